Context: an optimization exercise on an open-source flow, tuned for small area and a short achievable clock period. The choices shown serve that exercise and are no tape-out recipe.
RTL that was checked went through simulation tests only; none was proved equivalent to the original.
Runs are listed by start time; runs that overlapped did not see each other's results, and the first one shown may already differ from the original design.
Some runs may be left out. An edit can pass the tests and still lose a function that they never use.
The RTL of runs 5, 6, 9 to 11, 17, 20, 26 and 27 was laid out without a check of its function.
Power is estimated from default activity; no workload was simulated.

==> design.v <==
`timescale 1ns / 10ps
`timescale 1ns / 10ps
module PC1(
       clk,
		 rst,       
		 nextPC,		 
		 currPC);
		 input clk,rst;		 
		 input [16 - 1:0]nextPC;		  
		 output reg [16 - 1:0]currPC;
always @( posedge clk)
begin
if (rst) begin
	 currPC <= 0;
	end else begin
	 currPC <= nextPC;
	end
end
endmodule	
`timescale 1ns / 10ps
module control(
  input [3:0] inst,
  output reg wen,
  output reg memread,
  output reg memwrite,
  output reg Branch,
  output reg alusrc,
  output reg memtoreg,
  output reg [3:0] aluop,
  output reg jr,
  output reg jump,
  output reg jal,
  output reg regdst
  );
  always@(*)
  begin
  wen = 1'b0;
  aluop = inst;
  alusrc = 1'b0;
  memtoreg = 1'b1;
  memread = 1'b0;
  memwrite = 1'b0;
  Branch = 1'b0;
  jal = 1'b0;
  jump = 1'b0;
  jr = 1'b0;
  regdst = 1'b0;
	begin
    case(inst)
    4'b0000: begin
        wen=1'b1;
        aluop=inst;
		  alusrc=1'b0;
        memtoreg=1'b1;   
		  memread= 1'b0;
		  memwrite = 1'b0;
		  Branch=1'b0;
		  jal = 1'b0;
		  jump = 1'b0;
		  jr = 1'b0;
      end
	  4'b0001: begin
        wen=1'b1;
		  aluop=inst;
		  alusrc=1'b0;
		  memtoreg=1'b1;
		  memread= 1'b0;
		  memwrite = 1'b0;
		  Branch=1'b0;
		  jal = 1'b0;
		  jump = 1'b0;
		  jr = 1'b0;
	  end
     4'b0010: begin
			 wen=1'b1;
			 aluop=inst;
			 alusrc=1'b0;
			 memtoreg=1'b1;
			 memread= 1'b0;
			 memwrite = 1'b0;
			 Branch=1'b0;
			 jal = 1'b0;
		    jump = 1'b0;
		    jr = 1'b0;
        end
        4'b0011: begin
          wen=1'b1;
          aluop=inst;
			 alusrc=1'b0;
			 memtoreg=1'b1;
			 memread= 1'b0;
			 memwrite = 1'b0;
			 Branch=1'b0;
			 jal = 1'b0;
		    jump = 1'b0;
		    jr = 1'b0;
        end
        4'b0100: begin
          wen=1'b1;
          aluop=inst;
          alusrc=1'b1;
          memtoreg=1'b1;
          memread= 1'b0;
			 memwrite = 1'b0;
          Branch=1'b0;     
			 jal = 1'b0;
		    jump = 1'b0;
		    jr = 1'b0;			 
        end
        4'b0101: begin
          wen=1'b1;
          aluop=inst;
          alusrc=1'b1;
          memtoreg=1'b1;
          memread= 1'b0;
			 memwrite = 1'b0;
			 Branch=1'b0;
			 jal = 1'b0;
		    jump = 1'b0;
		    jr = 1'b0;
        end
        4'b0110: begin
          wen=1'b1;
          aluop=inst;
          alusrc=1'b0;
          memtoreg=1'b1;
          memread= 1'b0;
			 memwrite = 1'b0;
			 Branch=1'b0;
			 jal = 1'b0;
		    jump = 1'b0;
		    jr = 1'b0;
        end
        4'b0111: begin
          wen=1'b1;
          aluop=inst;
          alusrc=1'b0;
          memtoreg=1'b1;
          memread= 1'b0;
			 memwrite = 1'b0;
          Branch=1'b0;
			 jal = 1'b0;
		    jump = 1'b0;
	    	 jr = 1'b0;
        end
          4'b1000: begin
                  wen=1'b1;
                     aluop = inst;
                     alusrc=1'b1;
                     memtoreg=1'b0;
                     memread= 1'b1;
						   memwrite = 1'b0;
							Branch=1'b0;
							jal = 1'b0;
		               jump = 1'b0;
		               jr = 1'b0;
          end
          4'b1001: begin
                wen=1'b0;
                  aluop = inst;
                  alusrc=1'b1;
                  memtoreg=1'b1;
                  memread= 1'b0;
						memwrite = 1'b1;
						Branch=1'b0;
						jal = 1'b0;
		  jump = 1'b0;
		  jr = 1'b0;
		  regdst = 1'b1;
          end
          4'b1010: begin
                wen = 1'b0;
                  aluop = inst;
                  alusrc=1'b0;
                  memtoreg=1'b1;
                  Branch=1'b1;
                  memread= 1'b0;
						memwrite = 1'b0;
						jal = 1'b0;
		            jump = 1'b0;
		            jr = 1'b0;
						regdst = 1'b1;
          end
		    4'b1011: begin
			 wen = 1'b0;
          aluop = inst;
          alusrc=1'b0;
          memtoreg=1'b1;
          Branch=1'b0;
          memread= 1'b0;
			 memwrite = 1'b0;
			 jal = 1'b0;
		    jump = 1'b1;
		    jr = 1'b0;
          end
			 4'b1100: begin 
			 wen = 1'b0;
			 aluop = inst;
			 alusrc=1'b0;
			 memtoreg=1'b1;
			 Branch=1'b0;
			 memread= 1'b0;
			 memwrite = 1'b0;
			 jal = 1'b0;
		    jump = 1'b0;
		    jr = 1'b1;
          end
			 4'b1101: begin
			 wen = 1'b1;
			 aluop = inst;
			 alusrc=1'b0;
			 memtoreg=1'b1;
			 Branch=1'b0;
			 memread= 1'b0;
			 memwrite = 1'b0;
			 jal = 1'b1;
		    jump = 1'b1;
		    jr = 1'b0;
          end
    endcase
	 end
  end
endmodule
`timescale 1ns / 10ps
module alu(
   a,    
   b,    
   op,    
   imm,    
   out,
   zero    
   );
   input [16-1:0] a, b;
   input [3:0] op;
   input [16-1:0] imm;
   output [16-1:0] out;
   output reg zero;
	reg [16-1:0] out;
always @(a or b or op or imm)
begin
   zero = (a==b);
   case(op)
       4'b0000: out = a+b;
       4'b0001: out = a - b;
       4'b0010: out = a & b;
       4'b0011:  out = a^b;
       4'b0100: out = a << imm;
       4'b0101: out = a >> imm;
       4'b0110: out = a<=b;
       4'b0111: out = a*b;
		 4'b1000: out = a+b;
		 4'b1001: out = a+b;
       default: out = 0;
   endcase
end
endmodule
`timescale 1ns / 10ps
module regfile (
	clk,
	rst,
	wen,
	raddr1, 
	raddr2, 
	waddr, 
	wdata, 
	rdata1,
	rdata2
	);
	input clk;
	input rst;
	input wen;
	input [4-1:0] raddr1; 
	input [4-1:0] raddr2; 
	input [4-1:0] waddr; 
	input [16-1:0] wdata; 
	output [16-1:0] rdata1;
	output [16-1:0] rdata2;
	reg [16-1:0] regdata [0:16-1];
integer i;
	always@(posedge clk)
		begin
			if(rst)
				begin
					for (i=0; i<16; i=i+1)
						regdata[i] <=0;
					regdata[1] <=5; 
				end
			else
				regdata[waddr] <= (wen == 1) ? wdata : regdata[waddr];
		end
	assign rdata1 =  regdata[raddr1];
	assign rdata2 =  regdata[raddr2];
endmodule 
`timescale 1ns / 1ps
module sign_extend(in, out);
input[3:0] in;
output[15:0] out;
assign out = {{12{in[3]}}, in[3:0]};
endmodule
`timescale 1ns / 10ps
module ID_EXE_stage (
	input  clk,
   input  rst,	
	input [3:0]aluop_in,
	input Branch_in,
	input [16-1:0]PCOUT_in,
	input [16-1:0] s_ext_in,
	input [16-1:0] rdata1_in,
	input [16-1:0]b_in,
	input [16-1:0] rdata2_in,
	input [4-1:0]waddr_in,
	input wen_in,
	input memread_in,
	input memwrite_in,
	input memtoreg_in,
   input jal_in,
	output reg [3:0] aluop_out,
	output reg Branch_out,
	output reg [16-1:0]PCOUT_out,
	output reg [16-1:0] s_ext_out,
	output reg [16-1:0] rdata1_out,
	output reg [16-1:0]b_out,
	output reg [16-1:0] rdata2_out,
	output reg [4-1:0]waddr_out,
	output reg wen_out,
	output reg memread_out,
	output reg memwrite_out,
	output reg memtoreg_out,
	output reg jal_out
);
always @ (posedge clk) begin
	if(rst) begin
		Branch_out <= 0;
		wen_out <= 0;
		memread_out <= 0;
		memwrite_out <= 0;
		jal_out <= 0;
	end
		 else
		 begin
		 aluop_out <= aluop_in;
		 Branch_out  <= Branch_in;
		 PCOUT_out <= PCOUT_in;
		 s_ext_out  <= s_ext_in;
		 rdata1_out    <= rdata1_in;
		 b_out <= b_in;
		 rdata2_out <= rdata2_in;
		 waddr_out <= waddr_in;
		 wen_out <= wen_in;
		 memread_out <= memread_in;
		 memwrite_out <= memwrite_in;
	    memtoreg_out <= memtoreg_in;
		 jal_out<=jal_in;
	end
end
endmodule
`timescale 1ns / 10ps
module EXE_MEM_stage (
	input  clk,  
	input  rst,
	input [16-1:0]aluout_in,
	input [16-1:0] rdata2_in,
	input [4-1:0]waddr_in,
	input wen_in,
	input memread_in,
	input memwrite_in,
	input memtoreg_in,
   input jal_in,
	input [16-1:0]PCOUT_in,
	output reg [16-1:0]aluout_out,
	output reg [16-1:0] rdata2_out,
	output reg [4-1:0]waddr_out,
	output reg wen_out,
	output reg memread_out,
	output reg memwrite_out,
	output reg memtoreg_out,
	output reg jal_out,
	output reg [16-1:0]PCOUT_out
);
always @ (posedge clk) begin
	if(rst) begin
		 wen_out <= 0;
		 memread_out <= 0;
		 memwrite_out <= 0;
		 jal_out <= 0;
	end
	else
		 begin
		 aluout_out  <= aluout_in;
		 rdata2_out <= rdata2_in;
		 waddr_out  <= waddr_in;
		 wen_out    <= wen_in;
		 memread_out <= memread_in;
		 memwrite_out <= memwrite_in;
	    memtoreg_out <= memtoreg_in;
       jal_out<=jal_in;		 
		 PCOUT_out<=PCOUT_in;
	end
end
endmodule
`timescale 1ns / 1ps
`timescale 1ns / 10ps
module MEM_WBstage(
    input [16-1:0]data_out_in,
    input [16-1:0]aluout_in,
    input [4-1:0]waddr_in,
    input wen_in,
    input memtoreg_in,
	 input clk,
	 input rst,
	 input jal_in,
	 input [16-1:0]PCOUT_in,
    output reg [16-1:0]data_out_out,
    output reg [16-1:0]aluout_out,
    output reg [4-1:0]waddr_out,
    output reg wen_out,
    output reg memtoreg_out,
	 output reg jal_out,
	 output reg [16-1:0]PCOUT_out
    );
always @ (posedge clk) 
	if(rst) begin
		 wen_out <= 0;
		 jal_out <= 0;
	end
	else
		 begin
		 data_out_out <=  data_out_in;
		 aluout_out   <=  aluout_in;
		 waddr_out    <=  waddr_in;
		 wen_out      <=  wen_in;
		 memtoreg_out <=  memtoreg_in;
		 jal_out <= jal_in;
		 PCOUT_out <= PCOUT_in;
	    end
endmodule
`timescale 1ns / 1ps
`timescale 1ns / 10ps
module pipelined_regfile_2stage(clk, rst, imem_addr, imem_data, dmem_addr, dmem_wdata, dmem_we, dmem_re, dmem_rdata, wb_en, wb_addr, wb_data);
input clk;
input rst;
output [16-1:0] imem_addr;
input  [16-1:0] imem_data;
output [16-1:0] dmem_addr;
output [16-1:0] dmem_wdata;
output dmem_we;
output dmem_re;
input  [16-1:0] dmem_rdata;
output wb_en;
output [4-1:0] wb_addr;
output [16-1:0] wb_data;
wire [16-1:0] s_ext ;
wire [16-1:0]PCOUT;
wire [16-1:0] rdata1;
wire [16-1:0] rdata2;
wire [16-1:0] aluout;
wire [16-1:0]INST;
wire [3:0] aluop;
wire Branch;
wire regdst;
wire alusrc;
wire memtoreg;
wire jump;
wire jr;
wire jal;
wire PCsrc;
wire [3:0] raddr2; 
wire zero;                               
wire [15:0] data_out ; 
wire [16-1:0]PCIN;
wire memwrite;
wire memread;
wire [16-1:0]MemToRegRes;
wire [4-1:0]waddr;
wire [16-1:0]wdata;
wire [3:0] aluop_ID_EXE;
wire Branch_ID_EXE;
wire [16-1:0]PCOUT_ID_EXE;
wire [16-1:0]s_ext_ID_EXE;
wire [16-1:0]rdata1_ID_EXE;
wire [16-1:0]b_ID_EXE;
wire [16-1:0]rdata2_ID_EXE;
wire [4-1:0]waddr_ID_EXE;
wire wen_ID_EXE;
wire memread_ID_EXE;
wire memwrite_ID_EXE;
wire memtoreg_ID_EXE;
wire jal_ID_EXE;
wire [16-1:0] aluout_EXE_MEM;
wire [16-1:0]PCOUT_EXE_MEM;
wire [16-1:0]rdata2_EXE_MEM;
wire [4-1:0]waddr_EXE_MEM;
wire wen_EXE_MEM;
wire memread_EXE_MEM;
wire memwrite_EXE_MEM;
wire memtoreg_EXE_MEM;
wire jal_EXE_MEM;
wire [16-1:0]data_out_MEM_WB;
wire [16-1:0]aluout_MEM_WB;
wire [16-1:0]PCOUT_MEM_WB;
wire [4-1:0]waddr_MEM_WB;
wire wen_MEM_WB;
wire memtoreg_MEM_WB;
wire [16-1:0]PCIN1;
wire wen;
wire jal_MEM_WB;
PC1 pc(.clk(clk),.rst(rst),.nextPC(PCIN),.currPC(PCOUT));
assign PCIN1 = PCsrc ? PCOUT_ID_EXE + s_ext_ID_EXE : PCOUT + 16'b1;  
assign imem_addr = PCOUT;
assign INST = imem_data;
control C0 (.inst(INST[15:12]),.wen(wen), .aluop(aluop),.regdst(regdst),.alusrc(alusrc),.memtoreg(memtoreg),.memread(memread),.memwrite(memwrite),.Branch(Branch),.jump(jump),.jal(jal),.jr(jr));
assign raddr2 = (regdst) ? INST[11:8] : INST[3:0] ;   
regfile  RF0 ( .clk(clk), .rst(rst), .wen(wen_MEM_WB), .raddr1(INST[7:4]), .raddr2(raddr2), .waddr(waddr), .wdata(wdata), .rdata1(rdata1), .rdata2(rdata2));
sign_extend S (.in(INST[3:0]), .out(s_ext));
wire [16-1:0]b;
assign b = (alusrc) ? s_ext : rdata2; 
ID_EXE_stage PIPE1 (.clk(clk),.rst(rst),.aluop_in(aluop),.Branch_in(Branch),.PCOUT_in(PCOUT),.s_ext_in(s_ext),.jal_in(jal),.rdata1_in(rdata1),.b_in(b),.rdata2_in(rdata2),.waddr_in(INST[11:8]),.wen_in(wen),.memwrite_in(memwrite),.memread_in(memread),.memtoreg_in(memtoreg),.aluop_out(aluop_ID_EXE),.Branch_out(Branch_ID_EXE),.PCOUT_out(PCOUT_ID_EXE),.s_ext_out(s_ext_ID_EXE),.rdata1_out(rdata1_ID_EXE),.b_out(b_ID_EXE),.rdata2_out(rdata2_ID_EXE),.waddr_out(waddr_ID_EXE),.wen_out(wen_ID_EXE),.memwrite_out(memwrite_ID_EXE),.memread_out(memread_ID_EXE),.memtoreg_out(memtoreg_ID_EXE),.jal_out(jal_ID_EXE));
alu ALU0 ( .a(rdata1_ID_EXE), .b(b_ID_EXE), .op(aluop_ID_EXE), .imm(s_ext_ID_EXE), .out(aluout),.zero(zero));
EXE_MEM_stage PIPE2 (.clk(clk),.rst(rst),.aluout_in(aluout),.rdata2_in(rdata2_ID_EXE),.PCOUT_in(PCOUT_ID_EXE),.jal_in(jal_ID_EXE),.waddr_in(waddr_ID_EXE),.wen_in(wen_ID_EXE),.memread_in(memread_ID_EXE),.memwrite_in(memwrite_ID_EXE),.memtoreg_in(memtoreg_ID_EXE),.aluout_out(aluout_EXE_MEM),.rdata2_out(rdata2_EXE_MEM),.PCOUT_out(PCOUT_EXE_MEM),.waddr_out(waddr_EXE_MEM),.wen_out(wen_EXE_MEM),.memread_out(memread_EXE_MEM),.memwrite_out(memwrite_EXE_MEM),.memtoreg_out(memtoreg_EXE_MEM),.jal_out(jal_EXE_MEM));
assign dmem_addr = aluout_EXE_MEM;
assign dmem_wdata = rdata2_EXE_MEM;
assign dmem_we = memwrite_EXE_MEM;
assign dmem_re = memread_EXE_MEM;
assign data_out = dmem_rdata;
assign MemToRegRes = (memtoreg_MEM_WB) ? aluout_MEM_WB : data_out_MEM_WB;
assign PCsrc = Branch_ID_EXE & zero;
MEM_WBstage PIPE3 (.clk(clk),.rst(rst),.data_out_in(data_out),.aluout_in(aluout_EXE_MEM),.PCOUT_in(PCOUT_EXE_MEM),.jal_in(jal_EXE_MEM),.waddr_in(waddr_EXE_MEM),.wen_in(wen_EXE_MEM),.memtoreg_in(memtoreg_EXE_MEM),.data_out_out(data_out_MEM_WB),.aluout_out(aluout_MEM_WB),.waddr_out(waddr_MEM_WB),.wen_out(wen_MEM_WB),.memtoreg_out(memtoreg_MEM_WB), .jal_out(jal_MEM_WB),.PCOUT_out(PCOUT_MEM_WB));
wire [16-1:0]jumpres;
assign jumpres = jump ? {PCOUT[15:12],INST[11:0]} : PCIN1;
assign PCIN = jr ? rdata1 : jumpres;
assign wdata = jal_MEM_WB ? PCOUT_MEM_WB : MemToRegRes;
assign waddr = jal_MEM_WB ? 4'b1111 : waddr_MEM_WB; 
assign wb_en = wen_MEM_WB;
assign wb_addr = waddr;
assign wb_data = wdata;
endmodule
==> run.sh <==
#!/bin/bash
# synth_recipe.tcl (not shown) runs the flow's synth.tcl, then flattens the netlist and writes it again
# the make line also repeats each setting of config.mk as NAME=value (left out here)
make -C /OpenROAD-flow-scripts/flow DESIGN_CONFIG=/design/flow/config.mk WORK_HOME=/design/flow/orfs CLKGATE_MAP_FILE= SYNTH_SCRIPT=/design/flow/synth_recipe.tcl finish
==> config.mk <==
export PLATFORM = sky130hd
export DESIGN_NAME = pipelined_regfile_2stage
export DESIGN_NICKNAME = pipelined_regfile_2stage
export VERILOG_FILES = /design/flow/design.v
export SDC_FILE = /design/flow/constraint.sdc
export NUM_CORES = 4
export LEC_CHECK = 0
export CAP_MARGIN = 20
export CORE_MARGIN = 2
export CORE_UTILIZATION = 40
export SLEW_MARGIN = 20
==> constraint.sdc <==
create_clock -name core_clock -period 7.0 [get_ports {clk}]
set_input_delay 1.4000 -clock core_clock [delete_from_list [all_inputs] [get_ports {clk}]]
set_output_delay 1.4000 -clock core_clock [all_outputs]
set_load 0.01 [all_outputs]
==> flow_summary_export.csv, run 1 <==
group,metric,value,unit
min_path,timing.hold.worst_path_depth,0,
drt,vias,19800,
logic_synthesis,syn-mean-instance-area,11.9,sq um
floorplan,core_region_area,69800,sq um
drt,totalWireLength,89700,um
global_routing,grt_pass1_vias,20000,
worst_setup_path,crit_fanout,15,
timing,slew-limit-headroom,22.7,%
clock_tree,ctsResizeCount,0,
global_routing,maximum_number_of_pins_on_one_net_before_global_route_repair,80,
clock_tree,cts_hold_buffers,0,
logic_synthesis,edff_count_synth,439,
timing,finalHoldWorstSlack,0.417,ns
pwr,power_density,309,nW/um^2
worst_setup_path,critPathLaunchType,"flip-flop",
global_routing,grt_overall_usage,25.0,%
worst_setup_path,worst_setup_path_end_kind,"flip-flop",
worst_setup_path,critPathRequiredTime,7.35,ns
floorplan,floorplan.io_pins,105,
drt,detail-route-antenna-nets,0,
logic_synthesis,syn_inst,2353,
pwr,maximum_vdd_ir_drop,290,uV
worst_setup_path,reg2reg_depth,18,
clock_tree,cts_root_buf,"sky130_fd_sc_hd__clkbuf_16",
worst_setup_path,critical_path_buf_inv_count,4,
worst_setup_path,timing.setup.critical_path_class,"flip-flop to flip-flop",
min_path,worst_hold_path_class,"flip-flop to flip-flop",
clock_tree,htree_levels,2,
global_routing,number_of_antenna_violations_at_the_first_check_in_global_routing,5,
clock_tree,clock_tree_from_tritoncts,"yes",
floorplan,dieWidth,269,um
floorplan,fp.dieArea,72400,sq um
min_path,hold_path_end,"PIPE3.waddr_out[1]$_DFFE_PN_",
floorplan,initial_core_utilization,40.3,%
clock_tree,cts.reportedPaths.clkPinSlew,0.06,ns
worst_setup_path,cp_slowest_cell,"sky130_fd_sc_hd__edfxtp_1",
timing,setup_repair_after_global_routing_missed_its_margin,"false",
clock_tree,postCtsSetupRepairBufs,0,
logic_synthesis,synth_top_area_share,46.9,%
timing,hold_violations,0,
clock_tree,cts-root-to-sink-buffers,3,
pwr,cellLeakagePower,0.0123,uW
logic_synthesis,synth.ff_latch_count,466,
timing,setup_viol_count_final,0,
logic_synthesis,ys_warn_count,7,
logic_synthesis,synth-xor-area-share,2.03,%
floorplan,die_height,269,um
placement,gpl.final_weighted_congestion,0.966,
layout,layout.nets,2617,
logic_synthesis,synth_area,28100,sq um
floorplan,rows,97,
drt,detail_route.first_pass.iterations,5,
layout,layout-drive-gt1-share,12.6,%
worst_setup_path,timing.rr.end,"PIPE2.aluout_out[15]$_DFFE_PN_",
worst_setup_path,path_delay_family,"adder cells",
timing,pin_slew_with_the_least_headroom_to_its_limit,1.16,ns
logic_synthesis,synth_adder_area_share,10.2,%
worst_setup_path,cp.arrival,6.62,ns
logic_synthesis,synth.yosys.seq_area_share,48.8,%
worst_setup_path,crit_path_max_incr_delay,0.78,ns
clock_tree,clk-insertion-delay-late,0.64,ns
min_path,hold_path.startpoint,"PIPE2.waddr_out[1]$_DFFE_PN_",
logic_synthesis,synth_simple_gate_area_share,12.2,%
logic_synthesis,synth.mux.area_fraction,14.4,%
timing,report.final.slew_viol_count,0,
logic_synthesis,netlist_top_cells_area,"sky130_fd_sc_hd__edfxtp_1, sky130_fd_sc_hd__mux4_2, sky130_fd_sc_hd__fa_1",
run,max-cap-violations,0,
timing,finalClockSkew,0.0520,ns
global_routing,grt_pass1_wl,133000,um
status,run_status,"no timing/DRC/antenna violations",
worst_setup_path,ff2ff_setup_slack,0.73,ns
drt,drt_iter0_markers,2274,
timing,finalCriticalPeriod,6.27,ns
clock_tree,tritoncts.num_buffers,52,
logic_synthesis,synth_compound_gate_area_share,7.67,%
logic_synthesis,synth_cell_type_count,76,
logic_synthesis,synth_ff_type,"sky130_fd_sc_hd__edfxtp_1",
timing,timing.fmax,160,MHz
global_routing,gr-total-overflow,0,
logic_synthesis,postSynth.asyncResetShare,0,%
placement,place.detailed.hpwl,63100,um
placement,port_buffers,104,
layout,area_growth_syn_to_layout,13.6,%
layout,fillCellCount,6341,
drt,vias_per_cell,5.86,
worst_setup_path,worstPathCellList,"ha_1, fa_1, inv_1, fa_1, fa_1, fa_1, inv_1, fa_1, inv_1, fa_1, inv_1, ha_1, and2_1, o21a_1, a211oi_1, a21oi_1, xnor2_1, a221o_1",
timing,fin_crit_sh,89.6,%
drt,drc,0,
logic_synthesis,netlist.top_cell.by_area,"sky130_fd_sc_hd__edfxtp_1",
worst_setup_path,rr_startpoint,"PIPE1.rdata1_out[5]$_DFFE_PN_",
clock_tree,clock_tree_sinks,466,
timing,fin_tns_setup,0,ns
logic_synthesis,main_combinational_cell_family_by_area_after_synthesis,"multiplexers",
drt,avgRoutedWirePerCell,26.5,um
worst_setup_path,most_frequent_cell_on_the_critical_path,"sky130_fd_sc_hd__fa_1",
-- flip-flops by register name (all words and copies together), names as in the netlist, 4 cells and up --
name and cells:
PIPE3.waddr_out 4, PIPE2.rdata2_out 16, PIPE1.aluop_out 4, RF0.regdata 256, PIPE1.s_ext_out 4, PIPE3.data_out_out 16, PIPE2.waddr_out 4, PIPE2.aluout_out 16
pc.currPC 16, PIPE1.waddr_out 4, PIPE1.rdata1_out 16, PIPE3.PCOUT_out 16, PIPE1.rdata2_out 16, PIPE1.PCOUT_out 16, PIPE3.aluout_out 16, PIPE2.PCOUT_out 16
PIPE1.b_out 16
-- worst register-to-register path: stages (launching register included) --
cell,delay [ns]
sky130_fd_sc_hd__edfxtp_1,0.78
sky130_fd_sc_hd__ha_1,0.50
sky130_fd_sc_hd__fa_1,0.48
sky130_fd_sc_hd__inv_1,0.08
sky130_fd_sc_hd__fa_1,0.43
sky130_fd_sc_hd__fa_1,0.43
sky130_fd_sc_hd__fa_1,0.50
sky130_fd_sc_hd__inv_1,0.06
sky130_fd_sc_hd__fa_1,0.52
sky130_fd_sc_hd__inv_1,0.05
sky130_fd_sc_hd__fa_1,0.47
sky130_fd_sc_hd__inv_1,0.04
sky130_fd_sc_hd__ha_1,0.33
sky130_fd_sc_hd__and2_1,0.18
sky130_fd_sc_hd__o21a_1,0.16
sky130_fd_sc_hd__a211oi_1,0.38
sky130_fd_sc_hd__a21oi_1,0.14
sky130_fd_sc_hd__xnor2_1,0.15
sky130_fd_sc_hd__a221o_1,0.34
-- power breakdown --
part / switching, uW / internal (uW) / total (uW) / leakage, uW
Sequential: 202 / 3260 / 3470 / 0.00469
Combinational: 2070 / 1530 / 3600 / 0.00674
Clock: 1200 / 1610 / 2810 / 0.000855
Total: 3470 / 6400 / 9870 / 0.0123
-- synth_stat cells, drive strengths merged, types with 43 or more instances --
master  number
edfxtp     439
inv        172
xnor2       46
fa          83
mux2i       67
nor2       362
clkbuf     121
and2        64
o21ai       43
mux4       145
ha          97
nand2      192
a21oi       90
-- cells by family after synthesis --
kind of cell | Yosys count
compound gates | 315
xor+xnor | 65
fa+ha+maj | 180
buf+inv | 329
flops | 466
mux | 220
simple gates | 778
-- layer usage --
layer	up-vias	track usage, %	part of all wire, %	wire length [um]
met3	191	4.67	8.1	7260
met2	906	40.8	48	42800
met1	10100	33.6	41	36400
met5	-	0	0.030	27
met4	4	8.59	3.5	3160
li1	8612	-	-	-
-- area by class of cell --
class	instances	area, sq um	area share, %
timing repair buffer	153	1430	4.47
tap	940	1180	3.69
antenna	1	2.50	0.00784
sequential	466	13700	43.0
inverter	172	653	2.05
clock inverter	26	314	0.984
multi-input combinational	1558	13200	41.3
clock buffer	71	1440	4.52
-- placed cells by master (no fill, tap or decap), types with 28 or more instances in the layout --
master,n
sky130_fd_sc_hd__edfxtp_1,439
sky130_fd_sc_hd__nor2_1,362
sky130_fd_sc_hd__nand2_1,192
sky130_fd_sc_hd__inv_1,170
sky130_fd_sc_hd__mux4_2,145
sky130_fd_sc_hd__clkdlybuf4s50_1,102
sky130_fd_sc_hd__ha_1,97
sky130_fd_sc_hd__fa_1,83
sky130_fd_sc_hd__a21oi_1,82
sky130_fd_sc_hd__and2_1,63
sky130_fd_sc_hd__mux2i_1,63
sky130_fd_sc_hd__clkbuf_16,53
sky130_fd_sc_hd__buf_4,48
sky130_fd_sc_hd__xnor2_1,46
sky130_fd_sc_hd__nor3_1,35
sky130_fd_sc_hd__a211oi_1,32
sky130_fd_sc_hd__o21ai_0,29
sky130_fd_sc_hd__nand2b_1,28
-- through the flow --
stage	worst slack (ns)	utilization [%]	instances	area (sq um)	power [uW]
floorplan	1.15	-	2353	28100	5950
global placement	0.860	43.2	3289	30100	7070
detailed placement	0.752	43.2	3289	30200	7100
CTS	0.751	45.7	3386	31900	9910
global route	0.525	45.7	3386	31900	10400
finish	0.731	45.7	3387	31900	9870
-- worst max path at each step --
stage,slack [ns],to,startpoint,cells after the start
2_1_floorplan,1.15,RF0.regdata[0][0]$_SDFFCE_PN0P_,rst,4
3_3_place_gp,0.86,PIPE2.aluout_out[15]$_DFFE_PN_,PIPE1.rdata1_out[5]$_DFFE_PN_,18
3_5_place_dp,0.75,PIPE2.aluout_out[15]$_DFFE_PN_,PIPE1.rdata1_out[5]$_DFFE_PN_,18
4_1_cts,0.75,PIPE2.aluout_out[15]$_DFFE_PN_,PIPE1.rdata1_out[5]$_DFFE_PN_,18
5_1_grt,0.52,PIPE2.aluout_out[15]$_DFFE_PN_,PIPE1.rdata1_out[5]$_DFFE_PN_,18
6_report,0.73,PIPE2.aluout_out[15]$_DFFE_PN_,PIPE1.rdata1_out[5]$_DFFE_PN_,18
==> run 2, diff against run 1 <==
==> design.v (replaced) <==
`timescale 1ns / 10ps
`timescale 1ns / 10ps
module alu (
  input  [15:0] a,       
  input  [15:0] b,       
  input  [3:0]  op,
  input  [3:0]  imm,
  output reg [15:0] out,
  output [15:0] carry,   
  output        zero     
);
  wire [15:0] sext = {{12{imm[3]}}, imm};
  wire sub = (op == 4'b0001) | (op == 4'b0110);
  wire [15:0] bb = (op == 4'b1000 || op == 4'b1001) ? sext : b;
  wire [16:0] sum = {1'b0, a} + {1'b0, sub ? ~bb : bb} + {16'd0, sub};
  assign zero = (a == b);
  wire le = ~sum[16] | zero;        
  wire [15:0] ms;
  mul_csa M (.a(a), .b(b), .s(ms), .c(carry));
  wire [15:0] shl = imm[3] ? 16'd0 : a << imm[2:0];
  wire [15:0] shr = imm[3] ? 16'd0 : a >> imm[2:0];
  always @(*) begin
    case (op)
      4'b0000, 4'b0001, 4'b1000, 4'b1001: out = sum[15:0];
      4'b0010: out = a & b;
      4'b0011: out = a ^ b;
      4'b0100: out = shl;
      4'b0101: out = shr;
      4'b0110: out = {15'd0, le};
      4'b0111: out = ms;
      default: out = 16'd0;
    endcase
  end
endmodule
module mul_csa (
  input  [15:0] a,
  input  [15:0] b,
  output [15:0] s,
  output [15:0] c
);
  wire [15:0] pp0 = a[15:0] & {16{b[0]}};
  wire [14:0] pp1 = a[14:0] & {15{b[1]}};
  wire [13:0] pp2 = a[13:0] & {14{b[2]}};
  wire [12:0] pp3 = a[12:0] & {13{b[3]}};
  wire [11:0] pp4 = a[11:0] & {12{b[4]}};
  wire [10:0] pp5 = a[10:0] & {11{b[5]}};
  wire [9:0] pp6 = a[9:0] & {10{b[6]}};
  wire [8:0] pp7 = a[8:0] & {9{b[7]}};
  wire [7:0] pp8 = a[7:0] & {8{b[8]}};
  wire [6:0] pp9 = a[6:0] & {7{b[9]}};
  wire [5:0] pp10 = a[5:0] & {6{b[10]}};
  wire [4:0] pp11 = a[4:0] & {5{b[11]}};
  wire [3:0] pp12 = a[3:0] & {4{b[12]}};
  wire [2:0] pp13 = a[2:0] & {3{b[13]}};
  wire [1:0] pp14 = a[1:0] & {2{b[14]}};
  wire [0:0] pp15 = a[0:0] & {1{b[15]}};
  wire s0 = pp0[13] ^ pp1[12];
  wire c0 = pp0[13] & pp1[12];
  wire s1 = pp0[14] ^ pp1[13] ^ pp2[12];
  wire c1 = (pp0[14] & pp1[13]) | (pp0[14] & pp2[12]) | (pp1[13] & pp2[12]);
  wire s2 = pp3[11] ^ pp4[10];
  wire c2 = pp3[11] & pp4[10];
  wire s3 = pp0[15] ^ pp1[14] ^ pp2[13];
  wire c3 = (pp0[15] & pp1[14]) | (pp0[15] & pp2[13]) | (pp1[14] & pp2[13]);
  wire s4 = pp3[12] ^ pp4[11] ^ pp5[10];
  wire c4 = (pp3[12] & pp4[11]) | (pp3[12] & pp5[10]) | (pp4[11] & pp5[10]);
  wire s5 = pp6[9] ^ pp7[8];
  wire c5 = pp6[9] & pp7[8];
  wire s6 = pp0[9] ^ pp1[8];
  wire c6 = pp0[9] & pp1[8];
  wire s7 = pp0[10] ^ pp1[9] ^ pp2[8];
  wire c7 = (pp0[10] & pp1[9]) | (pp0[10] & pp2[8]) | (pp1[9] & pp2[8]);
  wire s8 = pp3[7] ^ pp4[6];
  wire c8 = pp3[7] & pp4[6];
  wire s9 = pp0[11] ^ pp1[10] ^ pp2[9];
  wire c9 = (pp0[11] & pp1[10]) | (pp0[11] & pp2[9]) | (pp1[10] & pp2[9]);
  wire s10 = pp3[8] ^ pp4[7] ^ pp5[6];
  wire c10 = (pp3[8] & pp4[7]) | (pp3[8] & pp5[6]) | (pp4[7] & pp5[6]);
  wire s11 = pp6[5] ^ pp7[4];
  wire c11 = pp6[5] & pp7[4];
  wire s12 = pp0[12] ^ pp1[11] ^ pp2[10];
  wire c12 = (pp0[12] & pp1[11]) | (pp0[12] & pp2[10]) | (pp1[11] & pp2[10]);
  wire s13 = pp3[9] ^ pp4[8] ^ pp5[7];
  wire c13 = (pp3[9] & pp4[8]) | (pp3[9] & pp5[7]) | (pp4[8] & pp5[7]);
  wire s14 = pp6[6] ^ pp7[5] ^ pp8[4];
  wire c14 = (pp6[6] & pp7[5]) | (pp6[6] & pp8[4]) | (pp7[5] & pp8[4]);
  wire s15 = pp9[3] ^ pp10[2];
  wire c15 = pp9[3] & pp10[2];
  wire s16 = pp2[11] ^ pp3[10] ^ pp4[9];
  wire c16 = (pp2[11] & pp3[10]) | (pp2[11] & pp4[9]) | (pp3[10] & pp4[9]);
  wire s17 = pp5[8] ^ pp6[7] ^ pp7[6];
  wire c17 = (pp5[8] & pp6[7]) | (pp5[8] & pp7[6]) | (pp6[7] & pp7[6]);
  wire s18 = pp8[5] ^ pp9[4] ^ pp10[3];
  wire c18 = (pp8[5] & pp9[4]) | (pp8[5] & pp10[3]) | (pp9[4] & pp10[3]);
  wire s19 = pp11[2] ^ pp12[1] ^ pp13[0];
  wire c19 = (pp11[2] & pp12[1]) | (pp11[2] & pp13[0]) | (pp12[1] & pp13[0]);
  wire s20 = pp5[9] ^ pp6[8] ^ pp7[7];
  wire c20 = (pp5[9] & pp6[8]) | (pp5[9] & pp7[7]) | (pp6[8] & pp7[7]);
  wire s21 = pp8[6] ^ pp9[5] ^ pp10[4];
  wire c21 = (pp8[6] & pp9[5]) | (pp8[6] & pp10[4]) | (pp9[5] & pp10[4]);
  wire s22 = pp11[3] ^ pp12[2] ^ pp13[1];
  wire c22 = (pp11[3] & pp12[2]) | (pp11[3] & pp13[1]) | (pp12[2] & pp13[1]);
  wire s23 = pp14[0] ^ c0 ^ s1;
  wire c23 = (pp14[0] & c0) | (pp14[0] & s1) | (c0 & s1);
  wire s24 = pp8[7] ^ pp9[6] ^ pp10[5];
  wire c24 = (pp8[7] & pp9[6]) | (pp8[7] & pp10[5]) | (pp9[6] & pp10[5]);
  wire s25 = pp11[4] ^ pp12[3] ^ pp13[2];
  wire c25 = (pp11[4] & pp12[3]) | (pp11[4] & pp13[2]) | (pp12[3] & pp13[2]);
  wire s26 = pp14[1] ^ pp15[0] ^ c1;
  wire c26 = (pp14[1] & pp15[0]) | (pp14[1] & c1) | (pp15[0] & c1);
  wire s27 = c2 ^ s3 ^ s4;
  wire c27 = (c2 & s3) | (c2 & s4) | (s3 & s4);
  wire s28 = pp0[6] ^ pp1[5];
  wire c28 = pp0[6] & pp1[5];
  wire s29 = pp0[7] ^ pp1[6] ^ pp2[5];
  wire c29 = (pp0[7] & pp1[6]) | (pp0[7] & pp2[5]) | (pp1[6] & pp2[5]);
  wire s30 = pp3[4] ^ pp4[3];
  wire c30 = pp3[4] & pp4[3];
  wire s31 = pp0[8] ^ pp1[7] ^ pp2[6];
  wire c31 = (pp0[8] & pp1[7]) | (pp0[8] & pp2[6]) | (pp1[7] & pp2[6]);
  wire s32 = pp3[5] ^ pp4[4] ^ pp5[3];
  wire c32 = (pp3[5] & pp4[4]) | (pp3[5] & pp5[3]) | (pp4[4] & pp5[3]);
  wire s33 = pp6[2] ^ pp7[1];
  wire c33 = pp6[2] & pp7[1];
  wire s34 = pp2[7] ^ pp3[6] ^ pp4[5];
  wire c34 = (pp2[7] & pp3[6]) | (pp2[7] & pp4[5]) | (pp3[6] & pp4[5]);
  wire s35 = pp5[4] ^ pp6[3] ^ pp7[2];
  wire c35 = (pp5[4] & pp6[3]) | (pp5[4] & pp7[2]) | (pp6[3] & pp7[2]);
  wire s36 = pp8[1] ^ pp9[0] ^ s6;
  wire c36 = (pp8[1] & pp9[0]) | (pp8[1] & s6) | (pp9[0] & s6);
  wire s37 = pp5[5] ^ pp6[4] ^ pp7[3];
  wire c37 = (pp5[5] & pp6[4]) | (pp5[5] & pp7[3]) | (pp6[4] & pp7[3]);
  wire s38 = pp8[2] ^ pp9[1] ^ pp10[0];
  wire c38 = (pp8[2] & pp9[1]) | (pp8[2] & pp10[0]) | (pp9[1] & pp10[0]);
  wire s39 = c6 ^ s7 ^ s8;
  wire c39 = (c6 & s7) | (c6 & s8) | (s7 & s8);
  wire s40 = pp8[3] ^ pp9[2] ^ pp10[1];
  wire c40 = (pp8[3] & pp9[2]) | (pp8[3] & pp10[1]) | (pp9[2] & pp10[1]);
  wire s41 = pp11[0] ^ c7 ^ c8;
  wire c41 = (pp11[0] & c7) | (pp11[0] & c8) | (c7 & c8);
  wire s42 = s9 ^ s10 ^ s11;
  wire c42 = (s9 & s10) | (s9 & s11) | (s10 & s11);
  wire s43 = pp11[1] ^ pp12[0] ^ c9;
  wire c43 = (pp11[1] & pp12[0]) | (pp11[1] & c9) | (pp12[0] & c9);
  wire s44 = c10 ^ c11 ^ s12;
  wire c44 = (c10 & c11) | (c10 & s12) | (c11 & s12);
  wire s45 = s13 ^ s14 ^ s15;
  wire c45 = (s13 & s14) | (s13 & s15) | (s14 & s15);
  wire s46 = s0 ^ c12 ^ c13;
  wire c46 = (s0 & c12) | (s0 & c13) | (c12 & c13);
  wire s47 = c14 ^ c15 ^ s16;
  wire c47 = (c14 & c15) | (c14 & s16) | (c15 & s16);
  wire s48 = s17 ^ s18 ^ s19;
  wire c48 = (s17 & s18) | (s17 & s19) | (s18 & s19);
  wire s49 = s2 ^ c16 ^ c17;
  wire c49 = (s2 & c16) | (s2 & c17) | (c16 & c17);
  wire s50 = c18 ^ c19 ^ s20;
  wire c50 = (c18 & c19) | (c18 & s20) | (c19 & s20);
  wire s51 = s21 ^ s22 ^ s23;
  wire c51 = (s21 & s22) | (s21 & s23) | (s22 & s23);
  wire s52 = s5 ^ c20 ^ c21;
  wire c52 = (s5 & c20) | (s5 & c21) | (c20 & c21);
  wire s53 = c22 ^ c23 ^ s24;
  wire c53 = (c22 & c23) | (c22 & s24) | (c23 & s24);
  wire s54 = s25 ^ s26 ^ s27;
  wire c54 = (s25 & s26) | (s25 & s27) | (s26 & s27);
  wire s55 = pp0[4] ^ pp1[3];
  wire c55 = pp0[4] & pp1[3];
  wire s56 = pp0[5] ^ pp1[4] ^ pp2[3];
  wire c56 = (pp0[5] & pp1[4]) | (pp0[5] & pp2[3]) | (pp1[4] & pp2[3]);
  wire s57 = pp3[2] ^ pp4[1];
  wire c57 = pp3[2] & pp4[1];
  wire s58 = pp2[4] ^ pp3[3] ^ pp4[2];
  wire c58 = (pp2[4] & pp3[3]) | (pp2[4] & pp4[2]) | (pp3[3] & pp4[2]);
  wire s59 = pp5[1] ^ pp6[0] ^ s28;
  wire c59 = (pp5[1] & pp6[0]) | (pp5[1] & s28) | (pp6[0] & s28);
  wire s60 = pp5[2] ^ pp6[1] ^ pp7[0];
  wire c60 = (pp5[2] & pp6[1]) | (pp5[2] & pp7[0]) | (pp6[1] & pp7[0]);
  wire s61 = c28 ^ s29 ^ s30;
  wire c61 = (c28 & s29) | (c28 & s30) | (s29 & s30);
  wire s62 = pp8[0] ^ c29 ^ c30;
  wire c62 = (pp8[0] & c29) | (pp8[0] & c30) | (c29 & c30);
  wire s63 = s31 ^ s32 ^ s33;
  wire c63 = (s31 & s32) | (s31 & s33) | (s32 & s33);
  wire s64 = c31 ^ c32 ^ c33;
  wire c64 = (c31 & c32) | (c31 & c33) | (c32 & c33);
  wire s65 = s34 ^ s35 ^ s36;
  wire c65 = (s34 & s35) | (s34 & s36) | (s35 & s36);
  wire s66 = c34 ^ c35 ^ c36;
  wire c66 = (c34 & c35) | (c34 & c36) | (c35 & c36);
  wire s67 = s37 ^ s38 ^ s39;
  wire c67 = (s37 & s38) | (s37 & s39) | (s38 & s39);
  wire s68 = c37 ^ c38 ^ c39;
  wire c68 = (c37 & c38) | (c37 & c39) | (c38 & c39);
  wire s69 = s40 ^ s41 ^ s42;
  wire c69 = (s40 & s41) | (s40 & s42) | (s41 & s42);
  wire s70 = c40 ^ c41 ^ c42;
  wire c70 = (c40 & c41) | (c40 & c42) | (c41 & c42);
  wire s71 = s43 ^ s44 ^ s45;
  wire c71 = (s43 & s44) | (s43 & s45) | (s44 & s45);
  wire s72 = c43 ^ c44 ^ c45;
  wire c72 = (c43 & c44) | (c43 & c45) | (c44 & c45);
  wire s73 = s46 ^ s47 ^ s48;
  wire c73 = (s46 & s47) | (s46 & s48) | (s47 & s48);
  wire s74 = c46 ^ c47 ^ c48;
  wire c74 = (c46 & c47) | (c46 & c48) | (c47 & c48);
  wire s75 = s49 ^ s50 ^ s51;
  wire c75 = (s49 & s50) | (s49 & s51) | (s50 & s51);
  wire s76 = c49 ^ c50 ^ c51;
  wire c76 = (c49 & c50) | (c49 & c51) | (c50 & c51);
  wire s77 = s52 ^ s53 ^ s54;
  wire c77 = (s52 & s53) | (s52 & s54) | (s53 & s54);
  wire s78 = pp0[3] ^ pp1[2];
  wire c78 = pp0[3] & pp1[2];
  wire s79 = pp2[2] ^ pp3[1] ^ pp4[0];
  wire c79 = (pp2[2] & pp3[1]) | (pp2[2] & pp4[0]) | (pp3[1] & pp4[0]);
  wire s80 = pp5[0] ^ c55 ^ s56;
  wire c80 = (pp5[0] & c55) | (pp5[0] & s56) | (c55 & s56);
  wire s81 = c56 ^ c57 ^ s58;
  wire c81 = (c56 & c57) | (c56 & s58) | (c57 & s58);
  wire s82 = c58 ^ c59 ^ s60;
  wire c82 = (c58 & c59) | (c58 & s60) | (c59 & s60);
  wire s83 = c60 ^ c61 ^ s62;
  wire c83 = (c60 & c61) | (c60 & s62) | (c61 & s62);
  wire s84 = c62 ^ c63 ^ s64;
  wire c84 = (c62 & c63) | (c62 & s64) | (c63 & s64);
  wire s85 = c64 ^ c65 ^ s66;
  wire c85 = (c64 & c65) | (c64 & s66) | (c65 & s66);
  wire s86 = c66 ^ c67 ^ s68;
  wire c86 = (c66 & c67) | (c66 & s68) | (c67 & s68);
  wire s87 = c68 ^ c69 ^ s70;
  wire c87 = (c68 & c69) | (c68 & s70) | (c69 & s70);
  wire s88 = c70 ^ c71 ^ s72;
  wire c88 = (c70 & c71) | (c70 & s72) | (c71 & s72);
  wire s89 = c72 ^ c73 ^ s74;
  wire c89 = (c72 & c73) | (c72 & s74) | (c73 & s74);
  wire s90 = c74 ^ c75 ^ s76;
  wire c90 = (c74 & c75) | (c74 & s76) | (c75 & s76);
  wire s91 = pp0[2] ^ pp1[1];
  wire c91 = pp0[2] & pp1[1];
  wire s92 = pp2[1] ^ pp3[0] ^ s78;
  wire c92 = (pp2[1] & pp3[0]) | (pp2[1] & s78) | (pp3[0] & s78);
  wire s93 = s55 ^ c78 ^ s79;
  wire c93 = (s55 & c78) | (s55 & s79) | (c78 & s79);
  wire s94 = s57 ^ c79 ^ s80;
  wire c94 = (s57 & c79) | (s57 & s80) | (c79 & s80);
  wire s95 = s59 ^ c80 ^ s81;
  wire c95 = (s59 & c80) | (s59 & s81) | (c80 & s81);
  wire s96 = s61 ^ c81 ^ s82;
  wire c96 = (s61 & c81) | (s61 & s82) | (c81 & s82);
  wire s97 = s63 ^ c82 ^ s83;
  wire c97 = (s63 & c82) | (s63 & s83) | (c82 & s83);
  wire s98 = s65 ^ c83 ^ s84;
  wire c98 = (s65 & c83) | (s65 & s84) | (c83 & s84);
  wire s99 = s67 ^ c84 ^ s85;
  wire c99 = (s67 & c84) | (s67 & s85) | (c84 & s85);
  wire s100 = s69 ^ c85 ^ s86;
  wire c100 = (s69 & c85) | (s69 & s86) | (c85 & s86);
  wire s101 = s71 ^ c86 ^ s87;
  wire c101 = (s71 & c86) | (s71 & s87) | (c86 & s87);
  wire s102 = s73 ^ c87 ^ s88;
  wire c102 = (s73 & c87) | (s73 & s88) | (c87 & s88);
  wire s103 = s75 ^ c88 ^ s89;
  wire c103 = (s75 & c88) | (s75 & s89) | (c88 & s89);
  wire s104 = s77 ^ c89 ^ s90;
  wire c104 = (s77 & c89) | (s77 & s90) | (c89 & s90);
  assign s = {c103, c102, c101, c100, c99, c98, c97, c96, c95, c94, c93, c92, c91, pp2[0], pp0[1], pp0[0]};
  assign c = {s104, s103, s102, s101, s100, s99, s98, s97, s96, s95, s94, s93, s92, s91, pp1[0], 1'b0};
endmodule
`timescale 1ns / 10ps
module regfile (
  input              clk,
  input              rst,
  input              wen,
  input  [3:0]       raddr1,
  input  [3:0]       raddr2,
  input  [3:0]       waddr,
  input  [15:0]      wdata,
  output [15:0]      rdata1,
  output [15:0]      rdata2
);
  reg [15:0] regdata [0:15];
  wire [15:0] wd = rst ? 16'd0 : wdata;
  genvar i;
  generate
    for (i = 0; i < 16; i = i + 1) begin : r
      wire we = rst | (wen & (waddr == i));
      always @(posedge clk)
        if (we) regdata[i] <= (i == 1) ? (wd | {13'd0, rst, 1'b0, rst}) : wd;
    end
  endgenerate
  assign rdata1 = regdata[raddr1];
  assign rdata2 = regdata[raddr2];
endmodule
`timescale 1ns / 1ps
`timescale 1ns / 10ps
module pipelined_regfile_2stage(clk, rst, imem_addr, imem_data, dmem_addr, dmem_wdata, dmem_we, dmem_re, dmem_rdata, wb_en, wb_addr, wb_data);
input clk;
input rst;
output [15:0] imem_addr;
input  [15:0] imem_data;
output [15:0] dmem_addr;
output [15:0] dmem_wdata;
output dmem_we;
output dmem_re;
input  [15:0] dmem_rdata;
output wb_en;
output [3:0] wb_addr;
output [15:0] wb_data;
reg  [15:0] pc;
wire [15:0] inst = imem_data;
wire [3:0]  op = inst[15:12];
wire        regdst = (op == 4'b1001) | (op == 4'b1010);
wire        jump = (op == 4'b1011) | (op == 4'b1101);
wire        jr = (op == 4'b1100);
wire [15:0] rdata1, rdata2;
wire [3:0]  raddr2 = regdst ? inst[11:8] : inst[3:0];
reg         wb_wen;
reg  [3:0]  wb_rd;
reg  [15:0] wb_val;
regfile RF0 (.clk(clk), .rst(rst), .wen(wb_wen), .raddr1(inst[7:4]), .raddr2(raddr2),
             .waddr(wb_rd), .wdata(wb_val), .rdata1(rdata1), .rdata2(rdata2));
reg         ex_v;
reg  [3:0]  ex_op, ex_imm, ex_rd;
reg  [15:0] ex_a, ex_b, ex_pc;
always @(posedge clk) begin
  ex_v   <= ~rst;
  ex_op  <= op;
  ex_imm <= inst[3:0];
  ex_rd  <= inst[11:8];
  ex_a   <= rdata1;
  ex_b   <= rdata2;
  ex_pc  <= pc;
end
wire [15:0] aluout, alucarry;
wire        zero;
alu ALU0 (.a(ex_a), .b(ex_b), .op(ex_op), .imm(ex_imm), .out(aluout), .carry(alucarry), .zero(zero));
wire ex_jal = (ex_op == 4'b1101);
wire ex_mul = (ex_op == 4'b0111);
wire taken  = ex_v & (ex_op == 4'b1010) & zero;
wire [15:0] btarget = ex_pc + {{12{ex_imm[3]}}, ex_imm};
wire [15:0] pc_next = jr ? rdata1 :
                      jump ? {pc[15:12], inst[11:0]} :
                      taken ? btarget : pc + 16'd1;
always @(posedge clk)
  pc <= rst ? 16'd0 : pc_next;
assign imem_addr = pc;
reg         mem_wen, mem_re, mem_we, mem_mul;
reg  [3:0]  mem_rd;
reg  [15:0] mem_res, mem_aux;
always @(posedge clk) begin
  mem_wen <= ~rst & ex_v & ((ex_op <= 4'b1000) | ex_jal);
  mem_re  <= ~rst & ex_v & (ex_op == 4'b1000);
  mem_we  <= ~rst & ex_v & (ex_op == 4'b1001);
  mem_mul <= ex_mul;
  mem_rd  <= ex_jal ? 4'd15 : ex_rd;
  mem_res <= ex_jal ? ex_pc : aluout;
  mem_aux <= ex_mul ? alucarry : ex_b;
end
assign dmem_addr  = mem_res;
assign dmem_wdata = mem_aux;
assign dmem_we    = mem_we;
assign dmem_re    = mem_re;
wire [15:0] mem_val = mem_re ? dmem_rdata : mem_mul ? mem_res + mem_aux : mem_res;
always @(posedge clk) begin
  wb_wen <= ~rst & mem_wen;
  wb_rd  <= mem_rd;
  wb_val <= mem_val;
end
assign wb_en   = wb_wen;
assign wb_addr = wb_rd;
assign wb_data = wb_val;
endmodule
==> run 2 against run 1 <==
Effect of this change: the layout now fails its checks (antenna violations); setup slack improved by 1.5 ns; global-route usage is 4.5 points higher; first-iteration DRC count increased by 23%; clock skew is 0.036 ns lower; fmax is 33% higher; critical path depth fell by 7; critical endpoint is now mem_res[15]$_DFF_P_; highest routed layer is now met4; sequential power shrank 3%; critical path type unchanged; sequential share of layout area shrank 3.5 points.
==> flow_summary_export.csv, run 2 <==
group,metric,value,unit
timing,fin_tns_setup,0,ns
layout,area_growth_syn_to_layout,16.1,%
clock_tree,cts-root-to-sink-buffers,3,
placement,port_buffers,104,
timing,fin_crit_sh,67.4,%
clock_tree,clock_tree_sinks,394,
logic_synthesis,syn_inst,2082,
clock_tree,postCtsSetupRepairBufs,0,
timing,setup_repair_after_global_routing_missed_its_margin,"false",
run,max-cap-violations,0,
floorplan,initial_core_utilization,40.4,%
pwr,cellLeakagePower,0.00990,uW
clock_tree,clk-insertion-delay-late,0.60,ns
layout,layout-drive-gt1-share,10.7,%
global_routing,grt_pass1_wl,129000,um
worst_setup_path,timing.critical_path.from,"ex_b[1]$_DFF_P_",
timing,finalCriticalPeriod,4.72,ns
logic_synthesis,synth_cell_type_count,86,
clock_tree,cts_root_buf,"sky130_fd_sc_hd__clkbuf_16",
timing,timing.fmax,212,MHz
logic_synthesis,synth.ff_latch_count,394,
layout,layout.nets,2362,
timing,setup_viol_count_final,0,
floorplan,fp.dieArea,58900,sq um
logic_synthesis,netlist_top_cells_area,"sky130_fd_sc_hd__edfxtp_1, sky130_fd_sc_hd__dfxtp_1, sky130_fd_sc_hd__fa_1",
timing,finalHoldWorstSlack,0.323,ns
global_routing,maximum_number_of_pins_on_one_net_before_global_route_repair,47,
drt,drc,0,
floorplan,dieWidth,243,um
logic_synthesis,synth.yosys.seq_area_share,45.8,%
logic_synthesis,netlist.top_cell.by_area,"sky130_fd_sc_hd__edfxtp_1",
timing,report.final.slew_viol_count,0,
logic_synthesis,synth_area,22800,sq um
clock_tree,ctsResizeCount,0,
layout,final_cell_mix,"sky130_fd_sc_hd__edfxtp_1, sky130_fd_sc_hd__nand2_1, sky130_fd_sc_hd__a22oi_1, sky130_fd_sc_hd__dfxtp_1, sky130_fd_sc_hd__clkdlybuf4s50_1",
worst_setup_path,reg2reg_depth,11,
logic_synthesis,postSynth.asyncResetShare,0,%
timing,slew-limit-headroom,19.5,%
placement,place.detailed.hpwl,59500,um
drt,totalWireLength,88600,um
logic_synthesis,synth_most_common_cell,"sky130_fd_sc_hd__edfxtp_1",
timing,finalClockSkew,0.0163,ns
timing,hold_violations,0,
global_routing,gr-total-overflow,0,
layout,largest_register_ffs,256,
worst_setup_path,critPathRequiredTime,7.39,ns
drt,detail-route-antenna-nets,1,
clock_tree,clock_tree_from_tritoncts,"yes",
global_routing,number_of_antenna_violations_at_the_first_check_in_global_routing,1,
logic_synthesis,ys_warn_count,4,
worst_setup_path,worst_setup_path_end_kind,"flip-flop",
floorplan,die_height,243,um
drt,drt_iter0_markers,2808,
clock_tree,cts.reportedPaths.clkPinSlew,0.06,ns
floorplan,core_region_area,56400,sq um
layout,max_flop_register,"RF0.regdata",
pwr,maximum_vdd_ir_drop,206,uV
clock_tree,tritoncts.num_buffers,44,
drt,avgRoutedWirePerCell,29.9,um
logic_synthesis,edff_count_synth,256,
pwr,power_density,319,nW/um^2
drt,detail_route.first_pass.iterations,10,
worst_setup_path,cp.arrival,5.11,ns
worst_setup_path,timing.setup.critical_path_class,"flip-flop to flip-flop",
logic_synthesis,netlist_top_cells_count,"sky130_fd_sc_hd__edfxtp_1, sky130_fd_sc_hd__nand2_1, sky130_fd_sc_hd__a22oi_1",
min_path,worst_hold_path_class,"flip-flop to flip-flop",
floorplan,floorplan.io_pins,105,
global_routing,grt_pass1_vias,18800,
logic_synthesis,syn-mean-instance-area,11.0,sq um
drt,vias_per_cell,6.41,
worst_setup_path,ff2ff_setup_slack,2.28,ns
status,violations,"antenna violations",
layout,layout_commonest_cell,"sky130_fd_sc_hd__edfxtp_1",
drt,vias,19000,
worst_setup_path,rr_startpoint,"ex_b[1]$_DFF_P_",
logic_synthesis,synth_ff_type,"sky130_fd_sc_hd__edfxtp_1",
worst_setup_path,crit_fanout,16,
global_routing,grt_overall_usage,29.6,%
clock_tree,cts_hold_buffers,0,
clock_tree,htree_levels,2,
placement,gpl.final_weighted_congestion,0.956,
worst_setup_path,critPathLaunchType,"flip-flop",
floorplan,rows,87,
worst_setup_path,endpoint,"mem_res[15]$_DFF_P_",
status,run_status,"finished with violations",
timing,pin_slew_with_the_least_headroom_to_its_limit,1.21,ns
logic_synthesis,synth_top_area_share,33.7,%
worst_setup_path,timing.rr.end,"mem_res[15]$_DFF_P_",
run 2: cell count changes after synthesis, sizes merged, moves of 29 or more:
cell | previous run | this run
a22o | 2 | 33
a22oi | 9 | 169
dfxtp | 27 | 138
edfxtp | 439 | 256
inv | 172 | 86
mux2i | 67 | 38
mux4 | 145 | 5
nor2 | 362 | 97
o21ai | 43 | 82
run 2: metrics by stage:
stage          power (uW)  worst slack, ns  instance area (sq um)  std cells  utilization (%)
2_1_floorplan        4940             2.90                  22800       2082                -
3_3_place_gp         6080             2.02                  24900       2870             44.1
3_5_place_dp         6120             2.16                  25000       2881             44.3
4_1_cts              8410             2.36                  26400       2963             46.9
5_1_grt              8800             2.24                  26500       2963             46.9
6_report             8440             2.28                  26500       2968             46.9
run 2: where the power goes:
group / internal (uW) / total [uW] / switching, uW
Clock: 1340 / 2300 / 965
Combinational: 1170 / 2750 / 1580
Sequential: 2930 / 3380 / 455
Total: 5440 / 8440 / 3000
run 2: worst min-delay path by stage:
stage	cells after the start	endpoint	slack (ns)	from
after global routing	0	wb_rd[1]$_DFF_P_	0.33	mem_rd[1]$_SDFF_PP1_
after global placement	0	wb_rd[2]$_DFF_P_	0.31	mem_rd[2]$_SDFF_PP1_
after floorplan	0	wb_rd[0]$_DFF_P_	0.31	mem_rd[0]$_SDFF_PP1_
after detailed placement	0	wb_rd[1]$_DFF_P_	0.31	mem_rd[1]$_SDFF_PP1_
after CTS	0	wb_rd[1]$_DFF_P_	0.33	mem_rd[1]$_SDFF_PP1_
final	0	wb_rd[2]$_DFF_P_	0.32	mem_rd[2]$_SDFF_PP1_
run 2: area by class of cell:
cell class / instances / area [sq um]
flip-flops and latches: 394 / 10500
multi-input cells: 1464 / 11600
repair buffers: 180 / 1670
well taps: 756 / 946
clock buffers: 61 / 1260
diodes: 5 / 12.5
clock inverters: 21 / 180
fillers: 5174 / 29900
inverters: 87 / 327
run 2: kinds of logic after synthesis:
family	after synthesis	share of synthesized area, %
AND/OR/NAND/NOR	594	14.3
flip-flops	394	45.8
multiplexers	54	2.92
AO/OA/AOI/OAI	567	18.1
adder cells (fa/ha/maj)	157	11.3
buffers and inverters	224	4.07
XOR/XNOR	92	3.53
run 2: critical path, stage by stage (launching register included):
cell	delay (ns)
sky130_fd_sc_hd__dfxtp_1	0.97
sky130_fd_sc_hd__and2_1	0.26
sky130_fd_sc_hd__fa_1	0.43
sky130_fd_sc_hd__inv_1	0.09
sky130_fd_sc_hd__fa_1	0.42
sky130_fd_sc_hd__fa_1	0.54
sky130_fd_sc_hd__fa_1	0.56
sky130_fd_sc_hd__inv_1	0.06
sky130_fd_sc_hd__fa_1	0.41
sky130_fd_sc_hd__a221oi_1	0.32
sky130_fd_sc_hd__o221a_2	0.23
sky130_fd_sc_hd__o21ai_0	0.21
run 2: layer usage:
| layer | vias to the layer above | share of wire (%) | global-route usage (%) |
|---|---|---|---|
| met1 | 9237 | 37 | 37.0 |
| li1 | 8011 | - | - |
| met2 | 1352 | 46 | 47.4 |
| met3 | 416 | 10 | 6.41 |
| met5 | - | 0 | 0 |
| met4 | 0 | 7.0 | 16.7 |
==> run 3, diff against run 2 <==
--- a/config.mk
+++ b/config.mk
@@ -9,3 +9,4 @@
 export CORE_MARGIN = 2
 export CORE_UTILIZATION = 40
+export SETUP_SLACK_MARGIN = 2.5
 export SLEW_MARGIN = 20
==> run 3 against run 2 <==
Effect of this change: the run now finishes clean; via count down 0.46%; die area unchanged; routed wire length about the same; critical path type unchanged; highest routed layer unchanged.
==> flow_summary_export.csv, run 3 <==
group,metric,value,unit
status,run_status,"no timing/DRC/antenna violations",
placement,place.detailed.hpwl,59500,um
logic_synthesis,syn_inst,2082,
logic_synthesis,synth_ff_type,"sky130_fd_sc_hd__edfxtp_1",
drt,detail-route-antenna-nets,0,
clock_tree,clk-insertion-delay-late,0.60,ns
clock_tree,htree_levels,2,
floorplan,initial_core_utilization,40.4,%
global_routing,grt_pass1_wl,129000,um
logic_synthesis,postSynth.asyncResetShare,0,%
pwr,internal_dissipation,5440,uW
logic_synthesis,netlist_top_cells_area,"sky130_fd_sc_hd__edfxtp_1, sky130_fd_sc_hd__dfxtp_1, sky130_fd_sc_hd__fa_1",
worst_setup_path,crit_fanout,9,
timing,timing.fmax,225,MHz
layout,fillCellCount,5177,
layout,layout.nets,2362,
worst_setup_path,timing.rr.end,"mem_res[15]$_DFF_P_",
pwr,p_seq_share,40.1,%
layout,area_of_the_multi_input_gates,11600,sq um
placement,port_buffers,104,
worst_setup_path,critPathRequiredTime,7.39,ns
timing,finalClockSkew,0.0143,ns
timing,report.final.slew_viol_count,0,
floorplan,floorplan.io_pins,105,
timing,fin_tns_setup,0,ns
worst_setup_path,critPathLaunchType,"flip-flop",
worst_setup_path,worst_setup_path_end_kind,"flip-flop",
worst_setup_path,reg2reg_depth,10,
floorplan,rows,87,
global_routing,maximum_number_of_pins_on_one_net_before_global_route_repair,47,
logic_synthesis,synth_area,22800,sq um
clock_tree,clock_tree_sinks,394,
timing,fin_crit_sh,63.6,%
placement,gpl.final_weighted_congestion,0.956,
floorplan,die_height,243,um
clock_tree,cts_root_buf,"sky130_fd_sc_hd__clkbuf_16",
drt,totalWireLength,88500,um
placement,detailed_place.area,25000,sq um
logic_synthesis,syn-mean-instance-area,11.0,sq um
clock_tree,cts.reportedPaths.clkPinSlew,0.06,ns
worst_setup_path,rr_startpoint,"ex_b[10]$_DFF_P_",
clock_tree,cts-root-to-sink-buffers,3,
pwr,power_density,319,nW/um^2
drt,vias_per_cell,6.39,
timing,setup_viol_count_final,0,
logic_synthesis,synth_cell_type_count,86,
worst_setup_path,timing.setup.critical_path_class,"flip-flop to flip-flop",
timing,slew-limit-headroom,17.8,%
logic_synthesis,synth.yosys.seq_area_share,45.8,%
drt,drt_iter0_markers,2795,
pwr,cellLeakagePower,0.00990,uW
layout,regArea,10500,sq um
layout,final_core_util,46.9,%
pwr,combinationalPowerShare,32.6,%
logic_synthesis,netlist_top_cells_count,"sky130_fd_sc_hd__edfxtp_1, sky130_fd_sc_hd__nand2_1, sky130_fd_sc_hd__a22oi_1",
run,max-cap-violations,0,
global_routing,grt_overall_usage,29.6,%
clock_tree,tritoncts.num_buffers,44,
logic_synthesis,synth_most_common_cell,"sky130_fd_sc_hd__edfxtp_1",
global_routing,gr-total-overflow,0,
floorplan,dieWidth,243,um
global_routing,grt_pass1_vias,18800,
timing,hold_violations,0,
logic_synthesis,netlist.top_cell.by_area,"sky130_fd_sc_hd__edfxtp_1",
timing,finalCriticalPeriod,4.45,ns
logic_synthesis,edff_count_synth,256,
layout,area_growth_syn_to_layout,16.1,%
drt,avgRoutedWirePerCell,29.9,um
layout,layout-drive-gt1-share,11.1,%
floorplan,core_region_area,56400,sq um
drt,detail_route.first_pass.iterations,8,
clock_tree,clock_tree_from_tritoncts,"yes",
layout,stdcell_area,26500,sq um
drt,drc,0,
drt,vias,18900,
pwr,proportion_of_power_drawn_by_the_clock_network,27.3,%
timing,pin_slew_with_the_least_headroom_to_its_limit,1.23,ns
logic_synthesis,synth_top_area_share,33.7,%
floorplan,fp.dieArea,58900,sq um
layout,antenna_cells,0,
worst_setup_path,cp.arrival,4.84,ns
min_path,timing.hold.worst_path_depth,0,
layout,largest_register_ffs,256,
logic_synthesis,synth.ff_latch_count,394,
layout,final_cell_mix,"sky130_fd_sc_hd__edfxtp_1, sky130_fd_sc_hd__nand2_1, sky130_fd_sc_hd__a22oi_1, sky130_fd_sc_hd__dfxtp_1, sky130_fd_sc_hd__clkdlybuf4s50_1",
min_path,hold_path.startpoint,"mem_rd[2]$_SDFF_PP1_",
timing,setup_repair_after_global_routing_missed_its_margin,"false",
pwr,maximum_vdd_ir_drop,205,uV
clock_tree,postCtsSetupRepairBufs,0,
min_path,hold_path_end,"wb_rd[2]$_DFF_P_",
worst_setup_path,ff2ff_setup_slack,2.55,ns
logic_synthesis,ys_warn_count,4,
pwr,switching_power_as_a_share_of_total_power,35.5,%
layout,layout_commonest_cell,"sky130_fd_sc_hd__edfxtp_1",
pwr,p_sw,3000,uW
layout,max_flop_register,"RF0.regdata",
global_routing,number_of_antenna_violations_at_the_first_check_in_global_routing,1,
min_path,worst_hold_path_class,"flip-flop to flip-flop",
-- run 3: final cells by class --
cell class / instances / area share [%]
tap: 756 / 3.57
multi-input combinational: 1464 / 43.9
clock buffer: 61 / 4.75
sequential: 394 / 39.5
clock inverter: 21 / 0.681
inverter: 87 / 1.23
timing repair buffer: 180 / 6.31
-- run 3: per-layer routing --
metal	up-vias	track usage (%)	wire, um
met2	1323	47.4	40700
met1	9197	37.0	32800
met5	-	0	0
met3	413	6.41	8890
met4	0	16.7	6210
li1	7996	-	-
-- run 3: power by group through the flow --
stage	Clock, uW	Sequential (uW)	Combinational (uW)
floorplan	0	3210	1740
global placement	0	3420	2660
detailed placement	0	3410	2710
CTS	2310	3370	2720
global route	2410	3410	2980
finish	2300	3390	2750
-- run 3: cells by family after synthesis --
family | count (synthesis) | synth area share (%)
AOI/OAI and AO/OA | 567 | 18.1
DFF | 394 | 45.8
xor gates and xnor gates | 92 | 3.53
muxes | 54 | 2.92
adders and majority gates | 157 | 11.3
buffers and inverters | 224 | 4.07
and+or+nand+nor | 594 | 14.3
-- run 3: worst max path at each step --
stage                startpoint             endpoint  slack, ns  cells past startpoint
6_report       ex_b[10]$_DFF_P_  mem_res[15]$_DFF_P_       2.55                     10
5_1_grt        ex_b[10]$_DFF_P_  mem_res[15]$_DFF_P_       2.51                     10
4_1_cts        ex_a[11]$_DFF_P_  mem_res[15]$_DFF_P_       2.53                     12
3_5_place_dp      imem_data[12]      ex_b[0]$_DFF_P_       2.16                     13
3_3_place_gp      imem_data[12]      ex_b[7]$_DFF_P_       2.02                     10
2_1_floorplan   ex_a[0]$_DFF_P_  mem_res[15]$_DFF_P_       2.90                     12
-- run 3: per-stage QoR --
step                      instances  hold WS (ns)  setup slack (ns)  power, uW
after global routing           2963         0.328              2.51       8800
after global placement         2870         0.310              2.02       6080
after detailed placement       2881         0.314              2.16       6120
after CTS                      2963         0.326              2.53       8410
final                          2963         0.324              2.55       8440
after floorplan                2082         0.310              2.90       4940
-- run 3: critical path, stage by stage, from the launching register on --
cell and delay (ns):
sky130_fd_sc_hd__dfxtp_1 0.72, sky130_fd_sc_hd__nand2_1 0.17, sky130_fd_sc_hd__fa_1 0.53, sky130_fd_sc_hd__fa_1 0.46, sky130_fd_sc_hd__fa_1 0.52, sky130_fd_sc_hd__fa_1 0.55, sky130_fd_sc_hd__inv_1 0.06, sky130_fd_sc_hd__fa_1 0.47
sky130_fd_sc_hd__a221oi_1 0.32, sky130_fd_sc_hd__o221a_2 0.23, sky130_fd_sc_hd__o21ai_0 0.21
-- run 3: timing repair --
item,in CTS,in global routing
endpoints found under the setup margin,1,2
gates resized for setup,3,6
hold buffers,0,0
==> run 4, diff against run 3 <==
--- a/config.mk
+++ b/config.mk
@@ -9,4 +9,5 @@
 export CORE_MARGIN = 2
 export CORE_UTILIZATION = 40
+export CTS_BUF_LIST = sky130_fd_sc_hd__clkbuf_4 sky130_fd_sc_hd__clkbuf_8
 export SETUP_SLACK_MARGIN = 2.5
 export SLEW_MARGIN = 20
==> run 4 against run 3 <==
Effect of this change: largest power group unchanged; first-iteration DRC count down 5.0%; critical endpoint unchanged; fmax fell by 0.43%; critical path type unchanged; cell count rose by 1.8%; count of clock-buffer cells in the layout increased by 35; sequential share of layout area down 0.074 points; final area up 0.21%; combinational power about the same; setup slack got worse by 0.019 ns; clock power fell by 3%.
==> flow_summary_export.csv, run 4 <==
group,metric,value,unit
drt,drt_iter0_markers,2655,
layout,area_growth_syn_to_layout,16.3,%
logic_synthesis,netlist_top_cells_area,"sky130_fd_sc_hd__edfxtp_1, sky130_fd_sc_hd__dfxtp_1, sky130_fd_sc_hd__fa_1",
floorplan,rows,87,
min_path,worst_hold_path_class,"flip-flop to flip-flop",
layout,layout_commonest_cell,"sky130_fd_sc_hd__edfxtp_1",
logic_synthesis,netlist.top_cell.by_area,"sky130_fd_sc_hd__edfxtp_1",
placement,gpl.final_weighted_congestion,0.956,
timing,setup_repair_after_global_routing_missed_its_margin,"false",
floorplan,initial_core_utilization,40.4,%
pwr,maximum_vdd_ir_drop,176,uV
logic_synthesis,ys_warn_count,4,
timing,hold_violations,0,
clock_tree,clock_tree_sinks,394,
worst_setup_path,critPathRequiredTime,7.48,ns
clock_tree,clk-insertion-delay-late,0.70,ns
timing,fin_crit_sh,63.8,%
placement,place.detailed.hpwl,59500,um
floorplan,die_height,243,um
drt,avgRoutedWirePerCell,29.5,um
global_routing,grt_pass1_wl,129000,um
min_path,hold_path.startpoint,"mem_rd[2]$_SDFF_PP1_",
drt,drc,0,
layout,largest_register_ffs,256,
logic_synthesis,syn_inst,2082,
global_routing,number_of_antenna_violations_at_the_first_check_in_global_routing,2,
logic_synthesis,synth_top_area_share,33.7,%
timing,finalCriticalPeriod,4.47,ns
worst_setup_path,worst_setup_path_end_kind,"flip-flop",
layout,final_cell_mix,"sky130_fd_sc_hd__edfxtp_1, sky130_fd_sc_hd__nand2_1, sky130_fd_sc_hd__a22oi_1, sky130_fd_sc_hd__dfxtp_1, sky130_fd_sc_hd__clkdlybuf4s50_1",
timing,pin_slew_with_the_least_headroom_to_its_limit,1.14,ns
logic_synthesis,synth.yosys.seq_area_share,45.8,%
logic_synthesis,postSynth.asyncResetShare,0,%
logic_synthesis,synth_most_common_cell,"sky130_fd_sc_hd__edfxtp_1",
floorplan,fp.dieArea,58900,sq um
layout,fillCellCount,5211,
floorplan,core_region_area,56400,sq um
floorplan,floorplan.io_pins,105,
worst_setup_path,timing.critical_path.from,"ex_b[10]$_DFF_P_",
global_routing,grt_overall_usage,29.7,%
logic_synthesis,syn-mean-instance-area,11.0,sq um
timing,slew-limit-headroom,23.7,%
drt,vias_per_cell,6.35,
clock_tree,postCtsSetupRepairBufs,0,
worst_setup_path,timing.setup.critical_path_class,"flip-flop to flip-flop",
clock_tree,htree_levels,3,
layout,final-instance-count-excl-fill,3016,
timing,finalClockSkew,0.0419,ns
pwr,cellLeakagePower,0.00998,uW
placement,placedCellCount,2881,
timing,fin_tns_setup,0,ns
clock_tree,cts_root_buf,"sky130_fd_sc_hd__clkbuf_8",
layout,layout.nets,2389,
floorplan,dieWidth,243,um
clock_tree,clock_tree_from_tritoncts,"yes",
layout,max_flop_register,"RF0.regdata",
timing,timing.fmax,224,MHz
drt,vias,19200,
worst_setup_path,critPathLaunchType,"flip-flop",
drt,detail-route-antenna-nets,0,
run,max-cap-violations,0,
logic_synthesis,synth_area,22800,sq um
clock_tree,cts-root-to-sink-buffers,3,
drt,detail_route.first_pass.iterations,8,
global_routing,grt_pass1_vias,19000,
logic_synthesis,synth_cell_type_count,86,
placement,port_buffers,104,
timing,report.final.slew_viol_count,0,
logic_synthesis,synth.ff_latch_count,394,
global_routing,gr-total-overflow,0,
worst_setup_path,rr_startpoint,"ex_b[10]$_DFF_P_",
worst_setup_path,crit_fanout,9,
timing,setup_viol_count_final,0,
clock_tree,cts.reportedPaths.clkPinSlew,0.06,ns
clock_tree,tritoncts.num_buffers,71,
drt,totalWireLength,89000,um
clock_tree,cts_hold_buffers,0,
logic_synthesis,synth_ff_type,"sky130_fd_sc_hd__edfxtp_1",
logic_synthesis,edff_count_synth,256,
global_routing,maximum_number_of_pins_on_one_net_before_global_route_repair,47,
logic_synthesis,netlist_top_cells_count,"sky130_fd_sc_hd__edfxtp_1, sky130_fd_sc_hd__nand2_1, sky130_fd_sc_hd__a22oi_1",
worst_setup_path,cp.arrival,4.95,ns
pwr,power_density,316,nW/um^2
status,run_status,"no timing/DRC/antenna violations",
layout,layout-drive-gt1-share,13.1,%
## run 4: logic make-up (layout without fill, tap and decap cells)
family                   count (synthesis)  count (layout)  synth area share [%]
adder cells (fa/ha/maj)                157             157                  11.3
multiplexers                            54              54                  2.92
XOR/XNOR                                92              92                  3.53
flip-flops                             394             394                  45.8
buffers and inverters                  224             399                  4.07
AO/OA/AOI/OAI                          567             567                  18.1
other                                    0               3                     0
AND/OR/NAND/NOR                        594             594                  14.3
## run 4: power by group
part           internal (uW)  switching [uW]
combinational           1170            1580
sequential              2930             454
clock                   1230            1010
total                   5330            3050
## run 4: critical path: stages, from the launching register on
cell,delay [ns]
sky130_fd_sc_hd__dfxtp_1,0.75
sky130_fd_sc_hd__nand2_1,0.17
sky130_fd_sc_hd__fa_1,0.59
sky130_fd_sc_hd__fa_1,0.48
sky130_fd_sc_hd__fa_1,0.47
sky130_fd_sc_hd__fa_1,0.52
sky130_fd_sc_hd__inv_1,0.06
sky130_fd_sc_hd__fa_1,0.47
sky130_fd_sc_hd__a221oi_1,0.32
sky130_fd_sc_hd__o221a_2,0.24
sky130_fd_sc_hd__o21ai_0,0.19
## run 4: timing repair
item                                   in CTS  in global routing
pin swaps                                   0                  0
gates resized for setup                     4                  7
setup endpoints to repair                   1                  3
endpoints found under the hold margin       0                  0
## run 4: worst paths after layout
kind                              end  slack, ns  cells after the start
setup / recovery  mem_res[15]$_DFF_P_       2.53                     10
hold / removal       wb_rd[2]$_DFF_P_       0.32                      0
setup reg to reg  mem_res[15]$_DFF_P_       2.53                     10
hold reg to reg      wb_rd[2]$_DFF_P_       0.32                      0
## run 4: stage by stage
stage | instance area [sq um] | setup WS [ns] | total power (uW) | util [%] | hold WS, ns
3_5_place_dp | 25000 | 2.16 | 6120 | 44.3 | 0.314
6_report | 26500 | 2.53 | 8380 | 47.0 | 0.321
3_3_place_gp | 24900 | 2.02 | 6080 | 44.1 | 0.310
5_1_grt | 26500 | 2.51 | 8770 | 47.0 | 0.330
4_1_cts | 26500 | 2.51 | 8370 | 47.0 | 0.322
2_1_floorplan | 22800 | 2.90 | 4940 | - | 0.310
## run 4: layer usage
layer / wire length, um / track usage [%] / part of all wire (%)
met4: 6110 / 17.5 / 6.9
met2: 40900 / 47.4 / 46
met1: 33000 / 36.0 / 37
met5: 13 / 0 / 0.015
met3: 8930 / 7.88 / 10
## run 4: area by class of cell
type	count	area (sq um)	share of cell area, %
tap	756	946	3.57
antenna	3	7.51	0.0283
clock buffer	96	1220	4.60
inverter	87	327	1.23
sequential	394	10500	39.5
timing repair buffer	180	1670	6.29
multi-input combinational	1464	11600	43.8
clock inverter	36	263	0.991
==> run 5, diff against run 4 <==
--- a/design.v
+++ b/design.v
@@ -4,38 +4,44 @@
   input  [15:0] a,       
   input  [15:0] b,       
+  input  [15:0] pc,      
   input  [3:0]  op,
   input  [3:0]  imm,
-  output reg [15:0] out,
-  output [15:0] carry,   
+  output [15:0] out,
+  output [15:0] aux,
+  output [15:0] x2,      
+  output [15:0] x3,
+  output        cin,
   output        zero     
 );
   wire [15:0] sext = {{12{imm[3]}}, imm};
-  wire sub = (op == 4'b0001) | (op == 4'b0110);
-  wire [15:0] bb = (op == 4'b1000 || op == 4'b1001) ? sext : b;
-  wire [16:0] sum = {1'b0, a} + {1'b0, sub ? ~bb : bb} + {16'd0, sub};
+  wire [15:0] addr = a + sext;
   assign zero = (a == b);
-  wire le = ~sum[16] | zero;        
-  wire [15:0] ms;
-  mul_csa M (.a(a), .b(b), .s(ms), .c(carry));
-  wire [15:0] shl = imm[3] ? 16'd0 : a << imm[2:0];
-  wire [15:0] shr = imm[3] ? 16'd0 : a >> imm[2:0];
-  always @(*) begin
-    case (op)
-      4'b0000, 4'b0001, 4'b1000, 4'b1001: out = sum[15:0];
-      4'b0010: out = a & b;
-      4'b0011: out = a ^ b;
-      4'b0100: out = shl;
-      4'b0101: out = shr;
-      4'b0110: out = {15'd0, le};
-      4'b0111: out = ms;
-      default: out = 16'd0;
-    endcase
-  end
+  wire [15:0] ms, mc, m2, m3;
+  mul_csa M (.a(a), .b(b), .v0(ms), .v1(mc), .v2(m2), .v3(m3));
+  wire sel_a   = (op == 4'b0000) | (op == 4'b0001) | (op == 4'b0110);
+  wire sel_and = (op == 4'b0010);
+  wire sel_xor = (op == 4'b0011);
+  wire sel_mul = (op == 4'b0111) | (op == 4'b0100) | (op == 4'b0101);
+  wire sel_adr = (op == 4'b1000) | (op == 4'b1001);
+  wire sel_pc  = (op == 4'b1101);
+  wire sub     = (op == 4'b0001) | (op == 4'b0110);
+  assign out = ({16{sel_a}}   & a)
+             | ({16{sel_and}} & (a & b))
+             | ({16{sel_xor}} & (a ^ b))
+             | ({16{sel_mul}} & ms)
+             | ({16{sel_adr}} & addr)
+             | ({16{sel_pc}}  & pc);
+  assign aux = sel_mul ? mc : ({16{sel_a | sel_adr}} & (b ^ {16{sub}}));
+  assign x2 = {16{sel_mul}} & m2;
+  assign x3 = {16{sel_mul}} & m3;
+  assign cin = sub;
 endmodule
 module mul_csa (
   input  [15:0] a,
   input  [15:0] b,
-  output [15:0] s,
-  output [15:0] c
+  output [15:0] v0,
+  output [15:0] v1,
+  output [15:0] v2,
+  output [15:0] v3
 );
   wire [15:0] pp0 = a[15:0] & {16{b[0]}};
@@ -211,60 +217,75 @@
   wire s77 = s52 ^ s53 ^ s54;
   wire c77 = (s52 & s53) | (s52 & s54) | (s53 & s54);
-  wire s78 = pp0[3] ^ pp1[2];
-  wire c78 = pp0[3] & pp1[2];
-  wire s79 = pp2[2] ^ pp3[1] ^ pp4[0];
-  wire c79 = (pp2[2] & pp3[1]) | (pp2[2] & pp4[0]) | (pp3[1] & pp4[0]);
-  wire s80 = pp5[0] ^ c55 ^ s56;
-  wire c80 = (pp5[0] & c55) | (pp5[0] & s56) | (c55 & s56);
-  wire s81 = c56 ^ c57 ^ s58;
-  wire c81 = (c56 & c57) | (c56 & s58) | (c57 & s58);
-  wire s82 = c58 ^ c59 ^ s60;
-  wire c82 = (c58 & c59) | (c58 & s60) | (c59 & s60);
-  wire s83 = c60 ^ c61 ^ s62;
-  wire c83 = (c60 & c61) | (c60 & s62) | (c61 & s62);
-  wire s84 = c62 ^ c63 ^ s64;
-  wire c84 = (c62 & c63) | (c62 & s64) | (c63 & s64);
-  wire s85 = c64 ^ c65 ^ s66;
-  wire c85 = (c64 & c65) | (c64 & s66) | (c65 & s66);
-  wire s86 = c66 ^ c67 ^ s68;
-  wire c86 = (c66 & c67) | (c66 & s68) | (c67 & s68);
-  wire s87 = c68 ^ c69 ^ s70;
-  wire c87 = (c68 & c69) | (c68 & s70) | (c69 & s70);
-  wire s88 = c70 ^ c71 ^ s72;
-  wire c88 = (c70 & c71) | (c70 & s72) | (c71 & s72);
-  wire s89 = c72 ^ c73 ^ s74;
-  wire c89 = (c72 & c73) | (c72 & s74) | (c73 & s74);
-  wire s90 = c74 ^ c75 ^ s76;
-  wire c90 = (c74 & c75) | (c74 & s76) | (c75 & s76);
-  wire s91 = pp0[2] ^ pp1[1];
-  wire c91 = pp0[2] & pp1[1];
-  wire s92 = pp2[1] ^ pp3[0] ^ s78;
-  wire c92 = (pp2[1] & pp3[0]) | (pp2[1] & s78) | (pp3[0] & s78);
-  wire s93 = s55 ^ c78 ^ s79;
-  wire c93 = (s55 & c78) | (s55 & s79) | (c78 & s79);
-  wire s94 = s57 ^ c79 ^ s80;
-  wire c94 = (s57 & c79) | (s57 & s80) | (c79 & s80);
-  wire s95 = s59 ^ c80 ^ s81;
-  wire c95 = (s59 & c80) | (s59 & s81) | (c80 & s81);
-  wire s96 = s61 ^ c81 ^ s82;
-  wire c96 = (s61 & c81) | (s61 & s82) | (c81 & s82);
-  wire s97 = s63 ^ c82 ^ s83;
-  wire c97 = (s63 & c82) | (s63 & s83) | (c82 & s83);
-  wire s98 = s65 ^ c83 ^ s84;
-  wire c98 = (s65 & c83) | (s65 & s84) | (c83 & s84);
-  wire s99 = s67 ^ c84 ^ s85;
-  wire c99 = (s67 & c84) | (s67 & s85) | (c84 & s85);
-  wire s100 = s69 ^ c85 ^ s86;
-  wire c100 = (s69 & c85) | (s69 & s86) | (c85 & s86);
-  wire s101 = s71 ^ c86 ^ s87;
-  wire c101 = (s71 & c86) | (s71 & s87) | (c86 & s87);
-  wire s102 = s73 ^ c87 ^ s88;
-  wire c102 = (s73 & c87) | (s73 & s88) | (c87 & s88);
-  wire s103 = s75 ^ c88 ^ s89;
-  wire c103 = (s75 & c88) | (s75 & s89) | (c88 & s89);
-  wire s104 = s77 ^ c89 ^ s90;
-  wire c104 = (s77 & c89) | (s77 & s90) | (c89 & s90);
-  assign s = {c103, c102, c101, c100, c99, c98, c97, c96, c95, c94, c93, c92, c91, pp2[0], pp0[1], pp0[0]};
-  assign c = {s104, s103, s102, s101, s100, s99, s98, s97, s96, s95, s94, s93, s92, s91, pp1[0], 1'b0};
+  assign v0 = {c74, c72, c70, c68, c66, c64, c62, c60, c58, c56, pp5[0], pp2[2], pp0[3], pp0[2], pp0[1], pp0[0]};
+  assign v1 = {c75, c73, c71, c69, c67, c65, c63, c61, c59, c57, c55, pp3[1], pp1[2], pp1[1], pp1[0], 1'b0};
+  assign v2 = {s76, s74, s72, s70, s68, s66, s64, s62, s60, s58, s56, pp4[0], pp2[1], pp2[0], 1'b0, 1'b0};
+  assign v3 = {s77, s75, s73, s71, s69, s67, s65, s63, s61, s59, s57, s55, pp3[0], 1'b0, 1'b0, 1'b0};
+endmodule
+module mem_add (
+  input  [15:0] v0,
+  input  [15:0] v1,
+  input  [15:0] v2,
+  input  [15:0] v3,
+  input         cin,
+  output [15:0] sum,
+  output        hi
+);
+  wire ms0 = v0[3] ^ v1[3];
+  wire mc0 = v0[3] & v1[3];
+  wire ms1 = v0[4] ^ v1[4] ^ v2[4];
+  wire mc1 = (v0[4] & v1[4]) | (v0[4] & v2[4]) | (v1[4] & v2[4]);
+  wire ms2 = v0[5] ^ v1[5] ^ v2[5];
+  wire mc2 = (v0[5] & v1[5]) | (v0[5] & v2[5]) | (v1[5] & v2[5]);
+  wire ms3 = v0[6] ^ v1[6] ^ v2[6];
+  wire mc3 = (v0[6] & v1[6]) | (v0[6] & v2[6]) | (v1[6] & v2[6]);
+  wire ms4 = v0[7] ^ v1[7] ^ v2[7];
+  wire mc4 = (v0[7] & v1[7]) | (v0[7] & v2[7]) | (v1[7] & v2[7]);
+  wire ms5 = v0[8] ^ v1[8] ^ v2[8];
+  wire mc5 = (v0[8] & v1[8]) | (v0[8] & v2[8]) | (v1[8] & v2[8]);
+  wire ms6 = v0[9] ^ v1[9] ^ v2[9];
+  wire mc6 = (v0[9] & v1[9]) | (v0[9] & v2[9]) | (v1[9] & v2[9]);
+  wire ms7 = v0[10] ^ v1[10] ^ v2[10];
+  wire mc7 = (v0[10] & v1[10]) | (v0[10] & v2[10]) | (v1[10] & v2[10]);
+  wire ms8 = v0[11] ^ v1[11] ^ v2[11];
+  wire mc8 = (v0[11] & v1[11]) | (v0[11] & v2[11]) | (v1[11] & v2[11]);
+  wire ms9 = v0[12] ^ v1[12] ^ v2[12];
+  wire mc9 = (v0[12] & v1[12]) | (v0[12] & v2[12]) | (v1[12] & v2[12]);
+  wire ms10 = v0[13] ^ v1[13] ^ v2[13];
+  wire mc10 = (v0[13] & v1[13]) | (v0[13] & v2[13]) | (v1[13] & v2[13]);
+  wire ms11 = v0[14] ^ v1[14] ^ v2[14];
+  wire mc11 = (v0[14] & v1[14]) | (v0[14] & v2[14]) | (v1[14] & v2[14]);
+  wire ms12 = v0[15] ^ v1[15] ^ v2[15];
+  wire mc12 = (v0[15] & v1[15]) | (v0[15] & v2[15]) | (v1[15] & v2[15]);
+  wire ms13 = v0[2] ^ v1[2];
+  wire mc13 = v0[2] & v1[2];
+  wire ms14 = v2[3] ^ v3[3] ^ ms0;
+  wire mc14 = (v2[3] & v3[3]) | (v2[3] & ms0) | (v3[3] & ms0);
+  wire ms15 = v3[4] ^ mc0 ^ ms1;
+  wire mc15 = (v3[4] & mc0) | (v3[4] & ms1) | (mc0 & ms1);
+  wire ms16 = v3[5] ^ mc1 ^ ms2;
+  wire mc16 = (v3[5] & mc1) | (v3[5] & ms2) | (mc1 & ms2);
+  wire ms17 = v3[6] ^ mc2 ^ ms3;
+  wire mc17 = (v3[6] & mc2) | (v3[6] & ms3) | (mc2 & ms3);
+  wire ms18 = v3[7] ^ mc3 ^ ms4;
+  wire mc18 = (v3[7] & mc3) | (v3[7] & ms4) | (mc3 & ms4);
+  wire ms19 = v3[8] ^ mc4 ^ ms5;
+  wire mc19 = (v3[8] & mc4) | (v3[8] & ms5) | (mc4 & ms5);
+  wire ms20 = v3[9] ^ mc5 ^ ms6;
+  wire mc20 = (v3[9] & mc5) | (v3[9] & ms6) | (mc5 & ms6);
+  wire ms21 = v3[10] ^ mc6 ^ ms7;
+  wire mc21 = (v3[10] & mc6) | (v3[10] & ms7) | (mc6 & ms7);
+  wire ms22 = v3[11] ^ mc7 ^ ms8;
+  wire mc22 = (v3[11] & mc7) | (v3[11] & ms8) | (mc7 & ms8);
+  wire ms23 = v3[12] ^ mc8 ^ ms9;
+  wire mc23 = (v3[12] & mc8) | (v3[12] & ms9) | (mc8 & ms9);
+  wire ms24 = v3[13] ^ mc9 ^ ms10;
+  wire mc24 = (v3[13] & mc9) | (v3[13] & ms10) | (mc9 & ms10);
+  wire ms25 = v3[14] ^ mc10 ^ ms11;
+  wire mc25 = (v3[14] & mc10) | (v3[14] & ms11) | (mc10 & ms11);
+  wire ms26 = v3[15] ^ mc11 ^ ms12;
+  wire mc26 = (v3[15] & mc11) | (v3[15] & ms12) | (mc11 & ms12);
+  wire [16:0] t = {1'b0, {mc25, mc24, mc23, mc22, mc21, mc20, mc19, mc18, mc17, mc16, mc15, mc14, mc13, v2[2], v0[1], v1[0]}} + {1'b0, {ms26, ms25, ms24, ms23, ms22, ms21, ms20, ms19, ms18, ms17, ms16, ms15, ms14, ms13, v1[1], v0[0]}} + {16'd0, cin};
+  assign sum = t[15:0];
+  assign hi = t[16] ^ mc12 ^ mc26;
 endmodule
 `timescale 1ns / 10ps
@@ -314,4 +335,6 @@
 wire        jump = (op == 4'b1011) | (op == 4'b1101);
 wire        jr = (op == 4'b1100);
+wire        shl = (op == 4'b0100);
+wire        shr = (op == 4'b0101);
 wire [15:0] rdata1, rdata2;
 wire [3:0]  raddr2 = regdst ? inst[11:8] : inst[3:0];
@@ -321,4 +344,9 @@
 regfile RF0 (.clk(clk), .rst(rst), .wen(wb_wen), .raddr1(inst[7:4]), .raddr2(raddr2),
              .waddr(wb_rd), .wdata(wb_val), .rdata1(rdata1), .rdata2(rdata2));
+function [15:0] rev16(input [15:0] x);
+  integer k;
+  for (k = 0; k < 16; k = k + 1) rev16[k] = x[15-k];
+endfunction
+wire [15:0] pow2 = inst[3] ? 16'd0 : (16'd1 << inst[2:0]);
 reg         ex_v;
 reg  [3:0]  ex_op, ex_imm, ex_rd;
@@ -328,15 +356,14 @@
   ex_op  <= op;
   ex_imm <= inst[3:0];
-  ex_rd  <= inst[11:8];
-  ex_a   <= rdata1;
-  ex_b   <= rdata2;
+  ex_rd  <= (op == 4'b1101) ? 4'd15 : inst[11:8];
+  ex_a   <= shr ? rev16(rdata1) : rdata1;
+  ex_b   <= (shl | shr) ? pow2 : rdata2;
   ex_pc  <= pc;
 end
-wire [15:0] aluout, alucarry;
-wire        zero;
-alu ALU0 (.a(ex_a), .b(ex_b), .op(ex_op), .imm(ex_imm), .out(aluout), .carry(alucarry), .zero(zero));
-wire ex_jal = (ex_op == 4'b1101);
-wire ex_mul = (ex_op == 4'b0111);
-wire taken  = ex_v & (ex_op == 4'b1010) & zero;
+wire [15:0] ex_out, ex_aux, ex_x2, ex_x3;
+wire        ex_cin, zero;
+alu ALU0 (.a(ex_a), .b(ex_b), .pc(ex_pc), .op(ex_op), .imm(ex_imm),
+          .out(ex_out), .aux(ex_aux), .x2(ex_x2), .x3(ex_x3), .cin(ex_cin), .zero(zero));
+wire taken = ex_v & (ex_op == 4'b1010) & zero;
 wire [15:0] btarget = ex_pc + {{12{ex_imm[3]}}, ex_imm};
 wire [15:0] pc_next = jr ? rdata1 :
@@ -346,15 +373,21 @@
   pc <= rst ? 16'd0 : pc_next;
 assign imem_addr = pc;
-reg         mem_wen, mem_re, mem_we, mem_mul;
+reg         mem_wen, mem_re, mem_we;
+reg         mem_cin, mem_com, mem_eq, mem_rev;
 reg  [3:0]  mem_rd;
-reg  [15:0] mem_res, mem_aux;
+reg  [15:0] mem_res, mem_aux, mem_x2, mem_x3;
 always @(posedge clk) begin
-  mem_wen <= ~rst & ex_v & ((ex_op <= 4'b1000) | ex_jal);
+  mem_wen <= ~rst & ex_v & ((ex_op <= 4'b1000) | (ex_op == 4'b1101));
   mem_re  <= ~rst & ex_v & (ex_op == 4'b1000);
   mem_we  <= ~rst & ex_v & (ex_op == 4'b1001);
-  mem_mul <= ex_mul;
-  mem_rd  <= ex_jal ? 4'd15 : ex_rd;
-  mem_res <= ex_jal ? ex_pc : aluout;
-  mem_aux <= ex_mul ? alucarry : ex_b;
+  mem_cin <= ex_cin;
+  mem_com <= (ex_op == 4'b0110);
+  mem_eq  <= zero;
+  mem_rev <= (ex_op == 4'b0101);
+  mem_rd  <= ex_rd;
+  mem_res <= ex_out;
+  mem_aux <= ex_aux;
+  mem_x2  <= ex_x2;
+  mem_x3  <= ex_x3;
 end
 assign dmem_addr  = mem_res;
@@ -362,5 +395,12 @@
 assign dmem_we    = mem_we;
 assign dmem_re    = mem_re;
-wire [15:0] mem_val = mem_re ? dmem_rdata : mem_mul ? mem_res + mem_aux : mem_res;
+wire [15:0] sum;
+wire        sum_hi;
+mem_add ADD0 (.v0(mem_res), .v1(mem_aux), .v2(mem_x2), .v3(mem_x3), .cin(mem_cin),
+              .sum(sum), .hi(sum_hi));
+wire        le = ~sum_hi | mem_eq;
+wire [15:0] mem_val = mem_re  ? dmem_rdata :
+                      mem_com ? {15'd0, le} :
+                      mem_rev ? rev16(sum[15:0]) : sum[15:0];
 always @(posedge clk) begin
   wb_wen <= ~rst & mem_wen;
--- a/config.mk
+++ b/config.mk
@@ -9,5 +9,4 @@
 export CORE_MARGIN = 2
 export CORE_UTILIZATION = 40
-export CTS_BUF_LIST = sky130_fd_sc_hd__clkbuf_4 sky130_fd_sc_hd__clkbuf_8
-export SETUP_SLACK_MARGIN = 2.5
+export SETUP_SLACK_MARGIN = 3.6
 export SLEW_MARGIN = 20
==> run 5 against run 4 <==
Effect of this change: sequential power rose by 7.7%; register-to-register slack improved by 1.1 ns; synthesized cell count rose by 8.8%; clock skew fell by 0.021 ns; clock power rose by 16%; total power rose by 6.2%; worst hold slack improved by 0.0037 ns; still clean; largest cell class unchanged; combinational power fell by 3%; cell count rose by 6.2%; final area rose by 7.2%; sequential cell count rose by 30; highest routed layer unchanged.
==> flow_summary_export.csv, run 5 <==
group,metric,value,unit
status,run_status,"no timing/DRC/antenna violations",
floorplan,fp.dieArea,61700,sq um
drt,drt_iter0_markers,2386,
pwr,p_seq_share,41.0,%
timing,hold_violations,0,
worst_setup_path,crit_path_max_incr_delay,0.86,ns
timing,report.final.slew_viol_count,0,
placement,gpl.final_weighted_congestion,0.961,
logic_synthesis,synth_top_area_share,32.2,%
clock_tree,cts.reportedPaths.clkPinSlew,0.06,ns
logic_synthesis,synth.yosys.seq_area_share,46.3,%
layout,layout_commonest_cell,"sky130_fd_sc_hd__edfxtp_1",
global_routing,use_met2,48.5,%
floorplan,die_height,248,um
clock_tree,cts_root_buf,"sky130_fd_sc_hd__clkbuf_16",
floorplan,floorplan.io_pins,105,
min_path,hold_path.startpoint,"ex_rd[2]$_SDFF_PP1_",
timing,timing.fmax,285,MHz
placement,port_buffers,104,
layout,largest_register_ffs,256,
pwr,combinationalPowerShare,29.9,%
worst_setup_path,timing.setup.critical_path_class,"primary input to flip-flop",
floorplan,dieWidth,248,um
pwr,power_density,313,nW/um^2
timing,setup_viol_count_final,0,
global_routing,maximum_number_of_pins_on_one_net_before_global_route_repair,41,
logic_synthesis,edff_count_synth,256,
logic_synthesis,netlist.top_cell.by_area,"sky130_fd_sc_hd__edfxtp_1",
timing,finalClockSkew,0.0214,ns
pwr,proportion_of_power_drawn_by_the_clock_network,29.1,%
timing,finalCriticalPeriod,3.51,ns
clock_tree,clock_tree_sinks,424,
logic_synthesis,synth_most_common_cell,"sky130_fd_sc_hd__edfxtp_1",
logic_synthesis,netlist_top_cells_area,"sky130_fd_sc_hd__edfxtp_1, sky130_fd_sc_hd__dfxtp_1, sky130_fd_sc_hd__fa_1",
logic_synthesis,synth_area,23900,sq um
logic_synthesis,synth_ff_type,"sky130_fd_sc_hd__edfxtp_1",
timing,slew-limit-headroom,22.5,%
drt,detail_route.first_pass.iterations,9,
timing,fin_tns_setup,0,ns
worst_setup_path,critPathRequiredTime,7.42,ns
logic_synthesis,netlist_top_cells_count,"sky130_fd_sc_hd__edfxtp_1, sky130_fd_sc_hd__nand2_1, sky130_fd_sc_hd__dfxtp_1",
drt,detail-route-antenna-nets,0,
worst_setup_path,critPathLaunchType,"primary input",
drt,avgRoutedWirePerCell,29.5,um
worst_setup_path,most_frequent_cell_on_the_critical_path,"sky130_fd_sc_hd__buf_4",
clock_tree,clk-insertion-delay-late,0.61,ns
clock_tree,cts_hold_buffers,0,
pwr,p_sw,3120,uW
global_routing,grt_overall_usage,30.3,%
clock_tree,cts-root-to-sink-buffers,3,
pwr,cellLeakagePower,0.0106,uW
layout,layout-drive-gt1-share,14.2,%
drt,totalWireLength,94500,um
logic_synthesis,syn_inst,2265,
layout,layout.nets,2584,
logic_synthesis,postSynth.asyncResetShare,0,%
layout,final_cell_mix,"sky130_fd_sc_hd__edfxtp_1, sky130_fd_sc_hd__nand2_1, sky130_fd_sc_hd__dfxtp_1, sky130_fd_sc_hd__a22oi_1, sky130_fd_sc_hd__inv_1",
worst_setup_path,rr_startpoint,"mem_res[6]$_DFF_P_",
logic_synthesis,synth.ff_latch_count,424,
timing,worst_slack,3.49,ns
floorplan,core_region_area,59000,sq um
logic_synthesis,synth_cell_type_count,82,
layout,final-instance-count-excl-fill,3204,
global_routing,use_met3,6.36,%
global_routing,number_of_antenna_violations_at_the_first_check_in_global_routing,2,
worst_setup_path,worst_setup_path_end_kind,"flip-flop",
pwr,internal_dissipation,5780,uW
worst_setup_path,worstPathCellList,"buf_4, nor2b_2, buf_4, nand2_1, o21ai_0, a32oi_1, nor2_1, o32ai_1, a211oi_1",
logic_synthesis,ys_warn_count,3,
layout,fillCellCount,5363,
drt,drc,0,
timing,finalHoldWorstSlack,0.325,ns
clock_tree,htree_levels,2,
layout,area_growth_syn_to_layout,19.1,%
worst_setup_path,cp_slowest_cell,"sky130_fd_sc_hd__o32ai_1",
worst_setup_path,crit_fanout,31,
timing,pin_slew_with_the_least_headroom_to_its_limit,1.16,ns
placement,placedCellCount,3076,
timing,fin_crit_sh,50.2,%
pwr,maximum_vdd_ir_drop,356,uV
global_routing,gr-total-overflow,0,
clock_tree,clock_tree_from_tritoncts,"yes",
drt,vias,20200,
worst_setup_path,cp.arrival,3.94,ns
placement,place.detailed.hpwl,64200,um
global_routing,top_usage_layer,"met2",
timing,setup_repair_after_global_routing_missed_its_margin,"true",
pwr,power_total,8900,uW
pwr,switching_power_as_a_share_of_total_power,35.0,%
run,max-cap-violations,0,
global_routing,grt_pass1_wl,135000,um
logic_synthesis,syn-mean-instance-area,10.5,sq um
drt,vias_per_cell,6.31,
floorplan,rows,89,
global_routing,grt_pass1_vias,19800,
global_routing,gr-usage-met1,37.9,%
clock_tree,tritoncts.num_buffers,47,
floorplan,initial_core_utilization,40.4,%
layout,max_flop_register,"RF0.regdata",
worst_setup_path,timing.critical_path.from,"imem_data[7]",
placement,pre_cts_slack,2.12,ns
min_path,worst_hold_path_class,"flip-flop to flip-flop",
run 5: cells by family (layout without fill, tap and decap cells):
kind of cell             Yosys count  after routing  share of synthesized area [%]
adder cells (fa/ha/maj)          159            159                           11.0
XOR/XNOR                          83             83                           3.08
flip-flops                       424            424                           46.3
buffers and inverters            277            441                           4.67
AND/OR/NAND/NOR                  670            670                           14.5
multiplexers                      56             56                           2.45
other                              0              2                              0
AO/OA/AOI/OAI                    596            596                           18.0
run 5: final timing paths:
check | end | slack (ns) | depth (start not counted)
worst min register to register | mem_rd[2]$_DFF_P_ | 0.33 | 0
worst max-delay path | pc[7]$_SDFF_PP0_ | 3.49 | 9
worst max register to register | wb_val[15]$_DFF_P_ | 3.67 | 13
worst min-delay path | mem_rd[2]$_DFF_P_ | 0.33 | 0
run 5: repair_timing:
item,CTS,global route
cloned,0,0
setup endpoints to repair,62,42
buffers inserted,23,16
pin swaps,20,25
resized for setup,82,56
hold endpoints to repair,0,0
run 5: area by class of cell:
| cell class | count | area, sq um | area share, % |
|---|---|---|---|
| Multi-Input combinational cell | 1564 | 12200 | 43.1 |
| Timing Repair Buffer | 210 | 1970 | 6.94 |
| Sequential cell | 424 | 11100 | 39.0 |
| Tap cell | 773 | 967 | 3.40 |
| Clock inverter | 29 | 373 | 1.31 |
| Inverter | 144 | 548 | 1.93 |
| Clock buffer | 58 | 1240 | 4.35 |
| Antenna cell | 2 | 5.00 | 0.0176 |
run 5: through the flow:
stage          area, sq um  util (%)
2_1_floorplan        23900         -
3_3_place_gp         25900      43.8
3_5_place_dp         26000      44.0
4_1_cts              28100      47.6
5_1_grt              28400      48.2
6_report             28400      48.2
run 5: routing by layer:
| layer | share of wire (%) | wire length, um |
|---|---|---|
| met5 | 0.013 | 12 |
| met4 | 6.5 | 6180 |
| met3 | 9.3 | 8800 |
| met2 | 46 | 43600 |
| met1 | 38 | 35900 |
run 5: critical path, delay by kind of cell:
kind                   cells  cell delay [ns]
AO/OA/AOI/OAI              4             1.44
buffers and inverters      2             0.65
AND/OR/NAND/NOR            3             0.39
run 5: power by group through the flow:
stage          clock network (uW)  logic, uW  registers (uW)
6_report                     2590       2660            3650
4_1_cts                      2620       2540            3630
2_1_floorplan                   0       1510            3440
3_5_place_dp                    0       2410            3670
5_1_grt                      2720       2900            3670
3_3_place_gp                    0       2370            3680
==> run 6, diff against run 5 <==
--- a/config.mk
+++ b/config.mk
@@ -9,4 +9,6 @@
 export CORE_MARGIN = 2
 export CORE_UTILIZATION = 40
+export CTS_CLUSTER_DIAMETER = 60
+export CTS_CLUSTER_SIZE = 20
 export SETUP_SLACK_MARGIN = 3.6
 export SLEW_MARGIN = 20
==> run 6 against run 5 <==
Effect of this change: still clean on timing, DRC and antenna; cell count shrank 0.47%; total power shrank 3.2%; worst hold slack gained 0.0036 ns; setup slack gained 0.14 ns; combinational power grew 2%; count of clock-buffer cells in the layout shrank 16; largest cell class unchanged; largest power group unchanged; highest routed layer is now met4.
==> flow_summary_export.csv, run 6 <==
group,metric,value,unit
timing,fin_tns_setup,0,ns
worst_setup_path,critPathLaunchType,"primary input",
logic_synthesis,synth_most_common_cell,"sky130_fd_sc_hd__edfxtp_1",
layout,final-instance-count-excl-fill,3189,
drt,vias_per_cell,6.30,
timing,pin_slew_with_the_least_headroom_to_its_limit,1.17,ns
worst_setup_path,timing.critical_path.from,"imem_data[1]",
logic_synthesis,syn-mean-instance-area,10.5,sq um
floorplan,die_height,248,um
logic_synthesis,netlist_top_cells_area,"sky130_fd_sc_hd__edfxtp_1, sky130_fd_sc_hd__dfxtp_1, sky130_fd_sc_hd__fa_1",
placement,place.detailed.hpwl,64200,um
logic_synthesis,synth_top_area_share,32.2,%
placement,detailed_place.area,26000,sq um
pwr,cellLeakagePower,0.0105,uW
floorplan,fp.dieArea,61700,sq um
status,run_status,"no timing/DRC/antenna violations",
logic_synthesis,postSynth.asyncResetShare,0,%
timing,setup_viol_count_final,0,
floorplan,rows,89,
worst_setup_path,timing.setup.critical_path_class,"primary input to flip-flop",
worst_setup_path,worst_setup_path_end_kind,"flip-flop",
logic_synthesis,netlist_top_cells_count,"sky130_fd_sc_hd__edfxtp_1, sky130_fd_sc_hd__nand2_1, sky130_fd_sc_hd__dfxtp_1",
timing,hold_violations,0,
min_path,hold_path.startpoint,"ex_rd[3]$_SDFF_PP1_",
placement,port_buffers,104,
layout,layout-drive-gt1-share,14.3,%
worst_setup_path,rr_startpoint,"mem_res[4]$_DFF_P_",
global_routing,maximum_number_of_pins_on_one_net_before_global_route_repair,41,
global_routing,gr-total-overflow,0,
logic_synthesis,synth_cell_type_count,82,
min_path,worst_hold_path_class,"flip-flop to flip-flop",
layout,largest_register_ffs,256,
timing,worst_slack,3.63,ns
global_routing,grt_pass1_vias,19700,
floorplan,initial_core_utilization,40.4,%
global_routing,grt_overall_usage,30.3,%
layout,stdcell_area,28200,sq um
logic_synthesis,synth.yosys.seq_area_share,46.3,%
clock_tree,clk-insertion-delay-late,0.59,ns
drt,vias,20100,
drt,drt_iter0_markers,2254,
clock_tree,cts_hold_buffers,0,
clock_tree,cts-root-to-sink-buffers,3,
timing,finalClockSkew,0.0252,ns
clock_tree,clock_tree_from_tritoncts,"yes",
layout,max_flop_register,"RF0.regdata",
timing,fin_crit_sh,48.2,%
timing,timing.fmax,297,MHz
placement,placedCellCount,3076,
logic_synthesis,synth.ff_latch_count,424,
drt,detail_route.first_pass.iterations,7,
drt,drc,0,
floorplan,dieWidth,248,um
placement,gpl.final_weighted_congestion,0.961,
logic_synthesis,synth_area,23900,sq um
placement,pre_cts_slack,2.12,ns
clock_tree,clock_tree_sinks,424,
pwr,power_density,305,nW/um^2
drt,totalWireLength,94500,um
worst_setup_path,crit_fanout,12,
global_routing,number_of_antenna_violations_at_the_first_check_in_global_routing,2,
drt,avgRoutedWirePerCell,29.6,um
drt,detail-route-antenna-nets,0,
layout,layout.nets,2580,
timing,setup_repair_after_global_routing_missed_its_margin,"true",
logic_synthesis,syn_inst,2265,
clock_tree,cts.reportedPaths.clkPinSlew,0.08,ns
floorplan,floorplan.io_pins,105,
run,max-cap-violations,0,
clock_tree,cts_root_buf,"sky130_fd_sc_hd__clkbuf_16",
timing,finalCriticalPeriod,3.37,ns
timing,slew-limit-headroom,21.8,%
layout,layout_commonest_cell,"sky130_fd_sc_hd__edfxtp_1",
worst_setup_path,critPathRequiredTime,7.52,ns
clock_tree,htree_levels,2,
logic_synthesis,edff_count_synth,256,
layout,fillCellCount,5388,
pwr,maximum_vdd_ir_drop,352,uV
worst_setup_path,cp.arrival,3.89,ns
timing,report.final.slew_viol_count,0,
global_routing,grt_pass1_wl,135000,um
layout,area_growth_syn_to_layout,18.2,%
clock_tree,tritoncts.num_buffers,38,
logic_synthesis,synth_ff_type,"sky130_fd_sc_hd__edfxtp_1",
logic_synthesis,netlist.top_cell.by_area,"sky130_fd_sc_hd__edfxtp_1",
logic_synthesis,ys_warn_count,3,
floorplan,core_region_area,59000,sq um
layout,final_cell_mix,"sky130_fd_sc_hd__edfxtp_1, sky130_fd_sc_hd__nand2_1, sky130_fd_sc_hd__dfxtp_1, sky130_fd_sc_hd__a22oi_1, sky130_fd_sc_hd__inv_1",
-- run 6: cell types whose count changed in the layout (fill, tap and decap cells not counted), moves of 4 or more --
cell                        before  now
sky130_fd_sc_hd__bufinv_16       6    1
sky130_fd_sc_hd__clkbuf_1        9    1
sky130_fd_sc_hd__inv_12          0    6
sky130_fd_sc_hd__inv_8           0    6
sky130_fd_sc_hd__clkbuf_16      47   40
sky130_fd_sc_hd__clkinv_1        5    1
sky130_fd_sc_hd__buf_4          87   91
-- run 6: worst paths after layout --
| kind | depth (start not counted) | to | slack (ns) |
|---|---|---|---|
| worst max-delay path | 8 | ex_b[6]$_DFF_P_ | 3.63 |
| worst min-delay path | 0 | mem_rd[3]$_DFF_P_ | 0.33 |
| worst max register to register | 11 | wb_val[0]$_DFF_P_ | 3.63 |
| worst min register to register | 0 | mem_rd[3]$_DFF_P_ | 0.33 |
-- run 6: cells by family (layout without fill, tap and decap cells) --
family,Yosys count,in the layout,synth area share [%]
xor+xnor,83,83,3.08
simple gates,670,670,14.5
mux,56,56,2.45
buf+inv,277,426,4.67
flops,424,424,46.3
compound gates,596,596,18.0
other cells,0,2,0
fa+ha+maj,159,159,11.0
-- run 6: cell type report --
| cell class | count | area (sq um) | share of cell area [%] |
|---|---|---|---|
| Tap cell | 773 | 967 | 3.43 |
| Antenna cell | 2 | 5.00 | 0.0177 |
| Sequential cell | 424 | 11100 | 39.3 |
| Clock buffer | 42 | 1010 | 3.59 |
| Clock inverter | 25 | 307 | 1.09 |
| Multi-Input combinational cell | 1564 | 12300 | 43.5 |
| Inverter | 144 | 546 | 1.93 |
| Timing Repair Buffer | 215 | 2000 | 7.08 |
-- run 6: timing repair --
item,CTS,global route
pin swaps,18,22
endpoints found under the setup margin,62,45
gates resized for setup,85,57
hold endpoints to repair,0,0
setup buffers,31,12
-- run 6: power by group --
group	internal (uW)	switching, uW	total (uW)
logic	1130	1580	2710
clock network	1160	1110	2260
registers	3180	465	3640
-- run 6: per-layer routing --
layer / share of wire [%] / GRT usage, %
met3: 8.9 / 6.28
met2: 47 / 49.2
met1: 38 / 37.9
met5: 0 / 0
met4: 6.1 / 16.4
-- run 6: critical path: stages --
cell                            delay [ns]
sky130_fd_sc_hd__dlygate4sd2_1        0.62
sky130_fd_sc_hd__nand2_1              0.46
sky130_fd_sc_hd__o31ai_4              0.65
sky130_fd_sc_hd__buf_8                0.26
sky130_fd_sc_hd__a22oi_1              0.11
sky130_fd_sc_hd__nand4_1              0.11
sky130_fd_sc_hd__o32ai_1              0.11
sky130_fd_sc_hd__o21ai_1              0.14
-- run 6: per-stage QoR --
stage / hold slack [ns] / utilization, % / power (uW)
detailed placement: 0.312 / 44.0 / 6080
finish: 0.329 / 47.8 / 8610
global route: 0.338 / 47.8 / 8990
floorplan: 0.310 / - / 4960
global placement: 0.312 / 43.8 / 6060
CTS: 0.321 / 47.2 / 8440
==> run 7, diff against run 6 <==
--- a/design.v
+++ b/design.v
@@ -294,6 +294,6 @@
   input              rst,
   input              wen,
-  input  [3:0]       raddr1,
-  input  [3:0]       raddr2,
+  input  [15:0]      rsel1,     
+  input  [15:0]      rsel2,
   input  [3:0]       waddr,
   input  [15:0]      wdata,
@@ -311,6 +311,16 @@
     end
   endgenerate
-  assign rdata1 = regdata[raddr1];
-  assign rdata2 = regdata[raddr2];
+  reg [15:0] rd1, rd2;
+  integer k;
+  always @(*) begin
+    rd1 = 16'd0;
+    rd2 = 16'd0;
+    for (k = 0; k < 16; k = k + 1) begin
+      rd1 = rd1 | ({16{rsel1[k]}} & regdata[k]);
+      rd2 = rd2 | ({16{rsel2[k]}} & regdata[k]);
+    end
+  end
+  assign rdata1 = rd1;
+  assign rdata2 = rd2;
 endmodule
 `timescale 1ns / 1ps
@@ -338,9 +348,12 @@
 wire        shr = (op == 4'b0101);
 wire [15:0] rdata1, rdata2;
-wire [3:0]  raddr2 = regdst ? inst[11:8] : inst[3:0];
+wire [15:0] sel_rs = 16'd1 << inst[7:4];
+wire [15:0] sel_rd = 16'd1 << inst[11:8];
+wire [15:0] sel_rt = 16'd1 << inst[3:0];
+wire [15:0] sel2 = regdst ? sel_rd : sel_rt;
 reg         wb_wen;
 reg  [3:0]  wb_rd;
 reg  [15:0] wb_val;
-regfile RF0 (.clk(clk), .rst(rst), .wen(wb_wen), .raddr1(inst[7:4]), .raddr2(raddr2),
+regfile RF0 (.clk(clk), .rst(rst), .wen(wb_wen), .rsel1(sel_rs), .rsel2(sel2),
              .waddr(wb_rd), .wdata(wb_val), .rdata1(rdata1), .rdata2(rdata2));
 function [15:0] rev16(input [15:0] x);
==> flow/run.sh (new file) <==
#!/bin/bash
# The standard layout, with plain buffers (not delay cells) on the ports.
set -euo pipefail
export BUFFER_PORTS_ARGS="-buffer_cell sky130_fd_sc_hd__buf_2"
bash standard.sh > standard.log 2>&1
==> standard.sh (new file) <==
#!/bin/bash
# synth_recipe.tcl (not shown) runs the flow's synth.tcl, then flattens the netlist and writes it again
# the make line also repeats each setting of config.mk as NAME=value (left out here)
make -C /OpenROAD-flow-scripts/flow DESIGN_CONFIG=/design/flow/config.mk WORK_HOME=/design/flow/orfs CLKGATE_MAP_FILE= SYNTH_SCRIPT=/design/flow/synth_recipe.tcl "${@:-finish}"
--- a/config.mk
+++ b/config.mk
@@ -11,4 +11,4 @@
 export CTS_CLUSTER_DIAMETER = 60
 export CTS_CLUSTER_SIZE = 20
-export SETUP_SLACK_MARGIN = 3.6
+export SETUP_SLACK_MARGIN = 3.9
 export SLEW_MARGIN = 20
removed: run.sh
==> run 7 against run 6 <==
Effect of this change: setup slack got worse by 0.24 ns; count of clock-buffer cells in the layout fell by 1; combinational power fell by 7%; clock power barely moved; cell count fell by 6.5%; routed wire length fell by 6.8%; utilization rose by 1.3 points; area after synthesis fell by 4.8%; critical path depth rose by 7; fmax fell by 6.6%; sequential cell count did not move; critical endpoint is now wb_val[0]$_DFF_P_.
==> flow_summary_export.csv, run 7 <==
group,metric,value,unit
global_routing,grt_pass1_wl,123000,um
clock_tree,cts.reportedPaths.clkPinSlew,0.08,ns
floorplan,core_region_area,56300,sq um
min_path,worst_hold_path_class,"flip-flop to flip-flop",
layout,layout.nets,2388,
layout,final-instance-count-excl-fill,2982,
clock_tree,cts-root-to-sink-buffers,3,
layout,final_cell_mix,"sky130_fd_sc_hd__edfxtp_1, sky130_fd_sc_hd__dfxtp_1, sky130_fd_sc_hd__buf_4, sky130_fd_sc_hd__a22oi_1, sky130_fd_sc_hd__nand2_1",
clock_tree,htree_levels,2,
timing,slew-limit-headroom,24.1,%
layout,area_growth_syn_to_layout,21.6,%
layout,final_core_util,49.1,%
timing,timing.fmax,277,MHz
placement,gpl.final_weighted_congestion,0.952,
layout,layout_commonest_cell,"sky130_fd_sc_hd__edfxtp_1",
floorplan,fp.dieArea,58700,sq um
worst_setup_path,ff2ff_setup_slack,3.39,ns
timing,setup_viol_count_final,0,
timing,pin_slew_with_the_least_headroom_to_its_limit,1.13,ns
logic_synthesis,synth_ff_type,"sky130_fd_sc_hd__edfxtp_1",
timing,finalHoldWorstSlack,0.327,ns
timing,report.final.slew_viol_count,0,
layout,max_flop_register,"RF0.regdata",
clock_tree,clock_tree_sinks,424,
placement,place.detailed.hpwl,56800,um
timing,finalCriticalPeriod,3.61,ns
global_routing,maximum_number_of_pins_on_one_net_before_global_route_repair,39,
global_routing,gr-total-overflow,0,
min_path,hold_path_end,"wb_rd[3]$_DFF_P_",
worst_setup_path,critical_path_cell_count,15,
clock_tree,clk-insertion-delay-late,0.60,ns
timing,finalClockSkew,0.0283,ns
clock_tree,cts_hold_buffers,0,
logic_synthesis,syn-mean-instance-area,11.5,sq um
drt,drt_iter0_markers,2656,
worst_setup_path,cp.arrival,4.09,ns
worst_setup_path,timing.setup.critical_path_class,"flip-flop to flip-flop",
pwr,maximum_vdd_ir_drop,221,uV
drt,vias_per_cell,6.28,
floorplan,rows,87,
floorplan,dieWidth,242,um
worst_setup_path,reg2reg_depth,15,
drt,vias,18700,
global_routing,grt_pass1_vias,18000,
worst_setup_path,worstPathCellList,"fa_1, inv_1, fa_1, inv_2, ha_4, o21a_1, o31a_1, o31ai_4, o211ai_1, buf_4, a311oi_2, buf_4, a21oi_2, xnor2_2, a221oi_2",
placement,placedCellCount,2773,
timing,hold_violations,0,
floorplan,floorplan.io_pins,105,
floorplan,die_height,242,um
worst_setup_path,critical_path_buf_inv_count,4,
timing,fin_tns_setup,0,ns
logic_synthesis,edff_count_synth,256,
run,max-cap-violations,0,
logic_synthesis,synth.ff_latch_count,424,
worst_setup_path,critPathLaunchType,"flip-flop",
global_routing,grt_overall_usage,28.6,%
worst_setup_path,path_delay_family,"compound AO/OA/AOI/OAI gates",
timing,fin_crit_sh,51.6,%
drt,detail_route.first_pass.iterations,10,
pwr,power_total,8530,uW
timing,setup_repair_after_global_routing_missed_its_margin,"true",
worst_setup_path,critPathRequiredTime,7.48,ns
logic_synthesis,ys_warn_count,3,
logic_synthesis,synth_top_area_share,33.8,%
worst_setup_path,rr_startpoint,"mem_res[4]$_DFF_P_",
global_routing,use_met3,6.11,%
logic_synthesis,synth.yosys.seq_area_share,48.6,%
global_routing,top_usage_layer,"met2",
worst_setup_path,crit_path_max_incr_delay,0.54,ns
global_routing,use_met2,46.4,%
clock_tree,clock_tree_from_tritoncts,"yes",
pwr,cellLeakagePower,0.0107,uW
drt,detail-route-antenna-nets,0,
drt,drc,0,
min_path,timing.hold.worst_path_depth,0,
status,run_status,"no timing/DRC/antenna violations",
logic_synthesis,postSynth.asyncResetShare,0,%
drt,avgRoutedWirePerCell,29.5,um
clock_tree,cts_root_buf,"sky130_fd_sc_hd__clkbuf_16",
global_routing,number_of_antenna_violations_at_the_first_check_in_global_routing,2,
logic_synthesis,syn_inst,1976,
worst_setup_path,timing.rr.end,"wb_val[0]$_DFF_P_",
pwr,power_density,309,nW/um^2
worst_setup_path,cp_slowest_cell,"sky130_fd_sc_hd__fa_1",
floorplan,initial_core_utilization,40.4,%
clock_tree,tritoncts.num_buffers,39,
global_routing,gr-usage-met1,35.0,%
layout,largest_register_ffs,256,
worst_setup_path,crit_fanout,4,
logic_synthesis,netlist_top_cells_count,"sky130_fd_sc_hd__edfxtp_1, sky130_fd_sc_hd__dfxtp_1, sky130_fd_sc_hd__a22oi_1",
logic_synthesis,netlist_top_cells_area,"sky130_fd_sc_hd__edfxtp_1, sky130_fd_sc_hd__dfxtp_1, sky130_fd_sc_hd__fa_1",
logic_synthesis,synth_most_common_cell,"sky130_fd_sc_hd__edfxtp_1",
layout,layout-drive-gt1-share,24.0,%
placement,port_buffers,104,
drt,totalWireLength,88100,um
min_path,hold_path.startpoint,"mem_rd[3]$_DFF_P_",
worst_setup_path,worst_setup_path_end_kind,"flip-flop",
logic_synthesis,netlist.top_cell.by_area,"sky130_fd_sc_hd__edfxtp_1",
logic_synthesis,synth_cell_type_count,77,
logic_synthesis,synth_area,22700,sq um
==> run 7: cell count changes after synthesis, moves of 17 or more <==
cell,change
sky130_fd_sc_hd__nor2_1,-17
sky130_fd_sc_hd__clkbuf_1,-18
sky130_fd_sc_hd__a22o_1,+44
sky130_fd_sc_hd__o21ai_0,-35
sky130_fd_sc_hd__mux2_2,-17
sky130_fd_sc_hd__nand2_1,-60
sky130_fd_sc_hd__a221oi_1,+37
sky130_fd_sc_hd__a21oi_1,-40
sky130_fd_sc_hd__nand2b_1,-18
sky130_fd_sc_hd__inv_1,-58
sky130_fd_sc_hd__a32oi_1,-19
==> run 7: worst max path at each step <==
| stage | slack (ns) | from | end |
|---|---|---|---|
| after CTS | 3.46 | mem_res[4]$_DFF_P_ | wb_val[0]$_DFF_P_ |
| after detailed placement | 2.62 | imem_data[12] | ex_b[2]$_DFF_P_ |
| after global placement | 2.72 | imem_data[12] | ex_b[9]$_SDFF_PN0_ |
| after floorplan | 3.42 | imem_data[12] | ex_b[11]$_SDFF_PN0_ |
| final | 3.39 | mem_res[4]$_DFF_P_ | wb_val[0]$_DFF_P_ |
| after global routing | 3.29 | mem_res[4]$_DFF_P_ | wb_val[0]$_DFF_P_ |
==> run 7: cell families (layout without fill, tap and decap cells) <==
group / Yosys count / count (layout) / synth area share, %
muxes: 40 / 41 / 1.97
DFF: 424 / 424 / 48.6
other: 0 / 1 / 0
and+or+nand+nor: 552 / 552 / 13.8
buffers and inverters: 196 / 444 / 3.86
adders and majority gates: 159 / 159 / 11.5
xor gates and xnor gates: 90 / 90 / 3.50
AOI/OAI and AO/OA: 515 / 515 / 16.8
==> run 7: layout make-up <==
type | count | area, sq um
Multi-Input combinational cell | 1357 | 11500
Fill cell | 4914 | 28700
Antenna cell | 1 | 2.50
Sequential cell | 424 | 11100
Tap cell | 756 | 946
Clock inverter | 30 | 363
Clock buffer | 41 | 983
Inverter | 86 | 323
Timing Repair Buffer | 287 | 2410
==> run 7: where the power goes <==
group | total, uW | internal, uW | switching, uW
combinational | 2530 | 1050 | 1480
sequential | 3710 | 3180 | 532
clock | 2290 | 1150 | 1140
total | 8530 | 5380 | 3150
==> run 7: worst reg2reg max path, delay by kind of cell (launching register included) <==
| family | cells | cell delay [ns] |
|---|---|---|
| buffers and inverters | 4 | 0.44 |
| adders and majority gates | 3 | 1.26 |
| DFF | 1 | 0.35 |
| xor gates and xnor gates | 1 | 0.19 |
| AOI/OAI and AO/OA | 7 | 1.28 |
==> run 7: metal layers <==
layer,vias to the layer above,part of all wire (%)
li1,7898,-
met1,9180,37
met2,1266,46
met3,391,9.4
met4,0,6.8
met5,-,0
==> run 7: repair_timing <==
item,CTS,global route
pin swaps,45,47
gates cloned,1,4
resized for setup,110,96
setup buffers,89,42
setup endpoints to repair,73,59
==> run 7: metrics by stage <==
stage,instance area [sq um],worst slack (ns)
final,27600,3.39
after floorplan,22900,3.42
after CTS,26800,3.46
after global placement,24200,2.72
after detailed placement,24200,2.62
after global routing,27600,3.29
==> run 8, diff against run 7 <==
==> run.sh (new file) <==
#!/bin/bash
# synth_recipe.tcl (not shown) runs the flow's synth.tcl, then flattens the netlist and writes it again
# the make line also repeats each setting of config.mk as NAME=value (left out here)
make -C /OpenROAD-flow-scripts/flow DESIGN_CONFIG=/design/flow/config.mk WORK_HOME=/design/flow/orfs CLKGATE_MAP_FILE= SYNTH_SCRIPT=/design/flow/synth_recipe.tcl finish
--- a/config.mk
+++ b/config.mk
@@ -11,4 +11,4 @@
 export CTS_CLUSTER_DIAMETER = 60
 export CTS_CLUSTER_SIZE = 20
-export SETUP_SLACK_MARGIN = 3.9
+export SETUP_SLACK_MARGIN = 3.6
 export SLEW_MARGIN = 20
removed: flow/run.sh
removed: standard.sh
==> run 8 against run 7 <==
Effect of this change: still clean; critical path depth unchanged; area after synthesis unchanged; global-route usage decreased by 0.25 points; die area unchanged; via count decreased by 2.6%; count of clock-buffer cells in the layout increased by 7.
==> flow_summary_export.csv, run 8 <==
group,metric,value,unit
pwr,p_sw,3000,uW
global_routing,number_of_antenna_violations_at_the_first_check_in_global_routing,1,
layout,area_growth_syn_to_layout,18.8,%
timing,pin_slew_with_the_least_headroom_to_its_limit,1.12,ns
clock_tree,cts_root_buf,"sky130_fd_sc_hd__clkbuf_16",
timing,finalClockSkew,0.0195,ns
drt,avgRoutedWirePerCell,29.2,um
clock_tree,clock_tree_sinks,424,
logic_synthesis,syn_inst,1976,
timing,slew-limit-headroom,25.1,%
layout,max_flop_register,"RF0.regdata",
drt,drc,0,
floorplan,fp.dieArea,58700,sq um
drt,detail_route.first_pass.iterations,6,
logic_synthesis,syn-mean-instance-area,11.5,sq um
clock_tree,clk-insertion-delay-late,0.58,ns
pwr,cellLeakagePower,0.0101,uW
floorplan,rows,87,
logic_synthesis,ys_warn_count,3,
pwr,switching_power_as_a_share_of_total_power,35.9,%
clock_tree,tritoncts.num_buffers,38,
worst_setup_path,cp_slowest_cell,"sky130_fd_sc_hd__fa_1",
logic_synthesis,synth_top_area_share,33.8,%
worst_setup_path,rr_startpoint,"mem_x2[4]$_DFF_P_",
clock_tree,cts.reportedPaths.clkPinSlew,0.08,ns
drt,drt_iter0_markers,2475,
floorplan,floorplan.io_pins,105,
global_routing,maximum_number_of_pins_on_one_net_before_global_route_repair,40,
timing,setup_repair_after_global_routing_missed_its_margin,"true",
timing,fin_crit_sh,49.9,%
worst_setup_path,worst_setup_path_end_kind,"flip-flop",
pwr,proportion_of_power_drawn_by_the_clock_network,26.2,%
drt,vias_per_cell,6.26,
status,run_status,"no timing/DRC/antenna violations",
worst_setup_path,crit_fanout,3,
placement,place.detailed.hpwl,57100,um
worst_setup_path,timing.setup.critical_path_class,"flip-flop to flip-flop",
clock_tree,cts-root-to-sink-buffers,3,
pwr,p_seq_share,44.7,%
min_path,worst_hold_path_class,"flip-flop to flip-flop",
logic_synthesis,synth.yosys.seq_area_share,48.6,%
timing,report.final.slew_viol_count,0,
global_routing,grt_pass1_wl,123000,um
timing,finalHoldWorstSlack,0.327,ns
timing,hold_violations,0,
logic_synthesis,synth_ff_type,"sky130_fd_sc_hd__edfxtp_1",
global_routing,grt_overall_usage,28.4,%
logic_synthesis,edff_count_synth,256,
logic_synthesis,synth_most_common_cell,"sky130_fd_sc_hd__edfxtp_1",
layout,largest_register_ffs,256,
clock_tree,clock_tree_from_tritoncts,"yes",
timing,finalCriticalPeriod,3.49,ns
floorplan,die_height,242,um
logic_synthesis,synth_cell_type_count,77,
placement,port_buffers,104,
pwr,combinationalPowerShare,29.2,%
worst_setup_path,critPathLaunchType,"flip-flop",
floorplan,dieWidth,242,um
logic_synthesis,postSynth.asyncResetShare,0,%
logic_synthesis,netlist_top_cells_count,"sky130_fd_sc_hd__edfxtp_1, sky130_fd_sc_hd__dfxtp_1, sky130_fd_sc_hd__a22oi_1",
floorplan,initial_core_utilization,40.4,%
drt,totalWireLength,85000,um
layout,layout.nets,2321,
timing,setup_viol_count_final,0,
logic_synthesis,netlist.top_cell.by_area,"sky130_fd_sc_hd__edfxtp_1",
worst_setup_path,timing.critical_path.from,"mem_x2[4]$_DFF_P_",
min_path,hold_path.startpoint,"ex_rd[2]$_SDFF_PP1_",
worst_setup_path,critPathRequiredTime,7.47,ns
worst_setup_path,worstPathCellList,"fa_1, inv_2, fa_1, inv_2, ha_4, o21a_1, o31a_1, o31ai_4, o211ai_1, buf_4, buf_4, a31oi_4, xnor2_2, mux2i_1, o31ai_2",
timing,timing.fmax,286,MHz
worst_setup_path,reg2reg_depth,15,
logic_synthesis,synth_area,22700,sq um
timing,fin_tns_setup,0,ns
clock_tree,htree_levels,2,
logic_synthesis,netlist_top_cells_area,"sky130_fd_sc_hd__edfxtp_1, sky130_fd_sc_hd__dfxtp_1, sky130_fd_sc_hd__fa_1",
logic_synthesis,synth.ff_latch_count,424,
placement,gpl.final_weighted_congestion,0.978,
clock_tree,cts_hold_buffers,0,
layout,final_cell_mix,"sky130_fd_sc_hd__edfxtp_1, sky130_fd_sc_hd__dfxtp_1, sky130_fd_sc_hd__a22oi_1, sky130_fd_sc_hd__nand2_1, sky130_fd_sc_hd__and2_1",
floorplan,core_region_area,56300,sq um
pwr,maximum_vdd_ir_drop,186,uV
worst_setup_path,crit_path_max_incr_delay,0.56,ns
drt,detail-route-antenna-nets,0,
pwr,power_density,309,nW/um^2
drt,vias,18300,
global_routing,grt_pass1_vias,18200,
global_routing,gr-total-overflow,0,
min_path,timing.hold.worst_path_depth,0,
layout,layout_commonest_cell,"sky130_fd_sc_hd__edfxtp_1",
pwr,internal_dissipation,5350,uW
run,max-cap-violations,0,
layout,layout-drive-gt1-share,14.9,%
worst_setup_path,cp.arrival,3.97,ns
run 8: cell types whose count changed in the layout (fill, tap and decap cells not counted), sizes merged, moves of 2 or more:
cell           previous run  this run
buf                     285       121
clkdlybuf4s50             0        93
inv                     106        94
clkbuf                   43        54
clkinv                    6        13
clkinvlp                  3         1
run 8: final cells by class:
| cell class | instances | area, sq um |
|---|---|---|
| antenna | 1 | 2.50 |
| clock buffer | 48 | 1050 |
| clock inverter | 22 | 240 |
| fill | 5017 | 29300 |
| inverter | 86 | 323 |
| multi-input combinational | 1356 | 11300 |
| sequential | 424 | 11100 |
| tap | 756 | 946 |
| timing repair buffer | 222 | 2050 |
run 8: power groups by stage:
stage / Clock [uW] / Combinational [uW] / Sequential [uW]
2_1_floorplan: 0 / 1440 / 3450
3_5_place_dp: 0 / 2230 / 3760
6_report: 2180 / 2430 / 3730
4_1_cts: 2210 / 2340 / 3720
3_3_place_gp: 0 / 2190 / 3770
5_1_grt: 2310 / 2640 / 3770
run 8: through the flow:
stage | setup WS [ns] | instance area [sq um] | util (%) | instances | total power (uW)
global placement | 2.21 | 24700 | 43.9 | 2780 | 5970
finish | 3.51 | 27000 | 48.0 | 2915 | 8350
CTS | 3.52 | 26600 | 47.3 | 2892 | 8270
floorplan | 3.42 | 22800 | - | 1976 | 4900
global route | 3.35 | 27000 | 48.0 | 2914 | 8720
detailed placement | 2.19 | 24700 | 43.9 | 2781 | 5990
run 8: repair_timing:
item,in CTS,in global routing
gates cloned,1,1
buffers inserted,40,21
gates resized for setup,98,51
pin swaps,19,24
hold endpoints to repair,0,0
endpoints found under the setup margin,69,37
run 8: cells by family (layout without fill, tap and decap cells):
family / after synthesis / count (layout) / synth area share (%)
and+or+nand+nor: 552 / 552 / 13.8
AOI/OAI and AO/OA: 515 / 515 / 16.8
DFF: 424 / 424 / 48.6
buffers and inverters: 196 / 378 / 3.86
adders and majority gates: 159 / 159 / 11.5
xor gates and xnor gates: 90 / 90 / 3.50
muxes: 40 / 40 / 1.97
other: 0 / 1 / 0
run 8: final timing paths:
| kind | end | slack (ns) |
|---|---|---|
| worst max register to register | wb_val[3]$_DFF_P_ | 3.51 |
| worst min-delay path | mem_rd[2]$_DFF_P_ | 0.33 |
| worst max-delay path | wb_val[3]$_DFF_P_ | 3.51 |
| worst min register to register | mem_rd[2]$_DFF_P_ | 0.33 |
run 8: critical path, delay by kind of cell (launching register included):
family / cells / cell delay (ns)
buf+inv: 4 / 0.35
flops: 1 / 0.33
fa+ha+maj: 3 / 1.33
compound gates: 6 / 0.94
xor+xnor: 1 / 0.29
mux: 1 / 0.15
run 8: routing by layer:
metal	GRT usage, %	wire length [um]	vias up
li1	-	-	7769
met1	35.4	31900	8860
met2	45.6	39200	1265
met3	5.51	8100	357
met4	17.2	5870	0
met5	0	0	-
==> run 9, diff against run 8 <==
--- a/design.v
+++ b/design.v
@@ -17,16 +17,25 @@
   wire [15:0] addr = a + sext;
   assign zero = (a == b);
+  wire        le = (a <= b);
+  wire [15:0] shl = imm[3] ? 16'd0 : a << imm[2:0];
+  wire [15:0] shr = imm[3] ? 16'd0 : a >> imm[2:0];
   wire [15:0] ms, mc, m2, m3;
   mul_csa M (.a(a), .b(b), .v0(ms), .v1(mc), .v2(m2), .v3(m3));
-  wire sel_a   = (op == 4'b0000) | (op == 4'b0001) | (op == 4'b0110);
+  wire sel_a   = (op == 4'b0000) | (op == 4'b0001);
   wire sel_and = (op == 4'b0010);
   wire sel_xor = (op == 4'b0011);
-  wire sel_mul = (op == 4'b0111) | (op == 4'b0100) | (op == 4'b0101);
+  wire sel_shl = (op == 4'b0100);
+  wire sel_shr = (op == 4'b0101);
+  wire sel_com = (op == 4'b0110);
+  wire sel_mul = (op == 4'b0111);
   wire sel_adr = (op == 4'b1000) | (op == 4'b1001);
   wire sel_pc  = (op == 4'b1101);
-  wire sub     = (op == 4'b0001) | (op == 4'b0110);
+  wire sub     = (op == 4'b0001);
   assign out = ({16{sel_a}}   & a)
              | ({16{sel_and}} & (a & b))
              | ({16{sel_xor}} & (a ^ b))
+             | ({16{sel_shl}} & shl)
+             | ({16{sel_shr}} & shr)
+             | {15'd0, sel_com & le}
              | ({16{sel_mul}} & ms)
              | ({16{sel_adr}} & addr)
@@ -228,6 +237,5 @@
   input  [15:0] v3,
   input         cin,
-  output [15:0] sum,
-  output        hi
+  output [15:0] sum
 );
   wire ms0 = v0[3] ^ v1[3];
@@ -285,7 +293,5 @@
   wire ms26 = v3[15] ^ mc11 ^ ms12;
   wire mc26 = (v3[15] & mc11) | (v3[15] & ms12) | (mc11 & ms12);
-  wire [16:0] t = {1'b0, {mc25, mc24, mc23, mc22, mc21, mc20, mc19, mc18, mc17, mc16, mc15, mc14, mc13, v2[2], v0[1], v1[0]}} + {1'b0, {ms26, ms25, ms24, ms23, ms22, ms21, ms20, ms19, ms18, ms17, ms16, ms15, ms14, ms13, v1[1], v0[0]}} + {16'd0, cin};
-  assign sum = t[15:0];
-  assign hi = t[16] ^ mc12 ^ mc26;
+  assign sum = {mc25, mc24, mc23, mc22, mc21, mc20, mc19, mc18, mc17, mc16, mc15, mc14, mc13, v2[2], v0[1], v1[0]} + {ms26, ms25, ms24, ms23, ms22, ms21, ms20, ms19, ms18, ms17, ms16, ms15, ms14, ms13, v1[1], v0[0]} + {15'd0, cin};
 endmodule
 `timescale 1ns / 10ps
@@ -302,11 +308,13 @@
 );
   reg [15:0] regdata [0:15];
-  wire [15:0] wd = rst ? 16'd0 : wdata;
+  reg rst_q;
+  always @(posedge clk) rst_q <= rst;
+  wire [15:0] wd = rst_q ? 16'd0 : wdata;
   genvar i;
   generate
     for (i = 0; i < 16; i = i + 1) begin : r
-      wire we = rst | (wen & (waddr == i));
+      wire we = rst_q | (wen & (waddr == i));
       always @(posedge clk)
-        if (we) regdata[i] <= (i == 1) ? (wd | {13'd0, rst, 1'b0, rst}) : wd;
+        if (we) regdata[i] <= (i == 1) ? (wd | {13'd0, rst_q, 1'b0, rst_q}) : wd;
     end
   endgenerate
@@ -345,6 +353,4 @@
 wire        jump = (op == 4'b1011) | (op == 4'b1101);
 wire        jr = (op == 4'b1100);
-wire        shl = (op == 4'b0100);
-wire        shr = (op == 4'b0101);
 wire [15:0] rdata1, rdata2;
 wire [15:0] sel_rs = 16'd1 << inst[7:4];
@@ -357,9 +363,4 @@
 regfile RF0 (.clk(clk), .rst(rst), .wen(wb_wen), .rsel1(sel_rs), .rsel2(sel2),
              .waddr(wb_rd), .wdata(wb_val), .rdata1(rdata1), .rdata2(rdata2));
-function [15:0] rev16(input [15:0] x);
-  integer k;
-  for (k = 0; k < 16; k = k + 1) rev16[k] = x[15-k];
-endfunction
-wire [15:0] pow2 = inst[3] ? 16'd0 : (16'd1 << inst[2:0]);
 reg         ex_v;
 reg  [3:0]  ex_op, ex_imm, ex_rd;
@@ -370,6 +371,6 @@
   ex_imm <= inst[3:0];
   ex_rd  <= (op == 4'b1101) ? 4'd15 : inst[11:8];
-  ex_a   <= shr ? rev16(rdata1) : rdata1;
-  ex_b   <= (shl | shr) ? pow2 : rdata2;
+  ex_a   <= rdata1;
+  ex_b   <= rdata2;
   ex_pc  <= pc;
 end
@@ -387,5 +388,5 @@
 assign imem_addr = pc;
 reg         mem_wen, mem_re, mem_we;
-reg         mem_cin, mem_com, mem_eq, mem_rev;
+reg         mem_cin;
 reg  [3:0]  mem_rd;
 reg  [15:0] mem_res, mem_aux, mem_x2, mem_x3;
@@ -395,7 +396,4 @@
   mem_we  <= ~rst & ex_v & (ex_op == 4'b1001);
   mem_cin <= ex_cin;
-  mem_com <= (ex_op == 4'b0110);
-  mem_eq  <= zero;
-  mem_rev <= (ex_op == 4'b0101);
   mem_rd  <= ex_rd;
   mem_res <= ex_out;
@@ -409,11 +407,7 @@
 assign dmem_re    = mem_re;
 wire [15:0] sum;
-wire        sum_hi;
 mem_add ADD0 (.v0(mem_res), .v1(mem_aux), .v2(mem_x2), .v3(mem_x3), .cin(mem_cin),
-              .sum(sum), .hi(sum_hi));
-wire        le = ~sum_hi | mem_eq;
-wire [15:0] mem_val = mem_re  ? dmem_rdata :
-                      mem_com ? {15'd0, le} :
-                      mem_rev ? rev16(sum[15:0]) : sum[15:0];
+              .sum(sum));
+wire [15:0] mem_val = mem_re ? dmem_rdata : sum;
 always @(posedge clk) begin
   wb_wen <= ~rst & mem_wen;
--- a/config.mk
+++ b/config.mk
@@ -11,4 +11,5 @@
 export CTS_CLUSTER_DIAMETER = 60
 export CTS_CLUSTER_SIZE = 20
-export SETUP_SLACK_MARGIN = 3.6
+export SETUP_SLACK_MARGIN = 3.8
 export SLEW_MARGIN = 20
+export SYNTH_HIERARCHICAL = 1
==> run 9 against run 8 <==
Effect of this change: total power decreased by 2.1%; die area increased by 5.8%; critical path depth decreased by 2; cell count increased by 2.0%; synthesized cell count increased by 6.3%; area after synthesis increased by 5.9%; count of clock-buffer cells in the layout decreased by 4; sequential power decreased by 7.2%; register-to-register slack improved by 0.22 ns; final area increased by 4.3%; combinational power about the same; critical path type unchanged; largest power group unchanged.
==> flow_summary_export.csv, run 9 <==
group,metric,value,unit
drt,totalWireLength,80500,um
logic_synthesis,synth_area,24100,sq um
clock_tree,cts.reportedPaths.clkPinSlew,0.08,ns
drt,drt_iter0_markers,1996,
drt,wl_met2,37000,um
placement,placedCellCount,2867,
timing,report.final.slew_viol_count,0,
pwr,cellLeakagePower,0.0107,uW
floorplan,rows,89,
global_routing,grt_overall_usage,25.4,%
worst_setup_path,rr_startpoint,"mem_x2[4]$_DFF_P_",
timing,finalClockSkew,0.0209,ns
layout,stdcell_area,28200,sq um
pwr,maximum_vdd_ir_drop,178,uV
clock_tree,clock_tree_from_tritoncts,"yes",
layout,final-instance-count-excl-fill,2972,
timing,setup_repair_after_global_routing_missed_its_margin,"true",
worst_setup_path,ff2ff_setup_slack,3.72,ns
drt,top_signal_layer_used,"met4",
worst_setup_path,reg2reg_depth,13,
layout,area_growth_syn_to_layout,17.0,%
clock_tree,htree_levels,2,
worst_setup_path,crit_fanout,3,
min_path,hold_path_end,"wb_rd[3]$_DFF_P_",
worst_setup_path,critPathLaunchType,"flip-flop",
clock_tree,cts_hold_buffers,0,
min_path,worst_hold_path_class,"flip-flop to flip-flop",
worst_setup_path,timing.setup.critical_path_class,"flip-flop to flip-flop",
timing,fin_crit_sh,46.8,%
logic_synthesis,ys_warn_count,9,
global_routing,maximum_number_of_pins_on_one_net_before_global_route_repair,59,
layout,max_flop_register,"RF0.regdata",
drt,detail_route.first_pass.iterations,8,
clock_tree,tritoncts.num_buffers,37,
floorplan,dieWidth,249,um
drt,avgRoutedWirePerCell,27.1,um
layout,layout-drive-gt1-share,17.5,%
status,run_status,"no timing/DRC/antenna violations",
floorplan,fp.dieArea,62100,sq um
worst_setup_path,critPathRequiredTime,7.46,ns
timing,setup_viol_count_final,0,
placement,gpl.final_weighted_congestion,0.989,
drt,vias,18200,
drt,met1Wirelength,33700,um
clock_tree,clock_tree_sinks,422,
global_routing,grt_pass1_vias,18000,
timing,finalCriticalPeriod,3.28,ns
worst_setup_path,cp.arrival,3.74,ns
global_routing,grt_pass1_wl,119000,um
drt,detailroute.wirelength.met3,6460,um
floorplan,core_region_area,59200,sq um
timing,timing.fmax,305,MHz
layout,final_cell_mix,"sky130_fd_sc_hd__edfxtp_1, sky130_fd_sc_hd__a22o_1, sky130_fd_sc_hd__inv_1, sky130_fd_sc_hd__dfxtp_1, sky130_fd_sc_hd__nand2_1",
pwr,power_density,290,nW/um^2
min_path,hold_path.startpoint,"mem_rd[3]$_DFF_P_",
layout,largest_register_ffs,256,
global_routing,number_of_antenna_violations_at_the_first_check_in_global_routing,4,
floorplan,die_height,249,um
timing,hold_violations,0,
floorplan,floorplan.io_pins,105,
layout,layout.nets,2376,
layout,layout_commonest_cell,"sky130_fd_sc_hd__edfxtp_1",
logic_synthesis,syn-mean-instance-area,11.5,sq um
worst_setup_path,timing.rr.end,"wb_val[14]$_DFF_P_",
placement,place.detailed.hpwl,57400,um
placement,detailed_place.area,25500,sq um
logic_synthesis,syn_inst,2100,
layout,final_core_util,47.5,%
floorplan,initial_core_utilization,40.6,%
placement,port_buffers,104,
worst_setup_path,timing.critical_path.from,"mem_x2[4]$_DFF_P_",
run,max-cap-violations,0,
worst_setup_path,worst_setup_path_end_kind,"flip-flop",
timing,pin_slew_with_the_least_headroom_to_its_limit,1.12,ns
clock_tree,cts-root-to-sink-buffers,3,
drt,vias_per_cell,6.12,
min_path,timing.hold.worst_path_depth,0,
clock_tree,cts_root_buf,"sky130_fd_sc_hd__clkbuf_16",
global_routing,gr-total-overflow,0,
drt,detail-route-antenna-nets,0,
timing,finalHoldWorstSlack,0.329,ns
layout,fillCellCount,5316,
drt,drc,0,
clock_tree,clk-insertion-delay-late,0.58,ns
timing,fin_tns_setup,0,ns
timing,slew-limit-headroom,25.5,%
run 9: cell types whose count changed in the layout (fill, tap and decap cells not counted), moves of 27 or more:
cell / delta
sky130_fd_sc_hd__a221oi_1: +47
sky130_fd_sc_hd__a221oi_2: +27
sky130_fd_sc_hd__a22o_1: +95
sky130_fd_sc_hd__a22oi_1: -111
sky130_fd_sc_hd__inv_1: +66
sky130_fd_sc_hd__nand3_1: -43
sky130_fd_sc_hd__nor2_1: -28
run 9: how the worst max path moves through the flow:
| stage | to | slack [ns] |
|---|---|---|
| 6_report | wb_val[14]$_DFF_P_ | 3.72 |
| 5_1_grt | wb_val[14]$_DFF_P_ | 3.61 |
| 4_1_cts | wb_val[14]$_DFF_P_ | 3.66 |
| 3_5_place_dp | ex_b[0]$_DFF_P_ | 2.38 |
| 3_3_place_gp | ex_b[2]$_DFF_P_ | 2.32 |
| 2_1_floorplan | ex_b[10]$_DFF_P_ | 3.80 |
run 9: metrics by stage:
step / setup WS, ns / total power, uW
floorplan: 3.80 / 4870
global placement: 2.32 / 5660
detailed placement: 2.38 / 5680
CTS: 3.66 / 8100
global route: 3.61 / 8560
finish: 3.72 / 8170
run 9: repair_timing:
item                                    CTS  global route
gates cloned                              1             0
pin swaps                                23            32
endpoints found under the setup margin   68            48
resized for setup                       143            84
setup buffers                            16            19
run 9: cell type report:
class	count	area [sq um]	area share [%]
multi-input combinational	1354	12300	43.6
sequential	422	11100	39.3
timing repair buffer	201	1920	6.82
clock buffer	44	1000	3.57
tap	773	967	3.44
inverter	153	574	2.04
clock inverter	24	344	1.22
antenna	1	2.50	0.00889
run 9: critical path, cell delays in order, from the launching register on:
cell and delay [ns]:
sky130_fd_sc_hd__dfxtp_1 0.31, sky130_fd_sc_hd__inv_1 0.05, sky130_fd_sc_hd__fa_1 0.50, sky130_fd_sc_hd__fa_1 0.52, sky130_fd_sc_hd__inv_2 0.05, sky130_fd_sc_hd__ha_4 0.22, sky130_fd_sc_hd__a21o_4 0.23, sky130_fd_sc_hd__a221oi_4 0.26
sky130_fd_sc_hd__buf_6 0.16, sky130_fd_sc_hd__o21ai_2 0.09, sky130_fd_sc_hd__a31o_1 0.21, sky130_fd_sc_hd__a21oi_2 0.18, sky130_fd_sc_hd__xnor2_2 0.10, sky130_fd_sc_hd__mux2_2 0.27
run 9: report_power, final:
part / total (uW) / switching [uW] / leakage (uW) / internal [uW]
sequential: 3460 / 348 / 0.00401 / 3110
clock: 2290 / 1080 / 0.000657 / 1210
combinational: 2430 / 1410 / 0.00602 / 1020
run 9: routing by layer:
metal	vias up	global-route usage, %
li1	7981	-
met1	9046	34.4
met2	969	40.6
met3	199	4.04
met4	0	10.3
met5	-	0
==> run 10, diff against run 9 <==
--- a/design.v
+++ b/design.v
@@ -29,5 +29,7 @@
   wire sel_com = (op == 4'b0110);
   wire sel_mul = (op == 4'b0111);
-  wire sel_adr = (op == 4'b1000) | (op == 4'b1001);
+  wire sel_lw  = (op == 4'b1000);
+  wire sel_sw  = (op == 4'b1001);
+  wire sel_adr = sel_lw | sel_sw;
   wire sel_pc  = (op == 4'b1101);
   wire sub     = (op == 4'b0001);
@@ -41,8 +43,8 @@
              | ({16{sel_adr}} & addr)
              | ({16{sel_pc}}  & pc);
-  assign aux = sel_mul ? mc : ({16{sel_a | sel_adr}} & (b ^ {16{sub}}));
+  assign aux = sel_mul ? mc : sel_lw ? ~addr : ({16{sel_a | sel_sw}} & (b ^ {16{sub}}));
   assign x2 = {16{sel_mul}} & m2;
   assign x3 = {16{sel_mul}} & m3;
-  assign cin = sub;
+  assign cin = sub | sel_lw;
 endmodule
 module mul_csa (
@@ -241,58 +243,114 @@
   wire ms0 = v0[3] ^ v1[3];
   wire mc0 = v0[3] & v1[3];
-  wire ms1 = v0[4] ^ v1[4] ^ v2[4];
-  wire mc1 = (v0[4] & v1[4]) | (v0[4] & v2[4]) | (v1[4] & v2[4]);
-  wire ms2 = v0[5] ^ v1[5] ^ v2[5];
-  wire mc2 = (v0[5] & v1[5]) | (v0[5] & v2[5]) | (v1[5] & v2[5]);
-  wire ms3 = v0[6] ^ v1[6] ^ v2[6];
-  wire mc3 = (v0[6] & v1[6]) | (v0[6] & v2[6]) | (v1[6] & v2[6]);
-  wire ms4 = v0[7] ^ v1[7] ^ v2[7];
-  wire mc4 = (v0[7] & v1[7]) | (v0[7] & v2[7]) | (v1[7] & v2[7]);
-  wire ms5 = v0[8] ^ v1[8] ^ v2[8];
-  wire mc5 = (v0[8] & v1[8]) | (v0[8] & v2[8]) | (v1[8] & v2[8]);
-  wire ms6 = v0[9] ^ v1[9] ^ v2[9];
-  wire mc6 = (v0[9] & v1[9]) | (v0[9] & v2[9]) | (v1[9] & v2[9]);
-  wire ms7 = v0[10] ^ v1[10] ^ v2[10];
-  wire mc7 = (v0[10] & v1[10]) | (v0[10] & v2[10]) | (v1[10] & v2[10]);
-  wire ms8 = v0[11] ^ v1[11] ^ v2[11];
-  wire mc8 = (v0[11] & v1[11]) | (v0[11] & v2[11]) | (v1[11] & v2[11]);
-  wire ms9 = v0[12] ^ v1[12] ^ v2[12];
-  wire mc9 = (v0[12] & v1[12]) | (v0[12] & v2[12]) | (v1[12] & v2[12]);
-  wire ms10 = v0[13] ^ v1[13] ^ v2[13];
-  wire mc10 = (v0[13] & v1[13]) | (v0[13] & v2[13]) | (v1[13] & v2[13]);
-  wire ms11 = v0[14] ^ v1[14] ^ v2[14];
-  wire mc11 = (v0[14] & v1[14]) | (v0[14] & v2[14]) | (v1[14] & v2[14]);
-  wire ms12 = v0[15] ^ v1[15] ^ v2[15];
-  wire mc12 = (v0[15] & v1[15]) | (v0[15] & v2[15]) | (v1[15] & v2[15]);
+  wire ms1, mc1, mt1;
+  xor2 mX1a (.a(v0[4]), .b(v1[4]), .y(mt1));
+  xor2 mX1b (.a(mt1), .b(v2[4]), .y(ms1));
+  maj3 mM1 (.a(v0[4]), .b(v1[4]), .c(v2[4]), .y(mc1));
+  wire ms2, mc2, mt2;
+  xor2 mX2a (.a(v0[5]), .b(v1[5]), .y(mt2));
+  xor2 mX2b (.a(mt2), .b(v2[5]), .y(ms2));
+  maj3 mM2 (.a(v0[5]), .b(v1[5]), .c(v2[5]), .y(mc2));
+  wire ms3, mc3, mt3;
+  xor2 mX3a (.a(v0[6]), .b(v1[6]), .y(mt3));
+  xor2 mX3b (.a(mt3), .b(v2[6]), .y(ms3));
+  maj3 mM3 (.a(v0[6]), .b(v1[6]), .c(v2[6]), .y(mc3));
+  wire ms4, mc4, mt4;
+  xor2 mX4a (.a(v0[7]), .b(v1[7]), .y(mt4));
+  xor2 mX4b (.a(mt4), .b(v2[7]), .y(ms4));
+  maj3 mM4 (.a(v0[7]), .b(v1[7]), .c(v2[7]), .y(mc4));
+  wire ms5, mc5, mt5;
+  xor2 mX5a (.a(v0[8]), .b(v1[8]), .y(mt5));
+  xor2 mX5b (.a(mt5), .b(v2[8]), .y(ms5));
+  maj3 mM5 (.a(v0[8]), .b(v1[8]), .c(v2[8]), .y(mc5));
+  wire ms6, mc6, mt6;
+  xor2 mX6a (.a(v0[9]), .b(v1[9]), .y(mt6));
+  xor2 mX6b (.a(mt6), .b(v2[9]), .y(ms6));
+  maj3 mM6 (.a(v0[9]), .b(v1[9]), .c(v2[9]), .y(mc6));
+  wire ms7, mc7, mt7;
+  xor2 mX7a (.a(v0[10]), .b(v1[10]), .y(mt7));
+  xor2 mX7b (.a(mt7), .b(v2[10]), .y(ms7));
+  maj3 mM7 (.a(v0[10]), .b(v1[10]), .c(v2[10]), .y(mc7));
+  wire ms8, mc8, mt8;
+  xor2 mX8a (.a(v0[11]), .b(v1[11]), .y(mt8));
+  xor2 mX8b (.a(mt8), .b(v2[11]), .y(ms8));
+  maj3 mM8 (.a(v0[11]), .b(v1[11]), .c(v2[11]), .y(mc8));
+  wire ms9, mc9, mt9;
+  xor2 mX9a (.a(v0[12]), .b(v1[12]), .y(mt9));
+  xor2 mX9b (.a(mt9), .b(v2[12]), .y(ms9));
+  maj3 mM9 (.a(v0[12]), .b(v1[12]), .c(v2[12]), .y(mc9));
+  wire ms10, mc10, mt10;
+  xor2 mX10a (.a(v0[13]), .b(v1[13]), .y(mt10));
+  xor2 mX10b (.a(mt10), .b(v2[13]), .y(ms10));
+  maj3 mM10 (.a(v0[13]), .b(v1[13]), .c(v2[13]), .y(mc10));
+  wire ms11, mc11, mt11;
+  xor2 mX11a (.a(v0[14]), .b(v1[14]), .y(mt11));
+  xor2 mX11b (.a(mt11), .b(v2[14]), .y(ms11));
+  maj3 mM11 (.a(v0[14]), .b(v1[14]), .c(v2[14]), .y(mc11));
+  wire ms12, mc12, mt12;
+  xor2 mX12a (.a(v0[15]), .b(v1[15]), .y(mt12));
+  xor2 mX12b (.a(mt12), .b(v2[15]), .y(ms12));
+  maj3 mM12 (.a(v0[15]), .b(v1[15]), .c(v2[15]), .y(mc12));
   wire ms13 = v0[2] ^ v1[2];
   wire mc13 = v0[2] & v1[2];
-  wire ms14 = v2[3] ^ v3[3] ^ ms0;
-  wire mc14 = (v2[3] & v3[3]) | (v2[3] & ms0) | (v3[3] & ms0);
-  wire ms15 = v3[4] ^ mc0 ^ ms1;
-  wire mc15 = (v3[4] & mc0) | (v3[4] & ms1) | (mc0 & ms1);
-  wire ms16 = v3[5] ^ mc1 ^ ms2;
-  wire mc16 = (v3[5] & mc1) | (v3[5] & ms2) | (mc1 & ms2);
-  wire ms17 = v3[6] ^ mc2 ^ ms3;
-  wire mc17 = (v3[6] & mc2) | (v3[6] & ms3) | (mc2 & ms3);
-  wire ms18 = v3[7] ^ mc3 ^ ms4;
-  wire mc18 = (v3[7] & mc3) | (v3[7] & ms4) | (mc3 & ms4);
-  wire ms19 = v3[8] ^ mc4 ^ ms5;
-  wire mc19 = (v3[8] & mc4) | (v3[8] & ms5) | (mc4 & ms5);
-  wire ms20 = v3[9] ^ mc5 ^ ms6;
-  wire mc20 = (v3[9] & mc5) | (v3[9] & ms6) | (mc5 & ms6);
-  wire ms21 = v3[10] ^ mc6 ^ ms7;
-  wire mc21 = (v3[10] & mc6) | (v3[10] & ms7) | (mc6 & ms7);
-  wire ms22 = v3[11] ^ mc7 ^ ms8;
-  wire mc22 = (v3[11] & mc7) | (v3[11] & ms8) | (mc7 & ms8);
-  wire ms23 = v3[12] ^ mc8 ^ ms9;
-  wire mc23 = (v3[12] & mc8) | (v3[12] & ms9) | (mc8 & ms9);
-  wire ms24 = v3[13] ^ mc9 ^ ms10;
-  wire mc24 = (v3[13] & mc9) | (v3[13] & ms10) | (mc9 & ms10);
-  wire ms25 = v3[14] ^ mc10 ^ ms11;
-  wire mc25 = (v3[14] & mc10) | (v3[14] & ms11) | (mc10 & ms11);
-  wire ms26 = v3[15] ^ mc11 ^ ms12;
-  wire mc26 = (v3[15] & mc11) | (v3[15] & ms12) | (mc11 & ms12);
+  wire ms14, mc14, mt14;
+  xor2 mX14a (.a(v2[3]), .b(v3[3]), .y(mt14));
+  xor2 mX14b (.a(mt14), .b(ms0), .y(ms14));
+  maj3 mM14 (.a(v2[3]), .b(v3[3]), .c(ms0), .y(mc14));
+  wire ms15, mc15, mt15;
+  xor2 mX15a (.a(v3[4]), .b(mc0), .y(mt15));
+  xor2 mX15b (.a(mt15), .b(ms1), .y(ms15));
+  maj3 mM15 (.a(v3[4]), .b(mc0), .c(ms1), .y(mc15));
+  wire ms16, mc16, mt16;
+  xor2 mX16a (.a(v3[5]), .b(mc1), .y(mt16));
+  xor2 mX16b (.a(mt16), .b(ms2), .y(ms16));
+  maj3 mM16 (.a(v3[5]), .b(mc1), .c(ms2), .y(mc16));
+  wire ms17, mc17, mt17;
+  xor2 mX17a (.a(v3[6]), .b(mc2), .y(mt17));
+  xor2 mX17b (.a(mt17), .b(ms3), .y(ms17));
+  maj3 mM17 (.a(v3[6]), .b(mc2), .c(ms3), .y(mc17));
+  wire ms18, mc18, mt18;
+  xor2 mX18a (.a(v3[7]), .b(mc3), .y(mt18));
+  xor2 mX18b (.a(mt18), .b(ms4), .y(ms18));
+  maj3 mM18 (.a(v3[7]), .b(mc3), .c(ms4), .y(mc18));
+  wire ms19, mc19, mt19;
+  xor2 mX19a (.a(v3[8]), .b(mc4), .y(mt19));
+  xor2 mX19b (.a(mt19), .b(ms5), .y(ms19));
+  maj3 mM19 (.a(v3[8]), .b(mc4), .c(ms5), .y(mc19));
+  wire ms20, mc20, mt20;
+  xor2 mX20a (.a(v3[9]), .b(mc5), .y(mt20));
+  xor2 mX20b (.a(mt20), .b(ms6), .y(ms20));
+  maj3 mM20 (.a(v3[9]), .b(mc5), .c(ms6), .y(mc20));
+  wire ms21, mc21, mt21;
+  xor2 mX21a (.a(v3[10]), .b(mc6), .y(mt21));
+  xor2 mX21b (.a(mt21), .b(ms7), .y(ms21));
+  maj3 mM21 (.a(v3[10]), .b(mc6), .c(ms7), .y(mc21));
+  wire ms22, mc22, mt22;
+  xor2 mX22a (.a(v3[11]), .b(mc7), .y(mt22));
+  xor2 mX22b (.a(mt22), .b(ms8), .y(ms22));
+  maj3 mM22 (.a(v3[11]), .b(mc7), .c(ms8), .y(mc22));
+  wire ms23, mc23, mt23;
+  xor2 mX23a (.a(v3[12]), .b(mc8), .y(mt23));
+  xor2 mX23b (.a(mt23), .b(ms9), .y(ms23));
+  maj3 mM23 (.a(v3[12]), .b(mc8), .c(ms9), .y(mc23));
+  wire ms24, mc24, mt24;
+  xor2 mX24a (.a(v3[13]), .b(mc9), .y(mt24));
+  xor2 mX24b (.a(mt24), .b(ms10), .y(ms24));
+  maj3 mM24 (.a(v3[13]), .b(mc9), .c(ms10), .y(mc24));
+  wire ms25, mc25, mt25;
+  xor2 mX25a (.a(v3[14]), .b(mc10), .y(mt25));
+  xor2 mX25b (.a(mt25), .b(ms11), .y(ms25));
+  maj3 mM25 (.a(v3[14]), .b(mc10), .c(ms11), .y(mc25));
+  wire ms26, mc26, mt26;
+  xor2 mX26a (.a(v3[15]), .b(mc11), .y(mt26));
+  xor2 mX26b (.a(mt26), .b(ms12), .y(ms26));
+  maj3 mM26 (.a(v3[15]), .b(mc11), .c(ms12), .y(mc26));
   assign sum = {mc25, mc24, mc23, mc22, mc21, mc20, mc19, mc18, mc17, mc16, mc15, mc14, mc13, v2[2], v0[1], v1[0]} + {ms26, ms25, ms24, ms23, ms22, ms21, ms20, ms19, ms18, ms17, ms16, ms15, ms14, ms13, v1[1], v0[0]} + {15'd0, cin};
 endmodule
+module xor2 (input a, input b, output y);
+  assign y = a ^ b;
+endmodule
+module maj3 (input a, input b, input c, output y);
+  assign y = (a & b) | (a & c) | (b & c);
+endmodule
 `timescale 1ns / 10ps
 module regfile (
@@ -409,5 +467,5 @@
 mem_add ADD0 (.v0(mem_res), .v1(mem_aux), .v2(mem_x2), .v3(mem_x3), .cin(mem_cin),
               .sum(sum));
-wire [15:0] mem_val = mem_re ? dmem_rdata : sum;
+wire [15:0] mem_val = sum | ({16{mem_re}} & dmem_rdata);
 always @(posedge clk) begin
   wb_wen <= ~rst & mem_wen;
--- a/config.mk
+++ b/config.mk
@@ -11,5 +11,5 @@
 export CTS_CLUSTER_DIAMETER = 60
 export CTS_CLUSTER_SIZE = 20
-export SETUP_SLACK_MARGIN = 3.8
+export SETUP_SLACK_MARGIN = 3.9
 export SLEW_MARGIN = 20
 export SYNTH_HIERARCHICAL = 1
==> run 10 against run 9 <==
Effect of this change: critical path depth fell by 4; fmax shrank 1.7%; first-iteration DRC count rose by 18%; count of clock-buffer cells in the layout shrank 2; setup slack got worse by 0.056 ns; sequential cell count unchanged; via count is 7.9% higher; global-route usage up 2.4 points; clock skew up 0.014 ns; utilization up 0.70 points; highest routed layer unchanged.
==> flow_summary_export.csv, run 10 <==
group,metric,value,unit
drt,avgRoutedWirePerCell,28.6,um
drt,top_signal_layer_used,"met4",
layout,layout_commonest_cell,"sky130_fd_sc_hd__edfxtp_1",
worst_setup_path,worst_setup_path_end_kind,"flip-flop",
worst_setup_path,crit_fanout,3,
clock_tree,cts-root-to-sink-buffers,3,
logic_synthesis,syn_inst,2203,
floorplan,core_region_area,60500,sq um
floorplan,die_height,251,um
layout,antenna_cells,0,
placement,port_buffers,104,
clock_tree,clock_tree_from_tritoncts,"yes",
clock_tree,cts_hold_buffers,0,
clock_tree,tritoncts.num_buffers,39,
drt,vias,19600,
floorplan,rows,90,
timing,setup_repair_after_global_routing_missed_its_margin,"true",
worst_setup_path,critPathLaunchType,"flip-flop",
drt,drc,0,
layout,largest_register_ffs,256,
drt,drt_iter0_markers,2362,
layout,final_cell_mix,"sky130_fd_sc_hd__edfxtp_1, sky130_fd_sc_hd__nand2_1, sky130_fd_sc_hd__a22o_1, sky130_fd_sc_hd__dfxtp_1, sky130_fd_sc_hd__and2_1",
timing,pin_slew_with_the_least_headroom_to_its_limit,1.18,ns
layout,stdcell_area,29200,sq um
placement,placedCellCount,2970,
timing,slew-limit-headroom,21.3,%
clock_tree,clock_tree_sinks,422,
clock_tree,cts_root_buf,"sky130_fd_sc_hd__clkbuf_16",
drt,detail-route-antenna-nets,0,
worst_setup_path,path_delay_family,"adder cells",
logic_synthesis,synth_area,24500,sq um
layout,layout-drive-gt1-share,20.2,%
pwr,cellLeakagePower,0.0116,uW
placement,pre_cts_slack,2.34,ns
floorplan,dieWidth,251,um
worst_setup_path,cp.arrival,3.80,ns
global_routing,grt_overall_usage,27.8,%
clock_tree,htree_levels,2,
worst_setup_path,critPathRequiredTime,7.47,ns
worst_setup_path,crit_path_max_incr_delay,0.55,ns
worst_setup_path,most_frequent_cell_on_the_critical_path,"sky130_fd_sc_hd__fa_1",
global_routing,gr-total-overflow,0,
timing,fin_tns_setup,0,ns
layout,max_flop_register,"RF0.regdata",
status,run_status,"no timing/DRC/antenna violations",
layout,final_core_util,48.2,%
drt,detail_route.first_pass.iterations,7,
timing,timing.fmax,300,MHz
worst_setup_path,worstPathCellList,"nand2_4, fa_1, fa_1, fa_1, inv_2, fa_2, a221o_1, o21bai_1, a311o_1",
timing,fin_crit_sh,47.6,%
global_routing,grt_pass1_wl,129000,um
logic_synthesis,syn-mean-instance-area,11.1,sq um
floorplan,initial_core_utilization,40.5,%
pwr,power_density,288,nW/um^2
global_routing,number_of_antenna_violations_at_the_first_check_in_global_routing,1,
drt,vias_per_cell,6.29,
worst_setup_path,cp_slowest_cell,"sky130_fd_sc_hd__fa_1",
worst_setup_path,critical_path_buf_inv_count,1,
global_routing,maximum_number_of_pins_on_one_net_before_global_route_repair,53,
timing,worst_slack,3.67,ns
pwr,maximum_vdd_ir_drop,220,uV
layout,area_growth_syn_to_layout,19.1,%
clock_tree,clk-insertion-delay-late,0.61,ns
run,max-cap-violations,0,
drt,totalWireLength,89300,um
min_path,worst_hold_path_class,"flip-flop to flip-flop",
placement,gpl.final_weighted_congestion,0.974,
timing,hold_violations,0,
placement,place.detailed.hpwl,59900,um
drt,wl_met2,41700,um
worst_setup_path,timing.setup.critical_path_class,"flip-flop to flip-flop",
logic_synthesis,ys_warn_count,9,
floorplan,floorplan.io_pins,105,
timing,finalClockSkew,0.0347,ns
timing,setup_viol_count_final,0,
clock_tree,cts.reportedPaths.clkPinSlew,0.08,ns
drt,detailroute.wirelength.met3,8140,um
timing,finalCriticalPeriod,3.33,ns
floorplan,fp.dieArea,63200,sq um
layout,layout.nets,2491,
placement,detailed_place.area,26400,sq um
drt,met1Wirelength,34600,um
global_routing,grt_pass1_vias,19300,
timing,report.final.slew_viol_count,0,
layout,final-instance-count-excl-fill,3119,
[run 10: cell types whose count changed in the layout (fill, tap and decap cells not counted), moves of 21 or more]
| cell | before | now |
|---|---|---|
| sky130_fd_sc_hd__a221oi_2 | 29 | 54 |
| sky130_fd_sc_hd__maj3_2 | 0 | 23 |
| sky130_fd_sc_hd__xor2_1 | 23 | 80 |
| sky130_fd_sc_hd__fa_1 | 80 | 51 |
| sky130_fd_sc_hd__a21oi_1 | 54 | 76 |
| sky130_fd_sc_hd__nand2_1 | 117 | 141 |
| sky130_fd_sc_hd__a221oi_1 | 106 | 85 |
| sky130_fd_sc_hd__inv_1 | 148 | 89 |
| sky130_fd_sc_hd__a21o_1 | 22 | 43 |
[run 10: area by class of cell]
| type | count | area [sq um] |
|---|---|---|
| fill | 5306 | 31300 |
| tap | 782 | 978 |
| clock inverter | 29 | 329 |
| sequential | 422 | 11100 |
| inverter | 95 | 357 |
| multi-input combinational | 1507 | 13000 |
| clock buffer | 42 | 997 |
| timing repair buffer | 242 | 2460 |
[run 10: power breakdown]
| group | switching [uW] | total (uW) | internal [uW] |
|---|---|---|---|
| logic | 1600 | 2710 | 1110 |
| registers | 349 | 3470 | 3120 |
| clock network | 1110 | 2220 | 1110 |
| total | 3060 | 8390 | 5330 |
[run 10: repair_timing]
item / CTS / global route
setup buffers: 60 / 16
pin swaps: 36 / 25
gates resized for setup: 128 / 88
gates cloned: 2 / 0
setup endpoints to repair: 65 / 44
[run 10: routing by layer]
metal,vias up,GRT usage (%)
li1,8504,-
met5,-,0
met1,9659,35.4
met3,300,5.13
met4,0,13.8
met2,1165,45.3
[run 10: final timing paths]
path / from / to / slack, ns / cells after the start
worst min register to register: mem_rd[0]$_DFF_P_ / wb_rd[0]$_DFF_P_ / 0.31 / 0
worst max-delay path: ex_b[0]$_DFF_P_ / mem_aux[15]$_DFF_P_ / 3.67 / 9
worst max register to register: ex_b[0]$_DFF_P_ / mem_aux[15]$_DFF_P_ / 3.67 / 9
worst min-delay path: mem_rd[0]$_DFF_P_ / wb_rd[0]$_DFF_P_ / 0.31 / 0
[run 10: through the flow]
step | power [uW] | hold WS [ns]
finish | 8390 | 0.311
global route | 8730 | 0.310
CTS | 8280 | 0.315
detailed placement | 5900 | 0.316
global placement | 5870 | 0.317
floorplan | 5040 | 0.310
==> run 11, diff against run 10 <==
--- a/design.v
+++ b/design.v
@@ -18,5 +18,4 @@
   assign zero = (a == b);
   wire        le = (a <= b);
-  wire [15:0] shl = imm[3] ? 16'd0 : a << imm[2:0];
   wire [15:0] shr = imm[3] ? 16'd0 : a >> imm[2:0];
   wire [15:0] ms, mc, m2, m3;
@@ -25,8 +24,7 @@
   wire sel_and = (op == 4'b0010);
   wire sel_xor = (op == 4'b0011);
-  wire sel_shl = (op == 4'b0100);
   wire sel_shr = (op == 4'b0101);
   wire sel_com = (op == 4'b0110);
-  wire sel_mul = (op == 4'b0111);
+  wire sel_mul = (op == 4'b0111) | (op == 4'b0100);
   wire sel_lw  = (op == 4'b1000);
   wire sel_sw  = (op == 4'b1001);
@@ -37,5 +35,4 @@
              | ({16{sel_and}} & (a & b))
              | ({16{sel_xor}} & (a ^ b))
-             | ({16{sel_shl}} & shl)
              | ({16{sel_shr}} & shr)
              | {15'd0, sel_com & le}
@@ -43,8 +40,8 @@
              | ({16{sel_adr}} & addr)
              | ({16{sel_pc}}  & pc);
-  assign aux = sel_mul ? mc : sel_lw ? ~addr : ({16{sel_a | sel_sw}} & (b ^ {16{sub}}));
+  assign aux = sel_mul ? mc : ({16{sel_a | sel_adr}} & (b ^ {16{sub}}));
   assign x2 = {16{sel_mul}} & m2;
   assign x3 = {16{sel_mul}} & m3;
-  assign cin = sub | sel_lw;
+  assign cin = sub;
 endmodule
 module mul_csa (
@@ -360,4 +357,5 @@
   input  [15:0]      rsel1,     
   input  [15:0]      rsel2,
+  input  [15:0]      inj2,      
   input  [3:0]       waddr,
   input  [15:0]      wdata,
@@ -381,5 +379,5 @@
   always @(*) begin
     rd1 = 16'd0;
-    rd2 = 16'd0;
+    rd2 = inj2;
     for (k = 0; k < 16; k = k + 1) begin
       rd1 = rd1 | ({16{rsel1[k]}} & regdata[k]);
@@ -408,16 +406,13 @@
 wire [15:0] inst = imem_data;
 wire [3:0]  op = inst[15:12];
-wire        regdst = (op == 4'b1001) | (op == 4'b1010);
 wire        jump = (op == 4'b1011) | (op == 4'b1101);
 wire        jr = (op == 4'b1100);
 wire [15:0] rdata1, rdata2;
-wire [15:0] sel_rs = 16'd1 << inst[7:4];
-wire [15:0] sel_rd = 16'd1 << inst[11:8];
-wire [15:0] sel_rt = 16'd1 << inst[3:0];
-wire [15:0] sel2 = regdst ? sel_rd : sel_rt;
+wire [15:0] sel_rs, sel2, pow2;
+read_select RS (.inst(inst), .sel1(sel_rs), .sel2(sel2), .pow2(pow2));
 reg         wb_wen;
 reg  [3:0]  wb_rd;
 reg  [15:0] wb_val;
-regfile RF0 (.clk(clk), .rst(rst), .wen(wb_wen), .rsel1(sel_rs), .rsel2(sel2),
+regfile RF0 (.clk(clk), .rst(rst), .wen(wb_wen), .rsel1(sel_rs), .rsel2(sel2), .inj2(pow2),
              .waddr(wb_rd), .wdata(wb_val), .rdata1(rdata1), .rdata2(rdata2));
 reg         ex_v;
@@ -457,6 +452,6 @@
   mem_res <= ex_out;
   mem_aux <= ex_aux;
-  mem_x2  <= ex_x2;
-  mem_x3  <= ex_x3;
+  mem_x2  <= ex_x2 & 16'hfffc;    
+  mem_x3  <= ex_x3 & 16'hfff8;
 end
 assign dmem_addr  = mem_res;
@@ -467,5 +462,5 @@
 mem_add ADD0 (.v0(mem_res), .v1(mem_aux), .v2(mem_x2), .v3(mem_x3), .cin(mem_cin),
               .sum(sum));
-wire [15:0] mem_val = sum | ({16{mem_re}} & dmem_rdata);
+wire [15:0] mem_val = mem_re ? dmem_rdata : sum;
 always @(posedge clk) begin
   wb_wen <= ~rst & mem_wen;
@@ -477,2 +472,17 @@
 assign wb_data = wb_val;
 endmodule
+module read_select (
+  input  [15:0] inst,
+  output [15:0] sel1,
+  output [15:0] sel2,
+  output [15:0] pow2
+);
+  wire [3:0]  op = inst[15:12];
+  wire        regdst = (op == 4'b1001) | (op == 4'b1010);
+  wire        shl = (op == 4'b0100);
+  wire [15:0] sel_rd = 16'd1 << inst[11:8];
+  wire [15:0] sel_rt = 16'd1 << inst[3:0];
+  assign sel1 = 16'd1 << inst[7:4];
+  assign sel2 = ({16{regdst}} & sel_rd) | ({16{~regdst & ~shl}} & sel_rt);
+  assign pow2 = (shl & ~inst[3]) ? (16'd1 << inst[2:0]) : 16'd0;
+endmodule
--- a/config.mk
+++ b/config.mk
@@ -11,5 +11,5 @@
 export CTS_CLUSTER_DIAMETER = 60
 export CTS_CLUSTER_SIZE = 20
-export SETUP_SLACK_MARGIN = 3.9
+export SETUP_SLACK_MARGIN = 3.7
 export SLEW_MARGIN = 20
 export SYNTH_HIERARCHICAL = 1
==> run 11 against run 10 <==
Effect of this change: final area shrank 6.3%; register-to-register slack better by 0.02 ns; routed wire length fell by 1.9%; clock power about the same; worst hold slack gained 0.018 ns; global-route usage down 0.39 points; first-iteration DRC count increased by 11%; die area is 2.1% lower; fmax down 2.3%; sequential cell count stayed put; clock skew fell by 0.0034 ns; largest cell class unchanged.
==> flow_summary_export.csv, run 11 <==
group,metric,value,unit
layout,area_growth_syn_to_layout,14.1,%
floorplan,fp.dieArea,61900,sq um
timing,slew-limit-headroom,23.7,%
pwr,switching_power_as_a_share_of_total_power,35.8,%
clock_tree,cts-root-to-sink-buffers,3,
worst_setup_path,critPathRequiredTime,7.47,ns
worst_setup_path,cp_slowest_cell,"sky130_fd_sc_hd__nor3_4",
worst_setup_path,rr_startpoint,"ex_b[10]$_DFF_P_",
timing,finalClockSkew,0.0313,ns
worst_setup_path,timing.rr.end,"pc[6]$_SDFF_PP0_",
pwr,p_sw,2920,uW
clock_tree,cts_root_buf,"sky130_fd_sc_hd__clkbuf_16",
worst_setup_path,crit_path_max_incr_delay,0.39,ns
drt,avgRoutedWirePerCell,29.3,um
layout,final_cell_mix,"sky130_fd_sc_hd__edfxtp_1, sky130_fd_sc_hd__nand2_1, sky130_fd_sc_hd__dfxtp_1, sky130_fd_sc_hd__and2_1, sky130_fd_sc_hd__clkdlybuf4s50_1",
floorplan,core_region_area,59100,sq um
pwr,combinationalPowerShare,28.9,%
layout,regArea,11100,sq um
clock_tree,clock_tree_sinks,422,
clock_tree,cts.reportedPaths.clkPinSlew,0.08,ns
min_path,hold_path.startpoint,"mem_rd[0]$_DFF_P_",
floorplan,initial_core_utilization,40.5,%
global_routing,grt_overall_usage,27.4,%
run,max-cap-violations,0,
layout,largest_register_ffs,256,
layout,final_core_util,46.2,%
drt,detail-route-antenna-nets,0,
placement,place.detailed.hpwl,59000,um
worst_setup_path,critical_path_buf_inv_count,4,
logic_synthesis,ys_warn_count,9,
worst_setup_path,cp.arrival,3.88,ns
timing,fin_tns_setup,0,ns
logic_synthesis,syn-mean-instance-area,11.3,sq um
placement,pre_cts_slack,2.32,ns
worst_setup_path,ff2ff_setup_slack,3.69,ns
timing,setup_viol_count_final,0,
layout,layout.nets,2374,
pwr,proportion_of_power_drawn_by_the_clock_network,27.4,%
layout,layout_commonest_cell,"sky130_fd_sc_hd__edfxtp_1",
timing,worst_slack,3.59,ns
worst_setup_path,crit_fanout,11,
clock_tree,cts_hold_buffers,0,
timing,fin_crit_sh,48.7,%
worst_setup_path,critical_path_cell_count,11,
min_path,hold_path_end,"wb_rd[0]$_DFF_P_",
worst_setup_path,reg2reg_depth,11,
drt,vias_per_cell,6.33,
worst_setup_path,worst_setup_path_end_kind,"flip-flop",
min_path,timing.hold.worst_path_depth,0,
global_routing,gr-total-overflow,0,
pwr,internal_dissipation,5240,uW
logic_synthesis,synth_area,24000,sq um
timing,report.final.slew_viol_count,0,
clock_tree,clock_tree_from_tritoncts,"yes",
layout,layout-drive-gt1-share,16.0,%
layout,max_flop_register,"RF0.regdata",
timing,pin_slew_with_the_least_headroom_to_its_limit,1.15,ns
pwr,power_density,298,nW/um^2
placement,gpl.final_weighted_congestion,0.939,
pwr,maximum_vdd_ir_drop,149,uV
worst_setup_path,worstPathCellList,"clkdlybuf4s15_2, nand2b_2, nor3_4, buf_6, a221oi_2, nand4_1, buf_4, buf_4, a21oi_1, and4b_2, a2111oi_2",
global_routing,grt_pass1_wl,126000,um
placement,port_buffers,104,
pwr,p_seq_share,43.7,%
timing,setup_repair_after_global_routing_missed_its_margin,"true",
floorplan,die_height,249,um
floorplan,rows,89,
worst_setup_path,path_delay_family,"simple AND/OR/NAND/NOR gates",
global_routing,maximum_number_of_pins_on_one_net_before_global_route_repair,44,
status,run_status,"no timing/DRC/antenna violations",
drt,drt_iter0_markers,2617,
floorplan,floorplan.io_pins,105,
logic_synthesis,syn_inst,2120,
clock_tree,htree_levels,2,
clock_tree,tritoncts.num_buffers,37,
global_routing,number_of_antenna_violations_at_the_first_check_in_global_routing,4,
layout,area_of_the_multi_input_gates,11900,sq um
drt,vias,18900,
worst_setup_path,critPathLaunchType,"primary input",
timing,timing.fmax,293,MHz
timing,hold_violations,0,
layout,fillCellCount,5379,
min_path,worst_hold_path_class,"flip-flop to flip-flop",
clock_tree,clk-insertion-delay-late,0.59,ns
floorplan,dieWidth,249,um
worst_setup_path,timing.setup.critical_path_class,"primary input to flip-flop",
worst_setup_path,most_frequent_cell_on_the_critical_path,"sky130_fd_sc_hd__buf_4",
drt,drc,0,
drt,totalWireLength,87600,um
global_routing,grt_pass1_vias,18600,
pwr,cellLeakagePower,0.0107,uW
timing,finalCriticalPeriod,3.41,ns
drt,detail_route.first_pass.iterations,7,
## run 11: power by group through the flow
stage / combinational (uW) / clock [uW] / sequential [uW]
final: 2350 / 2240 / 3560
after global routing: 2550 / 2350 / 3590
after CTS: 2300 / 2260 / 3550
after detailed placement: 2270 / 0 / 3590
after global placement: 2240 / 0 / 3610
after floorplan: 1640 / 0 / 3430
## run 11: how the worst max path moves through the flow
stage / from / end / slack, ns
global placement: imem_data[6] / pc[14]$_SDFFE_PP0P_ / 2.43
CTS: imem_data[6] / pc[15]$_SDFFE_PP0P_ / 3.71
global route: imem_data[6] / pc[14]$_SDFFE_PP0P_ / 3.59
floorplan: imem_data[12] / ex_b[10]$_DFF_P_ / 3.79
detailed placement: imem_data[6] / pc[15]$_SDFFE_PP0P_ / 2.32
finish: imem_data[6] / pc[14]$_SDFFE_PP0P_ / 3.59
## run 11: repair_timing
item,CTS,global route
setup endpoints to repair,50,27
gates cloned,0,1
gates resized for setup,59,33
pin swaps,10,7
buffers inserted,20,17
## run 11: per-layer routing
layer / track usage [%] / vias to the layer above / share of wire (%)
met4: 15.8 / 4 / 6.6
met1: 35.2 / 9228 / 39
met5: 0 / - / 0.031
li1: - / 8047 / -
met3: 5.29 / 357 / 9.4
met2: 43.3 / 1296 / 45
## run 11: cell type report
type | instances | area share [%]
Multi-Input combinational cell | 1445 | 43.4
Sequential cell | 422 | 40.4
Timing Repair Buffer | 199 | 6.67
Tap cell | 773 | 3.54
Clock buffer | 39 | 3.49
Clock inverter | 26 | 1.30
Inverter | 86 | 1.18
Antenna cell | 1 | 0.00915
## run 11: metrics by stage
stage	hold WS, ns	power (uW)	std cells	area [sq um]
after detailed placement	0.312	5860	2887	25500
after CTS	0.330	8110	2972	27100
final	0.329	8160	2991	27300
after global routing	0.331	8490	2990	27300
after global placement	0.313	5840	2887	25500
after floorplan	0.310	5070	2127	24000
==> run 12, diff against run 11 <==
--- a/design.v
+++ b/design.v
@@ -18,4 +18,5 @@
   assign zero = (a == b);
   wire        le = (a <= b);
+  wire [15:0] shl = imm[3] ? 16'd0 : a << imm[2:0];
   wire [15:0] shr = imm[3] ? 16'd0 : a >> imm[2:0];
   wire [15:0] ms, mc, m2, m3;
@@ -24,7 +25,8 @@
   wire sel_and = (op == 4'b0010);
   wire sel_xor = (op == 4'b0011);
+  wire sel_shl = (op == 4'b0100);
   wire sel_shr = (op == 4'b0101);
   wire sel_com = (op == 4'b0110);
-  wire sel_mul = (op == 4'b0111) | (op == 4'b0100);
+  wire sel_mul = (op == 4'b0111);
   wire sel_lw  = (op == 4'b1000);
   wire sel_sw  = (op == 4'b1001);
@@ -35,4 +37,5 @@
              | ({16{sel_and}} & (a & b))
              | ({16{sel_xor}} & (a ^ b))
+             | ({16{sel_shl}} & shl)
              | ({16{sel_shr}} & shr)
              | {15'd0, sel_com & le}
@@ -357,5 +360,4 @@
   input  [15:0]      rsel1,     
   input  [15:0]      rsel2,
-  input  [15:0]      inj2,      
   input  [3:0]       waddr,
   input  [15:0]      wdata,
@@ -379,5 +381,5 @@
   always @(*) begin
     rd1 = 16'd0;
-    rd2 = inj2;
+    rd2 = 16'd0;
     for (k = 0; k < 16; k = k + 1) begin
       rd1 = rd1 | ({16{rsel1[k]}} & regdata[k]);
@@ -406,13 +408,16 @@
 wire [15:0] inst = imem_data;
 wire [3:0]  op = inst[15:12];
+wire        regdst = (op == 4'b1001) | (op == 4'b1010);
 wire        jump = (op == 4'b1011) | (op == 4'b1101);
 wire        jr = (op == 4'b1100);
 wire [15:0] rdata1, rdata2;
-wire [15:0] sel_rs, sel2, pow2;
-read_select RS (.inst(inst), .sel1(sel_rs), .sel2(sel2), .pow2(pow2));
+wire [15:0] sel_rs = 16'd1 << inst[7:4];
+wire [15:0] sel_rd = 16'd1 << inst[11:8];
+wire [15:0] sel_rt = 16'd1 << inst[3:0];
+wire [15:0] sel2 = regdst ? sel_rd : sel_rt;
 reg         wb_wen;
 reg  [3:0]  wb_rd;
 reg  [15:0] wb_val;
-regfile RF0 (.clk(clk), .rst(rst), .wen(wb_wen), .rsel1(sel_rs), .rsel2(sel2), .inj2(pow2),
+regfile RF0 (.clk(clk), .rst(rst), .wen(wb_wen), .rsel1(sel_rs), .rsel2(sel2),
              .waddr(wb_rd), .wdata(wb_val), .rdata1(rdata1), .rdata2(rdata2));
 reg         ex_v;
@@ -452,6 +457,6 @@
   mem_res <= ex_out;
   mem_aux <= ex_aux;
-  mem_x2  <= ex_x2 & 16'hfffc;    
-  mem_x3  <= ex_x3 & 16'hfff8;
+  mem_x2  <= ex_x2;
+  mem_x3  <= ex_x3;
 end
 assign dmem_addr  = mem_res;
@@ -472,17 +477,2 @@
 assign wb_data = wb_val;
 endmodule
-module read_select (
-  input  [15:0] inst,
-  output [15:0] sel1,
-  output [15:0] sel2,
-  output [15:0] pow2
-);
-  wire [3:0]  op = inst[15:12];
-  wire        regdst = (op == 4'b1001) | (op == 4'b1010);
-  wire        shl = (op == 4'b0100);
-  wire [15:0] sel_rd = 16'd1 << inst[11:8];
-  wire [15:0] sel_rt = 16'd1 << inst[3:0];
-  assign sel1 = 16'd1 << inst[7:4];
-  assign sel2 = ({16{regdst}} & sel_rd) | ({16{~regdst & ~shl}} & sel_rt);
-  assign pow2 = (shl & ~inst[3]) ? (16'd1 << inst[2:0]) : 16'd0;
-endmodule
--- a/config.mk
+++ b/config.mk
@@ -11,5 +11,5 @@
 export CTS_CLUSTER_DIAMETER = 60
 export CTS_CLUSTER_SIZE = 20
-export SETUP_SLACK_MARGIN = 3.7
+export SETUP_SLACK_MARGIN = 3.9
 export SLEW_MARGIN = 20
 export SYNTH_HIERARCHICAL = 1
==> run 12 against run 11 <==
Effect of this change: setup slack gained 0.28 ns; total power shrank 3.3%; sequential power shrank 2%; synthesized cell count shrank 1.1%; register-to-register slack gained 0.18 ns; sequential share of layout area shrank 0.86 points; final area grew 2.5%; first-iteration DRC count shrank 24%; count of clock-buffer cells in the layout grew 3; global-route usage shrank 0.80 points; die area grew 0.62%; clock skew grew 0.027 ns; critical path type is now flip-flop to flip-flop; critical endpoint is now pc[7]$_SDFF_PP0_; largest cell class unchanged; largest power group unchanged; highest routed layer unchanged.
==> flow_summary_export.csv, run 12 <==
group,metric,value,unit
placement,gpl.final_weighted_congestion,0.917,
layout,layout.nets,2354,
global_routing,maximum_number_of_pins_on_one_net_before_global_route_repair,59,
drt,vias,18600,
timing,worst_slack,3.87,ns
drt,detailroute.wirelength.met3,7290,um
timing,pin_slew_with_the_least_headroom_to_its_limit,1.16,ns
worst_setup_path,path_delay_family,"simple AND/OR/NAND/NOR gates",
worst_setup_path,critPathLaunchType,"flip-flop",
worst_setup_path,crit_fanout,8,
worst_setup_path,cp_slowest_cell,"sky130_fd_sc_hd__a222oi_1",
global_routing,number_of_antenna_violations_at_the_first_check_in_global_routing,4,
timing,fin_tns_setup,0,ns
layout,area_of_the_multi_input_gates,12300,sq um
floorplan,floorplan.io_pins,105,
floorplan,dieWidth,250,um
clock_tree,htree_levels,2,
drt,wl_met2,39200,um
layout,largest_register_ffs,256,
timing,setup_viol_count_final,0,
worst_setup_path,worstPathCellList,"buf_12, buf_4, buf_4, ha_4, nand4_1, nor3_4, nand4b_1, nor2_2, buf_6, nor2_2, a222oi_1, a31oi_1",
clock_tree,cts-root-to-sink-buffers,3,
timing,slew-limit-headroom,23.0,%
min_path,timing.hold.worst_path_depth,0,
worst_setup_path,timing.setup.critical_path_class,"flip-flop to flip-flop",
worst_setup_path,rr_startpoint,"ex_b[0]$_DFF_P_",
timing,finalCriticalPeriod,3.13,ns
clock_tree,tritoncts.num_buffers,35,
worst_setup_path,reg2reg_depth,12,
drt,top_signal_layer_used,"met5",
timing,fin_crit_sh,44.8,%
logic_synthesis,syn_inst,2097,
layout,fillCellCount,5422,
global_routing,grt_pass1_wl,122000,um
status,run_status,"no timing/DRC/antenna violations",
drt,met1Wirelength,33600,um
worst_setup_path,cp.arrival,3.55,ns
floorplan,die_height,250,um
clock_tree,clock_tree_sinks,422,
drt,drt_iter0_markers,1996,
timing,timing.fmax,319,MHz
run,max-cap-violations,0,
worst_setup_path,crit_path_max_incr_delay,0.52,ns
layout,final-instance-count-excl-fill,2980,
layout,max_flop_register,"RF0.regdata",
global_routing,grt_overall_usage,26.6,%
clock_tree,clk-insertion-delay-late,0.61,ns
drt,totalWireLength,84400,um
timing,setup_repair_after_global_routing_missed_its_margin,"true",
layout,area_growth_syn_to_layout,16.2,%
placement,detailed_place.area,25800,sq um
layout,stdcell_area,28000,sq um
floorplan,rows,90,
pwr,maximum_vdd_ir_drop,168,uV
clock_tree,cts_root_buf,"sky130_fd_sc_hd__clkbuf_16",
drt,detail-route-antenna-nets,0,
timing,hold_violations,0,
floorplan,fp.dieArea,62300,sq um
clock_tree,clock_tree_from_tritoncts,"yes",
pwr,cellLeakagePower,0.0109,uW
placement,place.detailed.hpwl,56100,um
worst_setup_path,worst_setup_path_end_kind,"flip-flop",
timing,finalClockSkew,0.0580,ns
min_path,hold_path_end,"wb_rd[0]$_DFF_P_",
layout,layout_commonest_cell,"sky130_fd_sc_hd__edfxtp_1",
drt,vias_per_cell,6.25,
drt,detail_route.first_pass.iterations,9,
global_routing,gr-total-overflow,0,
layout,final_cell_mix,"sky130_fd_sc_hd__edfxtp_1, sky130_fd_sc_hd__a22o_1, sky130_fd_sc_hd__dfxtp_1, sky130_fd_sc_hd__nand2_1, sky130_fd_sc_hd__and2_1",
min_path,hold_path.startpoint,"mem_rd[0]$_DFF_P_",
placement,port_buffers,104,
clock_tree,cts.reportedPaths.clkPinSlew,0.07,ns
worst_setup_path,critical_path_cell_count,12,
timing,report.final.slew_viol_count,0,
global_routing,grt_pass1_vias,18400,
placement,pre_cts_slack,2.37,ns
clock_tree,cts_hold_buffers,0,
floorplan,core_region_area,60000,sq um
floorplan,initial_core_utilization,40.2,%
placement,placedCellCount,2864,
worst_setup_path,critPathRequiredTime,7.42,ns
worst_setup_path,timing.rr.end,"pc[7]$_SDFF_PP0_",
drt,drc,0,
layout,regArea,11100,sq um
drt,avgRoutedWirePerCell,28.3,um
pwr,power_density,281,nW/um^2
worst_setup_path,ff2ff_setup_slack,3.87,ns
pwr,power_total,7880,uW
min_path,worst_hold_path_class,"flip-flop to flip-flop",
layout,layout-drive-gt1-share,18.8,%
logic_synthesis,syn-mean-instance-area,11.5,sq um
worst_setup_path,critical_path_buf_inv_count,4,
logic_synthesis,synth_area,24100,sq um
logic_synthesis,ys_warn_count,9,
run 12: power by group:
group	internal, uW	leakage, uW	switching, uW
registers	3100	0.00401	383
logic	979	0.00631	1360
clock network	1030	0.000569	1020
total	5110	0.0109	2770
run 12: what timing repair did:
action | 4_1_cts | 5_1_grt
pin swaps | 23 | 14
gates cloned | 0 | 1
endpoints found under the setup margin | 63 | 47
buffers inserted | 38 | 12
gates resized for setup | 95 | 63
run 12: layout make-up:
cell class / count / share of cell area, %
antenna: 2 / 0.0179
multi-input combinational: 1408 / 43.9
clock buffer: 42 / 3.29
timing repair buffer: 210 / 7.49
inverter: 93 / 1.25
clock inverter: 21 / 0.951
tap: 782 / 3.49
sequential: 422 / 39.6
run 12: worst max-delay path by stage:
stage / slack [ns] / start / endpoint
floorplan: 3.87 / imem_data[13] / ex_b[4]$_DFF_P_
global placement: 2.39 / imem_data[13] / ex_b[4]$_DFF_P_
detailed placement: 2.37 / imem_data[13] / ex_b[12]$_DFF_P_
CTS: 3.90 / ex_a[14]$_DFF_P_ / mem_aux[15]$_DFF_P_
global route: 3.82 / ex_b[2]$_DFF_P_ / mem_res[13]$_DFF_P_
finish: 3.87 / ex_b[0]$_DFF_P_ / pc[7]$_SDFF_PP0_
run 12: through the flow:
step	util [%]	hold WS, ns
finish	46.7	0.329
global route	46.7	0.335
CTS	46.2	0.330
detailed placement	43.0	0.312
global placement	43.0	0.313
floorplan	-	0.310
run 12: layer usage:
metal | vias to the layer above | track usage (%)
li1 | 8055 | -
met1 | 9300 | 33.7
met2 | 1029 | 42.8
met3 | 237 | 6.17
met4 | 4 | 12.9
met5 | - | 0
==> run 13, diff against run 12 <==
==> flow/run.sh (new file) <==
#!/bin/bash
# The standard layout (standard.sh, unchanged synthesis and steps), with
# plain buffers instead of delay cells on the ports. make's full output goes
# to standard.log here; each step's own log is under orfs/logs/.
set -euo pipefail
export BUFFER_PORTS_ARGS="-buffer_cell sky130_fd_sc_hd__buf_2"
bash standard.sh > standard.log 2>&1
==> standard.sh (new file) <==
#!/bin/bash
# synth_recipe.tcl (not shown) runs the flow's synth.tcl, then flattens the netlist and writes it again
# the make line also repeats each setting of config.mk as NAME=value (left out here)
make -C /OpenROAD-flow-scripts/flow DESIGN_CONFIG=/design/flow/config.mk WORK_HOME=/design/flow/orfs CLKGATE_MAP_FILE= SYNTH_SCRIPT=/design/flow/synth_recipe.tcl "${@:-finish}"
removed: run.sh
==> run 13 against run 12 <==
Effect of this change: non-clock buffer count decreased by 13; still clean on timing, DRC and antenna; clock power increased by 15%; utilization decreased by 0.99 points; sequential share of layout area increased by 0.78 points; count of clock-buffer cells in the layout increased by 8; clock skew decreased by 0.012 ns; cell count decreased by 0.10%; final area decreased by 2.1%; sequential cell count unchanged; critical path depth decreased by 3.
==> flow_summary_export.csv, run 13 <==
group,metric,value,unit
status,run_status,"no timing/DRC/antenna violations",
run,max-cap-violations,0,
floorplan,floorplan.io_pins,105,
layout,layout.nets,2346,
clock_tree,clock_tree_from_tritoncts,"yes",
worst_setup_path,most_frequent_cell_on_the_critical_path,"sky130_fd_sc_hd__nor2_1",
pwr,cellLeakagePower,0.0110,uW
clock_tree,clk-insertion-delay-late,0.61,ns
layout,regArea,11100,sq um
worst_setup_path,cp_slowest_cell,"sky130_fd_sc_hd__a221oi_1",
pwr,internal_dissipation,5230,uW
worst_setup_path,path_delay_family,"compound AO/OA/AOI/OAI gates",
placement,gpl.final_weighted_congestion,0.959,
layout,final_cell_mix,"sky130_fd_sc_hd__edfxtp_1, sky130_fd_sc_hd__a22o_1, sky130_fd_sc_hd__dfxtp_1, sky130_fd_sc_hd__nand2_1, sky130_fd_sc_hd__and2_1",
worst_setup_path,critical_path_buf_inv_count,2,
global_routing,maximum_number_of_pins_on_one_net_before_global_route_repair,58,
pwr,maximum_vdd_ir_drop,190,uV
worst_setup_path,worst_setup_path_end_kind,"flip-flop",
layout,area_of_the_multi_input_gates,12300,sq um
drt,detail_route.first_pass.iterations,8,
timing,finalCriticalPeriod,3.12,ns
global_routing,grt_pass1_vias,18000,
timing,fin_tns_setup,0,ns
worst_setup_path,crit_path_max_incr_delay,0.43,ns
floorplan,rows,90,
global_routing,gr-total-overflow,0,
pwr,proportion_of_power_drawn_by_the_clock_network,29.1,%
clock_tree,cts.reportedPaths.clkPinSlew,0.08,ns
pwr,power_density,296,nW/um^2
timing,setup_viol_count_final,0,
layout,layout_commonest_cell,"sky130_fd_sc_hd__edfxtp_1",
pwr,p_seq_share,42.9,%
global_routing,number_of_antenna_violations_at_the_first_check_in_global_routing,0,
floorplan,initial_core_utilization,40.2,%
logic_synthesis,synth_area,24100,sq um
floorplan,fp.dieArea,62300,sq um
drt,vias,18300,
placement,place.detailed.hpwl,57800,um
layout,layout-drive-gt1-share,22.5,%
timing,setup_repair_after_global_routing_missed_its_margin,"true",
drt,detail-route-antenna-nets,0,
timing,report.final.slew_viol_count,0,
timing,pin_slew_with_the_least_headroom_to_its_limit,1.07,ns
drt,totalWireLength,82400,um
layout,fillCellCount,5473,
drt,drc,0,
worst_setup_path,critPathRequiredTime,7.45,ns
drt,avgRoutedWirePerCell,27.7,um
worst_setup_path,cp.arrival,3.58,ns
worst_setup_path,timing.setup.critical_path_class,"primary input to flip-flop",
pwr,p_sw,2880,uW
pwr,switching_power_as_a_share_of_total_power,35.5,%
layout,area_growth_syn_to_layout,13.7,%
layout,largest_register_ffs,256,
timing,finalClockSkew,0.0461,ns
timing,slew-limit-headroom,28.4,%
layout,max_flop_register,"RF0.regdata",
pwr,combinationalPowerShare,28.0,%
floorplan,dieWidth,250,um
floorplan,die_height,250,um
min_path,worst_hold_path_class,"flip-flop to flip-flop",
clock_tree,cts-root-to-sink-buffers,3,
pwr,power_total,8110,uW
clock_tree,cts_root_buf,"sky130_fd_sc_hd__clkbuf_16",
timing,timing.fmax,320,MHz
clock_tree,htree_levels,2,
clock_tree,tritoncts.num_buffers,40,
worst_setup_path,worstPathCellList,"clkbuf_4, nand2_1, nor2_1, buf_4, a22o_1, a221oi_1, nand4_1, a222oi_1, nor2_1",
worst_setup_path,critPathLaunchType,"primary input",
placement,port_buffers,104,
worst_setup_path,crit_fanout,16,
timing,hold_violations,0,
timing,fin_crit_sh,44.6,%
drt,drt_iter0_markers,2080,
global_routing,grt_overall_usage,25.9,%
global_routing,grt_pass1_wl,120000,um
clock_tree,clock_tree_sinks,422,
worst_setup_path,ff2ff_setup_slack,3.96,ns
drt,vias_per_cell,6.15,
floorplan,core_region_area,60000,sq um
logic_synthesis,syn-mean-instance-area,11.5,sq um
logic_synthesis,ys_warn_count,9,
logic_synthesis,syn_inst,2097,
[run 13: routing by layer]
metal	global-route usage, %	wire [um]	up-vias
met5	0	56	-
met4	8.71	3120	3
met2	43.1	39200	914
met1	34.2	33300	9196
li1	-	-	8033
met3	4.36	6750	170
[run 13: timing repair]
item	4_1_cts	5_1_grt
pin swaps	9	14
setup buffers	15	12
endpoints found under the hold margin	0	0
setup endpoints to repair	42	39
hold buffers	0	0
cloned	0	1
gates resized for setup	44	65
[run 13: worst paths after layout]
kind,endpoint,cells past startpoint,startpoint
setup reg to reg,mem_aux[15]$_DFF_P_,8,ex_b[2]$_DFF_P_
hold reg to reg,mem_rd[2]$_DFF_P_,0,ex_rd[2]$_SDFF_PP1_
hold / removal,mem_rd[2]$_DFF_P_,0,ex_rd[2]$_SDFF_PP1_
setup / recovery,pc[0]$_SDFF_PP0_,9,imem_data[7]
[run 13: power by group through the flow]
| stage | sequential, uW | clock (uW) | combinational (uW) |
|---|---|---|---|
| 3_3_place_gp | 3510 | 0 | 2090 |
| 6_report | 3480 | 2360 | 2270 |
| 5_1_grt | 3520 | 2490 | 2450 |
| 4_1_cts | 3460 | 2390 | 2180 |
| 2_1_floorplan | 3400 | 0 | 1490 |
| 3_5_place_dp | 3510 | 0 | 2120 |
[run 13: worst register-to-register path: stages, from the launching register on]
cell and delay, ns:
sky130_fd_sc_hd__dfxtp_2 0.36, sky130_fd_sc_hd__buf_12 0.14, sky130_fd_sc_hd__nand2_1 0.09, sky130_fd_sc_hd__fa_1 0.55, sky130_fd_sc_hd__fa_1 0.45, sky130_fd_sc_hd__fa_1 0.55
sky130_fd_sc_hd__inv_1 0.06, sky130_fd_sc_hd__fa_2 0.41, sky130_fd_sc_hd__a22o_1 0.28
[run 13: layout make-up]
cell class / instances / share of cell area [%]
clock inverters: 24 / 1.10
flip-flops and latches: 422 / 40.4
clock buffers: 50 / 4.06
diodes: 1 / 0.00913
repair buffers: 197 / 4.93
inverters: 93 / 1.27
well taps: 782 / 3.57
multi-input cells: 1408 / 44.7
[run 13: through the flow]
stage	cells	util, %	hold WS (ns)	area [sq um]	setup WS [ns]
after floorplan	2097	-	0.310	24400	3.87
after global placement	2874	42.2	0.311	25300	3.03
after detailed placement	2874	42.2	0.313	25300	2.91
after CTS	2963	45.0	0.330	27000	3.69
after global routing	2976	45.7	0.335	27400	3.86
final	2977	45.7	0.327	27400	3.88
==> run 14, diff against run 13 <==
--- a/config.mk
+++ b/config.mk
@@ -8,8 +8,8 @@
 export CAP_MARGIN = 20
 export CORE_MARGIN = 2
-export CORE_UTILIZATION = 40
+export CORE_UTILIZATION = 75
 export CTS_CLUSTER_DIAMETER = 60
 export CTS_CLUSTER_SIZE = 20
-export SETUP_SLACK_MARGIN = 3.9
+export SETUP_SLACK_MARGIN = 4.0
 export SLEW_MARGIN = 20
 export SYNTH_HIERARCHICAL = 1
==> run 14 against run 13 <==
Effect of this change: sequential power up 2%; highest routed layer unchanged; via count up 8.5%; combinational power down 4%; die area down 46%.
==> flow_summary_export.csv, run 14 <==
group,metric,value,unit
status,run_status,"no timing/DRC/antenna violations",
timing,finalCriticalPeriod,3.09,ns
floorplan,core_region_area,31600,sq um
worst_setup_path,critPathLaunchType,"flip-flop",
timing,fin_tns_setup,0,ns
floorplan,rows,65,
worst_setup_path,cp_slowest_cell,"sky130_fd_sc_hd__dfxtp_4",
min_path,worst_hold_path_class,"flip-flop to flip-flop",
worst_setup_path,worst_setup_path_end_kind,"flip-flop",
worst_setup_path,cp.arrival,3.60,ns
drt,drt_iter0_markers,3594,
pwr,maximum_vdd_ir_drop,309,uV
worst_setup_path,ff2ff_setup_slack,3.91,ns
layout,final_cell_mix,"sky130_fd_sc_hd__edfxtp_1, sky130_fd_sc_hd__a22o_1, sky130_fd_sc_hd__dfxtp_1, sky130_fd_sc_hd__nand2_1, sky130_fd_sc_hd__and2_1",
layout,layout.nets,2338,
timing,setup_viol_count_final,0,
timing,worst_slack,3.91,ns
floorplan,dieWidth,183,um
global_routing,maximum_number_of_pins_on_one_net_before_global_route_repair,47,
timing,pin_slew_with_the_least_headroom_to_its_limit,1.13,ns
worst_setup_path,most_frequent_cell_on_the_critical_path,"sky130_fd_sc_hd__buf_4",
logic_synthesis,synth_area,24100,sq um
drt,vias,19900,
logic_synthesis,ys_warn_count,9,
floorplan,die_height,183,um
logic_synthesis,syn_inst,2097,
timing,setup_repair_after_global_routing_missed_its_margin,"true",
layout,layout_commonest_cell,"sky130_fd_sc_hd__edfxtp_1",
layout,layout-drive-gt1-share,23.1,%
worst_setup_path,reg2reg_depth,11,
drt,avgRoutedWirePerCell,31.4,um
timing,timing.fmax,324,MHz
drt,detail_route.first_pass.iterations,10,
layout,max_flop_register,"RF0.regdata",
clock_tree,htree_levels,1,
global_routing,gr-total-overflow,0,
timing,fin_crit_sh,44.1,%
placement,gpl.final_weighted_congestion,0.981,
placement,placedCellCount,2476,
timing,finalClockSkew,0.0415,ns
global_routing,number_of_antenna_violations_at_the_first_check_in_global_routing,6,
clock_tree,cts_hold_buffers,0,
drt,totalWireLength,81100,um
floorplan,initial_core_utilization,76.2,%
drt,vias_per_cell,7.70,
global_routing,grt_overall_usage,47.1,%
pwr,power_total,7510,uW
worst_setup_path,critPathRequiredTime,7.51,ns
worst_setup_path,crit_path_max_incr_delay,0.41,ns
run,max-cap-violations,0,
clock_tree,cts.reportedPaths.clkPinSlew,0.08,ns
pwr,cellLeakagePower,0.0108,uW
floorplan,floorplan.io_pins,105,
clock_tree,cts_root_buf,"sky130_fd_sc_hd__clkbuf_16",
clock_tree,cts-root-to-sink-buffers,3,
placement,pre_cts_slack,2.77,ns
clock_tree,tritoncts.num_buffers,30,
clock_tree,clock_tree_from_tritoncts,"yes",
timing,hold_violations,0,
logic_synthesis,syn-mean-instance-area,11.5,sq um
clock_tree,clk-insertion-delay-late,0.64,ns
global_routing,grt_pass1_vias,19200,
drt,detail-route-antenna-nets,0,
layout,stdcell_area,26800,sq um
floorplan,fp.dieArea,33600,sq um
min_path,timing.hold.worst_path_depth,0,
worst_setup_path,timing.setup.critical_path_class,"flip-flop to flip-flop",
timing,report.final.slew_viol_count,0,
layout,area_growth_syn_to_layout,11.2,%
drt,drc,0,
placement,place.detailed.hpwl,52100,um
clock_tree,clock_tree_sinks,422,
worst_setup_path,crit_fanout,9,
placement,detailed_place.area,24900,sq um
global_routing,grt_pass1_wl,117000,um
pwr,power_density,280,nW/um^2
worst_setup_path,worstPathCellList,"buf_4, buf_4, ha_1, nand4_1, nor3_4, nand4b_1, nor2_4, buf_8, mux2_2, a222oi_1, nor2_1",
layout,final-instance-count-excl-fill,2583,
placement,port_buffers,104,
layout,largest_register_ffs,256,
timing,slew-limit-headroom,24.4,%
[run 14: through the flow]
step	hold WS (ns)	utilization [%]
finish	0.334	84.8
global route	0.347	84.8
CTS	0.335	83.0
detailed placement	0.313	78.8
global placement	0.310	78.8
floorplan	0.310	-
[run 14: cell type report]
cell class / count / area, sq um
Fill cell: 1636 / 4820
Sequential cell: 422 / 11100
Antenna cell: 3 / 7.51
Timing Repair Buffer: 199 / 1420
Clock inverter: 12 / 133
Clock buffer: 44 / 825
Inverter: 93 / 349
Multi-Input combinational cell: 1408 / 12500
Tap cell: 402 / 503
[run 14: repair_timing]
item                                    4_1_cts  5_1_grt
pin swaps                                    17       20
endpoints found under the setup margin       41       35
buffers inserted                             26       19
resized for setup                            51       73
gates cloned                                  0        2
[run 14: report_power, final]
group,internal [uW],leakage [uW],switching [uW]
sequential,3100,0.00401,432
combinational,858,0.00637,1320
clock,846,0.000451,944
[run 14: per-layer routing]
layer | vias up | global-route usage (%) | part of all wire (%)
met4 | 4 | 35.5 | 9.8
met3 | 605 | 12.4 | 14
met5 | - | 0.593 | 0.031
met1 | 9386 | 58.8 | 33
met2 | 1853 | 70.8 | 43
li1 | 8033 | - | -
[run 14: worst paths after layout]
kind,endpoint,from
worst max-delay path,pc[1]$_SDFF_PP0_,ex_b[0]$_DFF_P_
worst min-delay path,wb_rd[2]$_DFF_P_,mem_rd[2]$_DFF_P_
worst max register to register,pc[1]$_SDFF_PP0_,ex_b[0]$_DFF_P_
worst min register to register,wb_rd[2]$_DFF_P_,mem_rd[2]$_DFF_P_
[run 14: critical path, delay by kind of cell (launching register included)]
| family | cells | cell delay, ns |
|---|---|---|
| AOI/OAI and AO/OA | 1 | 0.31 |
| and+or+nand+nor | 5 | 1.04 |
| muxes | 1 | 0.34 |
| DFF | 1 | 0.41 |
| buffers and inverters | 3 | 0.51 |
| adders and majority gates | 1 | 0.34 |
==> run 15, diff against run 14 <==
--- a/config.mk
+++ b/config.mk
@@ -8,8 +8,9 @@
 export CAP_MARGIN = 20
 export CORE_MARGIN = 2
-export CORE_UTILIZATION = 75
+export CORE_UTILIZATION = 60
+export CTS_BUF_LIST = sky130_fd_sc_hd__clkbuf_8
 export CTS_CLUSTER_DIAMETER = 60
 export CTS_CLUSTER_SIZE = 20
-export SETUP_SLACK_MARGIN = 4.0
+export SETUP_SLACK_MARGIN = 3.9
 export SLEW_MARGIN = 20
 export SYNTH_HIERARCHICAL = 1
==> run 15 against run 14 <==
Effect of this change: final area fell by 2.0%; routed wire length shrank 2.8%; cell count is 4.2% higher; synthesized cell count did not move; setup slack gained 0.021 ns.
==> flow_summary_export.csv, run 15 <==
group,metric,value,unit
drt,detail-route-antenna-nets,0,
floorplan,initial_core_utilization,60.7,%
global_routing,maximum_number_of_pins_on_one_net_before_global_route_repair,59,
timing,finalCriticalPeriod,3.07,ns
worst_setup_path,cp.arrival,3.58,ns
pwr,power_density,271,nW/um^2
global_routing,gr-total-overflow,0,
timing,slew-limit-headroom,22.0,%
floorplan,die_height,204,um
placement,port_buffers,104,
drt,drt_iter0_markers,2181,
layout,fillCellCount,3102,
logic_synthesis,syn-mean-instance-area,11.5,sq um
layout,largest_register_ffs,256,
worst_setup_path,timing.setup.critical_path_class,"primary input to flip-flop",
timing,worst_slack,3.93,ns
timing,pin_slew_with_the_least_headroom_to_its_limit,1.17,ns
floorplan,dieWidth,204,um
logic_synthesis,synth_area,24100,sq um
min_path,worst_hold_path_class,"flip-flop to flip-flop",
timing,timing.fmax,326,MHz
logic_synthesis,ys_warn_count,9,
timing,setup_repair_after_global_routing_missed_its_margin,"false",
layout,antenna_cells,0,
drt,detail_route.first_pass.iterations,8,
status,run_status,"no timing/DRC/antenna violations",
floorplan,core_region_area,39700,sq um
clock_tree,tritoncts.num_buffers,34,
drt,avgRoutedWirePerCell,29.3,um
clock_tree,cts-root-to-sink-buffers,3,
worst_setup_path,critPathLaunchType,"primary input",
timing,finalClockSkew,0.0584,ns
global_routing,grt_pass1_wl,115000,um
clock_tree,clock_tree_from_tritoncts,"yes",
worst_setup_path,critPathRequiredTime,7.51,ns
logic_synthesis,syn_inst,2097,
pwr,p_seq_share,48.7,%
pwr,maximum_vdd_ir_drop,230,uV
timing,hold_violations,0,
pwr,switching_power_as_a_share_of_total_power,36.3,%
placement,place.detailed.hpwl,51900,um
clock_tree,clk-insertion-delay-late,0.66,ns
drt,totalWireLength,78800,um
layout,layout-drive-gt1-share,20.9,%
floorplan,rows,73,
global_routing,grt_pass1_vias,18000,
timing,report.final.slew_viol_count,0,
timing,setup_viol_count_final,0,
layout,area_of_the_multi_input_gates,12200,sq um
worst_setup_path,crit_fanout,16,
placement,gpl.final_weighted_congestion,0.964,
timing,fin_tns_setup,0,ns
pwr,p_sw,2580,uW
drt,vias,18500,
layout,area_growth_syn_to_layout,9.03,%
pwr,proportion_of_power_drawn_by_the_clock_network,21.5,%
layout,max_flop_register,"RF0.regdata",
floorplan,floorplan.io_pins,105,
timing,fin_crit_sh,43.8,%
clock_tree,cts_root_buf,"sky130_fd_sc_hd__clkbuf_8",
layout,layout.nets,2326,
pwr,combinationalPowerShare,29.7,%
layout,final_cell_mix,"sky130_fd_sc_hd__edfxtp_1, sky130_fd_sc_hd__a22o_1, sky130_fd_sc_hd__dfxtp_1, sky130_fd_sc_hd__nand2_1, sky130_fd_sc_hd__and2_1",
pwr,cellLeakagePower,0.0106,uW
clock_tree,clock_tree_sinks,422,
clock_tree,cts_hold_buffers,0,
layout,layout_commonest_cell,"sky130_fd_sc_hd__edfxtp_1",
layout,regArea,11100,sq um
pwr,internal_dissipation,4540,uW
global_routing,grt_overall_usage,37.8,%
clock_tree,htree_levels,2,
drt,drc,0,
worst_setup_path,worst_setup_path_end_kind,"flip-flop",
clock_tree,cts.reportedPaths.clkPinSlew,0.11,ns
floorplan,fp.dieArea,41800,sq um
drt,vias_per_cell,6.86,
placement,pre_cts_slack,2.76,ns
run,max-cap-violations,0,
global_routing,number_of_antenna_violations_at_the_first_check_in_global_routing,0,
-- run 15: layer usage --
metal	vias to the layer above	GRT usage [%]	share of wire (%)
met5	-	0	0
met4	0	21.8	6.3
met3	296	5.64	8.7
met2	1090	60.9	47
met1	9087	48.9	38
li1	7988	-	-
-- run 15: cell type report --
cell class	instances	share of cell area, %
clock buffers	35	1.83
multi-input cells	1408	46.4
repair buffers	183	4.73
clock inverters	26	1.08
inverters	93	1.33
well taps	525	2.50
flip-flops and latches	422	42.1
-- run 15: worst paths after layout --
| kind | slack [ns] | cells past startpoint | end | startpoint |
|---|---|---|---|---|
| hold reg to reg | 0.33 | 0 | wb_rd[3]$_DFF_P_ | mem_rd[3]$_DFF_P_ |
| setup reg to reg | 3.95 | 11 | mem_res[12]$_DFF_P_ | ex_b[2]$_DFF_P_ |
| setup / recovery | 3.93 | 9 | pc[3]$_SDFF_PP0_ | imem_data[7] |
| hold / removal | 0.33 | 0 | wb_rd[3]$_DFF_P_ | mem_rd[3]$_DFF_P_ |
-- run 15: critical path: stages --
cell and delay (ns):
sky130_fd_sc_hd__clkbuf_4 0.20, sky130_fd_sc_hd__nand2_1 0.20, sky130_fd_sc_hd__nor2_1 0.08, sky130_fd_sc_hd__buf_4 0.24, sky130_fd_sc_hd__a22o_1 0.22, sky130_fd_sc_hd__a221oi_1 0.27, sky130_fd_sc_hd__nand4_1 0.42, sky130_fd_sc_hd__a222oi_1 0.45
sky130_fd_sc_hd__nor2_1 0.08
-- run 15: through the flow --
step	util [%]	std cells	hold slack, ns	total power (uW)	cell area (sq um)
2_1_floorplan	-	2097	0.310	4880	24400
3_3_place_gp	62.8	2601	0.313	5460	24900
3_5_place_dp	62.8	2601	0.314	5490	24900
4_1_cts	65.6	2682	0.331	7040	26100
5_1_grt	66.2	2692	0.339	7430	26300
6_report	66.2	2692	0.329	7120	26300
-- run 15: what timing repair did --
item | CTS | global route
endpoints found under the setup margin | 43 | 23
resized for setup | 54 | 39
pin swaps | 14 | 7
hold endpoints to repair | 0 | 0
buffers inserted | 20 | 9
cloned | 0 | 1
-- run 15: power groups by stage --
stage	clock, uW	combinational [uW]	sequential (uW)
final	1530	2120	3470
after CTS	1550	2040	3450
after global routing	1640	2300	3500
after detailed placement	0	1990	3500
after global placement	0	1960	3500
after floorplan	0	1490	3400
==> run 16, diff against run 15 <==
--- a/config.mk
+++ b/config.mk
@@ -9,5 +9,4 @@
 export CORE_MARGIN = 2
 export CORE_UTILIZATION = 60
-export CTS_BUF_LIST = sky130_fd_sc_hd__clkbuf_8
 export CTS_CLUSTER_DIAMETER = 60
 export CTS_CLUSTER_SIZE = 20
==> run 16 against run 15 <==
Effect of this change: final area increased by 1.4%; still clean on timing, DRC and antenna; combinational power about the same; largest power group unchanged; sequential share of layout area decreased by 0.60 points; count of clock-buffer cells in the layout increased by 10; critical path type unchanged; largest cell class unchanged; sequential power about the same; register-to-register slack about the same; worst hold slack got worse by 0.0017 ns.
==> flow_summary_export.csv, run 16 <==
group,metric,value,unit
floorplan,dieWidth,204,um
min_path,worst_hold_path_class,"flip-flop to flip-flop",
worst_setup_path,crit_path_max_incr_delay,0.48,ns
clock_tree,cts_hold_buffers,0,
global_routing,number_of_antenna_violations_at_the_first_check_in_global_routing,0,
timing,setup_viol_count_final,0,
drt,drc,0,
placement,detailed_place.area,24900,sq um
timing,hold_violations,0,
pwr,maximum_vdd_ir_drop,218,uV
floorplan,floorplan.io_pins,105,
layout,fillCellCount,3045,
placement,port_buffers,104,
global_routing,gr-total-overflow,0,
worst_setup_path,cp_slowest_cell,"sky130_fd_sc_hd__a222oi_1",
worst_setup_path,most_frequent_cell_on_the_critical_path,"sky130_fd_sc_hd__buf_4",
floorplan,die_height,204,um
logic_synthesis,syn_inst,2097,
worst_setup_path,crit_fanout,16,
run,max-cap-violations,0,
global_routing,maximum_number_of_pins_on_one_net_before_global_route_repair,59,
placement,gpl.final_weighted_congestion,0.964,
clock_tree,cts_root_buf,"sky130_fd_sc_hd__clkbuf_16",
timing,finalClockSkew,0.0290,ns
worst_setup_path,worstPathCellList,"buf_4, nand2b_4, nor2_1, buf_4, a22o_1, a221oi_1, nand4_1, buf_4, a222oi_1, o2bb2ai_1",
worst_setup_path,reg2reg_depth,11,
floorplan,core_region_area,39700,sq um
worst_setup_path,critPathLaunchType,"primary input",
logic_synthesis,ys_warn_count,9,
clock_tree,clk-insertion-delay-late,0.58,ns
timing,finalCriticalPeriod,3.05,ns
drt,drt_iter0_markers,2334,
timing,setup_repair_after_global_routing_missed_its_margin,"false",
layout,layout.nets,2320,
worst_setup_path,rr_startpoint,"ex_a[8]$_DFF_P_",
clock_tree,clock_tree_from_tritoncts,"yes",
timing,report.final.slew_viol_count,0,
layout,antenna_cells,0,
clock_tree,tritoncts.num_buffers,34,
worst_setup_path,timing.rr.end,"mem_res[12]$_DFF_P_",
layout,area_growth_syn_to_layout,10.6,%
layout,regArea,11100,sq um
layout,layout-drive-gt1-share,20.8,%
drt,totalWireLength,78600,um
drt,avgRoutedWirePerCell,29.3,um
worst_setup_path,timing.setup.critical_path_class,"primary input to flip-flop",
drt,vias,18500,
floorplan,initial_core_utilization,60.7,%
layout,stdcell_area,26700,sq um
layout,largest_register_ffs,256,
worst_setup_path,cp.arrival,3.49,ns
layout,final_cell_mix,"sky130_fd_sc_hd__edfxtp_1, sky130_fd_sc_hd__a22o_1, sky130_fd_sc_hd__dfxtp_1, sky130_fd_sc_hd__nand2_1, sky130_fd_sc_hd__and2_1",
layout,layout_commonest_cell,"sky130_fd_sc_hd__edfxtp_1",
worst_setup_path,ff2ff_setup_slack,3.95,ns
pwr,power_density,286,nW/um^2
status,run_status,"no timing/DRC/antenna violations",
clock_tree,htree_levels,2,
global_routing,grt_pass1_wl,115000,um
layout,area_of_the_multi_input_gates,12200,sq um
timing,timing.fmax,328,MHz
floorplan,rows,73,
global_routing,grt_pass1_vias,18000,
placement,place.detailed.hpwl,51900,um
timing,fin_crit_sh,43.6,%
timing,pin_slew_with_the_least_headroom_to_its_limit,1.16,ns
pwr,cellLeakagePower,0.0107,uW
worst_setup_path,worst_setup_path_end_kind,"flip-flop",
clock_tree,cts.reportedPaths.clkPinSlew,0.08,ns
timing,fin_tns_setup,0,ns
logic_synthesis,syn-mean-instance-area,11.5,sq um
drt,detail_route.first_pass.iterations,6,
global_routing,grt_overall_usage,37.7,%
drt,detail-route-antenna-nets,0,
min_path,hold_path.startpoint,"mem_rd[3]$_DFF_P_",
drt,vias_per_cell,6.87,
clock_tree,clock_tree_sinks,422,
layout,max_flop_register,"RF0.regdata",
min_path,hold_path_end,"wb_rd[3]$_DFF_P_",
logic_synthesis,synth_area,24100,sq um
floorplan,fp.dieArea,41800,sq um
worst_setup_path,critPathRequiredTime,7.44,ns
clock_tree,cts-root-to-sink-buffers,3,
min_path,timing.hold.worst_path_depth,0,
timing,slew-limit-headroom,22.5,%
==> run 16: worst max path at each step <==
stage                                from                   to  slack, ns  depth (start not counted)
final                        imem_data[7]    pc[10]$_SDFF_PP0_       3.95                         10
after global routing      ex_a[9]$_DFF_P_  mem_res[12]$_DFF_P_       3.89                         11
after CTS                    imem_data[7]     pc[6]$_SDFF_PP0_       3.90                         12
after global placement      imem_data[13]      ex_b[4]$_DFF_P_       2.82                          9
after detailed placement    imem_data[13]      ex_b[2]$_DFF_P_       2.76                          9
after floorplan             imem_data[13]      ex_b[4]$_DFF_P_       3.87                         10
==> run 16: repair_timing <==
item / CTS / global route
pin swaps: 12 / 11
endpoints found under the setup margin: 42 / 20
gates resized for setup: 54 / 45
buffers inserted: 14 / 9
gates cloned: 0 / 1
==> run 16: through the flow <==
step           worst slack [ns]  util (%)  hold slack (ns)  cells  total power (uW)
3_3_place_gp               2.82      62.8            0.313   2601              5460
4_1_cts                    3.90      66.5            0.326   2676              7540
6_report                   3.95      67.1            0.328   2686              7620
5_1_grt                    3.89      67.1            0.333   2686              7930
3_5_place_dp               2.76      62.8            0.314   2601              5490
2_1_floorplan              3.87         -            0.310   2097              4880
==> run 16: final cells by class <==
cell class | count | area share, %
tap | 525 | 2.46
clock inverter | 16 | 0.882
clock buffer | 45 | 3.46
timing repair buffer | 177 | 4.49
multi-input combinational | 1408 | 45.9
sequential | 422 | 41.5
inverter | 93 | 1.31
==> run 16: metal layers <==
metal	GRT usage, %	vias up	wire length (um)
met1	48.6	9120	29900
met4	22.6	0	4860
met5	0	-	0
met3	5.64	272	6790
li1	-	7984	-
met2	60.6	1077	37000
==> run 16: power by group <==
part | internal (uW) | total [uW] | switching [uW]
Sequential | 3100 | 3470 | 373
Combinational | 844 | 2110 | 1270
Clock | 1020 | 2030 | 1010
==> run 16: worst max-delay path: cells and delay by family <==
kind / cells / cell delay (ns)
AND/OR/NAND/NOR: 3 / 0.38
buffers and inverters: 3 / 0.60
AO/OA/AOI/OAI: 4 / 1.09
==> run 17, diff against run 16 <==
--- a/design.v
+++ b/design.v
@@ -18,15 +18,11 @@
   assign zero = (a == b);
   wire        le = (a <= b);
-  wire [15:0] shl = imm[3] ? 16'd0 : a << imm[2:0];
   wire [15:0] shr = imm[3] ? 16'd0 : a >> imm[2:0];
-  wire [15:0] ms, mc, m2, m3;
-  mul_csa M (.a(a), .b(b), .v0(ms), .v1(mc), .v2(m2), .v3(m3));
   wire sel_a   = (op == 4'b0000) | (op == 4'b0001);
   wire sel_and = (op == 4'b0010);
   wire sel_xor = (op == 4'b0011);
-  wire sel_shl = (op == 4'b0100);
   wire sel_shr = (op == 4'b0101);
   wire sel_com = (op == 4'b0110);
-  wire sel_mul = (op == 4'b0111);
+  wire sel_mul = (op == 4'b0111) | (op == 4'b0100);
   wire sel_lw  = (op == 4'b1000);
   wire sel_sw  = (op == 4'b1001);
@@ -34,16 +30,14 @@
   wire sel_pc  = (op == 4'b1101);
   wire sub     = (op == 4'b0001);
-  assign out = ({16{sel_a}}   & a)
-             | ({16{sel_and}} & (a & b))
-             | ({16{sel_xor}} & (a ^ b))
-             | ({16{sel_shl}} & shl)
-             | ({16{sel_shr}} & shr)
-             | {15'd0, sel_com & le}
-             | ({16{sel_mul}} & ms)
-             | ({16{sel_adr}} & addr)
-             | ({16{sel_pc}}  & pc);
-  assign aux = sel_mul ? mc : ({16{sel_a | sel_adr}} & (b ^ {16{sub}}));
-  assign x2 = {16{sel_mul}} & m2;
-  assign x3 = {16{sel_mul}} & m3;
+  wire [15:0] o0 = ({16{sel_a}}   & a)
+                 | ({16{sel_and}} & (a & b))
+                 | ({16{sel_xor}} & (a ^ b))
+                 | ({16{sel_shr}} & shr)
+                 | {15'd0, sel_com & le}
+                 | ({16{sel_adr}} & addr)
+                 | ({16{sel_pc}}  & pc);
+  wire [15:0] o1 = {16{sel_a | sel_adr}} & (b ^ {16{sub}});
+  mul_csa M (.a(a), .b(b), .sel(sel_mul), .o0(o0), .o1(o1),
+             .v0(out), .v1(aux), .v2(x2), .v3(x3));
   assign cin = sub;
 endmodule
@@ -51,4 +45,7 @@
   input  [15:0] a,
   input  [15:0] b,
+  input         sel,
+  input  [15:0] o0,
+  input  [15:0] o1,
   output [15:0] v0,
   output [15:0] v1,
@@ -228,8 +225,12 @@
   wire s77 = s52 ^ s53 ^ s54;
   wire c77 = (s52 & s53) | (s52 & s54) | (s53 & s54);
-  assign v0 = {c74, c72, c70, c68, c66, c64, c62, c60, c58, c56, pp5[0], pp2[2], pp0[3], pp0[2], pp0[1], pp0[0]};
-  assign v1 = {c75, c73, c71, c69, c67, c65, c63, c61, c59, c57, c55, pp3[1], pp1[2], pp1[1], pp1[0], 1'b0};
-  assign v2 = {s76, s74, s72, s70, s68, s66, s64, s62, s60, s58, s56, pp4[0], pp2[1], pp2[0], 1'b0, 1'b0};
-  assign v3 = {s77, s75, s73, s71, s69, s67, s65, s63, s61, s59, s57, s55, pp3[0], 1'b0, 1'b0, 1'b0};
+  wire [15:0] t0 = {c74, c72, c70, c68, c66, c64, c62, c60, c58, c56, pp5[0], pp2[2], pp0[3], pp0[2], pp0[1], pp0[0]};
+  wire [15:0] t1 = {c75, c73, c71, c69, c67, c65, c63, c61, c59, c57, c55, pp3[1], pp1[2], pp1[1], pp1[0], 1'b0};
+  wire [15:0] t2 = {s76, s74, s72, s70, s68, s66, s64, s62, s60, s58, s56, pp4[0], pp2[1], pp2[0], 1'b0, 1'b0};
+  wire [15:0] t3 = {s77, s75, s73, s71, s69, s67, s65, s63, s61, s59, s57, s55, pp3[0], 1'b0, 1'b0, 1'b0};
+  assign v0 = sel ? t0 : o0;
+  assign v1 = sel ? t1 : o1;
+  assign v2 = {16{sel}} & t2;
+  assign v3 = {16{sel}} & t3;
 endmodule
 module mem_add (
@@ -360,4 +361,5 @@
   input  [15:0]      rsel1,     
   input  [15:0]      rsel2,
+  input  [15:0]      inj2,      
   input  [3:0]       waddr,
   input  [15:0]      wdata,
@@ -381,5 +383,5 @@
   always @(*) begin
     rd1 = 16'd0;
-    rd2 = 16'd0;
+    rd2 = inj2;
     for (k = 0; k < 16; k = k + 1) begin
       rd1 = rd1 | ({16{rsel1[k]}} & regdata[k]);
@@ -409,5 +411,4 @@
 wire [3:0]  op = inst[15:12];
 wire        regdst = (op == 4'b1001) | (op == 4'b1010);
-wire        jump = (op == 4'b1011) | (op == 4'b1101);
 wire        jr = (op == 4'b1100);
 wire [15:0] rdata1, rdata2;
@@ -415,9 +416,11 @@
 wire [15:0] sel_rd = 16'd1 << inst[11:8];
 wire [15:0] sel_rt = 16'd1 << inst[3:0];
-wire [15:0] sel2 = regdst ? sel_rd : sel_rt;
+wire        shl = (op == 4'b0100);
+wire [15:0] sel2 = regdst ? sel_rd : shl ? 16'd0 : sel_rt;
+wire [15:0] pow2 = (shl & ~inst[3]) ? (16'd1 << inst[2:0]) : 16'd0;
 reg         wb_wen;
 reg  [3:0]  wb_rd;
 reg  [15:0] wb_val;
-regfile RF0 (.clk(clk), .rst(rst), .wen(wb_wen), .rsel1(sel_rs), .rsel2(sel2),
+regfile RF0 (.clk(clk), .rst(rst), .wen(wb_wen), .rsel1(sel_rs), .rsel2(sel2), .inj2(pow2),
              .waddr(wb_rd), .wdata(wb_val), .rdata1(rdata1), .rdata2(rdata2));
 reg         ex_v;
@@ -437,9 +440,8 @@
 alu ALU0 (.a(ex_a), .b(ex_b), .pc(ex_pc), .op(ex_op), .imm(ex_imm),
           .out(ex_out), .aux(ex_aux), .x2(ex_x2), .x3(ex_x3), .cin(ex_cin), .zero(zero));
-wire taken = ex_v & (ex_op == 4'b1010) & zero;
-wire [15:0] btarget = ex_pc + {{12{ex_imm[3]}}, ex_imm};
-wire [15:0] pc_next = jr ? rdata1 :
-                      jump ? {pc[15:12], inst[11:0]} :
-                      taken ? btarget : pc + 16'd1;
+wire [15:0] pc_other;
+pc_other PO (.pc(pc), .inst(inst), .ex_v(ex_v), .ex_op(ex_op), .ex_imm(ex_imm),
+             .ex_pc(ex_pc), .zero(zero), .next(pc_other));
+wire [15:0] pc_next = jr ? rdata1 : pc_other;
 always @(posedge clk)
   pc <= rst ? 16'd0 : pc_next;
@@ -457,6 +459,6 @@
   mem_res <= ex_out;
   mem_aux <= ex_aux;
-  mem_x2  <= ex_x2;
-  mem_x3  <= ex_x3;
+  mem_x2  <= ex_x2 & 16'hfffc;    
+  mem_x3  <= ex_x3 & 16'hfff8;
 end
 assign dmem_addr  = mem_res;
@@ -477,2 +479,19 @@
 assign wb_data = wb_val;
 endmodule
+module pc_other (
+  input  [15:0] pc,
+  input  [15:0] inst,
+  input         ex_v,
+  input  [3:0]  ex_op,
+  input  [3:0]  ex_imm,
+  input  [15:0] ex_pc,
+  input         zero,
+  output [15:0] next
+);
+  wire [3:0]  op = inst[15:12];
+  wire        jump = (op == 4'b1011) | (op == 4'b1101);
+  wire        taken = ex_v & (ex_op == 4'b1010) & zero;
+  wire [15:0] btarget = ex_pc + {{12{ex_imm[3]}}, ex_imm};
+  assign next = jump ? {pc[15:12], inst[11:0]} :
+                taken ? btarget : pc + 16'd1;
+endmodule
==> run 17 against run 16 <==
Effect of this change: combinational power rose by about 10%; utilization is 0.20 points lower; setup slack got worse by 0.055 ns; highest routed layer is now met5; via count increased by 5.2%; register-to-register slack lost 0.06 ns; largest power group unchanged; sequential power increased by 4%; critical path type is now flip-flop to flip-flop; critical endpoint is now pc[11]$_SDFF_PP0_; global-route usage increased by 1.2 points; count of clock-buffer cells in the layout decreased by 3; non-clock buffer count decreased by 2; routed wire length rose by 3.6%.
==> flow_summary_export.csv, run 17 <==
group,metric,value,unit
clock_tree,clk-insertion-delay-late,0.59,ns
global_routing,grt_overall_usage,38.9,%
timing,report.final.slew_viol_count,0,
timing,setup_viol_count_final,0,
layout,layout-drive-gt1-share,18.5,%
drt,totalWireLength,81400,um
worst_setup_path,timing.setup.critical_path_class,"flip-flop to flip-flop",
placement,placedCellCount,2706,
worst_setup_path,ff2ff_setup_slack,3.89,ns
layout,final_cell_mix,"sky130_fd_sc_hd__edfxtp_1, sky130_fd_sc_hd__nand2_1, sky130_fd_sc_hd__dfxtp_1, sky130_fd_sc_hd__buf_2, sky130_fd_sc_hd__nor2_1",
timing,timing.fmax,322,MHz
timing,pin_slew_with_the_least_headroom_to_its_limit,1.11,ns
worst_setup_path,crit_path_max_incr_delay,0.58,ns
pwr,maximum_vdd_ir_drop,281,uV
floorplan,die_height,203,um
worst_setup_path,critical_path_buf_inv_count,2,
clock_tree,htree_levels,2,
worst_setup_path,timing.critical_path.from,"ex_b[8]$_DFF_P_",
placement,place.detailed.hpwl,53600,um
run,max-cap-violations,0,
clock_tree,clock_tree_from_tritoncts,"yes",
pwr,cellLeakagePower,0.0105,uW
drt,vias_per_cell,6.97,
global_routing,grt_pass1_wl,118000,um
drt,vias,19400,
timing,slew-limit-headroom,26.1,%
drt,drc,0,
drt,drt_iter0_markers,2569,
layout,area_of_the_multi_input_gates,11900,sq um
layout,stdcell_area,26400,sq um
placement,detailed_place.area,24800,sq um
global_routing,maximum_number_of_pins_on_one_net_before_global_route_repair,83,
layout,regArea,11100,sq um
placement,port_buffers,104,
worst_setup_path,endpoint,"pc[11]$_SDFF_PP0_",
layout,max_flop_register,"RF0.regdata",
floorplan,fp.dieArea,41400,sq um
timing,finalClockSkew,0.0377,ns
layout,fillCellCount,3084,
global_routing,gr-total-overflow,0,
floorplan,dieWidth,203,um
worst_setup_path,timing.rr.end,"pc[11]$_SDFF_PP0_",
floorplan,rows,73,
logic_synthesis,synth_area,23900,sq um
worst_setup_path,worst_setup_path_end_kind,"flip-flop",
timing,hold_violations,0,
clock_tree,cts.reportedPaths.clkPinSlew,0.08,ns
drt,detail_route.first_pass.iterations,9,
worst_setup_path,reg2reg_depth,12,
clock_tree,cts_root_buf,"sky130_fd_sc_hd__clkbuf_16",
floorplan,core_region_area,39500,sq um
clock_tree,tritoncts.num_buffers,36,
logic_synthesis,ys_warn_count,9,
logic_synthesis,syn_inst,2150,
layout,final-instance-count-excl-fill,2787,
timing,fin_crit_sh,44.4,%
clock_tree,cts-root-to-sink-buffers,3,
layout,antenna_cells,0,
clock_tree,clock_tree_sinks,422,
layout,largest_register_ffs,256,
logic_synthesis,syn-mean-instance-area,11.1,sq um
global_routing,grt_pass1_vias,18600,
worst_setup_path,crit_fanout,12,
timing,setup_repair_after_global_routing_missed_its_margin,"true",
drt,detail-route-antenna-nets,0,
worst_setup_path,most_frequent_cell_on_the_critical_path,"sky130_fd_sc_hd__nor3_2",
drt,avgRoutedWirePerCell,29.2,um
min_path,worst_hold_path_class,"flip-flop to flip-flop",
worst_setup_path,critPathLaunchType,"flip-flop",
status,run_status,"no timing/DRC/antenna violations",
worst_setup_path,worstPathCellList,"inv_1, ha_1, nand4_1, nor3_2, nand4b_1, nor3b_2, buf_6, or2_4, o22ai_1, nor3_2, nand2_2, a21oi_1",
worst_setup_path,critical_path_cell_count,12,
worst_setup_path,critPathRequiredTime,7.51,ns
layout,area_growth_syn_to_layout,10.7,%
layout,layout_commonest_cell,"sky130_fd_sc_hd__edfxtp_1",
placement,gpl.final_weighted_congestion,0.970,
global_routing,number_of_antenna_violations_at_the_first_check_in_global_routing,1,
timing,finalCriticalPeriod,3.11,ns
timing,fin_tns_setup,0,ns
layout,layout.nets,2417,
floorplan,initial_core_utilization,60.5,%
pwr,power_density,306,nW/um^2
floorplan,floorplan.io_pins,105,
worst_setup_path,path_delay_family,"simple AND/OR/NAND/NOR gates",
worst_setup_path,cp_slowest_cell,"sky130_fd_sc_hd__dfxtp_2",
worst_setup_path,rr_startpoint,"ex_b[8]$_DFF_P_",
worst_setup_path,cp.arrival,3.62,ns
==> run 17: repair_timing <==
action | 4_1_cts | 5_1_grt
endpoints found under the hold margin | 0 | 0
gates cloned | 0 | 2
gates resized for setup | 44 | 22
endpoints found under the setup margin | 20 | 15
hold buffers | 0 | 0
pin swaps | 2 | 7
buffers inserted | 1 | 11
==> run 17: final cells by class <==
type,instances,area share (%)
multi-input combinational,1506,45.1
clock inverter,24,1.20
clock buffer,42,3.57
timing repair buffer,175,4.36
inverter,93,1.32
tap,525,2.49
sequential,422,41.9
==> run 17: worst min path at each step <==
stage / startpoint / end / slack (ns) / cells after the start
2_1_floorplan: ex_rd[0]$_SDFF_PN1_ / mem_rd[0]$_DFF_P_ / 0.31 / 0
3_3_place_gp: mem_rd[2]$_DFF_P_ / wb_rd[2]$_DFF_P_ / 0.31 / 0
3_5_place_dp: mem_rd[2]$_DFF_P_ / wb_rd[2]$_DFF_P_ / 0.31 / 0
4_1_cts: mem_rd[2]$_DFF_P_ / wb_rd[2]$_DFF_P_ / 0.33 / 0
5_1_grt: mem_rd[2]$_DFF_P_ / wb_rd[2]$_DFF_P_ / 0.34 / 0
6_report: mem_rd[2]$_DFF_P_ / wb_rd[2]$_DFF_P_ / 0.33 / 0
==> run 17: where the power goes <==
part / internal [uW] / total, uW / leakage, uW / switching (uW)
Sequential: 3150 / 3610 / 0.00400 / 462
Combinational: 936 / 2330 / 0.00589 / 1390
Clock: 1080 / 2150 / 0.000604 / 1070
Total: 5170 / 8090 / 0.0105 / 2920
==> run 17: metal layers <==
metal | vias up | GRT usage [%] | share of wire [%]
li1 | 8241 | - | -
met2 | 1381 | 62.5 | 46
met4 | 2 | 18.9 | 5.7
met5 | - | 0 | 0.015
met1 | 9442 | 50.8 | 37
met3 | 347 | 7.48 | 11
==> run 17: through the flow <==
| stage | setup WS [ns] | power, uW | hold WS, ns | utilization, % |
|---|---|---|---|---|
| final | 3.89 | 8090 | 0.329 | 66.9 |
| after global routing | 3.82 | 8420 | 0.341 | 66.9 |
| after global placement | 3.19 | 5820 | 0.311 | 62.7 |
| after floorplan | 3.91 | 4970 | 0.310 | - |
| after CTS | 3.86 | 8000 | 0.331 | 66.4 |
| after detailed placement | 3.22 | 5850 | 0.314 | 62.9 |
==> run 18, diff against run 17 <==
--- a/design.v
+++ b/design.v
@@ -19,4 +19,6 @@
   wire        le = (a <= b);
   wire [15:0] shr = imm[3] ? 16'd0 : a >> imm[2:0];
+  wire [15:0] ms, mc, m2, m3;
+  mul_csa M (.a(a), .b(b), .v0(ms), .v1(mc), .v2(m2), .v3(m3));
   wire sel_a   = (op == 4'b0000) | (op == 4'b0001);
   wire sel_and = (op == 4'b0010);
@@ -30,14 +32,15 @@
   wire sel_pc  = (op == 4'b1101);
   wire sub     = (op == 4'b0001);
-  wire [15:0] o0 = ({16{sel_a}}   & a)
-                 | ({16{sel_and}} & (a & b))
-                 | ({16{sel_xor}} & (a ^ b))
-                 | ({16{sel_shr}} & shr)
-                 | {15'd0, sel_com & le}
-                 | ({16{sel_adr}} & addr)
-                 | ({16{sel_pc}}  & pc);
-  wire [15:0] o1 = {16{sel_a | sel_adr}} & (b ^ {16{sub}});
-  mul_csa M (.a(a), .b(b), .sel(sel_mul), .o0(o0), .o1(o1),
-             .v0(out), .v1(aux), .v2(x2), .v3(x3));
+  assign out = ({16{sel_a}}   & a)
+             | ({16{sel_and}} & (a & b))
+             | ({16{sel_xor}} & (a ^ b))
+             | ({16{sel_shr}} & shr)
+             | {15'd0, sel_com & le}
+             | ({16{sel_mul}} & ms)
+             | ({16{sel_adr}} & addr)
+             | ({16{sel_pc}}  & pc);
+  assign aux = sel_mul ? mc : ({16{sel_a | sel_adr}} & (b ^ {16{sub}}));
+  assign x2 = {16{sel_mul}} & m2;
+  assign x3 = {16{sel_mul}} & m3;
   assign cin = sub;
 endmodule
@@ -45,7 +48,4 @@
   input  [15:0] a,
   input  [15:0] b,
-  input         sel,
-  input  [15:0] o0,
-  input  [15:0] o1,
   output [15:0] v0,
   output [15:0] v1,
@@ -225,12 +225,8 @@
   wire s77 = s52 ^ s53 ^ s54;
   wire c77 = (s52 & s53) | (s52 & s54) | (s53 & s54);
-  wire [15:0] t0 = {c74, c72, c70, c68, c66, c64, c62, c60, c58, c56, pp5[0], pp2[2], pp0[3], pp0[2], pp0[1], pp0[0]};
-  wire [15:0] t1 = {c75, c73, c71, c69, c67, c65, c63, c61, c59, c57, c55, pp3[1], pp1[2], pp1[1], pp1[0], 1'b0};
-  wire [15:0] t2 = {s76, s74, s72, s70, s68, s66, s64, s62, s60, s58, s56, pp4[0], pp2[1], pp2[0], 1'b0, 1'b0};
-  wire [15:0] t3 = {s77, s75, s73, s71, s69, s67, s65, s63, s61, s59, s57, s55, pp3[0], 1'b0, 1'b0, 1'b0};
-  assign v0 = sel ? t0 : o0;
-  assign v1 = sel ? t1 : o1;
-  assign v2 = {16{sel}} & t2;
-  assign v3 = {16{sel}} & t3;
+  assign v0 = {c74, c72, c70, c68, c66, c64, c62, c60, c58, c56, pp5[0], pp2[2], pp0[3], pp0[2], pp0[1], pp0[0]};
+  assign v1 = {c75, c73, c71, c69, c67, c65, c63, c61, c59, c57, c55, pp3[1], pp1[2], pp1[1], pp1[0], 1'b0};
+  assign v2 = {s76, s74, s72, s70, s68, s66, s64, s62, s60, s58, s56, pp4[0], pp2[1], pp2[0], 1'b0, 1'b0};
+  assign v3 = {s77, s75, s73, s71, s69, s67, s65, s63, s61, s59, s57, s55, pp3[0], 1'b0, 1'b0, 1'b0};
 endmodule
 module mem_add (
@@ -411,4 +407,5 @@
 wire [3:0]  op = inst[15:12];
 wire        regdst = (op == 4'b1001) | (op == 4'b1010);
+wire        jump = (op == 4'b1011) | (op == 4'b1101);
 wire        jr = (op == 4'b1100);
 wire [15:0] rdata1, rdata2;
@@ -440,8 +437,9 @@
 alu ALU0 (.a(ex_a), .b(ex_b), .pc(ex_pc), .op(ex_op), .imm(ex_imm),
           .out(ex_out), .aux(ex_aux), .x2(ex_x2), .x3(ex_x3), .cin(ex_cin), .zero(zero));
-wire [15:0] pc_other;
-pc_other PO (.pc(pc), .inst(inst), .ex_v(ex_v), .ex_op(ex_op), .ex_imm(ex_imm),
-             .ex_pc(ex_pc), .zero(zero), .next(pc_other));
-wire [15:0] pc_next = jr ? rdata1 : pc_other;
+wire taken = ex_v & (ex_op == 4'b1010) & zero;
+wire [15:0] btarget = ex_pc + {{12{ex_imm[3]}}, ex_imm};
+wire [15:0] pc_next = jr ? rdata1 :
+                      jump ? {pc[15:12], inst[11:0]} :
+                      taken ? btarget : pc + 16'd1;
 always @(posedge clk)
   pc <= rst ? 16'd0 : pc_next;
@@ -479,19 +477,2 @@
 assign wb_data = wb_val;
 endmodule
-module pc_other (
-  input  [15:0] pc,
-  input  [15:0] inst,
-  input         ex_v,
-  input  [3:0]  ex_op,
-  input  [3:0]  ex_imm,
-  input  [15:0] ex_pc,
-  input         zero,
-  output [15:0] next
-);
-  wire [3:0]  op = inst[15:12];
-  wire        jump = (op == 4'b1011) | (op == 4'b1101);
-  wire        taken = ex_v & (ex_op == 4'b1010) & zero;
-  wire [15:0] btarget = ex_pc + {{12{ex_imm[3]}}, ex_imm};
-  assign next = jump ? {pc[15:12], inst[11:0]} :
-                taken ? btarget : pc + 16'd1;
-endmodule
==> run 18 against run 17 <==
Effect of this change: cell count fell by 2.4%; combinational power about the same; sequential power decreased by 4%; synthesized cell count fell by 1.8%; sequential cell count stayed put; routed wire length fell by 0.42%; sequential share of layout area rose by 0.46 points; total power is 3.4% lower; still clean; largest power group unchanged; area after synthesis fell by 0.17%; global-route usage up 0.18 points; critical path type is now primary input to flip-flop; setup slack improved by 0.055 ns; highest routed layer is now met4; largest cell class unchanged; final area shrank 1.3%.
==> flow_summary_export.csv, run 18 <==
group,metric,value,unit
timing,fin_tns_setup,0,ns
run,max-cap-violations,0,
placement,pre_cts_slack,3.17,ns
logic_synthesis,synth_area,23800,sq um
pwr,p_sw,2760,uW
timing,setup_viol_count_final,0,
timing,fin_crit_sh,43.6,%
timing,pin_slew_with_the_least_headroom_to_its_limit,1.15,ns
clock_tree,clk-insertion-delay-late,0.59,ns
timing,worst_slack,3.95,ns
timing,setup_repair_after_global_routing_missed_its_margin,"false",
placement,gpl.final_weighted_congestion,0.950,
pwr,internal_dissipation,5050,uW
layout,final_cell_mix,"sky130_fd_sc_hd__edfxtp_1, sky130_fd_sc_hd__nand2_1, sky130_fd_sc_hd__dfxtp_1, sky130_fd_sc_hd__buf_2, sky130_fd_sc_hd__and2_1",
timing,slew-limit-headroom,23.1,%
layout,final-instance-count-excl-fill,2720,
drt,drt_iter0_markers,2055,
layout,layout_commonest_cell,"sky130_fd_sc_hd__edfxtp_1",
floorplan,floorplan.io_pins,105,
layout,area_growth_syn_to_layout,9.42,%
timing,hold_violations,0,
clock_tree,cts-root-to-sink-buffers,3,
worst_setup_path,critPathLaunchType,"primary input",
worst_setup_path,ff2ff_setup_slack,4.00,ns
pwr,maximum_vdd_ir_drop,301,uV
layout,area_of_the_multi_input_gates,11600,sq um
layout,layout-drive-gt1-share,18.5,%
pwr,switching_power_as_a_share_of_total_power,35.3,%
pwr,power_density,300,nW/um^2
clock_tree,cts.reportedPaths.clkPinSlew,0.08,ns
clock_tree,cts_hold_buffers,0,
pwr,power_total,7820,uW
min_path,worst_hold_path_class,"flip-flop to flip-flop",
timing,report.final.slew_viol_count,0,
drt,vias,18600,
global_routing,number_of_antenna_violations_at_the_first_check_in_global_routing,1,
global_routing,maximum_number_of_pins_on_one_net_before_global_route_repair,44,
worst_setup_path,crit_fanout,16,
clock_tree,htree_levels,2,
worst_setup_path,timing.setup.critical_path_class,"primary input to flip-flop",
worst_setup_path,cp.arrival,3.41,ns
pwr,combinationalPowerShare,29.5,%
timing,finalClockSkew,0.0354,ns
drt,detail_route.first_pass.iterations,7,
clock_tree,cts_root_buf,"sky130_fd_sc_hd__clkbuf_16",
drt,vias_per_cell,6.83,
clock_tree,tritoncts.num_buffers,35,
placement,placedCellCount,2630,
floorplan,dieWidth,203,um
floorplan,core_region_area,38900,sq um
global_routing,grt_pass1_vias,18500,
floorplan,rows,72,
worst_setup_path,crit_path_max_incr_delay,0.41,ns
worst_setup_path,cp_slowest_cell,"sky130_fd_sc_hd__a222oi_1",
global_routing,grt_pass1_wl,118000,um
drt,drc,0,
worst_setup_path,path_delay_family,"simple AND/OR/NAND/NOR gates",
layout,layout.nets,2357,
logic_synthesis,syn_inst,2111,
layout,max_flop_register,"RF0.regdata",
floorplan,fp.dieArea,41300,sq um
timing,timing.fmax,328,MHz
drt,avgRoutedWirePerCell,29.8,um
logic_synthesis,ys_warn_count,9,
clock_tree,clock_tree_from_tritoncts,"yes",
pwr,p_seq_share,44.5,%
floorplan,die_height,203,um
pwr,cellLeakagePower,0.0106,uW
clock_tree,clock_tree_sinks,422,
worst_setup_path,worstPathCellList,"buf_2, xnor2_1, nor3b_4, nor2_2, nand2_1, o22ai_1, buf_4, a222oi_1, nand4_1",
floorplan,initial_core_utilization,61.2,%
logic_synthesis,syn-mean-instance-area,11.3,sq um
pwr,proportion_of_power_drawn_by_the_clock_network,26.0,%
global_routing,gr-total-overflow,0,
placement,port_buffers,104,
global_routing,grt_overall_usage,39.1,%
drt,detail-route-antenna-nets,0,
worst_setup_path,critical_path_buf_inv_count,2,
worst_setup_path,worst_setup_path_end_kind,"flip-flop",
drt,totalWireLength,81100,um
layout,largest_register_ffs,256,
layout,final_core_util,67.0,%
status,run_status,"no timing/DRC/antenna violations",
layout,fillCellCount,3021,
timing,finalCriticalPeriod,3.05,ns
placement,place.detailed.hpwl,52500,um
layout,regArea,11000,sq um
worst_setup_path,critPathRequiredTime,7.36,ns
run 18: metrics by stage:
step / instance area [sq um] / hold WS (ns)
2_1_floorplan: 23900 / 0.310
3_3_place_gp: 24400 / 0.310
3_5_place_dp: 24500 / 0.312
4_1_cts: 25700 / 0.331
5_1_grt: 26100 / 0.345
6_report: 26100 / 0.333
run 18: metal layers:
layer | share of wire [%] | vias up | wire, um | GRT usage [%]
met5 | 0 | - | 0 | 0
met4 | 6.9 | 0 | 5620 | 22.9
met3 | 10 | 343 | 8340 | 7.56
met2 | 46 | 1210 | 37600 | 64.1
met1 | 36 | 9080 | 29500 | 48.3
li1 | - | 7958 | - | -
run 18: cell type report:
| cell class | instances | area share, % |
|---|---|---|
| well taps | 518 | 2.49 |
| diodes | 1 | 0.00960 |
| clock inverters | 19 | 0.888 |
| clock buffers | 45 | 3.58 |
| inverters | 87 | 1.25 |
| flip-flops and latches | 422 | 42.4 |
| repair buffers | 188 | 4.87 |
| multi-input cells | 1440 | 44.5 |
run 18: path summary, 6_finish.rpt:
path,from,endpoint,cells after the start
worst min-delay path,mem_rd[2]$_DFF_P_,wb_rd[2]$_DFF_P_,0
worst max register to register,ex_b[0]$_DFF_P_,mem_aux[15]$_DFF_P_,9
worst max-delay path,imem_data[12],ex_b[11]$_DFF_P_,9
worst min register to register,mem_rd[2]$_DFF_P_,wb_rd[2]$_DFF_P_,0
run 18: power groups by stage:
stage          combinational (uW)  clock [uW]  sequential (uW)
2_1_floorplan                1650           0             3440
4_1_cts                      2240        2040             3460
3_3_place_gp                 2170           0             3510
5_1_grt                      2510        2120             3520
6_report                     2300        2030             3480
3_5_place_dp                 2200           0             3510
run 18: timing repair:
action | in CTS | in global routing
gates cloned | 0 | 2
gates resized for setup | 18 | 45
setup buffers | 3 | 20
endpoints found under the hold margin | 0 | 0
endpoints found under the setup margin | 24 | 24
pin swaps | 1 | 10
==> run 19, diff against run 18 <==
--- a/config.mk
+++ b/config.mk
@@ -11,5 +11,5 @@
 export CTS_CLUSTER_DIAMETER = 60
 export CTS_CLUSTER_SIZE = 20
-export SETUP_SLACK_MARGIN = 3.9
+export SETUP_SLACK_MARGIN = 3.7
 export SLEW_MARGIN = 20
 export SYNTH_HIERARCHICAL = 1
==> run 19 against run 18 <==
Effect of this change: utilization down 1.1 points; critical path depth up 1; non-clock buffer count down 30; cell count down 1.3%; global-route usage down 0.96 points; total power down 1.1%; setup slack worse by 0.18 ns; die area unchanged; largest power group unchanged.
==> flow_summary_export.csv, run 19 <==
group,metric,value,unit
worst_setup_path,cp.arrival,3.80,ns
global_routing,grt_pass1_vias,17900,
drt,avgRoutedWirePerCell,29.5,um
logic_synthesis,ys_warn_count,9,
worst_setup_path,critPathRequiredTime,7.57,ns
floorplan,initial_core_utilization,61.2,%
drt,detail-route-antenna-nets,0,
layout,layout_commonest_cell,"sky130_fd_sc_hd__edfxtp_1",
timing,report.final.slew_viol_count,0,
pwr,cellLeakagePower,0.0104,uW
global_routing,maximum_number_of_pins_on_one_net_before_global_route_repair,44,
status,run_status,"no timing/DRC/antenna violations",
layout,largest_register_ffs,256,
layout,layout-drive-gt1-share,16.8,%
layout,layout.nets,2324,
worst_setup_path,reg2reg_depth,10,
pwr,power_total,7730,uW
layout,max_flop_register,"RF0.regdata",
floorplan,core_region_area,38900,sq um
drt,vias_per_cell,6.87,
min_path,timing.hold.worst_path_depth,0,
min_path,hold_path_end,"wb_rd[1]$_DFF_P_",
worst_setup_path,critPathLaunchType,"flip-flop",
clock_tree,cts-root-to-sink-buffers,3,
min_path,worst_hold_path_class,"flip-flop to flip-flop",
placement,port_buffers,104,
logic_synthesis,syn-mean-instance-area,11.3,sq um
clock_tree,cts.reportedPaths.clkPinSlew,0.08,ns
drt,vias,18500,
floorplan,dieWidth,203,um
global_routing,number_of_antenna_violations_at_the_first_check_in_global_routing,5,
placement,place.detailed.hpwl,52000,um
drt,drc,0,
pwr,maximum_vdd_ir_drop,325,uV
timing,slew-limit-headroom,21.7,%
min_path,hold_path.startpoint,"mem_rd[1]$_DFF_P_",
timing,finalClockSkew,0.0324,ns
worst_setup_path,ff2ff_setup_slack,3.77,ns
worst_setup_path,timing.rr.end,"wb_val[15]$_DFF_P_",
floorplan,die_height,203,um
worst_setup_path,crit_fanout,4,
global_routing,grt_pass1_wl,116000,um
clock_tree,clock_tree_sinks,422,
timing,setup_repair_after_global_routing_missed_its_margin,"false",
placement,gpl.final_weighted_congestion,0.968,
worst_setup_path,worst_setup_path_end_kind,"flip-flop",
layout,area_growth_syn_to_layout,7.61,%
clock_tree,cts_root_buf,"sky130_fd_sc_hd__clkbuf_16",
timing,setup_viol_count_final,0,
logic_synthesis,syn_inst,2111,
drt,detail_route.first_pass.iterations,9,
floorplan,rows,72,
clock_tree,cts_hold_buffers,0,
drt,drt_iter0_markers,2415,
clock_tree,htree_levels,1,
clock_tree,clk-insertion-delay-late,0.64,ns
timing,pin_slew_with_the_least_headroom_to_its_limit,1.18,ns
run,max-cap-violations,0,
floorplan,fp.dieArea,41300,sq um
clock_tree,clock_tree_from_tritoncts,"yes",
floorplan,floorplan.io_pins,105,
worst_setup_path,rr_startpoint,"mem_res[4]$_DFF_P_",
timing,fin_crit_sh,46.2,%
timing,fin_tns_setup,0,ns
timing,timing.fmax,309,MHz
drt,totalWireLength,79400,um
logic_synthesis,synth_area,23800,sq um
worst_setup_path,timing.setup.critical_path_class,"flip-flop to flip-flop",
timing,finalCriticalPeriod,3.23,ns
timing,hold_violations,0,
global_routing,gr-total-overflow,0,
layout,final_cell_mix,"sky130_fd_sc_hd__edfxtp_1, sky130_fd_sc_hd__nand2_1, sky130_fd_sc_hd__dfxtp_1, sky130_fd_sc_hd__buf_2, sky130_fd_sc_hd__and2_1",
pwr,power_density,302,nW/um^2
clock_tree,tritoncts.num_buffers,31,
global_routing,grt_overall_usage,38.1,%
## run 19: layout make-up
class,count,area (sq um)
Antenna cell,3,7.51
Fill cell,3065,13300
Sequential cell,422,11000
Multi-Input combinational cell,1441,11600
Tap cell,518,648
Clock buffer,38,802
Inverter,87,327
Clock inverter,19,295
Timing Repair Buffer,158,953
## run 19: how the worst max path moves through the flow
stage                        from                   to  slack, ns  cells after the start
2_1_floorplan       imem_data[15]      ex_b[0]$_DFF_P_       3.78                     10
4_1_cts           ex_b[9]$_DFF_P_  pc[12]$_SDFFE_PP0P_       3.70                     12
3_3_place_gp        imem_data[12]      ex_b[2]$_DFF_P_       3.08                      8
5_1_grt           ex_b[9]$_DFF_P_     pc[1]$_SDFF_PP0_       3.73                     14
6_report       mem_res[4]$_DFF_P_   wb_val[15]$_DFF_P_       3.77                     10
3_5_place_dp        imem_data[12]      ex_b[2]$_DFF_P_       3.01                      8
## run 19: timing repair
| item | in CTS | in global routing |
|---|---|---|
| setup buffers | 1 | 2 |
| gates resized for setup | 11 | 15 |
| endpoints found under the setup margin | 20 | 9 |
| pin swaps | 0 | 1 |
| cloned | 0 | 1 |
## run 19: worst max-delay path, stage by stage (launching register included)
cell                       delay (ns)
sky130_fd_sc_hd__dfxtp_1         0.41
sky130_fd_sc_hd__xor2_1          0.20
sky130_fd_sc_hd__xor2_1          0.45
sky130_fd_sc_hd__xor2_1          0.22
sky130_fd_sc_hd__ha_1            0.32
sky130_fd_sc_hd__a21oi_1         0.28
sky130_fd_sc_hd__o211ai_2        0.19
sky130_fd_sc_hd__a31oi_4         0.28
sky130_fd_sc_hd__o21ai_2         0.13
sky130_fd_sc_hd__xnor2_2         0.41
sky130_fd_sc_hd__mux2_2          0.29
## run 19: through the flow
step,hold slack [ns],instance area (sq um),cells,utilization (%),setup WS (ns)
floorplan,0.310,23800,2118,-,3.78
global placement,0.311,24400,2620,62.6,3.08
detailed placement,0.314,24400,2620,62.7,3.01
CTS,0.334,25500,2678,65.6,3.70
global route,0.339,25600,2685,65.8,3.73
finish,0.331,25600,2686,65.8,3.77
## run 19: where the power goes
group          switching [uW]  total, uW  leakage, uW  internal, uW
combinational            1390       2260      0.00583           866
clock                     959       1960     0.000529          1000
sequential                386       3520      0.00400          3130
total                    2730       7730       0.0104          5000
## run 19: metal layers
| metal | track usage [%] | up-vias | part of all wire, % |
|---|---|---|---|
| li1 | - | 7909 | - |
| met1 | 50.7 | 8978 | 38 |
| met4 | 20.5 | 4 | 6.4 |
| met5 | 0 | - | 0.033 |
| met2 | 59.3 | 1239 | 45 |
| met3 | 7.45 | 330 | 11 |
==> run 20, diff against run 19 <==
==> design.v (replaced) <==
`timescale 1ns / 10ps
`timescale 1ns / 10ps
module alu (
  input  [15:0] a,       
  input  [15:0] b,       
  input  [15:0] pc,      
  input  [3:0]  op,
  input  [3:0]  imm,
  output [15:0] out,
  output [15:0] aux,
  output        cin,
  output        zero     
);
  wire [15:0] sext = {{12{imm[3]}}, imm};
  wire [15:0] addr = a + sext;
  assign zero = (a == b);
  wire        le = (a <= b);
  wire [15:0] shr = imm[3] ? 16'd0 : a >> imm[2:0];
  wire sel_a   = (op == 4'b0000) | (op == 4'b0001);
  wire sel_and = (op == 4'b0010);
  wire sel_xor = (op == 4'b0011);
  wire sel_shr = (op == 4'b0101);
  wire sel_com = (op == 4'b0110);
  wire sel_mul = (op == 4'b0111) | (op == 4'b0100);
  wire sel_lw  = (op == 4'b1000);
  wire sel_sw  = (op == 4'b1001);
  wire sel_adr = sel_lw | sel_sw;
  wire sel_pc  = (op == 4'b1101);
  wire sub     = (op == 4'b0001);
  wire [15:0] o0 = ({16{sel_a}}   & a)
                 | ({16{sel_and}} & (a & b))
                 | ({16{sel_xor}} & (a ^ b))
                 | ({16{sel_shr}} & shr)
                 | {15'd0, sel_com & le}
                 | ({16{sel_adr}} & addr)
                 | ({16{sel_pc}}  & pc);
  wire [15:0] o1 = {16{sel_a | sel_adr}} & (b ^ {16{sub}});
  mul_csa M (.a(a), .b(b), .sel(sel_mul), .o0(o0), .o1(o1), .s(out), .c(aux));
  assign cin = sub;
endmodule
module mul_csa (
  input  [15:0] a,
  input  [15:0] b,
  input         sel,
  input  [15:0] o0,
  input  [15:0] o1,
  output [15:0] s,
  output [15:0] c
);
  wire [15:0] pp0 = a[15:0] & {16{b[0]}};
  wire [14:0] pp1 = a[14:0] & {15{b[1]}};
  wire [13:0] pp2 = a[13:0] & {14{b[2]}};
  wire [12:0] pp3 = a[12:0] & {13{b[3]}};
  wire [11:0] pp4 = a[11:0] & {12{b[4]}};
  wire [10:0] pp5 = a[10:0] & {11{b[5]}};
  wire [9:0] pp6 = a[9:0] & {10{b[6]}};
  wire [8:0] pp7 = a[8:0] & {9{b[7]}};
  wire [7:0] pp8 = a[7:0] & {8{b[8]}};
  wire [6:0] pp9 = a[6:0] & {7{b[9]}};
  wire [5:0] pp10 = a[5:0] & {6{b[10]}};
  wire [4:0] pp11 = a[4:0] & {5{b[11]}};
  wire [3:0] pp12 = a[3:0] & {4{b[12]}};
  wire [2:0] pp13 = a[2:0] & {3{b[13]}};
  wire [1:0] pp14 = a[1:0] & {2{b[14]}};
  wire [0:0] pp15 = a[0:0] & {1{b[15]}};
  wire s0 = pp0[13] ^ pp1[12];
  wire c0 = pp0[13] & pp1[12];
  wire s1, c1, t1;
  xor2 X1a (.a(pp0[14]), .b(pp1[13]), .y(t1));
  xor2 X1b (.a(t1), .b(pp2[12]), .y(s1));
  maj3 M1 (.a(pp0[14]), .b(pp1[13]), .c(pp2[12]), .y(c1));
  wire s2 = pp3[11] ^ pp4[10];
  wire c2 = pp3[11] & pp4[10];
  wire s3, c3, t3;
  xor2 X3a (.a(pp0[15]), .b(pp1[14]), .y(t3));
  xor2 X3b (.a(t3), .b(pp2[13]), .y(s3));
  wire s4, c4, t4;
  xor2 X4a (.a(pp3[12]), .b(pp4[11]), .y(t4));
  xor2 X4b (.a(t4), .b(pp5[10]), .y(s4));
  wire s5 = pp6[9] ^ pp7[8];
  wire s6 = pp0[9] ^ pp1[8];
  wire c6 = pp0[9] & pp1[8];
  wire s7, c7, t7;
  xor2 X7a (.a(pp0[10]), .b(pp1[9]), .y(t7));
  xor2 X7b (.a(t7), .b(pp2[8]), .y(s7));
  maj3 M7 (.a(pp0[10]), .b(pp1[9]), .c(pp2[8]), .y(c7));
  wire s8 = pp3[7] ^ pp4[6];
  wire c8 = pp3[7] & pp4[6];
  wire s9, c9, t9;
  xor2 X9a (.a(pp0[11]), .b(pp1[10]), .y(t9));
  xor2 X9b (.a(t9), .b(pp2[9]), .y(s9));
  maj3 M9 (.a(pp0[11]), .b(pp1[10]), .c(pp2[9]), .y(c9));
  wire s10, c10, t10;
  xor2 X10a (.a(pp3[8]), .b(pp4[7]), .y(t10));
  xor2 X10b (.a(t10), .b(pp5[6]), .y(s10));
  maj3 M10 (.a(pp3[8]), .b(pp4[7]), .c(pp5[6]), .y(c10));
  wire s11 = pp6[5] ^ pp7[4];
  wire c11 = pp6[5] & pp7[4];
  wire s12, c12, t12;
  xor2 X12a (.a(pp0[12]), .b(pp1[11]), .y(t12));
  xor2 X12b (.a(t12), .b(pp2[10]), .y(s12));
  maj3 M12 (.a(pp0[12]), .b(pp1[11]), .c(pp2[10]), .y(c12));
  wire s13, c13, t13;
  xor2 X13a (.a(pp3[9]), .b(pp4[8]), .y(t13));
  xor2 X13b (.a(t13), .b(pp5[7]), .y(s13));
  maj3 M13 (.a(pp3[9]), .b(pp4[8]), .c(pp5[7]), .y(c13));
  wire s14, c14, t14;
  xor2 X14a (.a(pp6[6]), .b(pp7[5]), .y(t14));
  xor2 X14b (.a(t14), .b(pp8[4]), .y(s14));
  maj3 M14 (.a(pp6[6]), .b(pp7[5]), .c(pp8[4]), .y(c14));
  wire s15 = pp9[3] ^ pp10[2];
  wire c15 = pp9[3] & pp10[2];
  wire s16, c16, t16;
  xor2 X16a (.a(pp2[11]), .b(pp3[10]), .y(t16));
  xor2 X16b (.a(t16), .b(pp4[9]), .y(s16));
  maj3 M16 (.a(pp2[11]), .b(pp3[10]), .c(pp4[9]), .y(c16));
  wire s17, c17, t17;
  xor2 X17a (.a(pp5[8]), .b(pp6[7]), .y(t17));
  xor2 X17b (.a(t17), .b(pp7[6]), .y(s17));
  maj3 M17 (.a(pp5[8]), .b(pp6[7]), .c(pp7[6]), .y(c17));
  wire s18, c18, t18;
  xor2 X18a (.a(pp8[5]), .b(pp9[4]), .y(t18));
  xor2 X18b (.a(t18), .b(pp10[3]), .y(s18));
  maj3 M18 (.a(pp8[5]), .b(pp9[4]), .c(pp10[3]), .y(c18));
  wire s19, c19, t19;
  xor2 X19a (.a(pp11[2]), .b(pp12[1]), .y(t19));
  xor2 X19b (.a(t19), .b(pp13[0]), .y(s19));
  maj3 M19 (.a(pp11[2]), .b(pp12[1]), .c(pp13[0]), .y(c19));
  wire s20, c20, t20;
  xor2 X20a (.a(pp5[9]), .b(pp6[8]), .y(t20));
  xor2 X20b (.a(t20), .b(pp7[7]), .y(s20));
  maj3 M20 (.a(pp5[9]), .b(pp6[8]), .c(pp7[7]), .y(c20));
  wire s21, c21, t21;
  xor2 X21a (.a(pp8[6]), .b(pp9[5]), .y(t21));
  xor2 X21b (.a(t21), .b(pp10[4]), .y(s21));
  maj3 M21 (.a(pp8[6]), .b(pp9[5]), .c(pp10[4]), .y(c21));
  wire s22, c22, t22;
  xor2 X22a (.a(pp11[3]), .b(pp12[2]), .y(t22));
  xor2 X22b (.a(t22), .b(pp13[1]), .y(s22));
  maj3 M22 (.a(pp11[3]), .b(pp12[2]), .c(pp13[1]), .y(c22));
  wire s23, c23, t23;
  xor2 X23a (.a(pp14[0]), .b(c0), .y(t23));
  xor2 X23b (.a(t23), .b(s1), .y(s23));
  maj3 M23 (.a(pp14[0]), .b(c0), .c(s1), .y(c23));
  wire s24, c24, t24;
  xor2 X24a (.a(pp8[7]), .b(pp9[6]), .y(t24));
  xor2 X24b (.a(t24), .b(pp10[5]), .y(s24));
  wire s25, c25, t25;
  xor2 X25a (.a(pp11[4]), .b(pp12[3]), .y(t25));
  xor2 X25b (.a(t25), .b(pp13[2]), .y(s25));
  wire s26, c26, t26;
  xor2 X26a (.a(pp14[1]), .b(pp15[0]), .y(t26));
  xor2 X26b (.a(t26), .b(c1), .y(s26));
  wire s27, c27, t27;
  xor2 X27a (.a(c2), .b(s3), .y(t27));
  xor2 X27b (.a(t27), .b(s4), .y(s27));
  wire s28 = pp0[6] ^ pp1[5];
  wire c28 = pp0[6] & pp1[5];
  wire s29, c29, t29;
  xor2 X29a (.a(pp0[7]), .b(pp1[6]), .y(t29));
  xor2 X29b (.a(t29), .b(pp2[5]), .y(s29));
  maj3 M29 (.a(pp0[7]), .b(pp1[6]), .c(pp2[5]), .y(c29));
  wire s30 = pp3[4] ^ pp4[3];
  wire c30 = pp3[4] & pp4[3];
  wire s31, c31, t31;
  xor2 X31a (.a(pp0[8]), .b(pp1[7]), .y(t31));
  xor2 X31b (.a(t31), .b(pp2[6]), .y(s31));
  maj3 M31 (.a(pp0[8]), .b(pp1[7]), .c(pp2[6]), .y(c31));
  wire s32, c32, t32;
  xor2 X32a (.a(pp3[5]), .b(pp4[4]), .y(t32));
  xor2 X32b (.a(t32), .b(pp5[3]), .y(s32));
  maj3 M32 (.a(pp3[5]), .b(pp4[4]), .c(pp5[3]), .y(c32));
  wire s33 = pp6[2] ^ pp7[1];
  wire c33 = pp6[2] & pp7[1];
  wire s34, c34, t34;
  xor2 X34a (.a(pp2[7]), .b(pp3[6]), .y(t34));
  xor2 X34b (.a(t34), .b(pp4[5]), .y(s34));
  maj3 M34 (.a(pp2[7]), .b(pp3[6]), .c(pp4[5]), .y(c34));
  wire s35, c35, t35;
  xor2 X35a (.a(pp5[4]), .b(pp6[3]), .y(t35));
  xor2 X35b (.a(t35), .b(pp7[2]), .y(s35));
  maj3 M35 (.a(pp5[4]), .b(pp6[3]), .c(pp7[2]), .y(c35));
  wire s36, c36, t36;
  xor2 X36a (.a(pp8[1]), .b(pp9[0]), .y(t36));
  xor2 X36b (.a(t36), .b(s6), .y(s36));
  maj3 M36 (.a(pp8[1]), .b(pp9[0]), .c(s6), .y(c36));
  wire s37, c37, t37;
  xor2 X37a (.a(pp5[5]), .b(pp6[4]), .y(t37));
  xor2 X37b (.a(t37), .b(pp7[3]), .y(s37));
  maj3 M37 (.a(pp5[5]), .b(pp6[4]), .c(pp7[3]), .y(c37));
  wire s38, c38, t38;
  xor2 X38a (.a(pp8[2]), .b(pp9[1]), .y(t38));
  xor2 X38b (.a(t38), .b(pp10[0]), .y(s38));
  maj3 M38 (.a(pp8[2]), .b(pp9[1]), .c(pp10[0]), .y(c38));
  wire s39, c39, t39;
  xor2 X39a (.a(c6), .b(s7), .y(t39));
  xor2 X39b (.a(t39), .b(s8), .y(s39));
  maj3 M39 (.a(c6), .b(s7), .c(s8), .y(c39));
  wire s40, c40, t40;
  xor2 X40a (.a(pp8[3]), .b(pp9[2]), .y(t40));
  xor2 X40b (.a(t40), .b(pp10[1]), .y(s40));
  maj3 M40 (.a(pp8[3]), .b(pp9[2]), .c(pp10[1]), .y(c40));
  wire s41, c41, t41;
  xor2 X41a (.a(pp11[0]), .b(c7), .y(t41));
  xor2 X41b (.a(t41), .b(c8), .y(s41));
  maj3 M41 (.a(pp11[0]), .b(c7), .c(c8), .y(c41));
  wire s42, c42, t42;
  xor2 X42a (.a(s9), .b(s10), .y(t42));
  xor2 X42b (.a(t42), .b(s11), .y(s42));
  maj3 M42 (.a(s9), .b(s10), .c(s11), .y(c42));
  wire s43, c43, t43;
  xor2 X43a (.a(pp11[1]), .b(pp12[0]), .y(t43));
  xor2 X43b (.a(t43), .b(c9), .y(s43));
  maj3 M43 (.a(pp11[1]), .b(pp12[0]), .c(c9), .y(c43));
  wire s44, c44, t44;
  xor2 X44a (.a(c10), .b(c11), .y(t44));
  xor2 X44b (.a(t44), .b(s12), .y(s44));
  maj3 M44 (.a(c10), .b(c11), .c(s12), .y(c44));
  wire s45, c45, t45;
  xor2 X45a (.a(s13), .b(s14), .y(t45));
  xor2 X45b (.a(t45), .b(s15), .y(s45));
  maj3 M45 (.a(s13), .b(s14), .c(s15), .y(c45));
  wire s46, c46, t46;
  xor2 X46a (.a(s0), .b(c12), .y(t46));
  xor2 X46b (.a(t46), .b(c13), .y(s46));
  maj3 M46 (.a(s0), .b(c12), .c(c13), .y(c46));
  wire s47, c47, t47;
  xor2 X47a (.a(c14), .b(c15), .y(t47));
  xor2 X47b (.a(t47), .b(s16), .y(s47));
  maj3 M47 (.a(c14), .b(c15), .c(s16), .y(c47));
  wire s48, c48, t48;
  xor2 X48a (.a(s17), .b(s18), .y(t48));
  xor2 X48b (.a(t48), .b(s19), .y(s48));
  maj3 M48 (.a(s17), .b(s18), .c(s19), .y(c48));
  wire s49, c49, t49;
  xor2 X49a (.a(s2), .b(c16), .y(t49));
  xor2 X49b (.a(t49), .b(c17), .y(s49));
  maj3 M49 (.a(s2), .b(c16), .c(c17), .y(c49));
  wire s50, c50, t50;
  xor2 X50a (.a(c18), .b(c19), .y(t50));
  xor2 X50b (.a(t50), .b(s20), .y(s50));
  maj3 M50 (.a(c18), .b(c19), .c(s20), .y(c50));
  wire s51, c51, t51;
  xor2 X51a (.a(s21), .b(s22), .y(t51));
  xor2 X51b (.a(t51), .b(s23), .y(s51));
  maj3 M51 (.a(s21), .b(s22), .c(s23), .y(c51));
  wire s52, c52, t52;
  xor2 X52a (.a(s5), .b(c20), .y(t52));
  xor2 X52b (.a(t52), .b(c21), .y(s52));
  wire s53, c53, t53;
  xor2 X53a (.a(c22), .b(c23), .y(t53));
  xor2 X53b (.a(t53), .b(s24), .y(s53));
  wire s54, c54, t54;
  xor2 X54a (.a(s25), .b(s26), .y(t54));
  xor2 X54b (.a(t54), .b(s27), .y(s54));
  wire s55 = pp0[4] ^ pp1[3];
  wire c55 = pp0[4] & pp1[3];
  wire s56, c56, t56;
  xor2 X56a (.a(pp0[5]), .b(pp1[4]), .y(t56));
  xor2 X56b (.a(t56), .b(pp2[3]), .y(s56));
  maj3 M56 (.a(pp0[5]), .b(pp1[4]), .c(pp2[3]), .y(c56));
  wire s57 = pp3[2] ^ pp4[1];
  wire c57 = pp3[2] & pp4[1];
  wire s58, c58, t58;
  xor2 X58a (.a(pp2[4]), .b(pp3[3]), .y(t58));
  xor2 X58b (.a(t58), .b(pp4[2]), .y(s58));
  maj3 M58 (.a(pp2[4]), .b(pp3[3]), .c(pp4[2]), .y(c58));
  wire s59, c59, t59;
  xor2 X59a (.a(pp5[1]), .b(pp6[0]), .y(t59));
  xor2 X59b (.a(t59), .b(s28), .y(s59));
  maj3 M59 (.a(pp5[1]), .b(pp6[0]), .c(s28), .y(c59));
  wire s60, c60, t60;
  xor2 X60a (.a(pp5[2]), .b(pp6[1]), .y(t60));
  xor2 X60b (.a(t60), .b(pp7[0]), .y(s60));
  maj3 M60 (.a(pp5[2]), .b(pp6[1]), .c(pp7[0]), .y(c60));
  wire s61, c61, t61;
  xor2 X61a (.a(c28), .b(s29), .y(t61));
  xor2 X61b (.a(t61), .b(s30), .y(s61));
  maj3 M61 (.a(c28), .b(s29), .c(s30), .y(c61));
  wire s62, c62, t62;
  xor2 X62a (.a(pp8[0]), .b(c29), .y(t62));
  xor2 X62b (.a(t62), .b(c30), .y(s62));
  maj3 M62 (.a(pp8[0]), .b(c29), .c(c30), .y(c62));
  wire s63, c63, t63;
  xor2 X63a (.a(s31), .b(s32), .y(t63));
  xor2 X63b (.a(t63), .b(s33), .y(s63));
  maj3 M63 (.a(s31), .b(s32), .c(s33), .y(c63));
  wire s64, c64, t64;
  xor2 X64a (.a(c31), .b(c32), .y(t64));
  xor2 X64b (.a(t64), .b(c33), .y(s64));
  maj3 M64 (.a(c31), .b(c32), .c(c33), .y(c64));
  wire s65, c65, t65;
  xor2 X65a (.a(s34), .b(s35), .y(t65));
  xor2 X65b (.a(t65), .b(s36), .y(s65));
  maj3 M65 (.a(s34), .b(s35), .c(s36), .y(c65));
  wire s66, c66, t66;
  xor2 X66a (.a(c34), .b(c35), .y(t66));
  xor2 X66b (.a(t66), .b(c36), .y(s66));
  maj3 M66 (.a(c34), .b(c35), .c(c36), .y(c66));
  wire s67, c67, t67;
  xor2 X67a (.a(s37), .b(s38), .y(t67));
  xor2 X67b (.a(t67), .b(s39), .y(s67));
  maj3 M67 (.a(s37), .b(s38), .c(s39), .y(c67));
  wire s68, c68, t68;
  xor2 X68a (.a(c37), .b(c38), .y(t68));
  xor2 X68b (.a(t68), .b(c39), .y(s68));
  maj3 M68 (.a(c37), .b(c38), .c(c39), .y(c68));
  wire s69, c69, t69;
  xor2 X69a (.a(s40), .b(s41), .y(t69));
  xor2 X69b (.a(t69), .b(s42), .y(s69));
  maj3 M69 (.a(s40), .b(s41), .c(s42), .y(c69));
  wire s70, c70, t70;
  xor2 X70a (.a(c40), .b(c41), .y(t70));
  xor2 X70b (.a(t70), .b(c42), .y(s70));
  maj3 M70 (.a(c40), .b(c41), .c(c42), .y(c70));
  wire s71, c71, t71;
  xor2 X71a (.a(s43), .b(s44), .y(t71));
  xor2 X71b (.a(t71), .b(s45), .y(s71));
  maj3 M71 (.a(s43), .b(s44), .c(s45), .y(c71));
  wire s72, c72, t72;
  xor2 X72a (.a(c43), .b(c44), .y(t72));
  xor2 X72b (.a(t72), .b(c45), .y(s72));
  maj3 M72 (.a(c43), .b(c44), .c(c45), .y(c72));
  wire s73, c73, t73;
  xor2 X73a (.a(s46), .b(s47), .y(t73));
  xor2 X73b (.a(t73), .b(s48), .y(s73));
  maj3 M73 (.a(s46), .b(s47), .c(s48), .y(c73));
  wire s74, c74, t74;
  xor2 X74a (.a(c46), .b(c47), .y(t74));
  xor2 X74b (.a(t74), .b(c48), .y(s74));
  maj3 M74 (.a(c46), .b(c47), .c(c48), .y(c74));
  wire s75, c75, t75;
  xor2 X75a (.a(s49), .b(s50), .y(t75));
  xor2 X75b (.a(t75), .b(s51), .y(s75));
  maj3 M75 (.a(s49), .b(s50), .c(s51), .y(c75));
  wire s76, c76, t76;
  xor2 X76a (.a(c49), .b(c50), .y(t76));
  xor2 X76b (.a(t76), .b(c51), .y(s76));
  wire s77, c77, t77;
  xor2 X77a (.a(s52), .b(s53), .y(t77));
  xor2 X77b (.a(t77), .b(s54), .y(s77));
  wire s78 = pp0[3] ^ pp1[2];
  wire c78 = pp0[3] & pp1[2];
  wire s79, c79, t79;
  xor2 X79a (.a(pp2[2]), .b(pp3[1]), .y(t79));
  xor2 X79b (.a(t79), .b(pp4[0]), .y(s79));
  maj3 M79 (.a(pp2[2]), .b(pp3[1]), .c(pp4[0]), .y(c79));
  wire s80, c80, t80;
  xor2 X80a (.a(pp5[0]), .b(c55), .y(t80));
  xor2 X80b (.a(t80), .b(s56), .y(s80));
  maj3 M80 (.a(pp5[0]), .b(c55), .c(s56), .y(c80));
  wire s81, c81, t81;
  xor2 X81a (.a(c56), .b(c57), .y(t81));
  xor2 X81b (.a(t81), .b(s58), .y(s81));
  maj3 M81 (.a(c56), .b(c57), .c(s58), .y(c81));
  wire s82, c82, t82;
  xor2 X82a (.a(c58), .b(c59), .y(t82));
  xor2 X82b (.a(t82), .b(s60), .y(s82));
  maj3 M82 (.a(c58), .b(c59), .c(s60), .y(c82));
  wire s83, c83, t83;
  xor2 X83a (.a(c60), .b(c61), .y(t83));
  xor2 X83b (.a(t83), .b(s62), .y(s83));
  maj3 M83 (.a(c60), .b(c61), .c(s62), .y(c83));
  wire s84, c84, t84;
  xor2 X84a (.a(c62), .b(c63), .y(t84));
  xor2 X84b (.a(t84), .b(s64), .y(s84));
  maj3 M84 (.a(c62), .b(c63), .c(s64), .y(c84));
  wire s85, c85, t85;
  xor2 X85a (.a(c64), .b(c65), .y(t85));
  xor2 X85b (.a(t85), .b(s66), .y(s85));
  maj3 M85 (.a(c64), .b(c65), .c(s66), .y(c85));
  wire s86, c86, t86;
  xor2 X86a (.a(c66), .b(c67), .y(t86));
  xor2 X86b (.a(t86), .b(s68), .y(s86));
  maj3 M86 (.a(c66), .b(c67), .c(s68), .y(c86));
  wire s87, c87, t87;
  xor2 X87a (.a(c68), .b(c69), .y(t87));
  xor2 X87b (.a(t87), .b(s70), .y(s87));
  maj3 M87 (.a(c68), .b(c69), .c(s70), .y(c87));
  wire s88, c88, t88;
  xor2 X88a (.a(c70), .b(c71), .y(t88));
  xor2 X88b (.a(t88), .b(s72), .y(s88));
  maj3 M88 (.a(c70), .b(c71), .c(s72), .y(c88));
  wire s89, c89, t89;
  xor2 X89a (.a(c72), .b(c73), .y(t89));
  xor2 X89b (.a(t89), .b(s74), .y(s89));
  maj3 M89 (.a(c72), .b(c73), .c(s74), .y(c89));
  wire s90, c90, t90;
  xor2 X90a (.a(c74), .b(c75), .y(t90));
  xor2 X90b (.a(t90), .b(s76), .y(s90));
  wire s91 = pp0[2] ^ pp1[1];
  wire c91 = pp0[2] & pp1[1];
  wire s92, c92, t92;
  xor2 X92a (.a(pp2[1]), .b(pp3[0]), .y(t92));
  xor2 X92b (.a(t92), .b(s78), .y(s92));
  maj3 M92 (.a(pp2[1]), .b(pp3[0]), .c(s78), .y(c92));
  wire s93, c93, t93;
  xor2 X93a (.a(s55), .b(c78), .y(t93));
  xor2 X93b (.a(t93), .b(s79), .y(s93));
  maj3 M93 (.a(s55), .b(c78), .c(s79), .y(c93));
  wire s94, c94, t94;
  xor2 X94a (.a(s57), .b(c79), .y(t94));
  xor2 X94b (.a(t94), .b(s80), .y(s94));
  maj3 M94 (.a(s57), .b(c79), .c(s80), .y(c94));
  wire s95, c95, t95;
  xor2 X95a (.a(s59), .b(c80), .y(t95));
  xor2 X95b (.a(t95), .b(s81), .y(s95));
  maj3 M95 (.a(s59), .b(c80), .c(s81), .y(c95));
  wire s96, c96, t96;
  xor2 X96a (.a(s61), .b(c81), .y(t96));
  xor2 X96b (.a(t96), .b(s82), .y(s96));
  maj3 M96 (.a(s61), .b(c81), .c(s82), .y(c96));
  wire s97, c97, t97;
  xor2 X97a (.a(s63), .b(c82), .y(t97));
  xor2 X97b (.a(t97), .b(s83), .y(s97));
  maj3 M97 (.a(s63), .b(c82), .c(s83), .y(c97));
  wire s98, c98, t98;
  xor2 X98a (.a(s65), .b(c83), .y(t98));
  xor2 X98b (.a(t98), .b(s84), .y(s98));
  maj3 M98 (.a(s65), .b(c83), .c(s84), .y(c98));
  wire s99, c99, t99;
  xor2 X99a (.a(s67), .b(c84), .y(t99));
  xor2 X99b (.a(t99), .b(s85), .y(s99));
  maj3 M99 (.a(s67), .b(c84), .c(s85), .y(c99));
  wire s100, c100, t100;
  xor2 X100a (.a(s69), .b(c85), .y(t100));
  xor2 X100b (.a(t100), .b(s86), .y(s100));
  maj3 M100 (.a(s69), .b(c85), .c(s86), .y(c100));
  wire s101, c101, t101;
  xor2 X101a (.a(s71), .b(c86), .y(t101));
  xor2 X101b (.a(t101), .b(s87), .y(s101));
  maj3 M101 (.a(s71), .b(c86), .c(s87), .y(c101));
  wire s102, c102, t102;
  xor2 X102a (.a(s73), .b(c87), .y(t102));
  xor2 X102b (.a(t102), .b(s88), .y(s102));
  maj3 M102 (.a(s73), .b(c87), .c(s88), .y(c102));
  wire s103, c103, t103;
  xor2 X103a (.a(s75), .b(c88), .y(t103));
  xor2 X103b (.a(t103), .b(s89), .y(s103));
  maj3 M103 (.a(s75), .b(c88), .c(s89), .y(c103));
  wire s104, c104, t104;
  xor2 X104a (.a(s77), .b(c89), .y(t104));
  xor2 X104b (.a(t104), .b(s90), .y(s104));
  assign s = sel ? {c103, c102, c101, c100, c99, c98, c97, c96, c95, c94, c93, c92, c91, pp2[0], pp0[1], pp0[0]} : o0;
  assign c = sel ? {s104, s103, s102, s101, s100, s99, s98, s97, s96, s95, s94, s93, s92, s91, pp1[0], 1'b0} : o1;
endmodule
module xor2 (input a, input b, output y);
  assign y = a ^ b;
endmodule
module maj3 (input a, input b, input c, output y);
  assign y = (a & b) | (a & c) | (b & c);
endmodule
`timescale 1ns / 10ps
module regfile (
  input              clk,
  input              rst,
  input              wen,
  input  [15:0]      rsel1,     
  input  [15:0]      rsel2,
  input  [15:0]      inj2,      
  input  [3:0]       waddr,
  input  [15:0]      wdata,
  output [15:0]      rdata1,
  output [15:0]      rdata2
);
  reg [15:0] regdata [0:15];
  reg rst_q;
  always @(posedge clk) rst_q <= rst;
  wire [15:0] wd = rst_q ? 16'd0 : wdata;
  genvar i;
  generate
    for (i = 0; i < 16; i = i + 1) begin : r
      wire we = rst_q | (wen & (waddr == i));
      always @(posedge clk)
        if (we) regdata[i] <= (i == 1) ? (wd | {13'd0, rst_q, 1'b0, rst_q}) : wd;
    end
  endgenerate
  reg [15:0] rd1, rd2;
  integer k;
  always @(*) begin
    rd1 = 16'd0;
    rd2 = inj2;
    for (k = 0; k < 16; k = k + 1) begin
      rd1 = rd1 | ({16{rsel1[k]}} & regdata[k]);
      rd2 = rd2 | ({16{rsel2[k]}} & regdata[k]);
    end
  end
  assign rdata1 = rd1;
  assign rdata2 = rd2;
endmodule
`timescale 1ns / 1ps
`timescale 1ns / 10ps
module pipelined_regfile_2stage(clk, rst, imem_addr, imem_data, dmem_addr, dmem_wdata, dmem_we, dmem_re, dmem_rdata, wb_en, wb_addr, wb_data);
input clk;
input rst;
output [15:0] imem_addr;
input  [15:0] imem_data;
output [15:0] dmem_addr;
output [15:0] dmem_wdata;
output dmem_we;
output dmem_re;
input  [15:0] dmem_rdata;
output wb_en;
output [3:0] wb_addr;
output [15:0] wb_data;
reg  [15:0] pc;
wire [15:0] inst = imem_data;
wire [3:0]  op = inst[15:12];
wire        regdst = (op == 4'b1001) | (op == 4'b1010);
wire        jump = (op == 4'b1011) | (op == 4'b1101);
wire        jr = (op == 4'b1100);
wire [15:0] rdata1, rdata2;
wire [15:0] sel_rs = 16'd1 << inst[7:4];
wire [15:0] sel_rd = 16'd1 << inst[11:8];
wire [15:0] sel_rt = 16'd1 << inst[3:0];
wire        shl = (op == 4'b0100);
wire [15:0] sel2 = regdst ? sel_rd : shl ? 16'd0 : sel_rt;
wire [15:0] pow2 = (shl & ~inst[3]) ? (16'd1 << inst[2:0]) : 16'd0;
reg         wb_wen;
reg  [3:0]  wb_rd;
reg  [15:0] wb_val;
regfile RF0 (.clk(clk), .rst(rst), .wen(wb_wen), .rsel1(sel_rs), .rsel2(sel2), .inj2(pow2),
             .waddr(wb_rd), .wdata(wb_val), .rdata1(rdata1), .rdata2(rdata2));
reg         ex_v;
reg  [3:0]  ex_op, ex_imm, ex_rd;
reg  [15:0] ex_a, ex_b, ex_pc;
always @(posedge clk) begin
  ex_v   <= ~rst;
  ex_op  <= op;
  ex_imm <= inst[3:0];
  ex_rd  <= (op == 4'b1101) ? 4'd15 : inst[11:8];
  ex_a   <= rdata1;
  ex_b   <= rdata2;
  ex_pc  <= pc;
end
wire [15:0] ex_out, ex_aux;
wire        ex_cin, zero;
alu ALU0 (.a(ex_a), .b(ex_b), .pc(ex_pc), .op(ex_op), .imm(ex_imm),
          .out(ex_out), .aux(ex_aux), .cin(ex_cin), .zero(zero));
wire taken = ex_v & (ex_op == 4'b1010) & zero;
wire [15:0] btarget = ex_pc + {{12{ex_imm[3]}}, ex_imm};
wire [15:0] pc_next = jr ? rdata1 :
                      jump ? {pc[15:12], inst[11:0]} :
                      taken ? btarget : pc + 16'd1;
always @(posedge clk)
  pc <= rst ? 16'd0 : pc_next;
assign imem_addr = pc;
reg         mem_wen, mem_re, mem_we;
reg         mem_cin;
reg  [3:0]  mem_rd;
reg  [15:0] mem_res, mem_aux;
always @(posedge clk) begin
  mem_wen <= ~rst & ex_v & ((ex_op <= 4'b1000) | (ex_op == 4'b1101));
  mem_re  <= ~rst & ex_v & (ex_op == 4'b1000);
  mem_we  <= ~rst & ex_v & (ex_op == 4'b1001);
  mem_cin <= ex_cin;
  mem_rd  <= ex_rd;
  mem_res <= ex_out;
  mem_aux <= ex_aux;
end
assign dmem_addr  = mem_res;
assign dmem_wdata = mem_aux;
assign dmem_we    = mem_we;
assign dmem_re    = mem_re;
wire [15:0] sum = mem_res + mem_aux + {15'd0, mem_cin};
wire [15:0] mem_val = mem_re ? dmem_rdata : sum;
always @(posedge clk) begin
  wb_wen <= ~rst & mem_wen;
  wb_rd  <= mem_rd;
  wb_val <= mem_val;
end
assign wb_en   = wb_wen;
assign wb_addr = wb_rd;
assign wb_data = wb_val;
endmodule
--- a/config.mk
+++ b/config.mk
@@ -11,5 +11,5 @@
 export CTS_CLUSTER_DIAMETER = 60
 export CTS_CLUSTER_SIZE = 20
-export SETUP_SLACK_MARGIN = 3.7
+export SETUP_SLACK_MARGIN = 3.9
 export SLEW_MARGIN = 20
 export SYNTH_HIERARCHICAL = 1
==> run 20 against run 19 <==
Effect of this change: worst hold slack is essentially flat; total power grew 4.2%; via count grew 3.7%; area after synthesis shrank 1.2%; setup slack gained 0.21 ns; critical endpoint is now ex_b[3]$_DFF_P_; highest routed layer is now met4; synthesized cell count grew 0.81%; utilization grew 1.1 points; cell count grew 3.0%; routed wire length grew 2.8%; register-to-register slack gained 0.21 ns.
==> flow_summary_export.csv, run 20 <==
group,metric,value,unit
status,run_status,"no timing/DRC/antenna violations",
timing,timing.fmax,331,MHz
timing,pin_slew_with_the_least_headroom_to_its_limit,1.17,ns
run,max-cap-violations,0,
clock_tree,clock_tree_from_tritoncts,"yes",
drt,wl_met2,37200,um
global_routing,maximum_number_of_pins_on_one_net_before_global_route_repair,37,
pwr,maximum_vdd_ir_drop,257,uV
logic_synthesis,synth_area,23500,sq um
drt,met1Wirelength,30800,um
logic_synthesis,postSynth.asyncResetShare,0,%
placement,detailed_place.area,24500,sq um
timing,finalClockSkew,0.0234,ns
drt,vias_per_cell,6.92,
drt,detailroute.wirelength.met3,8900,um
layout,final_cell_mix,"sky130_fd_sc_hd__edfxtp_1, sky130_fd_sc_hd__xor2_1, sky130_fd_sc_hd__and2_1, sky130_fd_sc_hd__dfxtp_1, sky130_fd_sc_hd__buf_2",
timing,finalHoldWorstSlack,0.331,ns
global_routing,number_of_antenna_violations_at_the_first_check_in_global_routing,2,
layout,layout.nets,2349,
timing,hold_violations,0,
layout,layout-drive-gt1-share,20.0,%
pwr,power_total,8060,uW
timing,finalCriticalPeriod,3.02,ns
floorplan,core_region_area,38600,sq um
logic_synthesis,synth.ff_latch_count,395,
pwr,cellLeakagePower,0.0107,uW
logic_synthesis,syn_inst,2128,
logic_synthesis,synth.yosys.seq_area_share,44.5,%
layout,area_growth_syn_to_layout,9.94,%
drt,totalWireLength,81600,um
floorplan,rows,72,
timing,fin_tns_setup,0,ns
logic_synthesis,ys_warn_count,9,
layout,stdcell_area,25900,sq um
floorplan,floorplan.io_pins,105,
timing,setup_viol_count_final,0,
drt,vias,19100,
clock_tree,tritoncts.num_buffers,31,
timing,report.final.slew_viol_count,0,
placement,port_buffers,104,
layout,max_flop_register,"RF0.regdata",
drt,avgRoutedWirePerCell,29.5,um
timing,slew-limit-headroom,21.8,%
placement,gpl.final_weighted_congestion,0.978,
logic_synthesis,syn-mean-instance-area,11.1,sq um
logic_synthesis,synth_ff_type,"sky130_fd_sc_hd__edfxtp_1",
pwr,p_sw,3050,uW
worst_setup_path,crit_fanout,16,
clock_tree,cts.reportedPaths.clkPinSlew,0.08,ns
clock_tree,clk-insertion-delay-late,0.63,ns
drt,top_signal_layer_used,"met4",
drt,drt_iter0_markers,2522,
layout,layout_commonest_cell,"sky130_fd_sc_hd__edfxtp_1",
clock_tree,cts-root-to-sink-buffers,3,
clock_tree,htree_levels,1,
global_routing,grt_pass1_vias,18200,
floorplan,initial_core_utilization,60.9,%
worst_setup_path,cp.arrival,3.59,ns
logic_synthesis,synth_cell_type_count,85,
layout,fillCellCount,2942,
drt,detail_route.first_pass.iterations,9,
min_path,worst_hold_path_class,"flip-flop to flip-flop",
placement,place.detailed.hpwl,53100,um
pwr,switching_power_as_a_share_of_total_power,37.9,%
logic_synthesis,netlist_top_cells_count,"sky130_fd_sc_hd__edfxtp_1, sky130_fd_sc_hd__xor2_1, sky130_fd_sc_hd__dfxtp_1",
global_routing,grt_overall_usage,39.0,%
floorplan,die_height,202,um
global_routing,gr-total-overflow,0,
pwr,power_density,312,nW/um^2
logic_synthesis,synth_top_area_share,32.7,%
worst_setup_path,critPathRequiredTime,7.56,ns
drt,drc,0,
logic_synthesis,edff_count_synth,256,
worst_setup_path,worst_setup_path_end_kind,"flip-flop",
pwr,combinationalPowerShare,34.3,%
pwr,p_seq_share,42.7,%
logic_synthesis,synth_most_common_cell,"sky130_fd_sc_hd__edfxtp_1",
layout,largest_register_ffs,256,
clock_tree,clock_tree_sinks,395,
timing,setup_repair_after_global_routing_missed_its_margin,"true",
clock_tree,cts_root_buf,"sky130_fd_sc_hd__clkbuf_16",
logic_synthesis,netlist_top_cells_area,"sky130_fd_sc_hd__edfxtp_1, sky130_fd_sc_hd__dfxtp_1, sky130_fd_sc_hd__xor2_1",
global_routing,grt_pass1_wl,118000,um
pwr,internal_dissipation,5010,uW
floorplan,dieWidth,202,um
worst_setup_path,critPathLaunchType,"primary input",
floorplan,fp.dieArea,40800,sq um
logic_synthesis,netlist.top_cell.by_area,"sky130_fd_sc_hd__edfxtp_1",
timing,fin_crit_sh,43.2,%
pwr,proportion_of_power_drawn_by_the_clock_network,23.0,%
drt,detail-route-antenna-nets,0,
worst_setup_path,timing.setup.critical_path_class,"primary input to flip-flop",
==> run 20: worst paths after layout <==
| kind | cells after the start | from | slack, ns | endpoint |
|---|---|---|---|---|
| worst min register to register | 0 | mem_rd[0]$_DFF_P_ | 0.33 | wb_rd[0]$_DFF_P_ |
| worst max register to register | 10 | ex_b[6]$_DFF_P_ | 3.98 | mem_aux[14]$_DFF_P_ |
| worst min-delay path | 0 | mem_rd[0]$_DFF_P_ | 0.33 | wb_rd[0]$_DFF_P_ |
| worst max-delay path | 10 | imem_data[12] | 3.98 | ex_b[3]$_DFF_P_ |
==> run 20: power by group through the flow <==
stage                     Combinational [uW]  Sequential (uW)  Clock [uW]
after floorplan                         1870             3280           0
after global placement                  2580             3460           0
after detailed placement                2630             3460           0
after CTS                               2660             3420        1860
after global routing                    2980             3460        1950
final                                   2760             3440        1860
==> run 20: cell type report <==
| class | count | area, sq um | share of cell area [%] |
|---|---|---|---|
| clock inverter | 18 | 235 | 0.910 |
| antenna | 3 | 7.51 | 0.0290 |
| multi-input combinational | 1572 | 12300 | 47.6 |
| tap | 518 | 648 | 2.51 |
| timing repair buffer | 176 | 1140 | 4.39 |
| inverter | 45 | 169 | 0.653 |
| sequential | 395 | 10500 | 40.7 |
| clock buffer | 39 | 816 | 3.15 |
==> run 20: worst max-delay path, cell delays in order <==
cell and delay [ns]:
sky130_fd_sc_hd__buf_2 0.15, sky130_fd_sc_hd__xnor2_1 0.15, sky130_fd_sc_hd__nor3b_2 0.17, sky130_fd_sc_hd__buf_4 0.15, sky130_fd_sc_hd__or3b_1 0.45, sky130_fd_sc_hd__o22ai_1 0.24
sky130_fd_sc_hd__buf_4 0.36, sky130_fd_sc_hd__a22oi_1 0.19, sky130_fd_sc_hd__and4_1 0.23, sky130_fd_sc_hd__nand4_1 0.09
==> run 20: through the flow <==
stage          instances  utilization [%]  setup WS [ns]
3_5_place_dp        2685             63.3           3.20
2_1_floorplan       2135                -           3.91
4_1_cts             2742             66.1           3.87
3_3_place_gp        2683             63.2           3.18
6_report            2766             66.9           3.98
5_1_grt             2765             66.9           3.80
==> run 20: routing by layer <==
| layer | vias to the layer above | global-route usage [%] |
|---|---|---|
| met4 | 0 | 18.5 |
| met5 | - | 0 |
| li1 | 8290 | - |
| met2 | 1293 | 62.9 |
| met3 | 349 | 7.01 |
| met1 | 9216 | 51.2 |
==> run 20: per-module statistics from Yosys (local to each module, per instance) <==
module                    area, sq um  flops+latches  copies in the design
mul_csa                          1540              0                     1
maj3                             11.3              0                    78
pipelined_regfile_2stage         5580            138                     1
alu                              2730              0                     1
regfile                         11200            257                     1
xor2                             8.76              0                   182
==> run 20: cells by family (layout without fill, tap and decap cells) <==
family / Yosys count / in the layout / synth area share (%)
DFF: 395 / 395 / 44.5
AOI/OAI and AO/OA: 570 / 570 / 18.8
xor gates and xnor gates: 232 / 232 / 8.64
other: 1 / 11 / 0.0159
buffers and inverters: 168 / 278 / 3.94
and+or+nand+nor: 533 / 533 / 12.3
adders and majority gates: 172 / 172 / 8.86
muxes: 57 / 57 / 2.95
==> run 20: timing repair <==
item / in CTS / in global routing
setup buffers: 0 / 20
setup endpoints to repair: 36 / 20
hold buffers: 0 / 0
pin swaps: 0 / 10
resized for setup: 27 / 27
==> run 21, diff against run 20 <==
==> design.v: back to that of run 18 <==
--- a/config.mk
+++ b/config.mk
@@ -11,5 +11,5 @@
 export CTS_CLUSTER_DIAMETER = 60
 export CTS_CLUSTER_SIZE = 20
-export SETUP_SLACK_MARGIN = 3.9
+export SETUP_SLACK_MARGIN = 4.0
 export SLEW_MARGIN = 20
 export SYNTH_HIERARCHICAL = 1
==> run 21 against run 20 <==
Effect of this change: sequential share of layout area increased by 1.2 points; cell count decreased by 0.72%; clock skew increased by 0.012 ns; global-route usage increased by 0.37 points; synthesized cell count decreased by 0.80%; area after synthesis increased by 1.2%; still clean; first-iteration DRC count increased by 14%; critical endpoint is now ex_b[9]$_DFF_P_; count of clock-buffer cells in the layout increased by 3; non-clock buffer count increased by 47; utilization increased by 0.80 points; fmax increased by 0.50%.
==> flow_summary_export.csv, run 21 <==
group,metric,value,unit
timing,fin_crit_sh,43.0,%
global_routing,number_of_antenna_violations_at_the_first_check_in_global_routing,2,
placement,place.detailed.hpwl,53200,um
layout,final-instance-count-excl-fill,2746,
global_routing,grt_pass1_vias,18100,
drt,avgRoutedWirePerCell,30.1,um
layout,final_core_util,67.7,%
timing,pin_slew_with_the_least_headroom_to_its_limit,1.17,ns
pwr,power_density,293,nW/um^2
worst_setup_path,timing.setup.critical_path_class,"primary input to flip-flop",
pwr,power_total,7730,uW
min_path,worst_hold_path_class,"flip-flop to flip-flop",
drt,detail_route.first_pass.iterations,6,
layout,regArea,11100,sq um
floorplan,rows,72,
floorplan,floorplan.io_pins,105,
logic_synthesis,syn-mean-instance-area,11.3,sq um
global_routing,grt_overall_usage,39.4,%
worst_setup_path,crit_path_max_incr_delay,0.41,ns
worst_setup_path,worst_setup_path_end_kind,"flip-flop",
timing,fin_tns_setup,0,ns
worst_setup_path,cp_slowest_cell,"sky130_fd_sc_hd__nand4_1",
floorplan,dieWidth,203,um
clock_tree,cts_hold_buffers,0,
floorplan,die_height,203,um
worst_setup_path,worstPathCellList,"buf_6, xnor2_4, nor3b_4, nor2_4, nand3b_1, o22ai_2, buf_6, a222oi_1, nand4_1",
clock_tree,cts_root_buf,"sky130_fd_sc_hd__clkbuf_16",
timing,slew-limit-headroom,22.1,%
worst_setup_path,most_frequent_cell_on_the_critical_path,"sky130_fd_sc_hd__buf_6",
layout,area_growth_syn_to_layout,10.7,%
timing,report.final.slew_viol_count,0,
timing,setup_viol_count_final,0,
worst_setup_path,critPathRequiredTime,7.34,ns
layout,layout-drive-gt1-share,20.6,%
status,run_status,"no timing/DRC/antenna violations",
logic_synthesis,synth_area,23800,sq um
pwr,maximum_vdd_ir_drop,225,uV
logic_synthesis,syn_inst,2111,
drt,vias,18800,
run,max-cap-violations,0,
timing,hold_violations,0,
clock_tree,tritoncts.num_buffers,30,
timing,timing.fmax,332,MHz
floorplan,core_region_area,38900,sq um
worst_setup_path,critPathLaunchType,"primary input",
worst_setup_path,crit_fanout,7,
placement,port_buffers,104,
drt,drt_iter0_markers,2872,
layout,layout.nets,2387,
drt,detail-route-antenna-nets,0,
layout,final_cell_mix,"sky130_fd_sc_hd__edfxtp_1, sky130_fd_sc_hd__nand2_1, sky130_fd_sc_hd__dfxtp_1, sky130_fd_sc_hd__and2_1, sky130_fd_sc_hd__buf_2",
worst_setup_path,cp.arrival,3.35,ns
timing,finalCriticalPeriod,3.01,ns
worst_setup_path,path_delay_family,"simple AND/OR/NAND/NOR gates",
layout,layout_commonest_cell,"sky130_fd_sc_hd__edfxtp_1",
timing,finalHoldWorstSlack,0.330,ns
layout,largest_register_ffs,256,
layout,max_flop_register,"RF0.regdata",
clock_tree,htree_levels,1,
logic_synthesis,ys_warn_count,9,
global_routing,gr-total-overflow,0,
placement,gpl.final_weighted_congestion,0.968,
global_routing,grt_pass1_wl,119000,um
layout,antenna_cells,0,
floorplan,fp.dieArea,41300,sq um
clock_tree,clock_tree_sinks,422,
global_routing,maximum_number_of_pins_on_one_net_before_global_route_repair,44,
layout,fillCellCount,2946,
timing,setup_repair_after_global_routing_missed_its_margin,"true",
pwr,cellLeakagePower,0.0107,uW
clock_tree,clock_tree_from_tritoncts,"yes",
clock_tree,cts.reportedPaths.clkPinSlew,0.08,ns
worst_setup_path,critical_path_buf_inv_count,2,
layout,area_of_the_multi_input_gates,11700,sq um
drt,totalWireLength,82600,um
clock_tree,clk-insertion-delay-late,0.64,ns
placement,placedCellCount,2619,
drt,vias_per_cell,6.86,
timing,finalClockSkew,0.0349,ns
drt,drc,0,
clock_tree,cts-root-to-sink-buffers,3,
floorplan,initial_core_utilization,61.2,%
[run 21: cell types whose count changed in the layout (fill, tap and decap cells not counted), sizes merged, moves of 31 or more]
| cell | previous run | this run |
|---|---|---|
| inv | 54 | 93 |
| and2 | 135 | 103 |
| buf | 176 | 216 |
| maj3 | 78 | 23 |
| o21ai | 86 | 55 |
| nand2 | 95 | 153 |
| xor2 | 209 | 80 |
| fa | 4 | 59 |
[run 21: worst register-to-register path, stage by stage, from the launching register on]
cell	delay, ns
sky130_fd_sc_hd__dfxtp_4	0.40
sky130_fd_sc_hd__nand2_1	0.09
sky130_fd_sc_hd__fa_1	0.56
sky130_fd_sc_hd__fa_1	0.45
sky130_fd_sc_hd__fa_1	0.54
sky130_fd_sc_hd__inv_1	0.05
sky130_fd_sc_hd__fa_1	0.47
sky130_fd_sc_hd__a21oi_2	0.15
sky130_fd_sc_hd__o21ai_2	0.10
[run 21: what timing repair did]
item	in CTS	in global routing
setup buffers	12	56
pin swaps	3	20
cloned	0	1
resized for setup	25	62
endpoints found under the setup margin	22	23
[run 21: per-layer routing]
layer / vias to the layer above / global-route usage, % / wire, um
li1: 8010 / - / -
met1: 9226 / 52.3 / 31100
met2: 1303 / 62.1 / 37700
met3: 283 / 8.85 / 9500
met4: 2 / 17.8 / 4270
met5: - / 0 / 9
[run 21: final timing paths]
path	depth (start not counted)	slack, ns	end	start
worst max-delay path	9	3.99	ex_b[9]$_DFF_P_	imem_data[12]
worst min-delay path	0	0.33	wb_rd[1]$_DFF_P_	mem_rd[1]$_DFF_P_
worst max register to register	8	4.01	mem_aux[15]$_DFF_P_	ex_b[2]$_DFF_P_
worst min register to register	0	0.33	wb_rd[1]$_DFF_P_	mem_rd[1]$_DFF_P_
[run 21: layout make-up]
cell class | instances | share of cell area, %
clock buffers | 42 | 3.10
well taps | 518 | 2.46
inverters | 87 | 1.24
repair buffers | 223 | 5.96
clock inverters | 14 | 0.764
multi-input cells | 1440 | 44.5
flip-flops and latches | 422 | 42.0
[run 21: report_power, final]
part           switching (uW)  total, uW  internal, uW
clock                     946       1840           890
combinational            1470       2400           928
sequential                362       3490          3130
[run 21: stage by stage]
stage          instance area [sq um]  setup slack (ns)
2_1_floorplan                  23900              4.00
3_3_place_gp                   24400              3.28
3_5_place_dp                   24400              3.24
4_1_cts                        25600              3.84
5_1_grt                        26400              3.90
6_report                       26400              3.99
==> run 22, diff against run 21 <==
==> design.v (replaced) <==
`timescale 1ns / 10ps
`timescale 1ns / 10ps
module alu (
  input  [15:0] a,       
  input  [15:0] b,       
  input  [15:0] pc,      
  input  [3:0]  op,
  input  [3:0]  imm,
  output [15:0] out,
  output [15:0] aux,
  output        cin,
  output        zero     
);
  wire [15:0] sext = {{12{imm[3]}}, imm};
  wire [15:0] addr = a + sext;
  assign zero = (a == b);
  wire [15:0] shr = imm[3] ? 16'd0 : a >> imm[2:0];
  wire sel_a   = (op == 4'b0000) | (op == 4'b0001) | (op == 4'b0110);
  wire sel_and = (op == 4'b0010);
  wire sel_xor = (op == 4'b0011);
  wire sel_shr = (op == 4'b0101);
  wire sel_mul = (op == 4'b0111) | (op == 4'b0100);
  wire sel_lw  = (op == 4'b1000);
  wire sel_sw  = (op == 4'b1001);
  wire sel_adr = sel_lw | sel_sw;
  wire sel_pc  = (op == 4'b1101);
  wire sub     = (op == 4'b0001) | (op == 4'b0110);
  wire [15:0] o0 = ({16{sel_a}}   & a)
                 | ({16{sel_and}} & (a & b))
                 | ({16{sel_xor}} & (a ^ b))
                 | ({16{sel_shr}} & shr)
                 | ({16{sel_adr}} & addr)
                 | ({16{sel_pc}}  & pc);
  wire [15:0] o1 = {16{sel_a | sel_adr}} & (b ^ {16{sub}});
  mul_csa M (.a(a), .b(b), .sel(sel_mul), .o0(o0), .o1(o1), .s(out), .c(aux));
  assign cin = sub;
endmodule
module mul_csa (
  input  [15:0] a,
  input  [15:0] b,
  input         sel,
  input  [15:0] o0,
  input  [15:0] o1,
  output [15:0] s,
  output [15:0] c
);
  wire [15:0] pp0 = a[15:0] & {16{b[0]}};
  wire [14:0] pp1 = a[14:0] & {15{b[1]}};
  wire [13:0] pp2 = a[13:0] & {14{b[2]}};
  wire [12:0] pp3 = a[12:0] & {13{b[3]}};
  wire [11:0] pp4 = a[11:0] & {12{b[4]}};
  wire [10:0] pp5 = a[10:0] & {11{b[5]}};
  wire [9:0] pp6 = a[9:0] & {10{b[6]}};
  wire [8:0] pp7 = a[8:0] & {9{b[7]}};
  wire [7:0] pp8 = a[7:0] & {8{b[8]}};
  wire [6:0] pp9 = a[6:0] & {7{b[9]}};
  wire [5:0] pp10 = a[5:0] & {6{b[10]}};
  wire [4:0] pp11 = a[4:0] & {5{b[11]}};
  wire [3:0] pp12 = a[3:0] & {4{b[12]}};
  wire [2:0] pp13 = a[2:0] & {3{b[13]}};
  wire [1:0] pp14 = a[1:0] & {2{b[14]}};
  wire [0:0] pp15 = a[0:0] & {1{b[15]}};
  wire s0 = pp0[13] ^ pp1[12];
  wire c0 = pp0[13] & pp1[12];
  wire s1, c1, t1;
  xor2 X1a (.a(pp0[14]), .b(pp1[13]), .y(t1));
  xor2 X1b (.a(t1), .b(pp2[12]), .y(s1));
  maj3 M1 (.a(pp0[14]), .b(pp1[13]), .c(pp2[12]), .y(c1));
  wire s2 = pp3[11] ^ pp4[10];
  wire c2 = pp3[11] & pp4[10];
  wire s3, c3, t3;
  xor2 X3a (.a(pp0[15]), .b(pp1[14]), .y(t3));
  xor2 X3b (.a(t3), .b(pp2[13]), .y(s3));
  wire s4, c4, t4;
  xor2 X4a (.a(pp3[12]), .b(pp4[11]), .y(t4));
  xor2 X4b (.a(t4), .b(pp5[10]), .y(s4));
  wire s5 = pp6[9] ^ pp7[8];
  wire s6 = pp0[9] ^ pp1[8];
  wire c6 = pp0[9] & pp1[8];
  wire s7, c7, t7;
  xor2 X7a (.a(pp0[10]), .b(pp1[9]), .y(t7));
  xor2 X7b (.a(t7), .b(pp2[8]), .y(s7));
  maj3 M7 (.a(pp0[10]), .b(pp1[9]), .c(pp2[8]), .y(c7));
  wire s8 = pp3[7] ^ pp4[6];
  wire c8 = pp3[7] & pp4[6];
  wire s9, c9, t9;
  xor2 X9a (.a(pp0[11]), .b(pp1[10]), .y(t9));
  xor2 X9b (.a(t9), .b(pp2[9]), .y(s9));
  maj3 M9 (.a(pp0[11]), .b(pp1[10]), .c(pp2[9]), .y(c9));
  wire s10, c10, t10;
  xor2 X10a (.a(pp3[8]), .b(pp4[7]), .y(t10));
  xor2 X10b (.a(t10), .b(pp5[6]), .y(s10));
  maj3 M10 (.a(pp3[8]), .b(pp4[7]), .c(pp5[6]), .y(c10));
  wire s11 = pp6[5] ^ pp7[4];
  wire c11 = pp6[5] & pp7[4];
  wire s12, c12, t12;
  xor2 X12a (.a(pp0[12]), .b(pp1[11]), .y(t12));
  xor2 X12b (.a(t12), .b(pp2[10]), .y(s12));
  maj3 M12 (.a(pp0[12]), .b(pp1[11]), .c(pp2[10]), .y(c12));
  wire s13, c13, t13;
  xor2 X13a (.a(pp3[9]), .b(pp4[8]), .y(t13));
  xor2 X13b (.a(t13), .b(pp5[7]), .y(s13));
  maj3 M13 (.a(pp3[9]), .b(pp4[8]), .c(pp5[7]), .y(c13));
  wire s14, c14, t14;
  xor2 X14a (.a(pp6[6]), .b(pp7[5]), .y(t14));
  xor2 X14b (.a(t14), .b(pp8[4]), .y(s14));
  maj3 M14 (.a(pp6[6]), .b(pp7[5]), .c(pp8[4]), .y(c14));
  wire s15 = pp9[3] ^ pp10[2];
  wire c15 = pp9[3] & pp10[2];
  wire s16, c16, t16;
  xor2 X16a (.a(pp2[11]), .b(pp3[10]), .y(t16));
  xor2 X16b (.a(t16), .b(pp4[9]), .y(s16));
  maj3 M16 (.a(pp2[11]), .b(pp3[10]), .c(pp4[9]), .y(c16));
  wire s17, c17, t17;
  xor2 X17a (.a(pp5[8]), .b(pp6[7]), .y(t17));
  xor2 X17b (.a(t17), .b(pp7[6]), .y(s17));
  maj3 M17 (.a(pp5[8]), .b(pp6[7]), .c(pp7[6]), .y(c17));
  wire s18, c18, t18;
  xor2 X18a (.a(pp8[5]), .b(pp9[4]), .y(t18));
  xor2 X18b (.a(t18), .b(pp10[3]), .y(s18));
  maj3 M18 (.a(pp8[5]), .b(pp9[4]), .c(pp10[3]), .y(c18));
  wire s19, c19, t19;
  xor2 X19a (.a(pp11[2]), .b(pp12[1]), .y(t19));
  xor2 X19b (.a(t19), .b(pp13[0]), .y(s19));
  maj3 M19 (.a(pp11[2]), .b(pp12[1]), .c(pp13[0]), .y(c19));
  wire s20, c20, t20;
  xor2 X20a (.a(pp5[9]), .b(pp6[8]), .y(t20));
  xor2 X20b (.a(t20), .b(pp7[7]), .y(s20));
  maj3 M20 (.a(pp5[9]), .b(pp6[8]), .c(pp7[7]), .y(c20));
  wire s21, c21, t21;
  xor2 X21a (.a(pp8[6]), .b(pp9[5]), .y(t21));
  xor2 X21b (.a(t21), .b(pp10[4]), .y(s21));
  maj3 M21 (.a(pp8[6]), .b(pp9[5]), .c(pp10[4]), .y(c21));
  wire s22, c22, t22;
  xor2 X22a (.a(pp11[3]), .b(pp12[2]), .y(t22));
  xor2 X22b (.a(t22), .b(pp13[1]), .y(s22));
  maj3 M22 (.a(pp11[3]), .b(pp12[2]), .c(pp13[1]), .y(c22));
  wire s23, c23, t23;
  xor2 X23a (.a(pp14[0]), .b(c0), .y(t23));
  xor2 X23b (.a(t23), .b(s1), .y(s23));
  maj3 M23 (.a(pp14[0]), .b(c0), .c(s1), .y(c23));
  wire s24, c24, t24;
  xor2 X24a (.a(pp8[7]), .b(pp9[6]), .y(t24));
  xor2 X24b (.a(t24), .b(pp10[5]), .y(s24));
  wire s25, c25, t25;
  xor2 X25a (.a(pp11[4]), .b(pp12[3]), .y(t25));
  xor2 X25b (.a(t25), .b(pp13[2]), .y(s25));
  wire s26, c26, t26;
  xor2 X26a (.a(pp14[1]), .b(pp15[0]), .y(t26));
  xor2 X26b (.a(t26), .b(c1), .y(s26));
  wire s27, c27, t27;
  xor2 X27a (.a(c2), .b(s3), .y(t27));
  xor2 X27b (.a(t27), .b(s4), .y(s27));
  wire s28 = pp0[6] ^ pp1[5];
  wire c28 = pp0[6] & pp1[5];
  wire s29, c29, t29;
  xor2 X29a (.a(pp0[7]), .b(pp1[6]), .y(t29));
  xor2 X29b (.a(t29), .b(pp2[5]), .y(s29));
  maj3 M29 (.a(pp0[7]), .b(pp1[6]), .c(pp2[5]), .y(c29));
  wire s30 = pp3[4] ^ pp4[3];
  wire c30 = pp3[4] & pp4[3];
  wire s31, c31, t31;
  xor2 X31a (.a(pp0[8]), .b(pp1[7]), .y(t31));
  xor2 X31b (.a(t31), .b(pp2[6]), .y(s31));
  maj3 M31 (.a(pp0[8]), .b(pp1[7]), .c(pp2[6]), .y(c31));
  wire s32, c32, t32;
  xor2 X32a (.a(pp3[5]), .b(pp4[4]), .y(t32));
  xor2 X32b (.a(t32), .b(pp5[3]), .y(s32));
  maj3 M32 (.a(pp3[5]), .b(pp4[4]), .c(pp5[3]), .y(c32));
  wire s33 = pp6[2] ^ pp7[1];
  wire c33 = pp6[2] & pp7[1];
  wire s34, c34, t34;
  xor2 X34a (.a(pp2[7]), .b(pp3[6]), .y(t34));
  xor2 X34b (.a(t34), .b(pp4[5]), .y(s34));
  maj3 M34 (.a(pp2[7]), .b(pp3[6]), .c(pp4[5]), .y(c34));
  wire s35, c35, t35;
  xor2 X35a (.a(pp5[4]), .b(pp6[3]), .y(t35));
  xor2 X35b (.a(t35), .b(pp7[2]), .y(s35));
  maj3 M35 (.a(pp5[4]), .b(pp6[3]), .c(pp7[2]), .y(c35));
  wire s36, c36, t36;
  xor2 X36a (.a(pp8[1]), .b(pp9[0]), .y(t36));
  xor2 X36b (.a(t36), .b(s6), .y(s36));
  maj3 M36 (.a(pp8[1]), .b(pp9[0]), .c(s6), .y(c36));
  wire s37, c37, t37;
  xor2 X37a (.a(pp5[5]), .b(pp6[4]), .y(t37));
  xor2 X37b (.a(t37), .b(pp7[3]), .y(s37));
  maj3 M37 (.a(pp5[5]), .b(pp6[4]), .c(pp7[3]), .y(c37));
  wire s38, c38, t38;
  xor2 X38a (.a(pp8[2]), .b(pp9[1]), .y(t38));
  xor2 X38b (.a(t38), .b(pp10[0]), .y(s38));
  maj3 M38 (.a(pp8[2]), .b(pp9[1]), .c(pp10[0]), .y(c38));
  wire s39, c39, t39;
  xor2 X39a (.a(c6), .b(s7), .y(t39));
  xor2 X39b (.a(t39), .b(s8), .y(s39));
  maj3 M39 (.a(c6), .b(s7), .c(s8), .y(c39));
  wire s40, c40, t40;
  xor2 X40a (.a(pp8[3]), .b(pp9[2]), .y(t40));
  xor2 X40b (.a(t40), .b(pp10[1]), .y(s40));
  maj3 M40 (.a(pp8[3]), .b(pp9[2]), .c(pp10[1]), .y(c40));
  wire s41, c41, t41;
  xor2 X41a (.a(pp11[0]), .b(c7), .y(t41));
  xor2 X41b (.a(t41), .b(c8), .y(s41));
  maj3 M41 (.a(pp11[0]), .b(c7), .c(c8), .y(c41));
  wire s42, c42, t42;
  xor2 X42a (.a(s9), .b(s10), .y(t42));
  xor2 X42b (.a(t42), .b(s11), .y(s42));
  maj3 M42 (.a(s9), .b(s10), .c(s11), .y(c42));
  wire s43, c43, t43;
  xor2 X43a (.a(pp11[1]), .b(pp12[0]), .y(t43));
  xor2 X43b (.a(t43), .b(c9), .y(s43));
  maj3 M43 (.a(pp11[1]), .b(pp12[0]), .c(c9), .y(c43));
  wire s44, c44, t44;
  xor2 X44a (.a(c10), .b(c11), .y(t44));
  xor2 X44b (.a(t44), .b(s12), .y(s44));
  maj3 M44 (.a(c10), .b(c11), .c(s12), .y(c44));
  wire s45, c45, t45;
  xor2 X45a (.a(s13), .b(s14), .y(t45));
  xor2 X45b (.a(t45), .b(s15), .y(s45));
  maj3 M45 (.a(s13), .b(s14), .c(s15), .y(c45));
  wire s46, c46, t46;
  xor2 X46a (.a(s0), .b(c12), .y(t46));
  xor2 X46b (.a(t46), .b(c13), .y(s46));
  maj3 M46 (.a(s0), .b(c12), .c(c13), .y(c46));
  wire s47, c47, t47;
  xor2 X47a (.a(c14), .b(c15), .y(t47));
  xor2 X47b (.a(t47), .b(s16), .y(s47));
  maj3 M47 (.a(c14), .b(c15), .c(s16), .y(c47));
  wire s48, c48, t48;
  xor2 X48a (.a(s17), .b(s18), .y(t48));
  xor2 X48b (.a(t48), .b(s19), .y(s48));
  maj3 M48 (.a(s17), .b(s18), .c(s19), .y(c48));
  wire s49, c49, t49;
  xor2 X49a (.a(s2), .b(c16), .y(t49));
  xor2 X49b (.a(t49), .b(c17), .y(s49));
  maj3 M49 (.a(s2), .b(c16), .c(c17), .y(c49));
  wire s50, c50, t50;
  xor2 X50a (.a(c18), .b(c19), .y(t50));
  xor2 X50b (.a(t50), .b(s20), .y(s50));
  maj3 M50 (.a(c18), .b(c19), .c(s20), .y(c50));
  wire s51, c51, t51;
  xor2 X51a (.a(s21), .b(s22), .y(t51));
  xor2 X51b (.a(t51), .b(s23), .y(s51));
  maj3 M51 (.a(s21), .b(s22), .c(s23), .y(c51));
  wire s52, c52, t52;
  xor2 X52a (.a(s5), .b(c20), .y(t52));
  xor2 X52b (.a(t52), .b(c21), .y(s52));
  wire s53, c53, t53;
  xor2 X53a (.a(c22), .b(c23), .y(t53));
  xor2 X53b (.a(t53), .b(s24), .y(s53));
  wire s54, c54, t54;
  xor2 X54a (.a(s25), .b(s26), .y(t54));
  xor2 X54b (.a(t54), .b(s27), .y(s54));
  wire s55 = pp0[4] ^ pp1[3];
  wire c55 = pp0[4] & pp1[3];
  wire s56, c56, t56;
  xor2 X56a (.a(pp0[5]), .b(pp1[4]), .y(t56));
  xor2 X56b (.a(t56), .b(pp2[3]), .y(s56));
  maj3 M56 (.a(pp0[5]), .b(pp1[4]), .c(pp2[3]), .y(c56));
  wire s57 = pp3[2] ^ pp4[1];
  wire c57 = pp3[2] & pp4[1];
  wire s58, c58, t58;
  xor2 X58a (.a(pp2[4]), .b(pp3[3]), .y(t58));
  xor2 X58b (.a(t58), .b(pp4[2]), .y(s58));
  maj3 M58 (.a(pp2[4]), .b(pp3[3]), .c(pp4[2]), .y(c58));
  wire s59, c59, t59;
  xor2 X59a (.a(pp5[1]), .b(pp6[0]), .y(t59));
  xor2 X59b (.a(t59), .b(s28), .y(s59));
  maj3 M59 (.a(pp5[1]), .b(pp6[0]), .c(s28), .y(c59));
  wire s60, c60, t60;
  xor2 X60a (.a(pp5[2]), .b(pp6[1]), .y(t60));
  xor2 X60b (.a(t60), .b(pp7[0]), .y(s60));
  maj3 M60 (.a(pp5[2]), .b(pp6[1]), .c(pp7[0]), .y(c60));
  wire s61, c61, t61;
  xor2 X61a (.a(c28), .b(s29), .y(t61));
  xor2 X61b (.a(t61), .b(s30), .y(s61));
  maj3 M61 (.a(c28), .b(s29), .c(s30), .y(c61));
  wire s62, c62, t62;
  xor2 X62a (.a(pp8[0]), .b(c29), .y(t62));
  xor2 X62b (.a(t62), .b(c30), .y(s62));
  maj3 M62 (.a(pp8[0]), .b(c29), .c(c30), .y(c62));
  wire s63, c63, t63;
  xor2 X63a (.a(s31), .b(s32), .y(t63));
  xor2 X63b (.a(t63), .b(s33), .y(s63));
  maj3 M63 (.a(s31), .b(s32), .c(s33), .y(c63));
  wire s64, c64, t64;
  xor2 X64a (.a(c31), .b(c32), .y(t64));
  xor2 X64b (.a(t64), .b(c33), .y(s64));
  maj3 M64 (.a(c31), .b(c32), .c(c33), .y(c64));
  wire s65, c65, t65;
  xor2 X65a (.a(s34), .b(s35), .y(t65));
  xor2 X65b (.a(t65), .b(s36), .y(s65));
  maj3 M65 (.a(s34), .b(s35), .c(s36), .y(c65));
  wire s66, c66, t66;
  xor2 X66a (.a(c34), .b(c35), .y(t66));
  xor2 X66b (.a(t66), .b(c36), .y(s66));
  maj3 M66 (.a(c34), .b(c35), .c(c36), .y(c66));
  wire s67, c67, t67;
  xor2 X67a (.a(s37), .b(s38), .y(t67));
  xor2 X67b (.a(t67), .b(s39), .y(s67));
  maj3 M67 (.a(s37), .b(s38), .c(s39), .y(c67));
  wire s68, c68, t68;
  xor2 X68a (.a(c37), .b(c38), .y(t68));
  xor2 X68b (.a(t68), .b(c39), .y(s68));
  maj3 M68 (.a(c37), .b(c38), .c(c39), .y(c68));
  wire s69, c69, t69;
  xor2 X69a (.a(s40), .b(s41), .y(t69));
  xor2 X69b (.a(t69), .b(s42), .y(s69));
  maj3 M69 (.a(s40), .b(s41), .c(s42), .y(c69));
  wire s70, c70, t70;
  xor2 X70a (.a(c40), .b(c41), .y(t70));
  xor2 X70b (.a(t70), .b(c42), .y(s70));
  maj3 M70 (.a(c40), .b(c41), .c(c42), .y(c70));
  wire s71, c71, t71;
  xor2 X71a (.a(s43), .b(s44), .y(t71));
  xor2 X71b (.a(t71), .b(s45), .y(s71));
  maj3 M71 (.a(s43), .b(s44), .c(s45), .y(c71));
  wire s72, c72, t72;
  xor2 X72a (.a(c43), .b(c44), .y(t72));
  xor2 X72b (.a(t72), .b(c45), .y(s72));
  maj3 M72 (.a(c43), .b(c44), .c(c45), .y(c72));
  wire s73, c73, t73;
  xor2 X73a (.a(s46), .b(s47), .y(t73));
  xor2 X73b (.a(t73), .b(s48), .y(s73));
  maj3 M73 (.a(s46), .b(s47), .c(s48), .y(c73));
  wire s74, c74, t74;
  xor2 X74a (.a(c46), .b(c47), .y(t74));
  xor2 X74b (.a(t74), .b(c48), .y(s74));
  maj3 M74 (.a(c46), .b(c47), .c(c48), .y(c74));
  wire s75, c75, t75;
  xor2 X75a (.a(s49), .b(s50), .y(t75));
  xor2 X75b (.a(t75), .b(s51), .y(s75));
  maj3 M75 (.a(s49), .b(s50), .c(s51), .y(c75));
  wire s76, c76, t76;
  xor2 X76a (.a(c49), .b(c50), .y(t76));
  xor2 X76b (.a(t76), .b(c51), .y(s76));
  wire s77, c77, t77;
  xor2 X77a (.a(s52), .b(s53), .y(t77));
  xor2 X77b (.a(t77), .b(s54), .y(s77));
  wire s78 = pp0[3] ^ pp1[2];
  wire c78 = pp0[3] & pp1[2];
  wire s79, c79, t79;
  xor2 X79a (.a(pp2[2]), .b(pp3[1]), .y(t79));
  xor2 X79b (.a(t79), .b(pp4[0]), .y(s79));
  maj3 M79 (.a(pp2[2]), .b(pp3[1]), .c(pp4[0]), .y(c79));
  wire s80, c80, t80;
  xor2 X80a (.a(pp5[0]), .b(c55), .y(t80));
  xor2 X80b (.a(t80), .b(s56), .y(s80));
  maj3 M80 (.a(pp5[0]), .b(c55), .c(s56), .y(c80));
  wire s81, c81, t81;
  xor2 X81a (.a(c56), .b(c57), .y(t81));
  xor2 X81b (.a(t81), .b(s58), .y(s81));
  maj3 M81 (.a(c56), .b(c57), .c(s58), .y(c81));
  wire s82, c82, t82;
  xor2 X82a (.a(c58), .b(c59), .y(t82));
  xor2 X82b (.a(t82), .b(s60), .y(s82));
  maj3 M82 (.a(c58), .b(c59), .c(s60), .y(c82));
  wire s83, c83, t83;
  xor2 X83a (.a(c60), .b(c61), .y(t83));
  xor2 X83b (.a(t83), .b(s62), .y(s83));
  maj3 M83 (.a(c60), .b(c61), .c(s62), .y(c83));
  wire s84, c84, t84;
  xor2 X84a (.a(c62), .b(c63), .y(t84));
  xor2 X84b (.a(t84), .b(s64), .y(s84));
  maj3 M84 (.a(c62), .b(c63), .c(s64), .y(c84));
  wire s85, c85, t85;
  xor2 X85a (.a(c64), .b(c65), .y(t85));
  xor2 X85b (.a(t85), .b(s66), .y(s85));
  maj3 M85 (.a(c64), .b(c65), .c(s66), .y(c85));
  wire s86, c86, t86;
  xor2 X86a (.a(c66), .b(c67), .y(t86));
  xor2 X86b (.a(t86), .b(s68), .y(s86));
  maj3 M86 (.a(c66), .b(c67), .c(s68), .y(c86));
  wire s87, c87, t87;
  xor2 X87a (.a(c68), .b(c69), .y(t87));
  xor2 X87b (.a(t87), .b(s70), .y(s87));
  maj3 M87 (.a(c68), .b(c69), .c(s70), .y(c87));
  wire s88, c88, t88;
  xor2 X88a (.a(c70), .b(c71), .y(t88));
  xor2 X88b (.a(t88), .b(s72), .y(s88));
  maj3 M88 (.a(c70), .b(c71), .c(s72), .y(c88));
  wire s89, c89, t89;
  xor2 X89a (.a(c72), .b(c73), .y(t89));
  xor2 X89b (.a(t89), .b(s74), .y(s89));
  maj3 M89 (.a(c72), .b(c73), .c(s74), .y(c89));
  wire s90, c90, t90;
  xor2 X90a (.a(c74), .b(c75), .y(t90));
  xor2 X90b (.a(t90), .b(s76), .y(s90));
  wire s91 = pp0[2] ^ pp1[1];
  wire c91 = pp0[2] & pp1[1];
  wire s92, c92, t92;
  xor2 X92a (.a(pp2[1]), .b(pp3[0]), .y(t92));
  xor2 X92b (.a(t92), .b(s78), .y(s92));
  maj3 M92 (.a(pp2[1]), .b(pp3[0]), .c(s78), .y(c92));
  wire s93, c93, t93;
  xor2 X93a (.a(s55), .b(c78), .y(t93));
  xor2 X93b (.a(t93), .b(s79), .y(s93));
  maj3 M93 (.a(s55), .b(c78), .c(s79), .y(c93));
  wire s94, c94, t94;
  xor2 X94a (.a(s57), .b(c79), .y(t94));
  xor2 X94b (.a(t94), .b(s80), .y(s94));
  maj3 M94 (.a(s57), .b(c79), .c(s80), .y(c94));
  wire s95, c95, t95;
  xor2 X95a (.a(s59), .b(c80), .y(t95));
  xor2 X95b (.a(t95), .b(s81), .y(s95));
  maj3 M95 (.a(s59), .b(c80), .c(s81), .y(c95));
  wire s96, c96, t96;
  xor2 X96a (.a(s61), .b(c81), .y(t96));
  xor2 X96b (.a(t96), .b(s82), .y(s96));
  maj3 M96 (.a(s61), .b(c81), .c(s82), .y(c96));
  wire s97, c97, t97;
  xor2 X97a (.a(s63), .b(c82), .y(t97));
  xor2 X97b (.a(t97), .b(s83), .y(s97));
  maj3 M97 (.a(s63), .b(c82), .c(s83), .y(c97));
  wire s98, c98, t98;
  xor2 X98a (.a(s65), .b(c83), .y(t98));
  xor2 X98b (.a(t98), .b(s84), .y(s98));
  maj3 M98 (.a(s65), .b(c83), .c(s84), .y(c98));
  wire s99, c99, t99;
  xor2 X99a (.a(s67), .b(c84), .y(t99));
  xor2 X99b (.a(t99), .b(s85), .y(s99));
  maj3 M99 (.a(s67), .b(c84), .c(s85), .y(c99));
  wire s100, c100, t100;
  xor2 X100a (.a(s69), .b(c85), .y(t100));
  xor2 X100b (.a(t100), .b(s86), .y(s100));
  maj3 M100 (.a(s69), .b(c85), .c(s86), .y(c100));
  wire s101, c101, t101;
  xor2 X101a (.a(s71), .b(c86), .y(t101));
  xor2 X101b (.a(t101), .b(s87), .y(s101));
  maj3 M101 (.a(s71), .b(c86), .c(s87), .y(c101));
  wire s102, c102, t102;
  xor2 X102a (.a(s73), .b(c87), .y(t102));
  xor2 X102b (.a(t102), .b(s88), .y(s102));
  maj3 M102 (.a(s73), .b(c87), .c(s88), .y(c102));
  wire s103, c103, t103;
  xor2 X103a (.a(s75), .b(c88), .y(t103));
  xor2 X103b (.a(t103), .b(s89), .y(s103));
  maj3 M103 (.a(s75), .b(c88), .c(s89), .y(c103));
  wire s104, c104, t104;
  xor2 X104a (.a(s77), .b(c89), .y(t104));
  xor2 X104b (.a(t104), .b(s90), .y(s104));
  assign s = sel ? {c103, c102, c101, c100, c99, c98, c97, c96, c95, c94, c93, c92, c91, pp2[0], pp0[1], pp0[0]} : o0;
  assign c = sel ? {s104, s103, s102, s101, s100, s99, s98, s97, s96, s95, s94, s93, s92, s91, pp1[0], 1'b0} : o1;
endmodule
module xor2 (input a, input b, output y);
  assign y = a ^ b;
endmodule
module maj3 (input a, input b, input c, output y);
  assign y = (a & b) | (a & c) | (b & c);
endmodule
`timescale 1ns / 10ps
module regfile (
  input              clk,
  input              rst,
  input              wen,
  input  [15:0]      rsel1,     
  input  [15:0]      rsel2,
  input  [15:0]      inj2,      
  input  [3:0]       waddr,
  input  [15:0]      wdata,
  output [15:0]      rdata1,
  output [15:0]      rdata2
);
  reg [15:0] regdata [0:15];
  reg rst_q;
  always @(posedge clk) rst_q <= rst;
  wire [15:0] wd = rst_q ? 16'd0 : wdata;
  genvar i;
  generate
    for (i = 0; i < 16; i = i + 1) begin : r
      wire we = rst_q | (wen & (waddr == i));
      always @(posedge clk)
        if (we) regdata[i] <= (i == 1) ? (wd | {13'd0, rst_q, 1'b0, rst_q}) : wd;
    end
  endgenerate
  reg [15:0] rd1, rd2;
  integer k;
  always @(*) begin
    rd1 = 16'd0;
    rd2 = inj2;
    for (k = 0; k < 16; k = k + 1) begin
      rd1 = rd1 | ({16{rsel1[k]}} & regdata[k]);
      rd2 = rd2 | ({16{rsel2[k]}} & regdata[k]);
    end
  end
  assign rdata1 = rd1;
  assign rdata2 = rd2;
endmodule
`timescale 1ns / 1ps
`timescale 1ns / 10ps
module pipelined_regfile_2stage(clk, rst, imem_addr, imem_data, dmem_addr, dmem_wdata, dmem_we, dmem_re, dmem_rdata, wb_en, wb_addr, wb_data);
input clk;
input rst;
output [15:0] imem_addr;
input  [15:0] imem_data;
output [15:0] dmem_addr;
output [15:0] dmem_wdata;
output dmem_we;
output dmem_re;
input  [15:0] dmem_rdata;
output wb_en;
output [3:0] wb_addr;
output [15:0] wb_data;
reg  [15:0] pc;
wire [15:0] inst = imem_data;
wire [3:0]  op = inst[15:12];
wire        regdst = (op == 4'b1001) | (op == 4'b1010);
wire        jump = (op == 4'b1011) | (op == 4'b1101);
wire        jr = (op == 4'b1100);
wire [15:0] rdata1, rdata2;
wire [15:0] sel_rs = 16'd1 << inst[7:4];
wire [15:0] sel_rd = 16'd1 << inst[11:8];
wire [15:0] sel_rt = 16'd1 << inst[3:0];
wire        shl = (op == 4'b0100);
wire [15:0] sel2 = regdst ? sel_rd : shl ? 16'd0 : sel_rt;
wire [15:0] pow2 = (shl & ~inst[3]) ? (16'd1 << inst[2:0]) : 16'd0;
reg         wb_wen;
reg  [3:0]  wb_rd;
reg  [15:0] wb_val;
regfile RF0 (.clk(clk), .rst(rst), .wen(wb_wen), .rsel1(sel_rs), .rsel2(sel2), .inj2(pow2),
             .waddr(wb_rd), .wdata(wb_val), .rdata1(rdata1), .rdata2(rdata2));
reg         ex_v;
reg  [3:0]  ex_op, ex_imm, ex_rd;
reg  [15:0] ex_a, ex_b, ex_pc;
always @(posedge clk) begin
  ex_v   <= ~rst;
  ex_op  <= op;
  ex_imm <= inst[3:0];
  ex_rd  <= (op == 4'b1101) ? 4'd15 : inst[11:8];
  ex_a   <= rdata1;
  ex_b   <= rdata2;
  ex_pc  <= pc;
end
wire [15:0] ex_out, ex_aux;
wire        ex_cin, zero;
alu ALU0 (.a(ex_a), .b(ex_b), .pc(ex_pc), .op(ex_op), .imm(ex_imm),
          .out(ex_out), .aux(ex_aux), .cin(ex_cin), .zero(zero));
wire taken = ex_v & (ex_op == 4'b1010) & zero;
wire [15:0] btarget = ex_pc + {{12{ex_imm[3]}}, ex_imm};
wire [15:0] pc_next = jr ? rdata1 :
                      jump ? {pc[15:12], inst[11:0]} :
                      taken ? btarget : pc + 16'd1;
always @(posedge clk)
  pc <= rst ? 16'd0 : pc_next;
assign imem_addr = pc;
reg         mem_wen, mem_re, mem_we;
reg         mem_cin, mem_com, mem_eq;
reg  [3:0]  mem_rd;
reg  [15:0] mem_res, mem_aux;
always @(posedge clk) begin
  mem_wen <= ~rst & ex_v & ((ex_op <= 4'b1000) | (ex_op == 4'b1101));
  mem_re  <= ~rst & ex_v & (ex_op == 4'b1000);
  mem_we  <= ~rst & ex_v & (ex_op == 4'b1001);
  mem_cin <= ex_cin;
  mem_com <= (ex_op == 4'b0110);
  mem_eq  <= zero;
  mem_rd  <= ex_rd;
  mem_res <= ex_out;
  mem_aux <= ex_aux;
end
assign dmem_addr  = mem_res;
assign dmem_wdata = mem_aux;
assign dmem_we    = mem_we;
assign dmem_re    = mem_re;
wire [16:0] sum17 = {1'b0, mem_res} + {1'b0, mem_aux} + {16'd0, mem_cin};
wire        le = ~sum17[16] | mem_eq;
wire [15:0] sum = mem_com ? {15'd0, le} : sum17[15:0];
wire [15:0] mem_val = mem_re ? dmem_rdata : sum;
always @(posedge clk) begin
  wb_wen <= ~rst & mem_wen;
  wb_rd  <= mem_rd;
  wb_val <= mem_val;
end
assign wb_en   = wb_wen;
assign wb_addr = wb_rd;
assign wb_data = wb_val;
endmodule
==> run 22 against run 21 <==
Effect of this change: clock skew is 0.032 ns higher; critical path depth is 2 higher; sequential cell count is 25 lower; still clean; cell count is 0.76% lower; largest power group unchanged; largest cell class unchanged.
==> flow_summary_export.csv, run 22 <==
group,metric,value,unit
layout,final_cell_mix,"sky130_fd_sc_hd__edfxtp_1, sky130_fd_sc_hd__xor2_1, sky130_fd_sc_hd__and2_1, sky130_fd_sc_hd__dfxtp_1, sky130_fd_sc_hd__buf_2",
worst_setup_path,most_frequent_cell_on_the_critical_path,"sky130_fd_sc_hd__xor2_1",
drt,detail-route-antenna-nets,0,
pwr,maximum_vdd_ir_drop,239,uV
placement,gpl.final_weighted_congestion,0.962,
pwr,power_density,320,nW/um^2
timing,fin_tns_setup,0,ns
min_path,hold_path_end,"wb_rd[2]$_DFF_P_",
timing,slew-limit-headroom,20.4,%
clock_tree,clock_tree_sinks,397,
worst_setup_path,critPathRequiredTime,7.49,ns
status,run_status,"no timing/DRC/antenna violations",
worst_setup_path,critical_path_buf_inv_count,2,
drt,drt_iter0_markers,2173,
floorplan,initial_core_utilization,60.5,%
timing,setup_repair_after_global_routing_missed_its_margin,"true",
timing,finalCriticalPeriod,3.01,ns
drt,vias,18800,
worst_setup_path,ff2ff_setup_slack,3.99,ns
worst_setup_path,cp_slowest_cell,"sky130_fd_sc_hd__maj3_2",
min_path,worst_hold_path_class,"flip-flop to flip-flop",
layout,area_growth_syn_to_layout,12.4,%
drt,avgRoutedWirePerCell,30.5,um
floorplan,die_height,201,um
logic_synthesis,edff_count_synth,256,
placement,place.detailed.hpwl,53200,um
timing,finalHoldWorstSlack,0.329,ns
logic_synthesis,synth_most_common_cell,"sky130_fd_sc_hd__edfxtp_1",
clock_tree,cts_hold_buffers,0,
timing,finalClockSkew,0.0668,ns
layout,layout_commonest_cell,"sky130_fd_sc_hd__edfxtp_1",
worst_setup_path,critical_path_cell_count,11,
timing,hold_violations,0,
worst_setup_path,timing.rr.end,"mem_aux[14]$_DFF_P_",
placement,port_buffers,104,
timing,report.final.slew_viol_count,0,
logic_synthesis,syn_inst,2036,
layout,largest_register_ffs,256,
floorplan,core_region_area,38500,sq um
floorplan,fp.dieArea,40400,sq um
logic_synthesis,synth_cell_type_count,89,
clock_tree,clk-insertion-delay-late,0.65,ns
worst_setup_path,crit_fanout,8,
worst_setup_path,cp.arrival,3.50,ns
global_routing,grt_overall_usage,39.4,%
clock_tree,clock_tree_from_tritoncts,"yes",
global_routing,grt_pass1_vias,17800,
drt,drc,0,
min_path,hold_path.startpoint,"mem_rd[2]$_DFF_P_",
logic_synthesis,synth.ff_latch_count,397,
timing,pin_slew_with_the_least_headroom_to_its_limit,1.19,ns
global_routing,maximum_number_of_pins_on_one_net_before_global_route_repair,37,
timing,fin_crit_sh,43.1,%
logic_synthesis,synth_ff_type,"sky130_fd_sc_hd__edfxtp_1",
worst_setup_path,worst_setup_path_end_kind,"flip-flop",
pwr,cellLeakagePower,0.0107,uW
logic_synthesis,netlist.top_cell.by_area,"sky130_fd_sc_hd__edfxtp_1",
global_routing,number_of_antenna_violations_at_the_first_check_in_global_routing,6,
clock_tree,cts_root_buf,"sky130_fd_sc_hd__clkbuf_16",
timing,setup_viol_count_final,0,
drt,vias_per_cell,6.90,
worst_setup_path,reg2reg_depth,11,
worst_setup_path,critPathLaunchType,"flip-flop",
drt,detail_route.first_pass.iterations,8,
logic_synthesis,synth_area,23300,sq um
global_routing,grt_pass1_wl,117000,um
layout,layout-drive-gt1-share,24.0,%
clock_tree,cts-root-to-sink-buffers,3,
worst_setup_path,path_delay_family,"adder cells",
logic_synthesis,synth.yosys.seq_area_share,45.2,%
global_routing,gr-total-overflow,0,
clock_tree,htree_levels,1,
timing,timing.fmax,332,MHz
min_path,timing.hold.worst_path_depth,0,
worst_setup_path,rr_startpoint,"ex_b[4]$_DFF_P_",
drt,totalWireLength,83200,um
worst_setup_path,crit_path_max_incr_delay,0.36,ns
clock_tree,tritoncts.num_buffers,30,
floorplan,rows,72,
layout,max_flop_register,"RF0.regdata",
floorplan,floorplan.io_pins,105,
worst_setup_path,worstPathCellList,"buf_12, and2_1, xor2_1, xor2_1, buf_4, maj3_2, maj3_2, maj3_2, xor2_1, xor2_1, mux2_4",
logic_synthesis,netlist_top_cells_area,"sky130_fd_sc_hd__edfxtp_1, sky130_fd_sc_hd__dfxtp_1, sky130_fd_sc_hd__xor2_1",
logic_synthesis,synth_top_area_share,33.0,%
clock_tree,cts.reportedPaths.clkPinSlew,0.08,ns
logic_synthesis,netlist_top_cells_count,"sky130_fd_sc_hd__edfxtp_1, sky130_fd_sc_hd__xor2_1, sky130_fd_sc_hd__dfxtp_1",
floorplan,dieWidth,201,um
layout,layout.nets,2288,
logic_synthesis,postSynth.asyncResetShare,0,%
layout,fillCellCount,2949,
worst_setup_path,timing.setup.critical_path_class,"flip-flop to flip-flop",
logic_synthesis,syn-mean-instance-area,11.4,sq um
logic_synthesis,ys_warn_count,9,
run,max-cap-violations,0,
run 22: cell count changes in the layout (fill, tap and decap cells not counted), sizes merged, moves of 16 or more:
cell   delta
nand2    -83
xor2    +120
and2     +29
maj3     +55
dfxtp    -25
fa       -55
inv      -56
a21oi    -27
o21ai    -16
run 22: per-module statistics from Yosys, one instance, submodules excluded:
module / area (sq um) / cells inside / times used
regfile: 11200 / 674 / 1
pipelined_regfile_2stage: 5670 / 584 / 1
xor2: 8.76 / 1 / 182
mul_csa: 1540 / 202 / 1
alu: 2390 / 316 / 1
maj3: 11.3 / 1 / 78
run 22: cell families after synthesis:
kind of cell,after synthesis,share of synthesized area [%]
other,1,0.0161
buffers and inverters,152,3.76
XOR/XNOR,244,9.19
adder cells (fa/ha/maj),157,8.15
multiplexers,56,3.36
flip-flops,397,45.2
AO/OA/AOI/OAI,524,18.3
AND/OR/NAND/NOR,505,12.0
run 22: worst max-delay path by stage:
stage / startpoint / endpoint / slack [ns]
after detailed placement: imem_data[12] / ex_b[5]$_DFF_P_ / 2.97
after global placement: imem_data[12] / ex_b[12]$_DFF_P_ / 3.13
after global routing: ex_b[1]$_DFF_P_ / mem_aux[14]$_DFF_P_ / 3.91
after CTS: ex_imm[0]$_DFF_P_ / mem_res[12]$_DFF_P_ / 3.92
after floorplan: imem_data[13] / ex_b[12]$_DFF_P_ / 3.97
final: ex_b[4]$_DFF_P_ / mem_aux[14]$_DFF_P_ / 3.99
run 22: area by class of cell:
class	instances	area, sq um	area share (%)
well taps	518	648	2.48
repair buffers	218	1500	5.73
multi-input cells	1495	12200	46.7
inverters	33	124	0.474
flip-flops and latches	397	10600	40.5
clock inverters	19	290	1.11
diodes	8	20.0	0.0766
clock buffers	37	777	2.97
run 22: worst register-to-register path: cells and delay by family (launching register included):
kind | cells | cell delay [ns]
mux | 1 | 0.28
simple gates | 1 | 0.18
flops | 1 | 0.33
fa+ha+maj | 3 | 1.05
buf+inv | 2 | 0.29
xor+xnor | 4 | 0.73
run 22: per-stage QoR:
stage          cell area [sq um]  util [%]  total power [uW]  setup slack (ns)  std cells
2_1_floorplan              23300         -              5220              3.97       2043
3_3_place_gp               24200      62.8              6120              3.13       2598
3_5_place_dp               24200      62.9              6150              2.97       2598
4_1_cts                    25400      66.1              8050              3.92       2662
5_1_grt                    26100      68.0              8680              3.91       2721
6_report                   26200      68.0              8360              3.99       2725
run 22: layer usage:
metal	vias to the layer above	global-route usage (%)	part of all wire, %
li1	8104	-	-
met1	9085	51.4	38
met2	1279	61.9	44
met3	333	8.10	11
met4	0	21.7	6.5
met5	-	0	0
run 22: repair_timing:
action	4_1_cts	5_1_grt
pin swaps	6	42
buffers inserted	8	53
resized for setup	43	56
gates cloned	0	2
endpoints found under the setup margin	43	31
run 22: where the power goes:
| part | internal, uW | switching [uW] | total (uW) |
|---|---|---|---|
| Clock | 943 | 934 | 1880 |
| Sequential | 3000 | 437 | 3440 |
| Combinational | 1290 | 1750 | 3040 |
==> run 23, diff against run 22 <==
--- a/config.mk
+++ b/config.mk
@@ -11,5 +11,5 @@
 export CTS_CLUSTER_DIAMETER = 60
 export CTS_CLUSTER_SIZE = 20
-export SETUP_SLACK_MARGIN = 4.0
+export SETUP_SLACK_MARGIN = 3.9
 export SLEW_MARGIN = 20
 export SYNTH_HIERARCHICAL = 1
==> run 23 against run 22 <==
Effect of this change: routed wire length decreased by 2.8%; critical path depth down 2; first-iteration DRC count is 7.9% lower; non-clock buffer count down 46; final area down 2.6%; area after synthesis unchanged; sequential power is 1% higher; fmax fell by 2.9%; combinational power is 9.9% lower; utilization down 1.8 points; global-route usage is 0.092 points higher; largest cell class unchanged; highest routed layer unchanged.
==> flow_summary_export.csv, run 23 <==
group,metric,value,unit
timing,hold_violations,0,
worst_setup_path,crit_path_max_incr_delay,0.46,ns
run,max-cap-violations,0,
logic_synthesis,synth_cell_type_count,89,
layout,final_core_util,66.2,%
logic_synthesis,synth.ff_latch_count,397,
drt,detail_route.first_pass.iterations,9,
worst_setup_path,cp.arrival,3.60,ns
layout,layout-drive-gt1-share,21.1,%
worst_setup_path,timing.setup.critical_path_class,"primary input to flip-flop",
floorplan,core_region_area,38500,sq um
global_routing,maximum_number_of_pins_on_one_net_before_global_route_repair,35,
floorplan,dieWidth,201,um
drt,drc,0,
logic_synthesis,synth_area,23300,sq um
logic_synthesis,postSynth.asyncResetShare,0,%
worst_setup_path,worst_setup_path_end_kind,"flip-flop",
worst_setup_path,critical_path_cell_count,9,
logic_synthesis,netlist_top_cells_count,"sky130_fd_sc_hd__edfxtp_1, sky130_fd_sc_hd__xor2_1, sky130_fd_sc_hd__dfxtp_1",
drt,detail-route-antenna-nets,0,
drt,avgRoutedWirePerCell,30.3,um
logic_synthesis,netlist.top_cell.by_area,"sky130_fd_sc_hd__edfxtp_1",
worst_setup_path,critPathRequiredTime,7.50,ns
layout,area_growth_syn_to_layout,9.42,%
drt,top_signal_layer_used,"met4",
drt,vias_per_cell,6.99,
drt,drt_iter0_markers,2001,
layout,largest_register_ffs,256,
clock_tree,tritoncts.num_buffers,31,
global_routing,gr-total-overflow,0,
timing,slew-limit-headroom,24.1,%
status,run_status,"no timing/DRC/antenna violations",
drt,detailroute.wirelength.met3,8770,um
timing,setup_repair_after_global_routing_missed_its_margin,"true",
worst_setup_path,critPathLaunchType,"primary input",
timing,report.final.slew_viol_count,0,
worst_setup_path,reg2reg_depth,10,
timing,timing.fmax,322,MHz
layout,final_cell_mix,"sky130_fd_sc_hd__edfxtp_1, sky130_fd_sc_hd__xor2_1, sky130_fd_sc_hd__and2_1, sky130_fd_sc_hd__dfxtp_1, sky130_fd_sc_hd__buf_2",
timing,pin_slew_with_the_least_headroom_to_its_limit,1.14,ns
layout,layout.nets,2242,
floorplan,fp.dieArea,40400,sq um
logic_synthesis,netlist_top_cells_area,"sky130_fd_sc_hd__edfxtp_1, sky130_fd_sc_hd__dfxtp_1, sky130_fd_sc_hd__xor2_1",
logic_synthesis,synth_ff_type,"sky130_fd_sc_hd__edfxtp_1",
floorplan,die_height,201,um
placement,gpl.final_weighted_congestion,0.955,
worst_setup_path,cp_slowest_cell,"sky130_fd_sc_hd__nand4_1",
worst_setup_path,rr_startpoint,"mem_res[0]$_DFF_P_",
min_path,worst_hold_path_class,"flip-flop to flip-flop",
clock_tree,htree_levels,1,
timing,finalClockSkew,0.0163,ns
logic_synthesis,syn-mean-instance-area,11.4,sq um
timing,setup_viol_count_final,0,
placement,port_buffers,104,
worst_setup_path,ff2ff_setup_slack,3.96,ns
timing,fin_tns_setup,0,ns
global_routing,grt_pass1_vias,18300,
clock_tree,clk-insertion-delay-late,0.62,ns
clock_tree,cts_root_buf,"sky130_fd_sc_hd__clkbuf_16",
timing,fin_crit_sh,44.3,%
worst_setup_path,timing.rr.end,"wb_val[0]$_DFF_P_",
logic_synthesis,syn_inst,2036,
layout,layout_commonest_cell,"sky130_fd_sc_hd__edfxtp_1",
global_routing,number_of_antenna_violations_at_the_first_check_in_global_routing,1,
global_routing,grt_overall_usage,39.5,%
floorplan,initial_core_utilization,60.5,%
logic_synthesis,synth_top_area_share,33.0,%
timing,finalCriticalPeriod,3.10,ns
placement,place.detailed.hpwl,53000,um
worst_setup_path,crit_fanout,16,
pwr,power_density,315,nW/um^2
drt,totalWireLength,80900,um
logic_synthesis,synth.yosys.seq_area_share,45.2,%
clock_tree,cts.reportedPaths.clkPinSlew,0.08,ns
pwr,cellLeakagePower,0.0104,uW
floorplan,rows,72,
drt,met1Wirelength,29500,um
drt,vias,18700,
clock_tree,clock_tree_from_tritoncts,"yes",
worst_setup_path,worstPathCellList,"buf_2, nand2b_1, nor2_1, buf_4, a22o_1, a221oi_1, nand4_1, a22oi_1, o22ai_1",
logic_synthesis,synth_most_common_cell,"sky130_fd_sc_hd__edfxtp_1",
logic_synthesis,edff_count_synth,256,
global_routing,grt_pass1_wl,118000,um
drt,wl_met2,36500,um
layout,max_flop_register,"RF0.regdata",
clock_tree,clock_tree_sinks,397,
worst_setup_path,timing.critical_path.from,"imem_data[5]",
logic_synthesis,ys_warn_count,9,
worst_setup_path,critical_path_buf_inv_count,2,
floorplan,floorplan.io_pins,105,
worst_setup_path,endpoint,"pc[12]$_SDFFE_PP0P_",
worst_setup_path,path_delay_family,"compound AO/OA/AOI/OAI gates",
clock_tree,cts-root-to-sink-buffers,3,
pwr,maximum_vdd_ir_drop,276,uV
## run 23: stage by stage
stage	cells	power (uW)	setup WS [ns]	area (sq um)	hold WS (ns)
after detailed placement	2598	6110	3.28	24200	0.313
after floorplan	2043	5220	3.92	23300	0.310
final	2670	8020	3.90	25500	0.334
after CTS	2654	7920	3.82	25200	0.333
after global routing	2669	8390	3.82	25500	0.344
after global placement	2598	6060	3.29	24200	0.311
## run 23: worst min-delay path by stage
stage / startpoint / to / cells past startpoint
floorplan: ex_rd[0]$_SDFF_PP1_ / mem_rd[0]$_DFF_P_ / 0
global placement: ex_rd[2]$_SDFF_PP1_ / mem_rd[2]$_DFF_P_ / 0
detailed placement: ex_rd[2]$_SDFF_PP1_ / mem_rd[2]$_DFF_P_ / 0
CTS: ex_rd[2]$_SDFF_PP1_ / mem_rd[2]$_DFF_P_ / 0
global route: mem_rd[1]$_DFF_P_ / wb_rd[1]$_DFF_P_ / 0
finish: ex_rd[2]$_SDFF_PP1_ / mem_rd[2]$_DFF_P_ / 0
## run 23: layout make-up
class | instances | area (sq um)
flip-flops and latches | 397 | 10600
fillers | 3010 | 13000
clock buffers | 36 | 795
repair buffers | 172 | 1060
clock inverters | 19 | 221
multi-input cells | 1494 | 12000
inverters | 33 | 124
well taps | 518 | 648
diodes | 1 | 2.50
## run 23: layer usage
metal | vias to the layer above | track usage, %
met5 | - | 0
met4 | 0 | 23.4
met3 | 410 | 8.88
met2 | 1241 | 63.0
met1 | 9012 | 49.5
li1 | 8012 | -
## run 23: logic make-up (layout without fill, tap and decap cells)
| kind of cell | count (synthesis) | after routing | synth area share, % |
|---|---|---|---|
| AO/OA/AOI/OAI | 524 | 524 | 18.3 |
| AND/OR/NAND/NOR | 505 | 505 | 12.0 |
| flip-flops | 397 | 397 | 45.2 |
| XOR/XNOR | 244 | 244 | 9.19 |
| adder cells (fa/ha/maj) | 157 | 157 | 8.15 |
| buffers and inverters | 152 | 260 | 3.76 |
| multiplexers | 56 | 56 | 3.36 |
| other | 1 | 9 | 0.0161 |
## run 23: what timing repair did
item	in CTS	in global routing
pin swaps	2	7
endpoints found under the setup margin	25	31
endpoints found under the hold margin	0	0
setup buffers	1	15
hold buffers	0	0
resized for setup	24	28
## run 23: power by group
| group | internal, uW | switching (uW) |
|---|---|---|
| clock network | 866 | 946 |
| registers | 3000 | 473 |
| logic | 1160 | 1580 |
## run 23: worst reg2reg max path, delay by kind of cell, from the launching register on
kind / cells / cell delay [ns]
adders and majority gates: 2 / 0.85
and+or+nand+nor: 2 / 0.45
DFF: 1 / 0.38
buffers and inverters: 1 / 0.09
AOI/OAI and AO/OA: 5 / 1.10
## run 23: per-module statistics from Yosys (local to each module, per instance)
module,cells,flops+latches
mul_csa,202,0
maj3,1,0
alu,316,0
pipelined_regfile_2stage,584,140
xor2,1,0
regfile,674,257
==> run 24, diff against run 23 <==
--- a/config.mk
+++ b/config.mk
@@ -11,4 +11,5 @@
 export CTS_CLUSTER_DIAMETER = 60
 export CTS_CLUSTER_SIZE = 20
+export PLACE_DENSITY = 0.8
 export SETUP_SLACK_MARGIN = 3.9
 export SLEW_MARGIN = 20
==> run 24 against run 23 <==
Effect of this change: via count is 0.52% lower; register-to-register slack worse by 0.03 ns; area after synthesis stayed put; combinational power hardly changed; non-clock buffer count is 16 lower; global-route usage is 1.7 points lower; die area stayed put; worst hold slack worse by 0.015 ns; total power hardly changed; fmax is 0.35% higher; largest power group unchanged; highest routed layer unchanged.
==> flow_summary_export.csv, run 24 <==
group,metric,value,unit
layout,layout_commonest_cell,"sky130_fd_sc_hd__edfxtp_1",
global_routing,number_of_antenna_violations_at_the_first_check_in_global_routing,1,
pwr,cellLeakagePower,0.0103,uW
layout,largest_register_ffs,256,
clock_tree,cts_hold_buffers,0,
timing,timing.fmax,323,MHz
placement,place.detailed.hpwl,50500,um
layout,layout.nets,2224,
timing,fin_crit_sh,44.2,%
drt,detail_route.first_pass.iterations,7,
timing,finalCriticalPeriod,3.09,ns
worst_setup_path,critical_path_buf_inv_count,2,
drt,detail-route-antenna-nets,0,
logic_synthesis,synth_top_area_share,33.0,%
logic_synthesis,synth_most_common_cell,"sky130_fd_sc_hd__edfxtp_1",
floorplan,initial_core_utilization,60.5,%
worst_setup_path,cp.arrival,3.59,ns
layout,antenna_cells,0,
layout,area_of_the_multi_input_gates,12000,sq um
drt,avgRoutedWirePerCell,29.3,um
drt,vias,18600,
clock_tree,clock_tree_sinks,397,
floorplan,dieWidth,201,um
worst_setup_path,worstPathCellList,"buf_2, xnor2_1, nor3b_2, or3b_4, o22ai_1, buf_4, a22oi_1, and4_1, nand4_1",
timing,setup_repair_after_global_routing_missed_its_margin,"true",
logic_synthesis,ys_warn_count,9,
clock_tree,cts.reportedPaths.clkPinSlew,0.08,ns
worst_setup_path,critPathRequiredTime,7.50,ns
pwr,maximum_vdd_ir_drop,329,uV
worst_setup_path,timing.setup.critical_path_class,"primary input to flip-flop",
logic_synthesis,synth_area,23300,sq um
clock_tree,cts-root-to-sink-buffers,3,
worst_setup_path,crit_fanout,16,
logic_synthesis,synth.yosys.seq_area_share,45.2,%
pwr,power_density,317,nW/um^2
run,max-cap-violations,0,
clock_tree,cts_root_buf,"sky130_fd_sc_hd__clkbuf_16",
layout,final_cell_mix,"sky130_fd_sc_hd__edfxtp_1, sky130_fd_sc_hd__xor2_1, sky130_fd_sc_hd__and2_1, sky130_fd_sc_hd__dfxtp_1, sky130_fd_sc_hd__buf_2",
drt,drc,0,
timing,hold_violations,0,
global_routing,grt_pass1_vias,18100,
worst_setup_path,path_delay_family,"simple AND/OR/NAND/NOR gates",
clock_tree,clk-insertion-delay-late,0.62,ns
layout,final_core_util,65.8,%
timing,fin_tns_setup,0,ns
layout,layout-drive-gt1-share,20.3,%
min_path,worst_hold_path_class,"flip-flop to flip-flop",
worst_setup_path,crit_path_max_incr_delay,0.45,ns
worst_setup_path,critPathLaunchType,"primary input",
global_routing,grt_pass1_wl,114000,um
drt,vias_per_cell,7.01,
timing,slew-limit-headroom,20.7,%
logic_synthesis,syn_inst,2036,
floorplan,floorplan.io_pins,105,
status,run_status,"no timing/DRC/antenna violations",
timing,setup_viol_count_final,0,
clock_tree,htree_levels,1,
timing,report.final.slew_viol_count,0,
layout,area_growth_syn_to_layout,8.77,%
logic_synthesis,syn-mean-instance-area,11.4,sq um
layout,fillCellCount,2892,
floorplan,die_height,201,um
logic_synthesis,netlist_top_cells_area,"sky130_fd_sc_hd__edfxtp_1, sky130_fd_sc_hd__dfxtp_1, sky130_fd_sc_hd__xor2_1",
placement,port_buffers,104,
logic_synthesis,postSynth.asyncResetShare,0,%
floorplan,rows,72,
logic_synthesis,edff_count_synth,256,
layout,regArea,10600,sq um
worst_setup_path,cp_slowest_cell,"sky130_fd_sc_hd__or3b_4",
worst_setup_path,worst_setup_path_end_kind,"flip-flop",
timing,pin_slew_with_the_least_headroom_to_its_limit,1.19,ns
logic_synthesis,netlist.top_cell.by_area,"sky130_fd_sc_hd__edfxtp_1",
floorplan,core_region_area,38500,sq um
floorplan,fp.dieArea,40400,sq um
timing,finalHoldWorstSlack,0.319,ns
timing,finalClockSkew,0.0255,ns
clock_tree,clock_tree_from_tritoncts,"yes",
global_routing,grt_overall_usage,37.8,%
global_routing,gr-total-overflow,0,
logic_synthesis,netlist_top_cells_count,"sky130_fd_sc_hd__edfxtp_1, sky130_fd_sc_hd__xor2_1, sky130_fd_sc_hd__dfxtp_1",
global_routing,maximum_number_of_pins_on_one_net_before_global_route_repair,37,
logic_synthesis,synth_ff_type,"sky130_fd_sc_hd__edfxtp_1",
layout,max_flop_register,"RF0.regdata",
logic_synthesis,synth.ff_latch_count,397,
logic_synthesis,synth_cell_type_count,89,
drt,totalWireLength,77600,um
clock_tree,tritoncts.num_buffers,29,
placement,gpl.final_weighted_congestion,0.970,
drt,drt_iter0_markers,2201,
## run 24: final timing paths
| kind | from | end | slack, ns | cells past startpoint |
|---|---|---|---|---|
| min reg2reg | ex_rd[1]$_SDFF_PP1_ | mem_rd[1]$_DFF_P_ | 0.32 | 0 |
| min | ex_rd[1]$_SDFF_PP1_ | mem_rd[1]$_DFF_P_ | 0.32 | 0 |
| max reg2reg | ex_a[0]$_DFF_P_ | mem_res[10]$_DFF_P_ | 3.93 | 10 |
| max | imem_data[12] | ex_b[2]$_DFF_P_ | 3.91 | 9 |
## run 24: routing by layer
| metal | up-vias | track usage [%] | share of wire (%) |
|---|---|---|---|
| li1 | 7980 | - | - |
| met1 | 8884 | 47.7 | 36 |
| met2 | 1292 | 59.3 | 44 |
| met3 | 422 | 7.92 | 11 |
| met4 | 0 | 24.4 | 8.4 |
| met5 | - | 0.357 | 0 |
## run 24: repair_timing
item,CTS,global route
buffers inserted,0,5
resized for setup,22,29
pin swaps,0,5
endpoints found under the setup margin,18,24
## run 24: logic make-up after synthesis
group / after synthesis / share of synthesized area, %
DFF: 397 / 45.2
other: 1 / 0.0161
xor gates and xnor gates: 244 / 9.19
and+or+nand+nor: 505 / 12.0
AOI/OAI and AO/OA: 524 / 18.3
buffers and inverters: 152 / 3.76
adders and majority gates: 157 / 8.15
muxes: 56 / 3.36
## run 24: cell type report
type | count | area share (%)
well taps | 518 | 2.56
clock inverters | 18 | 0.979
inverters | 33 | 0.489
flip-flops and latches | 397 | 41.8
clock buffers | 36 | 2.97
multi-input cells | 1494 | 47.6
repair buffers | 156 | 3.61
## run 24: per-stage QoR
step | cell area, sq um | power, uW | setup WS [ns] | instances
global placement | 24100 | 6040 | 3.36 | 2592
finish | 25300 | 8020 | 3.91 | 2652
detailed placement | 24100 | 6100 | 3.33 | 2592
floorplan | 23300 | 5220 | 3.92 | 2043
global route | 25300 | 8340 | 3.85 | 2652
CTS | 25200 | 7900 | 3.83 | 2646
## run 24: report_power, final
group | switching [uW] | total [uW] | internal, uW | leakage, uW
clock network | 899 | 1810 | 912 | 0.000476
registers | 486 | 3490 | 3000 | 0.00380
logic | 1580 | 2720 | 1140 | 0.00603
## run 24: modules after synthesis, one instance, submodules excluded
module                    copies in the design  flops+latches  cells inside  area, sq um
alu                                          1              0           316         2390
maj3                                        78              0             1         11.3
mul_csa                                      1              0           202         1540
pipelined_regfile_2stage                     1            140           584         5670
regfile                                      1            257           674        11200
xor2                                       182              0             1         8.76
==> run 25, diff against run 24 <==
--- a/config.mk
+++ b/config.mk
@@ -9,7 +9,6 @@
 export CORE_MARGIN = 2
 export CORE_UTILIZATION = 60
-export CTS_CLUSTER_DIAMETER = 60
-export CTS_CLUSTER_SIZE = 20
-export PLACE_DENSITY = 0.8
+export CTS_CLUSTER_DIAMETER = 70
+export CTS_CLUSTER_SIZE = 26
 export SETUP_SLACK_MARGIN = 3.9
 export SLEW_MARGIN = 20
==> run 25 against run 24 <==
Effect of this change: worst hold slack better by 0.016 ns; critical path type is now flip-flop to flip-flop; largest cell class unchanged; utilization is 0.47 points higher; non-clock buffer count is 20 higher.
==> flow_summary_export.csv, run 25 <==
group,metric,value,unit
placement,port_buffers,104,
logic_synthesis,netlist_top_cells_count,"sky130_fd_sc_hd__edfxtp_1, sky130_fd_sc_hd__xor2_1, sky130_fd_sc_hd__dfxtp_1",
worst_setup_path,critical_path_cell_count,8,
clock_tree,cts-root-to-sink-buffers,3,
clock_tree,cts_root_buf,"sky130_fd_sc_hd__clkbuf_16",
worst_setup_path,worst_setup_path_end_kind,"flip-flop",
timing,setup_repair_after_global_routing_missed_its_margin,"false",
drt,detail-route-antenna-nets,0,
global_routing,number_of_antenna_violations_at_the_first_check_in_global_routing,1,
layout,layout-drive-gt1-share,21.3,%
clock_tree,htree_levels,1,
timing,finalHoldWorstSlack,0.335,ns
worst_setup_path,critPathLaunchType,"flip-flop",
logic_synthesis,synth.ff_latch_count,397,
floorplan,rows,72,
global_routing,grt_pass1_vias,18200,
timing,slew-limit-headroom,23.3,%
drt,drc,0,
layout,antenna_cells,0,
placement,place.detailed.hpwl,53000,um
drt,avgRoutedWirePerCell,30.4,um
layout,layout_commonest_cell,"sky130_fd_sc_hd__edfxtp_1",
pwr,power_density,315,nW/um^2
floorplan,fp.dieArea,40400,sq um
global_routing,grt_overall_usage,39.6,%
logic_synthesis,netlist_top_cells_area,"sky130_fd_sc_hd__edfxtp_1, sky130_fd_sc_hd__dfxtp_1, sky130_fd_sc_hd__xor2_1",
global_routing,grt_pass1_wl,118000,um
timing,fin_crit_sh,43.5,%
worst_setup_path,timing.critical_path.from,"ex_b[9]$_DFF_P_",
timing,fin_tns_setup,0,ns
min_path,worst_hold_path_class,"flip-flop to flip-flop",
clock_tree,cts.reportedPaths.clkPinSlew,0.09,ns
logic_synthesis,synth_most_common_cell,"sky130_fd_sc_hd__edfxtp_1",
logic_synthesis,synth.yosys.seq_area_share,45.2,%
clock_tree,clk-insertion-delay-late,0.64,ns
timing,report.final.slew_viol_count,0,
worst_setup_path,timing.setup.critical_path_class,"flip-flop to flip-flop",
timing,hold_violations,0,
drt,vias,18700,
logic_synthesis,synth_ff_type,"sky130_fd_sc_hd__edfxtp_1",
logic_synthesis,ys_warn_count,9,
logic_synthesis,edff_count_synth,256,
global_routing,gr-total-overflow,0,
worst_setup_path,rr_startpoint,"ex_b[9]$_DFF_P_",
worst_setup_path,timing.rr.end,"pc[4]$_SDFF_PP0_",
logic_synthesis,netlist.top_cell.by_area,"sky130_fd_sc_hd__edfxtp_1",
logic_synthesis,postSynth.asyncResetShare,0,%
clock_tree,cts_hold_buffers,0,
logic_synthesis,syn-mean-instance-area,11.4,sq um
timing,finalClockSkew,0.0477,ns
timing,setup_viol_count_final,0,
floorplan,floorplan.io_pins,105,
status,run_status,"no timing/DRC/antenna violations",
drt,detail_route.first_pass.iterations,8,
global_routing,maximum_number_of_pins_on_one_net_before_global_route_repair,35,
floorplan,die_height,201,um
worst_setup_path,worstPathCellList,"ha_1, nor4_1, and4_1, nand2_1, or3_4, a211oi_1, o21ai_0, a311oi_1",
floorplan,dieWidth,201,um
layout,largest_register_ffs,256,
clock_tree,tritoncts.num_buffers,28,
drt,drt_iter0_markers,2257,
clock_tree,clock_tree_sinks,397,
logic_synthesis,synth_area,23300,sq um
layout,area_growth_syn_to_layout,9.55,%
timing,pin_slew_with_the_least_headroom_to_its_limit,1.15,ns
floorplan,initial_core_utilization,60.5,%
floorplan,core_region_area,38500,sq um
placement,gpl.final_weighted_congestion,0.955,
worst_setup_path,crit_fanout,17,
worst_setup_path,crit_path_max_incr_delay,0.55,ns
timing,timing.fmax,329,MHz
drt,totalWireLength,81100,um
run,max-cap-violations,0,
layout,final_cell_mix,"sky130_fd_sc_hd__edfxtp_1, sky130_fd_sc_hd__xor2_1, sky130_fd_sc_hd__and2_1, sky130_fd_sc_hd__dfxtp_1, sky130_fd_sc_hd__buf_2",
worst_setup_path,endpoint,"pc[4]$_SDFF_PP0_",
pwr,maximum_vdd_ir_drop,310,uV
worst_setup_path,cp_slowest_cell,"sky130_fd_sc_hd__dfxtp_2",
clock_tree,clock_tree_from_tritoncts,"yes",
drt,vias_per_cell,7.01,
logic_synthesis,synth_cell_type_count,89,
worst_setup_path,cp.arrival,3.55,ns
worst_setup_path,critical_path_buf_inv_count,0,
worst_setup_path,critPathRequiredTime,7.51,ns
timing,finalCriticalPeriod,3.04,ns
worst_setup_path,ff2ff_setup_slack,3.96,ns
worst_setup_path,reg2reg_depth,8,
logic_synthesis,syn_inst,2036,
worst_setup_path,path_delay_family,"simple AND/OR/NAND/NOR gates",
logic_synthesis,synth_top_area_share,33.0,%
layout,layout.nets,2243,
layout,max_flop_register,"RF0.regdata",
pwr,cellLeakagePower,0.0104,uW
==> run 25: layer usage <==
metal  part of all wire (%)  global-route usage [%]  up-vias
met5                 0.0099                       0        -
met4                    7.1                    22.6        2
met3                     10                    8.46      373
met2                     46                    63.4     1215
met1                     37                    49.9     9105
li1                       -                       -     8021
==> run 25: area by class of cell <==
cell class / instances / area [sq um]
clock buffer: 31 / 722
clock inverter: 20 / 282
fill: 3004 / 13000
inverter: 33 / 124
multi-input combinational: 1494 / 12000
sequential: 397 / 10600
tap: 518 / 648
timing repair buffer: 176 / 1090
==> run 25: repair_timing <==
item / in CTS / in global routing
gates resized for setup: 29 / 27
buffers inserted: 1 / 19
pin swaps: 2 / 6
endpoints found under the setup margin: 26 / 20
==> run 25: cells by family (layout without fill, tap and decap cells) <==
kind of cell               Yosys count  in the layout  synth area share (%)
muxes                               56             56                  3.36
buffers and inverters              152            260                  3.76
other                                1              8                0.0161
and+or+nand+nor                    505            505                  12.0
AOI/OAI and AO/OA                  524            524                  18.3
adders and majority gates          157            157                  8.15
DFF                                397            397                  45.2
xor gates and xnor gates           244            244                  9.19
==> run 25: worst reg2reg max path, cell delays in order (launching register included) <==
cell	delay, ns
sky130_fd_sc_hd__dfxtp_2	0.55
sky130_fd_sc_hd__ha_1	0.32
sky130_fd_sc_hd__nor4_1	0.42
sky130_fd_sc_hd__and4_1	0.36
sky130_fd_sc_hd__nand2_1	0.09
sky130_fd_sc_hd__or3_4	0.44
sky130_fd_sc_hd__a211oi_1	0.23
sky130_fd_sc_hd__o21ai_0	0.15
sky130_fd_sc_hd__a311oi_1	0.36
==> run 25: report_power, final <==
group / total (uW) / switching (uW) / internal [uW] / leakage [uW]
clock network: 1800 / 979 / 822 / 0.000486
logic: 2770 / 1600 / 1170 / 0.00612
registers: 3460 / 460 / 3000 / 0.00380
total: 8030 / 3040 / 4990 / 0.0104
==> run 25: stage by stage <==
stage                     cell area, sq um  total power [uW]  cells  setup slack (ns)  utilization [%]
after floorplan                      23300              5220   2043              3.92                -
after global placement               24200              6060   2598              3.29             62.8
after detailed placement             24200              6110   2598              3.28             62.8
after CTS                            25200              7910   2650              3.92             65.6
after global routing                 25500              8380   2669              3.87             66.3
final                                25500              8030   2669              3.96             66.3
==> run 25: worst min-delay path by stage <==
| stage | start | end | slack (ns) | depth (start not counted) |
|---|---|---|---|---|
| global placement | ex_rd[2]$_SDFF_PP1_ | mem_rd[2]$_DFF_P_ | 0.31 | 0 |
| floorplan | ex_rd[0]$_SDFF_PP1_ | mem_rd[0]$_DFF_P_ | 0.31 | 0 |
| finish | mem_rd[0]$_DFF_P_ | wb_rd[0]$_DFF_P_ | 0.34 | 0 |
| global route | mem_rd[0]$_DFF_P_ | wb_rd[0]$_DFF_P_ | 0.35 | 0 |
| CTS | ex_rd[2]$_SDFF_PP1_ | mem_rd[2]$_DFF_P_ | 0.33 | 0 |
| detailed placement | ex_rd[2]$_SDFF_PP1_ | mem_rd[2]$_DFF_P_ | 0.31 | 0 |
==> run 25: modules after synthesis (local to each module, per instance) <==
| module | flops+latches | cells |
|---|---|---|
| regfile | 257 | 674 |
| pipelined_regfile_2stage | 140 | 584 |
| alu | 0 | 316 |
| mul_csa | 0 | 202 |
| maj3 | 0 | 1 |
| xor2 | 0 | 1 |
==> run 26, diff against run 25 <==
--- a/design.v
+++ b/design.v
@@ -504,14 +504,9 @@
 wire [15:0] inst = imem_data;
 wire [3:0]  op = inst[15:12];
-wire        regdst = (op == 4'b1001) | (op == 4'b1010);
 wire        jump = (op == 4'b1011) | (op == 4'b1101);
 wire        jr = (op == 4'b1100);
 wire [15:0] rdata1, rdata2;
-wire [15:0] sel_rs = 16'd1 << inst[7:4];
-wire [15:0] sel_rd = 16'd1 << inst[11:8];
-wire [15:0] sel_rt = 16'd1 << inst[3:0];
-wire        shl = (op == 4'b0100);
-wire [15:0] sel2 = regdst ? sel_rd : shl ? 16'd0 : sel_rt;
-wire [15:0] pow2 = (shl & ~inst[3]) ? (16'd1 << inst[2:0]) : 16'd0;
+wire [15:0] sel_rs, sel2, pow2;
+read_select RS (.inst(inst), .sel1(sel_rs), .sel2(sel2), .pow2(pow2));
 reg         wb_wen;
 reg  [3:0]  wb_rd;
@@ -575,2 +570,17 @@
 assign wb_data = wb_val;
 endmodule
+module read_select (
+  input  [15:0] inst,
+  output [15:0] sel1,
+  output [15:0] sel2,
+  output [15:0] pow2
+);
+  wire [3:0]  op = inst[15:12];
+  wire        regdst = (op == 4'b1001) | (op == 4'b1010);
+  wire        shl = (op == 4'b0100);
+  wire [15:0] sel_rd = 16'd1 << inst[11:8];
+  wire [15:0] sel_rt = 16'd1 << inst[3:0];
+  assign sel1 = 16'd1 << inst[7:4];
+  assign sel2 = ({16{regdst}} & sel_rd) | ({16{~regdst & ~shl}} & sel_rt);
+  assign pow2 = (shl & ~inst[3]) ? (16'd1 << inst[2:0]) : 16'd0;
+endmodule
--- a/config.mk
+++ b/config.mk
@@ -9,6 +9,6 @@
 export CORE_MARGIN = 2
 export CORE_UTILIZATION = 60
-export CTS_CLUSTER_DIAMETER = 70
-export CTS_CLUSTER_SIZE = 26
+export CTS_CLUSTER_DIAMETER = 60
+export CTS_CLUSTER_SIZE = 20
 export SETUP_SLACK_MARGIN = 3.9
 export SLEW_MARGIN = 20
==> run 26 against run 25 <==
Effect of this change: worst hold slack lost 0.0041 ns; sequential cell count unchanged; fmax down 1.3%; clock skew down 0.026 ns; die area up 0.42%; synthesized cell count fell by 0.29%; final area rose by 1.4%; via count hardly changed; critical path type is now primary input to flip-flop; critical endpoint is now pc[5]$_SDFF_PP0_.
==> flow_summary_export.csv, run 26 <==
group,metric,value,unit
layout,area_growth_syn_to_layout,10.6,%
timing,report.final.slew_viol_count,0,
timing,setup_viol_count_final,0,
placement,port_buffers,104,
worst_setup_path,reg2reg_depth,11,
logic_synthesis,syn-mean-instance-area,11.5,sq um
logic_synthesis,postSynth.asyncResetShare,0,%
drt,detail_route.first_pass.iterations,9,
global_routing,grt_overall_usage,39.4,%
worst_setup_path,cp.arrival,3.55,ns
drt,drc,0,
drt,vias,18700,
floorplan,floorplan.io_pins,105,
clock_tree,cts.reportedPaths.clkPinSlew,0.08,ns
min_path,timing.hold.worst_path_depth,0,
clock_tree,cts_root_buf,"sky130_fd_sc_hd__clkbuf_16",
layout,layout.nets,2237,
layout,layout_commonest_cell,"sky130_fd_sc_hd__edfxtp_1",
drt,avgRoutedWirePerCell,30.6,um
logic_synthesis,synth_top_area_share,32.9,%
layout,final_cell_mix,"sky130_fd_sc_hd__edfxtp_1, sky130_fd_sc_hd__xor2_1, sky130_fd_sc_hd__and2_1, sky130_fd_sc_hd__dfxtp_1, sky130_fd_sc_hd__buf_2",
worst_setup_path,endpoint,"pc[5]$_SDFF_PP0_",
worst_setup_path,critPathLaunchType,"primary input",
clock_tree,clk-insertion-delay-late,0.62,ns
clock_tree,clock_tree_sinks,397,
floorplan,rows,72,
placement,gpl.final_weighted_congestion,0.932,
global_routing,number_of_antenna_violations_at_the_first_check_in_global_routing,1,
pwr,maximum_vdd_ir_drop,274,uV
global_routing,grt_pass1_wl,119000,um
floorplan,core_region_area,38600,sq um
drt,vias_per_cell,7.02,
placement,place.detailed.hpwl,53200,um
logic_synthesis,ys_warn_count,9,
worst_setup_path,ff2ff_setup_slack,3.97,ns
logic_synthesis,netlist_top_cells_count,"sky130_fd_sc_hd__edfxtp_1, sky130_fd_sc_hd__xor2_1, sky130_fd_sc_hd__dfxtp_1",
timing,finalCriticalPeriod,3.08,ns
worst_setup_path,timing.critical_path.from,"imem_data[4]",
drt,drt_iter0_markers,2111,
worst_setup_path,rr_startpoint,"mem_res[0]$_DFF_P_",
global_routing,grt_pass1_vias,18200,
worst_setup_path,worst_setup_path_end_kind,"flip-flop",
worst_setup_path,crit_path_max_incr_delay,0.49,ns
worst_setup_path,timing.setup.critical_path_class,"primary input to flip-flop",
layout,antenna_cells,0,
timing,timing.fmax,324,MHz
timing,pin_slew_with_the_least_headroom_to_its_limit,1.18,ns
logic_synthesis,synth_most_common_cell,"sky130_fd_sc_hd__edfxtp_1",
worst_setup_path,critPathRequiredTime,7.47,ns
logic_synthesis,synth_ff_type,"sky130_fd_sc_hd__edfxtp_1",
logic_synthesis,synth_cell_type_count,91,
global_routing,gr-total-overflow,0,
logic_synthesis,netlist.top_cell.by_area,"sky130_fd_sc_hd__edfxtp_1",
clock_tree,clock_tree_from_tritoncts,"yes",
floorplan,die_height,201,um
timing,hold_violations,0,
timing,fin_crit_sh,44.1,%
logic_synthesis,synth.ff_latch_count,397,
timing,setup_repair_after_global_routing_missed_its_margin,"true",
drt,detail-route-antenna-nets,0,
worst_setup_path,cp_slowest_cell,"sky130_fd_sc_hd__a22oi_1",
logic_synthesis,synth_area,23400,sq um
pwr,cellLeakagePower,0.0106,uW
floorplan,fp.dieArea,40500,sq um
run,max-cap-violations,0,
placement,pre_cts_slack,3.22,ns
layout,largest_register_ffs,256,
logic_synthesis,syn_inst,2030,
drt,totalWireLength,81500,um
worst_setup_path,crit_fanout,16,
timing,fin_tns_setup,0,ns
worst_setup_path,timing.rr.end,"wb_val[14]$_DFF_P_",
clock_tree,htree_levels,1,
floorplan,initial_core_utilization,60.6,%
worst_setup_path,worstPathCellList,"buf_2, nand2b_4, nor2_1, buf_4, a22o_1, a221oi_1, nand4_1, a22oi_1, a21oi_1",
timing,slew-limit-headroom,21.6,%
floorplan,dieWidth,201,um
timing,worst_slack,3.92,ns
pwr,power_density,313,nW/um^2
layout,layout-drive-gt1-share,22.9,%
clock_tree,cts-root-to-sink-buffers,3,
layout,max_flop_register,"RF0.regdata",
logic_synthesis,synth.yosys.seq_area_share,45.0,%
timing,finalClockSkew,0.0220,ns
global_routing,maximum_number_of_pins_on_one_net_before_global_route_repair,37,
logic_synthesis,netlist_top_cells_area,"sky130_fd_sc_hd__edfxtp_1, sky130_fd_sc_hd__dfxtp_1, sky130_fd_sc_hd__xor2_1",
clock_tree,tritoncts.num_buffers,31,
min_path,worst_hold_path_class,"flip-flop to flip-flop",
status,run_status,"no timing/DRC/antenna violations",
logic_synthesis,edff_count_synth,256,
-- run 26: through the flow --
| stage | power [uW] | instances | hold WS (ns) | instance area (sq um) | utilization (%) |
|---|---|---|---|---|---|
| after floorplan | 5200 | 2037 | 0.310 | 23400 | - |
| after CTS | 7980 | 2643 | 0.333 | 25500 | 66.2 |
| after global placement | 6100 | 2582 | 0.312 | 24300 | 63.1 |
| after global routing | 8420 | 2667 | 0.334 | 25800 | 67.0 |
| after detailed placement | 6150 | 2583 | 0.313 | 24400 | 63.2 |
| final | 8090 | 2667 | 0.331 | 25800 | 67.0 |
-- run 26: cells by family (layout without fill, tap and decap cells) --
kind of cell	count (synthesis)	count (layout)	share of synthesized area (%)
buffers and inverters	156	268	3.93
adder cells (fa/ha/maj)	157	157	8.12
XOR/XNOR	243	243	9.11
flip-flops	397	397	45.0
other	1	8	0.0160
multiplexers	56	56	3.34
AO/OA/AOI/OAI	531	531	18.6
AND/OR/NAND/NOR	489	489	11.9
-- run 26: final cells by class --
class | count | area (sq um)
Clock buffer | 37 | 840
Clock inverter | 21 | 211
Fill cell | 2994 | 12700
Inverter | 31 | 116
Multi-Input combinational cell | 1484 | 12300
Sequential cell | 397 | 10600
Tap cell | 518 | 648
Timing Repair Buffer | 179 | 1190
-- run 26: worst min-delay path by stage --
stage | startpoint | to
final | mem_rd[1]$_DFF_P_ | wb_rd[1]$_DFF_P_
after global routing | ex_rd[1]$_SDFF_PP1_ | mem_rd[1]$_DFF_P_
after CTS | ex_rd[3]$_SDFF_PP1_ | mem_rd[3]$_DFF_P_
after detailed placement | ex_rd[0]$_SDFF_PP1_ | mem_rd[0]$_DFF_P_
after global placement | ex_rd[0]$_SDFF_PP1_ | mem_rd[0]$_DFF_P_
after floorplan | ex_rd[0]$_SDFF_PP1_ | mem_rd[0]$_DFF_P_
-- run 26: critical path: cells and delay by family --
family,cells,cell delay (ns)
AND/OR/NAND/NOR,3,0.59
buffers and inverters,2,0.45
AO/OA/AOI/OAI,4,1.09
-- run 26: report_power, final --
part           leakage (uW)  total (uW)  switching (uW)  internal (uW)
Combinational       0.00627        2830            1670           1160
Clock              0.000507        1840             940            898
Sequential          0.00380        3420             424           3000
-- run 26: metal layers --
layer  track usage [%]  share of wire (%)  wire [um]
met5                 0                  0          0
met4              22.3                6.9       5590
met3              8.07                 11       8660
met2              62.9                 45      36800
met1              50.2                 37      30400
-- run 26: timing repair --
item / in CTS / in global routing
hold buffers: 0 / 0
gates resized for setup: 22 / 36
pin swaps: 2 / 15
setup endpoints to repair: 42 / 39
setup buffers: 2 / 24
-- run 26: per-module statistics from Yosys (local to each module, per instance) --
module,times used,cells inside,flip-flops and latches,cell area (sq um)
alu,1,316,0,2390
maj3,78,1,0,11.3
read_select,1,86,0,513
mul_csa,1,202,0,1540
pipelined_regfile_2stage,1,492,140,5260
xor2,182,1,0,8.76
regfile,1,674,257,11200
==> run 27, diff against run 26 <==
==> design.v (replaced) <==
`timescale 1ns / 10ps
`timescale 1ns / 10ps
module alu (
  input  [15:0] a,       
  input  [15:0] b,       
  input  [15:0] pc,      
  input  [3:0]  op,
  input  [3:0]  imm,
  output [15:0] out,
  output [15:0] aux,
  output        cin,
  output        zero     
);
  wire [15:0] sext = {{12{imm[3]}}, imm};
  wire [15:0] addr = a + sext;
  assign zero = (a == b);
  wire [15:0] shr = imm[3] ? 16'd0 : a >> imm[2:0];
  wire sel_a   = (op == 4'b0000) | (op == 4'b0001) | (op == 4'b0110);
  wire sel_and = (op == 4'b0010);
  wire sel_xor = (op == 4'b0011);
  wire sel_shr = (op == 4'b0101);
  wire sel_mul = (op == 4'b0111) | (op == 4'b0100);
  wire sel_lw  = (op == 4'b1000);
  wire sel_sw  = (op == 4'b1001);
  wire sel_adr = sel_lw | sel_sw;
  wire sel_pc  = (op == 4'b1101);
  wire sub     = (op == 4'b0001) | (op == 4'b0110);
  wire [15:0] o0 = ({16{sel_a}}   & a)
                 | ({16{sel_and}} & (a & b))
                 | ({16{sel_xor}} & (a ^ b))
                 | ({16{sel_shr}} & shr)
                 | ({16{sel_adr}} & addr)
                 | ({16{sel_pc}}  & pc);
  wire [15:0] o1 = {16{sel_a | sel_adr}} & (b ^ {16{sub}});
  mul_csa M (.a(a), .b(b), .sel(sel_mul), .o0(o0), .o1(o1), .s(out), .c(aux));
  assign cin = sub;
endmodule
module mul_csa (
  input  [15:0] a,
  input  [15:0] b,
  input         sel,
  input  [15:0] o0,
  input  [15:0] o1,
  output [15:0] s,
  output [15:0] c
);
  wire [15:0] pp0 = a[15:0] & {16{b[0]}};
  wire [14:0] pp1 = a[14:0] & {15{b[1]}};
  wire [13:0] pp2 = a[13:0] & {14{b[2]}};
  wire [12:0] pp3 = a[12:0] & {13{b[3]}};
  wire [11:0] pp4 = a[11:0] & {12{b[4]}};
  wire [10:0] pp5 = a[10:0] & {11{b[5]}};
  wire [9:0] pp6 = a[9:0] & {10{b[6]}};
  wire [8:0] pp7 = a[8:0] & {9{b[7]}};
  wire [7:0] pp8 = a[7:0] & {8{b[8]}};
  wire [6:0] pp9 = a[6:0] & {7{b[9]}};
  wire [5:0] pp10 = a[5:0] & {6{b[10]}};
  wire [4:0] pp11 = a[4:0] & {5{b[11]}};
  wire [3:0] pp12 = a[3:0] & {4{b[12]}};
  wire [2:0] pp13 = a[2:0] & {3{b[13]}};
  wire [1:0] pp14 = a[1:0] & {2{b[14]}};
  wire [0:0] pp15 = a[0:0] & {1{b[15]}};
  wire s0 = pp0[13] ^ pp1[12];
  wire c0 = pp0[13] & pp1[12];
  wire s1, c1, t1;
  xor2 X1a (.a(pp0[14]), .b(pp1[13]), .y(t1));
  xor2 X1b (.a(t1), .b(pp2[12]), .y(s1));
  maj3 M1 (.a(pp0[14]), .b(pp1[13]), .c(pp2[12]), .y(c1));
  wire s2 = pp3[11] ^ pp4[10];
  wire c2 = pp3[11] & pp4[10];
  wire s3 = pp0[15] ^ pp1[14] ^ pp2[13];
  wire s4 = pp3[12] ^ pp4[11] ^ pp5[10];
  wire s5 = pp6[9] ^ pp7[8];
  wire s6 = pp0[9] ^ pp1[8];
  wire c6 = pp0[9] & pp1[8];
  wire s7 = pp0[10] ^ pp1[9] ^ pp2[8];
  wire c7 = (pp0[10] & pp1[9]) | (pp0[10] & pp2[8]) | (pp1[9] & pp2[8]);
  wire s8 = pp3[7] ^ pp4[6];
  wire c8 = pp3[7] & pp4[6];
  wire s9 = pp0[11] ^ pp1[10] ^ pp2[9];
  wire c9 = (pp0[11] & pp1[10]) | (pp0[11] & pp2[9]) | (pp1[10] & pp2[9]);
  wire s10 = pp3[8] ^ pp4[7] ^ pp5[6];
  wire c10 = (pp3[8] & pp4[7]) | (pp3[8] & pp5[6]) | (pp4[7] & pp5[6]);
  wire s11 = pp6[5] ^ pp7[4];
  wire c11 = pp6[5] & pp7[4];
  wire s12 = pp0[12] ^ pp1[11] ^ pp2[10];
  wire c12 = (pp0[12] & pp1[11]) | (pp0[12] & pp2[10]) | (pp1[11] & pp2[10]);
  wire s13 = pp3[9] ^ pp4[8] ^ pp5[7];
  wire c13 = (pp3[9] & pp4[8]) | (pp3[9] & pp5[7]) | (pp4[8] & pp5[7]);
  wire s14 = pp6[6] ^ pp7[5] ^ pp8[4];
  wire c14 = (pp6[6] & pp7[5]) | (pp6[6] & pp8[4]) | (pp7[5] & pp8[4]);
  wire s15 = pp9[3] ^ pp10[2];
  wire c15 = pp9[3] & pp10[2];
  wire s16 = pp2[11] ^ pp3[10] ^ pp4[9];
  wire c16 = (pp2[11] & pp3[10]) | (pp2[11] & pp4[9]) | (pp3[10] & pp4[9]);
  wire s17 = pp5[8] ^ pp6[7] ^ pp7[6];
  wire c17 = (pp5[8] & pp6[7]) | (pp5[8] & pp7[6]) | (pp6[7] & pp7[6]);
  wire s18 = pp8[5] ^ pp9[4] ^ pp10[3];
  wire c18 = (pp8[5] & pp9[4]) | (pp8[5] & pp10[3]) | (pp9[4] & pp10[3]);
  wire s19 = pp11[2] ^ pp12[1] ^ pp13[0];
  wire c19 = (pp11[2] & pp12[1]) | (pp11[2] & pp13[0]) | (pp12[1] & pp13[0]);
  wire s20 = pp5[9] ^ pp6[8] ^ pp7[7];
  wire c20 = (pp5[9] & pp6[8]) | (pp5[9] & pp7[7]) | (pp6[8] & pp7[7]);
  wire s21 = pp8[6] ^ pp9[5] ^ pp10[4];
  wire c21 = (pp8[6] & pp9[5]) | (pp8[6] & pp10[4]) | (pp9[5] & pp10[4]);
  wire s22 = pp11[3] ^ pp12[2] ^ pp13[1];
  wire c22 = (pp11[3] & pp12[2]) | (pp11[3] & pp13[1]) | (pp12[2] & pp13[1]);
  wire s23, c23, t23;
  xor2 X23a (.a(pp14[0]), .b(c0), .y(t23));
  xor2 X23b (.a(t23), .b(s1), .y(s23));
  maj3 M23 (.a(pp14[0]), .b(c0), .c(s1), .y(c23));
  wire s24 = pp8[7] ^ pp9[6] ^ pp10[5];
  wire s25 = pp11[4] ^ pp12[3] ^ pp13[2];
  wire s26 = pp14[1] ^ pp15[0] ^ c1;
  wire s27, c27, t27;
  xor2 X27a (.a(c2), .b(s3), .y(t27));
  xor2 X27b (.a(t27), .b(s4), .y(s27));
  wire s28 = pp0[6] ^ pp1[5];
  wire c28 = pp0[6] & pp1[5];
  wire s29 = pp0[7] ^ pp1[6] ^ pp2[5];
  wire c29 = (pp0[7] & pp1[6]) | (pp0[7] & pp2[5]) | (pp1[6] & pp2[5]);
  wire s30 = pp3[4] ^ pp4[3];
  wire c30 = pp3[4] & pp4[3];
  wire s31 = pp0[8] ^ pp1[7] ^ pp2[6];
  wire c31 = (pp0[8] & pp1[7]) | (pp0[8] & pp2[6]) | (pp1[7] & pp2[6]);
  wire s32 = pp3[5] ^ pp4[4] ^ pp5[3];
  wire c32 = (pp3[5] & pp4[4]) | (pp3[5] & pp5[3]) | (pp4[4] & pp5[3]);
  wire s33 = pp6[2] ^ pp7[1];
  wire c33 = pp6[2] & pp7[1];
  wire s34 = pp2[7] ^ pp3[6] ^ pp4[5];
  wire c34 = (pp2[7] & pp3[6]) | (pp2[7] & pp4[5]) | (pp3[6] & pp4[5]);
  wire s35 = pp5[4] ^ pp6[3] ^ pp7[2];
  wire c35 = (pp5[4] & pp6[3]) | (pp5[4] & pp7[2]) | (pp6[3] & pp7[2]);
  wire s36 = pp8[1] ^ pp9[0] ^ s6;
  wire c36 = (pp8[1] & pp9[0]) | (pp8[1] & s6) | (pp9[0] & s6);
  wire s37 = pp5[5] ^ pp6[4] ^ pp7[3];
  wire c37 = (pp5[5] & pp6[4]) | (pp5[5] & pp7[3]) | (pp6[4] & pp7[3]);
  wire s38 = pp8[2] ^ pp9[1] ^ pp10[0];
  wire c38 = (pp8[2] & pp9[1]) | (pp8[2] & pp10[0]) | (pp9[1] & pp10[0]);
  wire s39 = c6 ^ s7 ^ s8;
  wire c39 = (c6 & s7) | (c6 & s8) | (s7 & s8);
  wire s40 = pp8[3] ^ pp9[2] ^ pp10[1];
  wire c40 = (pp8[3] & pp9[2]) | (pp8[3] & pp10[1]) | (pp9[2] & pp10[1]);
  wire s41 = pp11[0] ^ c7 ^ c8;
  wire c41 = (pp11[0] & c7) | (pp11[0] & c8) | (c7 & c8);
  wire s42 = s9 ^ s10 ^ s11;
  wire c42 = (s9 & s10) | (s9 & s11) | (s10 & s11);
  wire s43 = pp11[1] ^ pp12[0] ^ c9;
  wire c43 = (pp11[1] & pp12[0]) | (pp11[1] & c9) | (pp12[0] & c9);
  wire s44 = c10 ^ c11 ^ s12;
  wire c44 = (c10 & c11) | (c10 & s12) | (c11 & s12);
  wire s45 = s13 ^ s14 ^ s15;
  wire c45 = (s13 & s14) | (s13 & s15) | (s14 & s15);
  wire s46 = s0 ^ c12 ^ c13;
  wire c46 = (s0 & c12) | (s0 & c13) | (c12 & c13);
  wire s47 = c14 ^ c15 ^ s16;
  wire c47 = (c14 & c15) | (c14 & s16) | (c15 & s16);
  wire s48 = s17 ^ s18 ^ s19;
  wire c48 = (s17 & s18) | (s17 & s19) | (s18 & s19);
  wire s49 = s2 ^ c16 ^ c17;
  wire c49 = (s2 & c16) | (s2 & c17) | (c16 & c17);
  wire s50 = c18 ^ c19 ^ s20;
  wire c50 = (c18 & c19) | (c18 & s20) | (c19 & s20);
  wire s51, c51, t51;
  xor2 X51a (.a(s21), .b(s22), .y(t51));
  xor2 X51b (.a(t51), .b(s23), .y(s51));
  maj3 M51 (.a(s21), .b(s22), .c(s23), .y(c51));
  wire s52 = s5 ^ c20 ^ c21;
  wire s53 = c22 ^ c23 ^ s24;
  wire s54, c54, t54;
  xor2 X54a (.a(s25), .b(s26), .y(t54));
  xor2 X54b (.a(t54), .b(s27), .y(s54));
  wire s55 = pp0[4] ^ pp1[3];
  wire c55 = pp0[4] & pp1[3];
  wire s56 = pp0[5] ^ pp1[4] ^ pp2[3];
  wire c56 = (pp0[5] & pp1[4]) | (pp0[5] & pp2[3]) | (pp1[4] & pp2[3]);
  wire s57 = pp3[2] ^ pp4[1];
  wire c57 = pp3[2] & pp4[1];
  wire s58 = pp2[4] ^ pp3[3] ^ pp4[2];
  wire c58 = (pp2[4] & pp3[3]) | (pp2[4] & pp4[2]) | (pp3[3] & pp4[2]);
  wire s59 = pp5[1] ^ pp6[0] ^ s28;
  wire c59 = (pp5[1] & pp6[0]) | (pp5[1] & s28) | (pp6[0] & s28);
  wire s60 = pp5[2] ^ pp6[1] ^ pp7[0];
  wire c60 = (pp5[2] & pp6[1]) | (pp5[2] & pp7[0]) | (pp6[1] & pp7[0]);
  wire s61 = c28 ^ s29 ^ s30;
  wire c61 = (c28 & s29) | (c28 & s30) | (s29 & s30);
  wire s62 = pp8[0] ^ c29 ^ c30;
  wire c62 = (pp8[0] & c29) | (pp8[0] & c30) | (c29 & c30);
  wire s63 = s31 ^ s32 ^ s33;
  wire c63 = (s31 & s32) | (s31 & s33) | (s32 & s33);
  wire s64 = c31 ^ c32 ^ c33;
  wire c64 = (c31 & c32) | (c31 & c33) | (c32 & c33);
  wire s65 = s34 ^ s35 ^ s36;
  wire c65 = (s34 & s35) | (s34 & s36) | (s35 & s36);
  wire s66 = c34 ^ c35 ^ c36;
  wire c66 = (c34 & c35) | (c34 & c36) | (c35 & c36);
  wire s67, c67, t67;
  xor2 X67a (.a(s37), .b(s38), .y(t67));
  xor2 X67b (.a(t67), .b(s39), .y(s67));
  maj3 M67 (.a(s37), .b(s38), .c(s39), .y(c67));
  wire s68, c68, t68;
  xor2 X68a (.a(c37), .b(c38), .y(t68));
  xor2 X68b (.a(t68), .b(c39), .y(s68));
  maj3 M68 (.a(c37), .b(c38), .c(c39), .y(c68));
  wire s69, c69, t69;
  xor2 X69a (.a(s40), .b(s41), .y(t69));
  xor2 X69b (.a(t69), .b(s42), .y(s69));
  maj3 M69 (.a(s40), .b(s41), .c(s42), .y(c69));
  wire s70, c70, t70;
  xor2 X70a (.a(c40), .b(c41), .y(t70));
  xor2 X70b (.a(t70), .b(c42), .y(s70));
  maj3 M70 (.a(c40), .b(c41), .c(c42), .y(c70));
  wire s71, c71, t71;
  xor2 X71a (.a(s43), .b(s44), .y(t71));
  xor2 X71b (.a(t71), .b(s45), .y(s71));
  maj3 M71 (.a(s43), .b(s44), .c(s45), .y(c71));
  wire s72, c72, t72;
  xor2 X72a (.a(c43), .b(c44), .y(t72));
  xor2 X72b (.a(t72), .b(c45), .y(s72));
  maj3 M72 (.a(c43), .b(c44), .c(c45), .y(c72));
  wire s73, c73, t73;
  xor2 X73a (.a(s46), .b(s47), .y(t73));
  xor2 X73b (.a(t73), .b(s48), .y(s73));
  maj3 M73 (.a(s46), .b(s47), .c(s48), .y(c73));
  wire s74, c74, t74;
  xor2 X74a (.a(c46), .b(c47), .y(t74));
  xor2 X74b (.a(t74), .b(c48), .y(s74));
  maj3 M74 (.a(c46), .b(c47), .c(c48), .y(c74));
  wire s75, c75, t75;
  xor2 X75a (.a(s49), .b(s50), .y(t75));
  xor2 X75b (.a(t75), .b(s51), .y(s75));
  maj3 M75 (.a(s49), .b(s50), .c(s51), .y(c75));
  wire s76, c76, t76;
  xor2 X76a (.a(c49), .b(c50), .y(t76));
  xor2 X76b (.a(t76), .b(c51), .y(s76));
  wire s77, c77, t77;
  xor2 X77a (.a(s52), .b(s53), .y(t77));
  xor2 X77b (.a(t77), .b(s54), .y(s77));
  wire s78 = pp0[3] ^ pp1[2];
  wire c78 = pp0[3] & pp1[2];
  wire s79 = pp2[2] ^ pp3[1] ^ pp4[0];
  wire c79 = (pp2[2] & pp3[1]) | (pp2[2] & pp4[0]) | (pp3[1] & pp4[0]);
  wire s80 = pp5[0] ^ c55 ^ s56;
  wire c80 = (pp5[0] & c55) | (pp5[0] & s56) | (c55 & s56);
  wire s81 = c56 ^ c57 ^ s58;
  wire c81 = (c56 & c57) | (c56 & s58) | (c57 & s58);
  wire s82 = c58 ^ c59 ^ s60;
  wire c82 = (c58 & c59) | (c58 & s60) | (c59 & s60);
  wire s83 = c60 ^ c61 ^ s62;
  wire c83 = (c60 & c61) | (c60 & s62) | (c61 & s62);
  wire s84 = c62 ^ c63 ^ s64;
  wire c84 = (c62 & c63) | (c62 & s64) | (c63 & s64);
  wire s85 = c64 ^ c65 ^ s66;
  wire c85 = (c64 & c65) | (c64 & s66) | (c65 & s66);
  wire s86, c86, t86;
  xor2 X86a (.a(c66), .b(c67), .y(t86));
  xor2 X86b (.a(t86), .b(s68), .y(s86));
  maj3 M86 (.a(c66), .b(c67), .c(s68), .y(c86));
  wire s87, c87, t87;
  xor2 X87a (.a(c68), .b(c69), .y(t87));
  xor2 X87b (.a(t87), .b(s70), .y(s87));
  maj3 M87 (.a(c68), .b(c69), .c(s70), .y(c87));
  wire s88, c88, t88;
  xor2 X88a (.a(c70), .b(c71), .y(t88));
  xor2 X88b (.a(t88), .b(s72), .y(s88));
  maj3 M88 (.a(c70), .b(c71), .c(s72), .y(c88));
  wire s89, c89, t89;
  xor2 X89a (.a(c72), .b(c73), .y(t89));
  xor2 X89b (.a(t89), .b(s74), .y(s89));
  maj3 M89 (.a(c72), .b(c73), .c(s74), .y(c89));
  wire s90, c90, t90;
  xor2 X90a (.a(c74), .b(c75), .y(t90));
  xor2 X90b (.a(t90), .b(s76), .y(s90));
  wire s91 = pp0[2] ^ pp1[1];
  wire c91 = pp0[2] & pp1[1];
  wire s92 = pp2[1] ^ pp3[0] ^ s78;
  wire c92 = (pp2[1] & pp3[0]) | (pp2[1] & s78) | (pp3[0] & s78);
  wire s93 = s55 ^ c78 ^ s79;
  wire c93 = (s55 & c78) | (s55 & s79) | (c78 & s79);
  wire s94 = s57 ^ c79 ^ s80;
  wire c94 = (s57 & c79) | (s57 & s80) | (c79 & s80);
  wire s95 = s59 ^ c80 ^ s81;
  wire c95 = (s59 & c80) | (s59 & s81) | (c80 & s81);
  wire s96 = s61 ^ c81 ^ s82;
  wire c96 = (s61 & c81) | (s61 & s82) | (c81 & s82);
  wire s97 = s63 ^ c82 ^ s83;
  wire c97 = (s63 & c82) | (s63 & s83) | (c82 & s83);
  wire s98 = s65 ^ c83 ^ s84;
  wire c98 = (s65 & c83) | (s65 & s84) | (c83 & s84);
  wire s99, c99, t99;
  xor2 X99a (.a(s67), .b(c84), .y(t99));
  xor2 X99b (.a(t99), .b(s85), .y(s99));
  maj3 M99 (.a(s67), .b(c84), .c(s85), .y(c99));
  wire s100, c100, t100;
  xor2 X100a (.a(s69), .b(c85), .y(t100));
  xor2 X100b (.a(t100), .b(s86), .y(s100));
  maj3 M100 (.a(s69), .b(c85), .c(s86), .y(c100));
  wire s101, c101, t101;
  xor2 X101a (.a(s71), .b(c86), .y(t101));
  xor2 X101b (.a(t101), .b(s87), .y(s101));
  maj3 M101 (.a(s71), .b(c86), .c(s87), .y(c101));
  wire s102, c102, t102;
  xor2 X102a (.a(s73), .b(c87), .y(t102));
  xor2 X102b (.a(t102), .b(s88), .y(s102));
  maj3 M102 (.a(s73), .b(c87), .c(s88), .y(c102));
  wire s103, c103, t103;
  xor2 X103a (.a(s75), .b(c88), .y(t103));
  xor2 X103b (.a(t103), .b(s89), .y(s103));
  maj3 M103 (.a(s75), .b(c88), .c(s89), .y(c103));
  wire s104, c104, t104;
  xor2 X104a (.a(s77), .b(c89), .y(t104));
  xor2 X104b (.a(t104), .b(s90), .y(s104));
  assign s = sel ? {c103, c102, c101, c100, c99, c98, c97, c96, c95, c94, c93, c92, c91, pp2[0], pp0[1], pp0[0]} : o0;
  assign c = sel ? {s104, s103, s102, s101, s100, s99, s98, s97, s96, s95, s94, s93, s92, s91, pp1[0], 1'b0} : o1;
endmodule
module xor2 (input a, input b, output y);
  assign y = a ^ b;
endmodule
module maj3 (input a, input b, input c, output y);
  assign y = (a & b) | (a & c) | (b & c);
endmodule
`timescale 1ns / 10ps
module regfile (
  input              clk,
  input              rst,
  input              wen,
  input  [15:0]      rsel1,     
  input  [15:0]      rsel2,
  input  [15:0]      inj2,      
  input  [3:0]       waddr,
  input  [15:0]      wdata,
  output [15:0]      rdata1,
  output [15:0]      rdata2
);
  reg [15:0] regdata [0:15];
  reg rst_q;
  always @(posedge clk) rst_q <= rst;
  wire [15:0] wd = rst_q ? 16'd0 : wdata;
  genvar i;
  generate
    for (i = 0; i < 16; i = i + 1) begin : r
      wire we = rst_q | (wen & (waddr == i));
      always @(posedge clk)
        if (we) regdata[i] <= (i == 1) ? (wd | {13'd0, rst_q, 1'b0, rst_q}) : wd;
    end
  endgenerate
  reg [15:0] rd1, rd2;
  integer k;
  always @(*) begin
    rd1 = 16'd0;
    rd2 = inj2;
    for (k = 0; k < 16; k = k + 1) begin
      rd1 = rd1 | ({16{rsel1[k]}} & regdata[k]);
      rd2 = rd2 | ({16{rsel2[k]}} & regdata[k]);
    end
  end
  assign rdata1 = rd1;
  assign rdata2 = rd2;
endmodule
`timescale 1ns / 1ps
`timescale 1ns / 10ps
module pipelined_regfile_2stage(clk, rst, imem_addr, imem_data, dmem_addr, dmem_wdata, dmem_we, dmem_re, dmem_rdata, wb_en, wb_addr, wb_data);
input clk;
input rst;
output [15:0] imem_addr;
input  [15:0] imem_data;
output [15:0] dmem_addr;
output [15:0] dmem_wdata;
output dmem_we;
output dmem_re;
input  [15:0] dmem_rdata;
output wb_en;
output [3:0] wb_addr;
output [15:0] wb_data;
reg  [15:0] pc;
wire [15:0] inst = imem_data;
wire [3:0]  op = inst[15:12];
wire        regdst = (op == 4'b1001) | (op == 4'b1010);
wire        jump = (op == 4'b1011) | (op == 4'b1101);
wire        jr = (op == 4'b1100);
wire [15:0] rdata1, rdata2;
wire [15:0] sel_rs = 16'd1 << inst[7:4];
wire [15:0] sel_rd = 16'd1 << inst[11:8];
wire [15:0] sel_rt = 16'd1 << inst[3:0];
wire        shl = (op == 4'b0100);
wire [15:0] sel2 = regdst ? sel_rd : shl ? 16'd0 : sel_rt;
wire [15:0] pow2 = (shl & ~inst[3]) ? (16'd1 << inst[2:0]) : 16'd0;
reg         wb_wen;
reg  [3:0]  wb_rd;
reg  [15:0] wb_val;
regfile RF0 (.clk(clk), .rst(rst), .wen(wb_wen), .rsel1(sel_rs), .rsel2(sel2), .inj2(pow2),
             .waddr(wb_rd), .wdata(wb_val), .rdata1(rdata1), .rdata2(rdata2));
reg         ex_v;
reg  [3:0]  ex_op, ex_imm, ex_rd;
reg  [15:0] ex_a, ex_b, ex_pc;
always @(posedge clk) begin
  ex_v   <= ~rst;
  ex_op  <= op;
  ex_imm <= inst[3:0];
  ex_rd  <= (op == 4'b1101) ? 4'd15 : inst[11:8];
  ex_a   <= rdata1;
  ex_b   <= rdata2;
  ex_pc  <= pc;
end
wire [15:0] ex_out, ex_aux;
wire        ex_cin, zero;
alu ALU0 (.a(ex_a), .b(ex_b), .pc(ex_pc), .op(ex_op), .imm(ex_imm),
          .out(ex_out), .aux(ex_aux), .cin(ex_cin), .zero(zero));
wire taken = ex_v & (ex_op == 4'b1010) & zero;
wire [15:0] btarget = ex_pc + {{12{ex_imm[3]}}, ex_imm};
wire [15:0] pc_next = jr ? rdata1 :
                      jump ? {pc[15:12], inst[11:0]} :
                      taken ? btarget : pc + 16'd1;
always @(posedge clk)
  pc <= rst ? 16'd0 : pc_next;
assign imem_addr = pc;
reg         mem_wen, mem_re, mem_we;
reg         mem_cin, mem_com, mem_eq;
reg  [3:0]  mem_rd;
reg  [15:0] mem_res, mem_aux;
always @(posedge clk) begin
  mem_wen <= ~rst & ex_v & ((ex_op <= 4'b1000) | (ex_op == 4'b1101));
  mem_re  <= ~rst & ex_v & (ex_op == 4'b1000);
  mem_we  <= ~rst & ex_v & (ex_op == 4'b1001);
  mem_cin <= ex_cin;
  mem_com <= (ex_op == 4'b0110);
  mem_eq  <= zero;
  mem_rd  <= ex_rd;
  mem_res <= ex_out;
  mem_aux <= ex_aux;
end
assign dmem_addr  = mem_res;
assign dmem_wdata = mem_aux;
assign dmem_we    = mem_we;
assign dmem_re    = mem_re;
wire [16:0] sum17 = {1'b0, mem_res} + {1'b0, mem_aux} + {16'd0, mem_cin};
wire        le = ~sum17[16] | mem_eq;
wire [15:0] sum = mem_com ? {15'd0, le} : sum17[15:0];
wire [15:0] mem_val = mem_re ? dmem_rdata : sum;
always @(posedge clk) begin
  wb_wen <= ~rst & mem_wen;
  wb_rd  <= mem_rd;
  wb_val <= mem_val;
end
assign wb_en   = wb_wen;
assign wb_addr = wb_rd;
assign wb_data = wb_val;
endmodule
==> run 27 against run 26 <==
Effect of this change: first-iteration DRC count up 16%; sequential cell count unchanged; setup slack worse by 0.015 ns; total power up 3.3%; non-clock buffer count up 50; register-to-register slack worse by 0.07 ns; routed wire length down 1.3%; utilization up 1.8 points; sequential share of layout area up 0.13 points; synthesized cell count down 3.2%; worst hold slack worse by 0.0025 ns; global-route usage up 0.88 points.
==> flow_summary_export.csv, run 27 <==
group,metric,value,unit
global_routing,grt_overall_usage,40.3,%
worst_setup_path,timing.critical_path.from,"ex_b[1]$_DFF_P_",
clock_tree,clk-insertion-delay-late,0.60,ns
layout,final-instance-count-excl-fill,2656,
layout,fillCellCount,2839,
logic_synthesis,synth_area,22800,sq um
logic_synthesis,synth.yosys.seq_area_share,46.1,%
global_routing,use_met2,62.1,%
floorplan,dieWidth,199,um
worst_setup_path,cp.arrival,3.56,ns
floorplan,core_region_area,37500,sq um
layout,layout-drive-gt1-share,22.2,%
drt,drt_iter0_markers,2444,
layout,largest_register_ffs,256,
floorplan,floorplan.io_pins,105,
timing,slew-limit-headroom,21.1,%
timing,finalCriticalPeriod,3.10,ns
placement,port_buffers,104,
layout,antenna_cells,0,
global_routing,maximum_number_of_pins_on_one_net_before_global_route_repair,38,
global_routing,grt_pass1_wl,115000,um
layout,final_cell_mix,"sky130_fd_sc_hd__edfxtp_1, sky130_fd_sc_hd__nand2_1, sky130_fd_sc_hd__dfxtp_1, sky130_fd_sc_hd__buf_4, sky130_fd_sc_hd__buf_2",
floorplan,initial_core_utilization,60.8,%
clock_tree,cts_root_buf,"sky130_fd_sc_hd__clkbuf_16",
worst_setup_path,critPathRequiredTime,7.46,ns
layout,layout.nets,2289,
global_routing,top_usage_layer,"met2",
layout,max_flop_register,"RF0.regdata",
timing,hold_violations,0,
status,run_status,"no timing/DRC/antenna violations",
timing,timing.fmax,323,MHz
floorplan,fp.dieArea,39600,sq um
drt,detail_route.first_pass.iterations,6,
clock_tree,cts.reportedPaths.clkPinSlew,0.08,ns
pwr,maximum_vdd_ir_drop,246,uV
clock_tree,tritoncts.num_buffers,36,
pwr,power_density,324,nW/um^2
timing,setup_repair_after_global_routing_missed_its_margin,"true",
timing,report.final.slew_viol_count,0,
logic_synthesis,ys_warn_count,9,
timing,setup_viol_count_final,0,
placement,detailed_place.area,23700,sq um
run,max-cap-violations,0,
drt,vias,18500,
timing,finalClockSkew,0.0365,ns
logic_synthesis,synth_cell_type_count,91,
logic_synthesis,synth_most_common_cell,"sky130_fd_sc_hd__edfxtp_1",
global_routing,number_of_antenna_violations_at_the_first_check_in_global_routing,3,
worst_setup_path,timing.setup.critical_path_class,"flip-flop to flip-flop",
worst_setup_path,worst_setup_path_end_kind,"flip-flop",
layout,area_growth_syn_to_layout,13.3,%
global_routing,gr-usage-met1,50.6,%
floorplan,rows,71,
worst_setup_path,ff2ff_setup_slack,3.90,ns
min_path,worst_hold_path_class,"flip-flop to flip-flop",
worst_setup_path,crit_fanout,6,
logic_synthesis,netlist_top_cells_area,"sky130_fd_sc_hd__edfxtp_1, sky130_fd_sc_hd__dfxtp_1, sky130_fd_sc_hd__fa_1",
drt,totalWireLength,80500,um
placement,gpl.final_weighted_congestion,0.941,
clock_tree,cts_hold_buffers,0,
layout,layout_commonest_cell,"sky130_fd_sc_hd__edfxtp_1",
clock_tree,htree_levels,2,
clock_tree,clock_tree_sinks,397,
placement,placedCellCount,2519,
drt,vias_per_cell,6.97,
floorplan,die_height,199,um
timing,fin_tns_setup,0,ns
clock_tree,clock_tree_from_tritoncts,"yes",
drt,avgRoutedWirePerCell,30.3,um
logic_synthesis,synth_top_area_share,33.7,%
timing,pin_slew_with_the_least_headroom_to_its_limit,1.18,ns
drt,detail-route-antenna-nets,0,
global_routing,use_met3,11.3,%
logic_synthesis,postSynth.asyncResetShare,0,%
logic_synthesis,edff_count_synth,256,
clock_tree,cts-root-to-sink-buffers,3,
global_routing,grt_pass1_vias,17900,
timing,fin_crit_sh,44.3,%
global_routing,gr-total-overflow,0,
min_path,hold_path.startpoint,"ex_rd[0]$_SDFF_PP1_",
logic_synthesis,netlist.top_cell.by_area,"sky130_fd_sc_hd__edfxtp_1",
pwr,cellLeakagePower,0.0103,uW
logic_synthesis,syn-mean-instance-area,11.6,sq um
worst_setup_path,critPathLaunchType,"flip-flop",
worst_setup_path,rr_startpoint,"ex_b[1]$_DFF_P_",
logic_synthesis,synth.ff_latch_count,397,
logic_synthesis,synth_ff_type,"sky130_fd_sc_hd__edfxtp_1",
placement,place.detailed.hpwl,51000,um
layout,stdcell_area,25800,sq um
logic_synthesis,syn_inst,1965,
drt,drc,0,
logic_synthesis,netlist_top_cells_count,"sky130_fd_sc_hd__edfxtp_1, sky130_fd_sc_hd__dfxtp_1, sky130_fd_sc_hd__nand2_1",
==> run 27: what timing repair did <==
item | 4_1_cts | 5_1_grt
cloned | 0 | 3
setup buffers | 23 | 47
pin swaps | 4 | 28
resized for setup | 50 | 44
endpoints found under the setup margin | 33 | 40
==> run 27: through the flow <==
step / utilization (%) / hold WS [ns] / worst slack (ns) / total power [uW]
detailed placement: 63.2 / 0.316 / 3.29 / 5980
finish: 68.9 / 0.329 / 3.90 / 8360
CTS: 67.2 / 0.331 / 3.90 / 8100
global placement: 63.1 / 0.311 / 3.09 / 5920
floorplan: - / 0.310 / 3.91 / 5090
global route: 68.9 / 0.338 / 3.83 / 8720
==> run 27: area by class of cell <==
class                           count  area [sq um]  share of cell area (%)
Timing Repair Buffer              229          1670                    6.49
Clock buffer                       42           943                    3.65
Inverter                           74           278                    1.08
Multi-Input combinational cell   1381         11400                    44.3
Clock inverter                     22           246                   0.955
Tap cell                          511           639                    2.48
Sequential cell                   397         10600                    41.0
==> run 27: path summary, 6_finish.rpt <==
path / endpoint / cells after the start
setup / recovery: mem_aux[9]$_DFF_P_ / 9
setup reg to reg: mem_aux[9]$_DFF_P_ / 9
hold reg to reg: mem_rd[0]$_DFF_P_ / 0
hold / removal: mem_rd[0]$_DFF_P_ / 0
==> run 27: logic make-up after synthesis <==
logic type	share of synthesized area [%]
AO/OA/AOI/OAI	18.7
XOR/XNOR	5.03
adder cells (fa/ha/maj)	10.5
buffers and inverters	4.55
flip-flops	46.1
multiplexers	3.32
other	0.0165
AND/OR/NAND/NOR	11.7
==> run 27: routing by layer <==
layer | vias up | part of all wire (%)
met5 | - | 0.016
met3 | 422 | 11
li1 | 7809 | -
met2 | 1344 | 44
met1 | 8942 | 37
met4 | 2 | 7.2
==> run 27: critical path, stage by stage, from the launching register on <==
cell	delay [ns]
sky130_fd_sc_hd__dfxtp_4	0.46
sky130_fd_sc_hd__buf_8	0.17
sky130_fd_sc_hd__and2_1	0.18
sky130_fd_sc_hd__fa_2	0.47
sky130_fd_sc_hd__fa_1	0.45
sky130_fd_sc_hd__inv_2	0.07
sky130_fd_sc_hd__fa_1	0.41
sky130_fd_sc_hd__inv_1	0.08
sky130_fd_sc_hd__fa_1	0.41
sky130_fd_sc_hd__mux2_4	0.27
==> run 27: per-module statistics from Yosys (local to each module, per instance) <==
module	cells inside	times used	flops+latches	area (sq um)
regfile	674	1	257	11200
pipelined_regfile_2stage	584	1	140	5670
mul_csa	316	1	0	2830
alu	316	1	0	2390
maj3	1	21	0	11.3
xor2	1	54	0	8.76
==> run 27: report_power, final <==
part           leakage [uW]  internal [uW]  switching, uW
sequential          0.00380           3000            399
combinational       0.00592           1250           1650
clock              0.000578           1050           1000
total                0.0103           5310           3050
==> run 28, diff against run 27 <==
==> design.v: back to that of run 22 <==
--- a/config.mk
+++ b/config.mk
@@ -8,7 +8,8 @@
 export CAP_MARGIN = 20
 export CORE_MARGIN = 2
-export CORE_UTILIZATION = 60
+export CORE_UTILIZATION = 68
 export CTS_CLUSTER_DIAMETER = 60
 export CTS_CLUSTER_SIZE = 20
+export PLACE_DENSITY = 0.75
 export SETUP_SLACK_MARGIN = 3.9
 export SLEW_MARGIN = 20
==> run 28 against run 27 <==
Effect of this change: still clean; sequential cell count did not move; utilization up 6.8 points; via count grew 2.9%; final area decreased by 1.5%; largest power group unchanged; highest routed layer unchanged.
==> flow_summary_export.csv, run 28 <==
group,metric,value,unit
worst_setup_path,cp_slowest_cell,"sky130_fd_sc_hd__nand4_1",
layout,fillCellCount,2299,
logic_synthesis,ys_warn_count,9,
worst_setup_path,crit_path_max_incr_delay,0.45,ns
clock_tree,cts_root_buf,"sky130_fd_sc_hd__clkbuf_16",
layout,regArea,10600,sq um
placement,gpl.final_weighted_congestion,1.02,
global_routing,grt_pass1_wl,114000,um
layout,area_growth_syn_to_layout,9.34,%
global_routing,grt_overall_usage,43.3,%
placement,port_buffers,104,
min_path,worst_hold_path_class,"flip-flop to flip-flop",
layout,final_cell_mix,"sky130_fd_sc_hd__edfxtp_1, sky130_fd_sc_hd__xor2_1, sky130_fd_sc_hd__and2_1, sky130_fd_sc_hd__dfxtp_1, sky130_fd_sc_hd__buf_2",
worst_setup_path,crit_fanout,16,
logic_synthesis,synth_cell_type_count,89,
drt,detail_route.first_pass.iterations,11,
timing,setup_viol_count_final,0,
status,run_status,"no timing/DRC/antenna violations",
timing,finalHoldWorstSlack,0.323,ns
placement,place.detailed.hpwl,51100,um
drt,drt_iter0_markers,2544,
logic_synthesis,synth_area,23300,sq um
timing,finalCriticalPeriod,3.10,ns
floorplan,dieWidth,189,um
worst_setup_path,path_delay_family,"compound AO/OA/AOI/OAI gates",
clock_tree,tritoncts.num_buffers,31,
drt,vias,19100,
layout,area_of_the_multi_input_gates,12100,sq um
logic_synthesis,syn-mean-instance-area,11.4,sq um
layout,layout_commonest_cell,"sky130_fd_sc_hd__edfxtp_1",
floorplan,die_height,189,um
clock_tree,cts-root-to-sink-buffers,3,
global_routing,gr-total-overflow,0,
logic_synthesis,postSynth.asyncResetShare,0,%
drt,drc,0,
floorplan,initial_core_utilization,69.2,%
worst_setup_path,worst_setup_path_end_kind,"flip-flop",
timing,setup_repair_after_global_routing_missed_its_margin,"true",
layout,layout.nets,2239,
logic_synthesis,synth_top_area_share,33.0,%
layout,max_flop_register,"RF0.regdata",
timing,hold_violations,0,
timing,slew-limit-headroom,24.2,%
logic_synthesis,synth.ff_latch_count,397,
clock_tree,clock_tree_from_tritoncts,"yes",
floorplan,rows,67,
timing,pin_slew_with_the_least_headroom_to_its_limit,1.14,ns
logic_synthesis,edff_count_synth,256,
drt,detail-route-antenna-nets,0,
logic_synthesis,netlist_top_cells_area,"sky130_fd_sc_hd__edfxtp_1, sky130_fd_sc_hd__dfxtp_1, sky130_fd_sc_hd__xor2_1",
timing,timing.fmax,323,MHz
worst_setup_path,critPathLaunchType,"primary input",
clock_tree,cts.reportedPaths.clkPinSlew,0.08,ns
global_routing,grt_pass1_vias,18400,
logic_synthesis,syn_inst,2036,
worst_setup_path,cp.arrival,3.60,ns
drt,vias_per_cell,7.33,
clock_tree,clk-insertion-delay-late,0.64,ns
drt,avgRoutedWirePerCell,30.1,um
worst_setup_path,critPathRequiredTime,7.51,ns
logic_synthesis,synth.yosys.seq_area_share,45.2,%
timing,fin_tns_setup,0,ns
timing,report.final.slew_viol_count,0,
layout,antenna_cells,0,
worst_setup_path,timing.setup.critical_path_class,"primary input to flip-flop",
logic_synthesis,netlist.top_cell.by_area,"sky130_fd_sc_hd__edfxtp_1",
floorplan,floorplan.io_pins,105,
pwr,cellLeakagePower,0.0104,uW
timing,finalClockSkew,0.0227,ns
logic_synthesis,synth_most_common_cell,"sky130_fd_sc_hd__edfxtp_1",
drt,totalWireLength,78300,um
clock_tree,htree_levels,1,
layout,layout-drive-gt1-share,20.9,%
timing,fin_crit_sh,44.2,%
layout,largest_register_ffs,256,
global_routing,number_of_antenna_violations_at_the_first_check_in_global_routing,2,
pwr,maximum_vdd_ir_drop,380,uV
clock_tree,cts_hold_buffers,0,
worst_setup_path,worstPathCellList,"buf_2, nand2b_1, nor2_1, buf_4, a22o_1, a221oi_1, nand4_1, a22oi_1, o22ai_1",
floorplan,fp.dieArea,35700,sq um
run,max-cap-violations,0,
logic_synthesis,synth_ff_type,"sky130_fd_sc_hd__edfxtp_1",
clock_tree,clock_tree_sinks,397,
pwr,power_density,320,nW/um^2
logic_synthesis,netlist_top_cells_count,"sky130_fd_sc_hd__edfxtp_1, sky130_fd_sc_hd__xor2_1, sky130_fd_sc_hd__dfxtp_1",
floorplan,core_region_area,33600,sq um
global_routing,maximum_number_of_pins_on_one_net_before_global_route_repair,37,
worst_setup_path,critical_path_buf_inv_count,2,
[run 28: changes by cell type after synthesis, moves of 11 or more]
cell / change
sky130_fd_sc_hd__and2_1: +55
sky130_fd_sc_hd__maj3_2: +57
sky130_fd_sc_hd__xnor2_1: -11
sky130_fd_sc_hd__inv_1: -41
sky130_fd_sc_hd__xor2_1: +126
sky130_fd_sc_hd__fa_1: -57
sky130_fd_sc_hd__nand2_1: -54
[run 28: routing by layer]
metal | wire length, um | part of all wire, % | track usage, %
met1 | 27900 | 36 | 55.5
met2 | 34100 | 44 | 65.8
met3 | 9690 | 12 | 9.66
met4 | 6630 | 8.5 | 29.2
met5 | 11 | 0.014 | 0
[run 28: kinds of logic (layout without fill, tap and decap cells)]
family | Yosys count | after routing | synth area share (%)
mux | 56 | 56 | 3.36
simple gates | 505 | 505 | 12.0
flops | 397 | 397 | 45.2
buf+inv | 152 | 260 | 3.76
xor+xnor | 244 | 244 | 9.19
fa+ha+maj | 157 | 157 | 8.15
compound gates | 524 | 524 | 18.3
other cells | 1 | 8 | 0.0161
[run 28: layout make-up]
class / count / area share [%]
Inverter: 33 / 0.487
Sequential cell: 397 / 41.6
Clock buffer: 41 / 3.24
Multi-Input combinational cell: 1494 / 47.4
Clock inverter: 17 / 1.06
Timing Repair Buffer: 169 / 4.01
Tap cell: 448 / 2.20
[run 28: path summary, 6_finish.rpt]
check | slack (ns) | end | startpoint | cells past startpoint
worst max register to register | 3.96 | mem_res[10]$_DFF_P_ | ex_a[0]$_DFF_P_ | 11
worst min register to register | 0.32 | mem_rd[3]$_DFF_P_ | ex_rd[3]$_SDFF_PP1_ | 0
worst max-delay path | 3.90 | pc[12]$_SDFFE_PP0P_ | imem_data[5] | 9
worst min-delay path | 0.32 | mem_rd[3]$_DFF_P_ | ex_rd[3]$_SDFF_PP1_ | 0
[run 28: power by group]
part | internal (uW) | total (uW) | switching (uW)
logic | 1150 | 2740 | 1590
registers | 3000 | 3490 | 485
clock network | 956 | 1910 | 951
total | 5110 | 8140 | 3030
[run 28: metrics by stage]
step	cells	area (sq um)	power (uW)	utilization [%]	setup slack (ns)
finish	2599	25400	8140	75.7	3.90
global placement	2523	24000	6030	71.5	3.17
CTS	2582	25200	7990	75.0	3.88
global route	2599	25400	8430	75.7	3.89
floorplan	2043	23300	5220	-	3.92
detailed placement	2523	24000	6090	71.5	3.10
[run 28: modules after synthesis (local to each module, per instance)]
module	cell area [sq um]	flip-flops and latches	copies in the design
alu	2390	0	1
mul_csa	1540	0	1
maj3	11.3	0	78
xor2	8.76	0	182
regfile	11200	257	1
pipelined_regfile_2stage	5670	140	1
[run 28: what timing repair did]
action	in CTS	in global routing
gates cloned	0	0
resized for setup	30	26
setup endpoints to repair	22	30
buffers inserted	1	17
pin swaps	1	9
==> run 29, diff against run 28 <==
--- a/config.mk
+++ b/config.mk
@@ -8,8 +8,7 @@
 export CAP_MARGIN = 20
 export CORE_MARGIN = 2
-export CORE_UTILIZATION = 68
+export CORE_UTILIZATION = 50
 export CTS_CLUSTER_DIAMETER = 60
 export CTS_CLUSTER_SIZE = 20
-export PLACE_DENSITY = 0.75
 export SETUP_SLACK_MARGIN = 3.9
 export SLEW_MARGIN = 20
==> run 29 against run 28 <==
Effect of this change: still clean on timing, DRC and antenna; combinational power increased by 3%; fmax increased by 0.58%; sequential power decreased by 1%; via count decreased by 2.7%; routed wire length increased by 6.7%; total power increased by 1.4%; critical path depth decreased by 1; clock skew increased by 0.024 ns; synthesized cell count unchanged; global-route usage decreased by 8.8 points; area after synthesis unchanged; sequential cell count unchanged; largest cell class unchanged; largest power group unchanged.
==> flow_summary_export.csv, run 29 <==
group,metric,value,unit
clock_tree,clock_tree_sinks,397,
run,max-cap-violations,0,
timing,fin_crit_sh,44.0,%
layout,area_growth_syn_to_layout,11.2,%
floorplan,dieWidth,220,um
logic_synthesis,netlist_top_cells_area,"sky130_fd_sc_hd__edfxtp_1, sky130_fd_sc_hd__dfxtp_1, sky130_fd_sc_hd__xor2_1",
floorplan,initial_core_utilization,50.3,%
timing,setup_repair_after_global_routing_missed_its_margin,"true",
drt,detail_route.first_pass.iterations,8,
logic_synthesis,synth-xor-area-share,9.19,%
worst_setup_path,crit_path_max_incr_delay,0.75,ns
pwr,power_total,8250,uW
worst_setup_path,cp_slowest_cell,"sky130_fd_sc_hd__o22ai_4",
layout,final_cell_mix,"sky130_fd_sc_hd__edfxtp_1, sky130_fd_sc_hd__xor2_1, sky130_fd_sc_hd__and2_1, sky130_fd_sc_hd__dfxtp_1, sky130_fd_sc_hd__buf_2",
clock_tree,cts-root-to-sink-buffers,3,
timing,slew-limit-headroom,21.4,%
logic_synthesis,synth_cell_type_count,89,
logic_synthesis,netlist_top_cells_count,"sky130_fd_sc_hd__edfxtp_1, sky130_fd_sc_hd__xor2_1, sky130_fd_sc_hd__dfxtp_1",
layout,layout.nets,2250,
worst_setup_path,worstPathCellList,"buf_2, xnor2_1, nor3b_2, nand3_1, o22ai_4, buf_4, a222oi_1, nand4_1",
worst_setup_path,critical_path_buf_inv_count,2,
placement,gpl.final_weighted_congestion,0.956,
logic_synthesis,synth.mux.area_fraction,3.36,%
logic_synthesis,synth_area,23300,sq um
floorplan,die_height,220,um
worst_setup_path,crit_fanout,14,
timing,timing.fmax,325,MHz
logic_synthesis,postSynth.asyncResetShare,0,%
logic_synthesis,main_combinational_cell_family_by_area_after_synthesis,"compound AO/OA/AOI/OAI gates",
logic_synthesis,synth_compound_gate_area_share,18.3,%
status,run_status,"no timing/DRC/antenna violations",
drt,totalWireLength,83600,um
logic_synthesis,netlist.top_cell.by_area,"sky130_fd_sc_hd__edfxtp_1",
global_routing,maximum_number_of_pins_on_one_net_before_global_route_repair,37,
timing,pin_slew_with_the_least_headroom_to_its_limit,1.18,ns
worst_setup_path,timing.rr.end,"mem_res[15]$_DFF_P_",
pwr,maximum_vdd_ir_drop,214,uV
clock_tree,cts_root_buf,"sky130_fd_sc_hd__clkbuf_16",
floorplan,core_region_area,46300,sq um
logic_synthesis,syn_inst,2036,
worst_setup_path,path_delay_family,"compound AO/OA/AOI/OAI gates",
timing,finalClockSkew,0.0472,ns
placement,detailed_place.area,24300,sq um
drt,detail-route-antenna-nets,0,
clock_tree,clock_tree_from_tritoncts,"yes",
timing,fin_tns_setup,0,ns
floorplan,rows,79,
worst_setup_path,timing.setup.critical_path_class,"primary input to flip-flop",
placement,pre_cts_slack,2.81,ns
layout,layout_commonest_cell,"sky130_fd_sc_hd__edfxtp_1",
min_path,worst_hold_path_class,"flip-flop to flip-flop",
worst_setup_path,endpoint,"ex_b[9]$_DFF_P_",
pwr,power_density,319,nW/um^2
clock_tree,clk-insertion-delay-late,0.59,ns
clock_tree,tritoncts.num_buffers,34,
layout,final-instance-count-excl-fill,2770,
drt,vias_per_cell,6.69,
layout,max_flop_register,"RF0.regdata",
timing,finalCriticalPeriod,3.08,ns
timing,hold_violations,0,
drt,drc,0,
worst_setup_path,worst_setup_path_end_kind,"flip-flop",
drt,avgRoutedWirePerCell,30.2,um
global_routing,grt_pass1_vias,17800,
logic_synthesis,ys_warn_count,9,
logic_synthesis,syn-mean-instance-area,11.4,sq um
floorplan,fp.dieArea,48300,sq um
timing,report.final.slew_viol_count,0,
logic_synthesis,synth_ff_type,"sky130_fd_sc_hd__edfxtp_1",
worst_setup_path,reg2reg_depth,11,
layout,fillCellCount,3927,
drt,vias,18500,
placement,port_buffers,104,
logic_synthesis,synth_adder_area_share,8.15,%
global_routing,grt_pass1_wl,120000,um
logic_synthesis,edff_count_synth,256,
logic_synthesis,synth.yosys.seq_area_share,45.2,%
global_routing,gr-total-overflow,0,
global_routing,grt_overall_usage,34.5,%
logic_synthesis,synth_most_common_cell,"sky130_fd_sc_hd__edfxtp_1",
clock_tree,cts.reportedPaths.clkPinSlew,0.08,ns
worst_setup_path,timing.critical_path.from,"imem_data[12]",
floorplan,floorplan.io_pins,105,
worst_setup_path,critPathRequiredTime,7.52,ns
global_routing,number_of_antenna_violations_at_the_first_check_in_global_routing,1,
layout,area_of_the_multi_input_gates,12100,sq um
layout,layout-drive-gt1-share,21.9,%
placement,place.detailed.hpwl,54100,um
clock_tree,htree_levels,2,
worst_setup_path,ff2ff_setup_slack,3.98,ns
placement,placedCellCount,2688,
logic_synthesis,synth_top_area_share,33.0,%
worst_setup_path,critical_path_cell_count,8,
worst_setup_path,cp.arrival,3.59,ns
timing,setup_viol_count_final,0,
layout,stdcell_area,25900,sq um
layout,largest_register_ffs,256,
logic_synthesis,synth.ff_latch_count,397,
logic_synthesis,synth_simple_gate_area_share,12.0,%
drt,drt_iter0_markers,2592,
worst_setup_path,rr_startpoint,"ex_b[6]$_DFF_P_",
pwr,cellLeakagePower,0.0105,uW
layout,regArea,10600,sq um
worst_setup_path,critPathLaunchType,"primary input",
timing,worst_slack,3.92,ns
## run 29: cell types whose count changed in the layout (fill, tap and decap cells not counted), sizes merged
cell	previous run	this run
diode	0	3
clkinvlp	1	2
clkbuf	41	39
inv	40	44
clkinv	7	6
buf	169	176
## run 29: cell families (layout without fill, tap and decap cells)
family          after synthesis  in the layout
other cells                   1             11
compound gates              524            524
simple gates                505            505
xor+xnor                    244            244
mux                          56             56
flops                       397            397
fa+ha+maj                   157            157
buf+inv                     152            269
## run 29: what timing repair did
item                                    CTS  global route
endpoints found under the setup margin   40            32
buffers inserted                          1            19
pin swaps                                 1            15
gates resized for setup                  26            36
hold buffers                              0             0
hold endpoints to repair                  0             0
cloned                                    0             0
## run 29: where the power goes
part | switching, uW | internal [uW]
registers | 440 | 3000
clock network | 969 | 1030
logic | 1630 | 1180
## run 29: worst register-to-register path, delay by kind of cell, from the launching register on
kind                     cells  cell delay [ns]
XOR/XNOR                     6             1.14
flip-flops                   1             0.35
adder cells (fa/ha/maj)      2             0.67
buffers and inverters        1             0.21
multiplexers                 1             0.31
AND/OR/NAND/NOR              1             0.20
## run 29: layout make-up
| cell class | count | area share [%] |
|---|---|---|
| Sequential cell | 397 | 40.8 |
| Tap cell | 607 | 2.93 |
| Timing Repair Buffer | 177 | 4.50 |
| Multi-Input combinational cell | 1494 | 46.8 |
| Clock inverter | 21 | 1.02 |
| Inverter | 33 | 0.479 |
| Clock buffer | 38 | 3.38 |
| Antenna cell | 3 | 0.0290 |
## run 29: worst min path at each step
| stage | cells after the start | slack (ns) | end | from |
|---|---|---|---|---|
| after floorplan | 0 | 0.31 | mem_rd[0]$_DFF_P_ | ex_rd[0]$_SDFF_PP1_ |
| after global placement | 0 | 0.31 | wb_rd[0]$_DFF_P_ | mem_rd[0]$_DFF_P_ |
| after detailed placement | 0 | 0.31 | wb_rd[3]$_DFF_P_ | mem_rd[3]$_DFF_P_ |
| after CTS | 0 | 0.33 | wb_rd[1]$_DFF_P_ | mem_rd[1]$_DFF_P_ |
| after global routing | 0 | 0.34 | wb_rd[2]$_DFF_P_ | mem_rd[2]$_DFF_P_ |
| final | 0 | 0.33 | wb_rd[0]$_DFF_P_ | mem_rd[0]$_DFF_P_ |
## run 29: per-layer routing
metal / share of wire (%) / wire length, um / up-vias / GRT usage [%]
li1: - / - / 8026 / -
met1: 39 / 32300 / 9075 / 44.0
met2: 46 / 38500 / 1100 / 55.1
met3: 9.4 / 7860 / 336 / 7.33
met4: 5.9 / 4970 / 0 / 18.1
met5: 0 / 0 / - / 0
## run 29: through the flow
stage	hold slack (ns)	utilization (%)
final	0.332	55.9
after floorplan	0.310	-
after global routing	0.337	55.9
after detailed placement	0.314	52.6
after global placement	0.310	52.5
after CTS	0.335	55.2
## run 29: modules after synthesis (local to each module, per instance)
| module | cell area [sq um] | flops+latches | copies in the design |
|---|---|---|---|
| alu | 2390 | 0 | 1 |
| regfile | 11200 | 257 | 1 |
| mul_csa | 1540 | 0 | 1 |
| maj3 | 11.3 | 0 | 78 |
| xor2 | 8.76 | 0 | 182 |
| pipelined_regfile_2stage | 5670 | 140 | 1 |

## re-timing with driven ports
Ports are ideal in the flow. The routed layouts listed here were re-timed in OpenROAD. Step 1, drivers: a clkbuf_16 drives clk and a buf_2 each remaining input, both assumed. Step 2, shift: input delay + t, output delay - t, t = (earliest + latest rising clock arrival at the registers) / 2. This alone moves slack from input paths to output paths. Three values: no drivers, after step 1, after step 2; two values: the first two.
run | t, ns | slack for setup (ns) | worst setup path after step 2
run 1 | 0.682 | 0.731 / 0.731 / 0.731 | register to register
run 2 | 0.647 | 2.281 / 2.281 / 2.094 | input to register
run 3 | 0.647 | 2.550 / 2.550 / 2.075 | input to register
run 4 | 0.730 | 2.531 / 2.531 / 2.093 | input to register
run 5 | 0.653 | 3.486 / 3.520 / 2.867 | input to register
run 6 | 0.639 | 3.628 / 3.634 / 3.031 | input to register
run 7 | 0.652 | 3.388 / 3.388 / 3.017 | input to register
run 8 | 0.625 | 3.507 / 3.507 / 3.041 | input to register
run 9 | 0.626 | 3.722 / 3.722 / 3.222 | input to register
run 10 | 0.650 | 3.667 / 3.667 / 3.279 | input to register
run 11 | 0.636 | 3.590 / 3.623 / 2.987 | input to register
run 12 | 0.648 | 3.866 / 3.860 / 3.243 | input to register
run 13 | 0.645 | 3.875 / 3.901 / 3.256 | input to register
run 14 | 0.683 | 3.913 / 3.913 / 3.303 | input to register
run 15 | 0.694 | 3.934 / 3.951 / 3.265 | input to register
run 16 | 0.627 | 3.948 / 3.953 / 3.342 | input to register
run 17 | 0.629 | 3.893 / 3.893 / 3.465 | input to register
run 18 | 0.632 | 3.948 / 3.985 / 3.353 | input to register
run 19 | 0.679 | 3.767 / 3.742 / 3.154 | input to register
run 20 | 0.675 | 3.975 / 3.984 / 3.340 | input to register
run 21 | 0.680 | 3.991 / 4.015 / 3.338 | input to register
run 22 | 0.677 | 3.986 / 3.986 / 3.354 | input to register
run 23 | 0.675 | 3.897 / 3.928 / 3.253 | input to register
run 24 | 0.659 | 3.908 / 3.927 / 3.283 | input to register
run 25 | 0.668 | 3.956 / 3.956 / 3.326 | input to register
run 26 | 0.668 | 3.915 / 3.956 / 3.288 | input to register
run 27 | 0.638 | 3.900 / 3.900 / 3.352 | input to register
run 28 | 0.682 | 3.905 / 3.921 / 3.238 | input to register
run 29 | 0.626 | 3.923 / 3.963 / 3.337 | input to register
The setup slack of run 15, which loses most, moves by +0.017 ns with the drivers and by -0.669 ns with both steps.
